What follows belongs to an exercise in optimizing a design on an open flow for small area, a short achievable clock period and few clock cycles per item; a production flow would make more cautious choices. RTL that was checked went through simulation tests only; none was proved equivalent to the original. The runs stand in the order in which they began. Some may have run side by side, so a run need not build on the results above it, and the first need not be the original design. Not every run is shown, and edits may drop behaviour that the tests do not exercise. No functional check of the RTL was part of runs 1 to 10, 13, 16, 17, 24, 25, 28, 30 and 31.

**run.sh**
```bash
#!/bin/bash
# synth_recipe.tcl (not shown) runs the flow's synth.tcl, then flattens the netlist and writes it again
# the make line also repeats each setting of config.mk as NAME=value (left out here)
make -C /OpenROAD-flow-scripts/flow DESIGN_CONFIG=/design/flow/config.mk WORK_HOME=/design/flow/orfs CLKGATE_MAP_FILE= SYNTH_SCRIPT=/design/flow/synth_recipe.tcl finish
```
**config.mk**
```make
export PLATFORM = sky130hd
export DESIGN_NAME = sha_1_core
export DESIGN_NICKNAME = sha_1_core
export VERILOG_FILES = /design/flow/design.v
export SDC_FILE = /design/flow/constraint.sdc
export NUM_CORES = 4
export LEC_CHECK = 0
export CAP_MARGIN = 20
export CORE_MARGIN = 2
export CORE_UTILIZATION = 40
export PLACE_DENSITY = 0.6
export SLEW_MARGIN = 20
```
**constraint.sdc**
```tcl
create_clock -name core_clock -period 7.0 [get_ports {clk}]
set_input_delay 1.4000 -clock core_clock [delete_from_list [all_inputs] [get_ports {clk}]]
set_output_delay 1.4000 -clock core_clock [all_outputs]
set_load 0.01 [all_outputs]
```
**design.v**
```verilog
module sha_1_core(
    clk,
    rstn,
    din,
    din_vld,
    use_pre_cv,
    sha_1_end,
    busy,
    dout,
    dout_vld  
);
input wire clk;
input wire rstn;
input wire [31:0] din;
input wire din_vld;
input wire use_pre_cv;           
input wire sha_1_end;            
output reg busy;                 
output wire [159:0] dout; 
output reg dout_vld; 
parameter [31:0] H0_INIT = 32'h67452301,
                 H1_INIT = 32'hEFCDAB89,
                 H2_INIT = 32'h98BADCFE,
                 H3_INIT = 32'h10325476,
                 H4_INIT = 32'hC3D2E1F0;
reg w_busy;
reg [6:0] cnt_w;
reg [31:0] w_reg[0:15];
wire [31:0] w_next_xor;
wire [31:0] w_next;
assign w_next_xor = w_reg[13] ^ w_reg[8] ^ w_reg[2] ^ w_reg[0];
assign w_next = {w_next_xor[30:0], w_next_xor[31]};
always @(posedge clk or negedge rstn) begin
    if (!rstn) begin
        w_busy <= 1'b0;
    end
    else if (din_vld) begin
        w_busy <= 1'b1;
    end
    else if (cnt_w == 7'd79) begin
        w_busy <= 1'b0;
    end
    else begin
        w_busy <= w_busy;
    end
end
always @(posedge clk or negedge rstn) begin
    if (!rstn) begin
        cnt_w <= 7'd0;
    end
    else if (cnt_w == 7'd79) begin
        cnt_w <= 7'd0;
    end
    else if (din_vld || w_busy) begin
        cnt_w <= cnt_w + 1'b1;
    end
end
always @(posedge clk or negedge rstn) begin
    if (!rstn) begin
        w_reg[15] <= 32'd0;
    end
    else if (din_vld) begin
        w_reg[15] <= din;
    end
    else if (w_busy) begin
        w_reg[15] <= w_next;
    end
end
generate
    genvar i;
    for (i=0; i<15; i=i+1) begin: gen_w_reg
    always @(posedge clk) begin
        if (w_busy) begin
            w_reg[i] <= w_reg[i+1];
        end
    end
    end    
endgenerate
reg din_vld_d;
reg [1:0] k_f_state;
reg [31:0] a_reg;
reg [31:0] b_reg;
reg [31:0] c_reg;
reg [31:0] d_reg;
reg [31:0] e_reg;
reg [31:0] f_t;
reg [31:0] k_t;
reg a_e_busy;
reg a_e_busy_d;
reg [31:0] h0;
reg [31:0] h1;
reg [31:0] h2;
reg [31:0] h3;
reg [31:0] h4;
wire din_vld_posedge;
wire [31:0] a_next;
wire a_e_busy_negedge;
always @(posedge clk or negedge rstn) begin
    if (!rstn) begin
        din_vld_d <= 1'b0;
    end
    else begin
        din_vld_d <= din_vld;
    end
end
assign din_vld_posedge = ((!din_vld_d) & (din_vld));
always @(posedge clk or negedge rstn) begin
    if (!rstn) begin
        k_f_state <= 2'd0;
    end
    else if (din_vld_posedge) begin
        k_f_state <= 2'd0;
    end
    else if (cnt_w == 7'd20) begin
        k_f_state <= 2'd1;
    end
    else if (cnt_w == 7'd40) begin
        k_f_state <= 2'd2;
    end
    else if (cnt_w == 7'd60) begin
        k_f_state <= 2'd3;
    end
    else begin
        k_f_state <= k_f_state;
    end
end
always @(*) begin
    case (k_f_state)
        2'd0: begin
            f_t = (b_reg & c_reg) | ((~b_reg) & d_reg);
            k_t = 32'h5A827999;
        end
        2'd1: begin
            f_t = b_reg ^ c_reg ^ d_reg;
            k_t = 32'h6ED9EBA1;
        end
        2'd2: begin
            f_t = (b_reg & c_reg) | (b_reg & d_reg) | (c_reg & d_reg);
            k_t = 32'h8F1BBCDC;
        end
        2'd3: begin
            f_t = b_reg ^ c_reg ^ d_reg;
            k_t = 32'hCA62C1D6;
        end
        default: begin
        end
    endcase
end
assign a_next = ({a_reg[26:0], a_reg[31:27]} + f_t + e_reg + w_reg[15] + k_t);
always @(posedge clk or negedge rstn) begin
    if (!rstn) begin
        a_e_busy <= 1'b0;
    end
    else if (din_vld | w_busy) begin
        a_e_busy <= 1'b1;
    end
    else begin
        a_e_busy <= 1'b0;
    end
end
always @(posedge clk or negedge rstn) begin
    if (!rstn) begin
        a_e_busy_d <= 1'b0;
    end
    else begin
        a_e_busy_d <= a_e_busy;
    end
end
assign a_e_busy_negedge = ((!a_e_busy) & a_e_busy_d); 
always @(posedge clk or negedge rstn) begin
    if (!rstn) begin
        a_reg <= H0_INIT;
        b_reg <= H1_INIT;
        c_reg <= H2_INIT;
        d_reg <= H3_INIT;
        e_reg <= H4_INIT;
    end
    else if (din_vld_posedge) begin
        if (use_pre_cv) begin
            a_reg <= h0;
            b_reg <= h1;
            c_reg <= h2;
            d_reg <= h3;
            e_reg <= h4;
        end
        else begin
            a_reg <= H0_INIT;
            b_reg <= H1_INIT;
            c_reg <= H2_INIT;
            d_reg <= H3_INIT;
            e_reg <= H4_INIT;
        end
    end
    else if (a_e_busy) begin
        a_reg <= a_next;
        b_reg <= a_reg;
        c_reg <= {b_reg[1:0], b_reg[31:2]};
        d_reg <= c_reg;
        e_reg <= d_reg;
    end
end
always @(posedge clk or negedge rstn) begin
    if (!rstn) begin
        h0 <= H0_INIT;
        h1 <= H1_INIT;
        h2 <= H2_INIT;
        h3 <= H3_INIT;
        h4 <= H4_INIT;
    end
    else if (din_vld_posedge) begin
        if (!use_pre_cv) begin
            h0 <= H0_INIT;
            h1 <= H1_INIT;
            h2 <= H2_INIT;
            h3 <= H3_INIT;
            h4 <= H4_INIT;
        end
    end
    else if (a_e_busy_negedge) begin
        if (sha_1_end) begin
            h0 <= h0 + a_reg;
            h1 <= h1 + b_reg;
            h2 <= h2 + c_reg;
            h3 <= h3 + d_reg;
            h4 <= h4 + e_reg;
        end
        else begin
            h0 <= a_reg;
            h1 <= b_reg;
            h2 <= c_reg;
            h3 <= d_reg;
            h4 <= e_reg;
        end
    end
end
assign dout = {h0, h1, h2, h3, h4};
always @(posedge clk  or negedge rstn) begin
    if (!rstn) begin
        dout_vld <= 1'b0;
    end
    else if (a_e_busy_negedge) begin
        dout_vld <= 1'b1;
    end
    else begin
        dout_vld <= 1'b0;
    end
end
always @(posedge clk or negedge rstn) begin
    if (!rstn) begin
        busy <= 1'b0;
    end
    else if (din_vld_posedge) begin
        busy <= 1'b1;
    end
    else if (a_e_busy_negedge) begin
        busy <= 1'b0;
    end
end
endmodule
```
==> results.yml, run 1 <==
synthesis:
  synthesis.area_um2: 44900
  synth.area.top_cells: "edfxtp_1, dfrtp_1, dfstp_2"
  syn_area_per_cell_um2: 11.6
  seq_area_frac_synth_pct: 53.0
  synthesis.nets: 4242
  syn-instance-count: 3881
  ys_ff_latch: 847
  ys_async_sr_fraction_pct: 43.3
  synth-edff-count: 480
  yosys.area.top_type: "edfxtp_1"
  synth.top_cell.area_share_pct: 32.1
  synthFlopType: "edfxtp_1"
  synth_cell_type_count: 76
  yosys_warnings: 2
sta:
  period_needed_ns: 6.36
  min_period_over_period_pct: 90.8
  finalSetupViolCount: 0
  rsz0062_at_grt: "false"
  fmaxAchievable_mhz: 157
  fin_setup_tns_ns: 0
  tightest_slew_ns: 1.12
  relSlewSlack_pct: 25.1
  hold_violations: 0
  finClkSkew_ns: 0.0313
  finalMaxSlewViolations: 0
cells_and_area:
  final-seq-area_um2: 23800
  fillers: 10000
  multi_input_area_um2: 19500
  nets: 4423
  layout-drive-gt1-share_pct: 10.4
  largest_register_ff_count: 512
  area_delta_synth_final_pct: 15.4
global_routing:
  first_global_vias: 30600
  grtUsageTotal_pct: 23.7
  grt_overflow: 0
  antenna_found_initial: 1
  grt_max_degree: 192
  grt_pass1_wl_mm: 204
routing:
  drt_iter0_drc: 2917
  dr_total_vias: 31400
  routedWlPerCell_um: 24.5
  drt-vias-per-instance: 5.58
  drc: 0
  wirelength_mm: 138
  drt_pass1_iterations: 8
  antenna_left: 0
worst_setup_path:
  end_kind: "flip-flop"
  worst-path-max-fanout: 11
  worst-endpoint-required_ns: 7.54
  path_class: "reg2reg"
  cp.arrival_ns: 6.89
  cp-start-kind: "flip-flop"
  crit_top_cell: "o21ai_1"
  cp_slowest_cell: "fa_1"
  cp_slowest_stage_delay_ns: 0.54
floorplan:
  ios: 199
  die_area_um2: 115000
  die_h_um: 339
  num_rows: 122
  initial_core_util_pct: 40.4
  die_x_um: 339
  core-area_um2: 111000
cts:
  holdBufCountCts: 0
  cts_made_buffers: 92
  cts_max_level: 3
  cts_tree: "done"
  clk_latency_ns: 0.68
  cts.repair.resized: 0
  clk_path_buf_depth: 3
  root_buffer: "clkbuf_16"
  clkTransAtPathRegs_ns: 0.06
  cts.sinks: 847
  post_cts.repair.setup_buffers: 0
placement:
  place_hpwl_mm: 96.0
  io_buffers: 198
  gp_congestion: 0.944
min_path:
  min_path_type: "reg2reg"
run_status:
  status: "finished clean"
job:
  max-cap-violations: 0
## layer usage
metal / vias to the layer above / track usage, % / part of all wire, % / wire length, µm
met5: - / 0 / 0 / 0
li1: 14400 / - / - / -
met3: 270 / 3.71 / 6.2 / 8510
met4: 0 / 11.9 / 5.3 / 7350
met1: 15700 / 33.0 / 44 / 60900
met2: 1050 / 35.8 / 44 / 61100
## cells in the mapped netlist (all sizes together) (29+ instances only)
master,count
dfrtp,207
nand3,101
o21ai,326
nor3b,78
clkbuf,148
fa,125
nor2b,29
ha,199
mux2i,197
xnor2,200
edfxtp,480
nand2,200
nor2,208
xor2,63
a21o,91
a221o,32
inv,260
dfstp,160
a21oi,385
## critical path: cells and delay by family, from the launching register on
kind | cells | cell delay [ns]
fa+ha+maj | 6 | 2.28
compound gates | 10 | 2.22
buf+inv | 5 | 0.63
flops | 1 | 0.40
simple gates | 3 | 0.38
xor+xnor | 1 | 0.16
mux | 1 | 0.15
## cell type report
cell class / count / area share, %
Clock inverter: 46 / 1.12
Multi-Input combinational cell: 2601 / 37.7
Inverter: 260 / 1.88
Timing Repair Buffer: 260 / 4.85
Clock buffer: 126 / 4.93
Antenna cell: 2 / 0.00966
Tap cell: 1488 / 3.59
Sequential cell: 847 / 46.0
## placed cells by master (no fill, tap or decap), types with 10 or more instances in the layout
cell type and instances:
edfxtp_1 480, a21oi_1 382, o21ai_0 311, inv_1 258, dfrtp_1 205, nor2_1 204, xnor2_1 200, ha_1 199
nand2_1 198, mux2i_1 197, clkdlybuf4s50_1 194, dfstp_2 160, fa_1 125, nand3_1 101, clkbuf_16 93, a21o_1 91
nor3b_1 77, xor2_1 63, buf_4 59, a221o_1 32, nor2b_1 28, mux2_2 28, nor3_1 28, o21bai_1 28
a22oi_1 28, o21a_1 27, a31oi_1 25, nand2b_1 24, clkbuf_1 23, o22ai_1 21, clkinv_2 17, nand4_1 15
and3_1 15, a211oi_1 14, o21ai_1 13, o31ai_1 12, or3_1 12, clkbuf_8 10, bufinv_16 10
## logic make-up after synthesis
kind of cell / after synthesis / synth area share [%]
fa+ha+maj: 324 / 11.1
flops: 847 / 53.0
xor+xnor: 263 / 5.13
compound gates: 1057 / 14.1
buf+inv: 433 / 3.62
mux: 225 / 5.10
simple gates: 732 / 7.85
## path summary, 6_finish.rpt
kind                         startpoint            to  slack [ns]  depth (start not counted)
min reg2reg                w_reg[7][11]  w_reg[6][11]        0.40                          0
min                        w_reg[7][11]  w_reg[6][11]        0.40                          0
max in group asynchronous          rstn  w_reg[15][9]        4.95                          2
max                        k_f_state[1]     a_reg[31]        0.64                         26
min in group asynchronous          rstn        h3[13]        0.72                          1
max reg2reg                k_f_state[1]     a_reg[31]        0.64                         26
## per-stage QoR
stage	area [µm²]	worst slack, ns	instances	util, %	hold WS, ns
after global placement	48600	0.865	5455	43.8	0.400
after CTS	51800	0.717	5627	46.6	0.403
after detailed placement	48600	0.735	5455	43.8	0.405
after global routing	51800	0.318	5628	46.7	0.406
after floorplan	44900	0.0569	3881	-	0.352
final	51800	0.645	5630	46.7	0.399
Power of run 1 is not shown: the default activity estimate is doubtful for this run.
==> run 2: changes to the inputs <==
==> design.v (replaced) <==
module sha_1_core(
    clk,
    rstn,
    din,
    din_vld,
    use_pre_cv,
    sha_1_end,
    busy,
    dout,
    dout_vld
);
input wire clk;
input wire rstn;
input wire [31:0] din;
input wire din_vld;
input wire use_pre_cv;
input wire sha_1_end;
output reg busy;
output wire [159:0] dout;
output reg dout_vld;
localparam [31:0] H0_INIT = 32'h67452301,
                  H1_INIT = 32'hEFCDAB89,
                  H2_INIT = 32'h98BADCFE,
                  H3_INIT = 32'h10325476,
                  H4_INIT = 32'hC3D2E1F0;
reg [6:0] cnt;       
reg hvld;            
wire start = din_vld & ~busy;
wire last  = (cnt == 7'd82);
always @(posedge clk or negedge rstn) begin
    if (!rstn) begin
        cnt      <= 7'd0;
        busy     <= 1'b0;
        dout_vld <= 1'b0;
        hvld     <= 1'b0;
    end
    else begin
        dout_vld <= busy & last;
        if (start) begin
            cnt  <= 7'd1;
            busy <= 1'b1;
            hvld <= 1'b1;
        end
        else if (last) begin
            cnt  <= 7'd0;
            busy <= 1'b0;
        end
        else if (busy) begin
            cnt  <= cnt + 7'd1;
        end
    end
end
reg [31:0] w [0:15];
wire [31:0] w_xor = w[13] ^ w[8] ^ w[2] ^ w[0];
always @(posedge clk) begin
    w[15] <= din_vld ? din : {w_xor[30:0], w_xor[31]};
end
genvar i;
generate
    for (i = 0; i < 15; i = i + 1) begin: gen_w
        always @(posedge clk) w[i] <= w[i+1];
    end
endgenerate
reg [31:0] h0, h1, h2, h3, h4;
wire use_h = use_pre_cv & hvld;
wire [31:0] s0 = use_h ? h0 : H0_INIT;
wire [31:0] s1 = use_h ? h1 : H1_INIT;
wire [31:0] s2 = use_h ? h2 : H2_INIT;
wire [31:0] s3 = use_h ? h3 : H3_INIT;
wire [31:0] s4 = use_h ? h4 : H4_INIT;
reg [31:0] a, b, c, d, p;
wire [31:0] cb = {b[1:0], b[31:2]};            
reg  [31:0] f;
reg  [31:0] k;
always @(*) begin
    if (cnt <= 7'd20) begin
        f = (a & cb) | (~a & c);
        k = 32'h5A827999;
    end
    else if (cnt <= 7'd40) begin
        f = a ^ cb ^ c;
        k = 32'h6ED9EBA1;
    end
    else if (cnt <= 7'd60) begin
        f = (a & cb) | (a & c) | (cb & c);
        k = 32'h8F1BBCDC;
    end
    else begin
        f = a ^ cb ^ c;
        k = 32'hCA62C1D6;
    end
end
always @(posedge clk) begin
    p <= f + d + k + w[15];
end
always @(posedge clk) begin
    if (start) begin
        a <= s1;
        b <= {s2[29:0], s2[31:30]};
        c <= s3;
        d <= s4;
    end
    else begin
        if (cnt == 7'd1)
            a <= h0;
        else
            a <= {a[26:0], a[31:27]} + p;
        b <= a;
        c <= cb;
        d <= c;
    end
end
wire rot = busy & (cnt >= 7'd78);
wire [31:0] ff_x = (cnt <= 7'd80) ? {a[1:0], a[31:2]} : a;
wire [31:0] ff_sum = (sha_1_end ? h4 : 32'd0) + ff_x;
always @(posedge clk) begin
    if (start) begin
        h0 <= s0;
        h1 <= s1;
        h2 <= s2;
        h3 <= s3;
        h4 <= s4;
    end
    else if (rot) begin
        h0 <= ff_sum;
        h1 <= h0;
        h2 <= h1;
        h3 <= h2;
        h4 <= h3;
    end
end
assign dout = {h0, h1, h2, h3, h4};
endmodule
==> run 2 against run 1 <==
Compared with the run above: cell area shrank 28%; wire length shrank 41%; critical endpoint is now p[17]; setup slack gained 0.27 ns; synthesized area shrank 30%; core utilization grew 1.5 points; highest routed layer unchanged; synthesized cell count shrank 29%; largest cell class unchanged; still clean on timing, DRC and antenna.
==> results.yml, run 2 <==
sta:
  fmaxAchievable_mhz: 164
  finalSetupViolCount: 0
  finalMaxSlewViolations: 0
  rsz0062_at_grt: "false"
  holdWs_ns: 0.303
  relSlewSlack_pct: 33.5
  fin_setup_tns_ns: 0
  finClkSkew_ns: 0.0390
  period_needed_ns: 6.09
  hold_violations: 0
  min_period_over_period_pct: 87.0
  tightest_slew_ns: 0.995
routing:
  top_layer: "met4"
  wl_met1_mm: 39.1
  drc: 0
  antenna_left: 0
  drt_pass1_iterations: 5
  drt_iter0_drc: 1709
  wl_met2_mm: 36.3
  routedWlPerCell_um: 20.2
  wirelength_mm: 82.0
  wl_met3_mm: 4.64
  dr_total_vias: 20500
  drt-vias-per-instance: 5.03
min_path:
  holdPathStages: 0
  min_path_type: "reg2reg"
  hold-path-endpoint: "w[4][9]"
  min_from: "w[5][9]"
synthesis:
  syn_area_per_cell_um2: 11.4
  synthFlopType: "dfxtp_1"
  synth_cell_type_count: 61
  ys_async_sr_fraction_pct: 1.19
  seq_area_frac_synth_pct: 59.0
  ys_ff_latch: 842
  syn-instance-count: 2752
  yosys_warnings: 2
  yosys.area.top_type: "dfxtp_1"
  synth.area.top_cells: "dfxtp_1, edfxtp_1, fa_1"
  synthesis.area_um2: 31400
  synth-edff-count: 160
  synthesis.nets: 3011
  synth_most_common_cell: "dfxtp_1"
  synth_commonest_cells: "dfxtp_1, nand2_1, nor2_1, edfxtp_1, inv_1"
  synth.top_cell.area_share_pct: 42.9
cells_and_area:
  largest_register_ff_count: 512
  final_cell_mix: "dfxtp_1, nand2_1, clkdlybuf4s50_1"
  final_common_cell: "dfxtp_1"
  final-seq-area_um2: 18500
  multi_input_area_um2: 12000
  final_cells: 4071
  antennaDiodeCount: 0
  area_delta_synth_final_pct: 19.0
  nets: 3222
  final_util_pct: 48.2
  fillers: 7090
  layout-drive-gt1-share_pct: 6.83
global_routing:
  grtUsageTotal_pct: 20.2
  grt_overflow: 0
  first_global_vias: 20900
  grt_pass1_wl_mm: 126
  antenna_found_initial: 0
  grt_max_degree: 78
worst_setup_path:
  r2r_slack_ns: 0.91
  worst-path-max-fanout: 7
  rr_endpoint: "p[17]"
  worst-endpoint-required_ns: 7.54
  path_class: "reg2reg"
  rr_worst_depth: 23
  end_kind: "flip-flop"
  cp.arrival_ns: 6.63
  cp-start-kind: "flip-flop"
  reg2reg_from: "cnt[0]"
cts:
  cts.repair.resized: 0
  root_buffer: "clkbuf_16"
  holdBufCountCts: 0
  cts_max_level: 3
  clkTransAtPathRegs_ns: 0.06
  clk_latency_ns: 0.64
  post_cts.repair.setup_buffers: 0
  cts.sinks: 842
  clk_path_buf_depth: 3
  cts_tree: "done"
  cts_made_buffers: 83
placement:
  io_buffers: 198
  place_hpwl_mm: 58.9
  gp_congestion: 0.873
  dp.cells: 3918
floorplan:
  initial_core_util_pct: 40.5
  ios: 199
  num_rows: 102
  die_x_um: 284
  die_h_um: 284
  die_area_um2: 80700
  core-area_um2: 77600
job:
  max-cap-violations: 0
run_status:
  status: "finished clean"
## run 2: cell types whose count changed after synthesis, sizes merged, moves of 151 or more
cell / before / now
o21ai: 326 / 143
nand2: 200 / 351
edfxtp: 480 / 160
dfxtp: 0 / 672
a21oi: 385 / 113
dfstp: 160 / 0
mux2i: 197 / 6
dfrtp: 207 / 10
## run 2: through the flow
step           setup slack (ns)  area [µm²]
4_1_cts                   0.821       37400
3_5_place_dp              0.861       34500
5_1_grt                   0.274       37400
2_1_floorplan              1.56       31400
6_report                  0.910       37400
3_3_place_gp               1.04       34500
## run 2: logic make-up (layout without fill, tap and decap cells)
group | Yosys count | after routing | synth area share [%]
muxes | 36 | 36 | 1.27
and+or+nand+nor | 722 | 722 | 9.99
AOI/OAI and AO/OA | 507 | 507 | 10.8
adders and majority gates | 222 | 222 | 11.0
xor gates and xnor gates | 182 | 182 | 5.08
buffers and inverters | 241 | 520 | 2.88
DFF | 842 | 842 | 59.0
## run 2: worst max-delay path by stage
| stage | from | end | slack [ns] | cells past startpoint |
|---|---|---|---|---|
| 5_1_grt | cnt[0] | p[17] | 0.27 | 23 |
| 2_1_floorplan | din_vld | h1[0] | 1.56 | 5 |
| 6_report | cnt[0] | p[17] | 0.91 | 23 |
| 4_1_cts | cnt[0] | p[17] | 0.82 | 23 |
| 3_3_place_gp | cnt[0] | p[17] | 1.04 | 23 |
| 3_5_place_dp | cnt[0] | p[17] | 0.86 | 23 |
## run 2: final cells by class
class                           instances  area share, %
Clock buffer                          115           6.48
Multi-Input combinational cell       1669           32.2
Clock inverter                         38           1.14
Inverter                              147           1.48
Tap cell                             1040           3.48
Sequential cell                       842           49.5
Timing Repair Buffer                  220           5.73
## run 2: per-layer routing
metal | global-route usage, % | vias up
li1 | - | 9729
met1 | 29.4 | 10000
met2 | 31.0 | 627
met3 | 3.05 | 106
met4 | 6.14 | 0
met5 | 0 | -
## run 2: worst max-delay path, cell delays in order (launching register included)
cell       delay (ns)
dfrtp_1          0.42
inv_1            0.15
ha_1             0.17
nor2b_1          0.04
o21ai_0          0.14
nand2b_1         0.11
nor2_1           0.42
inv_1            0.30
nand2_1          0.35
o21ai_0          0.20
fa_1             0.42
inv_1            0.08
fa_1             0.42
ha_1             0.23
fa_1             0.46
a21oi_1          0.22
o21ai_1          0.12
a2111oi_2        0.51
o31ai_1          0.21
or4_1            0.46
nand2_1          0.11
o2111ai_1        0.13
a21oi_1          0.20
xnor2_1          0.14
Power of run 2 is not shown: default switching activity piles up to over one toggle a cycle in this logic, so the estimate is an artifact.
==> run 3: changes to the inputs <==
--- a/design.v
+++ b/design.v
@@ -25,17 +25,34 @@
                   H4_INIT = 32'hC3D2E1F0;
 reg [6:0] cnt;       
 reg hvld;            
+reg st1;             
+reg [1:0] ph;        
+reg rot;             
+reg ffa;             
+reg last;            
 wire start = din_vld & ~busy;
-wire last  = (cnt == 7'd82);
 always @(posedge clk or negedge rstn) begin
     if (!rstn) begin
         cnt      <= 7'd0;
         busy     <= 1'b0;
         dout_vld <= 1'b0;
         hvld     <= 1'b0;
+        st1      <= 1'b0;
+        ph       <= 2'd0;
+        rot      <= 1'b0;
+        ffa      <= 1'b0;
+        last     <= 1'b0;
     end
     else begin
-        dout_vld <= busy & last;
+        dout_vld <= last;
+        st1      <= start;
+        rot      <= (cnt == 7'd77) | (rot & ~last);
+        ffa      <= (cnt == 7'd80) | (ffa & ~last);
+        last     <= (cnt == 7'd81);
+        if (start)
+            ph <= 2'd0;
+        else if (cnt == 7'd20 || cnt == 7'd40 || cnt == 7'd60)
+            ph <= ph + 2'd1;
         if (start) begin
             cnt  <= 7'd1;
             busy <= 1'b1;
@@ -73,22 +90,24 @@
 reg  [31:0] f;
 reg  [31:0] k;
 always @(*) begin
-    if (cnt <= 7'd20) begin
-        f = (a & cb) | (~a & c);
-        k = 32'h5A827999;
-    end
-    else if (cnt <= 7'd40) begin
-        f = a ^ cb ^ c;
-        k = 32'h6ED9EBA1;
-    end
-    else if (cnt <= 7'd60) begin
-        f = (a & cb) | (a & c) | (cb & c);
-        k = 32'h8F1BBCDC;
-    end
-    else begin
-        f = a ^ cb ^ c;
-        k = 32'hCA62C1D6;
-    end
+    case (ph)
+        2'd0: begin
+            f = (a & cb) | (~a & c);
+            k = 32'h5A827999;
+        end
+        2'd1: begin
+            f = a ^ cb ^ c;
+            k = 32'h6ED9EBA1;
+        end
+        2'd2: begin
+            f = (a & cb) | (a & c) | (cb & c);
+            k = 32'h8F1BBCDC;
+        end
+        default: begin
+            f = a ^ cb ^ c;
+            k = 32'hCA62C1D6;
+        end
+    endcase
 end
 always @(posedge clk) begin
     p <= f + d + k + w[15];
@@ -101,7 +120,7 @@
         d <= s4;
     end
     else begin
-        if (cnt == 7'd1)
+        if (st1)
             a <= h0;
         else
             a <= {a[26:0], a[31:27]} + p;
@@ -110,8 +129,7 @@
         d <= c;
     end
 end
-wire rot = busy & (cnt >= 7'd78);
-wire [31:0] ff_x = (cnt <= 7'd80) ? {a[1:0], a[31:2]} : a;
+wire [31:0] ff_x = ffa ? a : {a[1:0], a[31:2]};
 wire [31:0] ff_sum = (sha_1_end ? h4 : 32'd0) + ff_x;
 always @(posedge clk) begin
     if (start) begin
--- a/config.mk
+++ b/config.mk
@@ -9,4 +9,5 @@
 export CORE_MARGIN = 2
 export CORE_UTILIZATION = 40
 export PLACE_DENSITY = 0.6
+export SETUP_SLACK_MARGIN = 3
 export SLEW_MARGIN = 20
==> run 3 against run 2 <==
Compared with the run above: still clean on timing, DRC and antenna; non-clock buffer count rose by 50; highest routed layer unchanged; setup slack better by 1.6 ns; die area fell by 0.42%; maximum frequency increased by 36%; wire length shrank 0.56%.
==> results.yml, run 3 <==
floorplan:
  die_area_um2: 80400
  ios: 199
  die_x_um: 284
  initial_core_util_pct: 40.3
  die_h_um: 284
  num_rows: 102
  core-area_um2: 77500
synthesis:
  synth.area.top_cells: "dfxtp_1, edfxtp_1, fa_1"
  yosys.area_share.simple_pct: 5.64
  ys_async_sr_fraction_pct: 1.89
  yosys.area.top_type: "dfxtp_1"
  ys_ff_latch: 848
  yosys_warnings: 2
  synthFlopType: "dfxtp_1"
  synth_most_common_cell: "dfxtp_1"
  synth_cell_type_count: 73
  synth-edff-count: 160
  seq_area_frac_synth_pct: 59.7
  synthesis.nets: 2777
  synthXorXnorAreaFrac_pct: 5.18
  synth.top_cell.area_share_pct: 43.0
  synth_commonest_cells: "dfxtp_1, edfxtp_1, inv_1, nand2_1, xnor2_1"
  syn-instance-count: 2544
  synthAdderAreaFrac_pct: 10.1
  syn_area_per_cell_um2: 12.3
  synthesis.area_um2: 31300
  synth.area.mux_share_pct: 2.49
  synth_compound_area_share_pct: 13.9
  synth_top_family_by_area: "compound AO/OA/AOI/OAI gates"
cts:
  root_buffer: "clkbuf_16"
  clk_path_buf_depth: 3
  holdBufCountCts: 0
  cts_tree: "done"
  clkTransAtPathRegs_ns: 0.07
  clk_latency_ns: 0.63
  cts.sinks: 848
  cts_made_buffers: 82
  cts_max_level: 3
sta:
  finalMaxSlewViolations: 0
  fin_setup_tns_ns: 0
  rsz0062_at_grt: "true"
  period_needed_ns: 4.47
  relSlewSlack_pct: 36.3
  min_period_over_period_pct: 63.9
  tightest_slew_ns: 0.956
  finClkSkew_ns: 0.0289
  hold_violations: 0
  holdWs_ns: 0.317
  fmaxAchievable_mhz: 224
  finalSetupViolCount: 0
worst_setup_path:
  reg2reg_from: "a[2]"
  critPathLaunch: "a[2]"
  rr_worst_depth: 17
  cp_slowest_stage_delay_ns: 0.51
  crit_top_cell: "a21oi_2"
  rr_endpoint: "p[31]"
  cp-start-kind: "flip-flop"
  r2r_slack_ns: 2.53
  crit_chain: "fa_1 -> a22o_1 -> a21oi_2 -> fa_1 -> fa_1 -> inv_2 -> fa_2 -> a21o_1 -> a21oi_2 -> o21bai_1 -> a21oi_2 -> o211ai_1 -> and2_4 -> o41a_1 -> a21oi_2 -> o221ai_2 -> xnor2_1"
  end_kind: "flip-flop"
  path_class: "reg2reg"
  worst-endpoint-required_ns: 7.51
  cp_slowest_cell: "fa_1"
  worst-path-max-fanout: 2
  cp.arrival_ns: 4.99
min_path:
  min_path_type: "reg2reg"
  hold-path-endpoint: "w[10][22]"
  holdPathStages: 0
  min_from: "w[11][22]"
routing:
  wirelength_mm: 81.6
  dr_total_vias: 20000
  drt-vias-per-instance: 5.12
  antenna_left: 0
  drc: 0
  routedWlPerCell_um: 20.8
  drt_pass1_iterations: 5
  drt_iter0_drc: 1297
global_routing:
  grt_max_degree: 137
  grt_overflow: 0
  antenna_found_initial: 1
  grt_pass1_wl_mm: 124
  first_global_vias: 20400
  grtUsageTotal_pct: 19.9
cells_and_area:
  final_cell_mix: "dfxtp_1, clkdlybuf4s50_1, edfxtp_1"
  final_common_cell: "dfxtp_1"
  largest_register_ff_count: 512
  final_util_pct: 49.8
  area_delta_synth_final_pct: 23.4
  layout-drive-gt1-share_pct: 14.5
  final_cells: 3914
  nets: 3037
  antennaDiodeCount: 0
placement:
  dp.cells: 3702
  place_hpwl_mm: 55.4
  gp_congestion: 0.905
  io_buffers: 198
job:
  max-cap-violations: 0
run_status:
  status: "finished clean"
[run 3: through the flow]
stage / cell area [µm²] / setup slack (ns)
6_report: 38600 / 2.53
5_1_grt: 38600 / 2.37
4_1_cts: 38300 / 2.52
3_5_place_dp: 34600 / 1.72
3_3_place_gp: 34600 / 1.85
2_1_floorplan: 31600 / 2.53
[run 3: worst max path at each step]
stage / to / slack, ns / cells after the start
floorplan: p[30] / 2.53 / 20
global placement: h0[30] / 1.85 / 16
detailed placement: p[30] / 1.72 / 19
CTS: p[31] / 2.52 / 17
global route: p[31] / 2.37 / 19
finish: p[31] / 2.53 / 17
[run 3: area by class of cell]
cell class / instances / area, µm²
tap: 1040 / 1300
clock inverter: 34 / 402
timing repair buffer: 270 / 2710
sequential: 848 / 18700
clock buffer: 120 / 2500
inverter: 153 / 577
multi-input combinational: 1449 / 12400
fill: 6804 / 38900
[run 3: cell families after synthesis]
| logic type | Yosys count |
|---|---|
| buf+inv | 250 |
| flops | 848 |
| compound gates | 597 |
| fa+ha+maj | 196 |
| xor+xnor | 185 |
| simple gates | 398 |
| mux | 70 |
[run 3: timing repair]
item,CTS,global route
setup endpoints to repair,39,31
gates resized for setup,93,37
pin swaps,46,26
endpoints found under the hold margin,0,0
setup buffers,39,14
gates cloned,4,1
[run 3: per-layer routing]
metal  vias up  part of all wire, %  global-route usage [%]
li1       9415                    -                       -
met1      9871                   46                    28.5
met2       650                   45                    30.7
met3       109                  5.8                    2.81
met4         0                  3.0                    7.00
met5         -                    0                       0
[run 3: worst max-delay path: cells and delay by family, from the launching register on]
family / cells / cell delay [ns]
flops: 1 / 0.36
compound gates: 10 / 1.77
xor+xnor: 1 / 0.13
buf+inv: 1 / 0.06
simple gates: 1 / 0.18
fa+ha+maj: 4 / 1.85
Power of run 3 is left out for the same reason.
==> run 4: changes to the inputs <==
--- a/config.mk
+++ b/config.mk
@@ -9,5 +9,5 @@
 export CORE_MARGIN = 2
 export CORE_UTILIZATION = 40
 export PLACE_DENSITY = 0.6
-export SETUP_SLACK_MARGIN = 3
+export SETUP_SLACK_MARGIN = 4.5
 export SLEW_MARGIN = 20
==> run 4 against run 3 <==
Compared with the run above: wire length up 9.5%; setup slack worse by 0.080 ns; worst hold slack worse by 0.0035 ns; clock skew up 0.010 ns; die area unchanged; cell count up 7.7%; first-iteration DRC count up 40%; sequential share of layout area down 3.3 points; via count up 9.4%; cell area up 7.3%; clock-buffer cell count up 5; critical endpoint is now p[30]; highest routed layer is now met5.
==> results.yml, run 4 <==
cells_and_area:
  final_common_cell: "dfxtp_1"
  area_delta_synth_final_pct: 32.4
  nets: 3343
  layout-drive-gt1-share_pct: 31.3
  fillers: 6522
  final_cell_mix: "dfxtp_1, buf_4, edfxtp_1"
  largest_register_ff_count: 512
  final-seq-area_um2: 18700
  multi_input_area_um2: 13300
sta:
  finalSetupViolCount: 0
  fin_setup_tns_ns: 0
  min_period_over_period_pct: 65.0
  tightest_slew_ns: 0.834
  fmaxAchievable_mhz: 220
  hold_violations: 0
  finClkSkew_ns: 0.0394
  relSlewSlack_pct: 44.4
  rsz0062_at_grt: "true"
  period_needed_ns: 4.55
  finalMaxSlewViolations: 0
worst_setup_path:
  worst-path-max-fanout: 20
  endpoint: "p[30]"
  worst-endpoint-required_ns: 7.52
  critPathLaunch: "ph[1]"
  cp-start-kind: "flip-flop"
  end_kind: "flip-flop"
  cp.arrival_ns: 5.07
  path_class: "reg2reg"
  reg2reg_from: "ph[1]"
  rr_worst_depth: 18
  rr_endpoint: "p[30]"
  r2r_slack_ns: 2.45
global_routing:
  antenna_found_initial: 2
  grt_max_degree: 83
  first_global_vias: 21500
  grt_overflow: 0
  grt_pass1_wl_mm: 134
  grtUsageTotal_pct: 21.5
routing:
  antenna_left: 0
  drc: 0
  drt-vias-per-instance: 5.20
  drt_iter0_drc: 1815
  routedWlPerCell_um: 21.2
  wirelength_mm: 89.3
  top_layer: "met5"
  dr_total_vias: 21900
  wl_met2_mm: 40.3
  wl_met1_mm: 40.2
  drt_pass1_iterations: 6
  wl_met3_mm: 6.31
synthesis:
  ys_ff_latch: 848
  seq_area_frac_synth_pct: 59.7
  ys_async_sr_fraction_pct: 1.89
  syn_area_per_cell_um2: 12.3
  synthFlopType: "dfxtp_1"
  synth_most_common_cell: "dfxtp_1"
  syn-instance-count: 2544
  synth-edff-count: 160
  yosys_warnings: 2
  synth.area.top_cells: "dfxtp_1, edfxtp_1, fa_1"
  synth_cell_type_count: 73
  synthesis.nets: 2777
  synth_commonest_cells: "dfxtp_1, edfxtp_1, inv_1, nand2_1, xnor2_1"
  synth.top_cell.area_share_pct: 43.0
  synthesis.area_um2: 31300
  yosys.area.top_type: "dfxtp_1"
floorplan:
  die_x_um: 284
  num_rows: 102
  initial_core_util_pct: 40.3
  ios: 199
  die_h_um: 284
  die_area_um2: 80400
  core-area_um2: 77500
cts:
  clkTransAtPathRegs_ns: 0.06
  clk_path_buf_depth: 3
  clk_latency_ns: 0.65
  cts.sinks: 848
  holdBufCountCts: 0
  cts_tree: "done"
  cts_max_level: 3
  root_buffer: "clkbuf_16"
  cts_made_buffers: 83
run_status:
  status: "finished clean"
min_path:
  min_path_type: "reg2reg"
job:
  max-cap-violations: 0
placement:
  place_hpwl_mm: 55.7
  gp_congestion: 0.902
  io_buffers: 198
[run 4: cell counts after synthesis]
No cell type changed its count.
[run 4: logic make-up after synthesis]
group | count (synthesis) | share of synthesized area, %
DFF | 848 | 59.7
xor gates and xnor gates | 185 | 5.18
and+or+nand+nor | 398 | 5.64
AOI/OAI and AO/OA | 597 | 13.9
buffers and inverters | 250 | 3.00
adders and majority gates | 196 | 10.1
muxes | 70 | 2.49
[run 4: how the worst min path moves through the flow]
stage	start	endpoint	slack, ns	cells past startpoint
global placement	w[14][30]	w[13][30]	0.31	0
CTS	w[6][7]	w[5][7]	0.32	0
finish	w[6][7]	w[5][7]	0.31	0
detailed placement	w[11][10]	w[10][10]	0.31	0
global route	w[7][21]	w[6][21]	0.31	0
floorplan	w[1][0]	w[0][0]	0.31	0
[run 4: per-layer routing]
metal	global-route usage (%)	vias to the layer above
met3	3.55	144
met1	30.5	10800
met4	6.48	2
met5	0	-
li1	-	10000
met2	33.9	917
[run 4: final cells by class]
cell class | count | share of cell area [%]
sequential | 848 | 45.2
clock buffer | 125 | 5.83
timing repair buffer | 571 | 11.4
multi-input combinational | 1452 | 32.0
inverter | 153 | 1.44
antenna | 1 | 0.00605
clock inverter | 26 | 0.919
tap | 1040 | 3.14
timing repair inverter | 1 | 0.0212
[run 4: timing repair]
action	in CTS	in global routing
endpoints found under the setup margin	614	293
gates resized for setup	895	139
setup buffers	264	90
pin swaps	104	74
gates cloned	10	0
[run 4: metrics by stage]
step / utilization, % / instance area (µm²) / std cells / worst slack, ns / hold WS (ns)
after floorplan: - / 31900 / 2544 / 2.53 / 0.310
after global placement: 44.9 / 34800 / 3701 / 1.88 / 0.310
after detailed placement: 44.9 / 34800 / 3701 / 1.73 / 0.312
after CTS: 51.7 / 40100 / 4126 / 2.54 / 0.315
after global routing: 53.4 / 41400 / 4216 / 2.30 / 0.315
final: 53.4 / 41400 / 4217 / 2.45 / 0.313
[run 4: critical path, cell delays in order, from the launching register on]
cell and delay, ns:
dfrtp_2 0.45, ha_4 0.21, buf_6 0.16, buf_16 0.17, a22oi_1 0.18, nand2_1 0.10
fa_1 0.51, inv_1 0.05, fa_1 0.49, inv_1 0.05, ha_1 0.33, o211a_1 0.22
o311a_4 0.40, o31ai_4 0.22, o21ai_2 0.11, o41ai_4 0.30, o311ai_1 0.12, a21oi_1 0.22
xnor2_1 0.10
Power of run 4 is left out for the same reason.
==> run 5: changes to the inputs <==
--- a/design.v
+++ b/design.v
@@ -27,6 +27,7 @@
 reg hvld;            
 reg st1;             
 reg [1:0] ph;        
+reg fch, fmaj;       
 reg rot;             
 reg ffa;             
 reg last;            
@@ -39,6 +40,8 @@
         hvld     <= 1'b0;
         st1      <= 1'b0;
         ph       <= 2'd0;
+        fch      <= 1'b1;
+        fmaj     <= 1'b0;
         rot      <= 1'b0;
         ffa      <= 1'b0;
         last     <= 1'b0;
@@ -49,10 +52,16 @@
         rot      <= (cnt == 7'd77) | (rot & ~last);
         ffa      <= (cnt == 7'd80) | (ffa & ~last);
         last     <= (cnt == 7'd81);
-        if (start)
-            ph <= 2'd0;
-        else if (cnt == 7'd20 || cnt == 7'd40 || cnt == 7'd60)
-            ph <= ph + 2'd1;
+        if (start) begin
+            ph   <= 2'd0;
+            fch  <= 1'b1;
+            fmaj <= 1'b0;
+        end
+        else if (cnt == 7'd20 || cnt == 7'd40 || cnt == 7'd60) begin
+            ph   <= ph + 2'd1;
+            fch  <= 1'b0;
+            fmaj <= (ph == 2'd1);
+        end
         if (start) begin
             cnt  <= 7'd1;
             busy <= 1'b1;
@@ -80,50 +89,52 @@
 endgenerate
 reg [31:0] h0, h1, h2, h3, h4;
 wire use_h = use_pre_cv & hvld;
-wire [31:0] s0 = use_h ? h0 : H0_INIT;
-wire [31:0] s1 = use_h ? h1 : H1_INIT;
-wire [31:0] s2 = use_h ? h2 : H2_INIT;
-wire [31:0] s3 = use_h ? h3 : H3_INIT;
-wire [31:0] s4 = use_h ? h4 : H4_INIT;
-reg [31:0] a, b, c, d, p;
+wire [31:0] s0_ = use_h ? h0 : H0_INIT;
+wire [31:0] s1_ = use_h ? h1 : H1_INIT;
+wire [31:0] s2_ = use_h ? h2 : H2_INIT;
+wire [31:0] s3_ = use_h ? h3 : H3_INIT;
+wire [31:0] s4_ = use_h ? h4 : H4_INIT;
+reg [31:0] a, b, c, d;
+reg [31:0] ps, pc;
 wire [31:0] cb = {b[1:0], b[31:2]};            
-reg  [31:0] f;
+wire [31:0] f_ch  = (a & cb) | (~a & c);
+wire [31:0] f_par = a ^ cb ^ c;
+wire [31:0] f_maj = (a & cb) | (a & c) | (cb & c);
+wire [31:0] f = fch ? f_ch : (fmaj ? f_maj : f_par);
 reg  [31:0] k;
 always @(*) begin
     case (ph)
-        2'd0: begin
-            f = (a & cb) | (~a & c);
-            k = 32'h5A827999;
-        end
-        2'd1: begin
-            f = a ^ cb ^ c;
-            k = 32'h6ED9EBA1;
-        end
-        2'd2: begin
-            f = (a & cb) | (a & c) | (cb & c);
-            k = 32'h8F1BBCDC;
-        end
-        default: begin
-            f = a ^ cb ^ c;
-            k = 32'hCA62C1D6;
-        end
+        2'd0:    k = 32'h5A827999;
+        2'd1:    k = 32'h6ED9EBA1;
+        2'd2:    k = 32'h8F1BBCDC;
+        default: k = 32'hCA62C1D6;
     endcase
 end
+wire [31:0] s1 = d ^ w[15] ^ k;
+wire [31:0] c1 = (d & w[15]) | (d & k) | (w[15] & k);
+wire [31:0] c1s = {c1[30:0], 1'b0};
+wire [31:0] s2 = f ^ s1 ^ c1s;
+wire [31:0] c2 = (f & s1) | (f & c1s) | (s1 & c1s);
 always @(posedge clk) begin
-    p <= f + d + k + w[15];
+    ps <= s2;
+    pc <= {c2[30:0], 1'b0};
 end
+wire [31:0] ra = {a[26:0], a[31:27]};
+wire [31:0] s3 = ra ^ ps ^ pc;
+wire [31:0] c3 = (ra & ps) | (ra & pc) | (ps & pc);
+wire [31:0] a_next = s3 + {c3[30:0], 1'b0};
 always @(posedge clk) begin
     if (start) begin
-        a <= s1;
-        b <= {s2[29:0], s2[31:30]};
-        c <= s3;
-        d <= s4;
+        a <= s1_;
+        b <= {s2_[29:0], s2_[31:30]};
+        c <= s3_;
+        d <= s4_;
     end
     else begin
         if (st1)
             a <= h0;
         else
-            a <= {a[26:0], a[31:27]} + p;
+            a <= a_next;
         b <= a;
         c <= cb;
         d <= c;
@@ -133,11 +144,11 @@
 wire [31:0] ff_sum = (sha_1_end ? h4 : 32'd0) + ff_x;
 always @(posedge clk) begin
     if (start) begin
-        h0 <= s0;
-        h1 <= s1;
-        h2 <= s2;
-        h3 <= s3;
-        h4 <= s4;
+        h0 <= s0_;
+        h1 <= s1_;
+        h2 <= s2_;
+        h3 <= s3_;
+        h4 <= s4_;
     end
     else if (rot) begin
         h0 <= ff_sum;
--- a/config.mk
+++ b/config.mk
@@ -9,5 +9,5 @@
 export CORE_MARGIN = 2
 export CORE_UTILIZATION = 40
 export PLACE_DENSITY = 0.6
-export SETUP_SLACK_MARGIN = 4.5
+export SETUP_SLACK_MARGIN = 3.5
 export SLEW_MARGIN = 20
==> run 5 against run 4 <==
Compared with the run above: still clean; worst hold slack about the same; global-route usage decreased by 1.3 points; sequential share of layout area increased by 6.0 points; largest cell class unchanged.
==> results.yml, run 5 <==
cells_and_area:
  largest_register_ff_count: 512
  nets: 2885
  final_cell_mix: "dfxtp_1, clkdlybuf4s50_1, edfxtp_1"
  layout-drive-gt1-share_pct: 10.2
  final_common_cell: "dfxtp_1"
  fillers: 6909
  area_delta_synth_final_pct: 20.4
routing:
  drt_pass1_iterations: 5
  wirelength_mm: 83.1
  routedWlPerCell_um: 22.1
  drt-vias-per-instance: 5.20
  dr_total_vias: 19600
  drc: 0
  drt_iter0_drc: 1518
  antenna_left: 0
synthesis:
  syn-instance-count: 2454
  yosys.area.top_type: "dfxtp_1"
  synth_most_common_cell: "dfxtp_1"
  synthesis.area_um2: 31400
  syn_area_per_cell_um2: 12.8
  yosys_warnings: 2
  synth_cell_type_count: 68
  synth-edff-count: 160
  seq_area_frac_synth_pct: 61.5
  ys_async_sr_fraction_pct: 2.04
  synth_commonest_cells: "dfxtp_1, edfxtp_1, a21oi_1, xnor2_1, nand2_1"
  synth.area.top_cells: "dfxtp_1, edfxtp_1, fa_1"
  synth.top_cell.area_share_pct: 44.8
  ys_ff_latch: 881
  synthFlopType: "dfxtp_1"
  synthesis.nets: 2686
sta:
  hold_violations: 0
  tightest_slew_ns: 0.957
  rsz0062_at_grt: "true"
  fmaxAchievable_mhz: 284
  relSlewSlack_pct: 36.0
  fin_setup_tns_ns: 0
  min_period_over_period_pct: 50.3
  finalMaxSlewViolations: 0
  finClkSkew_ns: 0.0387
  period_needed_ns: 3.52
  finalSetupViolCount: 0
cts:
  root_buffer: "clkbuf_16"
  clk_path_buf_depth: 3
  cts_tree: "done"
  cts_max_level: 3
  cts.sinks: 881
  clkTransAtPathRegs_ns: 0.06
  clk_latency_ns: 0.66
  cts_made_buffers: 85
floorplan:
  initial_core_util_pct: 40.5
  num_rows: 102
  die_area_um2: 80800
  die_h_um: 284
  die_x_um: 284
  core-area_um2: 77600
  ios: 199
global_routing:
  grtUsageTotal_pct: 20.3
  grt_pass1_wl_mm: 126
  antenna_found_initial: 2
  grt_overflow: 0
  first_global_vias: 20100
  grt_max_degree: 76
worst_setup_path:
  cp_slowest_cell: "o41a_1"
  crit_chain: "buf_12 -> and2_4 -> ha_4 -> inv_2 -> fa_2 -> and2b_2 -> o31ai_4 -> a211oi_4 -> a31oi_4 -> o41a_1 -> o31ai_2 -> xnor2_1 -> nor2_1"
  rr_worst_depth: 10
  cp.arrival_ns: 3.87
  cp_num_buf_inv: 2
  cp.depth: 13
  cp-start-kind: "primary input"
  critical-path-top-delay-family: "compound AO/OA/AOI/OAI gates"
  worst-endpoint-required_ns: 7.35
  path_class: "in2reg"
  cp_slowest_stage_delay_ns: 0.37
  end_kind: "flip-flop"
  worst-path-max-fanout: 10
run_status:
  status: "finished clean"
job:
  max-cap-violations: 0
placement:
  io_buffers: 198
  gp_congestion: 0.912
  place_hpwl_mm: 57.8
min_path:
  min_path_type: "reg2reg"
  holdPathStages: 0
==> run 5: final cells by class <==
cell class | instances | area, µm² | share of cell area, %
multi-input cells | 1368 | 11700 | 31.0
repair buffers | 222 | 2180 | 5.76
clock inverters | 39 | 440 | 1.16
clock buffers | 118 | 2460 | 6.51
well taps | 1040 | 1300 | 3.44
diodes | 2 | 5.00 | 0.0132
inverters | 95 | 359 | 0.949
flip-flops and latches | 881 | 19400 | 51.2
==> run 5: kinds of logic (layout without fill, tap and decap cells) <==
| family | after synthesis | after routing | synth area share (%) |
|---|---|---|---|
| flip-flops | 881 | 881 | 61.5 |
| AO/OA/AOI/OAI | 578 | 578 | 13.1 |
| AND/OR/NAND/NOR | 368 | 369 | 5.56 |
| buffers and inverters | 206 | 474 | 2.48 |
| adder cells (fa/ha/maj) | 195 | 195 | 10.7 |
| XOR/XNOR | 159 | 159 | 4.43 |
| multiplexers | 67 | 67 | 2.25 |
| other | 0 | 2 | 0 |
==> run 5: path summary, 6_finish.rpt <==
check	startpoint	endpoint	slack [ns]
max	sha_1_end	h0[28]	3.48
min	w[12][8]	w[11][8]	0.31
max reg2reg	a[0]	a[25]	3.55
min reg2reg	w[12][8]	w[11][8]	0.31
max in group asynchronous	rstn	fmaj	5.84
min in group asynchronous	rstn	st1	0.74
==> run 5: worst reg2reg max path: stages (launching register included) <==
cell	delay (ns)
dfxtp_2	0.54
fa_1	0.47
ha_1	0.43
a21o_1	0.23
a21oi_2	0.26
nand2_2	0.10
a21oi_1	0.29
o21ai_2	0.19
a31oi_1	0.26
xor2_1	0.41
a21oi_1	0.12
==> run 5: per-stage QoR <==
step | instance area, µm² | hold WS, ns | utilization (%) | instances | setup slack, ns
after floorplan | 31600 | 0.310 | - | 2454 | 3.08
after global placement | 34600 | 0.310 | 44.6 | 3597 | 2.00
after detailed placement | 34600 | 0.312 | 44.6 | 3597 | 1.92
after CTS | 37600 | 0.300 | 48.5 | 3758 | 3.51
after global routing | 37800 | 0.310 | 48.8 | 3763 | 3.46
final | 37800 | 0.313 | 48.8 | 3765 | 3.48
==> run 5: per-layer routing <==
layer,vias up,global-route usage [%],part of all wire (%)
met5,-,0,0
met4,0,5.75,2.2
met3,128,2.65,5.2
met2,606,31.3,45
met1,9795,29.8,47
li1,9037,-,-
==> run 5: what timing repair did <==
action / in CTS / in global routing
setup endpoints to repair: 40 / 18
gates resized for setup: 38 / 37
pin swaps: 4 / 14
buffers inserted: 4 / 4
gates cloned: 0 / 1
hold buffers: 0 / 0
Power of run 5 is left out for the same reason.
==> run 6: changes to the inputs <==
--- a/config.mk
+++ b/config.mk
@@ -8,6 +8,7 @@
 export CAP_MARGIN = 20
 export CORE_MARGIN = 2
 export CORE_UTILIZATION = 40
+export CTS_BUF_LIST = sky130_fd_sc_hd__clkbuf_8
 export PLACE_DENSITY = 0.6
 export SETUP_SLACK_MARGIN = 3.5
 export SLEW_MARGIN = 20
==> run 6 against run 5 <==
Compared with the run above: still clean; synthesized area stayed put; global-route usage increased by 0.27 points; critical path depth unchanged; worst hold slack about the same; register-to-register slack improved by 0.04 ns; sequential share of layout area up 0.16 points; maximum frequency rose by 1.7%; die area unchanged; highest routed layer unchanged.
==> results.yml, run 6 <==
sta:
  finalMaxSlewViolations: 0
  tightest_slew_ns: 0.968
  finClkSkew_ns: 0.0409
  rsz0062_at_grt: "true"
  fin_setup_tns_ns: 0
  finalSetupViolCount: 0
  period_needed_ns: 3.46
  fmaxAchievable_mhz: 289
  min_period_over_period_pct: 49.4
  hold_violations: 0
  relSlewSlack_pct: 35.2
synthesis:
  synth-edff-count: 160
  synth.area.top_cells: "dfxtp_1, edfxtp_1, fa_1"
  ys_async_sr_fraction_pct: 2.04
  seq_area_frac_synth_pct: 61.5
  ys_ff_latch: 881
  synth_commonest_cells: "dfxtp_1, edfxtp_1, a21oi_1, xnor2_1, nand2_1"
  synthFlopType: "dfxtp_1"
  synth.top_cell.area_share_pct: 44.8
  syn-instance-count: 2454
  yosys_warnings: 2
  synth_cell_type_count: 68
  synthesis.nets: 2686
  syn_area_per_cell_um2: 12.8
  synthesis.area_um2: 31400
  synth_most_common_cell: "dfxtp_1"
  yosys.area.top_type: "dfxtp_1"
worst_setup_path:
  rr_worst_depth: 11
  worst-path-max-fanout: 10
  cp_slowest_stage_delay_ns: 0.39
  critical-path-top-delay-family: "compound AO/OA/AOI/OAI gates"
  r2r_slack_ns: 3.59
  reg2reg_from: "a[0]"
  end_kind: "flip-flop"
  cp-start-kind: "primary input"
  cp.arrival_ns: 3.97
  worst-endpoint-required_ns: 7.52
  cp_slowest_cell: "o41a_1"
  rr_endpoint: "a[13]"
  crit_chain: "clkbuf_4 -> and2_4 -> ha_4 -> inv_2 -> fa_2 -> and2b_2 -> o31ai_4 -> a211oi_4 -> a31oi_4 -> o41a_1 -> o31ai_2 -> xnor2_1 -> nor2_1"
  path_class: "in2reg"
  cp_num_buf_inv: 2
routing:
  dr_total_vias: 19800
  drt-vias-per-instance: 5.12
  antenna_left: 0
  drt_iter0_drc: 1617
  wirelength_mm: 83.0
  drc: 0
  drt_pass1_iterations: 6
  routedWlPerCell_um: 21.5
cells_and_area:
  final_cell_mix: "dfxtp_1, clkdlybuf4s50_1, clkbuf_8"
  final_common_cell: "dfxtp_1"
  layout-drive-gt1-share_pct: 11.9
  postLayoutCellArea_um2: 37700
  area_delta_synth_final_pct: 20.0
  final-seq-area_um2: 19400
  multi_input_area_um2: 11700
  largest_register_ff_count: 512
  nets: 2936
  fillers: 6953
  final_util_pct: 48.6
job:
  max-cap-violations: 0
global_routing:
  grtUsageTotal_pct: 20.5
  antenna_found_initial: 3
  grt_pass1_wl_mm: 127
  grt_max_degree: 76
  first_global_vias: 20700
  grt_overflow: 0
cts:
  clk_path_buf_depth: 3
  clk_latency_ns: 0.79
  cts_tree: "done"
  cts.sinks: 881
  root_buffer: "clkbuf_8"
  holdBufCountCts: 0
  cts_max_level: 4
  cts_made_buffers: 139
  clkTransAtPathRegs_ns: 0.06
floorplan:
  die_area_um2: 80800
  die_h_um: 284
  die_x_um: 284
  num_rows: 102
  ios: 199
  core-area_um2: 77600
  initial_core_util_pct: 40.5
min_path:
  min_path_type: "reg2reg"
  holdPathStages: 0
  hold-path-endpoint: "w[9][12]"
  min_from: "w[10][12]"
placement:
  post_dp_cell_area_um2: 34600
  gp_congestion: 0.912
  place_hpwl_mm: 57.8
  io_buffers: 198
run_status:
  status: "finished clean"
-- run 6: cell counts after synthesis --
No cell type changed its count.
-- run 6: per-layer routing --
| metal | vias to the layer above | track usage [%] | wire length [µm] |
|---|---|---|---|
| li1 | 9166 | - | - |
| met5 | - | 0 | 0 |
| met4 | 0 | 7.88 | 2360 |
| met2 | 610 | 30.7 | 36700 |
| met1 | 9833 | 29.3 | 39300 |
| met3 | 148 | 4.18 | 4670 |
-- run 6: worst max path at each step --
stage / start / end / slack [ns] / cells after the start
floorplan: sha_1_end / h0[28] / 3.08 / 13
finish: sha_1_end / h0[28] / 3.54 / 13
CTS: a[28] / a[27] / 3.50 / 12
detailed placement: sha_1_end / h0[27] / 1.92 / 12
global route: a[30] / a[30] / 3.44 / 10
global placement: sha_1_end / h0[27] / 2.00 / 12
-- run 6: through the flow --
step,setup slack [ns],hold WS (ns),std cells
2_1_floorplan,3.08,0.310,2454
3_3_place_gp,2.00,0.310,3597
3_5_place_dp,1.92,0.312,3597
4_1_cts,3.50,0.311,3849
5_1_grt,3.44,0.308,3856
6_report,3.54,0.313,3856
-- run 6: final cells by class --
| cell class | count | area share (%) |
|---|---|---|
| clock inverters | 86 | 1.58 |
| flip-flops and latches | 881 | 51.3 |
| clock buffers | 166 | 6.06 |
| inverters | 95 | 0.952 |
| well taps | 1040 | 3.45 |
| diodes | 1 | 0.00664 |
| repair buffers | 220 | 5.70 |
| multi-input cells | 1367 | 30.9 |
-- run 6: kinds of logic (layout without fill, tap and decap cells) --
logic type | Yosys count | count (layout) | synth area share, %
DFF | 881 | 881 | 61.5
AOI/OAI and AO/OA | 578 | 578 | 13.1
and+or+nand+nor | 368 | 368 | 5.56
buffers and inverters | 206 | 567 | 2.48
adders and majority gates | 195 | 195 | 10.7
xor gates and xnor gates | 159 | 159 | 4.43
muxes | 67 | 67 | 2.25
other | 0 | 1 | 0
-- run 6: timing repair --
action,4_1_cts,5_1_grt
resized for setup,35,30
endpoints found under the setup margin,35,17
pin swaps,2,8
setup buffers,0,6
Power of run 6 is left out for the same reason.
==> run 7: changes to the inputs <==
--- a/design.v
+++ b/design.v
@@ -89,7 +89,6 @@
 endgenerate
 reg [31:0] h0, h1, h2, h3, h4;
 wire use_h = use_pre_cv & hvld;
-wire [31:0] s0_ = use_h ? h0 : H0_INIT;
 wire [31:0] s1_ = use_h ? h1 : H1_INIT;
 wire [31:0] s2_ = use_h ? h2 : H2_INIT;
 wire [31:0] s3_ = use_h ? h3 : H3_INIT;
@@ -141,22 +140,25 @@
     end
 end
 wire [31:0] ff_x = ffa ? a : {a[1:0], a[31:2]};
-wire [31:0] ff_sum = (sha_1_end ? h4 : 32'd0) + ff_x;
+reg se;
+always @(posedge clk) se <= sha_1_end;
+wire [31:0] ff_sum = (se ? h4 : 32'd0) + ff_x;
+wire ld_iv = start & ~use_h;    
 always @(posedge clk) begin
-    if (start) begin
-        h0 <= s0_;
-        h1 <= s1_;
-        h2 <= s2_;
-        h3 <= s3_;
-        h4 <= s4_;
-    end
-    else if (rot) begin
+    if (rot) begin
         h0 <= ff_sum;
         h1 <= h0;
         h2 <= h1;
         h3 <= h2;
         h4 <= h3;
     end
+    else if (ld_iv) begin
+        h0 <= H0_INIT;
+        h1 <= H1_INIT;
+        h2 <= H2_INIT;
+        h3 <= H3_INIT;
+        h4 <= H4_INIT;
+    end
 end
 assign dout = {h0, h1, h2, h3, h4};
 endmodule
--- a/config.mk
+++ b/config.mk
@@ -8,7 +8,9 @@
 export CAP_MARGIN = 20
 export CORE_MARGIN = 2
 export CORE_UTILIZATION = 40
-export CTS_BUF_LIST = sky130_fd_sc_hd__clkbuf_8
+export CTS_BUF_LIST = sky130_fd_sc_hd__clkbuf_4 sky130_fd_sc_hd__clkbuf_8
+export CTS_CLUSTER_DIAMETER = 50
+export CTS_CLUSTER_SIZE = 20
 export PLACE_DENSITY = 0.6
-export SETUP_SLACK_MARGIN = 3.5
+export SETUP_SLACK_MARGIN = 3.8
 export SLEW_MARGIN = 20
==> run 7 against run 6 <==
Compared with the run above: clock skew decreased by 0.0064 ns; die area decreased by 1.1%; clock-buffer cell count decreased by 77.
==> results.yml, run 7 <==
run_status:
  status: "finished clean"
global_routing:
  antenna_found_initial: 7
  grt_max_degree: 100
  grt_pass1_wl_mm: 119
  first_global_vias: 19100
  grtUsageTotal_pct: 19.8
  grt_overflow: 0
sta:
  relSlewSlack_pct: 29.5
  finClkSkew_ns: 0.0345
  fmaxAchievable_mhz: 302
  finalSetupViolCount: 0
  min_period_over_period_pct: 47.3
  period_needed_ns: 3.31
  fin_setup_tns_ns: 0
  rsz0062_at_grt: "true"
  finalMaxSlewViolations: 0
  postLayoutSetupSlackWorst_ns: 3.69
  hold_violations: 0
  tightest_slew_ns: 1.06
floorplan:
  num_rows: 102
  ios: 199
  initial_core_util_pct: 40.2
  die_area_um2: 79900
  core-area_um2: 77200
  die_h_um: 283
  die_x_um: 283
cts:
  cts_tree: "done"
  root_buffer: "clkbuf_8"
  cts_max_level: 3
  cts.sinks: 882
  clkTransAtPathRegs_ns: 0.11
  holdBufCountCts: 0
  cts_made_buffers: 72
  clk_latency_ns: 0.70
  clk_path_buf_depth: 3
worst_setup_path:
  cp_slowest_stage_delay_ns: 0.47
  path_class: "reg2reg"
  end_kind: "flip-flop"
  cp-start-kind: "flip-flop"
  crit_top_cell: "o21ai_2"
  crit_chain: "buf_12 -> buf_16 -> mux2_2 -> ha_4 -> nand2_1 -> o21ai_2 -> a221oi_4 -> o31ai_4 -> a311o_2 -> a31oi_4 -> o21ai_2 -> mux2_4"
  worst-path-max-fanout: 8
  rr_worst_depth: 12
  worst-endpoint-required_ns: 7.44
  cp_slowest_cell: "a311o_2"
  cp.arrival_ns: 3.75
cells_and_area:
  largest_register_ff_count: 512
  layout-drive-gt1-share_pct: 14.9
  area_delta_synth_final_pct: 20.1
  postLayoutCellArea_um2: 37300
  nets: 2898
  fillers: 6757
  final_cell_mix: "dfxtp_1, clkdlybuf4s50_1, edfxtp_1"
  final_common_cell: "dfxtp_1"
  final_cells: 3762
job:
  max-cap-violations: 0
synthesis:
  synth-edff-count: 160
  synth_most_common_cell: "dfxtp_1"
  synth_cell_type_count: 77
  syn_area_per_cell_um2: 13.0
  synthFlopType: "dfxtp_1"
  yosys_warnings: 2
  synth.top_cell.area_share_pct: 45.4
  ys_ff_latch: 882
  synthesis.area_um2: 31100
  syn-instance-count: 2386
  ys_async_sr_fraction_pct: 2.04
  synthesis.nets: 2618
  yosys.area.top_type: "dfxtp_1"
  synth_commonest_cells: "dfxtp_1, edfxtp_1, xnor2_1, fa_1, nand2_1"
  seq_area_frac_synth_pct: 62.3
  synth.area.top_cells: "dfxtp_1, edfxtp_1, fa_1"
placement:
  dp.cells: 3545
  pre_cts_slack_ns: 2.86
  io_buffers: 198
  post_dp_cell_area_um2: 34100
  place_hpwl_mm: 54.1
  gp_congestion: 0.879
routing:
  drc: 0
  antenna_left: 0
  wirelength_mm: 78.7
  drt-vias-per-instance: 4.97
  drt_pass1_iterations: 5
  dr_total_vias: 18700
  drt_iter0_drc: 1311
  routedWlPerCell_um: 20.9
min_path:
  holdPathStages: 0
  min_path_type: "reg2reg"
[run 7: cell count changes in the layout (fill, tap and decap cells not counted), moves of 57 or more]
cell / before / now
and2_1: 32 / 98
clkbuf_8: 166 / 80
nand2b_1: 5 / 79
buf_4: 20 / 86
inv_1: 143 / 86
o22a_1: 108 / 50
[run 7: worst paths after layout]
path,from,endpoint,slack [ns]
worst max-delay path,ffa,h0[31],3.69
min in group asynchronous,rstn,hvld,1.26
max in group asynchronous,rstn,rot,5.01
worst min-delay path,w[14][10],w[13][10],0.31
worst max register to register,ffa,h0[31],3.69
worst min register to register,w[14][10],w[13][10],0.31
[run 7: through the flow]
stage	utilization (%)	hold WS, ns
2_1_floorplan	-	0.310
3_3_place_gp	44.2	0.310
3_5_place_dp	44.2	0.312
4_1_cts	47.6	0.310
5_1_grt	48.3	0.333
6_report	48.3	0.310
[run 7: final cells by class]
class                   instances  area [µm²]  area share [%]
flip-flops and latches        882       19400            52.0
multi-input cells            1326       11800            31.5
repair buffers                295        2810            7.52
well taps                    1040        1300            3.49
clock buffers                  89        1170            3.13
clock inverters                39         517            1.38
inverters                      89         334           0.895
diodes                          2        5.00          0.0134
[run 7: logic make-up after synthesis]
family | count (synthesis) | share of synthesized area (%)
AOI/OAI and AO/OA | 441 | 9.99
xor gates and xnor gates | 156 | 4.40
adders and majority gates | 195 | 10.8
buffers and inverters | 180 | 2.20
DFF | 882 | 62.3
muxes | 73 | 2.49
and+or+nand+nor | 459 | 7.86
[run 7: worst max-delay path: cells and delay by family, from the launching register on]
kind                     cells  cell delay, ns
adder cells (fa/ha/maj)      1            0.25
AND/OR/NAND/NOR              1            0.13
multiplexers                 2            0.64
AO/OA/AOI/OAI                6            1.36
buffers and inverters        2            0.24
flip-flops                   1            0.43
[run 7: per-layer routing]
| layer | wire length, µm | global-route usage (%) | vias to the layer above | part of all wire (%) |
|---|---|---|---|---|
| li1 | - | - | 8706 | - |
| met1 | 37500 | 29.2 | 9317 | 48 |
| met2 | 34800 | 30.0 | 587 | 44 |
| met3 | 4460 | 2.73 | 91 | 5.7 |
| met4 | 1860 | 6.25 | 2 | 2.4 |
| met5 | 12 | 0 | - | 0.015 |
[run 7: repair_timing]
| action | CTS | global route |
|---|---|---|
| buffers inserted | 56 | 27 |
| resized for setup | 117 | 70 |
| cloned | 4 | 0 |
| pin swaps | 31 | 49 |
| endpoints found under the setup margin | 159 | 176 |
Power of run 7 is not shown: the default activity estimate is doubtful for this run.
==> run 8: changes to the inputs <==
--- a/config.mk
+++ b/config.mk
@@ -8,9 +8,9 @@
 export CAP_MARGIN = 20
 export CORE_MARGIN = 2
 export CORE_UTILIZATION = 40
-export CTS_BUF_LIST = sky130_fd_sc_hd__clkbuf_4 sky130_fd_sc_hd__clkbuf_8
+export CTS_BUF_LIST = sky130_fd_sc_hd__clkbuf_8
 export CTS_CLUSTER_DIAMETER = 50
 export CTS_CLUSTER_SIZE = 20
 export PLACE_DENSITY = 0.6
-export SETUP_SLACK_MARGIN = 3.8
+export SETUP_SLACK_MARGIN = 4.2
 export SLEW_MARGIN = 20
==> run 8 against run 7 <==
Compared with the run above: cell count grew 4.7%; setup slack gained 0.11 ns; flip-flop and latch count is the same; die area is the same; critical path depth shrank 1; register-to-register slack gained 0.11 ns; first-iteration DRC count grew 24%; via count grew 5.3%; clock skew shrank 0.011 ns; synthesized area is the same; maximum frequency grew 3.3%; critical path type unchanged; critical endpoint unchanged; largest cell class unchanged.
==> results.yml, run 8 <==
sta:
  fin_setup_tns_ns: 0
  tightest_slew_ns: 1.01
  rsz0062_at_grt: "true"
  period_needed_ns: 3.20
  min_period_over_period_pct: 45.8
  relSlewSlack_pct: 32.5
  postLayoutSetupSlackWorst_ns: 3.80
  hold_violations: 0
  finalSetupViolCount: 0
  fmaxAchievable_mhz: 312
  finalMaxSlewViolations: 0
  finClkSkew_ns: 0.0239
cells_and_area:
  layout-drive-gt1-share_pct: 26.3
  multi_input_area_um2: 12300
  final-seq-area_um2: 19400
  final_common_cell: "dfxtp_1"
  nets: 3079
  largest_register_ff_count: 512
  area_delta_synth_final_pct: 24.1
  final_util_pct: 49.9
  fillers: 6633
  postLayoutCellArea_um2: 38500
  final_cell_mix: "dfxtp_1, buf_4, edfxtp_1"
synthesis:
  ys_async_sr_fraction_pct: 2.04
  synth.top_cell.area_share_pct: 45.4
  syn_area_per_cell_um2: 13.0
  synthesis.area_um2: 31100
  synth_most_common_cell: "dfxtp_1"
  synth.area.top_cells: "dfxtp_1, edfxtp_1, fa_1"
  synthesis.nets: 2618
  syn-instance-count: 2386
  synth_cell_type_count: 77
  yosys_warnings: 2
  yosys.area.top_type: "dfxtp_1"
  synthFlopType: "dfxtp_1"
  synth_commonest_cells: "dfxtp_1, edfxtp_1, xnor2_1, fa_1, nand2_1"
  seq_area_frac_synth_pct: 62.3
  synth-edff-count: 160
  ys_ff_latch: 882
min_path:
  min_path_type: "reg2reg"
routing:
  antenna_left: 0
  drt-vias-per-instance: 5.00
  dr_total_vias: 19700
  wirelength_mm: 82.1
  drt_iter0_drc: 1620
  drc: 0
  drt_pass1_iterations: 7
  routedWlPerCell_um: 20.8
placement:
  place_hpwl_mm: 54.1
  post_dp_cell_area_um2: 34400
  gp_congestion: 0.912
  pre_cts_slack_ns: 2.68
  io_buffers: 198
worst_setup_path:
  critical-path-top-delay-family: "compound AO/OA/AOI/OAI gates"
  cp_slowest_stage_delay_ns: 0.40
  crit_top_cell: "o21ai_2"
  end_kind: "flip-flop"
  path_class: "reg2reg"
  worst-path-max-fanout: 9
  crit_chain: "buf_12 -> mux2_2 -> ha_4 -> o21ai_1 -> o21ai_2 -> a21boi_4 -> o31ai_4 -> a311o_1 -> a31oi_4 -> o21ai_2 -> mux2_4"
  worst-endpoint-required_ns: 7.44
  cp_num_buf_inv: 1
  cp-start-kind: "flip-flop"
  cp_slowest_cell: "dfrtp_1"
  cp.arrival_ns: 3.64
cts:
  cts_max_level: 3
  clk_path_buf_depth: 3
  root_buffer: "clkbuf_8"
  clk_latency_ns: 0.69
  clkTransAtPathRegs_ns: 0.11
  cts_made_buffers: 75
  cts.sinks: 882
  cts_tree: "done"
  holdBufCountCts: 0
run_status:
  status: "finished clean"
floorplan:
  ios: 199
  die_area_um2: 79900
  num_rows: 102
  initial_core_util_pct: 40.2
  die_h_um: 283
  die_x_um: 283
  core-area_um2: 77200
job:
  max-cap-violations: 0
global_routing:
  grtUsageTotal_pct: 20.5
  grt_max_degree: 106
  first_global_vias: 19600
  grt_pass1_wl_mm: 122
  antenna_found_initial: 5
  grt_overflow: 0
==> run 8: cell counts after synthesis <==
No cell type changed its count.
==> run 8: timing repair <==
item / in CTS / in global routing
setup buffers: 226 / 34
setup endpoints to repair: 460 / 224
gates cloned: 3 / 1
hold endpoints to repair: 0 / 0
resized for setup: 678 / 119
pin swaps: 72 / 63
==> run 8: cell families (layout without fill, tap and decap cells) <==
group           Yosys count  after routing  synth area share, %
compound gates          441            441                 9.99
xor+xnor                156            156                 4.40
fa+ha+maj               195            195                 10.8
buf+inv                 180            690                 2.20
flops                   882            882                 62.3
mux                      73             73                 2.49
other cells               0              1                    0
simple gates            459            462                 7.86
==> run 8: per-layer routing <==
| layer | vias up | share of wire (%) | GRT usage, % |
|---|---|---|---|
| met3 | 123 | 7.1 | 3.30 |
| met2 | 746 | 44 | 30.3 |
| met1 | 9753 | 47 | 30.6 |
| met4 | 0 | 2.5 | 6.19 |
| met5 | - | 0 | 0 |
| li1 | 9074 | - | - |
==> run 8: area by class of cell <==
cell class	count	area share, %
Clock inverter	46	1.09
Clock buffer	83	2.96
Inverter	89	0.873
Sequential cell	882	50.4
Antenna cell	1	0.00649
Tap cell	1040	3.38
Multi-Input combinational cell	1327	31.8
Timing Repair Buffer	472	9.44
==> run 8: through the flow <==
step / hold slack [ns] / cells
finish: 0.311 / 3940
global route: 0.318 / 3940
CTS: 0.324 / 3903
floorplan: 0.310 / 2386
detailed placement: 0.312 / 3545
global placement: 0.310 / 3545
==> run 8: path summary, 6_finish.rpt <==
kind | start | end | slack (ns) | depth (start not counted)
worst min-delay path | w[4][20] | w[3][20] | 0.31 | 0
worst min register to register | w[4][20] | w[3][20] | 0.31 | 0
min in group asynchronous | rstn | dout_vld | 1.26 | 1
worst max-delay path | ffa | h0[31] | 3.80 | 11
max in group asynchronous | rstn | rot | 5.01 | 1
worst max register to register | ffa | h0[31] | 3.80 | 11
Power of run 8 is not shown: the default activity estimate is doubtful for this run.
==> run 9: changes to the inputs <==
--- a/design.v
+++ b/design.v
@@ -25,6 +25,7 @@
                   H4_INIT = 32'hC3D2E1F0;
 reg [6:0] cnt;       
 reg hvld;            
+reg ivm;             
 reg st1;             
 reg [1:0] ph;        
 reg fch, fmaj;       
@@ -65,11 +66,11 @@
         if (start) begin
             cnt  <= 7'd1;
             busy <= 1'b1;
-            hvld <= 1'b1;
         end
         else if (last) begin
             cnt  <= 7'd0;
             busy <= 1'b0;
+            hvld <= 1'b1;
         end
         else if (busy) begin
             cnt  <= cnt + 7'd1;
@@ -93,8 +94,13 @@
 wire [31:0] s2_ = use_h ? h2 : H2_INIT;
 wire [31:0] s3_ = use_h ? h3 : H3_INIT;
 wire [31:0] s4_ = use_h ? h4 : H4_INIT;
+wire [31:0] s0_ = ivm ? H0_INIT : h0;
+always @(posedge clk) begin
+    if (start)
+        ivm <= ~use_h;
+end
 reg [31:0] a, b, c, d;
-reg [31:0] ps, pc;
+reg [31:0] pu, pv;
 wire [31:0] cb = {b[1:0], b[31:2]};            
 wire [31:0] f_ch  = (a & cb) | (~a & c);
 wire [31:0] f_par = a ^ cb ^ c;
@@ -114,13 +120,14 @@
 wire [31:0] c1s = {c1[30:0], 1'b0};
 wire [31:0] s2 = f ^ s1 ^ c1s;
 wire [31:0] c2 = (f & s1) | (f & c1s) | (s1 & c1s);
+wire [31:0] c2s = {c2[30:0], 1'b0};
 always @(posedge clk) begin
-    ps <= s2;
-    pc <= {c2[30:0], 1'b0};
+    pu <= s2 ^ c2s;
+    pv <= s2 & c2s;
 end
 wire [31:0] ra = {a[26:0], a[31:27]};
-wire [31:0] s3 = ra ^ ps ^ pc;
-wire [31:0] c3 = (ra & ps) | (ra & pc) | (ps & pc);
+wire [31:0] s3 = ra ^ pu;
+wire [31:0] c3 = pv | (ra & pu);
 wire [31:0] a_next = s3 + {c3[30:0], 1'b0};
 always @(posedge clk) begin
     if (start) begin
@@ -131,7 +138,7 @@
     end
     else begin
         if (st1)
-            a <= h0;
+            a <= s0_;
         else
             a <= a_next;
         b <= a;
@@ -142,8 +149,18 @@
 wire [31:0] ff_x = ffa ? a : {a[1:0], a[31:2]};
 reg se;
 always @(posedge clk) se <= sha_1_end;
-wire [31:0] ff_sum = (se ? h4 : 32'd0) + ff_x;
-wire ld_iv = start & ~use_h;    
+reg [31:0] ivk;
+always @(*) begin
+    case ({cnt[4], cnt[1], cnt[0]})
+        3'b010:  ivk = H4_INIT;      
+        3'b011:  ivk = H3_INIT;      
+        3'b100:  ivk = H2_INIT;      
+        3'b101:  ivk = H1_INIT;      
+        default: ivk = H0_INIT;      
+    endcase
+end
+wire [31:0] ff_h = ivm ? ivk : h4;
+wire [31:0] ff_sum = (se ? ff_h : 32'd0) + ff_x;
 always @(posedge clk) begin
     if (rot) begin
         h0 <= ff_sum;
@@ -152,13 +169,6 @@
         h3 <= h2;
         h4 <= h3;
     end
-    else if (ld_iv) begin
-        h0 <= H0_INIT;
-        h1 <= H1_INIT;
-        h2 <= H2_INIT;
-        h3 <= H3_INIT;
-        h4 <= H4_INIT;
-    end
 end
 assign dout = {h0, h1, h2, h3, h4};
 endmodule
==> flow/run.sh (new file) <==
#!/bin/bash
# The standard layout (standard.sh, synthesis unchanged), with the
# port buffers made from the smallest plain buffer instead of a delay cell.
set -euo pipefail
bash standard.sh "BUFFER_PORTS_ARGS=-buffer_cell sky130_fd_sc_hd__buf_1" finish > standard.log 2>&1
==> standard.sh (new file) <==
#!/bin/bash
# synth_recipe.tcl (not shown) runs the flow's synth.tcl, then flattens the netlist and writes it again
# the make line also repeats each setting of config.mk as NAME=value (left out here)
make -C /OpenROAD-flow-scripts/flow DESIGN_CONFIG=/design/flow/config.mk WORK_HOME=/design/flow/orfs CLKGATE_MAP_FILE= SYNTH_SCRIPT=/design/flow/synth_recipe.tcl "${@:-finish}"
--- a/config.mk
+++ b/config.mk
@@ -12,5 +12,5 @@
 export CTS_CLUSTER_DIAMETER = 50
 export CTS_CLUSTER_SIZE = 20
 export PLACE_DENSITY = 0.6
-export SETUP_SLACK_MARGIN = 4.2
+export SETUP_SLACK_MARGIN = 3.8
 export SLEW_MARGIN = 20
removed: run.sh
==> run 9 against run 8 <==
Compared with the run above: global-route usage decreased by 0.92 points; critical path depth up 6; register-to-register slack worse by 0.55 ns; maximum frequency decreased by 15%; highest routed layer unchanged.
==> results.yml, run 9 <==
run_status:
  status: "finished clean"
sta:
  min_period_over_period_pct: 53.6
  rsz0062_at_grt: "true"
  fmaxAchievable_mhz: 267
  period_needed_ns: 3.75
  hold_violations: 0
  fin_setup_tns_ns: 0
  finalSetupViolCount: 0
  finalMaxSlewViolations: 0
  tightest_slew_ns: 1.03
  finClkSkew_ns: 0.0437
  relSlewSlack_pct: 31.3
synthesis:
  syn-instance-count: 2310
  synth_cell_type_count: 60
  ys_async_sr_fraction_pct: 2.04
  synthFlopType: "dfxtp_1"
  synth.area.mux_share_pct: 3.26
  synth_top_family_by_area: "adder cells"
  syn_area_per_cell_um2: 13.1
  synth_compound_area_share_pct: 8.92
  synth.area.top_cells: "dfxtp_1, edfxtp_1, fa_1"
  yosys_warnings: 2
  synth_commonest_cells: "dfxtp_1, edfxtp_1, ha_1, xnor2_1, nor2_1"
  synthAdderAreaFrac_pct: 11.7
  synthesis.area_um2: 30400
  ys_ff_latch: 882
  synthXorXnorAreaFrac_pct: 4.82
  synth_most_common_cell: "dfxtp_1"
  synthesis.nets: 2576
  synth-edff-count: 161
  yosys.area_share.simple_pct: 5.07
  synth.top_cell.area_share_pct: 46.3
  yosys.area.top_type: "dfxtp_1"
  seq_area_frac_synth_pct: 63.7
cts:
  cts_made_buffers: 82
  clkTransAtPathRegs_ns: 0.10
  root_buffer: "clkbuf_8"
  cts.sinks: 882
  holdBufCountCts: 0
  clk_path_buf_depth: 3
  clk_latency_ns: 0.72
  cts_tree: "done"
  cts_max_level: 3
min_path:
  min_path_type: "reg2reg"
routing:
  drt_iter0_drc: 1236
  routedWlPerCell_um: 21.1
  drc: 0
  antenna_left: 0
  wirelength_mm: 76.9
  dr_total_vias: 18200
  drt-vias-per-instance: 4.99
  drt_pass1_iterations: 6
worst_setup_path:
  cp.arrival_ns: 4.19
  critical-path-top-delay-family: "compound AO/OA/AOI/OAI gates"
  crit_top_cell: "ha_4"
  cp_num_buf_inv: 2
  worst-path-max-fanout: 4
  end_kind: "flip-flop"
  cp_slowest_cell: "dfrtp_2"
  path_class: "reg2reg"
  cp-start-kind: "flip-flop"
  cp_slowest_stage_delay_ns: 0.46
  crit_chain: "inv_4 -> ha_4 -> nand3b_1 -> nand2_4 -> nor2_4 -> ha_4 -> inv_2 -> fa_2 -> nand2b_4 -> a21oi_4 -> o41a_4 -> a2111oi_4 -> o21ai_2 -> a211oi_4 -> o31ai_2 -> o41a_1 -> xor2_1"
  worst-endpoint-required_ns: 7.44
cells_and_area:
  fillers: 6781
  final-seq-area_um2: 19400
  nets: 2871
  layout-drive-gt1-share_pct: 17.4
  area_delta_synth_final_pct: 17.6
  postLayoutCellArea_um2: 35700
  final_cell_mix: "dfxtp_1, buf_1, edfxtp_1"
  final_common_cell: "dfxtp_1"
  multi_input_area_um2: 11100
  largest_register_ff_count: 512
floorplan:
  initial_core_util_pct: 40.2
  core-area_um2: 75600
  num_rows: 101
  die_area_um2: 78100
  die_h_um: 280
  ios: 199
  die_x_um: 280
global_routing:
  grt_overflow: 0
  antenna_found_initial: 2
  grtUsageTotal_pct: 19.5
  grt_max_degree: 77
  first_global_vias: 18500
  grt_pass1_wl_mm: 115
placement:
  gp_congestion: 0.857
  post_dp_cell_area_um2: 32300
  io_buffers: 198
  place_hpwl_mm: 53.1
job:
  max-cap-violations: 0
[run 9: cell types whose count changed after synthesis, moves of 30 or more]
cell / before / now
ha_1: 74 / 138
fa_1: 121 / 91
and2_1: 99 / 5
nor2_1: 67 / 135
inv_1: 89 / 134
nand2b_1: 79 / 18
[run 9: per-layer routing]
| metal | track usage [%] | up-vias | wire (µm) |
|---|---|---|---|
| met5 | 0 | - | 0 |
| li1 | - | 8503 | - |
| met1 | 27.3 | 9083 | 35500 |
| met4 | 6.38 | 0 | 1880 |
| met3 | 3.74 | 101 | 4810 |
| met2 | 30.6 | 544 | 34700 |
[run 9: layout make-up]
class,instances,share of cell area [%]
Clock buffer,85,3.28
Antenna cell,1,0.00701
Clock inverter,67,2.39
Tap cell,978,3.43
Sequential cell,882,54.4
Inverter,134,1.43
Multi-Input combinational cell,1227,30.9
Timing Repair Buffer,278,4.12
[run 9: through the flow]
| step | utilization (%) | setup WS (ns) | hold WS [ns] | cells |
|---|---|---|---|---|
| 2_1_floorplan | - | 3.46 | 0.310 | 2310 |
| 3_5_place_dp | 42.8 | 2.72 | 0.312 | 3431 |
| 6_report | 47.3 | 3.25 | 0.305 | 3652 |
| 3_3_place_gp | 42.7 | 2.74 | 0.310 | 3430 |
| 5_1_grt | 47.3 | 3.14 | 0.311 | 3652 |
| 4_1_cts | 46.4 | 3.29 | 0.297 | 3623 |
[run 9: repair_timing]
action | CTS | global route
resized for setup | 109 | 93
pin swaps | 36 | 57
setup endpoints to repair | 45 | 70
buffers inserted | 39 | 26
cloned | 1 | 1
[run 9: logic make-up (layout without fill, tap and decap cells)]
family | Yosys count | in the layout
muxes | 92 | 92
and+or+nand+nor | 335 | 337
adders and majority gates | 229 | 229
xor gates and xnor gates | 167 | 167
other | 0 | 1
AOI/OAI and AO/OA | 402 | 402
DFF | 882 | 882
buffers and inverters | 203 | 564
[run 9: path summary, 6_finish.rpt]
check | startpoint | end | slack, ns | cells after the start
setup / recovery | cnt[1] | h0[30] | 3.25 | 17
hold / removal | w[6][18] | w[5][18] | 0.30 | 0
setup reg to reg | cnt[1] | h0[30] | 3.25 | 17
hold reg to reg | w[6][18] | w[5][18] | 0.30 | 0
max in group asynchronous | rstn | fch | 6.06 | 2
min in group asynchronous | rstn | ph[1] | 0.67 | 2
[run 9: worst register-to-register path, delay by kind of cell (launching register included)]
kind / cells / cell delay (ns)
AO/OA/AOI/OAI: 7 / 1.63
XOR/XNOR: 1 / 0.15
adder cells (fa/ha/maj): 3 / 0.58
buffers and inverters: 2 / 0.16
flip-flops: 1 / 0.46
AND/OR/NAND/NOR: 4 / 0.53
Power of run 9 is not shown: default switching activity piles up to over one toggle a cycle in this logic, so the estimate is an artifact.
==> run 10: changes to the inputs <==
==> run.sh (new file) <==
#!/bin/bash
# synth_recipe.tcl (not shown) runs the flow's synth.tcl, then flattens the netlist and writes it again
# the make line also repeats each setting of config.mk as NAME=value (left out here)
make -C /OpenROAD-flow-scripts/flow DESIGN_CONFIG=/design/flow/config.mk WORK_HOME=/design/flow/orfs CLKGATE_MAP_FILE= SYNTH_SCRIPT=/design/flow/synth_recipe.tcl finish
removed: flow/run.sh
removed: standard.sh
==> run 10 against run 9 <==
Compared with the run above: still clean; clock skew rose by 0.014 ns; global-route usage grew 0.30 points; clock-buffer cell count decreased by 1; sequential share of layout area down 1.9 points; first-iteration DRC count fell by 22%; setup slack worse by 0.0042 ns.
==> results.yml, run 10 <==
run_status:
  status: "finished clean"
routing:
  drt_iter0_drc: 966
  dr_total_vias: 18500
  routedWlPerCell_um: 21.0
  wirelength_mm: 77.9
  drt-vias-per-instance: 4.97
  drt_pass1_iterations: 5
  drc: 0
  antenna_left: 0
placement:
  gp_congestion: 0.851
  place_hpwl_mm: 52.6
  io_buffers: 198
  dp.cells: 3431
worst_setup_path:
  rr_worst_depth: 17
  endpoint: "h0[30]"
  critPathLaunch: "cnt[1]"
  cp_slowest_cell: "dfrtp_2"
  worst-path-max-fanout: 4
  rr_endpoint: "h0[30]"
  cp_num_buf_inv: 2
  cp.arrival_ns: 4.17
  path_class: "reg2reg"
  cp.depth: 17
  cp-start-kind: "flip-flop"
  cp_slowest_stage_delay_ns: 0.46
  r2r_slack_ns: 3.25
  end_kind: "flip-flop"
  worst-endpoint-required_ns: 7.42
  reg2reg_from: "cnt[1]"
  critical-path-top-delay-family: "compound AO/OA/AOI/OAI gates"
  crit_chain: "inv_4 -> ha_4 -> nand3b_1 -> nand2_4 -> nor2_4 -> ha_4 -> inv_4 -> fa_2 -> nand2b_4 -> a21oi_4 -> o41a_4 -> a2111oi_4 -> o21ai_2 -> a211oi_4 -> o31ai_2 -> o41a_1 -> xor2_1"
synthesis:
  synthFlopType: "dfxtp_1"
  synth.area.top_cells: "dfxtp_1, edfxtp_1, fa_1"
  yosys.area.top_type: "dfxtp_1"
  synth.top_cell.area_share_pct: 46.3
  synth_cell_type_count: 60
  syn_area_per_cell_um2: 13.1
  yosys_warnings: 2
  synthesis.nets: 2576
  seq_area_frac_synth_pct: 63.7
  ys_ff_latch: 882
  synth_commonest_cells: "dfxtp_1, edfxtp_1, ha_1, xnor2_1, nor2_1"
  synth_most_common_cell: "dfxtp_1"
  syn-instance-count: 2310
  ys_async_sr_fraction_pct: 2.04
  synth-edff-count: 161
  synthesis.area_um2: 30400
sta:
  tightest_slew_ns: 1.35
  finalSetupViolCount: 0
  finClkSkew_ns: 0.0576
  rsz0062_at_grt: "true"
  min_period_over_period_pct: 53.6
  fin_setup_tns_ns: 0
  period_needed_ns: 3.75
  fmaxAchievable_mhz: 266
  relSlewSlack_pct: 9.65
  finalMaxSlewViolations: 0
  hold_violations: 0
cts:
  cts_tree: "done"
  cts_max_level: 3
  cts.sinks: 882
  clkTransAtPathRegs_ns: 0.12
  cts_made_buffers: 79
  clk_path_buf_depth: 3
  root_buffer: "clkbuf_8"
  clk_latency_ns: 0.72
cells_and_area:
  area_delta_synth_final_pct: 21.9
  nets: 2934
  fillers: 6636
  final_common_cell: "dfxtp_1"
  largest_register_ff_count: 512
  final_cells: 3713
  final_cell_mix: "dfxtp_1, clkdlybuf4s50_1, edfxtp_1"
  layout-drive-gt1-share_pct: 18.8
floorplan:
  die_h_um: 280
  die_area_um2: 78100
  initial_core_util_pct: 40.2
  core-area_um2: 75600
  die_x_um: 280
  ios: 199
  num_rows: 101
global_routing:
  grt_overflow: 0
  grt_max_degree: 76
  grt_pass1_wl_mm: 117
  antenna_found_initial: 2
  first_global_vias: 18800
  grtUsageTotal_pct: 19.8
min_path:
  min_path_type: "reg2reg"
job:
  max-cap-violations: 0
## run 10: cell type report
type                    instances  area [µm²]  area share [%]
flip-flops and latches        882       19400            52.5
multi-input cells            1226       10900            29.5
repair buffers                345        3100            8.38
well taps                     978        1220            3.31
clock buffers                  84        1160            3.12
clock inverters                62         679            1.84
inverters                     134         513            1.39
diodes                          2        5.00          0.0135
## run 10: worst reg2reg max path: stages (launching register included)
cell and delay (ns):
dfrtp_2 0.46, inv_4 0.11, ha_4 0.21, nand3b_1 0.22, nand2_4 0.13, nor2_4 0.04, ha_4 0.17, inv_4 0.05
fa_2 0.20, nand2b_4 0.14, a21oi_4 0.06, o41a_4 0.38, a2111oi_4 0.34, o21ai_2 0.13, a211oi_4 0.29, o31ai_2 0.11
o41a_1 0.33, xor2_1 0.15
## run 10: worst min-delay path by stage
stage	from	to	slack, ns	cells past startpoint
after floorplan	w[1][0]	w[0][0]	0.31	0
after global placement	w[12][5]	w[11][5]	0.31	0
after detailed placement	w[12][0]	w[11][0]	0.31	0
after CTS	w[3][20]	w[2][20]	0.32	0
after global routing	w[3][20]	w[2][20]	0.31	0
final	w[3][20]	w[2][20]	0.32	0
## run 10: what timing repair did
action                                  4_1_cts  5_1_grt
gates cloned                                  0        1
gates resized for setup                     143       71
pin swaps                                    33       46
buffers inserted                             91       42
hold buffers                                  0        0
endpoints found under the setup margin      126       64
## run 10: cells by family (layout without fill, tap and decap cells)
logic type                 after synthesis  count (layout)  share of synthesized area [%]
DFF                                    882             882                           63.7
AOI/OAI and AO/OA                      402             402                           8.92
and+or+nand+nor                        335             336                           5.07
adders and majority gates              229             229                           11.7
buffers and inverters                  203             625                           2.51
xor gates and xnor gates               167             167                           4.82
muxes                                   92              92                           3.26
other                                    0               2                              0
## run 10: stage by stage
step	hold slack (ns)	setup slack [ns]	utilization [%]	cell area [µm²]
after floorplan	0.310	3.46	-	30500
after global placement	0.310	2.75	44.4	33500
after detailed placement	0.312	2.67	44.4	33500
after CTS	0.318	3.21	48.2	36400
after global routing	0.310	3.12	49.0	37000
final	0.318	3.25	49.0	37000
## run 10: metal layers
metal / track usage, % / wire, µm / vias up
met3: 3.84 / 4520 / 122
met1: 28.1 / 36500 / 9184
li1: - / - / 8612
met5: 0 / 0 / -
met4: 6.54 / 2090 / 0
met2: 30.5 / 34800 / 545
Power of run 10 is not shown: the default activity estimate is doubtful for this run.
==> run 11: changes to the inputs <==
--- a/design.v
+++ b/design.v
@@ -29,9 +29,10 @@
 reg st1;             
 reg [1:0] ph;        
 reg fch, fmaj;       
-reg rot;             
-reg ffa;             
-reg last;            
+reg [4:0] fk;        
+wire rot  = |fk;     
+wire ffa  = fk[3] | fk[4];   
+wire last = fk[4];   
 wire start = din_vld & ~busy;
 always @(posedge clk or negedge rstn) begin
     if (!rstn) begin
@@ -43,16 +44,12 @@
         ph       <= 2'd0;
         fch      <= 1'b1;
         fmaj     <= 1'b0;
-        rot      <= 1'b0;
-        ffa      <= 1'b0;
-        last     <= 1'b0;
+        fk       <= 5'd0;
     end
     else begin
         dout_vld <= last;
         st1      <= start;
-        rot      <= (cnt == 7'd77) | (rot & ~last);
-        ffa      <= (cnt == 7'd80) | (ffa & ~last);
-        last     <= (cnt == 7'd81);
+        fk       <= {fk[3:0], (cnt == 7'd77)};
         if (start) begin
             ph   <= 2'd0;
             fch  <= 1'b1;
@@ -149,16 +146,9 @@
 wire [31:0] ff_x = ffa ? a : {a[1:0], a[31:2]};
 reg se;
 always @(posedge clk) se <= sha_1_end;
-reg [31:0] ivk;
-always @(*) begin
-    case ({cnt[4], cnt[1], cnt[0]})
-        3'b010:  ivk = H4_INIT;      
-        3'b011:  ivk = H3_INIT;      
-        3'b100:  ivk = H2_INIT;      
-        3'b101:  ivk = H1_INIT;      
-        default: ivk = H0_INIT;      
-    endcase
-end
+wire [31:0] ivk = ({32{fk[0]}} & H4_INIT) | ({32{fk[1]}} & H3_INIT) |
+                  ({32{fk[2]}} & H2_INIT) | ({32{fk[3]}} & H1_INIT) |
+                  ({32{fk[4]}} & H0_INIT);
 wire [31:0] ff_h = ivm ? ivk : h4;
 wire [31:0] ff_sum = (se ? ff_h : 32'd0) + ff_x;
 always @(posedge clk) begin
==> flow/run.sh (new file) <==
#!/bin/bash
# The standard layout (standard.sh, synthesis unchanged), with the
# port buffers made from the smallest plain buffer instead of a delay cell.
set -euo pipefail
bash standard.sh "BUFFER_PORTS_ARGS=-buffer_cell sky130_fd_sc_hd__buf_1" finish > standard.log 2>&1
==> standard.sh (new file) <==
#!/bin/bash
# synth_recipe.tcl (not shown) runs the flow's synth.tcl, then flattens the netlist and writes it again
# the make line also repeats each setting of config.mk as NAME=value (left out here)
make -C /OpenROAD-flow-scripts/flow DESIGN_CONFIG=/design/flow/config.mk WORK_HOME=/design/flow/orfs CLKGATE_MAP_FILE= SYNTH_SCRIPT=/design/flow/synth_recipe.tcl "${@:-finish}"
--- a/config.mk
+++ b/config.mk
@@ -7,10 +7,10 @@
 export LEC_CHECK = 0
 export CAP_MARGIN = 20
 export CORE_MARGIN = 2
-export CORE_UTILIZATION = 40
+export CORE_UTILIZATION = 55
 export CTS_BUF_LIST = sky130_fd_sc_hd__clkbuf_8
 export CTS_CLUSTER_DIAMETER = 50
 export CTS_CLUSTER_SIZE = 20
-export PLACE_DENSITY = 0.6
-export SETUP_SLACK_MARGIN = 3.8
+export PLACE_DENSITY = 0.7
+export SETUP_SLACK_MARGIN = 4.0
 export SLEW_MARGIN = 20
removed: run.sh
==> run 11 against run 10 <==
Compared with the run above: critical path depth is 4 lower; critical path type unchanged; global-route usage increased by 6.3 points; synthesized cell count increased by 1.2%; worst hold slack improved by 0.00082 ns; first-iteration DRC count rose by 52%; non-clock buffer count down 65; setup slack better by 0.36 ns; cell area shrank 4.4%.
==> results.yml, run 11 <==
routing:
  dr_total_vias: 18800
  drt_pass1_iterations: 6
  wirelength_mm: 74.7
  drt-vias-per-instance: 5.49
  drc: 0
  routedWlPerCell_um: 21.8
  antenna_left: 0
  drt_iter0_drc: 1469
run_status:
  status: "finished clean"
synthesis:
  seq_area_frac_synth_pct: 63.4
  yosys.area_share.simple_pct: 5.28
  synthAdderAreaFrac_pct: 11.5
  synthesis.area_um2: 30600
  ys_ff_latch: 884
  synth_compound_area_share_pct: 9.60
  synth_most_common_cell: "dfxtp_1"
  synthesis.nets: 2601
  synth-edff-count: 161
  synth_top_family_by_area: "adder cells"
  synth.area.mux_share_pct: 3.24
  synth_cell_type_count: 72
  synth_commonest_cells: "dfxtp_1, edfxtp_1, nor2_1, xnor2_1, ha_1"
  synthXorXnorAreaFrac_pct: 4.61
  synthFlopType: "dfxtp_1"
  yosys.area.top_type: "dfxtp_1"
  ys_async_sr_fraction_pct: 2.26
  yosys_warnings: 2
  synth.top_cell.area_share_pct: 46.0
  syn_area_per_cell_um2: 13.1
  syn-instance-count: 2338
  synth.area.top_cells: "dfxtp_1, edfxtp_1, fa_1"
floorplan:
  ios: 199
  die_area_um2: 57600
  num_rows: 86
  initial_core_util_pct: 55.6
  die_h_um: 240
  core-area_um2: 55100
  die_x_um: 240
cts:
  cts_tree: "done"
  holdBufCountCts: 0
  clk_path_buf_depth: 3
  root_buffer: "clkbuf_8"
  cts_max_level: 3
  cts.sinks: 884
  clk_latency_ns: 0.69
  cts_made_buffers: 73
  clkTransAtPathRegs_ns: 0.11
sta:
  rsz0062_at_grt: "true"
  fin_setup_tns_ns: 0
  relSlewSlack_pct: 39.8
  holdWs_ns: 0.319
  finalSetupViolCount: 0
  fmaxAchievable_mhz: 294
  finalMaxSlewViolations: 0
  finClkSkew_ns: 0.0315
  tightest_slew_ns: 0.903
  hold_violations: 0
  min_period_over_period_pct: 48.6
  period_needed_ns: 3.40
global_routing:
  antenna_found_initial: 1
  grt_overflow: 0
  grtUsageTotal_pct: 26.2
  first_global_vias: 18600
  grt_max_degree: 96
  grt_pass1_wl_mm: 113
placement:
  post_dp_cell_area_um2: 32400
  io_buffers: 198
  place_hpwl_mm: 52.1
  gp_congestion: 0.910
cells_and_area:
  layout-drive-gt1-share_pct: 16.6
  nets: 2890
  largest_register_ff_count: 512
  final_cell_mix: "dfxtp_1, buf_1, edfxtp_1"
  final_util_pct: 64.2
  area_delta_synth_final_pct: 15.6
  postLayoutCellArea_um2: 35400
  final_common_cell: "dfxtp_1"
worst_setup_path:
  cp-start-kind: "flip-flop"
  worst-path-max-fanout: 3
  worst-endpoint-required_ns: 7.43
  cp.arrival_ns: 3.83
  end_kind: "flip-flop"
  path_class: "reg2reg"
min_path:
  min_path_type: "reg2reg"
job:
  max-cap-violations: 0
==> run 11: worst paths after layout <==
path | startpoint | end | slack, ns | depth (start not counted)
setup / recovery | fk[4] | h0[30] | 3.60 | 13
hold / removal | w[7][21] | w[6][21] | 0.32 | 0
setup reg to reg | fk[4] | h0[30] | 3.60 | 13
hold reg to reg | w[7][21] | w[6][21] | 0.32 | 0
max in group asynchronous | rstn | fch | 6.04 | 2
min in group asynchronous | rstn | fk[1] | 0.67 | 2
==> run 11: cell families (layout without fill, tap and decap cells) <==
kind of cell    count (synthesis)  count (layout)
mux                            92              92
fa+ha+maj                     226             226
xor+xnor                      161             161
compound gates                430             430
other cells                     0               1
simple gates                  350             351
buf+inv                       195             531
flops                         884             884
==> run 11: worst max-delay path, cell delays in order, from the launching register on <==
cell and delay, ns:
dfrtp_4 0.50, nor2_4 0.14, buf_6 0.15, mux2_4 0.32, ha_4 0.17, fa_2 0.40
a211oi_2 0.23, o21bai_1 0.11, a21oi_2 0.25, o31ai_4 0.11, a21o_1 0.20, nor2b_4 0.15
a2111oi_4 0.30, xnor2_1 0.11
==> run 11: cell type report <==
class	count	area (µm²)
multi-input cells	1260	11400
well taps	748	936
clock inverters	43	449
clock buffers	80	1100
inverters	128	483
flip-flops and latches	884	19500
diodes	1	2.50
fillers	4156	19700
repair buffers	280	1480
==> run 11: repair_timing <==
item	CTS	global route
gates resized for setup	130	61
buffers inserted	45	22
pin swaps	48	45
setup endpoints to repair	74	36
gates cloned	3	0
==> run 11: layer usage <==
metal | global-route usage, % | part of all wire, %
met4 | 9.30 | 3.0
met3 | 4.68 | 7.6
met1 | 38.8 | 46
met5 | 0 | 0
met2 | 38.7 | 43
==> run 11: metrics by stage <==
step | setup WS (ns) | cells
floorplan | 3.91 | 2338
global placement | 2.56 | 3229
detailed placement | 2.47 | 3230
CTS | 3.57 | 3401
global route | 3.52 | 3424
finish | 3.60 | 3424
Testbench counts for the RTL of run 11, summed over its fixed seeds: cycles 15,936, blocks 192.
Power of run 11 is not shown: the default activity estimate is doubtful for this run.
==> run 12: changes to the inputs <==
--- a/config.mk
+++ b/config.mk
@@ -7,10 +7,10 @@
 export LEC_CHECK = 0
 export CAP_MARGIN = 20
 export CORE_MARGIN = 2
-export CORE_UTILIZATION = 55
+export CORE_UTILIZATION = 40
 export CTS_BUF_LIST = sky130_fd_sc_hd__clkbuf_8
 export CTS_CLUSTER_DIAMETER = 50
 export CTS_CLUSTER_SIZE = 20
-export PLACE_DENSITY = 0.7
-export SETUP_SLACK_MARGIN = 4.0
+export PLACE_DENSITY = 0.6
+export SETUP_SLACK_MARGIN = 3.8
 export SLEW_MARGIN = 20
==> run 12 against run 11 <==
Compared with the run above: cell area shrank 0.39%; via count decreased by 1.4%; synthesized area did not move; critical endpoint unchanged; critical path type unchanged; sequential share of layout area grew 0.11 points.
==> results.yml, run 12 <==
cells_and_area:
  area_delta_synth_final_pct: 15.1
  fillers: 6828
  layout-drive-gt1-share_pct: 14.7
  nets: 2874
  largest_register_ff_count: 512
  final_common_cell: "dfxtp_1"
  final_cells: 3642
  postLayoutCellArea_um2: 35200
  final_cell_mix: "dfxtp_1, buf_1, edfxtp_1"
synthesis:
  synthesis.area_um2: 30600
  yosys.area.top_type: "dfxtp_1"
  syn-instance-count: 2338
  synthFlopType: "dfxtp_1"
  yosys_warnings: 2
  ys_ff_latch: 884
  synth-edff-count: 161
  synth_most_common_cell: "dfxtp_1"
  ys_async_sr_fraction_pct: 2.26
  seq_area_frac_synth_pct: 63.4
  synth_commonest_cells: "dfxtp_1, edfxtp_1, nor2_1, xnor2_1, ha_1"
  syn_area_per_cell_um2: 13.1
  synthesis.nets: 2601
  synth_cell_type_count: 72
  synth.top_cell.area_share_pct: 46.0
  synth.area.top_cells: "dfxtp_1, edfxtp_1, fa_1"
routing:
  wirelength_mm: 78.1
  antenna_left: 0
  routedWlPerCell_um: 21.5
  drt-vias-per-instance: 5.09
  drt_iter0_drc: 1444
  drt_pass1_iterations: 5
  drc: 0
  dr_total_vias: 18500
worst_setup_path:
  path_class: "reg2reg"
  end_kind: "flip-flop"
  cp_num_buf_inv: 1
  reg2reg_from: "se"
  cp-start-kind: "flip-flop"
  cp.arrival_ns: 3.77
  r2r_slack_ns: 3.65
  worst-endpoint-required_ns: 7.42
  crit_top_cell: "a211o_1"
  cp_slowest_cell: "dfxtp_1"
  critical-path-top-delay-family: "compound AO/OA/AOI/OAI gates"
  crit_chain: "o31ai_2 -> buf_4 -> nor2_1 -> ha_4 -> a211o_1 -> a21oi_2 -> o21bai_1 -> a211o_1 -> a21o_1 -> nor2b_4 -> a2111oi_4 -> xnor2_1"
  rr_worst_depth: 12
  cp_slowest_stage_delay_ns: 0.71
  rr_endpoint: "h0[30]"
  worst-path-max-fanout: 7
sta:
  postLayoutSetupSlackWorst_ns: 3.65
  tightest_slew_ns: 0.993
  hold_violations: 0
  finalMaxSlewViolations: 0
  rsz0062_at_grt: "true"
  fin_setup_tns_ns: 0
  finalSetupViolCount: 0
  period_needed_ns: 3.35
  fmaxAchievable_mhz: 299
  min_period_over_period_pct: 47.9
  relSlewSlack_pct: 33.6
  finClkSkew_ns: 0.0390
run_status:
  status: "finished clean"
floorplan:
  die_x_um: 281
  core-area_um2: 75800
  die_h_um: 281
  ios: 199
  initial_core_util_pct: 40.4
  die_area_um2: 78800
  num_rows: 101
global_routing:
  gr-usage-met2_pct: 30.4
  use_met1_pct: 28.0
  grt_pass1_wl_mm: 117
  grt_overflow: 0
  first_global_vias: 18800
  grt_max_degree: 103
  use_met3_pct: 3.08
  antenna_found_initial: 1
  busiest_layer: "met2"
  grtUsageTotal_pct: 19.8
cts:
  root_buffer: "clkbuf_8"
  clk_latency_ns: 0.69
  clk_path_buf_depth: 3
  holdBufCountCts: 0
  clkTransAtPathRegs_ns: 0.11
  cts_max_level: 3
  cts_made_buffers: 72
  cts_tree: "done"
  cts.sinks: 884
job:
  max-cap-violations: 0
min_path:
  min_path_type: "reg2reg"
  min_from: "w[1][16]"
  hold-path-endpoint: "w[0][16]"
  holdPathStages: 0
placement:
  gp_congestion: 0.899
  io_buffers: 198
  pre_cts_slack_ns: 2.25
  place_hpwl_mm: 54.8
  dp.cells: 3459
  post_dp_cell_area_um2: 32500
-- run 12: worst max-delay path by stage --
stage / from / endpoint / slack (ns) / cells after the start
2_1_floorplan: fk[4] / h0[29] / 3.79 / 12
3_3_place_gp: fk[4] / h0[27] / 2.30 / 12
3_5_place_dp: fk[4] / h0[27] / 2.25 / 12
4_1_cts: fk[4] / h0[30] / 3.69 / 13
5_1_grt: se / h0[30] / 3.59 / 12
6_report: se / h0[30] / 3.65 / 12
-- run 12: repair_timing --
action / 4_1_cts / 5_1_grt
pin swaps: 29 / 32
setup endpoints to repair: 44 / 29
buffers inserted: 37 / 16
cloned: 3 / 0
resized for setup: 93 / 52
-- run 12: logic make-up (layout without fill, tap and decap cells) --
logic type | count (synthesis) | after routing | synth area share, %
buf+inv | 195 | 519 | 2.40
other cells | 0 | 1 | 0
mux | 92 | 92 | 3.24
fa+ha+maj | 226 | 226 | 11.5
simple gates | 350 | 351 | 5.28
compound gates | 430 | 430 | 9.60
flops | 884 | 884 | 63.4
xor+xnor | 161 | 161 | 4.61
-- run 12: layout make-up --
type	instances	area, µm²	area share [%]
Antenna cell	1	2.50	0.00710
Tap cell	978	1220	3.47
Clock inverter	47	567	1.61
Sequential cell	884	19400	55.2
Inverter	128	480	1.36
Multi-Input combinational cell	1260	11100	31.4
Clock buffer	79	1090	3.09
Timing Repair Buffer	265	1360	3.86
-- run 12: metal layers --
metal | wire length (µm) | part of all wire (%)
met4 | 2870 | 3.7
met5 | 0 | 0
met3 | 4710 | 6.0
met1 | 35900 | 46
met2 | 34700 | 44
-- run 12: per-stage QoR --
step / util, % / hold slack (ns)
final: 46.5 / 0.316
after global routing: 46.5 / 0.320
after CTS: 46.0 / 0.308
after detailed placement: 42.8 / 0.312
after global placement: 42.8 / 0.311
after floorplan: - / 0.310
Power of run 12 is not shown: the default activity estimate is doubtful for this run.
==> run 13: changes to the inputs <==
--- a/design.v
+++ b/design.v
@@ -144,13 +144,17 @@
     end
 end
 wire [31:0] ff_x = ffa ? a : {a[1:0], a[31:2]};
-reg se;
-always @(posedge clk) se <= sha_1_end;
-wire [31:0] ivk = ({32{fk[0]}} & H4_INIT) | ({32{fk[1]}} & H3_INIT) |
-                  ({32{fk[2]}} & H2_INIT) | ({32{fk[3]}} & H1_INIT) |
-                  ({32{fk[4]}} & H0_INIT);
-wire [31:0] ff_h = ivm ? ivk : h4;
-wire [31:0] ff_sum = (se ? ff_h : 32'd0) + ff_x;
+reg [4:0] fv;
+reg mh;
+always @(posedge clk) begin
+    fv <= {fv[3:0], (cnt == 7'd77) & sha_1_end & ivm};
+    mh <= sha_1_end & ~ivm;
+end
+wire [31:0] ivk = ({32{fv[0]}} & H4_INIT) | ({32{fv[1]}} & H3_INIT) |
+                  ({32{fv[2]}} & H2_INIT) | ({32{fv[3]}} & H1_INIT) |
+                  ({32{fv[4]}} & H0_INIT);
+wire [31:0] ff_h = ({32{mh}} & h4) | ivk;
+wire [31:0] ff_sum = ff_h + ff_x;
 always @(posedge clk) begin
     if (rot) begin
         h0 <= ff_sum;
==> run 13 against run 12 <==
Compared with the run above: largest cell class unchanged; maximum frequency down 4.3%; synthesized area is 0.48% lower; global-route usage fell by 0.42 points; critical endpoint is now h0[25]; clock-buffer cell count increased by 1; first-iteration DRC count is 9.3% lower; register-to-register slack worse by 0.15 ns; die area fell by 0.48%.
==> results.yml, run 13 <==
job:
  max-cap-violations: 0
synthesis:
  synth_compound_area_share_pct: 9.28
  synthXorXnorAreaFrac_pct: 4.74
  synth_cell_type_count: 61
  ys_ff_latch: 889
  synthAdderAreaFrac_pct: 11.5
  yosys.area_share.simple_pct: 4.82
  synthFlopType: "dfxtp_1"
  synth.area.mux_share_pct: 3.25
  yosys_warnings: 2
  synth.area.top_cells: "dfxtp_1, edfxtp_1, fa_1"
  yosys.area.top_type: "dfxtp_1"
  syn-instance-count: 2303
  syn_area_per_cell_um2: 13.2
  synthesis.nets: 2566
  synth-edff-count: 161
  ys_async_sr_fraction_pct: 2.25
  synthesis.area_um2: 30500
  synth.top_cell.area_share_pct: 46.5
  seq_area_frac_synth_pct: 64.0
  synth_commonest_cells: "dfxtp_1, edfxtp_1, nand2_1, xnor2_1, ha_1"
  synth_most_common_cell: "dfxtp_1"
  synth_top_family_by_area: "adder cells"
global_routing:
  antenna_found_initial: 2
  grtUsageTotal_pct: 19.3
  busiest_layer: "met2"
  grt_max_degree: 84
  gr-usage-met2_pct: 30.4
  use_met3_pct: 2.65
  grt_overflow: 0
  use_met1_pct: 27.4
  first_global_vias: 18500
  grt_pass1_wl_mm: 115
sta:
  fmaxAchievable_mhz: 286
  finClkSkew_ns: 0.0528
  min_period_over_period_pct: 50.0
  rsz0062_at_grt: "true"
  hold_violations: 0
  relSlewSlack_pct: 30.5
  holdWs_ns: 0.311
  fin_setup_tns_ns: 0
  period_needed_ns: 3.50
  finalMaxSlewViolations: 0
  tightest_slew_ns: 1.04
  finalSetupViolCount: 0
cts:
  root_buffer: "clkbuf_8"
  cts_max_level: 3
  clk_path_buf_depth: 3
  holdBufCountCts: 0
  clkTransAtPathRegs_ns: 0.11
  cts.sinks: 889
  clk_latency_ns: 0.71
  cts_made_buffers: 75
  cts_tree: "done"
cells_and_area:
  final_util_pct: 46.9
  fillers: 6603
  nets: 2860
  multi_input_area_um2: 11000
  area_delta_synth_final_pct: 16.4
  final_common_cell: "dfxtp_1"
  final_cell_mix: "dfxtp_1, buf_1, edfxtp_1"
  final-seq-area_um2: 19600
  layout-drive-gt1-share_pct: 15.5
  largest_register_ff_count: 512
floorplan:
  ios: 199
  die_x_um: 280
  core-area_um2: 75700
  die_area_um2: 78400
  initial_core_util_pct: 40.2
  die_h_um: 280
  num_rows: 101
min_path:
  holdPathStages: 0
  min_path_type: "reg2reg"
  min_from: "w[7][9]"
  hold-path-endpoint: "w[6][9]"
placement:
  io_buffers: 198
  place_hpwl_mm: 53.5
  gp_congestion: 0.897
worst_setup_path:
  reg2reg_from: "fk[3]"
  end_kind: "flip-flop"
  critPathLaunch: "fk[3]"
  rr_endpoint: "h0[25]"
  path_class: "reg2reg"
  worst-endpoint-required_ns: 7.43
  worst-path-max-fanout: 7
  crit_chain: "nor2_4 -> buf_12 -> buf_8 -> mux2_4 -> ha_4 -> a21o_1 -> a21o_1 -> a221o_1 -> nor2_2 -> a221oi_4 -> a221o_1 -> buf_4 -> a21o_1 -> a21oi_2 -> xnor2_1"
  cp_slowest_stage_delay_ns: 0.42
  cp-start-kind: "flip-flop"
  cp_slowest_cell: "dfrtp_1"
  rr_worst_depth: 15
  cp.arrival_ns: 3.93
  r2r_slack_ns: 3.50
  crit_top_cell: "a21o_1"
routing:
  drc: 0
  antenna_left: 0
  drt_iter0_drc: 1309
  drt-vias-per-instance: 5.02
  drt_pass1_iterations: 5
  wirelength_mm: 76.1
  routedWlPerCell_um: 21.0
  dr_total_vias: 18200
run_status:
  status: "finished clean"
## run 13: cell type report
class / instances / share of cell area [%]
diodes: 1 / 0.00705
flip-flops and latches: 889 / 55.2
clock inverters: 53 / 1.91
well taps: 978 / 3.45
inverters: 129 / 1.37
multi-input cells: 1224 / 31.0
clock buffers: 80 / 3.10
repair buffers: 278 / 4.00
## run 13: routing by layer
layer	vias to the layer above	part of all wire, %
li1	8476	-
met3	122	5.3
met2	592	46
met1	9029	46
met4	0	3.1
met5	-	0
## run 13: cell families (layout without fill, tap and decap cells)
family,after synthesis,count (layout)
AOI/OAI and AO/OA,416,416
xor gates and xnor gates,165,165
adders and majority gates,226,226
buffers and inverters,190,540
DFF,889,889
muxes,92,92
other,0,1
and+or+nand+nor,325,325
## run 13: repair_timing
action                                  4_1_cts  5_1_grt
gates cloned                                  1        0
resized for setup                            89       54
endpoints found under the setup margin       37       28
pin swaps                                    34       26
setup buffers                                43       19
## run 13: worst max path at each step
stage / end / slack (ns) / cells past startpoint
floorplan: h0[28] / 3.63 / 14
global placement: h0[31] / 2.91 / 13
detailed placement: h0[31] / 2.91 / 13
CTS: h0[31] / 3.46 / 14
global route: h0[25] / 3.41 / 15
finish: h0[25] / 3.50 / 15
## run 13: critical path: cells and delay by family (launching register included)
kind	cells	cell delay [ns]
AOI/OAI and AO/OA	7	1.47
and+or+nand+nor	2	0.30
muxes	1	0.32
xor gates and xnor gates	1	0.08
DFF	1	0.42
buffers and inverters	3	0.43
adders and majority gates	1	0.22
## run 13: per-stage QoR
step	setup slack (ns)	instance area, µm²	cells
finish	3.50	35500	3632
global route	3.41	35500	3632
CTS	3.46	35100	3612
detailed placement	2.91	32500	3435
global placement	2.91	32500	3435
floorplan	3.63	30600	2303
Power of run 13 is not shown: the default activity estimate is doubtful for this run.
==> run 14: changes to the inputs <==
--- a/design.v
+++ b/design.v
@@ -27,49 +27,52 @@
 reg hvld;            
 reg ivm;             
 reg st1;             
-reg [1:0] ph;        
-reg fch, fmaj;       
+reg [3:0] ph;        
+wire fch  = ph[0];   
+wire fmaj = ph[2];   
 reg [4:0] fk;        
 wire rot  = |fk;     
-wire ffa  = fk[3] | fk[4];   
+reg sr, sa;          
 wire last = fk[4];   
-wire start = din_vld & ~busy;
+reg idle;            
+wire start = din_vld & idle;
 always @(posedge clk or negedge rstn) begin
     if (!rstn) begin
         cnt      <= 7'd0;
         busy     <= 1'b0;
+        idle     <= 1'b1;
         dout_vld <= 1'b0;
         hvld     <= 1'b0;
         st1      <= 1'b0;
-        ph       <= 2'd0;
-        fch      <= 1'b1;
-        fmaj     <= 1'b0;
+        ph       <= 4'b0001;
         fk       <= 5'd0;
+        sr       <= 1'b0;
+        sa       <= 1'b0;
     end
     else begin
         dout_vld <= last;
         st1      <= start;
         fk       <= {fk[3:0], (cnt == 7'd77)};
+        sr       <= (cnt == 7'd77) | fk[0] | fk[1];
+        sa       <= fk[2] | fk[3];
         if (start) begin
-            ph   <= 2'd0;
-            fch  <= 1'b1;
-            fmaj <= 1'b0;
+            ph   <= 4'b0001;
         end
         else if (cnt == 7'd20 || cnt == 7'd40 || cnt == 7'd60) begin
-            ph   <= ph + 2'd1;
-            fch  <= 1'b0;
-            fmaj <= (ph == 2'd1);
+            ph   <= {ph[2:0], 1'b0};
         end
         if (start) begin
             cnt  <= 7'd1;
             busy <= 1'b1;
+            idle <= 1'b0;
         end
         else if (last) begin
             cnt  <= 7'd0;
             busy <= 1'b0;
+            idle <= 1'b1;
             hvld <= 1'b1;
         end
-        else if (busy) begin
+        else if (!idle) begin
             cnt  <= cnt + 7'd1;
         end
     end
@@ -103,15 +106,8 @@
 wire [31:0] f_par = a ^ cb ^ c;
 wire [31:0] f_maj = (a & cb) | (a & c) | (cb & c);
 wire [31:0] f = fch ? f_ch : (fmaj ? f_maj : f_par);
-reg  [31:0] k;
-always @(*) begin
-    case (ph)
-        2'd0:    k = 32'h5A827999;
-        2'd1:    k = 32'h6ED9EBA1;
-        2'd2:    k = 32'h8F1BBCDC;
-        default: k = 32'hCA62C1D6;
-    endcase
-end
+wire [31:0] k = ({32{ph[0]}} & 32'h5A827999) | ({32{ph[1]}} & 32'h6ED9EBA1) |
+                ({32{ph[2]}} & 32'h8F1BBCDC) | ({32{ph[3]}} & 32'hCA62C1D6);
 wire [31:0] s1 = d ^ w[15] ^ k;
 wire [31:0] c1 = (d & w[15]) | (d & k) | (w[15] & k);
 wire [31:0] c1s = {c1[30:0], 1'b0};
@@ -143,7 +139,7 @@
         d <= c;
     end
 end
-wire [31:0] ff_x = ffa ? a : {a[1:0], a[31:2]};
+wire [31:0] ff_x = ({32{sa}} & a) | ({32{sr}} & {a[1:0], a[31:2]});
 reg [4:0] fv;
 reg mh;
 always @(posedge clk) begin
==> run 14 against run 13 <==
Compared with the run above: setup slack better by 0.31 ns; non-clock buffer count fell by 41; via count rose by 0.90%; synthesized area is 0.93% higher; clock skew is 0.0080 ns lower; cell count increased by 1.4%; first-iteration DRC count is 17% higher; die area is 0.92% higher; critical endpoint is now h0[31].
==> results.yml, run 14 <==
run_status:
  status: "finished clean"
floorplan:
  initial_core_util_pct: 40.4
  num_rows: 101
  die_x_um: 281
  core-area_um2: 76100
  ios: 199
  die_h_um: 281
  die_area_um2: 79100
cells_and_area:
  final-seq-area_um2: 19600
  final_cell_mix: "dfxtp_1, buf_1, edfxtp_1"
  largest_register_ff_count: 512
  final_util_pct: 45.8
  fillers: 7004
  layout-drive-gt1-share_pct: 11.5
  multi_input_area_um2: 10700
  final_common_cell: "dfxtp_1"
  area_delta_synth_final_pct: 13.3
  nets: 2861
cts:
  cts_tree: "done"
  clkTransAtPathRegs_ns: 0.11
  cts_max_level: 3
  cts_made_buffers: 74
  holdBufCountCts: 0
  cts.sinks: 892
  clk_path_buf_depth: 3
  clk_latency_ns: 0.70
  root_buffer: "clkbuf_8"
global_routing:
  grt_pass1_wl_mm: 117
  first_global_vias: 18700
  grt_overflow: 0
  grtUsageTotal_pct: 19.7
  antenna_found_initial: 1
  grt_max_degree: 73
synthesis:
  synthFlopType: "dfxtp_1"
  synth.top_cell.area_share_pct: 46.1
  synthesis.area_um2: 30700
  synthesis.nets: 2621
  syn_area_per_cell_um2: 13.0
  synth_cell_type_count: 70
  synth-edff-count: 161
  ys_async_sr_fraction_pct: 2.58
  seq_area_frac_synth_pct: 63.7
  syn-instance-count: 2362
  yosys_warnings: 2
  yosys.area.top_type: "dfxtp_1"
  synth_commonest_cells: "dfxtp_1, edfxtp_1, nand2_1, inv_1, xnor2_1"
  synth_most_common_cell: "dfxtp_1"
  ys_ff_latch: 892
  synth.area.top_cells: "dfxtp_1, edfxtp_1, fa_1"
routing:
  dr_total_vias: 18400
  drt-vias-per-instance: 4.99
  drt_pass1_iterations: 5
  drc: 0
  wirelength_mm: 77.6
  drt_iter0_drc: 1529
  antenna_left: 0
  routedWlPerCell_um: 21.1
placement:
  gp_congestion: 0.899
  io_buffers: 198
  place_hpwl_mm: 55.8
worst_setup_path:
  path_class: "reg2reg"
  r2r_slack_ns: 3.81
  cp.arrival_ns: 3.64
  cp-start-kind: "flip-flop"
  worst-path-max-fanout: 7
  worst-endpoint-required_ns: 7.45
  end_kind: "flip-flop"
sta:
  finalSetupViolCount: 0
  finClkSkew_ns: 0.0448
  relSlewSlack_pct: 30.9
  rsz0062_at_grt: "true"
  min_period_over_period_pct: 45.6
  finalMaxSlewViolations: 0
  fin_setup_tns_ns: 0
  hold_violations: 0
  fmaxAchievable_mhz: 313
  tightest_slew_ns: 1.04
  period_needed_ns: 3.19
job:
  max-cap-violations: 0
min_path:
  min_path_type: "reg2reg"
run 14: cell types whose count changed in the layout (fill, tap and decap cells not counted), sizes merged, moves of 8 or more:
cell,before,now
o21ai,78,86
inv,156,172
nand3,8,21
a22o,48,80
a21o,48,31
buf,277,236
nor3,10,23
nor2,78,87
mux2,56,28
run 14: path summary, 6_finish.rpt:
| path | from | end | cells after the start |
|---|---|---|---|
| max reg2reg | sa | h0[31] | 13 |
| max | sa | h0[31] | 13 |
| max in group asynchronous | rstn | idle | 2 |
| min in group asynchronous | rstn | dout_vld | 2 |
| min | w[3][15] | w[2][15] | 0 |
| min reg2reg | w[3][15] | w[2][15] | 0 |
run 14: worst max-delay path, cell delays in order (launching register included):
cell and delay, ns:
dfrtp_4 0.50, buf_4 0.17, a22o_1 0.24, ha_1 0.28
a21o_1 0.18, a21oi_2 0.17, o21a_2 0.21, o41ai_4 0.08
buf_4 0.16, nor2_4 0.13, o31ai_4 0.11, a211o_4 0.40
a221oi_4 0.26, xnor2_1 0.09
run 14: stage by stage:
stage               setup WS [ns]  area [µm²]  hold slack [ns]  std cells
floorplan                    3.81       30800            0.310       2362
global placement             2.98       32600            0.310       3531
detailed placement           2.91       32600            0.312       3531
CTS                          3.79       34600            0.316       3677
global route                 3.67       34800            0.314       3684
finish                       3.81       34800            0.319       3684
run 14: per-layer routing:
| layer | up-vias | global-route usage [%] | share of wire [%] |
|---|---|---|---|
| met2 | 592 | 30.9 | 45 |
| met4 | 0 | 7.08 | 3.2 |
| li1 | 8580 | - | - |
| met5 | - | 0 | 0 |
| met1 | 9092 | 28.1 | 46 |
| met3 | 119 | 2.60 | 5.4 |
run 14: what timing repair did:
action,4_1_cts,5_1_grt
pin swaps,13,27
setup buffers,19,6
endpoints found under the setup margin,80,33
gates resized for setup,46,42
run 14: kinds of logic (layout without fill, tap and decap cells):
| logic type | Yosys count | in the layout | share of synthesized area (%) |
|---|---|---|---|
| other | 0 | 1 | 0 |
| AND/OR/NAND/NOR | 361 | 361 | 5.33 |
| multiplexers | 65 | 65 | 2.23 |
| adder cells (fa/ha/maj) | 222 | 222 | 11.3 |
| buffers and inverters | 217 | 508 | 2.65 |
| XOR/XNOR | 161 | 161 | 4.59 |
| AO/OA/AOI/OAI | 444 | 444 | 10.2 |
| flip-flops | 892 | 892 | 63.7 |
run 14: area by class of cell:
cell class	count	area share [%]
diodes	1	0.00718
clock inverters	49	1.59
well taps	1030	3.70
multi-input cells	1253	30.7
clock buffers	78	3.08
repair buffers	237	3.03
flip-flops and latches	892	56.3
inverters	144	1.55
Testbench counts for the RTL of run 14, summed over its fixed seeds: cycles 15,936, blocks 192.
Power of run 14 is not shown: the default activity estimate is doubtful for this run.
==> run 15: changes to the inputs <==
--- a/config.mk
+++ b/config.mk
@@ -12,5 +12,5 @@
 export CTS_CLUSTER_DIAMETER = 50
 export CTS_CLUSTER_SIZE = 20
 export PLACE_DENSITY = 0.6
-export SETUP_SLACK_MARGIN = 3.8
+export SETUP_SLACK_MARGIN = 4.1
 export SLEW_MARGIN = 20
==> run 15 against run 14 <==
Compared with the run above: maximum frequency fell by 0.56%; cell count rose by 2.2%; setup slack got worse by 0.018 ns; flip-flop and latch count did not move; worst hold slack improved by 0.0018 ns; core utilization rose by 1.9 points; cell area rose by 4.1%; register-to-register slack got worse by 0.02 ns; largest cell class unchanged; synthesized cell count did not move; clock skew fell by 0.0040 ns; wire length rose by 3.4%; first-iteration DRC count fell by 6.0%.
==> results.yml, run 15 <==
floorplan:
  die_x_um: 281
  die_area_um2: 79100
  ios: 199
  num_rows: 101
  core-area_um2: 76100
  initial_core_util_pct: 40.4
  die_h_um: 281
cells_and_area:
  final_cell_mix: "dfxtp_1, buf_1, edfxtp_1"
  layout-drive-gt1-share_pct: 17.7
  nets: 2938
  final_util_pct: 47.7
  area_delta_synth_final_pct: 18.0
  largest_register_ff_count: 512
  final_common_cell: "dfxtp_1"
worst_setup_path:
  end_kind: "flip-flop"
  rr_worst_depth: 12
  worst-endpoint-required_ns: 7.42
  worst-path-max-fanout: 7
  cp-start-kind: "flip-flop"
  path_class: "reg2reg"
  cp.arrival_ns: 3.63
job:
  max-cap-violations: 0
synthesis:
  ys_async_sr_fraction_pct: 2.58
  yosys.area.top_type: "dfxtp_1"
  yosys.area_share.simple_pct: 5.33
  synth_top_family_by_area: "adder cells"
  synth_compound_area_share_pct: 10.2
  synthesis.area_um2: 30700
  ys_ff_latch: 892
  synth_cell_type_count: 70
  synth.area.mux_share_pct: 2.23
  synth.area.top_cells: "dfxtp_1, edfxtp_1, fa_1"
  synthXorXnorAreaFrac_pct: 4.59
  synth_most_common_cell: "dfxtp_1"
  synthFlopType: "dfxtp_1"
  synthAdderAreaFrac_pct: 11.3
  syn_area_per_cell_um2: 13.0
  synth.top_cell.area_share_pct: 46.1
  synth_commonest_cells: "dfxtp_1, edfxtp_1, nand2_1, inv_1, xnor2_1"
  synth-edff-count: 161
  syn-instance-count: 2362
  synthesis.nets: 2621
  seq_area_frac_synth_pct: 63.7
  yosys_warnings: 2
global_routing:
  grt_overflow: 0
  antenna_found_initial: 3
  grt_max_degree: 73
  grtUsageTotal_pct: 20.0
  grt_pass1_wl_mm: 119
  first_global_vias: 19100
routing:
  routedWlPerCell_um: 21.3
  wirelength_mm: 80.3
  antenna_left: 0
  drc: 0
  dr_total_vias: 18900
  drt-vias-per-instance: 5.03
  drt_pass1_iterations: 5
  drt_iter0_drc: 1438
cts:
  clk_path_buf_depth: 3
  cts_max_level: 3
  root_buffer: "clkbuf_8"
  cts.sinks: 892
  clk_latency_ns: 0.71
  holdBufCountCts: 0
  cts_tree: "done"
  clkTransAtPathRegs_ns: 0.10
  cts_made_buffers: 74
min_path:
  min_path_type: "reg2reg"
  holdPathStages: 0
sta:
  finClkSkew_ns: 0.0408
  rsz0062_at_grt: "true"
  fmaxAchievable_mhz: 311
  relSlewSlack_pct: 37.7
  tightest_slew_ns: 0.934
  hold_violations: 0
  period_needed_ns: 3.21
  postLayoutSetupSlackWorst_ns: 3.79
  finalSetupViolCount: 0
  min_period_over_period_pct: 45.9
  fin_setup_tns_ns: 0
  finalMaxSlewViolations: 0
placement:
  gp_congestion: 0.922
  pre_cts_slack_ns: 3.05
  place_hpwl_mm: 55.9
  io_buffers: 198
run_status:
  status: "finished clean"
[run 15: cell counts after synthesis]
Identical to the previous run, type by type.
[run 15: cell families (layout without fill, tap and decap cells)]
logic type	after synthesis	in the layout
other cells	0	1
xor+xnor	161	161
simple gates	361	361
compound gates	444	444
buf+inv	217	589
mux	65	65
flops	892	892
fa+ha+maj	222	222
[run 15: timing repair]
action / in CTS / in global routing
gates resized for setup: 157 / 81
cloned: 0 / 1
setup endpoints to repair: 127 / 40
pin swaps: 44 / 46
setup buffers: 55 / 45
[run 15: critical path: stages, from the launching register on]
cell and delay, ns:
dfrtp_4 0.53, a22o_1 0.23, ha_2 0.19, fa_2 0.35
a21oi_2 0.16, o211ai_1 0.15, a221oi_4 0.38, a211oi_4 0.13
o211ai_2 0.29, a21oi_4 0.12, a21oi_2 0.16, o21ai_1 0.09
xnor2_1 0.15
[run 15: routing by layer]
layer / vias to the layer above / share of wire [%] / global-route usage (%) / wire [µm]
met3: 129 / 5.8 / 2.90 / 4690
met4: 0 / 3.3 / 7.76 / 2640
met1: 9415 / 45 / 27.9 / 35800
met5: - / 0 / 0 / 0
met2: 650 / 46 / 31.4 / 37100
li1: 8749 / - / - / -
[run 15: stage by stage]
step | cells | cell area (µm²) | hold slack [ns]
finish | 3765 | 36300 | 0.321
global route | 3765 | 36300 | 0.327
CTS | 3718 | 35500 | 0.316
detailed placement | 3532 | 32700 | 0.312
global placement | 3532 | 32700 | 0.310
floorplan | 2362 | 30800 | 0.310
[run 15: final cells by class]
class                      count  area, µm²
sequential                   892      19700
clock inverter                51        552
timing repair buffer         314       1720
tap                         1030       1290
antenna                        1       2.50
inverter                     144        543
clock buffer                  80       1100
multi-input combinational   1253      11400
fill                        6882      39800
[run 15: path summary, 6_finish.rpt]
check                         start  endpoint  slack, ns
min                        w[3][18]  w[2][18]       0.32
min in group asynchronous      rstn       st1       0.69
min reg2reg                w[3][18]  w[2][18]       0.32
max                              sr    h0[26]       3.79
max in group asynchronous      rstn     ph[0]       5.95
max reg2reg                      sr    h0[26]       3.79
Power of run 15 is not shown: the default activity estimate is doubtful for this run.
==> run 16: changes to the inputs <==
--- a/design.v
+++ b/design.v
@@ -32,7 +32,6 @@
 wire fmaj = ph[2];   
 reg [4:0] fk;        
 wire rot  = |fk;     
-reg sr, sa;          
 wire last = fk[4];   
 reg idle;            
 wire start = din_vld & idle;
@@ -46,15 +45,11 @@
         st1      <= 1'b0;
         ph       <= 4'b0001;
         fk       <= 5'd0;
-        sr       <= 1'b0;
-        sa       <= 1'b0;
     end
     else begin
         dout_vld <= last;
         st1      <= start;
         fk       <= {fk[3:0], (cnt == 7'd77)};
-        sr       <= (cnt == 7'd77) | fk[0] | fk[1];
-        sa       <= fk[2] | fk[3];
         if (start) begin
             ph   <= 4'b0001;
         end
@@ -139,7 +134,14 @@
         d <= c;
     end
 end
-wire [31:0] ff_x = ({32{sa}} & a) | ({32{sr}} & {a[1:0], a[31:2]});
+reg [31:0] ax;
+always @(posedge clk) begin
+    if (fk[2] | fk[3])
+        ax <= a_next;
+    else
+        ax <= {a_next[1:0], a_next[31:2]};
+end
+wire [31:0] ff_x = ax;
 reg [4:0] fv;
 reg mh;
 always @(posedge clk) begin
--- a/config.mk
+++ b/config.mk
@@ -8,9 +8,9 @@
 export CAP_MARGIN = 20
 export CORE_MARGIN = 2
 export CORE_UTILIZATION = 40
-export CTS_BUF_LIST = sky130_fd_sc_hd__clkbuf_8
-export CTS_CLUSTER_DIAMETER = 50
-export CTS_CLUSTER_SIZE = 20
+export CTS_BUF_LIST = sky130_fd_sc_hd__clkbuf_8 sky130_fd_sc_hd__clkbuf_16
+export CTS_CLUSTER_DIAMETER = 70
+export CTS_CLUSTER_SIZE = 26
 export PLACE_DENSITY = 0.6
-export SETUP_SLACK_MARGIN = 4.1
+export SETUP_SLACK_MARGIN = 3.8
 export SLEW_MARGIN = 20
==> run 16 against run 15 <==
Compared with the run above: non-clock buffer count shrank 65; via count shrank 2.2%; synthesized cell count grew 2.0%; cell count shrank 1.4%; core utilization shrank 1.3 points; cell area shrank 1.0%; wire length shrank 2.6%; die area grew 1.7%; synthesized area grew 1.7%; first-iteration DRC count shrank 24%.
==> results.yml, run 16 <==
synthesis:
  syn_area_per_cell_um2: 13.0
  synth.area.top_cells: "dfxtp_1, edfxtp_1, fa_1"
  syn-instance-count: 2410
  seq_area_frac_synth_pct: 64.5
  synthesis.area_um2: 31300
  ys_async_sr_fraction_pct: 2.28
  synth.top_cell.area_share_pct: 47.4
  yosys_warnings: 2
  synth-edff-count: 161
  synth_most_common_cell: "dfxtp_1"
  ys_ff_latch: 922
  synth_commonest_cells: "dfxtp_1, edfxtp_1, nand2_1, inv_1, xnor2_1"
  synthFlopType: "dfxtp_1"
  yosys.area.top_type: "dfxtp_1"
  synthesis.nets: 2669
  synth_cell_type_count: 63
worst_setup_path:
  cp_slowest_cell: "edfxtp_1"
  reg2reg_from: "h4[9]"
  critical-path-top-delay-family: "compound AO/OA/AOI/OAI gates"
  cp_num_buf_inv: 0
  rr_endpoint: "h0[29]"
  worst-endpoint-required_ns: 7.42
  crit_chain: "nand2_1 -> nand2_1 -> ha_1 -> nand4_1 -> nor2_1 -> o31a_1 -> a311o_2 -> o41ai_4 -> nand2b_1 -> a31o_2 -> mux2i_1 -> a2111oi_2"
  cp.arrival_ns: 3.80
  cp_slowest_stage_delay_ns: 0.60
  end_kind: "flip-flop"
  r2r_slack_ns: 3.62
  rr_worst_depth: 12
  path_class: "reg2reg"
  cp-start-kind: "flip-flop"
  crit_top_cell: "nand2_1"
  worst-path-max-fanout: 5
cells_and_area:
  final_cell_mix: "dfxtp_1, buf_1, edfxtp_1"
  layout-drive-gt1-share_pct: 12.0
  final_common_cell: "dfxtp_1"
  area_delta_synth_final_pct: 14.8
  antennaDiodeCount: 0
  final_util_pct: 46.3
  final_cells: 3713
  largest_register_ff_count: 512
  nets: 2901
global_routing:
  grt_pass1_wl_mm: 118
  grt_overflow: 0
  antenna_found_initial: 0
  first_global_vias: 19000
  grt_max_degree: 80
  grtUsageTotal_pct: 19.1
run_status:
  status: "finished clean"
placement:
  gp_congestion: 0.890
  place_hpwl_mm: 56.0
  dp.cells: 3589
  io_buffers: 198
floorplan:
  ios: 199
  num_rows: 102
  die_area_um2: 80500
  core-area_um2: 77500
  initial_core_util_pct: 40.4
  die_x_um: 284
  die_h_um: 284
cts:
  clkTransAtPathRegs_ns: 0.10
  holdBufCountCts: 0
  clk_latency_ns: 0.64
  clk_path_buf_depth: 3
  cts_max_level: 2
  cts_tree: "done"
  cts.sinks: 922
  cts_made_buffers: 50
  root_buffer: "clkbuf_16"
routing:
  drt-vias-per-instance: 4.99
  antenna_left: 0
  top_layer: "met4"
  drt_iter0_drc: 1092
  routedWlPerCell_um: 21.0
  wirelength_mm: 78.1
  wl_met1_mm: 35.0
  wl_met3_mm: 4.41
  drc: 0
  drt_pass1_iterations: 5
  wl_met2_mm: 36.6
  dr_total_vias: 18500
sta:
  min_period_over_period_pct: 48.3
  finClkSkew_ns: 0.0294
  fin_setup_tns_ns: 0
  relSlewSlack_pct: 35.3
  finalMaxSlewViolations: 0
  hold_violations: 0
  holdWs_ns: 0.326
  finalSetupViolCount: 0
  period_needed_ns: 3.38
  fmaxAchievable_mhz: 296
  rsz0062_at_grt: "true"
  tightest_slew_ns: 0.962
min_path:
  holdPathStages: 0
  hold-path-endpoint: "w[0][14]"
  min_path_type: "reg2reg"
  min_from: "w[1][14]"
job:
  max-cap-violations: 0
run 16: cell types whose count changed in the layout (fill, tap and decap cells not counted), moves of 23 or more:
cell       change
a22o_1        -27
buf_4         -53
clkbuf_16     +51
clkbuf_8      -79
dfxtp_1       +40
o21ai_0       +23
run 16: worst max-delay path by stage:
stage	from	end	slack, ns	depth (start not counted)
2_1_floorplan	fv[0]	h0[29]	3.80	12
3_3_place_gp	mh	h0[29]	2.97	12
3_5_place_dp	mh	h0[29]	2.81	12
4_1_cts	fv[0]	h0[29]	3.53	12
5_1_grt	fv[0]	h0[29]	3.52	12
6_report	h4[9]	h0[29]	3.62	12
run 16: cell type report:
class / count / area [µm²]
Clock buffer: 53 / 1320
Clock inverter: 30 / 352
Fill cell: 6946 / 41600
Inverter: 147 / 552
Multi-Input combinational cell: 1272 / 11000
Sequential cell: 922 / 20200
Tap cell: 1040 / 1300
Timing Repair Buffer: 249 / 1140
run 16: layer usage:
layer / up-vias / global-route usage [%]
met1: 9195 / 26.5
met5: - / 0
li1: 8656 / -
met3: 123 / 2.74
met4: 0 / 5.37
met2: 559 / 31.3
run 16: cell families (layout without fill, tap and decap cells):
family / count (synthesis) / in the layout / synth area share [%]
DFF: 922 / 922 / 64.5
AOI/OAI and AO/OA: 433 / 433 / 9.28
and+or+nand+nor: 380 / 381 / 5.46
adders and majority gates: 222 / 222 / 11.1
buffers and inverters: 217 / 479 / 2.60
xor gates and xnor gates: 160 / 160 / 4.48
muxes: 76 / 76 / 2.54
run 16: what timing repair did:
item	4_1_cts	5_1_grt
setup buffers	15	25
gates resized for setup	92	74
setup endpoints to repair	149	38
pin swaps	25	41
cloned	1	0
run 16: worst reg2reg max path: cells and delay by family, from the launching register on:
kind                       cells  cell delay [ns]
and+or+nand+nor                5             0.59
muxes                          1             0.13
adders and majority gates      1             0.37
DFF                            1             0.60
AOI/OAI and AO/OA              5             1.48
run 16: stage by stage:
| step | setup slack (ns) | cell area (µm²) |
|---|---|---|
| after floorplan | 3.80 | 31300 |
| after global placement | 2.97 | 33200 |
| after detailed placement | 2.81 | 33200 |
| after CTS | 3.53 | 35400 |
| after global routing | 3.52 | 35900 |
| final | 3.62 | 35900 |
Power of run 16 is left out: the tool's default activity adds up to more than one toggle a clock period on the data nets, which glitch-free logic cannot reach.
==> run 17: changes to the inputs <==
--- a/config.mk
+++ b/config.mk
@@ -12,5 +12,5 @@
 export CTS_CLUSTER_DIAMETER = 70
 export CTS_CLUSTER_SIZE = 26
 export PLACE_DENSITY = 0.6
-export SETUP_SLACK_MARGIN = 3.8
+export SETUP_SLACK_MARGIN = 4.1
 export SLEW_MARGIN = 20
==> run 17 against run 16 <==
Compared with the run above: first-iteration DRC count up 25%; die area unchanged; maximum frequency rose by 0.49%; synthesized cell count is the same.
==> results.yml, run 17 <==
cts:
  clkTransAtPathRegs_ns: 0.10
  cts_made_buffers: 47
  cts_max_level: 2
  clk_path_buf_depth: 3
  cts.sinks: 922
  clk_latency_ns: 0.62
  cts_tree: "done"
  holdBufCountCts: 0
  root_buffer: "clkbuf_16"
cells_and_area:
  area_delta_synth_final_pct: 17.1
  final_common_cell: "dfxtp_1"
  final_cell_mix: "dfxtp_1, buf_1, edfxtp_1"
  final_cells: 3752
  final_util_pct: 47.3
  final-seq-area_um2: 20300
  largest_register_ff_count: 512
  nets: 2945
  antennaDiodeCount: 0
  layout-drive-gt1-share_pct: 15.3
  multi_input_area_um2: 11400
  fillers: 6838
sta:
  fmaxAchievable_mhz: 297
  holdWs_ns: 0.323
  min_period_over_period_pct: 48.1
  hold_violations: 0
  fin_setup_tns_ns: 0
  finalSetupViolCount: 0
  finalMaxSlewViolations: 0
  period_needed_ns: 3.37
  rsz0062_at_grt: "true"
  finClkSkew_ns: 0.0268
  tightest_slew_ns: 0.985
  relSlewSlack_pct: 33.8
synthesis:
  synth_most_common_cell: "dfxtp_1"
  synth_cell_type_count: 63
  syn-instance-count: 2410
  synth_commonest_cells: "dfxtp_1, edfxtp_1, nand2_1, inv_1, xnor2_1"
  yosys_warnings: 2
  synthAdderAreaFrac_pct: 11.1
  synth.top_cell.area_share_pct: 47.4
  synth-edff-count: 161
  synth.area.top_cells: "dfxtp_1, edfxtp_1, fa_1"
  yosys.area_share.simple_pct: 5.46
  synthFlopType: "dfxtp_1"
  seq_area_frac_synth_pct: 64.5
  synthesis.area_um2: 31300
  ys_ff_latch: 922
  synthXorXnorAreaFrac_pct: 4.48
  syn_area_per_cell_um2: 13.0
  ys_async_sr_fraction_pct: 2.28
  yosys.area.top_type: "dfxtp_1"
  synth.area.mux_share_pct: 2.54
  synth_compound_area_share_pct: 9.28
  synth_top_family_by_area: "adder cells"
  synthesis.nets: 2669
worst_setup_path:
  cp_slowest_cell: "a311o_2"
  path_class: "reg2reg"
  end_kind: "flip-flop"
  r2r_slack_ns: 3.63
  critPathLaunch: "fv[1]"
  cp.arrival_ns: 3.75
  cp-start-kind: "flip-flop"
  worst-path-max-fanout: 4
  rr_worst_depth: 14
  rr_endpoint: "h0[27]"
  reg2reg_from: "fv[1]"
  worst-endpoint-required_ns: 7.38
  critical-path-top-delay-family: "compound AO/OA/AOI/OAI gates"
  cp_num_buf_inv: 3
  crit_chain: "nor3_4 -> buf_4 -> buf_6 -> nand2_2 -> ha_4 -> a21o_1 -> a21o_1 -> a311o_2 -> o41ai_4 -> nand2b_1 -> a31o_4 -> buf_6 -> a21oi_2 -> xnor2_1"
  cp_slowest_stage_delay_ns: 0.42
global_routing:
  busiest_layer: "met2"
  antenna_found_initial: 0
  grtUsageTotal_pct: 19.0
  use_met1_pct: 26.7
  first_global_vias: 19000
  grt_overflow: 0
  use_met3_pct: 2.77
  grt_max_degree: 68
  gr-usage-met2_pct: 30.5
  grt_pass1_wl_mm: 118
min_path:
  hold-path-endpoint: "w[11][20]"
  min_from: "w[12][20]"
  holdPathStages: 0
  min_path_type: "reg2reg"
floorplan:
  die_x_um: 284
  initial_core_util_pct: 40.4
  num_rows: 102
  die_area_um2: 80500
  core-area_um2: 77500
  ios: 199
  die_h_um: 284
routing:
  dr_total_vias: 18800
  drt_iter0_drc: 1364
  drc: 0
  drt_pass1_iterations: 6
  wirelength_mm: 78.4
  routedWlPerCell_um: 20.9
  antenna_left: 0
  drt-vias-per-instance: 5.02
placement:
  dp.cells: 3591
  gp_congestion: 0.873
  io_buffers: 198
  place_hpwl_mm: 55.9
run_status:
  status: "finished clean"
job:
  max-cap-violations: 0
## run 17: cell count changes in the layout (fill, tap and decap cells not counted), sizes merged
cell      previous run  this run
buf                248       295
clkbuf              54        50
clkinv              12         6
clkinvlp             1         0
inv                164       167
## run 17: cell type report
class / instances / area share [%]
Sequential cell: 922 / 55.4
Clock buffer: 49 / 3.32
Inverter: 147 / 1.51
Tap cell: 1040 / 3.55
Multi-Input combinational cell: 1272 / 31.3
Timing Repair Buffer: 296 / 4.26
Clock inverter: 26 / 0.694
## run 17: worst register-to-register path: stages (launching register included)
cell and delay [ns]:
dfxtp_2 0.37, nor3_4 0.34, buf_4 0.18, buf_6 0.09
nand2_2 0.06, ha_4 0.25, a21o_1 0.16, a21o_1 0.19
a311o_2 0.42, o41ai_4 0.31, nand2b_1 0.16, a31o_4 0.28
buf_6 0.11, a21oi_2 0.14, xnor2_1 0.08
## run 17: kinds of logic (layout without fill, tap and decap cells)
| kind of cell | after synthesis | in the layout |
|---|---|---|
| AOI/OAI and AO/OA | 433 | 433 |
| DFF | 922 | 922 |
| xor gates and xnor gates | 160 | 160 |
| buffers and inverters | 217 | 518 |
| adders and majority gates | 222 | 222 |
| muxes | 76 | 76 |
| and+or+nand+nor | 380 | 381 |
## run 17: worst max path at each step
stage | to | depth (start not counted)
after global placement | a[16] | 8
after detailed placement | a[13] | 8
after floorplan | h0[29] | 12
after global routing | h0[29] | 12
final | h0[27] | 14
after CTS | h0[27] | 13
## run 17: stage by stage
| step | worst slack (ns) | instance area, µm² |
|---|---|---|
| after CTS | 3.61 | 36000 |
| after detailed placement | 3.14 | 33300 |
| after floorplan | 3.95 | 31400 |
| final | 3.63 | 36600 |
| after global placement | 3.15 | 33300 |
| after global routing | 3.47 | 36600 |
## run 17: routing by layer
metal / part of all wire (%) / wire length, µm
met1: 45 / 35300
met3: 6.0 / 4680
met5: 0 / 0
met4: 2.8 / 2180
met2: 46 / 36200
## run 17: timing repair
item                                    CTS  global route
setup buffers                            45            40
gates resized for setup                 193            87
gates cloned                              1             0
pin swaps                                68            54
endpoints found under the setup margin  189           144
Power of run 17 is left out for the same reason.
==> run 18: changes to the inputs <==
--- a/design.v
+++ b/design.v
@@ -32,6 +32,7 @@
 wire fmaj = ph[2];   
 reg [4:0] fk;        
 wire rot  = |fk;     
+reg sr, sa;          
 wire last = fk[4];   
 reg idle;            
 wire start = din_vld & idle;
@@ -45,11 +46,15 @@
         st1      <= 1'b0;
         ph       <= 4'b0001;
         fk       <= 5'd0;
+        sr       <= 1'b0;
+        sa       <= 1'b0;
     end
     else begin
         dout_vld <= last;
         st1      <= start;
         fk       <= {fk[3:0], (cnt == 7'd77)};
+        sr       <= (cnt == 7'd77) | fk[0] | fk[1];
+        sa       <= fk[2] | fk[3];
         if (start) begin
             ph   <= 4'b0001;
         end
@@ -134,14 +139,7 @@
         d <= c;
     end
 end
-reg [31:0] ax;
-always @(posedge clk) begin
-    if (fk[2] | fk[3])
-        ax <= a_next;
-    else
-        ax <= {a_next[1:0], a_next[31:2]};
-end
-wire [31:0] ff_x = ax;
+wire [31:0] ff_x = ({32{sa}} & a) | ({32{sr}} & {a[1:0], a[31:2]});
 reg [4:0] fv;
 reg mh;
 always @(posedge clk) begin
--- a/config.mk
+++ b/config.mk
@@ -5,6 +5,7 @@
 export SDC_FILE = /design/flow/constraint.sdc
 export NUM_CORES = 4
 export LEC_CHECK = 0
+export ABC_AREA = 1
 export CAP_MARGIN = 20
 export CORE_MARGIN = 2
 export CORE_UTILIZATION = 40
@@ -12,5 +13,5 @@
 export CTS_CLUSTER_DIAMETER = 70
 export CTS_CLUSTER_SIZE = 26
 export PLACE_DENSITY = 0.6
-export SETUP_SLACK_MARGIN = 4.1
+export SETUP_SLACK_MARGIN = 3.8
 export SLEW_MARGIN = 20
==> run 18 against run 17 <==
Compared with the run above: clock skew rose by 0.013 ns; cell count up 14%; synthesized area grew 2.5%; highest routed layer unchanged; non-clock buffer count fell by 80; die area up 2.4%; worst hold slack lost 0.0048 ns.
==> results.yml, run 18 <==
sta:
  min_period_over_period_pct: 44.6
  finClkSkew_ns: 0.0402
  fin_setup_tns_ns: 0
  relSlewSlack_pct: 38.8
  finalSetupViolCount: 0
  fmaxAchievable_mhz: 321
  period_needed_ns: 3.12
  rsz0062_at_grt: "false"
  hold_violations: 0
  finalMaxSlewViolations: 0
  tightest_slew_ns: 0.918
routing:
  drt-vias-per-instance: 4.82
  routedWlPerCell_um: 18.8
  wirelength_mm: 80.2
  dr_total_vias: 20600
  antenna_left: 0
  drc: 0
  drt_iter0_drc: 1615
  drt_pass1_iterations: 5
min_path:
  min_from: "w[10][16]"
  min_path_type: "reg2reg"
worst_setup_path:
  worst-path-max-fanout: 16
  worst-endpoint-required_ns: 7.36
  cp-start-kind: "flip-flop"
  cp.arrival_ns: 3.48
  end_kind: "flip-flop"
  critPathLaunch: "sa"
  reg2reg_from: "sa"
  path_class: "reg2reg"
floorplan:
  core-area_um2: 79100
  num_rows: 103
  die_x_um: 287
  die_area_um2: 82400
  initial_core_util_pct: 40.5
  ios: 199
  die_h_um: 287
cts:
  cts.sinks: 892
  cts_max_level: 2
  clk_path_buf_depth: 3
  cts_made_buffers: 45
  cts_tree: "done"
  holdBufCountCts: 0
  clkTransAtPathRegs_ns: 0.09
  root_buffer: "clkbuf_16"
  clk_latency_ns: 0.64
global_routing:
  grt_max_degree: 157
  busiest_layer: "met2"
  use_met3_pct: 2.19
  use_met1_pct: 27.1
  grt_pass1_wl_mm: 119
  grtUsageTotal_pct: 19.2
  grt_overflow: 0
  gr-usage-met2_pct: 30.5
  first_global_vias: 19600
  antenna_found_initial: 0
synthesis:
  synthFlopType: "dfxtp_1"
  ys_async_sr_fraction_pct: 2.58
  seq_area_frac_synth_pct: 61.1
  synthesis.area_um2: 32100
  synth_commonest_cells: "dfxtp_1, nand2_1, inv_1, o21ai_0, nor2_1"
  synth.top_cell.area_share_pct: 44.2
  synth-edff-count: 161
  syn-instance-count: 2993
  synth.area.top_cells: "dfxtp_1, edfxtp_1, fa_1"
  syn_area_per_cell_um2: 10.7
  yosys.area.top_type: "dfxtp_1"
  synth_most_common_cell: "dfxtp_1"
  yosys_warnings: 2
  synthesis.nets: 3252
  ys_ff_latch: 892
  synth_cell_type_count: 48
placement:
  place_hpwl_mm: 61.0
  io_buffers: 198
  gp_congestion: 0.948
cells_and_area:
  antennaDiodeCount: 0
  fillers: 7501
  largest_register_ff_count: 512
  final_cell_mix: "dfxtp_1, nand2_1, inv_1"
  nets: 3451
  final_common_cell: "dfxtp_1"
  final_util_pct: 45.0
  area_delta_synth_final_pct: 11.2
  layout-drive-gt1-share_pct: 5.84
job:
  max-cap-violations: 0
run_status:
  status: "finished clean"
## run 18: kinds of logic (layout without fill, tap and decap cells)
family                     Yosys count  after routing  share of synthesized area, %
DFF                                892            892                          61.1
and+or+nand+nor                    874            874                          11.5
adders and majority gates          222            222                          10.9
buffers and inverters              466            690                          5.56
xor gates and xnor gates           125            125                          3.42
AOI/OAI and AO/OA                  414            414                          7.53
## run 18: critical path: stages (launching register included)
cell	delay [ns]
dfrtp_1	0.57
clkinvlp_4	0.44
o22ai_1	0.32
ha_1	0.32
a21oi_1	0.22
o21ai_0	0.24
a21oi_1	0.25
o211ai_1	0.27
xor2_1	0.21
## run 18: final timing paths
kind | slack (ns) | depth (start not counted) | end
max in group asynchronous | 5.93 | 2 | ph[0]
min | 0.32 | 0 | w[9][16]
min in group asynchronous | 0.74 | 2 | st1
max | 3.88 | 8 | h0[24]
min reg2reg | 0.32 | 0 | w[9][16]
max reg2reg | 3.88 | 8 | h0[24]
## run 18: per-layer routing
metal  routed length (µm)  vias to the layer above  part of all wire [%]
met5                    0                        -                     0
met4                 3100                        0                   3.9
met3                 4440                      153                   5.5
met2                36400                      652                    45
met1                36200                     9779                    45
li1                     -                     9982                     -
## run 18: per-stage QoR
step           instances  setup slack, ns  cell area, µm²  hold WS [ns]
2_1_floorplan       2993            0.121           32100         0.310
3_3_place_gp        4190             2.59           34000         0.310
3_5_place_dp        4190             2.55           34000         0.312
4_1_cts             4262             3.82           35600         0.323
5_1_grt             4267             3.80           35600         0.327
6_report            4267             3.88           35600         0.318
## run 18: timing repair
action | CTS | global route
cloned | 0 | 2
buffers inserted | 0 | 3
resized for setup | 14 | 8
endpoints found under the setup margin | 117 | 55
## run 18: area by class of cell
cell class / instances / area (µm²) / area share (%)
timing repair buffer: 216 / 937 / 2.63
clock buffer: 46 / 1150 / 3.23
multi-input combinational: 1635 / 10700 / 30.1
tap: 1050 / 1310 / 3.69
inverter: 400 / 1510 / 4.23
clock inverter: 26 / 387 / 1.08
sequential: 892 / 19600 / 55.0
timing repair inverter: 2 / 15.0 / 0.0421
Testbench counts for the RTL of run 18, summed over its fixed seeds: cycles 15,936, blocks 192.
Power of run 18 is not shown: the default activity estimate is doubtful for this run.
==> run 19: changes to the inputs <==
--- a/config.mk
+++ b/config.mk
@@ -5,7 +5,6 @@
 export SDC_FILE = /design/flow/constraint.sdc
 export NUM_CORES = 4
 export LEC_CHECK = 0
-export ABC_AREA = 1
 export CAP_MARGIN = 20
 export CORE_MARGIN = 2
 export CORE_UTILIZATION = 40
@@ -13,5 +12,5 @@
 export CTS_CLUSTER_DIAMETER = 70
 export CTS_CLUSTER_SIZE = 26
 export PLACE_DENSITY = 0.6
-export SETUP_SLACK_MARGIN = 3.8
+export SETUP_SLACK_MARGIN = 3.5
 export SLEW_MARGIN = 20
==> run 19 against run 18 <==
Compared with the run above: critical path depth up 4; cell area down 3.6%; critical endpoint is now a[30]; setup slack got worse by 0.27 ns; highest routed layer unchanged.
==> results.yml, run 19 <==
run_status:
  status: "finished clean"
global_routing:
  first_global_vias: 18300
  grtUsageTotal_pct: 19.7
  grt_pass1_wl_mm: 117
  grt_overflow: 0
  grt_max_degree: 80
  antenna_found_initial: 0
sta:
  relSlewSlack_pct: 25.4
  fmaxAchievable_mhz: 295
  fin_setup_tns_ns: 0
  period_needed_ns: 3.39
  hold_violations: 0
  finClkSkew_ns: 0.0350
  rsz0062_at_grt: "false"
  tightest_slew_ns: 1.12
  finalMaxSlewViolations: 0
  min_period_over_period_pct: 48.5
  finalSetupViolCount: 0
floorplan:
  num_rows: 101
  die_h_um: 281
  die_x_um: 281
  die_area_um2: 79100
  initial_core_util_pct: 40.4
  core-area_um2: 76100
  ios: 199
routing:
  routedWlPerCell_um: 21.5
  antenna_left: 0
  drc: 0
  drt-vias-per-instance: 5.05
  dr_total_vias: 18300
  drt_pass1_iterations: 5
  wirelength_mm: 77.8
  drt_iter0_drc: 1590
synthesis:
  synth_cell_type_count: 70
  synthesis.area_um2: 30700
  synth_most_common_cell: "dfxtp_1"
  syn-instance-count: 2362
  synthesis.nets: 2621
  yosys.area.top_type: "dfxtp_1"
  syn_area_per_cell_um2: 13.0
  synth-edff-count: 161
  synth_commonest_cells: "dfxtp_1, edfxtp_1, nand2_1, inv_1, xnor2_1"
  synth.top_cell.area_share_pct: 46.1
  ys_async_sr_fraction_pct: 2.58
  ys_ff_latch: 892
  yosys_warnings: 2
  synth.area.top_cells: "dfxtp_1, edfxtp_1, fa_1"
  synthFlopType: "dfxtp_1"
  seq_area_frac_synth_pct: 63.7
worst_setup_path:
  crit_chain: "ha_1 -> or2_2 -> ha_1 -> a21o_1 -> a31o_2 -> o21ai_4 -> a2bb2oi_4 -> o211a_4 -> o21ai_2 -> a221o_1 -> xnor2_1 -> a21oi_1"
  cp_slowest_cell: "dfxtp_2"
  end_kind: "flip-flop"
  cp-start-kind: "flip-flop"
  worst-path-max-fanout: 7
  cp.arrival_ns: 3.85
  cp_slowest_stage_delay_ns: 0.43
  crit_top_cell: "ha_1"
  worst-endpoint-required_ns: 7.46
  path_class: "reg2reg"
cts:
  cts_tree: "done"
  clk_path_buf_depth: 3
  root_buffer: "clkbuf_16"
  clkTransAtPathRegs_ns: 0.09
  cts.sinks: 892
  cts_max_level: 2
  cts_made_buffers: 47
  clk_latency_ns: 0.63
placement:
  place_hpwl_mm: 56.3
  gp_congestion: 0.906
  io_buffers: 198
cells_and_area:
  final_common_cell: "dfxtp_1"
  largest_register_ff_count: 512
  layout-drive-gt1-share_pct: 7.99
  area_delta_synth_final_pct: 11.8
  nets: 2824
  antennaDiodeCount: 0
  final_cell_mix: "dfxtp_1, buf_1, edfxtp_1"
  fillers: 6955
min_path:
  min_path_type: "reg2reg"
job:
  max-cap-violations: 0
## run 19: cell type report
cell class	count	area (µm²)	area share, %
inverter	144	541	1.57
tap	1030	1290	3.75
timing repair buffer	227	970	2.82
sequential	892	19600	57.0
clock buffer	48	1200	3.50
clock inverter	26	289	0.841
multi-input combinational	1253	10500	30.5
## run 19: cell families after synthesis
family	Yosys count	synth area share, %
flops	892	63.7
compound gates	444	10.2
mux	65	2.23
buf+inv	217	2.65
fa+ha+maj	222	11.3
simple gates	361	5.33
xor+xnor	161	4.59
## run 19: metal layers
| layer | routed length, µm | global-route usage (%) |
|---|---|---|
| met5 | 0 | 0 |
| met4 | 1850 | 4.87 |
| met3 | 4950 | 2.87 |
| met2 | 35300 | 30.5 |
| met1 | 35700 | 28.8 |
## run 19: final timing paths
| path | cells after the start | from | slack [ns] | end |
|---|---|---|---|---|
| max in group asynchronous | 2 | rstn | 5.88 | ph[0] |
| min in group asynchronous | 2 | rstn | 0.75 | dout_vld |
| worst max-delay path | 12 | a[31] | 3.61 | a[30] |
| worst min register to register | 0 | w[3][15] | 0.32 | w[2][15] |
| worst max register to register | 12 | a[31] | 3.61 | a[30] |
| worst min-delay path | 0 | w[3][15] | 0.32 | w[2][15] |
## run 19: repair_timing
item,in CTS,in global routing
setup buffers,3,13
hold buffers,0,0
pin swaps,1,5
endpoints found under the setup margin,14,20
resized for setup,14,14
## run 19: critical path, delay by kind of cell, from the launching register on
family	cells	cell delay, ns
AO/OA/AOI/OAI	8	1.71
adder cells (fa/ha/maj)	2	0.58
flip-flops	1	0.43
AND/OR/NAND/NOR	1	0.29
XOR/XNOR	1	0.23
## run 19: per-stage QoR
step                      worst slack (ns)  utilization, %  instance area (µm²)  std cells  hold slack (ns)
final                                 3.61            45.2                34400       3620            0.324
after global routing                  3.50            45.2                34400       3620            0.326
after floorplan                       3.76               -                30700       2362            0.310
after global placement                3.09            42.9                32600       3530            0.310
after detailed placement              3.00            42.9                32600       3530            0.312
after CTS                             3.51            45.0                34200       3607            0.329
Power of run 19 is not shown: the default activity estimate is doubtful for this run.
==> run 20: changes to the inputs <==
--- a/config.mk
+++ b/config.mk
@@ -12,5 +12,5 @@
 export CTS_CLUSTER_DIAMETER = 70
 export CTS_CLUSTER_SIZE = 26
 export PLACE_DENSITY = 0.6
-export SETUP_SLACK_MARGIN = 3.5
+export SETUP_SLACK_MARGIN = 3.8
 export SLEW_MARGIN = 20
==> run 20 against run 19 <==
Compared with the run above: wire length shrank 0.95%; core utilization grew 0.57 points; highest routed layer unchanged; first-iteration DRC count shrank 6.2%; still clean on timing, DRC and antenna; clock skew shrank 0.0018 ns; synthesized cell count is the same; global-route usage shrank 0.11 points.
==> results.yml, run 20 <==
run_status:
  status: "finished clean"
worst_setup_path:
  path_class: "reg2reg"
  worst-path-max-fanout: 16
  cp_slowest_cell: "dfrtp_4"
  cp.arrival_ns: 3.54
  worst-endpoint-required_ns: 7.37
  critical-path-top-delay-family: "compound AO/OA/AOI/OAI gates"
  r2r_slack_ns: 3.82
  reg2reg_from: "sa"
  cp_num_buf_inv: 2
  cp-start-kind: "flip-flop"
  cp_slowest_stage_delay_ns: 0.51
  rr_endpoint: "h0[30]"
  rr_worst_depth: 13
  crit_chain: "buf_4 -> buf_6 -> a22o_1 -> ha_1 -> a21oi_1 -> nand2_1 -> a31oi_2 -> a211oi_4 -> o211ai_2 -> a21oi_4 -> a21oi_2 -> o21ai_1 -> xor2_1"
  cp.depth: 13
  end_kind: "flip-flop"
synthesis:
  synthesis.area_um2: 30700
  synth.top_cell.area_share_pct: 46.1
  seq_area_frac_synth_pct: 63.7
  synth.area.top_cells: "dfxtp_1, edfxtp_1, fa_1"
  synth_commonest_cells: "dfxtp_1, edfxtp_1, nand2_1, inv_1, xnor2_1"
  synth-edff-count: 161
  ys_ff_latch: 892
  synthesis.nets: 2621
  syn_area_per_cell_um2: 13.0
  synthFlopType: "dfxtp_1"
  yosys_warnings: 2
  ys_async_sr_fraction_pct: 2.58
  synth_cell_type_count: 70
  yosys.area.top_type: "dfxtp_1"
  syn-instance-count: 2362
  synth_most_common_cell: "dfxtp_1"
placement:
  gp_congestion: 0.899
  place_hpwl_mm: 55.8
  io_buffers: 198
  pre_cts_slack_ns: 2.91
sta:
  fin_setup_tns_ns: 0
  fmaxAchievable_mhz: 315
  finalSetupViolCount: 0
  min_period_over_period_pct: 45.4
  finClkSkew_ns: 0.0332
  postLayoutSetupSlackWorst_ns: 3.82
  tightest_slew_ns: 1.05
  finalMaxSlewViolations: 0
  relSlewSlack_pct: 30.0
  hold_violations: 0
  period_needed_ns: 3.18
  rsz0062_at_grt: "true"
  holdWs_ns: 0.323
routing:
  drt_iter0_drc: 1492
  wirelength_mm: 77.1
  dr_total_vias: 18300
  routedWlPerCell_um: 21.2
  drt_pass1_iterations: 6
  antenna_left: 0
  drt-vias-per-instance: 5.03
  drc: 0
cts:
  clkTransAtPathRegs_ns: 0.09
  holdBufCountCts: 0
  root_buffer: "clkbuf_16"
  cts.sinks: 892
  clk_latency_ns: 0.62
  cts_max_level: 2
  cts_tree: "done"
  clk_path_buf_depth: 3
  cts_made_buffers: 47
min_path:
  hold-path-endpoint: "w[0][27]"
  min_path_type: "reg2reg"
  holdPathStages: 0
  min_from: "w[1][27]"
cells_and_area:
  area_delta_synth_final_pct: 13.2
  largest_register_ff_count: 512
  final_common_cell: "dfxtp_1"
  final_cell_mix: "dfxtp_1, buf_1, edfxtp_1"
  layout-drive-gt1-share_pct: 10.2
  final_util_pct: 45.7
  fillers: 6973
  nets: 2832
global_routing:
  first_global_vias: 18500
  grt_overflow: 0
  grtUsageTotal_pct: 19.5
  grt_max_degree: 73
  grt_pass1_wl_mm: 116
  antenna_found_initial: 0
job:
  max-cap-violations: 0
floorplan:
  num_rows: 101
  die_h_um: 281
  die_x_um: 281
  initial_core_util_pct: 40.4
  die_area_um2: 79100
  core-area_um2: 76100
  ios: 199
run 20: how the worst max path moves through the flow:
| stage | startpoint | end | slack (ns) |
|---|---|---|---|
| floorplan | sr | h0[24] | 3.81 |
| global placement | din_vld | a[27] | 2.98 |
| detailed placement | din_vld | a[18] | 2.91 |
| CTS | sr | h0[24] | 3.78 |
| global route | sr | h0[26] | 3.68 |
| finish | sa | h0[30] | 3.82 |
run 20: layout make-up:
cell class | count | area (µm²) | area share (%)
sequential | 892 | 19600 | 56.4
antenna | 1 | 2.50 | 0.00719
clock inverter | 26 | 287 | 0.823
tap | 1030 | 1290 | 3.70
clock buffer | 50 | 1240 | 3.56
inverter | 144 | 542 | 1.56
multi-input combinational | 1253 | 10800 | 30.9
timing repair buffer | 235 | 1060 | 3.04
run 20: timing repair:
item | 4_1_cts | 5_1_grt
pin swaps | 13 | 22
gates resized for setup | 53 | 48
setup endpoints to repair | 79 | 29
setup buffers | 19 | 4
run 20: metrics by stage:
| stage | area, µm² | instances |
|---|---|---|
| after global routing | 34800 | 3630 |
| after floorplan | 30800 | 2362 |
| after global placement | 32600 | 3531 |
| after CTS | 34600 | 3626 |
| after detailed placement | 32600 | 3531 |
| final | 34800 | 3631 |
run 20: per-layer routing:
metal	part of all wire [%]	track usage, %	vias up
li1	-	-	8507
met1	46	28.1	9086
met2	46	31.1	567
met3	5.5	2.24	101
met4	2.7	5.81	0
met5	0	0	-
run 20: cells by family (layout without fill, tap and decap cells):
group,after synthesis,count (layout),synth area share (%)
simple gates,361,361,5.33
buf+inv,217,455,2.65
fa+ha+maj,222,222,11.3
compound gates,444,444,10.2
mux,65,65,2.23
xor+xnor,161,161,4.59
other cells,0,1,0
flops,892,892,63.7
Power of run 20 is not shown: the default activity estimate is doubtful for this run.
==> run 21: changes to the inputs <==
--- a/config.mk
+++ b/config.mk
@@ -7,10 +7,10 @@
 export LEC_CHECK = 0
 export CAP_MARGIN = 20
 export CORE_MARGIN = 2
-export CORE_UTILIZATION = 40
-export CTS_BUF_LIST = sky130_fd_sc_hd__clkbuf_8 sky130_fd_sc_hd__clkbuf_16
+export CORE_UTILIZATION = 45
+export CTS_BUF_LIST = sky130_fd_sc_hd__clkbuf_4 sky130_fd_sc_hd__clkbuf_8 sky130_fd_sc_hd__clkbuf_16
 export CTS_CLUSTER_DIAMETER = 70
 export CTS_CLUSTER_SIZE = 26
-export PLACE_DENSITY = 0.6
+export PLACE_DENSITY = 0.65
 export SETUP_SLACK_MARGIN = 3.8
 export SLEW_MARGIN = 20
==> run 21 against run 20 <==
Compared with the run above: still clean on timing, DRC and antenna; cell count down 4.2%; global-route usage up 1.9 points; synthesized area unchanged; core utilization up 5.7 points; via count up 1.2%; worst hold slack worse by 0.0054 ns; clock-buffer cell count up 2; maximum frequency down 1.4%; critical path type unchanged; critical endpoint is now h0[26]; highest routed layer unchanged.
==> results.yml, run 21 <==
run_status:
  status: "finished clean"
synthesis:
  synth_most_common_cell: "dfxtp_1"
  synthesis.nets: 2621
  syn-instance-count: 2362
  syn_area_per_cell_um2: 13.0
  seq_area_frac_synth_pct: 63.7
  yosys_warnings: 2
  yosys.area.top_type: "dfxtp_1"
  synthFlopType: "dfxtp_1"
  synth-edff-count: 161
  ys_async_sr_fraction_pct: 2.58
  synth.top_cell.area_share_pct: 46.1
  synth.area.top_cells: "dfxtp_1, edfxtp_1, fa_1"
  ys_ff_latch: 892
  synth_cell_type_count: 70
  synth_commonest_cells: "dfxtp_1, edfxtp_1, nand2_1, inv_1, xnor2_1"
  synthesis.area_um2: 30700
cells_and_area:
  final_cell_mix: "dfxtp_1, buf_1, edfxtp_1"
  largest_register_ff_count: 512
  nets: 2839
  final_common_cell: "dfxtp_1"
  fillers: 5734
  multi_input_area_um2: 10800
  area_delta_synth_final_pct: 12.7
  final-seq-area_um2: 19700
  antennaDiodeCount: 0
  layout-drive-gt1-share_pct: 11.1
  final_util_pct: 51.4
  postLayoutCellArea_um2: 34700
floorplan:
  die_h_um: 265
  core-area_um2: 67400
  die_x_um: 265
  ios: 199
  die_area_um2: 70400
  initial_core_util_pct: 45.6
  num_rows: 95
worst_setup_path:
  critical-path-top-delay-family: "compound AO/OA/AOI/OAI gates"
  cp_slowest_stage_delay_ns: 0.54
  cp.arrival_ns: 3.60
  worst-path-max-fanout: 6
  cp_num_buf_inv: 0
  rr_endpoint: "h0[26]"
  r2r_slack_ns: 3.78
  rr_worst_depth: 12
  cp-start-kind: "flip-flop"
  crit_chain: "a22o_1 -> ha_4 -> fa_2 -> a21oi_4 -> o211ai_1 -> a221oi_4 -> a211oi_4 -> o211ai_2 -> a21oi_4 -> a21oi_2 -> o21ai_1 -> xnor2_1"
  cp_slowest_cell: "dfrtp_4"
  end_kind: "flip-flop"
  worst-endpoint-required_ns: 7.38
  crit_top_cell: "a21oi_4"
  path_class: "reg2reg"
  cp.depth: 12
  reg2reg_from: "sa"
cts:
  root_buffer: "clkbuf_16"
  cts_made_buffers: 46
  clk_latency_ns: 0.62
  clk_path_buf_depth: 3
  cts.sinks: 892
  clkTransAtPathRegs_ns: 0.11
  cts_tree: "done"
  holdBufCountCts: 0
  cts_max_level: 2
sta:
  tightest_slew_ns: 1.07
  finalMaxSlewViolations: 0
  finClkSkew_ns: 0.0268
  min_period_over_period_pct: 46.0
  hold_violations: 0
  fmaxAchievable_mhz: 310
  period_needed_ns: 3.22
  finalSetupViolCount: 0
  relSlewSlack_pct: 28.7
  rsz0062_at_grt: "true"
  postLayoutSetupSlackWorst_ns: 3.78
  fin_setup_tns_ns: 0
placement:
  io_buffers: 198
  pre_cts_slack_ns: 3.06
  place_hpwl_mm: 54.4
  post_dp_cell_area_um2: 32500
  gp_congestion: 0.912
min_path:
  min_from: "w[9][30]"
  hold-path-endpoint: "w[8][30]"
  holdPathStages: 0
  min_path_type: "reg2reg"
routing:
  drt-vias-per-instance: 5.31
  drt_iter0_drc: 1607
  drt_pass1_iterations: 5
  routedWlPerCell_um: 21.8
  antenna_left: 0
  wirelength_mm: 75.8
  drc: 0
  dr_total_vias: 18500
global_routing:
  grt_pass1_wl_mm: 115
  grtUsageTotal_pct: 21.5
  grt_max_degree: 78
  first_global_vias: 18600
  antenna_found_initial: 0
  grt_overflow: 0
job:
  max-cap-violations: 0
## run 21: worst max-delay path by stage
stage | start | to | slack (ns)
2_1_floorplan | sr | h0[24] | 3.81
3_3_place_gp | fv[2] | h0[31] | 2.95
3_5_place_dp | sa | h0[24] | 3.06
4_1_cts | ph[2] | pu[2] | 3.78
5_1_grt | sa | h0[26] | 3.65
6_report | sa | h0[26] | 3.78
## run 21: cell families (layout without fill, tap and decap cells)
group,after synthesis,after routing,synth area share (%)
flops,892,892,63.7
xor+xnor,161,161,4.59
compound gates,444,444,10.2
simple gates,361,361,5.33
fa+ha+maj,222,222,11.3
mux,65,65,2.23
buf+inv,217,461,2.65
## run 21: stage by stage
step / cells / hold slack [ns]
after floorplan: 2362 / 0.310
after global placement: 3374 / 0.310
after detailed placement: 3375 / 0.312
after CTS: 3467 / 0.326
after global routing: 3479 / 0.322
final: 3479 / 0.317
## run 21: routing by layer
layer  track usage [%]  routed length [µm]  vias up
met5                 0                   0        -
met4              6.61                2370        0
met3              2.99                4760      136
met2              34.0               34700      671
met1              30.6               33900     9162
li1                  -                   -     8509
## run 21: what timing repair did
action | in CTS | in global routing
endpoints found under the setup margin | 57 | 67
setup buffers | 18 | 12
resized for setup | 55 | 66
pin swaps | 17 | 28
hold endpoints to repair | 0 | 0
## run 21: worst reg2reg max path: stages, from the launching register on
cell	delay, ns
dfrtp_4	0.54
a22o_1	0.27
ha_4	0.19
fa_2	0.39
a21oi_4	0.15
o211ai_1	0.15
a221oi_4	0.37
a211oi_4	0.13
o211ai_2	0.27
a21oi_4	0.12
a21oi_2	0.18
o21ai_1	0.09
xnor2_1	0.13
## run 21: area by class of cell
| cell class | instances | share of cell area [%] |
|---|---|---|
| Sequential cell | 892 | 56.7 |
| Multi-Input combinational cell | 1253 | 31.1 |
| Timing Repair Buffer | 243 | 3.19 |
| Tap cell | 873 | 3.15 |
| Clock inverter | 22 | 0.834 |
| Inverter | 144 | 1.56 |
| Clock buffer | 52 | 3.50 |
Power of run 21 is not shown: the default activity estimate is doubtful for this run.
==> run 22: changes to the inputs <==
==> config.mk (replaced) <==
export PLATFORM = sky130hd
export DESIGN_NAME = sha_1_core
export DESIGN_NICKNAME = sha_1_core
export VERILOG_FILES = /design/flow/design.v
export SDC_FILE = /design/flow/constraint.sdc
export NUM_CORES = 4
export LEC_CHECK = 0
export CAP_MARGIN = 5
export CORE_MARGIN = 2
export CORE_UTILIZATION = 40
export CTS_BUF_LIST = sky130_fd_sc_hd__clkbuf_8 sky130_fd_sc_hd__clkbuf_16
export CTS_CLUSTER_DIAMETER = 70
export CTS_CLUSTER_SIZE = 26
export PLACE_DENSITY = 0.6
export SETUP_SLACK_MARGIN = 3.8
export SLEW_MARGIN = 5
==> run 22 against run 21 <==
Compared with the run above: non-clock buffer count down 8; worst hold slack better by 0.0054 ns; setup slack better by 0.045 ns; core utilization down 5.7 points.
==> results.yml, run 22 <==
run_status:
  status: "finished clean"
min_path:
  holdPathStages: 0
  min_path_type: "reg2reg"
cells_and_area:
  layout-drive-gt1-share_pct: 10.2
  final_common_cell: "dfxtp_1"
  nets: 2832
  largest_register_ff_count: 512
  area_delta_synth_final_pct: 13.2
  final_cell_mix: "dfxtp_1, buf_1, edfxtp_1"
worst_setup_path:
  worst-path-max-fanout: 16
  cp-start-kind: "flip-flop"
  rr_worst_depth: 13
  path_class: "reg2reg"
  worst-endpoint-required_ns: 7.37
  cp.arrival_ns: 3.54
  end_kind: "flip-flop"
routing:
  wl_met1_mm: 35.3
  drt_pass1_iterations: 6
  wirelength_mm: 77.1
  top_layer: "met4"
  routedWlPerCell_um: 21.2
  wl_met2_mm: 35.5
  wl_met3_mm: 4.21
  antenna_left: 0
  drt_iter0_drc: 1492
  drt-vias-per-instance: 5.03
  dr_total_vias: 18300
  drc: 0
cts:
  cts.sinks: 892
  cts_made_buffers: 47
  clk_latency_ns: 0.62
  root_buffer: "clkbuf_16"
  clkTransAtPathRegs_ns: 0.09
  holdBufCountCts: 0
  cts_max_level: 2
  clk_path_buf_depth: 3
  cts_tree: "done"
floorplan:
  die_h_um: 281
  core-area_um2: 76100
  initial_core_util_pct: 40.4
  ios: 199
  num_rows: 101
  die_x_um: 281
  die_area_um2: 79100
global_routing:
  grt_max_degree: 73
  grt_pass1_wl_mm: 116
  grt_overflow: 0
  grtUsageTotal_pct: 19.5
  antenna_found_initial: 0
  first_global_vias: 18500
sta:
  finClkSkew_ns: 0.0332
  relSlewSlack_pct: 30.0
  finalMaxSlewViolations: 0
  finalSetupViolCount: 0
  fin_setup_tns_ns: 0
  fmaxAchievable_mhz: 315
  tightest_slew_ns: 1.05
  hold_violations: 0
  min_period_over_period_pct: 45.4
  period_needed_ns: 3.18
  rsz0062_at_grt: "true"
synthesis:
  synth_commonest_cells: "dfxtp_1, edfxtp_1, nand2_1, inv_1, xnor2_1"
  ys_ff_latch: 892
  yosys_warnings: 2
  synth-edff-count: 161
  yosys.area.top_type: "dfxtp_1"
  synth_most_common_cell: "dfxtp_1"
  synthFlopType: "dfxtp_1"
  synth.area.top_cells: "dfxtp_1, edfxtp_1, fa_1"
  syn_area_per_cell_um2: 13.0
  synthesis.nets: 2621
  ys_async_sr_fraction_pct: 2.58
  synthesis.area_um2: 30700
  syn-instance-count: 2362
  synth.top_cell.area_share_pct: 46.1
  seq_area_frac_synth_pct: 63.7
  synth_cell_type_count: 70
placement:
  place_hpwl_mm: 55.8
  gp_congestion: 0.899
  io_buffers: 198
job:
  max-cap-violations: 0
-- run 22: cell count changes in the layout (fill, tap and decap cells not counted), sizes merged --
cell and delta:
buf -8, bufinv -2, clkbuf -2, diode +1, inv +7, clkinvlp -1
-- run 22: stage by stage --
stage	setup WS, ns	hold slack [ns]	utilization [%]	std cells	instance area [µm²]
2_1_floorplan	3.81	0.310	-	2362	30800
3_3_place_gp	2.98	0.310	42.9	3531	32600
3_5_place_dp	2.91	0.312	42.9	3531	32600
4_1_cts	3.78	0.324	45.4	3626	34600
5_1_grt	3.68	0.334	45.7	3630	34800
6_report	3.82	0.323	45.7	3631	34800
-- run 22: what timing repair did --
item,in CTS,in global routing
pin swaps,13,22
endpoints found under the setup margin,79,29
gates resized for setup,53,48
hold endpoints to repair,0,0
buffers inserted,19,4
-- run 22: logic make-up (layout without fill, tap and decap cells) --
group           count (synthesis)  count (layout)  synth area share, %
simple gates                  361             361                 5.33
xor+xnor                      161             161                 4.59
buf+inv                       217             455                 2.65
flops                         892             892                 63.7
fa+ha+maj                     222             222                 11.3
compound gates                444             444                 10.2
mux                            65              65                 2.23
other cells                     0               1                    0
-- run 22: critical path, stage by stage, from the launching register on --
cell and delay (ns):
dfrtp_4 0.51, buf_4 0.19, buf_6 0.17, a22o_1 0.23, ha_1 0.38, a21oi_1 0.19, nand2_1 0.10, a31oi_2 0.25
a211oi_4 0.12, o211ai_2 0.27, a21oi_4 0.11, a21oi_2 0.17, o21ai_1 0.09, xor2_1 0.14
-- run 22: metal layers --
layer	up-vias	global-route usage [%]
met2	567	31.1
li1	8507	-
met4	0	5.81
met1	9086	28.1
met5	-	0
met3	101	2.24
-- run 22: worst paths after layout --
kind / from / slack [ns] / endpoint
max: sa / 3.82 / h0[30]
min: w[1][27] / 0.32 / w[0][27]
min in group asynchronous: rstn / 0.76 / dout_vld
max reg2reg: sa / 3.82 / h0[30]
min reg2reg: w[1][27] / 0.32 / w[0][27]
max in group asynchronous: rstn / 5.90 / idle
-- run 22: layout make-up --
type	instances	area (µm²)
well taps	1030	1290
diodes	1	2.50
repair buffers	235	1060
fillers	6973	41300
flip-flops and latches	892	19600
multi-input cells	1253	10800
inverters	144	542
clock buffers	50	1240
clock inverters	26	287
Power of run 22 is not shown: the default activity estimate is doubtful for this run.
==> run 23: changes to the inputs <==
==> config.mk (replaced) <==
export PLATFORM = sky130hd
export DESIGN_NAME = sha_1_core
export DESIGN_NICKNAME = sha_1_core
export VERILOG_FILES = /design/flow/design.v
export SDC_FILE = /design/flow/constraint.sdc
export NUM_CORES = 4
export LEC_CHECK = 0
export CAP_MARGIN = 20
export CORE_MARGIN = 2
export CORE_UTILIZATION = 40
export CTS_BUF_LIST = sky130_fd_sc_hd__clkbuf_8 sky130_fd_sc_hd__clkbuf_16
export CTS_CLUSTER_DIAMETER = 70
export CTS_CLUSTER_SIZE = 26
export GPL_TIMING_DRIVEN = 0
export PLACE_DENSITY = 0.6
export SETUP_SLACK_MARGIN = 3.9
export SLEW_MARGIN = 20
==> run 23 against run 22 <==
Compared with the run above: flip-flop and latch count unchanged; global-route usage grew 1.8 points; maximum frequency fell by 3.7%; synthesized cell count stayed put; core utilization rose by 0.91 points; non-clock buffer count is 91 higher; cell count grew 2.3%; largest cell class unchanged; still clean; worst hold slack improved by 0.0018 ns; highest routed layer is now met5; clock skew shrank 0.0057 ns; critical endpoint is now h0[26]; critical path type unchanged; via count rose by 4.2%; wire length increased by 9.9%; clock-buffer cell count down 3.
==> results.yml, run 23 <==
run_status:
  status: "finished clean"
floorplan:
  die_area_um2: 79100
  ios: 199
  num_rows: 101
  core-area_um2: 76100
  initial_core_util_pct: 40.4
  die_x_um: 281
  die_h_um: 281
worst_setup_path:
  critPathLaunch: "sa"
  r2r_slack_ns: 3.70
  end_kind: "flip-flop"
  rr_worst_depth: 13
  endpoint: "h0[26]"
  worst-endpoint-required_ns: 7.38
  path_class: "reg2reg"
  worst-path-max-fanout: 5
  cp.arrival_ns: 3.68
  cp-start-kind: "flip-flop"
  reg2reg_from: "sa"
  rr_endpoint: "h0[26]"
sta:
  finalSetupViolCount: 0
  finalMaxSlewViolations: 0
  fin_setup_tns_ns: 0
  period_needed_ns: 3.30
  min_period_over_period_pct: 47.1
  hold_violations: 0
  fmaxAchievable_mhz: 303
  finClkSkew_ns: 0.0276
  rsz0062_at_grt: "true"
  tightest_slew_ns: 1.13
  relSlewSlack_pct: 23.8
synthesis:
  ys_ff_latch: 892
  synthFlopType: "dfxtp_1"
  synthXorXnorAreaFrac_pct: 4.59
  synthAdderAreaFrac_pct: 11.3
  synth_top_family_by_area: "adder cells"
  yosys_warnings: 2
  seq_area_frac_synth_pct: 63.7
  synth.area.top_cells: "dfxtp_1, edfxtp_1, fa_1"
  synthesis.area_um2: 30700
  ys_async_sr_fraction_pct: 2.58
  synth_compound_area_share_pct: 10.2
  synth_commonest_cells: "dfxtp_1, edfxtp_1, nand2_1, inv_1, xnor2_1"
  synth_most_common_cell: "dfxtp_1"
  synth-edff-count: 161
  syn-instance-count: 2362
  synthesis.nets: 2621
  synth_cell_type_count: 70
  syn_area_per_cell_um2: 13.0
  yosys.area_share.simple_pct: 5.33
  synth.area.mux_share_pct: 2.23
  synth.top_cell.area_share_pct: 46.1
  yosys.area.top_type: "dfxtp_1"
global_routing:
  antenna_found_initial: 3
  grt_pass1_wl_mm: 124
  grt_max_degree: 58
  grt_overflow: 0
  grtUsageTotal_pct: 21.3
  first_global_vias: 19300
cells_and_area:
  multi_input_area_um2: 10900
  nets: 2921
  final-seq-area_um2: 19600
  largest_register_ff_count: 512
  area_delta_synth_final_pct: 15.4
  layout-drive-gt1-share_pct: 12.6
  final_common_cell: "dfxtp_1"
  final_cell_mix: "dfxtp_1, buf_1, edfxtp_1"
  fillers: 6903
placement:
  gp_congestion: 0.927
  place_hpwl_mm: 63.2
  io_buffers: 198
min_path:
  min_from: "w[12][5]"
  min_path_type: "reg2reg"
routing:
  drt_iter0_drc: 1548
  routedWlPerCell_um: 22.8
  dr_total_vias: 19000
  antenna_left: 0
  wirelength_mm: 84.7
  wl_met2_mm: 38.8
  drt-vias-per-instance: 5.12
  drc: 0
  wl_met1_mm: 35.9
  drt_pass1_iterations: 5
  top_layer: "met5"
  wl_met3_mm: 5.43
cts:
  clk_latency_ns: 0.63
  cts_made_buffers: 45
  cts_tree: "done"
  root_buffer: "clkbuf_16"
  clk_path_buf_depth: 3
  cts_max_level: 2
  cts.sinks: 892
  clkTransAtPathRegs_ns: 0.10
job:
  max-cap-violations: 0
==> run 23: cell counts after synthesis <==
No cell type changed its count.
==> run 23: per-stage QoR <==
stage | instance area (µm²) | hold slack, ns | setup WS (ns) | utilization [%] | instances
6_report | 35500 | 0.324 | 3.70 | 46.7 | 3716
5_1_grt | 35500 | 0.335 | 3.60 | 46.7 | 3715
4_1_cts | 35200 | 0.330 | 3.67 | 46.2 | 3701
3_5_place_dp | 32900 | 0.312 | 2.71 | 43.3 | 3593
3_3_place_gp | 32800 | 0.310 | 2.60 | 43.1 | 3590
2_1_floorplan | 30800 | 0.310 | 3.94 | - | 2362
==> run 23: worst min path at each step <==
stage | to | slack [ns] | cells past startpoint
2_1_floorplan | w[0][0] | 0.31 | 0
3_3_place_gp | w[13][10] | 0.31 | 0
3_5_place_dp | w[11][26] | 0.31 | 0
4_1_cts | w[6][23] | 0.33 | 0
5_1_grt | w[13][1] | 0.34 | 0
6_report | w[11][5] | 0.32 | 0
==> run 23: area by class of cell <==
cell class                      instances  area share [%]
Sequential cell                       892            55.3
Clock inverter                         22           0.846
Clock buffer                           47            3.28
Tap cell                             1030            3.63
Buffer                                 73            1.16
Timing Repair Buffer                  253            3.45
Multi-Input combinational cell       1253            30.8
Antenna cell                            2          0.0141
Inverter                              144            1.53
==> run 23: worst max-delay path: stages (launching register included) <==
cell and delay [ns]:
dfrtp_2 0.46, buf_8 0.14, a22o_1 0.19, ha_2 0.19, fa_2 0.37, a21oi_4 0.16, o211ai_1 0.14, a221oi_4 0.40
a211oi_4 0.13, o211ai_2 0.26, a21oi_4 0.12, a21oi_2 0.21, o21ai_1 0.09, xnor2_1 0.16
==> run 23: logic make-up after synthesis <==
| logic type | Yosys count |
|---|---|
| adders and majority gates | 222 |
| and+or+nand+nor | 361 |
| AOI/OAI and AO/OA | 444 |
| DFF | 892 |
| buffers and inverters | 217 |
| muxes | 65 |
| xor gates and xnor gates | 161 |
==> run 23: routing by layer <==
| metal | up-vias | GRT usage, % |
|---|---|---|
| met2 | 743 | 34.3 |
| met3 | 194 | 3.35 |
| met4 | 2 | 10.4 |
| li1 | 8676 | - |
| met5 | - | 0 |
| met1 | 9419 | 28.1 |
==> run 23: what timing repair did <==
item / in CTS / in global routing
endpoints found under the setup margin: 147 / 57
hold buffers: 0 / 0
buffers inserted: 39 / 13
pin swaps: 39 / 29
gates resized for setup: 129 / 60
Power of run 23 is not shown: the default activity estimate is doubtful for this run.
==> run 24: changes to the inputs <==
--- a/design.v
+++ b/design.v
@@ -141,19 +141,27 @@
 end
 wire [31:0] ff_x = ({32{sa}} & a) | ({32{sr}} & {a[1:0], a[31:2]});
 reg [4:0] fv;
-reg mh;
+reg mh;              
+reg hr;              
+wire rot_nx = (cnt == 7'd77) | fk[0] | fk[1] | fk[2] | fk[3];
 always @(posedge clk) begin
     fv <= {fv[3:0], (cnt == 7'd77) & sha_1_end & ivm};
-    mh <= sha_1_end & ~ivm;
+    mh <= rot_nx & sha_1_end & ~ivm;
+end
+always @(posedge clk or negedge rstn) begin
+    if (!rstn)
+        hr <= 1'b1;
+    else
+        hr <= ~rot_nx;
 end
 wire [31:0] ivk = ({32{fv[0]}} & H4_INIT) | ({32{fv[1]}} & H3_INIT) |
                   ({32{fv[2]}} & H2_INIT) | ({32{fv[3]}} & H1_INIT) |
                   ({32{fv[4]}} & H0_INIT);
-wire [31:0] ff_h = ({32{mh}} & h4) | ivk;
+wire [31:0] ff_h = ({32{mh}} & h4) | ({32{hr}} & h0) | ivk;
 wire [31:0] ff_sum = ff_h + ff_x;
 always @(posedge clk) begin
+    h0 <= ff_sum;
     if (rot) begin
-        h0 <= ff_sum;
         h1 <= h0;
         h2 <= h1;
         h3 <= h2;
--- a/config.mk
+++ b/config.mk
@@ -11,7 +11,6 @@
 export CTS_BUF_LIST = sky130_fd_sc_hd__clkbuf_8 sky130_fd_sc_hd__clkbuf_16
 export CTS_CLUSTER_DIAMETER = 70
 export CTS_CLUSTER_SIZE = 26
-export GPL_TIMING_DRIVEN = 0
 export PLACE_DENSITY = 0.6
-export SETUP_SLACK_MARGIN = 3.9
+export SETUP_SLACK_MARGIN = 3.8
 export SLEW_MARGIN = 20
==> run 24 against run 23 <==
Compared with the run above: global-route usage shrank 2.0 points; critical path depth down 1; die area fell by 0.73%; core utilization is 0.87 points lower; still clean on timing, DRC and antenna; critical path type unchanged.
==> results.yml, run 24 <==
cells_and_area:
  nets: 2826
  antennaDiodeCount: 0
  multi_input_area_um2: 10800
  final-seq-area_um2: 19400
  final_cell_mix: "dfxtp_1, buf_1, inv_1"
  fillers: 6754
  final_cells: 3573
  area_delta_synth_final_pct: 13.5
  final_common_cell: "dfxtp_1"
  layout-drive-gt1-share_pct: 11.2
  largest_register_ff_count: 512
worst_setup_path:
  cp.arrival_ns: 3.84
  r2r_slack_ns: 3.68
  path_class: "reg2reg"
  end_kind: "flip-flop"
  cp_slowest_stage_delay_ns: 0.37
  crit_chain: "or3_4 -> a221o_1 -> ha_4 -> a21o_1 -> a21o_1 -> a221oi_2 -> a21boi_4 -> nor4_2 -> o31a_1 -> a2111oi_2 -> nor3_1 -> xor2_1"
  cp_num_buf_inv: 0
  cp-start-kind: "flip-flop"
  worst-path-max-fanout: 5
  reg2reg_from: "fv[3]"
  crit_top_cell: "a21o_1"
  critPathLaunch: "fv[3]"
  critical-path-top-delay-family: "compound AO/OA/AOI/OAI gates"
  worst-endpoint-required_ns: 7.52
  cp_slowest_cell: "dfxtp_4"
cts:
  holdBufCountCts: 0
  root_buffer: "clkbuf_16"
  clkTransAtPathRegs_ns: 0.10
  cts_max_level: 2
  cts_tree: "done"
  cts.sinks: 893
  clk_path_buf_depth: 3
  clk_latency_ns: 0.64
  cts_made_buffers: 47
synthesis:
  synth_commonest_cells: "dfxtp_1, xnor2_1, inv_1, edfxtp_1, ha_1"
  syn_area_per_cell_um2: 13.0
  yosys.area.top_type: "dfxtp_1"
  synth_most_common_cell: "dfxtp_1"
  synthFlopType: "dfxtp_1"
  synthesis.area_um2: 30500
  synth.area.top_cells: "dfxtp_1, edfxtp_1, fa_1"
  yosys_warnings: 2
  seq_area_frac_synth_pct: 63.2
  ys_ff_latch: 893
  synth.top_cell.area_share_pct: 48.5
  synth_cell_type_count: 62
  ys_async_sr_fraction_pct: 2.69
  synth-edff-count: 129
  synthesis.nets: 2601
  syn-instance-count: 2342
sta:
  relSlewSlack_pct: 33.1
  fmaxAchievable_mhz: 301
  tightest_slew_ns: 1.00
  postLayoutSetupSlackWorst_ns: 3.68
  hold_violations: 0
  finClkSkew_ns: 0.0419
  min_period_over_period_pct: 47.4
  holdWs_ns: 0.328
  period_needed_ns: 3.32
  fin_setup_tns_ns: 0
  rsz0062_at_grt: "true"
  finalSetupViolCount: 0
  finalMaxSlewViolations: 0
global_routing:
  grt_overflow: 0
  grt_max_degree: 68
  grtUsageTotal_pct: 19.4
  antenna_found_initial: 4
  grt_pass1_wl_mm: 115
  first_global_vias: 18400
routing:
  dr_total_vias: 18100
  drt_iter0_drc: 1201
  drc: 0
  routedWlPerCell_um: 21.6
  drt_pass1_iterations: 7
  antenna_left: 0
  wirelength_mm: 77.1
  drt-vias-per-instance: 5.08
placement:
  io_buffers: 198
  dp.cells: 3457
  gp_congestion: 0.879
  place_hpwl_mm: 55.7
  pre_cts_slack_ns: 2.95
min_path:
  min_path_type: "reg2reg"
  min_from: "w[1][14]"
floorplan:
  die_x_um: 280
  initial_core_util_pct: 40.3
  die_h_um: 280
  die_area_um2: 78500
  ios: 199
  num_rows: 101
  core-area_um2: 75700
run_status:
  status: "finished clean"
job:
  max-cap-violations: 0
## run 24: changes by cell type after synthesis, sizes merged, moves of 11 or more
cell / delta
edfxtp: -32
clkbuf: +11
a21oi: -13
dfxtp: +32
nand2: -55
a221o: +12
a22oi: +17
## run 24: worst register-to-register path, stage by stage, from the launching register on
cell	delay, ns
dfxtp_4	0.37
or3_4	0.37
a221o_1	0.30
ha_4	0.24
a21o_1	0.19
a21o_1	0.16
a221oi_2	0.23
a21boi_4	0.32
nor4_2	0.08
o31a_1	0.37
a2111oi_2	0.33
nor3_1	0.11
xor2_1	0.15
## run 24: worst paths after layout
| check | endpoint | cells past startpoint |
|---|---|---|
| setup / recovery | h0[29] | 12 |
| hold / removal | w[0][14] | 0 |
| setup reg to reg | h0[29] | 12 |
| hold reg to reg | w[0][14] | 0 |
| max in group asynchronous | idle | 2 |
| min in group asynchronous | st1 | 2 |
## run 24: cell families after synthesis
logic type / share of synthesized area (%)
fa+ha+maj: 11.4
xor+xnor: 4.71
mux: 2.21
simple gates: 4.91
flops: 63.2
buf+inv: 2.66
compound gates: 10.9
## run 24: per-layer routing
metal	vias to the layer above	GRT usage, %	wire length, µm
li1	8504	-	-
met1	9042	26.2	34700
met2	500	32.5	37100
met3	97	2.71	3470
met4	2	5.43	1870
met5	-	0	16
## run 24: final cells by class
cell class                 instances  share of cell area [%]
clock buffer                      50                    3.55
timing repair buffer             255                    3.46
clock inverter                    27                   0.885
multi-input combinational       1233                    31.2
sequential                       893                    55.9
inverter                         137                    1.49
tap                              978                    3.53
## run 24: repair_timing
| item | 4_1_cts | 5_1_grt |
|---|---|---|
| pin swaps | 22 | 26 |
| gates resized for setup | 64 | 58 |
| buffers inserted | 18 | 21 |
| endpoints found under the setup margin | 95 | 28 |
## run 24: through the flow
step | instance area [µm²] | utilization (%)
6_report | 34700 | 45.8
5_1_grt | 34700 | 45.8
4_1_cts | 34200 | 45.2
3_5_place_dp | 32400 | 42.8
3_3_place_gp | 32400 | 42.8
2_1_floorplan | 30500 | -
Power of run 24 is not shown: the default activity estimate is doubtful for this run.
==> run 25: changes to the inputs <==
--- a/config.mk
+++ b/config.mk
@@ -12,5 +12,5 @@
 export CTS_CLUSTER_DIAMETER = 70
 export CTS_CLUSTER_SIZE = 26
 export PLACE_DENSITY = 0.6
-export SETUP_SLACK_MARGIN = 3.8
+export SETUP_SLACK_MARGIN = 4.1
 export SLEW_MARGIN = 20
==> run 25 against run 24 <==
Compared with the run above: sequential share of layout area is 1.1 points lower; critical path depth stayed put; setup slack worse by 0.015 ns; non-clock buffer count is 42 higher; global-route usage is 0.68 points higher; cell area is 2.2% higher.
==> results.yml, run 25 <==
routing:
  drt_pass1_iterations: 5
  antenna_left: 0
  routedWlPerCell_um: 22.1
  drt_iter0_drc: 1529
  wirelength_mm: 79.6
  wl_met3_mm: 4.40
  drt-vias-per-instance: 5.15
  wl_met1_mm: 35.0
  wl_met2_mm: 38.0
  dr_total_vias: 18600
  drc: 0
  top_layer: "met5"
synthesis:
  yosys.area.top_type: "dfxtp_1"
  synth-edff-count: 129
  yosys_warnings: 2
  synth.top_cell.area_share_pct: 48.5
  ys_async_sr_fraction_pct: 2.69
  synthesis.nets: 2601
  synth.area.top_cells: "dfxtp_1, edfxtp_1, fa_1"
  syn-instance-count: 2342
  synth_cell_type_count: 62
  synthFlopType: "dfxtp_1"
  seq_area_frac_synth_pct: 63.2
  ys_ff_latch: 893
  syn_area_per_cell_um2: 13.0
  synth_most_common_cell: "dfxtp_1"
  synth_commonest_cells: "dfxtp_1, xnor2_1, inv_1, edfxtp_1, ha_1"
  synthesis.area_um2: 30500
placement:
  gp_congestion: 0.921
  place_hpwl_mm: 56.2
  io_buffers: 198
worst_setup_path:
  cp.arrival_ns: 3.85
  reg2reg_from: "fv[0]"
  worst-path-max-fanout: 4
  r2r_slack_ns: 3.67
  endpoint: "h0[29]"
  rr_endpoint: "h0[29]"
  rr_worst_depth: 12
  end_kind: "flip-flop"
  critPathLaunch: "fv[0]"
  path_class: "reg2reg"
  cp-start-kind: "flip-flop"
  worst-endpoint-required_ns: 7.51
floorplan:
  die_area_um2: 78500
  ios: 199
  core-area_um2: 75700
  initial_core_util_pct: 40.3
  die_x_um: 280
  die_h_um: 280
  num_rows: 101
sta:
  period_needed_ns: 3.33
  hold_violations: 0
  finClkSkew_ns: 0.0303
  rsz0062_at_grt: "true"
  relSlewSlack_pct: 42.9
  min_period_over_period_pct: 47.6
  fmaxAchievable_mhz: 300
  tightest_slew_ns: 0.856
  finalSetupViolCount: 0
  fin_setup_tns_ns: 0
  finalMaxSlewViolations: 0
cts:
  cts_made_buffers: 45
  cts.sinks: 893
  clk_latency_ns: 0.63
  clk_path_buf_depth: 3
  cts_max_level: 2
  cts_tree: "done"
  holdBufCountCts: 0
  root_buffer: "clkbuf_16"
  clkTransAtPathRegs_ns: 0.10
cells_and_area:
  multi_input_area_um2: 11200
  fillers: 6701
  final_common_cell: "dfxtp_1"
  area_delta_synth_final_pct: 16.1
  nets: 2866
  final-seq-area_um2: 19400
  layout-drive-gt1-share_pct: 14.4
  largest_register_ff_count: 512
  final_cell_mix: "dfxtp_1, buf_1, inv_1"
global_routing:
  grtUsageTotal_pct: 20.0
  grt_overflow: 0
  antenna_found_initial: 2
  first_global_vias: 18800
  grt_pass1_wl_mm: 119
  grt_max_degree: 75
job:
  max-cap-violations: 0
min_path:
  min_path_type: "reg2reg"
run_status:
  status: "finished clean"
[run 25: critical path: stages, from the launching register on]
cell       delay, ns
dfxtp_2         0.36
or3_4           0.39
a221o_1         0.30
ha_4            0.23
a21o_1          0.16
a21o_1          0.18
a221oi_2        0.24
a21boi_4        0.34
nor4_2          0.07
o31a_1          0.37
a2111oi_4       0.34
nor3_2          0.08
xor2_1          0.15
[run 25: worst min path at each step]
stage	startpoint	end	slack [ns]	cells after the start
5_1_grt	w[10][6]	w[9][6]	0.33	0
3_3_place_gp	w[14][3]	w[13][3]	0.31	0
3_5_place_dp	w[11][1]	w[10][1]	0.31	0
2_1_floorplan	w[1][0]	w[0][0]	0.31	0
4_1_cts	w[14][26]	w[13][26]	0.33	0
6_report	w[9][9]	w[8][9]	0.33	0
[run 25: cell families (layout without fill, tap and decap cells)]
| logic type | after synthesis | in the layout | synth area share, % |
|---|---|---|---|
| other cells | 0 | 1 | 0 |
| xor+xnor | 164 | 164 | 4.71 |
| mux | 64 | 64 | 2.21 |
| flops | 893 | 893 | 63.2 |
| compound gates | 469 | 469 | 10.9 |
| fa+ha+maj | 222 | 222 | 11.4 |
| buf+inv | 216 | 505 | 2.66 |
| simple gates | 314 | 314 | 4.91 |
[run 25: per-stage QoR]
stage	hold WS, ns	setup WS, ns	utilization (%)	std cells	cell area, µm²
after floorplan	0.310	3.83	-	2342	30600
after global placement	0.310	3.29	42.8	3456	32400
after detailed placement	0.312	3.25	42.8	3456	32400
after CTS	0.330	3.60	46.2	3583	34900
after global routing	0.334	3.61	46.8	3609	35400
final	0.329	3.67	46.8	3610	35400
[run 25: final cells by class]
type / instances / share of cell area (%)
inverters: 137 / 1.46
flip-flops and latches: 893 / 54.7
well taps: 978 / 3.45
repair buffers: 297 / 4.57
diodes: 1 / 0.00706
clock buffers: 48 / 3.36
clock inverters: 23 / 0.696
multi-input cells: 1233 / 31.7
[run 25: what timing repair did]
action                                  CTS  global route
endpoints found under the hold margin     0             0
gates resized for setup                 164            68
setup buffers                            55            25
endpoints found under the setup margin  143            87
cloned                                    1             1
pin swaps                                65            51
[run 25: routing by layer]
metal | up-vias | global-route usage (%)
met3 | 111 | 2.62
li1 | 8590 | -
met2 | 618 | 33.6
met1 | 9279 | 27.2
met4 | 2 | 5.76
met5 | - | 0
Power of run 25 is not shown: the default activity estimate is doubtful for this run.
==> run 26: changes to the inputs <==
--- a/design.v
+++ b/design.v
@@ -30,6 +30,7 @@
 reg [3:0] ph;        
 wire fch  = ph[0];   
 wire fmaj = ph[2];   
+reg q77;             
 reg [4:0] fk;        
 wire rot  = |fk;     
 reg sr, sa;          
@@ -45,6 +46,7 @@
         hvld     <= 1'b0;
         st1      <= 1'b0;
         ph       <= 4'b0001;
+        q77      <= 1'b0;
         fk       <= 5'd0;
         sr       <= 1'b0;
         sa       <= 1'b0;
@@ -52,8 +54,9 @@
     else begin
         dout_vld <= last;
         st1      <= start;
-        fk       <= {fk[3:0], (cnt == 7'd77)};
-        sr       <= (cnt == 7'd77) | fk[0] | fk[1];
+        q77      <= (cnt == 7'd76);
+        fk       <= {fk[3:0], q77};
+        sr       <= q77 | fk[0] | fk[1];
         sa       <= fk[2] | fk[3];
         if (start) begin
             ph   <= 4'b0001;
@@ -140,13 +143,13 @@
     end
 end
 wire [31:0] ff_x = ({32{sa}} & a) | ({32{sr}} & {a[1:0], a[31:2]});
-reg [4:0] fv;
+reg [4:0] gv;        
 reg mh;              
 reg hr;              
-wire rot_nx = (cnt == 7'd77) | fk[0] | fk[1] | fk[2] | fk[3];
+wire rot_nx = q77 | fk[0] | fk[1] | fk[2] | fk[3];
 always @(posedge clk) begin
-    fv <= {fv[3:0], (cnt == 7'd77) & sha_1_end & ivm};
-    mh <= rot_nx & sha_1_end & ~ivm;
+    gv <= {gv[3:0], (cnt == 7'd76) & ivm};
+    mh <= rot_nx & sha_1_end;
 end
 always @(posedge clk or negedge rstn) begin
     if (!rstn)
@@ -154,10 +157,11 @@
     else
         hr <= ~rot_nx;
 end
-wire [31:0] ivk = ({32{fv[0]}} & H4_INIT) | ({32{fv[1]}} & H3_INIT) |
-                  ({32{fv[2]}} & H2_INIT) | ({32{fv[3]}} & H1_INIT) |
-                  ({32{fv[4]}} & H0_INIT);
-wire [31:0] ff_h = ({32{mh}} & h4) | ({32{hr}} & h0) | ivk;
+wire ld_iv = |gv;
+wire [31:0] ivk = ({32{gv[0]}} & H4_INIT) | ({32{gv[1]}} & H3_INIT) |
+                  ({32{gv[2]}} & H2_INIT) | ({32{gv[3]}} & H1_INIT) |
+                  ({32{gv[4]}} & H0_INIT);
+wire [31:0] ff_h = ({32{mh}} & h4) | ({32{hr}} & h0);
 wire [31:0] ff_sum = ff_h + ff_x;
 always @(posedge clk) begin
     h0 <= ff_sum;
@@ -165,8 +169,11 @@
         h1 <= h0;
         h2 <= h1;
         h3 <= h2;
+    end
+    if (ld_iv)
+        h4 <= ivk;
+    else if (rot)
         h4 <= h3;
-    end
 end
 assign dout = {h0, h1, h2, h3, h4};
 endmodule
--- a/config.mk
+++ b/config.mk
@@ -12,5 +12,5 @@
 export CTS_CLUSTER_DIAMETER = 70
 export CTS_CLUSTER_SIZE = 26
 export PLACE_DENSITY = 0.6
-export SETUP_SLACK_MARGIN = 4.1
+export SETUP_SLACK_MARGIN = 3.8
 export SLEW_MARGIN = 20
==> run 26 against run 25 <==
Compared with the run above: still clean; maximum frequency grew 3.4%; non-clock buffer count is 67 lower; setup slack better by 0.11 ns; synthesized area increased by 0.67%; die area rose by 0.66%; critical path depth unchanged; wire length increased by 2.5%; clock skew fell by 0.0047 ns; sequential share of layout area up 1.4 points; synthesized cell count rose by 2.3%; clock-buffer cell count shrank 1; largest cell class unchanged; highest routed layer is now met4.
==> results.yml, run 26 <==
synthesis:
  synth.top_cell.area_share_pct: 48.2
  synth_most_common_cell: "dfxtp_1"
  syn_area_per_cell_um2: 12.8
  syn-instance-count: 2395
  synth-edff-count: 129
  seq_area_frac_synth_pct: 62.9
  synthesis.nets: 2653
  synth_cell_type_count: 64
  yosys.area.top_type: "dfxtp_1"
  synthFlopType: "dfxtp_1"
  synth.area.top_cells: "dfxtp_1, edfxtp_1, fa_1"
  synth_commonest_cells: "dfxtp_1, xnor2_1, nand2_1, inv_1, edfxtp_1"
  yosys_warnings: 2
  ys_ff_latch: 894
  synthesis.area_um2: 30700
  ys_async_sr_fraction_pct: 2.80
placement:
  io_buffers: 198
  gp_congestion: 0.968
  place_hpwl_mm: 59.4
  pre_cts_slack_ns: 3.18
floorplan:
  core-area_um2: 75900
  initial_core_util_pct: 40.5
  die_area_um2: 79100
  die_x_um: 281
  num_rows: 101
  die_h_um: 281
  ios: 199
routing:
  drt_pass1_iterations: 6
  drc: 0
  routedWlPerCell_um: 22.4
  wirelength_mm: 81.6
  drt_iter0_drc: 1510
  drt-vias-per-instance: 5.13
  dr_total_vias: 18700
  antenna_left: 0
min_path:
  min_path_type: "reg2reg"
cells_and_area:
  final_util_pct: 45.4
  final_cell_mix: "dfxtp_1, buf_1, inv_1"
  final_common_cell: "dfxtp_1"
  layout-drive-gt1-share_pct: 8.43
  area_delta_synth_final_pct: 12.2
  nets: 2846
  largest_register_ff_count: 512
cts:
  clkTransAtPathRegs_ns: 0.10
  clk_path_buf_depth: 3
  cts_tree: "done"
  cts_made_buffers: 46
  holdBufCountCts: 0
  cts.sinks: 894
  root_buffer: "clkbuf_16"
  clk_latency_ns: 0.62
  cts_max_level: 2
sta:
  tightest_slew_ns: 1.18
  fmaxAchievable_mhz: 310
  rsz0062_at_grt: "true"
  period_needed_ns: 3.22
  finalMaxSlewViolations: 0
  min_period_over_period_pct: 46.0
  fin_setup_tns_ns: 0
  finClkSkew_ns: 0.0256
  hold_violations: 0
  finalSetupViolCount: 0
  relSlewSlack_pct: 21.0
  postLayoutSetupSlackWorst_ns: 3.78
global_routing:
  grt_max_degree: 69
  grt_pass1_wl_mm: 122
  antenna_found_initial: 0
  grt_overflow: 0
  first_global_vias: 18800
  gr-usage-met2_pct: 32.3
  grtUsageTotal_pct: 20.5
  use_met3_pct: 2.98
  busiest_layer: "met2"
  use_met1_pct: 28.8
worst_setup_path:
  worst-endpoint-required_ns: 7.51
  path_class: "reg2reg"
  end_kind: "flip-flop"
  cp.arrival_ns: 3.73
  worst-path-max-fanout: 3
  cp-start-kind: "flip-flop"
run_status:
  status: "finished clean"
job:
  max-cap-violations: 0
==> run 26: cell count changes in the layout (fill, tap and decap cells not counted), sizes merged, moves of 9 or more <==
cell	previous run	this run
a31oi	6	15
buf	294	228
a22oi	22	8
nand2	90	135
a221o	15	0
a22o	84	114
==> run 26: layout make-up <==
class	count	area [µm²]
clock inverters	24	244
flip-flops and latches	894	19400
multi-input cells	1283	10900
clock buffers	47	1180
repair buffers	230	1040
fillers	6874	41500
well taps	1030	1290
inverters	133	499
diodes	1	2.50
==> run 26: kinds of logic (layout without fill, tap and decap cells) <==
group           after synthesis  after routing  share of synthesized area, %
compound gates              486            486                          11.0
mux                          65             65                          2.24
xor+xnor                    160            160                          4.56
flops                       894            894                          62.9
buf+inv                     218            434                          2.67
fa+ha+maj                   221            221                          11.3
simple gates                351            351                          5.34
other cells                   0              1                             0
==> run 26: critical path, stage by stage (launching register included) <==
cell     delay [ns]
dfxtp_4        0.36
ha_1           0.18
or2_2          0.32
ha_4           0.22
a21oi_2        0.16
and4b_2        0.28
o21ai_4        0.17
nor2_1         0.07
o32a_1         0.37
o31a_1         0.37
a31oi_2        0.24
xor2_1         0.28
a21oi_1        0.10
==> run 26: what timing repair did <==
action / 4_1_cts / 5_1_grt
setup endpoints to repair: 57 / 19
pin swaps: 9 / 11
buffers inserted: 7 / 7
endpoints found under the hold margin: 0 / 0
resized for setup: 30 / 34
gates cloned: 0 / 0
==> run 26: metal layers <==
metal / vias up / share of wire [%]
li1: 8593 / -
met1: 9303 / 45
met2: 662 / 45
met3: 129 / 6.2
met4: 0 / 3.5
met5: - / 0
==> run 26: worst paths after layout <==
check / from / endpoint / slack (ns) / cells past startpoint
max: a[28] / a[28] / 3.78 / 12
min: w[7][30] / w[6][30] / 0.33 / 0
max reg2reg: a[28] / a[28] / 3.78 / 12
min reg2reg: w[7][30] / w[6][30] / 0.33 / 0
max in group asynchronous: rstn / ph[2] / 5.64 / 1
min in group asynchronous: rstn / hvld / 0.81 / 1
==> run 26: metrics by stage <==
stage          instance area [µm²]  std cells  hold slack [ns]
2_1_floorplan                30700       2395            0.310
3_3_place_gp                 32600       3555            0.310
3_5_place_dp                 32600       3556            0.312
4_1_cts                      34300       3634            0.330
5_1_grt                      34500       3641            0.333
6_report                     34500       3642            0.329
Testbench counts for the RTL of run 26, summed over its fixed seeds: cycles 15,936, blocks 192.
Power of run 26 is not shown: the default activity estimate is doubtful for this run.
==> run 27: changes to the inputs <==
--- a/config.mk
+++ b/config.mk
@@ -12,5 +12,5 @@
 export CTS_CLUSTER_DIAMETER = 70
 export CTS_CLUSTER_SIZE = 26
 export PLACE_DENSITY = 0.6
-export SETUP_SLACK_MARGIN = 3.8
+export SETUP_SLACK_MARGIN = 4.1
 export SLEW_MARGIN = 20
==> run 27 against run 26 <==
Compared with the run above: still clean on timing, DRC and antenna; cell count rose by 2.1%; clock skew rose by 0.014 ns; register-to-register slack improved by 0.08 ns; via count rose by 2.3%.
==> results.yml, run 27 <==
run_status:
  status: "finished clean"
routing:
  routedWlPerCell_um: 21.9
  drc: 0
  drt_iter0_drc: 1546
  wirelength_mm: 81.4
  drt-vias-per-instance: 5.14
  drt_pass1_iterations: 5
  antenna_left: 0
  dr_total_vias: 19100
synthesis:
  synth-edff-count: 129
  syn_area_per_cell_um2: 12.8
  ys_ff_latch: 894
  synthesis.area_um2: 30700
  yosys.area.top_type: "dfxtp_1"
  synthFlopType: "dfxtp_1"
  seq_area_frac_synth_pct: 62.9
  synthesis.nets: 2653
  ys_async_sr_fraction_pct: 2.80
  synth_commonest_cells: "dfxtp_1, xnor2_1, nand2_1, inv_1, edfxtp_1"
  yosys_warnings: 2
  syn-instance-count: 2395
  synth.area.top_cells: "dfxtp_1, edfxtp_1, fa_1"
  synth.top_cell.area_share_pct: 48.2
  synth_cell_type_count: 64
  synth_most_common_cell: "dfxtp_1"
worst_setup_path:
  critical-path-top-delay-family: "compound AO/OA/AOI/OAI gates"
  worst-endpoint-required_ns: 7.52
  cp_slowest_cell: "o32a_1"
  crit_chain: "ha_4 -> or2_4 -> ha_4 -> a21oi_2 -> and4b_2 -> o21ai_4 -> nor2_1 -> o32a_1 -> o31a_1 -> a31oi_4 -> xor2_2 -> a21oi_1"
  path_class: "reg2reg"
  cp_slowest_stage_delay_ns: 0.42
  cp-start-kind: "flip-flop"
  cp_num_buf_inv: 0
  end_kind: "flip-flop"
  cp.arrival_ns: 3.66
  worst-path-max-fanout: 3
  crit_top_cell: "ha_4"
cts:
  holdBufCountCts: 0
  root_buffer: "clkbuf_16"
  clk_path_buf_depth: 3
  cts_tree: "done"
  clkTransAtPathRegs_ns: 0.10
  clk_latency_ns: 0.64
  cts.sinks: 894
  cts_max_level: 2
  cts_made_buffers: 48
sta:
  relSlewSlack_pct: 24.7
  fmaxAchievable_mhz: 318
  finClkSkew_ns: 0.0396
  finalMaxSlewViolations: 0
  tightest_slew_ns: 1.12
  finalSetupViolCount: 0
  hold_violations: 0
  period_needed_ns: 3.14
  min_period_over_period_pct: 44.9
  holdWs_ns: 0.321
  rsz0062_at_grt: "true"
  fin_setup_tns_ns: 0
floorplan:
  die_area_um2: 79100
  core-area_um2: 75900
  die_x_um: 281
  num_rows: 101
  ios: 199
  die_h_um: 281
  initial_core_util_pct: 40.5
global_routing:
  grt_max_degree: 76
  grtUsageTotal_pct: 20.2
  grt_overflow: 0
  grt_pass1_wl_mm: 121
  antenna_found_initial: 0
  first_global_vias: 19300
placement:
  dp.cells: 3558
  post_dp_cell_area_um2: 32600
  place_hpwl_mm: 56.7
  gp_congestion: 0.913
  io_buffers: 198
cells_and_area:
  antennaDiodeCount: 0
  layout-drive-gt1-share_pct: 15.4
  final_common_cell: "dfxtp_1"
  largest_register_ff_count: 512
  area_delta_synth_final_pct: 17.9
  nets: 2918
  final_cell_mix: "dfxtp_1, buf_1, inv_1"
  final_cells: 3717
  postLayoutCellArea_um2: 36200
min_path:
  min_path_type: "reg2reg"
job:
  max-cap-violations: 0
-- run 27: layout make-up --
class                      count  area, µm²
clock buffer                  50       1230
clock inverter                27        360
fill                        6676      39700
inverter                     133        499
multi-input combinational   1285      11700
sequential                   894      19400
tap                         1030       1290
timing repair buffer         298       1810
-- run 27: through the flow --
step | worst slack [ns] | utilization [%]
floorplan | 4.10 | -
detailed placement | 2.67 | 43.0
global route | 3.80 | 47.7
global placement | 2.69 | 43.0
finish | 3.86 | 47.7
CTS | 3.90 | 46.8
-- run 27: path summary, 6_finish.rpt --
kind / startpoint / endpoint / slack [ns] / cells past startpoint
min: w[6][14] / w[5][14] / 0.32 / 0
max in group asynchronous: rstn / ph[1] / 5.67 / 1
min reg2reg: w[6][14] / w[5][14] / 0.32 / 0
min in group asynchronous: rstn / hvld / 0.80 / 1
max reg2reg: a[28] / a[28] / 3.86 / 12
max: a[28] / a[28] / 3.86 / 12
-- run 27: routing by layer --
layer	vias up	GRT usage (%)	part of all wire [%]
met2	731	31.6	45
met1	9439	27.9	44
met4	0	9.26	5.0
met3	194	2.65	5.8
met5	-	0	0
li1	8748	-	-
-- run 27: repair_timing --
item / CTS / global route
pin swaps: 70 / 49
endpoints found under the setup margin: 192 / 39
resized for setup: 181 / 92
cloned: 4 / 2
buffers inserted: 54 / 22
-- run 27: kinds of logic (layout without fill, tap and decap cells) --
| logic type | count (synthesis) | after routing | synth area share [%] |
|---|---|---|---|
| muxes | 65 | 65 | 2.24 |
| buffers and inverters | 218 | 508 | 2.67 |
| adders and majority gates | 221 | 221 | 11.3 |
| xor gates and xnor gates | 160 | 160 | 4.56 |
| DFF | 894 | 894 | 62.9 |
| AOI/OAI and AO/OA | 486 | 486 | 11.0 |
| and+or+nand+nor | 351 | 353 | 5.34 |
Power of run 27 is not shown: the default activity estimate is doubtful for this run.
==> run 28: changes to the inputs <==
--- a/design.v
+++ b/design.v
@@ -26,11 +26,10 @@
 reg [6:0] cnt;       
 reg hvld;            
 reg ivm;             
-reg st1;             
+reg st1, st2;        
 reg [3:0] ph;        
-wire fch  = ph[0];   
-wire fmaj = ph[2];   
-reg q77;             
+reg [3:0] fph;       
+reg qff;             
 reg [4:0] fk;        
 wire rot  = |fk;     
 reg sr, sa;          
@@ -45,8 +44,10 @@
         dout_vld <= 1'b0;
         hvld     <= 1'b0;
         st1      <= 1'b0;
+        st2      <= 1'b0;
         ph       <= 4'b0001;
-        q77      <= 1'b0;
+        fph      <= 4'b0001;
+        qff      <= 1'b0;
         fk       <= 5'd0;
         sr       <= 1'b0;
         sa       <= 1'b0;
@@ -54,10 +55,12 @@
     else begin
         dout_vld <= last;
         st1      <= start;
-        q77      <= (cnt == 7'd76);
-        fk       <= {fk[3:0], q77};
-        sr       <= q77 | fk[0] | fk[1];
+        st2      <= st1;
+        qff      <= (cnt == 7'd77);
+        fk       <= {fk[3:0], qff};
+        sr       <= qff | fk[0] | fk[1];
         sa       <= fk[2] | fk[3];
+        fph      <= ph;
         if (start) begin
             ph   <= 4'b0001;
         end
@@ -93,62 +96,55 @@
 endgenerate
 reg [31:0] h0, h1, h2, h3, h4;
 wire use_h = use_pre_cv & hvld;
-wire [31:0] s1_ = use_h ? h1 : H1_INIT;
 wire [31:0] s2_ = use_h ? h2 : H2_INIT;
 wire [31:0] s3_ = use_h ? h3 : H3_INIT;
 wire [31:0] s4_ = use_h ? h4 : H4_INIT;
+wire [31:0] s1_ = ivm ? H1_INIT : h1;
 wire [31:0] s0_ = ivm ? H0_INIT : h0;
 always @(posedge clk) begin
     if (start)
         ivm <= ~use_h;
 end
-reg [31:0] a, b, c, d;
-reg [31:0] pu, pv;
-wire [31:0] cb = {b[1:0], b[31:2]};            
+reg [31:0] a, b, c;
+reg [31:0] q, p;
+wire [31:0] k = ({32{ph[0]}} & 32'h5A827999) | ({32{ph[1]}} & 32'h6ED9EBA1) |
+                ({32{ph[2]}} & 32'h8F1BBCDC) | ({32{ph[3]}} & 32'hCA62C1D6);
+wire [31:0] sq = c ^ w[15] ^ k;
+wire [31:0] cq = (c & w[15]) | (c & k) | (w[15] & k);
+always @(posedge clk) begin
+    q <= sq + {cq[30:0], 1'b0};
+end
+wire [31:0] cb = {b[1:0], b[31:2]};
 wire [31:0] f_ch  = (a & cb) | (~a & c);
 wire [31:0] f_par = a ^ cb ^ c;
 wire [31:0] f_maj = (a & cb) | (a & c) | (cb & c);
-wire [31:0] f = fch ? f_ch : (fmaj ? f_maj : f_par);
-wire [31:0] k = ({32{ph[0]}} & 32'h5A827999) | ({32{ph[1]}} & 32'h6ED9EBA1) |
-                ({32{ph[2]}} & 32'h8F1BBCDC) | ({32{ph[3]}} & 32'hCA62C1D6);
-wire [31:0] s1 = d ^ w[15] ^ k;
-wire [31:0] c1 = (d & w[15]) | (d & k) | (w[15] & k);
-wire [31:0] c1s = {c1[30:0], 1'b0};
-wire [31:0] s2 = f ^ s1 ^ c1s;
-wire [31:0] c2 = (f & s1) | (f & c1s) | (s1 & c1s);
-wire [31:0] c2s = {c2[30:0], 1'b0};
+wire [31:0] f = fph[0] ? f_ch : (fph[2] ? f_maj : f_par);
 always @(posedge clk) begin
-    pu <= s2 ^ c2s;
-    pv <= s2 & c2s;
+    p <= f + q;
 end
-wire [31:0] ra = {a[26:0], a[31:27]};
-wire [31:0] s3 = ra ^ pu;
-wire [31:0] c3 = pv | (ra & pu);
-wire [31:0] a_next = s3 + {c3[30:0], 1'b0};
+wire [31:0] a_next = {a[26:0], a[31:27]} + p;
+wire [31:0] a_ld = start ? {s2_[29:0], s2_[31:30]} : (st1 ? s1_ : s0_);
 always @(posedge clk) begin
+    if (start | st1 | st2)
+        a <= a_ld;
+    else
+        a <= a_next;
     if (start) begin
-        a <= s1_;
-        b <= {s2_[29:0], s2_[31:30]};
-        c <= s3_;
-        d <= s4_;
+        b <= {s3_[29:0], s3_[31:30]};
+        c <= s4_;
     end
     else begin
-        if (st1)
-            a <= s0_;
-        else
-            a <= a_next;
         b <= a;
         c <= cb;
-        d <= c;
     end
 end
 wire [31:0] ff_x = ({32{sa}} & a) | ({32{sr}} & {a[1:0], a[31:2]});
 reg [4:0] gv;        
 reg mh;              
 reg hr;              
-wire rot_nx = q77 | fk[0] | fk[1] | fk[2] | fk[3];
+wire rot_nx = qff | fk[0] | fk[1] | fk[2] | fk[3];
 always @(posedge clk) begin
-    gv <= {gv[3:0], (cnt == 7'd76) & ivm};
+    gv <= {gv[3:0], (cnt == 7'd77) & ivm};
     mh <= rot_nx & sha_1_end;
 end
 always @(posedge clk or negedge rstn) begin
--- a/config.mk
+++ b/config.mk
@@ -12,5 +12,5 @@
 export CTS_CLUSTER_DIAMETER = 70
 export CTS_CLUSTER_SIZE = 26
 export PLACE_DENSITY = 0.6
-export SETUP_SLACK_MARGIN = 4.1
+export SETUP_SLACK_MARGIN = 3.8
 export SLEW_MARGIN = 20
==> run 28 against run 27 <==
Compared with the run above: still clean; non-clock buffer count up 15; worst hold slack better by 0.0043 ns; synthesized area up 3.7%; global-route usage up 0.74 points; critical path depth up 4; core utilization down 0.13 points; critical path type unchanged.
==> results.yml, run 28 <==
run_status:
  status: "finished clean"
synthesis:
  synthesis.nets: 2957
  syn_area_per_cell_um2: 11.8
  synth.top_cell.area_share_pct: 44.6
  synth.area.top_cells: "dfxtp_1, edfxtp_1, ha_1"
  ys_async_sr_fraction_pct: 3.23
  synth-edff-count: 129
  synthesis.area_um2: 31900
  seq_area_frac_synth_pct: 59.0
  yosys_warnings: 2
  synth_cell_type_count: 83
  synth_commonest_cells: "dfxtp_1, a21oi_1, xnor2_1, nand2_1, ha_1"
  synthFlopType: "dfxtp_1"
  syn-instance-count: 2695
  synth_most_common_cell: "dfxtp_1"
  ys_ff_latch: 867
  yosys.area.top_type: "dfxtp_1"
global_routing:
  grt_max_degree: 79
  grt_pass1_wl_mm: 131
  first_global_vias: 21300
  grt_overflow: 0
  antenna_found_initial: 1
  grtUsageTotal_pct: 20.9
cts:
  cts_max_level: 2
  root_buffer: "clkbuf_16"
  holdBufCountCts: 0
  cts_tree: "done"
  clkTransAtPathRegs_ns: 0.09
  clk_path_buf_depth: 3
  cts_made_buffers: 49
  cts.sinks: 867
  clk_latency_ns: 0.64
floorplan:
  num_rows: 103
  initial_core_util_pct: 40.4
  core-area_um2: 78900
  die_area_um2: 81900
  ios: 199
  die_x_um: 286
  die_h_um: 286
routing:
  drt-vias-per-instance: 5.24
  wl_met1_mm: 39.5
  antenna_left: 0
  drc: 0
  routedWlPerCell_um: 21.9
  drt_pass1_iterations: 6
  drt_iter0_drc: 1439
  top_layer: "met4"
  wirelength_mm: 88.7
  dr_total_vias: 21200
  wl_met2_mm: 41.7
  wl_met3_mm: 4.11
worst_setup_path:
  crit_chain: "fa_1 -> nor2b_4 -> a211oi_2 -> a21oi_1 -> ha_2 -> inv_2 -> fa_2 -> nor2b_4 -> o2111ai_4 -> a21oi_2 -> o211ai_1 -> a21oi_2 -> o21ai_2 -> a31oi_4 -> mux2i_1 -> nand3_1"
  cp_slowest_stage_delay_ns: 0.53
  critical-path-top-delay-family: "compound AO/OA/AOI/OAI gates"
  cp-start-kind: "flip-flop"
  cp_slowest_cell: "fa_1"
  cp.arrival_ns: 4.08
  path_class: "reg2reg"
  worst-endpoint-required_ns: 7.51
  worst-path-max-fanout: 3
  end_kind: "flip-flop"
  cp_num_buf_inv: 1
cells_and_area:
  final_common_cell: "dfxtp_1"
  nets: 3233
  largest_register_ff_count: 512
  layout-drive-gt1-share_pct: 15.0
  fillers: 7095
  final_util_pct: 47.6
  area_delta_synth_final_pct: 17.8
  final_cell_mix: "dfxtp_1, buf_1, xnor2_1"
  antennaDiodeCount: 0
sta:
  rsz0062_at_grt: "true"
  finClkSkew_ns: 0.0204
  period_needed_ns: 3.56
  finalSetupViolCount: 0
  relSlewSlack_pct: 21.3
  fmaxAchievable_mhz: 281
  fin_setup_tns_ns: 0
  hold_violations: 0
  tightest_slew_ns: 1.17
  min_period_over_period_pct: 50.9
  finalMaxSlewViolations: 0
job:
  max-cap-violations: 0
min_path:
  min_path_type: "reg2reg"
placement:
  gp_congestion: 0.935
  io_buffers: 198
  place_hpwl_mm: 63.3
run 28: path summary, 6_finish.rpt:
path | startpoint | endpoint | slack [ns] | depth (start not counted)
min in group asynchronous | rstn | hvld | 0.88 | 1
hold reg to reg | w[11][13] | w[10][13] | 0.33 | 0
hold / removal | w[11][13] | w[10][13] | 0.33 | 0
max in group asynchronous | rstn | ph[3] | 5.49 | 1
setup / recovery | b[2] | p[30] | 3.44 | 16
setup reg to reg | b[2] | p[30] | 3.44 | 16
run 28: cells by family (layout without fill, tap and decap cells):
| family | after synthesis | in the layout | synth area share [%] |
|---|---|---|---|
| buf+inv | 209 | 514 | 2.53 |
| xor+xnor | 220 | 220 | 6.05 |
| mux | 33 | 33 | 1.09 |
| simple gates | 448 | 448 | 6.57 |
| fa+ha+maj | 225 | 225 | 10.3 |
| flops | 867 | 867 | 59.0 |
| compound gates | 693 | 693 | 14.4 |
run 28: layout make-up:
type	instances	area, µm²	share of cell area (%)
Clock buffer	55	1340	3.58
Clock inverter	25	260	0.694
Multi-Input combinational cell	1619	13500	35.9
Sequential cell	867	18900	50.4
Tap cell	1050	1310	3.50
Timing Repair Buffer	313	1790	4.77
Inverter	121	459	1.22
run 28: timing repair:
item | 4_1_cts | 5_1_grt
buffers inserted | 72 | 22
pin swaps | 94 | 71
endpoints found under the setup margin | 60 | 50
resized for setup | 174 | 115
gates cloned | 0 | 2
run 28: metrics by stage:
stage | area (µm²) | setup WS [ns] | hold slack (ns) | cells
6_report | 37500 | 3.44 | 0.326 | 4050
3_5_place_dp | 33800 | 3.01 | 0.312 | 3874
3_3_place_gp | 33800 | 3.10 | 0.310 | 3874
5_1_grt | 37500 | 3.30 | 0.318 | 4050
4_1_cts | 36700 | 3.53 | 0.324 | 4026
2_1_floorplan | 31900 | 3.68 | 0.310 | 2695
run 28: layer usage:
layer  GRT usage, %  vias to the layer above
met5              0                        -
met1           28.3                    10500
met2           34.8                      636
met4           7.15                        0
met3           2.50                      160
li1               -                     9942
Power of run 28 is not shown: default switching activity piles up to over one toggle a cycle in this logic, so the estimate is an artifact.
==> run 29: changes to the inputs <==
==> design.v: back to that of run 26 <==
--- a/config.mk
+++ b/config.mk
@@ -12,5 +12,5 @@
 export CTS_CLUSTER_DIAMETER = 70
 export CTS_CLUSTER_SIZE = 26
 export PLACE_DENSITY = 0.6
-export SETUP_SLACK_MARGIN = 3.8
+export SETUP_SLACK_MARGIN = 3.95
 export SLEW_MARGIN = 20
==> run 29 against run 28 <==
Compared with the run above: synthesized area shrank 3.5%; critical path type unchanged; cell count shrank 9.3%; critical endpoint is now a[28]; sequential share of layout area grew 4.6 points; worst hold slack lost 0.0094 ns; cell area shrank 6.1%; global-route usage shrank 0.88 points.
==> results.yml, run 29 <==
run_status:
  status: "finished clean"
synthesis:
  synth_cell_type_count: 64
  synthesis.area_um2: 30700
  synth.top_cell.area_share_pct: 48.2
  synthesis.nets: 2653
  synthFlopType: "dfxtp_1"
  seq_area_frac_synth_pct: 62.9
  yosys_warnings: 2
  yosys.area.top_type: "dfxtp_1"
  syn-instance-count: 2395
  synth.area.top_cells: "dfxtp_1, edfxtp_1, fa_1"
  ys_ff_latch: 894
  synth-edff-count: 129
  ys_async_sr_fraction_pct: 2.80
  synth_commonest_cells: "dfxtp_1, xnor2_1, nand2_1, inv_1, edfxtp_1"
  syn_area_per_cell_um2: 12.8
  synth_most_common_cell: "dfxtp_1"
cts:
  cts.sinks: 894
  holdBufCountCts: 0
  clk_path_buf_depth: 3
  cts_max_level: 2
  root_buffer: "clkbuf_16"
  cts_made_buffers: 47
  clkTransAtPathRegs_ns: 0.10
  clk_latency_ns: 0.64
  cts_tree: "done"
sta:
  hold_violations: 0
  finClkSkew_ns: 0.0338
  fmaxAchievable_mhz: 319
  finalMaxSlewViolations: 0
  finalSetupViolCount: 0
  rsz0062_at_grt: "true"
  fin_setup_tns_ns: 0
  tightest_slew_ns: 0.889
  relSlewSlack_pct: 40.7
  period_needed_ns: 3.14
  min_period_over_period_pct: 44.8
routing:
  wirelength_mm: 79.2
  dr_total_vias: 18700
  drc: 0
  routedWlPerCell_um: 21.5
  antenna_left: 0
  drt_iter0_drc: 1547
  drt_pass1_iterations: 5
  drt-vias-per-instance: 5.09
global_routing:
  first_global_vias: 19100
  grtUsageTotal_pct: 20.0
  grt_overflow: 0
  grt_pass1_wl_mm: 120
  antenna_found_initial: 0
  grt_max_degree: 73
worst_setup_path:
  critPathLaunch: "a[28]"
  worst-endpoint-required_ns: 7.52
  cp-start-kind: "flip-flop"
  cp.arrival_ns: 3.66
  end_kind: "flip-flop"
  reg2reg_from: "a[28]"
  worst-path-max-fanout: 3
  path_class: "reg2reg"
floorplan:
  die_x_um: 281
  num_rows: 101
  die_area_um2: 79100
  die_h_um: 281
  ios: 199
  initial_core_util_pct: 40.5
  core-area_um2: 75900
cells_and_area:
  layout-drive-gt1-share_pct: 11.9
  postLayoutCellArea_um2: 35200
  final_common_cell: "dfxtp_1"
  fillers: 6821
  antennaDiodeCount: 0
  final_cells: 3674
  nets: 2878
  largest_register_ff_count: 512
  area_delta_synth_final_pct: 14.7
  final_cell_mix: "dfxtp_1, buf_1, xnor2_1"
  final_util_pct: 46.4
min_path:
  min_from: "w[7][14]"
  min_path_type: "reg2reg"
placement:
  post_dp_cell_area_um2: 32600
  gp_congestion: 0.907
  io_buffers: 198
  dp.cells: 3560
  place_hpwl_mm: 56.9
job:
  max-cap-violations: 0
-- run 29: area by class of cell --
| cell class | count | area (µm²) | share of cell area, % |
|---|---|---|---|
| clock buffers | 47 | 1180 | 3.34 |
| flip-flops and latches | 894 | 19400 | 55.0 |
| repair buffers | 261 | 1320 | 3.74 |
| well taps | 1030 | 1290 | 3.66 |
| clock inverters | 26 | 319 | 0.905 |
| multi-input cells | 1283 | 11300 | 32.0 |
| inverters | 133 | 502 | 1.42 |
-- run 29: path summary, 6_finish.rpt --
check	slack, ns	cells past startpoint	end
min reg2reg	0.32	0	w[6][14]
min	0.32	0	w[6][14]
max in group asynchronous	5.68	1	ph[2]
max	3.86	12	a[28]
max reg2reg	3.86	12	a[28]
min in group asynchronous	0.80	1	hvld
-- run 29: timing repair --
item / in CTS / in global routing
setup buffers: 23 / 17
cloned: 1 / 0
endpoints found under the hold margin: 0 / 0
resized for setup: 92 / 67
pin swaps: 23 / 31
setup endpoints to repair: 123 / 32
-- run 29: metrics by stage --
step | hold slack, ns | setup WS, ns
finish | 0.316 | 3.86
detailed placement | 0.312 | 2.80
global placement | 0.310 | 2.86
floorplan | 0.310 | 4.01
CTS | 0.317 | 3.94
global route | 0.316 | 3.83
-- run 29: worst max-delay path, cell delays in order, from the launching register on --
cell     delay [ns]
dfxtp_4        0.38
ha_4           0.15
or2_4          0.24
ha_4           0.22
a21oi_2        0.15
and4b_2        0.27
o21ai_4        0.16
nor2_1         0.06
o32a_1         0.43
o31a_1         0.40
a31oi_4        0.26
xor2_2         0.23
a21oi_2        0.08
-- run 29: metal layers --
metal  wire, µm  vias up  GRT usage, %
li1           -     8676             -
met1      35700     9242          28.2
met2      35300      637          31.0
met3       4550      162          2.76
met4       3560        0          8.43
met5          0        -             0
-- run 29: cells by family (layout without fill, tap and decap cells) --
kind of cell | after synthesis | after routing | synth area share [%]
simple gates | 351 | 351 | 5.34
buf+inv | 218 | 467 | 2.67
fa+ha+maj | 221 | 221 | 11.3
flops | 894 | 894 | 62.9
xor+xnor | 160 | 160 | 4.56
compound gates | 486 | 486 | 11.0
mux | 65 | 65 | 2.24
Testbench counts for the RTL of run 29, summed over its fixed seeds: cycles 15,936, blocks 192.
Power of run 29 is not shown: the default activity estimate is doubtful for this run.
==> run 30: changes to the inputs <==
--- a/design.v
+++ b/design.v
@@ -93,11 +93,11 @@
 endgenerate
 reg [31:0] h0, h1, h2, h3, h4;
 wire use_h = use_pre_cv & hvld;
-wire [31:0] s1_ = use_h ? h1 : H1_INIT;
+wire [31:0] s0_ = use_h ? h0 : H0_INIT;
 wire [31:0] s2_ = use_h ? h2 : H2_INIT;
 wire [31:0] s3_ = use_h ? h3 : H3_INIT;
 wire [31:0] s4_ = use_h ? h4 : H4_INIT;
-wire [31:0] s0_ = ivm ? H0_INIT : h0;
+wire [31:0] s1_ = ivm ? H1_INIT : h1;       
 always @(posedge clk) begin
     if (start)
         ivm <= ~use_h;
@@ -105,9 +105,10 @@
 reg [31:0] a, b, c, d;
 reg [31:0] pu, pv;
 wire [31:0] cb = {b[1:0], b[31:2]};            
-wire [31:0] f_ch  = (a & cb) | (~a & c);
-wire [31:0] f_par = a ^ cb ^ c;
-wire [31:0] f_maj = (a & cb) | (a & c) | (cb & c);
+wire [31:0] fa = st1 ? s1_ : a;
+wire [31:0] f_ch  = (fa & cb) | (~fa & c);
+wire [31:0] f_par = fa ^ cb ^ c;
+wire [31:0] f_maj = (fa & cb) | (fa & c) | (cb & c);
 wire [31:0] f = fch ? f_ch : (fmaj ? f_maj : f_par);
 wire [31:0] k = ({32{ph[0]}} & 32'h5A827999) | ({32{ph[1]}} & 32'h6ED9EBA1) |
                 ({32{ph[2]}} & 32'h8F1BBCDC) | ({32{ph[3]}} & 32'hCA62C1D6);
@@ -118,26 +119,28 @@
 wire [31:0] c2 = (f & s1) | (f & c1s) | (s1 & c1s);
 wire [31:0] c2s = {c2[30:0], 1'b0};
 always @(posedge clk) begin
-    pu <= s2 ^ c2s;
-    pv <= s2 & c2s;
+    if (start) begin
+        pu <= s0_;
+        pv <= 32'd0;
+    end
+    else begin
+        pu <= s2 ^ c2s;
+        pv <= s2 & c2s;
+    end
 end
-wire [31:0] ra = {a[26:0], a[31:27]};
+wire [31:0] ra = {a[26:0], a[31:27]} & {32{~st1}};
 wire [31:0] s3 = ra ^ pu;
 wire [31:0] c3 = pv | (ra & pu);
 wire [31:0] a_next = s3 + {c3[30:0], 1'b0};
 always @(posedge clk) begin
+    a <= a_next;
     if (start) begin
-        a <= s1_;
         b <= {s2_[29:0], s2_[31:30]};
         c <= s3_;
         d <= s4_;
     end
     else begin
-        if (st1)
-            a <= s0_;
-        else
-            a <= a_next;
-        b <= a;
+        b <= st1 ? s1_ : a;
         c <= cb;
         d <= c;
     end
==> run 30 against run 29 <==
Compared with the run above: still clean; sequential share of layout area decreased by 3.7 points; cell area increased by 7.1%; cell count increased by 8.1%; non-clock buffer count rose by 91; worst hold slack got worse by 0.0020 ns; largest cell class unchanged.
==> results.yml, run 30 <==
floorplan:
  num_rows: 102
  initial_core_util_pct: 40.4
  die_h_um: 284
  die_area_um2: 80600
  die_x_um: 284
  core-area_um2: 77500
  ios: 199
worst_setup_path:
  worst-endpoint-required_ns: 7.51
  path_class: "reg2reg"
  worst-path-max-fanout: 4
  r2r_slack_ns: 3.42
  end_kind: "flip-flop"
  crit_top_cell: "ha_4"
  cp_slowest_stage_delay_ns: 0.52
  cp-start-kind: "flip-flop"
  cp.arrival_ns: 4.09
  cp_slowest_cell: "dfrtp_4"
  crit_chain: "buf_12 -> nor2b_4 -> ha_4 -> ha_4 -> fa_2 -> a211oi_2 -> o211ai_1 -> a41o_1 -> a221oi_4 -> buf_4 -> a21o_1 -> o31ai_4 -> nor4_2 -> nor3_2"
placement:
  post_dp_cell_area_um2: 33300
  pre_cts_slack_ns: 2.78
  io_buffers: 198
  gp_congestion: 0.907
  place_hpwl_mm: 61.9
cts:
  clkTransAtPathRegs_ns: 0.10
  cts_tree: "done"
  cts_max_level: 2
  holdBufCountCts: 0
  clk_latency_ns: 0.64
  cts.sinks: 894
  root_buffer: "clkbuf_16"
  cts_made_buffers: 46
  clk_path_buf_depth: 3
routing:
  wirelength_mm: 90.5
  drt-vias-per-instance: 5.21
  drt_pass1_iterations: 5
  drt_iter0_drc: 1872
  antenna_left: 0
  routedWlPerCell_um: 22.8
  dr_total_vias: 20700
  drc: 0
global_routing:
  grtUsageTotal_pct: 22.1
  first_global_vias: 20900
  grt_overflow: 0
  antenna_found_initial: 2
  grt_max_degree: 71
  grt_pass1_wl_mm: 135
sta:
  hold_violations: 0
  rsz0062_at_grt: "true"
  fin_setup_tns_ns: 0
  finalSetupViolCount: 0
  finalMaxSlewViolations: 0
  fmaxAchievable_mhz: 280
  tightest_slew_ns: 1.13
  finClkSkew_ns: 0.0398
  postLayoutSetupSlackWorst_ns: 3.42
  relSlewSlack_pct: 24.4
  period_needed_ns: 3.58
  min_period_over_period_pct: 51.1
synthesis:
  synth_commonest_cells: "dfxtp_1, nand2_1, inv_1, xnor2_1, edfxtp_1"
  seq_area_frac_synth_pct: 61.7
  synth.area.top_cells: "dfxtp_1, edfxtp_1, fa_1"
  syn-instance-count: 2600
  yosys.area.top_type: "dfxtp_1"
  synth_cell_type_count: 63
  ys_async_sr_fraction_pct: 2.80
  ys_ff_latch: 894
  synth.top_cell.area_share_pct: 47.3
  syn_area_per_cell_um2: 12.0
  synth-edff-count: 129
  synth_most_common_cell: "dfxtp_1"
  synthFlopType: "dfxtp_1"
  yosys_warnings: 2
  synthesis.nets: 2857
  synthesis.area_um2: 31300
cells_and_area:
  postLayoutCellArea_um2: 37700
  antennaDiodeCount: 0
  nets: 3161
  final_common_cell: "dfxtp_1"
  final_cell_mix: "dfxtp_1, nand2_1, buf_1"
  layout-drive-gt1-share_pct: 16.5
  area_delta_synth_final_pct: 20.5
  largest_register_ff_count: 512
  fillers: 6888
job:
  max-cap-violations: 0
min_path:
  min_path_type: "reg2reg"
run_status:
  status: "finished clean"
[run 30: worst max-delay path: cells and delay by family (launching register included)]
family | cells | cell delay (ns)
AO/OA/AOI/OAI | 6 | 1.36
adder cells (fa/ha/maj) | 3 | 0.75
buffers and inverters | 2 | 0.32
flip-flops | 1 | 0.52
AND/OR/NAND/NOR | 3 | 0.50
[run 30: worst paths after layout]
| check | from | end | cells after the start |
|---|---|---|---|
| worst max register to register | st1 | a[31] | 14 |
| worst min-delay path | w[6][30] | w[5][30] | 0 |
| worst max-delay path | st1 | a[31] | 14 |
| min in group asynchronous | rstn | busy | 1 |
| worst min register to register | w[6][30] | w[5][30] | 0 |
| max in group asynchronous | rstn | ph[2] | 1 |
[run 30: per-stage QoR]
| stage | utilization [%] | hold WS, ns | std cells |
|---|---|---|---|
| 6_report | 48.7 | 0.314 | 3970 |
| 5_1_grt | 48.7 | 0.335 | 3970 |
| 4_1_cts | 47.5 | 0.326 | 3930 |
| 3_5_place_dp | 43.0 | 0.312 | 3765 |
| 3_3_place_gp | 43.0 | 0.310 | 3765 |
| 2_1_floorplan | - | 0.310 | 2600 |
[run 30: kinds of logic after synthesis]
family,after synthesis,synth area share (%)
AO/OA/AOI/OAI,505,10.7
XOR/XNOR,160,4.47
adder cells (fa/ha/maj),220,11.0
buffers and inverters,289,3.46
flip-flops,894,61.7
multiplexers,40,1.28
AND/OR/NAND/NOR,492,7.39
[run 30: routing by layer]
metal	vias to the layer above	wire [µm]	GRT usage, %
li1	9351	-	-
met1	10300	40000	30.9
met2	849	39800	33.8
met3	199	6620	4.00
met4	6	4030	8.84
met5	-	41	0
[run 30: cell type report]
cell class	count	area [µm²]	area share, %
inverters	193	724	1.92
clock inverters	26	277	0.733
flip-flops and latches	894	19300	51.2
clock buffers	48	1190	3.15
repair buffers	352	2320	6.15
well taps	1040	1300	3.45
multi-input cells	1417	12600	33.4
[run 30: timing repair]
action                                  in CTS  in global routing
gates cloned                                 6                  0
endpoints found under the setup margin     161                 93
pin swaps                                   74                 97
resized for setup                          218                154
buffers inserted                            85                 40
Power of run 30 is not shown: the default activity estimate is doubtful for this run.
==> run 31: changes to the inputs <==
--- a/config.mk
+++ b/config.mk
@@ -12,5 +12,5 @@
 export CTS_CLUSTER_DIAMETER = 70
 export CTS_CLUSTER_SIZE = 26
 export PLACE_DENSITY = 0.6
-export SETUP_SLACK_MARGIN = 3.95
+export SETUP_SLACK_MARGIN = 4.2
 export SLEW_MARGIN = 20
==> run 31 against run 30 <==
Compared with the run above: still clean on timing, DRC and antenna; non-clock buffer count rose by 75; flip-flop and latch count unchanged; clock-buffer cell count rose by 3; wire length is 1.3% higher; cell area grew 3.9%; clock skew is 0.0070 ns lower; sequential share of layout area down 1.9 points; worst hold slack better by 0.014 ns; cell count up 1.9%; via count is 2.3% higher; critical endpoint is now h0[28].
==> results.yml, run 31 <==
cts:
  clk_latency_ns: 0.63
  cts_max_level: 2
  cts_tree: "done"
  cts_made_buffers: 47
  cts.sinks: 894
  root_buffer: "clkbuf_16"
  clk_path_buf_depth: 3
  holdBufCountCts: 0
  clkTransAtPathRegs_ns: 0.10
worst_setup_path:
  cp.arrival_ns: 3.94
  cp_slowest_cell: "or4b_1"
  path_class: "reg2reg"
  worst-path-max-fanout: 4
  cp-start-kind: "flip-flop"
  worst-endpoint-required_ns: 7.50
  end_kind: "flip-flop"
  cp_slowest_stage_delay_ns: 0.47
  rr_worst_depth: 12
  crit_chain: "buf_12 -> a22o_1 -> ha_2 -> fa_2 -> a211oi_4 -> o21ai_2 -> nor2b_4 -> a221o_1 -> a211oi_4 -> o21ai_2 -> or4b_1 -> and4_1"
synthesis:
  syn-instance-count: 2600
  seq_area_frac_synth_pct: 61.7
  synth_most_common_cell: "dfxtp_1"
  ys_async_sr_fraction_pct: 2.80
  synth_cell_type_count: 63
  synthesis.area_um2: 31300
  syn_area_per_cell_um2: 12.0
  synth-edff-count: 129
  synth.area.top_cells: "dfxtp_1, edfxtp_1, fa_1"
  synth.top_cell.area_share_pct: 47.3
  synth_commonest_cells: "dfxtp_1, nand2_1, inv_1, xnor2_1, edfxtp_1"
  synthesis.nets: 2857
  synthFlopType: "dfxtp_1"
  ys_ff_latch: 894
  yosys.area.top_type: "dfxtp_1"
  yosys_warnings: 2
job:
  max-cap-violations: 0
cells_and_area:
  area_delta_synth_final_pct: 25.2
  final_common_cell: "dfxtp_1"
  antennaDiodeCount: 0
  nets: 3239
  final_cell_mix: "dfxtp_1, nand2_1, buf_1"
  largest_register_ff_count: 512
  fillers: 6696
  layout-drive-gt1-share_pct: 22.3
sta:
  finalSetupViolCount: 0
  period_needed_ns: 3.44
  rsz0062_at_grt: "true"
  hold_violations: 0
  finClkSkew_ns: 0.0328
  finalMaxSlewViolations: 0
  min_period_over_period_pct: 49.1
  fmaxAchievable_mhz: 291
  relSlewSlack_pct: 26.8
  tightest_slew_ns: 1.09
  fin_setup_tns_ns: 0
routing:
  dr_total_vias: 21200
  drc: 0
  drt_iter0_drc: 1651
  wirelength_mm: 91.7
  drt_pass1_iterations: 6
  drt-vias-per-instance: 5.23
  antenna_left: 0
  routedWlPerCell_um: 22.7
min_path:
  holdPathStages: 0
  min_path_type: "reg2reg"
placement:
  place_hpwl_mm: 60.8
  gp_congestion: 0.929
  io_buffers: 198
global_routing:
  grt_overflow: 0
  grt_pass1_wl_mm: 135
  first_global_vias: 21000
  grt_max_degree: 75
  antenna_found_initial: 1
  grtUsageTotal_pct: 22.2
run_status:
  status: "finished clean"
floorplan:
  die_h_um: 284
  initial_core_util_pct: 40.4
  ios: 199
  die_area_um2: 80600
  die_x_um: 284
  core-area_um2: 77500
  num_rows: 102
run 31: cell counts after synthesis:
Identical to the previous run, type by type.
run 31: per-stage QoR:
step                      hold WS [ns]  area (µm²)  utilization, %  setup WS (ns)  std cells
after floorplan                  0.310       31700               -           3.79       2600
after global placement           0.310       33400            43.2           2.83       3759
after detailed placement         0.312       33500            43.2           2.85       3761
after CTS                        0.332       37900            48.9           3.61       3986
after global routing             0.333       39200            50.6           3.48       4047
final                            0.328       39200            50.6           3.56       4047
run 31: kinds of logic after synthesis:
group           synth area share (%)
fa+ha+maj                       11.0
mux                             1.28
flops                           61.7
simple gates                    7.39
buf+inv                         3.46
xor+xnor                        4.47
compound gates                  10.7
run 31: area by class of cell:
type | count | area, µm² | area share, %
inverters | 193 | 724 | 1.85
clock inverters | 23 | 248 | 0.632
flip-flops and latches | 894 | 19300 | 49.3
well taps | 1040 | 1300 | 3.32
clock buffers | 51 | 1240 | 3.17
repair buffers | 427 | 3190 | 8.13
multi-input cells | 1419 | 13200 | 33.6
run 31: worst max-delay path: cells and delay by family, from the launching register on:
| family | cells | cell delay [ns] |
|---|---|---|
| compound gates | 6 | 1.40 |
| simple gates | 3 | 0.76 |
| fa+ha+maj | 2 | 0.56 |
| flops | 1 | 0.45 |
| buf+inv | 1 | 0.14 |
run 31: path summary, 6_finish.rpt:
check	endpoint	start	slack, ns
max in group asynchronous	ph[2]	rstn	5.73
setup reg to reg	h0[28]	sr	3.56
hold / removal	w[5][18]	w[6][18]	0.33
hold reg to reg	w[5][18]	w[6][18]	0.33
setup / recovery	h0[28]	sr	3.56
min in group asynchronous	st1	rstn	0.78
run 31: layer usage:
| layer | share of wire (%) | global-route usage (%) | wire, µm | vias up |
|---|---|---|---|---|
| met3 | 7.0 | 3.46 | 6450 | 194 |
| li1 | - | - | - | 9486 |
| met2 | 45 | 34.3 | 40800 | 843 |
| met1 | 44 | 31.4 | 40500 | 10600 |
| met5 | 0 | 0 | 0 | - |
| met4 | 4.2 | 8.35 | 3840 | 0 |
run 31: timing repair:
action	in CTS	in global routing
endpoints found under the setup margin	228	142
buffers inserted	144	61
gates resized for setup	336	187
pin swaps	127	118
cloned	7	0
hold endpoints to repair	0	0
Power of run 31 is not shown: the default activity estimate is doubtful for this run.
==> run 32: changes to the inputs <==
--- a/design.v
+++ b/design.v
@@ -93,11 +93,11 @@
 endgenerate
 reg [31:0] h0, h1, h2, h3, h4;
 wire use_h = use_pre_cv & hvld;
-wire [31:0] s0_ = use_h ? h0 : H0_INIT;
+wire [31:0] s1_ = use_h ? h1 : H1_INIT;
 wire [31:0] s2_ = use_h ? h2 : H2_INIT;
 wire [31:0] s3_ = use_h ? h3 : H3_INIT;
 wire [31:0] s4_ = use_h ? h4 : H4_INIT;
-wire [31:0] s1_ = ivm ? H1_INIT : h1;       
+wire [31:0] s0_ = ivm ? H0_INIT : h0;
 always @(posedge clk) begin
     if (start)
         ivm <= ~use_h;
@@ -105,10 +105,9 @@
 reg [31:0] a, b, c, d;
 reg [31:0] pu, pv;
 wire [31:0] cb = {b[1:0], b[31:2]};            
-wire [31:0] fa = st1 ? s1_ : a;
-wire [31:0] f_ch  = (fa & cb) | (~fa & c);
-wire [31:0] f_par = fa ^ cb ^ c;
-wire [31:0] f_maj = (fa & cb) | (fa & c) | (cb & c);
+wire [31:0] f_ch  = (a & cb) | (~a & c);
+wire [31:0] f_par = a ^ cb ^ c;
+wire [31:0] f_maj = (a & cb) | (a & c) | (cb & c);
 wire [31:0] f = fch ? f_ch : (fmaj ? f_maj : f_par);
 wire [31:0] k = ({32{ph[0]}} & 32'h5A827999) | ({32{ph[1]}} & 32'h6ED9EBA1) |
                 ({32{ph[2]}} & 32'h8F1BBCDC) | ({32{ph[3]}} & 32'hCA62C1D6);
@@ -119,28 +118,26 @@
 wire [31:0] c2 = (f & s1) | (f & c1s) | (s1 & c1s);
 wire [31:0] c2s = {c2[30:0], 1'b0};
 always @(posedge clk) begin
-    if (start) begin
-        pu <= s0_;
-        pv <= 32'd0;
-    end
-    else begin
-        pu <= s2 ^ c2s;
-        pv <= s2 & c2s;
-    end
+    pu <= s2 ^ c2s;
+    pv <= s2 & c2s;
 end
-wire [31:0] ra = {a[26:0], a[31:27]} & {32{~st1}};
+wire [31:0] ra = {a[26:0], a[31:27]};
 wire [31:0] s3 = ra ^ pu;
 wire [31:0] c3 = pv | (ra & pu);
 wire [31:0] a_next = s3 + {c3[30:0], 1'b0};
 always @(posedge clk) begin
-    a <= a_next;
     if (start) begin
+        a <= s1_;
         b <= {s2_[29:0], s2_[31:30]};
         c <= s3_;
         d <= s4_;
     end
     else begin
-        b <= st1 ? s1_ : a;
+        if (st1)
+            a <= s0_;
+        else
+            a <= a_next;
+        b <= a;
         c <= cb;
         d <= c;
     end
--- a/config.mk
+++ b/config.mk
@@ -11,6 +11,6 @@
 export CTS_BUF_LIST = sky130_fd_sc_hd__clkbuf_8 sky130_fd_sc_hd__clkbuf_16
 export CTS_CLUSTER_DIAMETER = 70
 export CTS_CLUSTER_SIZE = 26
-export PLACE_DENSITY = 0.6
-export SETUP_SLACK_MARGIN = 4.2
+export PLACE_DENSITY = 0.5
+export SETUP_SLACK_MARGIN = 3.95
 export SLEW_MARGIN = 20
==> run 32 against run 31 <==
Compared with the run above: synthesized cell count shrank 7.9%; wire length down 8.6%; critical path type unchanged; synthesized area down 1.9%; register-to-register slack improved by 0.32 ns; still clean; die area down 1.9%.
==> results.yml, run 32 <==
run_status:
  status: "finished clean"
synthesis:
  ys_ff_latch: 894
  syn_area_per_cell_um2: 12.8
  syn-instance-count: 2395
  synth.top_cell.area_share_pct: 48.2
  synth_commonest_cells: "dfxtp_1, xnor2_1, nand2_1, inv_1, edfxtp_1"
  synthFlopType: "dfxtp_1"
  synth_most_common_cell: "dfxtp_1"
  synthesis.area_um2: 30700
  seq_area_frac_synth_pct: 62.9
  yosys.area.top_type: "dfxtp_1"
  ys_async_sr_fraction_pct: 2.80
  synth-edff-count: 129
  synthesis.nets: 2653
  yosys_warnings: 2
  synth_cell_type_count: 64
  synth.area.top_cells: "dfxtp_1, edfxtp_1, fa_1"
cts:
  cts_max_level: 2
  holdBufCountCts: 0
  clk_path_buf_depth: 3
  cts_made_buffers: 51
  root_buffer: "clkbuf_16"
  cts.sinks: 894
  cts_tree: "done"
  clkTransAtPathRegs_ns: 0.10
  clk_latency_ns: 0.65
global_routing:
  grt_max_degree: 70
  grtUsageTotal_pct: 21.1
  grt_pass1_wl_mm: 124
  antenna_found_initial: 1
  grt_overflow: 0
  first_global_vias: 18700
cells_and_area:
  final-seq-area_um2: 19400
  final_util_pct: 47.2
  largest_register_ff_count: 512
  layout-drive-gt1-share_pct: 13.8
  final_cell_mix: "dfxtp_1, buf_1, inv_1, nand2_1"
  fillers: 6850
  final_common_cell: "dfxtp_1"
  area_delta_synth_final_pct: 16.7
  multi_input_area_um2: 11500
  postLayoutCellArea_um2: 35800
  antennaDiodeCount: 0
  nets: 2897
worst_setup_path:
  worst-path-max-fanout: 3
  path_class: "reg2reg"
  endpoint: "a[30]"
  rr_endpoint: "a[30]"
  end_kind: "flip-flop"
  cp.arrival_ns: 3.66
  critPathLaunch: "a[28]"
  reg2reg_from: "a[28]"
  worst-endpoint-required_ns: 7.54
  rr_worst_depth: 14
  cp-start-kind: "flip-flop"
  r2r_slack_ns: 3.88
placement:
  post_dp_cell_area_um2: 32600
  io_buffers: 198
  gp_congestion: 0.897
  place_hpwl_mm: 59.4
sta:
  holdWs_ns: 0.311
  relSlewSlack_pct: 25.6
  finClkSkew_ns: 0.0422
  min_period_over_period_pct: 44.6
  fmaxAchievable_mhz: 321
  fin_setup_tns_ns: 0
  tightest_slew_ns: 1.11
  hold_violations: 0
  rsz0062_at_grt: "true"
  finalMaxSlewViolations: 0
  period_needed_ns: 3.12
  finalSetupViolCount: 0
floorplan:
  die_area_um2: 79100
  ios: 199
  num_rows: 101
  initial_core_util_pct: 40.5
  die_h_um: 281
  die_x_um: 281
  core-area_um2: 75900
job:
  max-cap-violations: 0
routing:
  drt-vias-per-instance: 5.11
  drt_pass1_iterations: 5
  dr_total_vias: 18900
  routedWlPerCell_um: 22.7
  antenna_left: 0
  drt_iter0_drc: 1441
  wirelength_mm: 83.8
  drc: 0
min_path:
  min_path_type: "reg2reg"
[run 32: stage by stage]
step | std cells | setup WS (ns)
floorplan | 2395 | 4.01
global placement | 3557 | 2.48
detailed placement | 3557 | 2.40
CTS | 3677 | 3.89
global route | 3700 | 3.80
finish | 3700 | 3.88
[run 32: worst min-delay path by stage]
stage,from,end,slack [ns],cells past startpoint
after global routing,w[14][14],w[13][14],0.33,0
after CTS,w[1][27],w[0][27],0.32,0
final,w[11][18],w[10][18],0.31,0
after floorplan,w[1][0],w[0][0],0.31,0
after global placement,w[3][18],w[2][18],0.31,0
after detailed placement,w[14][12],w[13][12],0.31,0
[run 32: area by class of cell]
cell class / instances / share of cell area, %
sequential: 894 / 54.1
tap: 1030 / 3.60
inverter: 133 / 1.41
timing repair buffer: 276 / 4.25
multi-input combinational: 1283 / 32.1
clock inverter: 31 / 0.894
clock buffer: 53 / 3.67
[run 32: timing repair]
item | in CTS | in global routing
setup endpoints to repair | 162 | 38
cloned | 2 | 0
resized for setup | 121 | 96
buffers inserted | 34 | 23
pin swaps | 38 | 41
[run 32: critical path: stages, from the launching register on]
cell	delay (ns)
dfxtp_4	0.38
ha_4	0.15
or2_4	0.24
ha_4	0.28
a21oi_4	0.06
and4b_2	0.32
o21ai_4	0.07
buf_4	0.14
buf_4	0.14
nor3_4	0.14
nor2_4	0.07
o41a_1	0.39
o21ai_4	0.30
a2111oi_4	0.11
a311oi_1	0.24
[run 32: per-layer routing]
| metal | global-route usage, % | part of all wire (%) | wire length (µm) |
|---|---|---|---|
| met2 | 32.6 | 44 | 37100 |
| met5 | 0 | 0 | 0 |
| met4 | 6.18 | 3.3 | 2780 |
| met3 | 2.70 | 5.7 | 4790 |
| met1 | 30.8 | 47 | 39100 |
[run 32: logic make-up (layout without fill, tap and decap cells)]
kind of cell             after synthesis  in the layout  synth area share, %
flip-flops                           894            894                 62.9
AND/OR/NAND/NOR                      351            351                 5.34
adder cells (fa/ha/maj)              221            221                 11.3
AO/OA/AOI/OAI                        486            486                 11.0
buffers and inverters                218            493                 2.67
XOR/XNOR                             160            160                 4.56
multiplexers                          65             65                 2.24
Testbench counts for the RTL of run 32, summed over its fixed seeds: cycles 15,936, blocks 192.
Power of run 32 is not shown: the default activity estimate is doubtful for this run.
==> run 33: changes to the inputs <==
--- a/config.mk
+++ b/config.mk
@@ -7,10 +7,10 @@
 export LEC_CHECK = 0
 export CAP_MARGIN = 20
 export CORE_MARGIN = 2
-export CORE_UTILIZATION = 40
+export CORE_UTILIZATION = 35
 export CTS_BUF_LIST = sky130_fd_sc_hd__clkbuf_8 sky130_fd_sc_hd__clkbuf_16
 export CTS_CLUSTER_DIAMETER = 70
 export CTS_CLUSTER_SIZE = 26
-export PLACE_DENSITY = 0.5
+export PLACE_DENSITY = 0.6
 export SETUP_SLACK_MARGIN = 3.95
 export SLEW_MARGIN = 20
==> run 33 against run 32 <==
Compared with the run above: synthesized area is the same; non-clock buffer count is the same; clock skew shrank 0.025 ns; sequential share of layout area grew 0.43 points; synthesized cell count is the same; critical path depth shrank 2; die area grew 14%; cell area shrank 0.80%; flip-flop and latch count is the same.
==> results.yml, run 33 <==
sta:
  finalMaxSlewViolations: 0
  finClkSkew_ns: 0.0170
  fmaxAchievable_mhz: 320
  min_period_over_period_pct: 44.6
  hold_violations: 0
  holdWs_ns: 0.329
  tightest_slew_ns: 1.17
  fin_setup_tns_ns: 0
  finalSetupViolCount: 0
  relSlewSlack_pct: 21.4
  period_needed_ns: 3.12
  rsz0062_at_grt: "true"
global_routing:
  grtUsageTotal_pct: 17.8
  grt_overflow: 0
  grt_max_degree: 76
  antenna_found_initial: 0
  grt_pass1_wl_mm: 122
  first_global_vias: 19200
routing:
  drt_pass1_iterations: 5
  wl_met3_mm: 4.67
  drt_iter0_drc: 1366
  top_layer: "met4"
  wirelength_mm: 81.5
  drc: 0
  dr_total_vias: 18800
  drt-vias-per-instance: 4.92
  routedWlPerCell_um: 21.4
  antenna_left: 0
  wl_met2_mm: 38.1
  wl_met1_mm: 35.7
placement:
  gp_congestion: 0.896
  place_hpwl_mm: 58.3
  io_buffers: 198
worst_setup_path:
  worst-endpoint-required_ns: 7.51
  cp_slowest_stage_delay_ns: 0.38
  path_class: "reg2reg"
  cp_slowest_cell: "o31a_1"
  worst-path-max-fanout: 5
  end_kind: "flip-flop"
  cp-start-kind: "flip-flop"
  cp.arrival_ns: 3.63
  crit_top_cell: "a21o_1"
  crit_chain: "ha_1 -> or2_4 -> ha_4 -> a21o_1 -> a21o_1 -> o21ai_4 -> nor2_2 -> o32a_1 -> o31a_1 -> a31oi_2 -> xor2_1 -> a21oi_1"
synthesis:
  synth-edff-count: 129
  synthFlopType: "dfxtp_1"
  synthesis.area_um2: 30700
  seq_area_frac_synth_pct: 62.9
  ys_ff_latch: 894
  synthesis.nets: 2653
  ys_async_sr_fraction_pct: 2.80
  synth_commonest_cells: "dfxtp_1, xnor2_1, nand2_1, inv_1, edfxtp_1"
  synth_most_common_cell: "dfxtp_1"
  synth.top_cell.area_share_pct: 48.2
  syn-instance-count: 2395
  yosys_warnings: 2
  synth_cell_type_count: 64
  yosys.area.top_type: "dfxtp_1"
  syn_area_per_cell_um2: 12.8
  synth.area.top_cells: "dfxtp_1, edfxtp_1, fa_1"
cells_and_area:
  layout-drive-gt1-share_pct: 12.6
  nets: 2892
  area_delta_synth_final_pct: 15.7
  final_common_cell: "dfxtp_1"
  final_cell_mix: "dfxtp_1, buf_1, xnor2_1"
  largest_register_ff_count: 512
  antennaDiodeCount: 0
floorplan:
  die_area_um2: 90200
  ios: 199
  core-area_um2: 86900
  die_h_um: 300
  initial_core_util_pct: 35.4
  die_x_um: 300
  num_rows: 108
cts:
  cts_made_buffers: 46
  cts_max_level: 2
  root_buffer: "clkbuf_16"
  clkTransAtPathRegs_ns: 0.10
  clk_path_buf_depth: 3
  cts_tree: "done"
  clk_latency_ns: 0.62
  cts.sinks: 894
job:
  max-cap-violations: 0
min_path:
  min_path_type: "reg2reg"
run_status:
  status: "finished clean"
==> run 33: logic make-up after synthesis <==
kind of cell / count (synthesis) / share of synthesized area (%)
AO/OA/AOI/OAI: 486 / 11.0
XOR/XNOR: 160 / 4.56
adder cells (fa/ha/maj): 221 / 11.3
AND/OR/NAND/NOR: 351 / 5.34
multiplexers: 65 / 2.24
buffers and inverters: 218 / 2.67
flip-flops: 894 / 62.9
==> run 33: per-layer routing <==
| layer | up-vias | GRT usage [%] |
|---|---|---|
| met5 | - | 0 |
| met4 | 0 | 6.30 |
| met1 | 9304 | 23.9 |
| met3 | 150 | 2.51 |
| met2 | 635 | 29.3 |
| li1 | 8689 | - |
==> run 33: final cells by class <==
cell class	count	area (µm²)
well taps	1155	1450
inverters	133	499
clock buffers	48	1190
multi-input cells	1283	11200
fillers	8079	51300
repair buffers	276	1460
flip-flops and latches	894	19400
clock inverters	25	340
==> run 33: worst max-delay path, delay by kind of cell, from the launching register on <==
| family | cells | cell delay, ns |
|---|---|---|
| adders and majority gates | 2 | 0.44 |
| xor gates and xnor gates | 1 | 0.27 |
| AOI/OAI and AO/OA | 7 | 1.64 |
| DFF | 1 | 0.36 |
| and+or+nand+nor | 2 | 0.31 |
==> run 33: stage by stage <==
stage                     std cells  area (µm²)  utilization [%]  worst slack, ns
after global placement         3681       32800             37.7             2.98
after CTS                      3796       35100             40.4             3.82
after global routing           3814       35600             40.9             3.82
after floorplan                2395       30700                -             4.01
after detailed placement       3681       32800             37.7             2.94
final                          3814       35600             40.9             3.88
==> run 33: what timing repair did <==
item | 4_1_cts | 5_1_grt
pin swaps | 37 | 44
buffers inserted | 41 | 18
resized for setup | 102 | 65
hold buffers | 0 | 0
gates cloned | 1 | 0
endpoints found under the setup margin | 109 | 43
==> run 33: path summary, 6_finish.rpt <==
path	startpoint	to	slack [ns]	depth (start not counted)
setup / recovery	a[30]	a[28]	3.88	12
hold / removal	w[14][14]	w[13][14]	0.33	0
setup reg to reg	a[30]	a[28]	3.88	12
hold reg to reg	w[14][14]	w[13][14]	0.33	0
max in group asynchronous	rstn	ph[2]	5.62	1
min in group asynchronous	rstn	fk[3]	0.83	1
Power of run 33 is not shown: the default activity estimate is doubtful for this run.
==> run 34: changes to the inputs <==
--- a/config.mk
+++ b/config.mk
@@ -7,10 +7,10 @@
 export LEC_CHECK = 0
 export CAP_MARGIN = 20
 export CORE_MARGIN = 2
-export CORE_UTILIZATION = 35
+export CORE_UTILIZATION = 40
 export CTS_BUF_LIST = sky130_fd_sc_hd__clkbuf_8 sky130_fd_sc_hd__clkbuf_16
-export CTS_CLUSTER_DIAMETER = 70
-export CTS_CLUSTER_SIZE = 26
+export CTS_CLUSTER_DIAMETER = 55
+export CTS_CLUSTER_SIZE = 32
 export PLACE_DENSITY = 0.6
 export SETUP_SLACK_MARGIN = 3.95
 export SLEW_MARGIN = 20
==> run 34 against run 33 <==
Compared with the run above: still clean; non-clock buffer count fell by 5; register-to-register slack improved by 0.04 ns; sequential share of layout area fell by 0.36 points; critical path depth fell by 4; largest cell class unchanged; highest routed layer unchanged.
==> results.yml, run 34 <==
min_path:
  hold-path-endpoint: "w[8][24]"
  holdPathStages: 0
  min_from: "w[9][24]"
  min_path_type: "reg2reg"
sta:
  min_period_over_period_pct: 44.1
  finalSetupViolCount: 0
  period_needed_ns: 3.08
  rsz0062_at_grt: "true"
  fmaxAchievable_mhz: 324
  relSlewSlack_pct: 41.5
  fin_setup_tns_ns: 0
  finalMaxSlewViolations: 0
  hold_violations: 0
  tightest_slew_ns: 0.877
  holdWs_ns: 0.322
  finClkSkew_ns: 0.0338
floorplan:
  initial_core_util_pct: 40.5
  ios: 199
  core-area_um2: 75900
  die_area_um2: 79100
  num_rows: 101
  die_h_um: 281
  die_x_um: 281
cts:
  root_buffer: "clkbuf_16"
  cts_max_level: 2
  cts.sinks: 894
  clk_path_buf_depth: 3
  clk_latency_ns: 0.65
  holdBufCountCts: 0
  cts_made_buffers: 51
  cts_tree: "done"
  clkTransAtPathRegs_ns: 0.10
global_routing:
  grtUsageTotal_pct: 20.0
  grt_max_degree: 73
  antenna_found_initial: 0
  first_global_vias: 19200
  grt_overflow: 0
  grt_pass1_wl_mm: 120
synthesis:
  syn-instance-count: 2395
  synth_commonest_cells: "dfxtp_1, xnor2_1, nand2_1, inv_1, edfxtp_1"
  synthesis.area_um2: 30700
  syn_area_per_cell_um2: 12.8
  synth.area.top_cells: "dfxtp_1, edfxtp_1, fa_1"
  synth.top_cell.area_share_pct: 48.2
  ys_ff_latch: 894
  synth_cell_type_count: 64
  synthFlopType: "dfxtp_1"
  ys_async_sr_fraction_pct: 2.80
  yosys_warnings: 2
  seq_area_frac_synth_pct: 62.9
  synthesis.nets: 2653
  synth_most_common_cell: "dfxtp_1"
  synth-edff-count: 129
  yosys.area.top_type: "dfxtp_1"
cells_and_area:
  fillers: 6799
  final_common_cell: "dfxtp_1"
  nets: 2892
  final_util_pct: 47.1
  antennaDiodeCount: 0
  final_cell_mix: "dfxtp_1, buf_1, xnor2_1"
  layout-drive-gt1-share_pct: 13.2
  largest_register_ff_count: 512
  area_delta_synth_final_pct: 16.5
worst_setup_path:
  rr_endpoint: "a[28]"
  path_class: "in2reg"
  reg2reg_from: "a[1]"
  crit_top_cell: "clkbuf_8"
  cp.arrival_ns: 3.62
  cp_slowest_cell: "clkbuf_8"
  cp_slowest_stage_delay_ns: 0.47
  worst-endpoint-required_ns: 7.54
  end_kind: "flip-flop"
  crit_chain: "clkbuf_2 -> nand2_2 -> clkbuf_8 -> inv_4 -> nand3_2 -> clkbuf_8 -> o22ai_1 -> a311oi_1"
  worst-path-max-fanout: 68
  r2r_slack_ns: 3.92
  rr_worst_depth: 11
  cp-start-kind: "primary input"
placement:
  gp_congestion: 0.907
  io_buffers: 198
  place_hpwl_mm: 56.9
routing:
  antenna_left: 0
  drt_pass1_iterations: 5
  drt_iter0_drc: 1408
  dr_total_vias: 19000
  routedWlPerCell_um: 21.6
  wirelength_mm: 79.9
  drt-vias-per-instance: 5.12
  drc: 0
run_status:
  status: "finished clean"
job:
  max-cap-violations: 0
==> run 34: cell count changes in the layout (fill, tap and decap cells not counted), sizes merged <==
| cell | change |
|---|---|
| inv | +8 |
| clkbuf | +12 |
| clkinvlp | +3 |
| bufinv | -3 |
| clkinv | +6 |
| buf | -9 |
==> run 34: metrics by stage <==
step	instance area (µm²)	setup slack, ns	std cells
finish	35800	3.92	3706
CTS	35200	3.94	3680
floorplan	30700	4.01	2395
detailed placement	32600	2.80	3560
global route	35800	3.84	3706
global placement	32600	2.86	3560
==> run 34: kinds of logic (layout without fill, tap and decap cells) <==
| logic type | after synthesis | in the layout | synth area share [%] |
|---|---|---|---|
| AND/OR/NAND/NOR | 351 | 351 | 5.34 |
| AO/OA/AOI/OAI | 486 | 486 | 11.0 |
| adder cells (fa/ha/maj) | 221 | 221 | 11.3 |
| buffers and inverters | 218 | 499 | 2.67 |
| multiplexers | 65 | 65 | 2.24 |
| flip-flops | 894 | 894 | 62.9 |
| XOR/XNOR | 160 | 160 | 4.56 |
==> run 34: what timing repair did <==
item | in CTS | in global routing
pin swaps | 28 | 34
setup buffers | 25 | 24
resized for setup | 97 | 77
endpoints found under the setup margin | 121 | 32
cloned | 0 | 2
==> run 34: worst max-delay path, delay by kind of cell <==
family                 cells  cell delay, ns
and+or+nand+nor            2            0.26
AOI/OAI and AO/OA          2            0.51
buffers and inverters      4            1.35
==> run 34: cell type report <==
class,instances,area [µm²],share of cell area [%]
timing repair buffer,271,1430,4.01
tap,1030,1290,3.60
clock inverter,39,541,1.51
inverter,133,502,1.40
clock buffer,56,1380,3.85
sequential,894,19400,54.1
multi-input combinational,1283,11300,31.5
==> run 34: per-layer routing <==
metal / global-route usage (%) / wire, µm / vias up
met5: 0 / 0 / -
met4: 8.42 / 4000 / 0
met1: 28.4 / 35900 / 9381
li1: - / - / 8715
met2: 31.0 / 35500 / 695
met3: 2.47 / 4540 / 173
==> run 34: how the worst max path moves through the flow <==
| stage | start | endpoint |
|---|---|---|
| floorplan | ph[2] | pu[16] |
| global route | a[5] | a[30] |
| finish | din_vld | a[30] |
| CTS | hr | h0[30] |
| detailed placement | din_vld | a[30] |
| global placement | din_vld | a[29] |
Power of run 34 is not shown: the default activity estimate is doubtful for this run.
==> run 35: changes to the inputs <==
--- a/config.mk
+++ b/config.mk
@@ -8,9 +8,9 @@
 export CAP_MARGIN = 20
 export CORE_MARGIN = 2
 export CORE_UTILIZATION = 40
-export CTS_BUF_LIST = sky130_fd_sc_hd__clkbuf_8 sky130_fd_sc_hd__clkbuf_16
-export CTS_CLUSTER_DIAMETER = 55
-export CTS_CLUSTER_SIZE = 32
+export CTS_BUF_LIST = sky130_fd_sc_hd__clkbuf_4 sky130_fd_sc_hd__clkbuf_8
+export CTS_CLUSTER_DIAMETER = 40
+export CTS_CLUSTER_SIZE = 16
 export PLACE_DENSITY = 0.6
 export SETUP_SLACK_MARGIN = 3.95
 export SLEW_MARGIN = 20
==> run 35 against run 34 <==
Compared with the run above: synthesized area unchanged; non-clock buffer count decreased by 3; global-route usage increased by 0.30 points; die area unchanged; setup slack got worse by 0.0085 ns; register-to-register slack about the same; flip-flop and latch count unchanged; synthesized cell count unchanged; clock skew increased by 0.0051 ns; clock-buffer cell count increased by 54.
==> results.yml, run 35 <==
run_status:
  status: "finished clean"
sta:
  tightest_slew_ns: 0.891
  finalSetupViolCount: 0
  fin_setup_tns_ns: 0
  holdWs_ns: 0.316
  relSlewSlack_pct: 40.6
  hold_violations: 0
  period_needed_ns: 3.09
  finClkSkew_ns: 0.0389
  finalMaxSlewViolations: 0
  rsz0062_at_grt: "true"
  min_period_over_period_pct: 44.2
  postLayoutSetupSlackWorst_ns: 3.91
  fmaxAchievable_mhz: 323
routing:
  drc: 0
  antenna_left: 0
  drt_iter0_drc: 1430
  drt_pass1_iterations: 5
  wirelength_mm: 80.6
  drt-vias-per-instance: 5.07
  routedWlPerCell_um: 21.3
  dr_total_vias: 19200
cts:
  root_buffer: "clkbuf_8"
  holdBufCountCts: 0
  cts.sinks: 894
  cts_max_level: 3
  clkTransAtPathRegs_ns: 0.09
  clk_latency_ns: 0.73
  cts_tree: "done"
  clk_path_buf_depth: 3
  cts_made_buffers: 98
global_routing:
  antenna_found_initial: 1
  grt_pass1_wl_mm: 121
  grt_overflow: 0
  grt_max_degree: 73
  grtUsageTotal_pct: 20.3
  first_global_vias: 19700
floorplan:
  die_h_um: 281
  ios: 199
  die_area_um2: 79100
  num_rows: 101
  core-area_um2: 75900
  initial_core_util_pct: 40.5
  die_x_um: 281
placement:
  io_buffers: 198
  gp_congestion: 0.907
  place_hpwl_mm: 56.9
  pre_cts_slack_ns: 2.80
worst_setup_path:
  cp.arrival_ns: 3.70
  cp_slowest_cell: "o31a_1"
  cp_slowest_stage_delay_ns: 0.40
  r2r_slack_ns: 3.91
  crit_chain: "ha_4 -> or2_4 -> ha_4 -> a21oi_2 -> and4b_2 -> o21ai_4 -> nor2_1 -> o32a_1 -> o31a_1 -> a31oi_4 -> xor2_2 -> a21oi_2"
  path_class: "reg2reg"
  end_kind: "flip-flop"
  cp_num_buf_inv: 0
  rr_endpoint: "a[28]"
  rr_worst_depth: 12
  worst-endpoint-required_ns: 7.61
  critPathLaunch: "a[28]"
  cp-start-kind: "flip-flop"
  critical-path-top-delay-family: "compound AO/OA/AOI/OAI gates"
  worst-path-max-fanout: 3
  reg2reg_from: "a[28]"
cells_and_area:
  largest_register_ff_count: 512
  area_delta_synth_final_pct: 17.7
  final_cell_mix: "dfxtp_1, buf_1, xnor2_1"
  fillers: 6799
  nets: 2936
  layout-drive-gt1-share_pct: 15.6
  final_common_cell: "dfxtp_1"
job:
  max-cap-violations: 0
synthesis:
  synthFlopType: "dfxtp_1"
  synthesis.area_um2: 30700
  yosys_warnings: 2
  syn_area_per_cell_um2: 12.8
  ys_ff_latch: 894
  synth.top_cell.area_share_pct: 48.2
  synth_most_common_cell: "dfxtp_1"
  yosys.area.top_type: "dfxtp_1"
  synth-edff-count: 129
  ys_async_sr_fraction_pct: 2.80
  synthesis.nets: 2653
  seq_area_frac_synth_pct: 62.9
  synth_commonest_cells: "dfxtp_1, xnor2_1, nand2_1, inv_1, edfxtp_1"
  synth.area.top_cells: "dfxtp_1, edfxtp_1, fa_1"
  synth_cell_type_count: 64
  syn-instance-count: 2395
min_path:
  min_path_type: "reg2reg"
  holdPathStages: 0
  min_from: "w[5][2]"
  hold-path-endpoint: "w[4][2]"
## run 35: routing by layer
layer | GRT usage [%] | share of wire [%] | vias to the layer above
met4 | 9.01 | 4.0 | 0
li1 | - | - | 8841
met1 | 28.2 | 44 | 9495
met2 | 31.5 | 45 | 685
met3 | 3.05 | 6.1 | 163
met5 | 0 | 0 | -
## run 35: stage by stage
stage	cells	cell area [µm²]	utilization, %
final	3786	36200	47.6
after global routing	3786	36200	47.6
after CTS	3758	35500	46.8
after detailed placement	3560	32600	43.0
after global placement	3560	32600	43.0
after floorplan	2395	30700	-
## run 35: logic make-up after synthesis
| family | after synthesis | share of synthesized area (%) |
|---|---|---|
| flip-flops | 894 | 62.9 |
| multiplexers | 65 | 2.24 |
| adder cells (fa/ha/maj) | 221 | 11.3 |
| buffers and inverters | 218 | 2.67 |
| AND/OR/NAND/NOR | 351 | 5.34 |
| XOR/XNOR | 160 | 4.56 |
| AO/OA/AOI/OAI | 486 | 11.0 |
## run 35: repair_timing
item	4_1_cts	5_1_grt
setup buffers	21	25
resized for setup	91	83
gates cloned	0	2
hold endpoints to repair	0	0
pin swaps	27	44
endpoints found under the setup margin	126	31
## run 35: area by class of cell
type | instances | area (µm²) | area share, %
diodes | 1 | 2.50 | 0.00692
clock buffers | 110 | 1480 | 4.10
clock inverters | 67 | 832 | 2.30
inverters | 133 | 502 | 1.39
multi-input cells | 1283 | 11300 | 31.2
flip-flops and latches | 894 | 19400 | 53.6
well taps | 1030 | 1290 | 3.56
repair buffers | 268 | 1390 | 3.85
## run 35: worst reg2reg max path: stages, from the launching register on
cell and delay (ns):
dfxtp_4 0.37, ha_4 0.15, or2_4 0.24, ha_4 0.22, a21oi_2 0.13, and4b_2 0.27
o21ai_4 0.19, nor2_1 0.06, o32a_1 0.37, o31a_1 0.40, a31oi_4 0.26, xor2_2 0.24
a21oi_2 0.08
## run 35: worst max-delay path by stage
| stage | cells after the start | endpoint |
|---|---|---|
| after floorplan | 8 | pu[16] |
| after global placement | 8 | a[29] |
| after detailed placement | 8 | a[30] |
| after CTS | 12 | a[28] |
| after global routing | 13 | h0[31] |
| final | 12 | a[28] |
Power of run 35 is not shown: the default activity estimate is doubtful for this run.
==> run 36: changes to the inputs <==
--- a/config.mk
+++ b/config.mk
@@ -8,9 +8,9 @@
 export CAP_MARGIN = 20
 export CORE_MARGIN = 2
 export CORE_UTILIZATION = 40
-export CTS_BUF_LIST = sky130_fd_sc_hd__clkbuf_4 sky130_fd_sc_hd__clkbuf_8
-export CTS_CLUSTER_DIAMETER = 40
-export CTS_CLUSTER_SIZE = 16
+export CTS_BUF_LIST = sky130_fd_sc_hd__clkbuf_4
+export CTS_CLUSTER_DIAMETER = 35
+export CTS_CLUSTER_SIZE = 12
 export PLACE_DENSITY = 0.6
 export SETUP_SLACK_MARGIN = 3.95
 export SLEW_MARGIN = 20
==> run 36 against run 35 <==
Compared with the run above: synthesized area unchanged; via count is 2.8% higher; wire length up 2.7%; clock-buffer cell count is 24 higher; critical path type unchanged; critical endpoint is now h0[24].
==> results.yml, run 36 <==
synthesis:
  syn-instance-count: 2395
  synthXorXnorAreaFrac_pct: 4.56
  yosys.area.top_type: "dfxtp_1"
  syn_area_per_cell_um2: 12.8
  synthFlopType: "dfxtp_1"
  synth-edff-count: 129
  yosys_warnings: 2
  synth.top_cell.area_share_pct: 48.2
  synthAdderAreaFrac_pct: 11.3
  synth.area.top_cells: "dfxtp_1, edfxtp_1, fa_1"
  synth_commonest_cells: "dfxtp_1, xnor2_1, nand2_1, inv_1, edfxtp_1"
  synth_top_family_by_area: "adder cells"
  seq_area_frac_synth_pct: 62.9
  synth.area.mux_share_pct: 2.24
  synth_cell_type_count: 64
  ys_async_sr_fraction_pct: 2.80
  synthesis.area_um2: 30700
  synth_compound_area_share_pct: 11.0
  yosys.area_share.simple_pct: 5.34
  synthesis.nets: 2653
  synth_most_common_cell: "dfxtp_1"
  ys_ff_latch: 894
sta:
  finClkSkew_ns: 0.0993
  finalSetupViolCount: 0
  finalMaxSlewViolations: 0
  tightest_slew_ns: 0.891
  relSlewSlack_pct: 40.6
  fin_setup_tns_ns: 0
  fmaxAchievable_mhz: 323
  period_needed_ns: 3.10
  min_period_over_period_pct: 44.3
  rsz0062_at_grt: "true"
  hold_violations: 0
cts:
  clk_path_buf_depth: 3
  root_buffer: "clkbuf_4"
  clk_latency_ns: 0.94
  cts_tree: "done"
  cts_made_buffers: 121
  cts_max_level: 3
  clkTransAtPathRegs_ns: 0.12
  cts.sinks: 894
floorplan:
  die_x_um: 281
  num_rows: 101
  die_area_um2: 79100
  initial_core_util_pct: 40.5
  core-area_um2: 75900
  die_h_um: 281
  ios: 199
placement:
  io_buffers: 198
  place_hpwl_mm: 56.9
  gp_congestion: 0.907
run_status:
  status: "finished clean"
worst_setup_path:
  cp_slowest_stage_delay_ns: 0.52
  crit_top_cell: "o31ai_4"
  reg2reg_from: "hr"
  end_kind: "flip-flop"
  endpoint: "h0[24]"
  critPathLaunch: "hr"
  rr_endpoint: "h0[24]"
  worst-path-max-fanout: 5
  path_class: "reg2reg"
  r2r_slack_ns: 3.90
  worst-endpoint-required_ns: 7.82
  cp.arrival_ns: 3.92
  cp_slowest_cell: "dfstp_4"
  rr_worst_depth: 14
  crit_chain: "buf_4 -> clkbuf_16 -> a22o_4 -> ha_4 -> nand4_1 -> nor2_1 -> a211oi_2 -> o31ai_4 -> nand2_2 -> o22ai_4 -> a21oi_4 -> buf_12 -> o31ai_4 -> xor2_1"
  cp-start-kind: "flip-flop"
routing:
  antenna_left: 0
  dr_total_vias: 19700
  drt_pass1_iterations: 5
  drc: 0
  drt-vias-per-instance: 5.02
  drt_iter0_drc: 1554
  wirelength_mm: 82.8
  routedWlPerCell_um: 21.1
cells_and_area:
  final_common_cell: "dfxtp_1"
  nets: 3069
  layout-drive-gt1-share_pct: 20.8
  final_cell_mix: "dfxtp_1, buf_1, buf_4"
  area_delta_synth_final_pct: 19.7
  largest_register_ff_count: 512
global_routing:
  grt_overflow: 0
  first_global_vias: 20200
  antenna_found_initial: 1
  grt_pass1_wl_mm: 125
  grtUsageTotal_pct: 20.9
  grt_max_degree: 73
min_path:
  min_path_type: "reg2reg"
job:
  max-cap-violations: 0
## run 36: worst max-delay path: cells and delay by family (launching register included)
kind                       cells  cell delay (ns)
xor gates and xnor gates       1             0.16
adders and majority gates      1             0.30
and+or+nand+nor                3             0.48
AOI/OAI and AO/OA              6             1.05
DFF                            1             0.52
buffers and inverters          3             0.46
## run 36: repair_timing
action	CTS	global route
buffers inserted	119	36
hold buffers	0	0
cloned	2	1
pin swaps	34	47
setup endpoints to repair	178	43
resized for setup	139	84
## run 36: how the worst min path moves through the flow
stage	startpoint	to	slack (ns)	depth (start not counted)
floorplan	w[1][0]	w[0][0]	0.31	0
global placement	w[14][28]	w[13][28]	0.31	0
detailed placement	w[11][29]	w[10][29]	0.31	0
CTS	w[10][28]	w[9][28]	0.25	0
global route	w[10][28]	w[9][28]	0.28	0
finish	w[10][28]	w[9][28]	0.27	0
## run 36: metrics by stage
step	instance area, µm²	hold WS [ns]	instances	util, %	setup WS [ns]
finish	36800	0.271	3931	48.4	3.90
floorplan	30700	0.310	2395	-	4.01
global placement	32600	0.310	3560	43.0	2.86
detailed placement	32600	0.312	3560	43.0	2.80
global route	36800	0.278	3931	48.4	3.82
CTS	36100	0.254	3893	47.5	3.92
## run 36: cell type report
cell class	count	area [µm²]
inverter	133	502
antenna	1	2.50
multi-input combinational	1283	11400
clock buffer	134	1010
timing repair buffer	378	2280
tap	1030	1290
clock inverter	78	925
fill	6777	39200
sequential	894	19400
## run 36: kinds of logic (layout without fill, tap and decap cells)
| family | Yosys count | in the layout |
|---|---|---|
| flops | 894 | 894 |
| mux | 65 | 65 |
| xor+xnor | 160 | 160 |
| simple gates | 351 | 351 |
| compound gates | 486 | 486 |
| other cells | 0 | 1 |
| buf+inv | 218 | 723 |
| fa+ha+maj | 221 | 221 |
## run 36: per-layer routing
metal | vias up | GRT usage, % | part of all wire (%)
li1 | 9157 | - | -
met2 | 718 | 32.1 | 45
met4 | 0 | 9.91 | 4.4
met3 | 158 | 3.18 | 6.4
met5 | - | 0 | 0
met1 | 9688 | 29.0 | 44
Power of run 36 is not shown: the default activity estimate is doubtful for this run.

-- static timing again, ports no longer ideal --
The results above use ideal ports. As a check the final layouts listed here were re-extracted and re-timed, cells and wires unchanged. Step 1 (the two cells are an assumption about what drives the block):
set clk [get_ports {clk}]
set_driving_cell -lib_cell sky130_fd_sc_hd__clkbuf_16 $clk
set_driving_cell -lib_cell sky130_fd_sc_hd__buf_2 [delete_from_list [all_inputs] $clk]
Step 2, shift: input delay + t, output delay - t, t = (earliest + latest rising clock arrival at the registers) / 2. This alone moves slack from input paths to output paths. Slacks: no drivers / after step 1 / after step 2; pairs: no drivers / after step 1.
run | t, ns | setup slack, ns | worst setup path at the end | clock arrival spread, ns | worst data-port slew with drivers (ns)
run 1 | 0.742 | 0.645 / 0.645 / 0.645 | register to register | 0.033 / 0.033 | 0.12
run 2 | 0.688 | 0.910 / 0.910 / 0.910 | register to register | 0.044 / 0.044 | 0.09
run 3 | 0.681 | 2.528 / 2.528 / 2.439 | input to register | 0.032 / 0.032 | 0.07
run 4 | 0.694 | 2.448 / 2.448 / 2.436 | input to register | 0.042 / 0.042 | 0.07
run 5 | 0.695 | 3.482 / 3.460 / 2.765 | input to register | 0.039 / 0.040 | 0.08
run 6 | 0.825 | 3.542 / 3.537 / 2.727 | input to register | 0.044 / 0.043 | 0.06
run 7 | 0.744 | 3.691 / 3.691 / 3.127 | input to register | 0.035 / 0.035 | 0.10
run 8 | 0.742 | 3.797 / 3.797 / 3.335 | input to register | 0.027 / 0.027 | 0.07
run 9 | 0.756 | 3.249 / 3.249 / 3.067 | input to register | 0.053 / 0.053 | 0.04
run 10 | 0.752 | 3.245 / 3.245 / 3.137 | input to register | 0.058 / 0.059 | 0.04
run 11 | 0.728 | 3.601 / 3.601 / 3.371 | input to register | 0.033 / 0.033 | 0.04
run 12 | 0.722 | 3.650 / 3.650 / 3.392 | input to register | 0.039 / 0.039 | 0.07
run 13 | 0.738 | 3.500 / 3.500 / 3.278 | input to register | 0.070 / 0.070 | 0.06
run 14 | 0.728 | 3.806 / 3.806 / 3.260 | input to register | 0.045 / 0.045 | 0.08
run 15 | 0.738 | 3.787 / 3.787 / 3.512 | input to register | 0.041 / 0.041 | 0.11
run 16 | 0.682 | 3.617 / 3.617 / 3.360 | input to register | 0.030 / 0.030 | 0.05
run 17 | 0.673 | 3.634 / 3.634 / 3.507 | input to register | 0.027 / 0.027 | 0.06
run 18 | 0.672 | 3.881 / 3.881 / 3.370 | input to register | 0.049 / 0.049 | 0.05
run 19 | 0.676 | 3.607 / 3.607 / 3.395 | input to register | 0.039 / 0.039 | 0.09
run 20 | 0.669 | 3.823 / 3.823 / 3.344 | input to register | 0.035 / 0.035 | 0.07
run 21 | 0.669 | 3.778 / 3.778 / 3.385 | input to register | 0.038 / 0.037 | 0.05
run 22 | 0.669 | 3.823 / 3.823 / 3.344 | input to register | 0.035 / 0.035 | 0.07
run 23 | 0.685 | 3.701 / 3.701 / 3.272 | input to register | 0.028 / 0.028 | 0.10
run 24 | 0.685 | 3.683 / 3.683 / 3.217 | input to register | 0.042 / 0.042 | 0.09
run 25 | 0.675 | 3.668 / 3.668 / 3.537 | input to register | 0.036 / 0.036 | 0.09
run 26 | 0.671 | 3.778 / 3.778 / 3.316 | input to register | 0.025 / 0.026 | 0.07
run 27 | 0.678 | 3.859 / 3.859 / 3.554 | input to register | 0.053 / 0.052 | 0.06
run 28 | 0.689 | 3.439 / 3.439 / 3.233 | input to register | 0.024 / 0.024 | 0.07
run 29 | 0.676 | 3.864 / 3.864 / 3.354 | input to register | 0.046 / 0.047 | 0.06
run 30 | 0.675 | 3.424 / 3.424 / 3.390 | input to register | 0.045 / 0.045 | 0.11
run 31 | 0.680 | 3.563 / 3.563 / 3.563 | register to register | 0.035 / 0.034 | 0.09
run 32 | 0.684 | 3.880 / 3.880 / 3.382 | input to register | 0.045 / 0.045 | 0.07
run 33 | 0.675 | 3.876 / 3.876 / 3.422 | input to register | 0.020 / 0.020 | 0.04
run 34 | 0.689 | 3.916 / 3.922 / 3.258 | input to register | 0.041 / 0.041 | 0.05
run 35 | 0.758 | 3.908 / 3.908 / 3.286 | input to register | 0.045 / 0.045 | 0.05
run 36 | 0.950 | 3.901 / 3.901 / 3.179 | input to register | 0.099 / 0.099 | 0.05
After both steps setup and hold are still met in every run listed. The setup slack of run 6, which loses most, moves by -0.005 ns with the drivers and by -0.815 ns with both steps.
